What follows belongs to an exercise in optimizing a design on an open flow for small area and a short achievable clock period; a production flow would make more cautious choices.
At most, simulation tests tie the RTL to the original design; equivalence was not proved.
Runs are listed by start time; runs that overlapped did not see each other's results, and the first one shown may already differ from the original design.
The series may have gaps, and a smaller design here may also do less where the tests do not look.
For runs 19, 21 to 23, 25, 29 and 33, only the layout was checked, not whether the RTL still works.

==> flow/run.sh <==
#!/bin/bash
# synth_recipe.tcl (not shown) runs the flow's synth.tcl, then flattens the netlist and writes it again
# the make line also repeats each setting of config.mk as NAME=value (left out here)
make -C /OpenROAD-flow-scripts/flow DESIGN_CONFIG=/design/flow/config.mk WORK_HOME=/design/flow/orfs CLKGATE_MAP_FILE= SYNTH_SCRIPT=/design/flow/synth_recipe.tcl finish
==> flow/config.mk <==
export PLATFORM = sky130hd
export DESIGN_NAME = iir_DF1_Biquad
export DESIGN_NICKNAME = iir_DF1_Biquad
export VERILOG_FILES = /design/flow/design.v
export SDC_FILE = /design/flow/constraint.sdc
export NUM_CORES = 4
export LEC_CHECK = 0
export CAP_MARGIN = 20
export CORE_MARGIN = 2
export CORE_UTILIZATION = 40
export SLEW_MARGIN = 20
==> flow/constraint.sdc <==
create_clock -name core_clock -period 11.0 [get_ports {clk}]
set_input_delay 2.2000 -clock core_clock [delete_from_list [all_inputs] [get_ports {clk}]]
set_output_delay 2.2000 -clock core_clock [all_outputs]
set_load 0.01 [all_outputs]
==> flow/design.v <==
`timescale 1ns / 1ps
module iir_DF1_Biquad (
  input clk,
  input rst,
  input signed [15:0] din,
  output signed [15:0] dout
);
  localparam signed [15:0] a1_fixed = -31881;
  localparam signed [15:0] a2_fixed = 15531;
  localparam signed [15:0] b0_fixed = 167;     
  localparam signed [15:0] b1_fixed = -302;    
  localparam signed [15:0] b2_fixed = 167;     
  reg signed [15:0] r_x;
  reg signed [15:0] r_x_z1;
  reg signed [15:0] r_x_z2;
  reg signed [15:0] r_y_z1;
  reg signed [15:0] r_y_z2;
  wire signed [31:0] w_product_a1;
  wire signed [31:0] w_product_a2;
  wire signed [31:0] w_product_b0;
  wire signed [31:0] w_product_b1;
  wire signed [31:0] w_product_b2;
  wire signed [31:0] w_sum;
  always @ (posedge clk)
    begin
      if (rst)
        begin
          r_x    <= 0;
          r_x_z1 <= 0;
          r_x_z2 <= 0;
          r_y_z1 <= 0;
          r_y_z2 <= 0;
        end
      else
        begin
          r_x <= din;
          r_x_z1 <= r_x;
          r_x_z2 <= r_x_z1;
          r_y_z1 <= w_sum >>> 14;   
          r_y_z2 <= r_y_z1;
        end
    end
  assign w_product_a1 = r_y_z1 * -a1_fixed;
  assign w_product_a2 = r_y_z2 * -a2_fixed;
  assign w_product_b0 = r_x * b0_fixed;
  assign w_product_b1 = r_x_z1 * b1_fixed;
  assign w_product_b2 = r_x_z2 * b2_fixed;
  assign w_sum = w_product_b0 + w_product_b1 + w_product_b2 + w_product_a1 + w_product_a2;
  assign dout = r_y_z1;
endmodule
==> metrics.yaml, run 1 <==
insertion_delay_ns: 0.40
max_slew_margin: 0.336
start_util: 0.403
worst_pin_slew_ns: 0.996
row_count: 86
grt_pass1_vias: 15300
fp.dieH_microns: 239
clock_sinks: 80
async_flop_share: 0
syn_avg_cell_area_sq_um: 10.5
ys.flop_type: "dfxtp_1"
ys_seq_elements: 80
clkSlewWorstSetupHoldPaths_ns: 0.07
vias: 13200
max_cap_viol_count: 0
start_kind: "flip-flop"
skew_ns: 0.0188
critical_path_buf_inv_count: 9
grt.total_usage: 0.189
firstDrtPassIters: 6
min_path_type: "flip-flop to flip-flop"
final_common_cell: "inv_1"
drt_iter0_drc: 495
yosys_warnings: 1
fin_crit_sh: 0.967
crit_family: "adder cells"
setup_viol: 0
port_buffers: 33
cts_tree: "done"
fmax_mhz: 94.0
syn_to_final_growth_pct: 7.86
grt_max_degree: 82
clockRootBuffer: "clkbuf_16"
drive_gt1_frac: 0.0344
max_stage_delay_ns: 0.54
overflow: 0
antenna_cells: 0
nNetsFinal: 3112
totalWireLength_microns: 48700
syn_nets: 3074
max-clock-path-buffers: 2
vias_per_cell: 4.64
ys_seq_area_frac: 0.0726
arrival_ns: 10.90
gp_congestion: 0.886
ys_types: 58
status: "complete, no violations"
synth_edf_count: 0
final_max_slew_viol_count: 0
critPathMaxFanout: 5
pin_count: 34
criticalPathCategory: "flip-flop to flip-flop"
die_width_microns: 239
synthCells: 2108
hold_viol: 0
cp_slowest_cell: "fa_1"
cp_common_cell: "fa_1"
dp_hpwl_microns: 43200
fin_tns_setup_ns: 0
ant_nets: 0
post-route-min-period_ns: 10.64
syn_area_sq_um: 22100
cts_made_buffers: 9
hold_buffers: 0
die-area_sq_um: 57000
critical_path_required_ns: 11.27
layout_common_cells: "inv_1, fa_1, ha_1"
htree_num_levels: 3
grt_pass1_wl_microns: 81100
wl_per_cell_microns: 17.1
core-area_sq_um: 54800
antenna_found_initial: 0
drcViolationCount: 0
cp-end-kind: "flip-flop"
nFillCells: 5186
routing by layer:
metal | global-route usage | share of wire | vias up
met5 | 0 | 0 | -
met3 | 0.0239 | 0.025 | 50
met1 | 0.233 | 0.41 | 6788
met2 | 0.344 | 0.53 | 127
met4 | 0.0532 | 0.027 | 0
li1 | - | - | 6271
Yosys cell counts, drive strengths merged (4+ instances only):
cell / n / area share
inv: 744 / 0.13
fa: 479 / 0.43
ha: 469 / 0.27
dfxtp: 80 / 0.073
xnor2: 67 / 0.027
nor2: 61 / 0.010
nor2b: 35 / 0.0099
a21oi: 19 / 0.0043
xor2: 17 / 0.0067
nand2: 16 / 0.0027
clkbuf: 11 / 0.0019
o21ai: 11 / 0.0027
nand3: 10 / 0.0023
nor3: 9 / 0.0020
o21a: 9 / 0.0031
mux2i: 7 / 0.0032
a21o: 6 / 0.0020
a211oi: 5 / 0.0017
and2: 4 / 0.0011
o21bai: 4 / 0.0014
or2: 4 / 0.0011
state kept, by name, indices dropped and copies added, names as in the netlist:
| name | count |
|---|---|
| r_x_z1 | 16 |
| r_y_z1 | 16 |
| r_x | 16 |
| r_x_z2 | 16 |
| r_y_z2 | 16 |
per-stage QoR:
step | setup WS (ns) | cell area (sq um) | hold slack, ns | std cells | utilization
floorplan | 0.746 | 22100 | 0.488 | 2108 | -
global placement | 0.190 | 23300 | 0.521 | 2837 | 0.425
detailed placement | -0.0316 | 23300 | 0.544 | 2837 | 0.425
CTS | 0.00347 | 23500 | 0.555 | 2853 | 0.430
global route | -0.0248 | 23800 | 0.540 | 2855 | 0.434
finish | 0.363 | 23800 | 0.528 | 2855 | 0.434
cells by family after synthesis:
group | after synthesis | share of synthesized area
simple gates | 150 | 0.0329
fa+ha+maj | 948 | 0.701
compound gates | 81 | 0.0280
flops | 80 | 0.0726
xor+xnor | 84 | 0.0333
buf+inv | 758 | 0.129
mux | 7 | 0.00318
worst paths after layout:
path | from | end | slack, ns | cells after the start
max | r_x_z1[2]$_SDFF_PP0_ | r_y_z1[15]$_SDFF_PP0_ | 0.36 | 39
min | r_x_z1[1]$_SDFF_PP0_ | r_x_z2[1]$_SDFF_PP0_ | 0.53 | 2
max reg2reg | r_x_z1[2]$_SDFF_PP0_ | r_y_z1[15]$_SDFF_PP0_ | 0.36 | 39
min reg2reg | r_x_z1[1]$_SDFF_PP0_ | r_x_z2[1]$_SDFF_PP0_ | 0.53 | 2
tightest hold or removal path, delay by kind of cell, from the launching register on:
family	cells	cell delay, ns
buf+inv	1	0.08
simple gates	1	0.06
flops	1	0.34
area by class of cell:
cell class / count / area (sq um) / share of cell area
Clock buffer: 9 / 225 / 0.00946
Clock inverter: 7 / 61.3 / 0.00258
Inverter: 744 / 2790 / 0.117
Multi-Input combinational cell: 1270 / 17800 / 0.749
Sequential cell: 80 / 1620 / 0.0680
Tap cell: 704 / 881 / 0.0370
Timing Repair Buffer: 41 / 388 / 0.0163
timing repair:
action,CTS,global route
setup endpoints to repair,1,9
resized for setup,1,50
buffers inserted,0,2
endpoints found under the hold margin,0,0
pin swaps,0,18
Power of run 1 is not shown: default switching activity piles up to over one toggle a cycle in this logic, so the estimate is an artifact.
==> inputs of run 2 (changes only) <==
==> flow/design.v (replaced) <==
module iir_DF1_Biquad (
  input clk,
  input rst,
  input signed [15:0] din,
  output signed [15:0] dout
);
  reg [15:0] y, xa, xb;
  reg c0_0;
  reg c0_1;
  reg c0_2;
  reg c0_3;
  reg c0_4;
  reg c0_5;
  reg c0_6;
  reg c0_7;
  reg c0_8;
  reg c0_9;
  reg c0_10;
  reg c0_11;
  reg c0_12;
  reg c0_13;
  reg c0_14;
  reg c0_15;
  reg c0_16;
  reg c0_17;
  reg c0_18;
  reg c0_19;
  reg c0_20;
  reg c0_21;
  reg c0_22;
  reg c0_23;
  reg c0_24;
  reg c0_25;
  reg c0_26;
  reg c0_27;
  reg c0_28;
  reg c0_29;
  reg c1_0;
  reg c1_1;
  reg c1_2;
  reg c1_3;
  reg c1_4;
  reg c1_5;
  reg c1_6;
  reg c1_7;
  reg c1_8;
  reg c1_9;
  reg c1_10;
  reg c1_11;
  reg c1_12;
  reg c1_13;
  reg c1_14;
  reg c1_15;
  reg c1_16;
  reg c1_17;
  reg c1_18;
  reg c1_19;
  reg c1_20;
  reg c1_21;
  reg c1_22;
  reg c1_23;
  reg c1_24;
  reg c1_25;
  reg c1_26;
  reg c1_29;
  wire s1;
  wire c2;
  wire s3;
  wire c4;
  wire s5;
  wire c6;
  wire s7;
  wire c8;
  wire s9;
  wire c10;
  wire s11;
  wire c12;
  wire s13;
  wire c14;
  wire s15;
  wire c16;
  wire s17;
  wire c18;
  wire s19;
  wire c20;
  wire s21;
  wire c22;
  wire s23;
  wire c24;
  wire s25;
  wire c26;
  wire s27;
  wire c28;
  wire s29;
  wire c30;
  wire s31;
  wire c32;
  wire s33;
  wire c34;
  wire s35;
  wire c36;
  wire s37;
  wire c38;
  wire s39;
  wire c40;
  wire s41;
  wire c42;
  wire s43;
  wire c44;
  wire s45;
  wire c46;
  wire s47;
  wire c48;
  wire s49;
  wire c50;
  wire s51;
  wire c52;
  wire s53;
  wire c54;
  wire s55;
  wire c56;
  wire s57;
  wire c58;
  wire s59;
  wire c60;
  wire s61;
  wire c62;
  wire s63;
  wire c64;
  wire s65;
  wire c66;
  wire s67;
  wire c68;
  wire s69;
  wire c70;
  wire s71;
  wire c72;
  wire s73;
  wire c74;
  wire s75;
  wire c76;
  wire s77;
  wire c78;
  wire s79;
  wire c80;
  wire s81;
  wire c82;
  wire s83;
  wire c84;
  wire s85;
  wire c86;
  wire s87;
  wire c88;
  wire s89;
  wire c90;
  wire s91;
  wire c92;
  wire s93;
  wire c94;
  wire s95;
  wire c96;
  wire s97;
  wire c98;
  wire s99;
  wire c100;
  wire s101;
  wire c102;
  wire s103;
  wire c104;
  wire s105;
  wire c106;
  wire s107;
  wire c108;
  wire s109;
  wire c110;
  wire s111;
  wire c112;
  wire s113;
  wire c114;
  wire s115;
  wire c116;
  wire s117;
  wire c118;
  wire s119;
  wire c120;
  wire s121;
  wire c122;
  wire s123;
  wire c124;
  wire s125;
  wire c126;
  wire s127;
  wire c128;
  wire s129;
  wire c130;
  wire s131;
  wire c132;
  wire s133;
  wire c134;
  wire s135;
  wire c136;
  wire s137;
  wire c138;
  wire s139;
  wire c140;
  wire s141;
  wire c142;
  wire s143;
  wire c144;
  wire s145;
  wire c146;
  wire s147;
  wire c148;
  wire s149;
  wire c150;
  wire s151;
  wire c152;
  wire s153;
  wire c154;
  wire s155;
  wire c156;
  wire s157;
  wire c158;
  wire s159;
  wire c160;
  wire s161;
  wire c162;
  wire s163;
  wire c164;
  wire s165;
  wire c166;
  wire s167;
  wire c168;
  wire s169;
  wire c170;
  wire s171;
  wire c172;
  wire s173;
  wire c174;
  wire s175;
  wire c176;
  wire s177;
  wire c178;
  wire s179;
  wire c180;
  wire s181;
  wire c182;
  wire s183;
  wire c184;
  wire s185;
  wire c186;
  wire s187;
  wire c188;
  wire s189;
  wire c190;
  wire s191;
  wire c192;
  wire s193;
  wire c194;
  wire s195;
  wire c196;
  wire s197;
  wire c198;
  wire s199;
  wire c200;
  wire s201;
  wire c202;
  wire s203;
  wire c204;
  wire s205;
  wire c206;
  wire s207;
  wire c208;
  wire s209;
  wire c210;
  wire s211;
  wire c212;
  wire s213;
  wire c214;
  wire s215;
  wire c216;
  wire s217;
  wire c218;
  wire s219;
  wire c220;
  wire s221;
  wire c222;
  wire s223;
  wire c224;
  wire s225;
  wire c226;
  wire s227;
  wire c228;
  wire s229;
  wire c230;
  wire s231;
  wire c232;
  wire s233;
  wire c234;
  wire s235;
  wire c236;
  wire s237;
  wire c238;
  wire s239;
  wire c240;
  wire s241;
  wire c242;
  wire s243;
  wire c244;
  wire s245;
  wire c246;
  wire s247;
  wire c248;
  wire s249;
  wire c250;
  wire s251;
  wire c252;
  wire s253;
  wire c254;
  wire s255;
  wire c256;
  wire s257;
  wire c258;
  wire s259;
  wire c260;
  wire s261;
  wire c262;
  wire s263;
  wire c264;
  wire s265;
  wire c266;
  wire s267;
  wire c268;
  wire s269;
  wire c270;
  wire s271;
  wire c272;
  wire s273;
  wire c274;
  wire s275;
  wire c276;
  wire s277;
  wire c278;
  wire s279;
  wire c280;
  wire s281;
  wire c282;
  wire s283;
  wire c284;
  wire s285;
  wire c286;
  wire s287;
  wire c288;
  wire s289;
  wire c290;
  wire s291;
  wire c292;
  wire s293;
  wire c294;
  wire s295;
  wire c296;
  wire s297;
  wire c298;
  wire s299;
  wire c300;
  wire s301;
  wire c302;
  wire s303;
  wire c304;
  wire s305;
  wire c306;
  wire s307;
  wire c308;
  wire s309;
  wire c310;
  wire s311;
  wire c312;
  wire s313;
  wire c314;
  wire s315;
  wire c316;
  wire s317;
  wire c318;
  wire s319;
  wire c320;
  wire s321;
  wire c322;
  wire s323;
  wire c324;
  wire s325;
  wire c326;
  wire s327;
  wire c328;
  wire s329;
  wire c330;
  wire s331;
  wire c332;
  wire s333;
  wire c334;
  wire s335;
  wire c336;
  wire s337;
  wire c338;
  wire s339;
  wire c340;
  wire s341;
  wire c342;
  wire s343;
  wire c344;
  wire s345;
  wire c346;
  wire s347;
  wire c348;
  wire s349;
  wire c350;
  wire s351;
  wire c352;
  wire s353;
  wire c354;
  wire s355;
  wire c356;
  wire s357;
  wire c358;
  wire s359;
  wire c360;
  wire s361;
  wire c362;
  wire s363;
  wire c364;
  wire s365;
  wire c366;
  wire s367;
  wire c368;
  wire s369;
  wire c370;
  wire s371;
  wire c372;
  wire s373;
  wire c374;
  wire s375;
  wire c376;
  wire s377;
  wire c378;
  wire s379;
  wire c380;
  wire s381;
  wire c382;
  wire s383;
  wire c384;
  wire s385;
  wire c386;
  wire s387;
  wire c388;
  wire s389;
  wire c390;
  wire s391;
  wire c392;
  wire s393;
  wire c394;
  wire s395;
  wire c396;
  wire s397;
  wire c398;
  wire s399;
  wire c400;
  wire s401;
  wire c402;
  wire s403;
  wire c404;
  wire s405;
  wire c406;
  wire s407;
  wire c408;
  wire s409;
  wire c410;
  wire s411;
  wire c412;
  wire s413;
  wire c414;
  wire s415;
  wire c416;
  wire s417;
  wire c418;
  wire s419;
  wire c420;
  wire s421;
  wire c422;
  wire s423;
  wire c424;
  wire s425;
  wire c426;
  wire s427;
  wire c428;
  wire s429;
  wire c430;
  wire s431;
  wire c432;
  wire s433;
  wire c434;
  wire s435;
  wire c436;
  wire s437;
  wire c438;
  wire s439;
  wire c440;
  wire s441;
  wire c442;
  wire s443;
  wire c444;
  wire s445;
  wire c446;
  wire s447;
  wire c448;
  wire s449;
  wire c450;
  wire s451;
  wire c452;
  wire s453;
  wire c454;
  wire s455;
  wire c456;
  wire s457;
  wire c458;
  wire s459;
  wire c460;
  wire s461;
  wire c462;
  wire s463;
  wire c464;
  wire s465;
  wire c466;
  wire s467;
  wire c468;
  wire s469;
  wire c470;
  wire s471;
  wire c472;
  wire s473;
  wire c474;
  wire s475;
  wire c476;
  wire s477;
  wire c478;
  wire s479;
  wire c480;
  wire s481;
  wire c482;
  wire s483;
  wire c484;
  wire s485;
  wire c486;
  wire s487;
  wire c488;
  wire s489;
  wire c490;
  wire s491;
  wire c492;
  wire s493;
  wire c494;
  wire s495;
  wire c496;
  wire s497;
  wire c498;
  wire s499;
  wire c500;
  wire s501;
  wire c502;
  wire s503;
  wire c504;
  wire s505;
  wire c506;
  wire s507;
  wire c508;
  wire s509;
  wire c510;
  wire s511;
  wire c512;
  wire s513;
  wire c514;
  wire s515;
  wire c516;
  wire s517;
  wire c518;
  wire s519;
  wire c520;
  wire s521;
  wire c522;
  wire s523;
  wire c524;
  wire s525;
  wire c526;
  wire s527;
  wire c528;
  wire s529;
  wire c530;
  wire s531;
  wire c532;
  wire s533;
  wire c534;
  wire s535;
  wire c536;
  wire s537;
  wire c538;
  wire s539;
  wire c540;
  wire s541;
  wire c542;
  wire s543;
  wire c544;
  wire s545;
  wire c546;
  wire s547;
  wire c548;
  wire s549;
  wire c550;
  wire s551;
  wire c552;
  wire s553;
  wire c554;
  wire s555;
  wire c556;
  wire s557;
  wire c558;
  wire s559;
  wire c560;
  wire s561;
  wire c562;
  wire s563;
  wire c564;
  wire s565;
  wire c566;
  wire s567;
  wire c568;
  wire s569;
  wire c570;
  wire s571;
  wire c572;
  wire s573;
  wire c574;
  wire s575;
  wire c576;
  wire s577;
  wire c578;
  wire s579;
  wire c580;
  wire s581;
  wire c582;
  wire s583;
  wire c584;
  wire s585;
  wire c586;
  wire s587;
  wire c588;
  wire s589;
  wire c590;
  wire s591;
  wire c592;
  wire s593;
  wire c594;
  wire s595;
  wire c596;
  wire s597;
  wire c598;
  wire s599;
  wire c600;
  wire s601;
  wire c602;
  wire s603;
  wire c604;
  wire s605;
  wire c606;
  wire s607;
  wire c608;
  wire s609;
  wire c610;
  wire s611;
  wire c612;
  wire s613;
  wire c614;
  wire s615;
  wire c616;
  wire s617;
  wire c618;
  wire s619;
  wire c620;
  wire s621;
  wire c622;
  wire s623;
  wire c624;
  wire s625;
  wire c626;
  wire s627;
  wire c628;
  wire s629;
  wire c630;
  wire s631;
  wire c632;
  wire s633;
  wire c634;
  wire s635;
  wire c636;
  wire s637;
  wire c638;
  wire s639;
  wire c640;
  wire s641;
  wire c642;
  wire s643;
  wire c644;
  wire s645;
  wire c646;
  wire s647;
  wire c648;
  wire s649;
  wire c650;
  wire s651;
  wire c652;
  wire s653;
  wire c654;
  wire s655;
  wire c656;
  wire s657;
  wire c658;
  wire s659;
  wire c660;
  wire s661;
  wire c662;
  wire s663;
  wire c664;
  wire s665;
  wire c666;
  wire s667;
  wire c668;
  wire s669;
  wire c670;
  wire s671;
  wire c672;
  wire s673;
  wire c674;
  wire s675;
  wire c676;
  wire s677;
  wire c678;
  wire s679;
  wire c680;
  wire s681;
  wire c682;
  wire s683;
  wire c684;
  wire s685;
  wire c686;
  wire s687;
  wire c688;
  wire s689;
  wire c690;
  wire s691;
  wire c692;
  wire s693;
  wire c694;
  wire s695;
  wire c696;
  wire s697;
  wire c698;
  wire s699;
  wire c700;
  wire s701;
  wire c702;
  wire s703;
  wire c704;
  wire s705;
  wire c706;
  wire s707;
  wire c708;
  wire s709;
  wire c710;
  wire s711;
  wire c712;
  wire s713;
  wire c714;
  wire s715;
  wire c716;
  wire s717;
  wire c718;
  wire s719;
  wire c720;
  wire s721;
  wire c722;
  wire [29:0] s_sum = {c720, s719, s717, c712, c706, s705, c694, c686, c678, s677, c662, c652, c642, c632, s629, c614, c606, c598, c590, s589, c576, c570, s567, c560, c556, c552, s549, c546, c544, c1_0} + {s721, c718, c716, s715, s711, c700, s699, s693, s685, c670, s669, s661, s651, s641, s631, s621, s613, s605, s597, c582, s581, s575, s569, s563, s559, s555, s551, s547, s545, s543};
  assign s1 = ~xb[0] ^ y[0];
  assign c2 = ~xb[0] & y[0];
  assign s3 = ~(~xb[1] ^ xa[0]);
  assign c4 = ~xb[1] | xa[0];
  assign s5 = y[1] ^ c2 ^ s3;
  assign c6 = (y[1] & c2) | (s3 & (y[1] ^ c2));
  assign s7 = ~xb[2] ^ xa[1] ^ y[2];
  assign c8 = (~xb[2] & xa[1]) | (y[2] & (~xb[2] ^ xa[1]));
  assign s9 = y[0] ^ c4 ^ s7;
  assign c10 = (y[0] & c4) | (s7 & (y[0] ^ c4));
  assign s11 = c6 ^ s9;
  assign c12 = c6 & s9;
  assign s13 = ~xb[3] ^ xb[0] ^ xa[2];
  assign c14 = (~xb[3] & xb[0]) | (xa[2] & (~xb[3] ^ xb[0]));
  assign s15 = y[3] ^ y[1] ^ c8;
  assign c16 = (y[3] & y[1]) | (c8 & (y[3] ^ y[1]));
  assign s17 = s13 ^ c10 ^ s15;
  assign c18 = (s13 & c10) | (s15 & (s13 ^ c10));
  assign s19 = c12 ^ s17 ^ ~din[3];
  assign c20 = (c12 & s17) | (~din[3] & (c12 ^ s17));
  assign s21 = ~xb[4] ^ xb[1] ^ xa[3];
  assign c22 = (~xb[4] & xb[1]) | (xa[3] & (~xb[4] ^ xb[1]));
  assign s23 = xa[0] ^ y[4] ^ y[2];
  assign c24 = (xa[0] & y[4]) | (y[2] & (xa[0] ^ y[4]));
  assign s25 = y[0] ^ c14 ^ s21;
  assign c26 = (y[0] & c14) | (s21 & (y[0] ^ c14));
  assign s27 = s23 ^ c16 ^ s25;
  assign c28 = (s23 & c16) | (s25 & (s23 ^ c16));
  assign s29 = c18 ^ s27 ^ ~din[4];
  assign c30 = (c18 & s27) | (~din[4] & (c18 ^ s27));
  assign s31 = din[1] ^ c20;
  assign c32 = din[1] & c20;
  assign s33 = ~xb[5] ^ xb[2] ^ xb[0];
  assign c34 = (~xb[5] & xb[2]) | (xb[0] & (~xb[5] ^ xb[2]));
  assign s35 = xa[4] ^ xa[1] ^ y[5];
  assign c36 = (xa[4] & xa[1]) | (y[5] & (xa[4] ^ xa[1]));
  assign s37 = y[3] ^ y[1] ^ c22;
  assign c38 = (y[3] & y[1]) | (c22 & (y[3] ^ y[1]));
  assign s39 = c24 ^ s33 ^ s35;
  assign c40 = (c24 & s33) | (s35 & (c24 ^ s33));
  assign s41 = c26 ^ s37 ^ s39;
  assign c42 = (c26 & s37) | (s39 & (c26 ^ s37));
  assign s43 = c28 ^ s41 ^ ~din[5];
  assign c44 = (c28 & s41) | (~din[5] & (c28 ^ s41));
  assign s45 = din[2] ^ din[0] ^ c30;
  assign c46 = (din[2] & din[0]) | (c30 & (din[2] ^ din[0]));
  assign s47 = s43 ^ c32;
  assign c48 = s43 & c32;
  assign s49 = ~(~xb[6] ^ xb[3]);
  assign c50 = ~xb[6] | xb[3];
  assign s51 = xb[1] ^ xa[5] ^ xa[2];
  assign c52 = (xb[1] & xa[5]) | (xa[2] & (xb[1] ^ xa[5]));
  assign s53 = ~xa[0] ^ y[6] ^ y[4];
  assign c54 = (~xa[0] & y[6]) | (y[4] & (~xa[0] ^ y[6]));
  assign s55 = y[2] ^ y[0] ^ s49;
  assign c56 = (y[2] & y[0]) | (s49 & (y[2] ^ y[0]));
  assign s57 = c34 ^ c36 ^ s51;
  assign c58 = (c34 & c36) | (s51 & (c34 ^ c36));
  assign s59 = s53 ^ s55 ^ c38;
  assign c60 = (s53 & s55) | (c38 & (s53 ^ s55));
  assign s61 = c40 ^ s57 ^ s59;
  assign c62 = (c40 & s57) | (s59 & (c40 ^ s57));
  assign s63 = c42 ^ s61 ^ ~din[6];
  assign c64 = (c42 & s61) | (~din[6] & (c42 ^ s61));
  assign s65 = din[3] ^ din[1] ^ c44;
  assign c66 = (din[3] & din[1]) | (c44 & (din[3] ^ din[1]));
  assign s67 = s63 ^ c46 ^ s65;
  assign c68 = (s63 & c46) | (s65 & (s63 ^ c46));
  assign s69 = ~xb[7] ^ xb[4] ^ xb[2];
  assign c70 = (~xb[7] & xb[4]) | (xb[2] & (~xb[7] ^ xb[4]));
  assign s71 = xb[0] ^ xa[6] ^ xa[3];
  assign c72 = (xb[0] & xa[6]) | (xa[3] & (xb[0] ^ xa[6]));
  assign s73 = ~xa[1] ^ y[7] ^ y[5];
  assign c74 = (~xa[1] & y[7]) | (y[5] & (~xa[1] ^ y[7]));
  assign s75 = y[3] ^ y[1] ^ c50;
  assign c76 = (y[3] & y[1]) | (c50 & (y[3] ^ y[1]));
  assign s77 = c52 ^ c54 ^ s69;
  assign c78 = (c52 & c54) | (s69 & (c52 ^ c54));
  assign s79 = s71 ^ s73 ^ c56;
  assign c80 = (s71 & s73) | (c56 & (s71 ^ s73));
  assign s81 = s75 ^ c58 ^ s77;
  assign c82 = (s75 & c58) | (s77 & (s75 ^ c58));
  assign s83 = s79 ^ c60 ^ s81;
  assign c84 = (s79 & c60) | (s81 & (s79 ^ c60));
  assign s85 = c62 ^ s83 ^ ~din[7];
  assign c86 = (c62 & s83) | (~din[7] & (c62 ^ s83));
  assign s87 = din[4] ^ din[2] ^ din[0];
  assign c88 = (din[4] & din[2]) | (din[0] & (din[4] ^ din[2]));
  assign s89 = c64 ^ s85 ^ s87;
  assign c90 = (c64 & s85) | (s87 & (c64 ^ s85));
  assign s91 = c66 ^ s89;
  assign c92 = c66 & s89;
  assign s93 = ~xb[8] ^ xb[5] ^ xb[3];
  assign c94 = (~xb[8] & xb[5]) | (xb[3] & (~xb[8] ^ xb[5]));
  assign s95 = xb[1] ^ xa[7] ^ xa[4];
  assign c96 = (xb[1] & xa[7]) | (xa[4] & (xb[1] ^ xa[7]));
  assign s97 = ~xa[2] ^ ~xa[0] ^ y[8];
  assign c98 = (~xa[2] & ~xa[0]) | (y[8] & (~xa[2] ^ ~xa[0]));
  assign s99 = y[6] ^ y[4] ^ y[2];
  assign c100 = (y[6] & y[4]) | (y[2] & (y[6] ^ y[4]));
  assign s101 = ~y[0] ^ c70 ^ c72;
  assign c102 = (~y[0] & c70) | (c72 & (~y[0] ^ c70));
  assign s103 = c74 ^ s93 ^ s95;
  assign c104 = (c74 & s93) | (s95 & (c74 ^ s93));
  assign s105 = s97 ^ s99 ^ c76;
  assign c106 = (s97 & s99) | (c76 & (s97 ^ s99));
  assign s107 = c78 ^ s101 ^ s103;
  assign c108 = (c78 & s101) | (s103 & (c78 ^ s101));
  assign s109 = c80 ^ s105 ^ c82;
  assign c110 = (c80 & s105) | (c82 & (c80 ^ s105));
  assign s111 = s107 ^ c84 ^ s109;
  assign c112 = (s107 & c84) | (s109 & (s107 ^ c84));
  assign s113 = ~din[8] ^ din[5] ^ din[3];
  assign c114 = (~din[8] & din[5]) | (din[3] & (~din[8] ^ din[5]));
  assign s115 = din[1] ^ s111 ^ c86;
  assign c116 = (din[1] & s111) | (c86 & (din[1] ^ s111));
  assign s117 = c88 ^ s113 ^ c90;
  assign c118 = (c88 & s113) | (c90 & (c88 ^ s113));
  assign s119 = s115 ^ c92;
  assign c120 = s115 & c92;
  assign s121 = ~(~xb[9] ^ xb[6]);
  assign c122 = ~xb[9] | xb[6];
  assign s123 = xb[4] ^ xb[2] ^ xa[8];
  assign c124 = (xb[4] & xb[2]) | (xa[8] & (xb[4] ^ xb[2]));
  assign s125 = xa[5] ^ ~xa[3] ^ ~xa[1];
  assign c126 = (xa[5] & ~xa[3]) | (~xa[1] & (xa[5] ^ ~xa[3]));
  assign s127 = y[9] ^ y[7] ^ y[5];
  assign c128 = (y[9] & y[7]) | (y[5] & (y[9] ^ y[7]));
  assign s129 = y[3] ^ ~y[1] ^ s121;
  assign c130 = (y[3] & ~y[1]) | (s121 & (y[3] ^ ~y[1]));
  assign s131 = c94 ^ c96 ^ c98;
  assign c132 = (c94 & c96) | (c98 & (c94 ^ c96));
  assign s133 = c100 ^ s123 ^ s125;
  assign c134 = (c100 & s123) | (s125 & (c100 ^ s123));
  assign s135 = s127 ^ s129 ^ c102;
  assign c136 = (s127 & s129) | (c102 & (s127 ^ s129));
  assign s137 = c104 ^ s131 ^ s133;
  assign c138 = (c104 & s131) | (s133 & (c104 ^ s131));
  assign s139 = c106 ^ s135 ^ c108;
  assign c140 = (c106 & s135) | (c108 & (c106 ^ s135));
  assign s141 = s137 ^ c110 ^ s139;
  assign c142 = (s137 & c110) | (s139 & (s137 ^ c110));
  assign s143 = ~din[9] ^ din[6] ^ din[4];
  assign c144 = (~din[9] & din[6]) | (din[4] & (~din[9] ^ din[6]));
  assign s145 = din[2] ^ c112 ^ s141;
  assign c146 = (din[2] & c112) | (s141 & (din[2] ^ c112));
  assign s147 = c114 ^ s143 ^ s145;
  assign c148 = (c114 & s143) | (s145 & (c114 ^ s143));
  assign s149 = c116 ^ s147 ^ c118;
  assign c150 = (c116 & s147) | (c118 & (c116 ^ s147));
  assign s151 = ~(~xb[10] ^ xb[7]);
  assign c152 = ~xb[10] | xb[7];
  assign s153 = xb[5] ^ xb[3] ^ xa[9];
  assign c154 = (xb[5] & xb[3]) | (xa[9] & (xb[5] ^ xb[3]));
  assign s155 = xa[6] ^ ~xa[4] ^ ~xa[2];
  assign c156 = (xa[6] & ~xa[4]) | (~xa[2] & (xa[6] ^ ~xa[4]));
  assign s157 = y[10] ^ y[8] ^ y[6];
  assign c158 = (y[10] & y[8]) | (y[6] & (y[10] ^ y[8]));
  assign s159 = y[4] ^ ~y[2] ^ y[0];
  assign c160 = (y[4] & ~y[2]) | (y[0] & (y[4] ^ ~y[2]));
  assign s161 = c122 ^ s151 ^ c124;
  assign c162 = (c122 & s151) | (c124 & (c122 ^ s151));
  assign s163 = c126 ^ c128 ^ s153;
  assign c164 = (c126 & c128) | (s153 & (c126 ^ c128));
  assign s165 = s155 ^ s157 ^ s159;
  assign c166 = (s155 & s157) | (s159 & (s155 ^ s157));
  assign s167 = c130 ^ c132 ^ c134;
  assign c168 = (c130 & c132) | (c134 & (c130 ^ c132));
  assign s169 = s161 ^ s163 ^ s165;
  assign c170 = (s161 & s163) | (s165 & (s161 ^ s163));
  assign s171 = c136 ^ c138 ^ s167;
  assign c172 = (c136 & c138) | (s167 & (c136 ^ c138));
  assign s173 = s169 ^ c140 ^ s171;
  assign c174 = (s169 & c140) | (s171 & (s169 ^ c140));
  assign s175 = ~din[10] ^ din[7] ^ din[5];
  assign c176 = (~din[10] & din[7]) | (din[5] & (~din[10] ^ din[7]));
  assign s177 = din[3] ^ c142 ^ s173;
  assign c178 = (din[3] & c142) | (s173 & (din[3] ^ c142));
  assign s179 = c144 ^ s175 ^ c146;
  assign c180 = (c144 & s175) | (c146 & (c144 ^ s175));
  assign s181 = s177 ^ c148 ^ s179;
  assign c182 = (s177 & c148) | (s179 & (s177 ^ c148));
  assign s183 = ~xb[11] ^ xb[8] ^ xb[6];
  assign c184 = (~xb[11] & xb[8]) | (xb[6] & (~xb[11] ^ xb[8]));
  assign s185 = xb[4] ^ xa[10] ^ xa[7];
  assign c186 = (xb[4] & xa[10]) | (xa[7] & (xb[4] ^ xa[10]));
  assign s187 = ~xa[5] ^ ~xa[3] ^ y[11];
  assign c188 = (~xa[5] & ~xa[3]) | (y[11] & (~xa[5] ^ ~xa[3]));
  assign s189 = y[9] ^ y[7] ^ y[5];
  assign c190 = (y[9] & y[7]) | (y[5] & (y[9] ^ y[7]));
  assign s191 = ~y[3] ^ y[1] ^ c152;
  assign c192 = (~y[3] & y[1]) | (c152 & (~y[3] ^ y[1]));
  assign s193 = c154 ^ c156 ^ c158;
  assign c194 = (c154 & c156) | (c158 & (c154 ^ c156));
  assign s195 = c160 ^ s183 ^ s185;
  assign c196 = (c160 & s183) | (s185 & (c160 ^ s183));
  assign s197 = s187 ^ s189 ^ s191;
  assign c198 = (s187 & s189) | (s191 & (s187 ^ s189));
  assign s199 = c162 ^ c164 ^ c166;
  assign c200 = (c162 & c164) | (c166 & (c162 ^ c164));
  assign s201 = s193 ^ s195 ^ s197;
  assign c202 = (s193 & s195) | (s197 & (s193 ^ s195));
  assign s203 = c168 ^ c170 ^ s199;
  assign c204 = (c168 & c170) | (s199 & (c168 ^ c170));
  assign s205 = s201 ^ c172 ^ s203;
  assign c206 = (s201 & c172) | (s203 & (s201 ^ c172));
  assign s207 = ~din[11] ^ din[8] ^ din[6];
  assign c208 = (~din[11] & din[8]) | (din[6] & (~din[11] ^ din[8]));
  assign s209 = din[4] ^ c174 ^ s205;
  assign c210 = (din[4] & c174) | (s205 & (din[4] ^ c174));
  assign s211 = c176 ^ s207 ^ c178;
  assign c212 = (c176 & s207) | (c178 & (c176 ^ s207));
  assign s213 = s209 ^ c180 ^ s211;
  assign c214 = (s209 & c180) | (s211 & (s209 ^ c180));
  assign s215 = ~xb[12] ^ xb[9] ^ xb[7];
  assign c216 = (~xb[12] & xb[9]) | (xb[7] & (~xb[12] ^ xb[9]));
  assign s217 = xb[5] ^ xa[11] ^ xa[8];
  assign c218 = (xb[5] & xa[11]) | (xa[8] & (xb[5] ^ xa[11]));
  assign s219 = ~xa[6] ^ ~xa[4] ^ y[12];
  assign c220 = (~xa[6] & ~xa[4]) | (y[12] & (~xa[6] ^ ~xa[4]));
  assign s221 = y[10] ^ y[8] ^ y[6];
  assign c222 = (y[10] & y[8]) | (y[6] & (y[10] ^ y[8]));
  assign s223 = ~y[4] ^ y[2] ^ c184;
  assign c224 = (~y[4] & y[2]) | (c184 & (~y[4] ^ y[2]));
  assign s225 = c186 ^ c188 ^ c190;
  assign c226 = (c186 & c188) | (c190 & (c186 ^ c188));
  assign s227 = s215 ^ s217 ^ s219;
  assign c228 = (s215 & s217) | (s219 & (s215 ^ s217));
  assign s229 = s221 ^ c192 ^ c194;
  assign c230 = (s221 & c192) | (c194 & (s221 ^ c192));
  assign s231 = c196 ^ s223 ^ s225;
  assign c232 = (c196 & s223) | (s225 & (c196 ^ s223));
  assign s233 = s227 ^ c198 ^ c200;
  assign c234 = (s227 & c198) | (c200 & (s227 ^ c198));
  assign s235 = s229 ^ s231 ^ c202;
  assign c236 = (s229 & s231) | (c202 & (s229 ^ s231));
  assign s237 = c204 ^ s233 ^ s235;
  assign c238 = (c204 & s233) | (s235 & (c204 ^ s233));
  assign s239 = ~din[12] ^ din[9] ^ din[7];
  assign c240 = (~din[12] & din[9]) | (din[7] & (~din[12] ^ din[9]));
  assign s241 = din[5] ^ c206 ^ c208;
  assign c242 = (din[5] & c206) | (c208 & (din[5] ^ c206));
  assign s243 = s237 ^ s239 ^ c210;
  assign c244 = (s237 & s239) | (c210 & (s237 ^ s239));
  assign s245 = s241 ^ c212 ^ s243;
  assign c246 = (s241 & c212) | (s243 & (s241 ^ c212));
  assign s247 = ~xb[13] ^ xb[10] ^ xb[8];
  assign c248 = (~xb[13] & xb[10]) | (xb[8] & (~xb[13] ^ xb[10]));
  assign s249 = xb[6] ^ xa[12] ^ xa[9];
  assign c250 = (xb[6] & xa[12]) | (xa[9] & (xb[6] ^ xa[12]));
  assign s251 = ~xa[7] ^ ~xa[5] ^ y[13];
  assign c252 = (~xa[7] & ~xa[5]) | (y[13] & (~xa[7] ^ ~xa[5]));
  assign s253 = y[11] ^ y[9] ^ y[7];
  assign c254 = (y[11] & y[9]) | (y[7] & (y[11] ^ y[9]));
  assign s255 = ~y[5] ^ y[3] ^ c216;
  assign c256 = (~y[5] & y[3]) | (c216 & (~y[5] ^ y[3]));
  assign s257 = c218 ^ c220 ^ c222;
  assign c258 = (c218 & c220) | (c222 & (c218 ^ c220));
  assign s259 = s247 ^ s249 ^ s251;
  assign c260 = (s247 & s249) | (s251 & (s247 ^ s249));
  assign s261 = s253 ^ c224 ^ c226;
  assign c262 = (s253 & c224) | (c226 & (s253 ^ c224));
  assign s263 = c228 ^ s255 ^ s257;
  assign c264 = (c228 & s255) | (s257 & (c228 ^ s255));
  assign s265 = s259 ^ c230 ^ c232;
  assign c266 = (s259 & c230) | (c232 & (s259 ^ c230));
  assign s267 = s261 ^ s263 ^ c234;
  assign c268 = (s261 & s263) | (c234 & (s261 ^ s263));
  assign s269 = s265 ^ c236 ^ ~din[13];
  assign c270 = (s265 & c236) | (~din[13] & (s265 ^ c236));
  assign s271 = din[10] ^ din[8] ^ din[6];
  assign c272 = (din[10] & din[8]) | (din[6] & (din[10] ^ din[8]));
  assign s273 = s267 ^ c238 ^ c240;
  assign c274 = (s267 & c238) | (c240 & (s267 ^ c238));
  assign s275 = s269 ^ s271 ^ c242;
  assign c276 = (s269 & s271) | (c242 & (s269 ^ s271));
  assign s277 = s273 ^ c244 ^ s275;
  assign c278 = (s273 & c244) | (s275 & (s273 ^ c244));
  assign s279 = ~(~xb[14] ^ xb[11]);
  assign c280 = ~xb[14] | xb[11];
  assign s281 = xb[9] ^ xb[7] ^ xa[13];
  assign c282 = (xb[9] & xb[7]) | (xa[13] & (xb[9] ^ xb[7]));
  assign s283 = xa[10] ^ ~xa[8] ^ ~xa[6];
  assign c284 = (xa[10] & ~xa[8]) | (~xa[6] & (xa[10] ^ ~xa[8]));
  assign s285 = y[14] ^ y[12] ^ y[10];
  assign c286 = (y[14] & y[12]) | (y[10] & (y[14] ^ y[12]));
  assign s287 = y[8] ^ ~y[6] ^ y[4];
  assign c288 = (y[8] & ~y[6]) | (y[4] & (y[8] ^ ~y[6]));
  assign s289 = ~y[0] ^ s279 ^ c248;
  assign c290 = (~y[0] & s279) | (c248 & (~y[0] ^ s279));
  assign s291 = c250 ^ c252 ^ c254;
  assign c292 = (c250 & c252) | (c254 & (c250 ^ c252));
  assign s293 = s281 ^ s283 ^ s285;
  assign c294 = (s281 & s283) | (s285 & (s281 ^ s283));
  assign s295 = s287 ^ c256 ^ c258;
  assign c296 = (s287 & c256) | (c258 & (s287 ^ c256));
  assign s297 = c260 ^ s289 ^ s291;
  assign c298 = (c260 & s289) | (s291 & (c260 ^ s289));
  assign s299 = s293 ^ c262 ^ c264;
  assign c300 = (s293 & c262) | (c264 & (s293 ^ c262));
  assign s301 = s295 ^ s297 ^ c266;
  assign c302 = (s295 & s297) | (c266 & (s295 ^ s297));
  assign s303 = s299 ^ c268 ^ ~din[14];
  assign c304 = (s299 & c268) | (~din[14] & (s299 ^ c268));
  assign s305 = din[11] ^ din[9] ^ din[7];
  assign c306 = (din[11] & din[9]) | (din[7] & (din[11] ^ din[9]));
  assign s307 = s301 ^ c270 ^ c272;
  assign c308 = (s301 & c270) | (c272 & (s301 ^ c270));
  assign s309 = s303 ^ s305 ^ c274;
  assign c310 = (s303 & s305) | (c274 & (s303 ^ s305));
  assign s311 = s307 ^ c276 ^ s309;
  assign c312 = (s307 & c276) | (s309 & (s307 ^ c276));
  assign s313 = xb[15] ^ xb[12] ^ xb[10];
  assign c314 = (xb[15] & xb[12]) | (xb[10] & (xb[15] ^ xb[12]));
  assign s315 = xb[8] ^ xa[14] ^ xa[11];
  assign c316 = (xb[8] & xa[14]) | (xa[11] & (xb[8] ^ xa[14]));
  assign s317 = ~xa[9] ^ ~xa[7] ^ ~y[15];
  assign c318 = (~xa[9] & ~xa[7]) | (~y[15] & (~xa[9] ^ ~xa[7]));
  assign s319 = y[13] ^ y[11] ^ y[9];
  assign c320 = (y[13] & y[11]) | (y[9] & (y[13] ^ y[11]));
  assign s321 = ~y[7] ^ y[5] ^ ~y[1];
  assign c322 = (~y[7] & y[5]) | (~y[1] & (~y[7] ^ y[5]));
  assign s323 = c280 ^ c282 ^ c284;
  assign c324 = (c280 & c282) | (c284 & (c280 ^ c282));
  assign s325 = c286 ^ c288 ^ s313;
  assign c326 = (c286 & c288) | (s313 & (c286 ^ c288));
  assign s327 = s315 ^ s317 ^ s319;
  assign c328 = (s315 & s317) | (s319 & (s315 ^ s317));
  assign s329 = s321 ^ c290 ^ c292;
  assign c330 = (s321 & c290) | (c292 & (s321 ^ c290));
  assign s331 = c294 ^ s323 ^ s325;
  assign c332 = (c294 & s323) | (s325 & (c294 ^ s323));
  assign s333 = s327 ^ c296 ^ c298;
  assign c334 = (s327 & c296) | (c298 & (s327 ^ c296));
  assign s335 = s329 ^ s331 ^ c300;
  assign c336 = (s329 & s331) | (c300 & (s329 ^ s331));
  assign s337 = s333 ^ c302 ^ din[15];
  assign c338 = (s333 & c302) | (din[15] & (s333 ^ c302));
  assign s339 = din[12] ^ din[10] ^ din[8];
  assign c340 = (din[12] & din[10]) | (din[8] & (din[12] ^ din[10]));
  assign s341 = s335 ^ c304 ^ c306;
  assign c342 = (s335 & c304) | (c306 & (s335 ^ c304));
  assign s343 = s337 ^ s339 ^ c308;
  assign c344 = (s337 & s339) | (c308 & (s337 ^ s339));
  assign s345 = s341 ^ c310 ^ s343;
  assign c346 = (s341 & c310) | (s343 & (s341 ^ c310));
  assign s347 = ~(xb[13] ^ xb[11]);
  assign c348 = xb[13] | xb[11];
  assign s349 = xb[9] ^ ~xa[15] ^ xa[12];
  assign c350 = (xb[9] & ~xa[15]) | (xa[12] & (xb[9] ^ ~xa[15]));
  assign s351 = ~xa[10] ^ ~xa[8] ^ y[14];
  assign c352 = (~xa[10] & ~xa[8]) | (y[14] & (~xa[10] ^ ~xa[8]));
  assign s353 = y[12] ^ y[10] ^ ~y[8];
  assign c354 = (y[12] & y[10]) | (~y[8] & (y[12] ^ y[10]));
  assign s355 = y[6] ^ ~y[2] ^ s347;
  assign c356 = (y[6] & ~y[2]) | (s347 & (y[6] ^ ~y[2]));
  assign s357 = c314 ^ c316 ^ c318;
  assign c358 = (c314 & c316) | (c318 & (c314 ^ c316));
  assign s359 = c320 ^ c322 ^ s349;
  assign c360 = (c320 & c322) | (s349 & (c320 ^ c322));
  assign s361 = s351 ^ s353 ^ s355;
  assign c362 = (s351 & s353) | (s355 & (s351 ^ s353));
  assign s363 = c324 ^ c326 ^ c328;
  assign c364 = (c324 & c326) | (c328 & (c324 ^ c326));
  assign s365 = s357 ^ s359 ^ c330;
  assign c366 = (s357 & s359) | (c330 & (s357 ^ s359));
  assign s367 = s361 ^ c332 ^ s363;
  assign c368 = (s361 & c332) | (s363 & (s361 ^ c332));
  assign s369 = c334 ^ s365 ^ s367;
  assign c370 = (c334 & s365) | (s367 & (c334 ^ s365));
  assign s371 = c336 ^ din[13] ^ din[11];
  assign c372 = (c336 & din[13]) | (din[11] & (c336 ^ din[13]));
  assign s373 = din[9] ^ s369 ^ c338;
  assign c374 = (din[9] & s369) | (c338 & (din[9] ^ s369));
  assign s375 = c340 ^ s371 ^ c342;
  assign c376 = (c340 & s371) | (c342 & (c340 ^ s371));
  assign s377 = s373 ^ c344 ^ s375;
  assign c378 = (s373 & c344) | (s375 & (s373 ^ c344));
  assign s379 = ~(xb[14] ^ xb[12]);
  assign c380 = xb[14] | xb[12];
  assign s381 = xb[10] ^ xa[13] ^ ~xa[11];
  assign c382 = (xb[10] & xa[13]) | (~xa[11] & (xb[10] ^ xa[13]));
  assign s383 = ~xa[9] ^ ~y[15] ^ y[13];
  assign c384 = (~xa[9] & ~y[15]) | (y[13] & (~xa[9] ^ ~y[15]));
  assign s385 = y[11] ^ ~y[9] ^ y[7];
  assign c386 = (y[11] & ~y[9]) | (y[7] & (y[11] ^ ~y[9]));
  assign s387 = ~y[3] ^ c348 ^ s379;
  assign c388 = (~y[3] & c348) | (s379 & (~y[3] ^ c348));
  assign s389 = c350 ^ c352 ^ c354;
  assign c390 = (c350 & c352) | (c354 & (c350 ^ c352));
  assign s391 = s381 ^ s383 ^ s385;
  assign c392 = (s381 & s383) | (s385 & (s381 ^ s383));
  assign s393 = c356 ^ s387 ^ c358;
  assign c394 = (c356 & s387) | (c358 & (c356 ^ s387));
  assign s395 = c360 ^ s389 ^ s391;
  assign c396 = (c360 & s389) | (s391 & (c360 ^ s389));
  assign s397 = c362 ^ c364 ^ s393;
  assign c398 = (c362 & c364) | (s393 & (c362 ^ c364));
  assign s399 = s395 ^ c366 ^ c368;
  assign c400 = (s395 & c366) | (c368 & (s395 ^ c366));
  assign s401 = s397 ^ din[14] ^ din[12];
  assign c402 = (s397 & din[14]) | (din[12] & (s397 ^ din[14]));
  assign s403 = din[10] ^ c370 ^ s399;
  assign c404 = (din[10] & c370) | (s399 & (din[10] ^ c370));
  assign s405 = c372 ^ s401 ^ s403;
  assign c406 = (c372 & s401) | (s403 & (c372 ^ s401));
  assign s407 = c374 ^ s405 ^ c376;
  assign c408 = (c374 & s405) | (c376 & (c374 ^ s405));
  assign s409 = ~(~xb[15] ^ xb[13]);
  assign c410 = ~xb[15] | xb[13];
  assign s411 = xb[11] ^ xa[14] ^ ~xa[12];
  assign c412 = (xb[11] & xa[14]) | (~xa[12] & (xb[11] ^ xa[14]));
  assign s413 = ~xa[10] ^ y[14] ^ y[12];
  assign c414 = (~xa[10] & y[14]) | (y[12] & (~xa[10] ^ y[14]));
  assign s415 = ~y[10] ^ y[8] ^ ~y[4];
  assign c416 = (~y[10] & y[8]) | (~y[4] & (~y[10] ^ y[8]));
  assign s417 = c380 ^ s409 ^ c382;
  assign c418 = (c380 & s409) | (c382 & (c380 ^ s409));
  assign s419 = c384 ^ c386 ^ s411;
  assign c420 = (c384 & c386) | (s411 & (c384 ^ c386));
  assign s421 = s413 ^ s415 ^ c388;
  assign c422 = (s413 & s415) | (c388 & (s413 ^ s415));
  assign s423 = c390 ^ c392 ^ s417;
  assign c424 = (c390 & c392) | (s417 & (c390 ^ c392));
  assign s425 = s419 ^ s421 ^ c394;
  assign c426 = (s419 & s421) | (c394 & (s419 ^ s421));
  assign s427 = c396 ^ s423 ^ c398;
  assign c428 = (c396 & s423) | (c398 & (c396 ^ s423));
  assign s429 = s425 ^ ~din[15] ^ din[13];
  assign c430 = (s425 & ~din[15]) | (din[13] & (s425 ^ ~din[15]));
  assign s431 = din[11] ^ c400 ^ s427;
  assign c432 = (din[11] & c400) | (s427 & (din[11] ^ c400));
  assign s433 = c402 ^ s429 ^ c404;
  assign c434 = (c402 & s429) | (c404 & (c402 ^ s429));
  assign s435 = s431 ^ c406 ^ s433;
  assign c436 = (s431 & c406) | (s433 & (s431 ^ c406));
  assign s437 = ~(xb[14] ^ xb[12]);
  assign c438 = xb[14] | xb[12];
  assign s439 = ~xa[15] ^ ~xa[13] ^ ~xa[11];
  assign c440 = (~xa[15] & ~xa[13]) | (~xa[11] & (~xa[15] ^ ~xa[13]));
  assign s441 = ~y[15] ^ y[13] ^ ~y[11];
  assign c442 = (~y[15] & y[13]) | (~y[11] & (~y[15] ^ y[13]));
  assign s443 = y[9] ^ ~y[5] ^ c410;
  assign c444 = (y[9] & ~y[5]) | (c410 & (y[9] ^ ~y[5]));
  assign s445 = s437 ^ c412 ^ c414;
  assign c446 = (s437 & c412) | (c414 & (s437 ^ c412));
  assign s447 = c416 ^ s439 ^ s441;
  assign c448 = (c416 & s439) | (s441 & (c416 ^ s439));
  assign s449 = s443 ^ c418 ^ c420;
  assign c450 = (s443 & c418) | (c420 & (s443 ^ c418));
  assign s451 = s445 ^ s447 ^ c422;
  assign c452 = (s445 & s447) | (c422 & (s445 ^ s447));
  assign s453 = c424 ^ s449 ^ s451;
  assign c454 = (c424 & s449) | (s451 & (c424 ^ s449));
  assign s455 = c426 ^ s453 ^ c428;
  assign c456 = (c426 & s453) | (c428 & (c426 ^ s453));
  assign s457 = din[14] ^ din[12] ^ c430;
  assign c458 = (din[14] & din[12]) | (c430 & (din[14] ^ din[12]));
  assign s459 = c432 ^ s455 ^ s457;
  assign c460 = (c432 & s455) | (s457 & (c432 ^ s455));
  assign s461 = c434 ^ s459;
  assign c462 = c434 & s459;
  assign s463 = ~(~xb[15] ^ xb[13]);
  assign c464 = ~xb[15] | xb[13];
  assign s465 = ~xa[14] ^ ~xa[12] ^ y[14];
  assign c466 = (~xa[14] & ~xa[12]) | (y[14] & (~xa[14] ^ ~xa[12]));
  assign s467 = ~y[12] ^ y[10] ^ ~y[6];
  assign c468 = (~y[12] & y[10]) | (~y[6] & (~y[12] ^ y[10]));
  assign s469 = c438 ^ s463 ^ c440;
  assign c470 = (c438 & s463) | (c440 & (c438 ^ s463));
  assign s471 = c442 ^ s465 ^ s467;
  assign c472 = (c442 & s465) | (s467 & (c442 ^ s465));
  assign s473 = c444 ^ c446 ^ c448;
  assign c474 = (c444 & c446) | (c448 & (c444 ^ c446));
  assign s475 = s469 ^ s471 ^ c450;
  assign c476 = (s469 & s471) | (c450 & (s469 ^ s471));
  assign s477 = s473 ^ c452 ^ s475;
  assign c478 = (s473 & c452) | (s475 & (s473 ^ c452));
  assign s479 = c454 ^ ~din[15] ^ din[13];
  assign c480 = (c454 & ~din[15]) | (din[13] & (c454 ^ ~din[15]));
  assign s481 = s477 ^ c456 ^ s479;
  assign c482 = (s477 & c456) | (s479 & (s477 ^ c456));
  assign s483 = c458 ^ s481 ^ c460;
  assign c484 = (c458 & s481) | (c460 & (c458 ^ s481));
  assign s485 = ~(xb[14] ^ xa[15]);
  assign c486 = xb[14] | xa[15];
  assign s487 = ~xa[13] ^ ~y[15] ^ ~y[13];
  assign c488 = (~xa[13] & ~y[15]) | (~y[13] & (~xa[13] ^ ~y[15]));
  assign s489 = y[11] ^ ~y[7] ^ c464;
  assign c490 = (y[11] & ~y[7]) | (c464 & (y[11] ^ ~y[7]));
  assign s491 = s485 ^ c466 ^ c468;
  assign c492 = (s485 & c466) | (c468 & (s485 ^ c466));
  assign s493 = s487 ^ s489 ^ c470;
  assign c494 = (s487 & s489) | (c470 & (s487 ^ s489));
  assign s495 = c472 ^ s491 ^ c474;
  assign c496 = (c472 & s491) | (c474 & (c472 ^ s491));
  assign s497 = s493 ^ c476 ^ s495;
  assign c498 = (s493 & c476) | (s495 & (s493 ^ c476));
  assign s499 = din[14] ^ c478 ^ s497;
  assign c500 = (din[14] & c478) | (s497 & (din[14] ^ c478));
  assign s501 = c480 ^ s499 ^ c482;
  assign c502 = (c480 & s499) | (c482 & (c480 ^ s499));
  assign s503 = ~xb[15] ^ ~xa[14] ^ ~y[14];
  assign c504 = (~xb[15] & ~xa[14]) | (~y[14] & (~xb[15] ^ ~xa[14]));
  assign s505 = y[12] ^ ~y[8] ^ c486;
  assign c506 = (y[12] & ~y[8]) | (c486 & (y[12] ^ ~y[8]));
  assign s507 = c488 ^ s503 ^ c490;
  assign c508 = (c488 & s503) | (c490 & (c488 ^ s503));
  assign s509 = s505 ^ c492 ^ s507;
  assign c510 = (s505 & c492) | (s507 & (s505 ^ c492));
  assign s511 = c494 ^ s509 ^ c496;
  assign c512 = (c494 & s509) | (c496 & (c494 ^ s509));
  assign s513 = ~din[15] ^ c498 ^ s511;
  assign c514 = (~din[15] & c498) | (s511 & (~din[15] ^ c498));
  assign s515 = c500 ^ s513;
  assign c516 = c500 & s513;
  assign s517 = ~(xa[15] ^ y[15]);
  assign c518 = xa[15] | y[15];
  assign s519 = y[13] ^ ~y[9] ^ s517;
  assign c520 = (y[13] & ~y[9]) | (s517 & (y[13] ^ ~y[9]));
  assign s521 = c504 ^ c506 ^ s519;
  assign c522 = (c504 & c506) | (s519 & (c504 ^ c506));
  assign s523 = c508 ^ s521 ^ c510;
  assign c524 = (c508 & s521) | (c510 & (c508 ^ s521));
  assign s525 = s523 ^ c512 ^ c514;
  assign c526 = (s523 & c512) | (c514 & (s523 ^ c512));
  assign s527 = ~(y[14] ^ ~y[10]);
  assign c528 = y[14] | ~y[10];
  assign s529 = c518 ^ s527 ^ c520;
  assign c530 = (c518 & s527) | (c520 & (c518 ^ s527));
  assign s531 = c522 ^ s529 ^ c524;
  assign c532 = (c522 & s529) | (c524 & (c522 ^ s529));
  assign s533 = ~y[15] ^ ~y[11] ^ c528;
  assign c534 = (~y[15] & ~y[11]) | (c528 & (~y[15] ^ ~y[11]));
  assign s535 = s533 ^ c530;
  assign c536 = s533 & c530;
  assign s537 = ~y[12] ^ c534;
  assign c538 = ~y[12] & c534;
  assign s539 = ~(~y[13] ^ c538);
  assign c540 = ~y[13] | c538;
  assign s541 = ~(~y[14] ^ c540);
  assign c542 = ~y[14] | c540;
  assign s543 = y[0] ^ c0_0;
  assign c544 = y[0] & c0_0;
  assign s545 = y[1] ^ c0_1 ^ c1_1;
  assign c546 = (y[1] & c0_1) | (c1_1 & (y[1] ^ c0_1));
  assign s547 = y[2] ^ c0_2 ^ c1_2;
  assign c548 = (y[2] & c0_2) | (c1_2 & (y[2] ^ c0_2));
  assign s549 = y[3] ^ y[0] ^ c0_3;
  assign c550 = (y[3] & y[0]) | (c0_3 & (y[3] ^ y[0]));
  assign s551 = c1_3 ^ c548;
  assign c552 = c1_3 & c548;
  assign s553 = y[4] ^ y[1] ^ c0_4;
  assign c554 = (y[4] & y[1]) | (c0_4 & (y[4] ^ y[1]));
  assign s555 = c1_4 ^ c550 ^ s553;
  assign c556 = (c1_4 & c550) | (s553 & (c1_4 ^ c550));
  assign s557 = y[5] ^ y[2] ^ c0_5;
  assign c558 = (y[5] & y[2]) | (c0_5 & (y[5] ^ y[2]));
  assign s559 = c1_5 ^ c554 ^ s557;
  assign c560 = (c1_5 & c554) | (s557 & (c1_5 ^ c554));
  assign s561 = y[6] ^ y[3] ^ c0_6;
  assign c562 = (y[6] & y[3]) | (c0_6 & (y[6] ^ y[3]));
  assign s563 = c1_6 ^ c558 ^ s561;
  assign c564 = (c1_6 & c558) | (s561 & (c1_6 ^ c558));
  assign s565 = y[7] ^ y[4] ^ y[0];
  assign c566 = (y[7] & y[4]) | (y[0] & (y[7] ^ y[4]));
  assign s567 = c0_7 ^ c1_7 ^ c562;
  assign c568 = (c0_7 & c1_7) | (c562 & (c0_7 ^ c1_7));
  assign s569 = s565 ^ c564;
  assign c570 = s565 & c564;
  assign s571 = y[8] ^ y[5] ^ y[1];
  assign c572 = (y[8] & y[5]) | (y[1] & (y[8] ^ y[5]));
  assign s573 = c0_8 ^ c1_8 ^ c566;
  assign c574 = (c0_8 & c1_8) | (c566 & (c0_8 ^ c1_8));
  assign s575 = s571 ^ c568 ^ s573;
  assign c576 = (s571 & c568) | (s573 & (s571 ^ c568));
  assign s577 = y[9] ^ y[6] ^ y[2];
  assign c578 = (y[9] & y[6]) | (y[2] & (y[9] ^ y[6]));
  assign s579 = c0_9 ^ c1_9 ^ c572;
  assign c580 = (c0_9 & c1_9) | (c572 & (c0_9 ^ c1_9));
  assign s581 = s577 ^ c574 ^ s579;
  assign c582 = (s577 & c574) | (s579 & (s577 ^ c574));
  assign s583 = y[10] ^ y[7] ^ y[3];
  assign c584 = (y[10] & y[7]) | (y[3] & (y[10] ^ y[7]));
  assign s585 = ~y[0] ^ c0_10 ^ c1_10;
  assign c586 = (~y[0] & c0_10) | (c1_10 & (~y[0] ^ c0_10));
  assign s587 = c578 ^ s583 ^ s585;
  assign c588 = (c578 & s583) | (s585 & (c578 ^ s583));
  assign s589 = c580 ^ s587;
  assign c590 = c580 & s587;
  assign s591 = y[11] ^ y[8] ^ y[4];
  assign c592 = (y[11] & y[8]) | (y[4] & (y[11] ^ y[8]));
  assign s593 = ~y[1] ^ c0_11 ^ c1_11;
  assign c594 = (~y[1] & c0_11) | (c1_11 & (~y[1] ^ c0_11));
  assign s595 = c584 ^ c586 ^ s591;
  assign c596 = (c584 & c586) | (s591 & (c584 ^ c586));
  assign s597 = s593 ^ c588 ^ s595;
  assign c598 = (s593 & c588) | (s595 & (s593 ^ c588));
  assign s599 = y[12] ^ y[9] ^ y[5];
  assign c600 = (y[12] & y[9]) | (y[5] & (y[12] ^ y[9]));
  assign s601 = ~y[2] ^ c0_12 ^ c1_12;
  assign c602 = (~y[2] & c0_12) | (c1_12 & (~y[2] ^ c0_12));
  assign s603 = c592 ^ c594 ^ s599;
  assign c604 = (c592 & c594) | (s599 & (c592 ^ c594));
  assign s605 = s601 ^ c596 ^ s603;
  assign c606 = (s601 & c596) | (s603 & (s601 ^ c596));
  assign s607 = y[13] ^ y[10] ^ y[6];
  assign c608 = (y[13] & y[10]) | (y[6] & (y[13] ^ y[10]));
  assign s609 = ~y[3] ^ c0_13 ^ c1_13;
  assign c610 = (~y[3] & c0_13) | (c1_13 & (~y[3] ^ c0_13));
  assign s611 = c600 ^ c602 ^ s607;
  assign c612 = (c600 & c602) | (s607 & (c600 ^ c602));
  assign s613 = s609 ^ c604 ^ s611;
  assign c614 = (s609 & c604) | (s611 & (s609 ^ c604));
  assign s615 = y[14] ^ y[11] ^ y[7];
  assign c616 = (y[14] & y[11]) | (y[7] & (y[14] ^ y[11]));
  assign s617 = ~y[4] ^ c0_14 ^ c1_14;
  assign c618 = (~y[4] & c0_14) | (c1_14 & (~y[4] ^ c0_14));
  assign s619 = c608 ^ c610 ^ s615;
  assign c620 = (c608 & c610) | (s615 & (c608 ^ c610));
  assign s621 = s617 ^ c612 ^ s619;
  assign c622 = (s617 & c612) | (s619 & (s617 ^ c612));
  assign s623 = ~y[15] ^ y[12] ^ y[8];
  assign c624 = (~y[15] & y[12]) | (y[8] & (~y[15] ^ y[12]));
  assign s625 = ~y[5] ^ y[0] ^ c0_15;
  assign c626 = (~y[5] & y[0]) | (c0_15 & (~y[5] ^ y[0]));
  assign s627 = c1_15 ^ c616 ^ c618;
  assign c628 = (c1_15 & c616) | (c618 & (c1_15 ^ c616));
  assign s629 = s623 ^ s625 ^ c620;
  assign c630 = (s623 & s625) | (c620 & (s623 ^ s625));
  assign s631 = s627 ^ c622;
  assign c632 = s627 & c622;
  assign s633 = y[13] ^ y[9] ^ ~y[6];
  assign c634 = (y[13] & y[9]) | (~y[6] & (y[13] ^ y[9]));
  assign s635 = y[1] ^ c0_16 ^ c1_16;
  assign c636 = (y[1] & c0_16) | (c1_16 & (y[1] ^ c0_16));
  assign s637 = c624 ^ c626 ^ s633;
  assign c638 = (c624 & c626) | (s633 & (c624 ^ c626));
  assign s639 = s635 ^ c628 ^ s637;
  assign c640 = (s635 & c628) | (s637 & (s635 ^ c628));
  assign s641 = c630 ^ s639;
  assign c642 = c630 & s639;
  assign s643 = y[14] ^ y[10] ^ ~y[7];
  assign c644 = (y[14] & y[10]) | (~y[7] & (y[14] ^ y[10]));
  assign s645 = y[2] ^ c0_17 ^ c1_17;
  assign c646 = (y[2] & c0_17) | (c1_17 & (y[2] ^ c0_17));
  assign s647 = c634 ^ c636 ^ s643;
  assign c648 = (c634 & c636) | (s643 & (c634 ^ c636));
  assign s649 = s645 ^ c638 ^ s647;
  assign c650 = (s645 & c638) | (s647 & (s645 ^ c638));
  assign s651 = c640 ^ s649;
  assign c652 = c640 & s649;
  assign s653 = ~y[15] ^ y[11] ^ ~y[8];
  assign c654 = (~y[15] & y[11]) | (~y[8] & (~y[15] ^ y[11]));
  assign s655 = y[3] ^ c0_18 ^ c1_18;
  assign c656 = (y[3] & c0_18) | (c1_18 & (y[3] ^ c0_18));
  assign s657 = c644 ^ c646 ^ s653;
  assign c658 = (c644 & c646) | (s653 & (c644 ^ c646));
  assign s659 = s655 ^ c648 ^ s657;
  assign c660 = (s655 & c648) | (s657 & (s655 ^ c648));
  assign s661 = c650 ^ s659;
  assign c662 = c650 & s659;
  assign s663 = y[12] ^ ~y[9] ^ y[4];
  assign c664 = (y[12] & ~y[9]) | (y[4] & (y[12] ^ ~y[9]));
  assign s665 = c0_19 ^ c1_19 ^ c654;
  assign c666 = (c0_19 & c1_19) | (c654 & (c0_19 ^ c1_19));
  assign s667 = c656 ^ s663 ^ c658;
  assign c668 = (c656 & s663) | (c658 & (c656 ^ s663));
  assign s669 = s665 ^ c660 ^ s667;
  assign c670 = (s665 & c660) | (s667 & (s665 ^ c660));
  assign s671 = y[13] ^ ~y[10] ^ y[5];
  assign c672 = (y[13] & ~y[10]) | (y[5] & (y[13] ^ ~y[10]));
  assign s673 = c0_20 ^ c1_20 ^ c664;
  assign c674 = (c0_20 & c1_20) | (c664 & (c0_20 ^ c1_20));
  assign s675 = s671 ^ c666 ^ s673;
  assign c676 = (s671 & c666) | (s673 & (s671 ^ c666));
  assign s677 = c668 ^ s675;
  assign c678 = c668 & s675;
  assign s679 = y[14] ^ ~y[11] ^ y[6];
  assign c680 = (y[14] & ~y[11]) | (y[6] & (y[14] ^ ~y[11]));
  assign s681 = c0_21 ^ c1_21 ^ c672;
  assign c682 = (c0_21 & c1_21) | (c672 & (c0_21 ^ c1_21));
  assign s683 = s679 ^ c674 ^ s681;
  assign c684 = (s679 & c674) | (s681 & (s679 ^ c674));
  assign s685 = c676 ^ s683;
  assign c686 = c676 & s683;
  assign s687 = ~y[15] ^ ~y[12] ^ y[7];
  assign c688 = (~y[15] & ~y[12]) | (y[7] & (~y[15] ^ ~y[12]));
  assign s689 = c0_22 ^ c1_22 ^ c680;
  assign c690 = (c0_22 & c1_22) | (c680 & (c0_22 ^ c1_22));
  assign s691 = s687 ^ c682 ^ s689;
  assign c692 = (s687 & c682) | (s689 & (s687 ^ c682));
  assign s693 = c684 ^ s691;
  assign c694 = c684 & s691;
  assign s695 = ~y[13] ^ y[8] ^ c0_23;
  assign c696 = (~y[13] & y[8]) | (c0_23 & (~y[13] ^ y[8]));
  assign s697 = c1_23 ^ c688 ^ s695;
  assign c698 = (c1_23 & c688) | (s695 & (c1_23 ^ c688));
  assign s699 = c690 ^ s697 ^ c692;
  assign c700 = (c690 & s697) | (c692 & (c690 ^ s697));
  assign s701 = ~y[14] ^ y[9] ^ c0_24;
  assign c702 = (~y[14] & y[9]) | (c0_24 & (~y[14] ^ y[9]));
  assign s703 = c1_24 ^ c696 ^ s701;
  assign c704 = (c1_24 & c696) | (s701 & (c1_24 ^ c696));
  assign s705 = c698 ^ s703;
  assign c706 = c698 & s703;
  assign s707 = y[15] ^ y[10] ^ c0_25;
  assign c708 = (y[15] & y[10]) | (c0_25 & (y[15] ^ y[10]));
  assign s709 = c1_25 ^ c702 ^ s707;
  assign c710 = (c1_25 & c702) | (s707 & (c1_25 ^ c702));
  assign s711 = c704 ^ s709;
  assign c712 = c704 & s709;
  assign s713 = y[11] ^ c0_26 ^ c1_26;
  assign c714 = (y[11] & c0_26) | (c1_26 & (y[11] ^ c0_26));
  assign s715 = c708 ^ s713 ^ c710;
  assign c716 = (c708 & s713) | (c710 & (c708 ^ s713));
  assign s717 = y[12] ^ c0_27 ^ c714;
  assign c718 = (y[12] & c0_27) | (c714 & (y[12] ^ c0_27));
  assign s719 = y[13] ^ c0_28;
  assign c720 = y[13] & c0_28;
  assign s721 = y[14] ^ c0_29 ^ c1_29;
  assign c722 = (y[14] & c0_29) | (c1_29 & (y[14] ^ c0_29));
  always @(posedge clk) begin
    if (rst) begin
      y <= 16'd0; xa <= 16'd0; xb <= 16'd0;
      c0_0 <= 1'b0;
      c0_1 <= 1'b0;
      c0_2 <= 1'b0;
      c0_3 <= 1'b0;
      c0_4 <= 1'b0;
      c0_5 <= 1'b0;
      c0_6 <= 1'b0;
      c0_7 <= 1'b0;
      c0_8 <= 1'b0;
      c0_9 <= 1'b0;
      c0_10 <= 1'b1;
      c0_11 <= 1'b0;
      c0_12 <= 1'b0;
      c0_13 <= 1'b0;
      c0_14 <= 1'b0;
      c0_15 <= 1'b1;
      c0_16 <= 1'b1;
      c0_17 <= 1'b1;
      c0_18 <= 1'b0;
      c0_19 <= 1'b1;
      c0_20 <= 1'b1;
      c0_21 <= 1'b1;
      c0_22 <= 1'b0;
      c0_23 <= 1'b1;
      c0_24 <= 1'b1;
      c0_25 <= 1'b0;
      c0_26 <= 1'b1;
      c0_27 <= 1'b1;
      c0_28 <= 1'b1;
      c0_29 <= 1'b1;
      c1_0 <= 1'b0;
      c1_1 <= 1'b0;
      c1_2 <= 1'b0;
      c1_3 <= 1'b0;
      c1_4 <= 1'b0;
      c1_5 <= 1'b0;
      c1_6 <= 1'b0;
      c1_7 <= 1'b0;
      c1_8 <= 1'b0;
      c1_9 <= 1'b0;
      c1_10 <= 1'b0;
      c1_11 <= 1'b0;
      c1_12 <= 1'b0;
      c1_13 <= 1'b0;
      c1_14 <= 1'b0;
      c1_15 <= 1'b0;
      c1_16 <= 1'b0;
      c1_17 <= 1'b0;
      c1_18 <= 1'b0;
      c1_19 <= 1'b0;
      c1_20 <= 1'b0;
      c1_21 <= 1'b0;
      c1_22 <= 1'b0;
      c1_23 <= 1'b0;
      c1_24 <= 1'b0;
      c1_25 <= 1'b0;
      c1_26 <= 1'b0;
      c1_29 <= 1'b0;
    end else begin
      y <= s_sum[29:14]; xa <= din; xb <= xa;
      c0_0 <= s1;
      c0_1 <= s5;
      c0_2 <= s11;
      c0_3 <= din[0];
      c0_4 <= s29;
      c0_5 <= s45;
      c0_6 <= c48;
      c0_7 <= s91;
      c0_8 <= s117;
      c0_9 <= c120;
      c0_10 <= s181;
      c0_11 <= c182;
      c0_12 <= c214;
      c0_13 <= c246;
      c0_14 <= c278;
      c0_15 <= c312;
      c0_16 <= c346;
      c0_17 <= c378;
      c0_18 <= s435;
      c0_19 <= c436;
      c0_20 <= c462;
      c0_21 <= s501;
      c0_22 <= s515;
      c0_23 <= c516;
      c0_24 <= s531;
      c0_25 <= s535;
      c0_26 <= s537;
      c0_27 <= s539;
      c0_28 <= s541;
      c0_29 <= y[15];
      c1_0 <= ~din[0];
      c1_1 <= ~din[1];
      c1_2 <= ~din[2];
      c1_3 <= s19;
      c1_4 <= s31;
      c1_5 <= s47;
      c1_6 <= s67;
      c1_7 <= c68;
      c1_8 <= s119;
      c1_9 <= s149;
      c1_10 <= c150;
      c1_11 <= s213;
      c1_12 <= s245;
      c1_13 <= s277;
      c1_14 <= s311;
      c1_15 <= s345;
      c1_16 <= s377;
      c1_17 <= s407;
      c1_18 <= c408;
      c1_19 <= s461;
      c1_20 <= s483;
      c1_21 <= c484;
      c1_22 <= c502;
      c1_23 <= s525;
      c1_24 <= c526;
      c1_25 <= c532;
      c1_26 <= c536;
      c1_29 <= c542;
    end
  end
  assign dout = y;
endmodule
==> run 2 against run 1 <==
Largest cell class unchanged. Still clean on timing, DRC and antenna. Count of clock-buffer cells in the layout grew 2. Critical path type unchanged. Sequential share of layout area is 8.7 points higher. Highest routed layer unchanged. Die area fell by 43%. Synthesized cell count is 45% lower. Flip-flop and latch count grew 25. Critical path depth is 28 lower. Worst setup slack improved by 5.3 ns. Non-clock buffer count shrank 2. Core utilization increased by 0.72 points.
==> metrics.yaml, run 2 <==
status: "complete, no violations"
ys_types: 50  # -14%
yosysMostFrequentCell: "inv_1"
arrival_ns: 5.61  # -5.29 ns
r2r_slack_ns: 5.62  # +5.26 ns
antenna_found_initial: 0  # unchanged
netlist.area_leader.share: 0.511  # +0.0766
wl_per_cell_microns: 18.5  # +8.3%
grt_pass1_wl_microns: 48300  # -40%
post-route-min-period_ns: 5.38  # -5.26 ns
critical_path_required_ns: 11.23  # -0.04 ns
clkSlewWorstSetupHoldPaths_ns: 0.07  # about the same
fmax_mhz: 186  # +98%
hold_buffers: 0  # unchanged
gp_congestion: 0.887  # +0.11%
start_util: 0.407  # +0.00447
htree_num_levels: 3  # unchanged
fp.dieH_microns: 181  # -24%
grt_pass1_vias: 8471  # -45%
final_common_cell: "inv_1"
max_slew_margin: 0.392  # +0.0555
synth_top_area_cell: "fa_1"
cp-end-kind: "flip-flop"
fin_tns_setup_ns: 0  # unchanged
reg_top3: "xa (16), xb (16), y (16)"
synth_edf_count: 0  # unchanged
async_flop_share: 0  # unchanged
vias_per_cell: 4.63  # about the same
overflow: 0  # unchanged
ant_nets: 0  # unchanged
final_max_slew_viol_count: 0  # unchanged
core-area_sq_um: 30700  # -44%
syn_area_sq_um: 12500  # -43%
drt_iter0_drc: 394  # -20%
synth.area.top_cells: "fa_1, dfxtp_1, inv_1, ha_1, nor2b_1"
cts_made_buffers: 9  # unchanged
pin_count: 34  # unchanged
cp_common_cell: "fa_1"
ys_seq_elements: 105  # +31%
firstDrtPassIters: 4  # -2
insertion_delay_ns: 0.38  # -0.02 ns
max_stage_delay_ns: 0.76  # +0.22 ns
syn_nets: 1571  # -49%
clockRootBuffer: "clkbuf_16"
antenna_cells: 0  # unchanged
criticalPathCategory: "flip-flop to flip-flop"
worst_pin_slew_ns: 0.911  # -0.0845 ns
path_cells: "inv_1 > fa_1 > fa_1 > fa_1 > fa_1 > fa_1 > fa_1 > fa_1 > inv_1 > fa_1 > nor2b_1"
row_count: 64  # -26%
die-area_sq_um: 32700  # -43%
drcViolationCount: 0  # unchanged
cp_slowest_cell: "dfxtp_1"
hold_viol: 0  # unchanged
max-clock-path-buffers: 2  # unchanged
critical_path_buf_inv_count: 2  # -7
cts_resized: 0  # -1
fin_crit_sh: 0.489  # -0.478
clock_sinks: 105  # +31%
grt_max_degree: 60  # -27%
ys.flop_type: "dfxtp_1"
port_buffers: 33  # unchanged
syn_to_final_growth_pct: 8.44
nNetsFinal: 1601  # -49%
synth_top_cells_by_count: "inv_1, fa_1, dfxtp_1"
syn_avg_cell_area_sq_um: 10.7  # +2.1%
critPathMaxFanout: 8  # +3
synthCells: 1169  # -45%
vias: 7412  # -44%
min_path_type: "flip-flop to flip-flop"
drive_gt1_frac: 0.0382  # +0.00380
nFillCells: 2911  # -44%
setup_viol: 0  # unchanged
start_kind: "flip-flop"
yosys_warnings: 1  # unchanged
totalWireLength_microns: 29600  # -39%
rsz0062_at_grt: "false"
crit_family: "adder cells"
max_cap_viol_count: 0  # unchanged
ys_seq_area_frac: 0.168  # +0.0957
layout_common_cells: "inv_1, fa_1, dfxtp_1"
die_width_microns: 181  # -24%
cts_setup_buffers: 0  # unchanged
grt.total_usage: 0.198  # +0.00942
cts_tree: "done"
skew_ns: 0.0107  # -0.00818 ns
dp_hpwl_microns: 25200  # -42%
## run 2: metal layers
layer,share of wire,wire (microns),global-route usage
met1,0.44,13000,0.271
met5,0,0,0
met3,0.043,1280,0.0347
met2,0.49,14500,0.328
met4,0.024,715,0.0526
## run 2: worst register-to-register path, delay by kind of cell (launching register included)
| family | cells | cell delay, ns |
|---|---|---|
| AND/OR/NAND/NOR | 1 | 0.14 |
| adder cells (fa/ha/maj) | 8 | 3.87 |
| buffers and inverters | 2 | 0.47 |
| flip-flops | 1 | 0.76 |
## run 2: layout make-up
cell class              instances  area, sq um  area share
multi-input cells             640         8790       0.649
flip-flops and latches        105         2100       0.155
inverters                     404         1520       0.112
well taps                     396          495      0.0366
repair buffers                 39          373      0.0275
clock buffers                  11          233      0.0172
clock inverters                 5         32.5     0.00240
## run 2: kinds of logic (layout without fill, tap and decap cells)
family	after synthesis	count (layout)	share of synthesized area
compound gates	89	89	0.0533
fa+ha+maj	384	384	0.576
simple gates	153	153	0.0627
flops	105	105	0.168
xor+xnor	8	8	0.00561
mux	6	6	0.00601
buf+inv	424	459	0.128
## run 2: stage by stage
stage | utilization | cells | hold WS, ns | worst slack [ns] | instance area [sq um]
2_1_floorplan | - | 1169 | 0.505 | 6.14 | 12500
3_3_place_gp | 0.433 | 1584 | 0.611 | 5.66 | 13300
3_5_place_dp | 0.433 | 1584 | 0.602 | 5.61 | 13300
4_1_cts | 0.442 | 1600 | 0.603 | 5.60 | 13500
5_1_grt | 0.442 | 1600 | 0.627 | 5.42 | 13500
6_report | 0.442 | 1600 | 0.609 | 5.62 | 13500
## run 2: final timing paths
kind,startpoint,to,depth (start not counted)
worst min-delay path,xa[15]$_SDFF_PP0_,xb[15]$_SDFF_PP0_,2
worst min register to register,xa[15]$_SDFF_PP0_,xb[15]$_SDFF_PP0_,2
worst max register to register,y[6]$_SDFF_PP0_,c1_12$_SDFF_PP0_,11
worst max-delay path,y[6]$_SDFF_PP0_,c1_12$_SDFF_PP0_,11
Power of run 2 is left out for the same reason.
==> run 3: too many edits to list; what changed since run 2 <==
flow/design.v: 1635 -> 2034 lines; modules unchanged: 0
  iir_DF1_Biquad: edited, 1635 -> 2030 lines, not shown
  iir_fa: new, 4 lines
==> module iir_fa as of run 3 <==
module iir_fa (input a, input b, input c, output s, output co);
  assign s = a ^ b ^ c;
  assign co = (a & b) | (c & (a ^ b));
endmodule
--- a/flow/config.mk
+++ b/flow/config.mk
@@ -9,3 +9,5 @@
 export CORE_MARGIN = 2
 export CORE_UTILIZATION = 40
 export SLEW_MARGIN = 20
+export SYNTH_HIERARCHICAL = 1
+export SYNTH_MINIMUM_KEEP_SIZE = 0
==> run 3 against run 2 <==
Still clean on timing, DRC and antenna. Synthesized cell count down 24%. Via count down 14%. Worst setup slack gained 0.28 ns. Synthesized area fell by 6.8%. Worst hold slack lost 0.092 ns. Critical path depth down 2. Register-to-register slack better by 0.32 ns.
==> metrics.yaml, run 3 <==
synth_edf_count: 0  # unchanged
nFillCells: 2660  # -8.6%
max_slew_margin: 0.272  # -0.120
critPathMaxFanout: 5  # -3
hold_viol: 0  # unchanged
syn_to_final_growth_pct: 9.86
dp_hpwl_microns: 20800  # -17%
clockRootBuffer: "clkbuf_16"
skew_ns: 0.0120  # +0.00131 ns
grt_pass1_vias: 7859  # -7.2%
cp-end-kind: "flip-flop"
die_width_microns: 175  # -3.4%
fin_tns_setup_ns: 0  # unchanged
drt_iter0_drc: 299  # -24%
ys_seq_elements: 106  # +0.95%
cts_resized: 0  # unchanged
min_from: "xa[15]$_SDFF_PP1_"
async_flop_share: 0  # unchanged
cts_made_buffers: 9  # unchanged
cp_slowest_cell: "clkdlybuf4s50_1"
htree_num_levels: 3  # unchanged
insertion_delay_ns: 0.37  # about the same
hold_buffers: 0  # unchanged
nNetsFinal: 1360  # -15%
die-area_sq_um: 30500  # -6.7%
syn_nets: 1315  # -16%
grt_pass1_wl_microns: 43200  # -11%
crit_start: "din[15]"
antenna_cells: 0  # unchanged
pin_count: 34  # unchanged
netlist.area_leader.share: 0.564  # +0.0529
grt.total_usage: 0.193  # -0.00494
cts_tree: "done"
max_cap_viol_count: 0  # unchanged
max_stage_delay_ns: 0.65  # -0.11 ns
yosysMostFrequentCell: "fa_1"
ys_types: 46  # -8.0%
gp_congestion: 0.827  # -6.8%
cts_setup_buffers: 0  # unchanged
syn_avg_cell_area_sq_um: 13.1  # +22%
synth.area.top_cells: "fa_1, dfxtp_1, ha_1, inv_1, nor2b_1"
synth_top_area_cell: "fa_1"
drcViolationCount: 0  # unchanged
clock_sinks: 106  # +0.95%
row_count: 62  # -3.1%
totalWireLength_microns: 25600  # -13%
clkSlewWorstSetupHoldPaths_ns: 0.09  # +0.02 ns
status: "complete, no violations"
firstDrtPassIters: 4  # unchanged
core-area_sq_um: 28700  # -6.4%
vias_per_cell: 4.81  # +3.8%
critical_path_required_ns: 11.25  # +0.02 ns
drive_gt1_frac: 0.0766  # +0.0384
path_cells: "clkdlybuf4s50_1 > fa_1 > fa_1 > inv_1 > fa_1 > inv_1 > fa_1 > fa_1 > or2_2"
syn_area_sq_um: 11600  # -6.8%
rsz0062_at_grt: "false"
start_kind: "input port"
fin_crit_sh: 0.464  # -0.0252
ys_seq_area_frac: 0.182  # +0.0140
vias: 6365  # -14%
cp_common_cell: "fa_1"
multi_input_comb_area_sq_um: 8860  # +0.71%
final_max_slew_viol_count: 0  # unchanged
ant_nets: 0  # unchanged
layout_common_cells: "fa_1, inv_1, dfxtp_1"
r2r_start: "y[7]$_SDFF_PP0_"
criticalPathCategory: "input port to flip-flop"
reg_top3: "xa (16), xb (16), y (16)"
fmax_mhz: 196  # +5.4%
setup_viol: 0  # unchanged
grt_max_degree: 107  # +78%
max-clock-path-buffers: 2  # unchanged
synth_top_cells_by_count: "fa_1, inv_1, dfxtp_1"
fp.dieH_microns: 175  # -3.4%
yosys_warnings: 7  # +6
wl_per_cell_microns: 19.4  # +4.7%
regArea_sq_um: 2120  # +0.95%
port_buffers: 33  # unchanged
arrival_ns: 5.36  # -0.25 ns
post-route-min-period_ns: 5.10  # -0.277 ns
worst_pin_slew_ns: 1.09  # +0.179 ns
antenna_found_initial: 0  # unchanged
min_path_type: "flip-flop to flip-flop"
ys.flop_type: "dfxtp_1"
overflow: 0  # unchanged
final_common_cell: "fa_1"
start_util: 0.405  # -0.00178
synthCells: 890  # -24%
[run 3: metrics by stage]
stage | instances | area [sq um] | hold slack (ns) | setup WS [ns] | util
3_3_place_gp | 1308 | 12500 | 0.504 | 5.54 | 0.435
5_1_grt | 1324 | 12800 | 0.542 | 5.75 | 0.445
3_5_place_dp | 1308 | 12500 | 0.504 | 5.52 | 0.435
6_report | 1324 | 12800 | 0.516 | 5.90 | 0.445
4_1_cts | 1324 | 12800 | 0.526 | 5.91 | 0.445
2_1_floorplan | 890 | 11600 | 0.478 | 6.27 | -
[run 3: cell type report]
class / instances / share of cell area
flip-flops and latches: 106 / 0.166
multi-input cells: 608 / 0.693
clock buffers: 10 / 0.0179
clock inverters: 6 / 0.00450
inverters: 164 / 0.0481
well taps: 384 / 0.0376
repair buffers: 46 / 0.0333
[run 3: final timing paths]
check                 endpoint  slack (ns)  cells after the start
max           c0_17$_SDFF_PP1_        5.90                      9
min          xb[15]$_SDFF_PP1_        0.52                      1
max reg2reg   c0_16$_SDFF_PP1_        5.94                      9
min reg2reg  xb[15]$_SDFF_PP1_        0.52                      1
[run 3: modules after synthesis (local to each module, per instance)]
module          cells  cell area, sq um  flops+latches
iir_fa              1              20.0              0
iir_DF1_Biquad    563              5090            106
[run 3: kinds of logic after synthesis]
family          after synthesis  synth area share
fa+ha+maj                   407             0.649
buf+inv                     176            0.0568
simple gates                140            0.0689
flops                       106             0.182
compound gates               48            0.0324
xor+xnor                     11           0.00828
mux                           2           0.00226
[run 3: critical path: cells and delay by family]
kind / cells / cell delay, ns
simple gates: 1 / 0.27
buf+inv: 3 / 0.77
fa+ha+maj: 5 / 2.12
[run 3: per-layer routing]
metal / share of wire / track usage / routed length, microns / up-vias
met3: 0.042 / 0.0311 / 1090 / 38
met2: 0.52 / 0.341 / 13300 / 128
met1: 0.41 / 0.247 / 10600 / 3429
met5: 0 / 0 / 0 / -
met4: 0.024 / 0.0549 / 625 / 0
li1: - / - / - / 2770
Power of run 3 is left out for the same reason.
## Run 4: large edit since run 3, in outline
flow/design.v: 2034 -> 2189 lines; modules unchanged: 1
  iir_DF1_Biquad: edited, 2030 -> 2185 lines, shown in part
==> module iir_DF1_Biquad, changes in run 4, first 132 of 3570 lines <==
@@ -5,6 +5,7 @@
   output signed [15:0] dout
 );
   reg [15:0] y, xa, xb;
+  reg [15:0] yc;   
   reg c0_0;
   reg c1_0;
   reg c0_1;
@@ -65,6 +66,48 @@
   reg c1_28;
   reg c0_29;
   reg c1_29;
+  reg p0_0;
+  reg p0_1;
+  reg p0_2;
+  reg p0_3;
+  reg p1_3;
+  reg p0_4;
+  reg p1_4;
+  reg p0_5;
+  reg p1_5;
+  reg p0_6;
+  reg p1_6;
+  reg p0_7;
+  reg p1_7;
+  reg p0_8;
+  reg p1_8;
+  reg p0_9;
+  reg p1_9;
+  reg p0_10;
+  reg p1_10;
+  reg p0_11;
+  reg p1_11;
+  reg p0_12;
+  reg p1_12;
+  reg p0_13;
+  reg p1_13;
+  reg p0_14;
+  reg p1_14;
+  reg p0_15;
+  reg p1_15;
+  reg p0_16;
+  reg p1_16;
+  reg p0_17;
+  reg p1_17;
+  reg p0_18;
+  reg p1_18;
+  reg p0_19;
+  reg p1_19;
+  reg p0_20;
+  reg p1_20;
+  reg p0_21;
+  reg p1_21;
+  reg p0_22;
   wire s1;
   wire c2;
   wire s3;
@@ -91,40 +134,40 @@
   wire c24;
   wire s25;
   wire c26;
-  wire s27;
-  wire c28;
-  wire s29;
-  wire c30;
+  wire n27;
+  wire s28;
+  wire c29;
+  wire n30;
   wire s31;
   wire c32;
-  wire s33;
-  wire c34;
-  wire s35;
-  wire c36;
+  wire n33;
+  wire s34;
+  wire c35;
+  wire n36;
   wire s37;
   wire c38;
-  wire s39;
-  wire c40;
-  wire s41;
-  wire c42;
+  wire n39;
+  wire s40;
+  wire c41;
+  wire n42;
   wire s43;
   wire c44;
-  wire s45;
-  wire c46;
-  wire s47;
-  wire c48;
+  wire n45;
+  wire s46;
+  wire c47;
+  wire n48;
   wire s49;
   wire c50;
-  wire s51;
-  wire c52;
-  wire s53;
-  wire c54;
-  wire s55;
-  wire c56;
-  wire s57;
-  wire c58;
-  wire s59;
-  wire c60;
+  wire n51;
+  wire s52;
+  wire c53;
+  wire s54;
+  wire c55;
+  wire s56;
+  wire c57;
+  wire s58;
+  wire c59;
+  wire n60;
   wire s61;
   wire c62;
   wire s63;
@@ -133,18 +176,18 @@
   wire c66;
   wire s67;
   wire c68;
-  wire n69;
-  wire s70;
-  wire c71;
-  wire s72;
==> run 4 against run 3 <==
Global-route usage is 0.50 points higher. Flip-flop and latch count grew 54. Die area rose by 11%. Cell count is 14% higher. Sequential share of layout area grew 5.7 points. Count of clock-buffer cells in the layout rose by 7. Critical path type is now flip-flop to flip-flop.
==> metrics.yaml, run 4 <==
grt_pass1_vias: 8586  # +9.3%
antenna_cells: 0  # unchanged
pin_count: 34  # unchanged
nNetsFinal: 1477  # +8.6%
port_buffers: 33  # unchanged
setup_ws_ns: 6.04  # +0.146 ns
die-area_sq_um: 33900  # +11%
clkSlewWorstSetupHoldPaths_ns: 0.07  # -0.02 ns
placed_area_sq_um: 13800  # +10%
final_common_cell: "fa_1"
rsz0062_at_grt: "false"
cts_resized: 0  # unchanged
synth_top_cells_by_count: "fa_1, inv_1, dfxtp_1"
ys.flop_type: "dfxtp_1"
post-route-min-period_ns: 4.96  # -0.146 ns
min_path_type: "flip-flop to flip-flop"
syn_area_sq_um: 13000  # +12%
gp_congestion: 0.862  # +4.2%
ys_seq_area_frac: 0.247  # +0.0643
die_width_microns: 184  # +5.5%
antenna_found_initial: 0  # unchanged
yosysMostFrequentCell: "fa_1"
cp-end-kind: "flip-flop"
vias: 7103  # +12%
start_util: 0.408  # +0.00293
drt_iter0_drc: 350  # +17%
criticalPathCategory: "flip-flop to flip-flop"
hold_buffers: 0  # unchanged
totalWireLength_microns: 29400  # +15%
layout_common_cells: "fa_1, inv_1, dfxtp_1"
setup_viol: 0  # unchanged
wl_per_cell_microns: 19.5  # +0.73%
final_max_slew_viol_count: 0  # unchanged
ys_types: 46  # unchanged
syn_nets: 1442  # +9.7%
hold_viol: 0  # unchanged
syn_avg_cell_area_sq_um: 12.7  # -3.0%
grt_pass1_wl_microns: 48100  # +12%
critPathMaxFanout: 6  # +1
cts_setup_buffers: 0  # unchanged
fp.dieH_microns: 184  # +5.5%
yosys_warnings: 7  # unchanged
critical_path_required_ns: 11.32  # +0.07 ns
fin_crit_sh: 0.451  # -0.0133
ant_nets: 0  # unchanged
arrival_ns: 5.28  # -0.08 ns
synthCells: 1024  # +15%
max_cap_viol_count: 0  # unchanged
synth.area.top_cells: "fa_1, dfxtp_1, ha_1, inv_1, nor2b_1"
core-area_sq_um: 31800  # +11%
dp_slack_ns: 6.06  # +0.540 ns
insertion_delay_ns: 0.43  # +0.06 ns
fmax_mhz: 202  # +2.9%
fin_tns_setup_ns: 0  # unchanged
netlist.area_leader.share: 0.506  # -0.0586
vias_per_cell: 4.71  # -2.0%
start_kind: "flip-flop"
status: "complete, no violations"
drcViolationCount: 0  # unchanged
synth_top_area_cell: "fa_1"
drive_gt1_frac: 0.0737  # -0.00290
grt.total_usage: 0.198  # +0.00498
row_count: 65  # +4.8%
nFillCells: 2942  # +11%
async_flop_share: 0  # unchanged
cts_made_buffers: 17  # +8
grt_max_degree: 103  # -3.7%
overflow: 0  # unchanged
worst_pin_slew_ns: 0.906  # -0.184 ns
max_slew_margin: 0.396  # +0.124
skew_ns: 0.0121  # +0.000141 ns
final_cell_area_sq_um: 14400  # +13%
cts_tree: "done"
firstDrtPassIters: 4  # unchanged
dp_hpwl_microns: 24700  # +19%
clock_sinks: 160  # +51%
synth_edf_count: 0  # unchanged
ys_seq_elements: 160  # +51%
syn_to_final_growth_pct: 10.8
hold_slack_ns: 0.637  # +0.120 ns
htree_num_levels: 4  # +1
max-clock-path-buffers: 2  # unchanged
clockRootBuffer: "clkbuf_16"
-- run 4: cell count changes in the layout (fill, tap and decap cells not counted), moves of 8 or more --
cell	delta
dfxtp_1	+54
inv_1	+35
nor2b_1	+24
nand2b_1	-20
buf_4	-12
or2_2	+12
and2_1	+9
clkbuf_16	+8
-- run 4: layout make-up --
class	instances	area [sq um]	share of cell area
Multi-Input combinational cell	647	8970	0.623
Sequential cell	160	3200	0.223
Inverter	199	747	0.0519
Tap cell	435	544	0.0378
Clock buffer	17	425	0.0296
Timing Repair Buffer	34	335	0.0233
Clock inverter	15	161	0.0112
-- run 4: kinds of logic after synthesis --
| logic type | Yosys count | share of synthesized area |
|---|---|---|
| compound gates | 48 | 0.0260 |
| xor+xnor | 10 | 0.00674 |
| fa+ha+maj | 400 | 0.575 |
| buf+inv | 217 | 0.0628 |
| flops | 160 | 0.247 |
| mux | 2 | 0.00164 |
| simple gates | 187 | 0.0812 |
-- run 4: per-layer routing --
layer / vias to the layer above / track usage / share of wire
li1: 3127 / - / -
met1: 3804 / 0.248 / 0.42
met2: 134 / 0.351 / 0.51
met3: 38 / 0.0385 / 0.042
met4: 0 / 0.0554 / 0.024
met5: - / 0 / 0
-- run 4: per-module statistics from Yosys (local to each module, per instance) --
| module | times used | flip-flops and latches |
|---|---|---|
| iir_DF1_Biquad | 1 | 160 |
| iir_fa | 327 | 0 |
-- run 4: stage by stage --
stage | util | std cells
6_report | 0.452 | 1507
5_1_grt | 0.452 | 1507
4_1_cts | 0.452 | 1507
3_5_place_dp | 0.434 | 1475
3_3_place_gp | 0.434 | 1475
2_1_floorplan | - | 1024
-- run 4: path summary, 6_finish.rpt --
check / slack [ns] / startpoint / endpoint / cells after the start
max: 6.04 / y[13]$_SDFF_PP0_ / y[12]$_SDFF_PP0_ / 13
min: 0.64 / xa[2]$_SDFF_PP0_ / xb[2]$_SDFF_PP0_ / 2
max reg2reg: 6.04 / y[13]$_SDFF_PP0_ / y[12]$_SDFF_PP0_ / 13
min reg2reg: 0.64 / xa[2]$_SDFF_PP0_ / xb[2]$_SDFF_PP0_ / 2
-- run 4: critical path, stage by stage, from the launching register on --
cell and delay, ns:
dfxtp_1 0.66, fa_1 0.52, fa_1 0.48, fa_1 0.51
fa_1 0.41, ha_1 0.33, a21o_1 0.19, a21o_1 0.18
a21oi_2 0.14, o22ai_1 0.14, o21a_1 0.25, or2_1 0.28
a311oi_2 0.37, mux2_1 0.36
Power of run 4 is left out for the same reason.
==> inputs of run 5 (changes only) <==
--- a/flow/design.v
+++ b/flow/design.v
@@ -1052,33 +1052,33 @@
   wire g942;
   wire p943;
   wire G944;
-  wire P945;
-  wire G946;
-  wire P947;
-  wire G948;
-  wire P949;
-  wire G950;
-  wire P951;
-  wire G952;
-  wire P953;
-  wire G954;
-  wire P955;
-  wire G956;
-  wire P957;
-  wire G958;
-  wire P959;
-  wire G960;
-  wire P961;
-  wire G962;
-  wire P963;
-  wire G964;
-  wire P965;
-  wire G966;
-  wire P967;
-  wire G968;
-  wire P969;
-  wire G970;
-  wire P971;
+  wire G945;
+  wire P946;
+  wire G947;
+  wire P948;
+  wire G949;
+  wire P950;
+  wire G951;
+  wire P952;
+  wire G953;
+  wire P954;
+  wire G955;
+  wire P956;
+  wire G957;
+  wire P958;
+  wire G959;
+  wire P960;
+  wire G961;
+  wire P962;
+  wire G963;
+  wire P964;
+  wire G965;
+  wire P966;
+  wire G967;
+  wire P968;
+  wire G969;
+  wire P970;
+  wire G971;
   wire G972;
   wire P973;
   wire G974;
@@ -1100,25 +1100,25 @@
   wire G990;
   wire P991;
   wire G992;
-  wire P993;
-  wire G994;
-  wire P995;
-  wire G996;
-  wire P997;
-  wire G998;
-  wire P999;
-  wire G1000;
-  wire P1001;
-  wire G1002;
-  wire P1003;
-  wire G1004;
-  wire P1005;
-  wire G1006;
-  wire P1007;
-  wire G1008;
-  wire P1009;
+  wire G993;
+  wire P994;
+  wire G995;
+  wire P996;
+  wire G997;
+  wire P998;
+  wire G999;
+  wire P1000;
+  wire G1001;
+  wire P1002;
+  wire G1003;
+  wire P1004;
+  wire G1005;
+  wire P1006;
+  wire G1007;
+  wire P1008;
+  wire G1009;
   wire G1010;
-  wire P1011;
+  wire G1011;
   wire G1012;
   wire P1013;
   wire G1014;
@@ -1130,69 +1130,18 @@
   wire G1020;
   wire P1021;
   wire G1022;
-  wire P1023;
+  wire G1023;
   wire G1024;
-  wire P1025;
+  wire G1025;
   wire G1026;
-  wire P1027;
+  wire G1027;
   wire G1028;
-  wire P1029;
+  wire G1029;
   wire G1030;
-  wire P1031;
+  wire G1031;
   wire G1032;
-  wire P1033;
+  wire G1033;
   wire G1034;
-  wire P1035;
-  wire G1036;
-  wire P1037;
-  wire G1038;
-  wire P1039;
-  wire G1040;
-  wire P1041;
-  wire G1042;
-  wire P1043;
-  wire G1044;
-  wire P1045;
-  wire G1046;
-  wire P1047;
-  wire G1048;
-  wire P1049;
-  wire G1050;
-  wire P1051;
-  wire G1052;
-  wire P1053;
-  wire G1054;
-  wire P1055;
-  wire G1056;
-  wire P1057;
-  wire G1058;
-  wire P1059;
-  wire G1060;
-  wire P1061;
-  wire G1062;
-  wire P1063;
-  wire G1064;
-  wire P1065;
-  wire G1066;
-  wire P1067;
-  wire G1068;
-  wire P1069;
-  wire G1070;
-  wire P1071;
-  wire G1072;
-  wire P1073;
-  wire G1074;
-  wire P1075;
-  wire G1076;
-  wire P1077;
-  wire G1078;
-  wire P1079;
-  wire G1080;
-  wire P1081;
-  wire G1082;
-  wire P1083;
-  wire G1084;
-  wire P1085;
   wire [29:14] s_sum;
   assign s1 = din[4] ^ din[7];
   assign c2 = din[4] & ~din[7];
@@ -1750,228 +1699,110 @@
   iir_fa us879 (.a(n878), .b(c794), .c(s795), .s(s879), .co(c880));
   assign n881 = ~c1_29;
   iir_fa us882 (.a(n881), .b(c796), .c(s797), .s(s882), .co(c883));
-  assign g884 = s799 & ~s725;
-  assign p885 = s799 ^ ~s725;
-  assign g886 = ~c800 & s802;
-  assign p887 = ~c800 ^ s802;
-  assign g888 = c803 & s805;
-  assign p889 = c803 ^ s805;
-  assign g890 = c806 & s808;
-  assign p891 = c806 ^ s808;
-  assign g892 = c809 & ~s811;
-  assign p893 = c809 ^ ~s811;
-  assign g894 = ~c812 & s814;
-  assign p895 = ~c812 ^ s814;
-  assign g896 = c815 & s817;
-  assign p897 = c815 ^ s817;
-  assign g898 = c818 & s819;
-  assign p899 = c818 ^ s819;
-  assign g900 = c820 & s821;
-  assign p901 = c820 ^ s821;
-  assign g902 = c822 & s824;
-  assign p903 = c822 ^ s824;
-  assign g904 = c825 & s827;
-  assign p905 = c825 ^ s827;
-  assign g906 = c828 & s830;
-  assign p907 = c828 ^ s830;
-  assign g908 = c831 & s833;
-  assign p909 = c831 ^ s833;
-  assign g910 = c834 & s836;
-  assign p911 = c834 ^ s836;
-  assign g912 = c837 & s839;
-  assign p913 = c837 ^ s839;
-  assign g914 = c840 & s842;
-  assign p915 = c840 ^ s842;
-  assign g916 = c843 & s845;
-  assign p917 = c843 ^ s845;
-  assign g918 = c846 & s848;
-  assign p919 = c846 ^ s848;
-  assign g920 = c849 & s851;
-  assign p921 = c849 ^ s851;
-  assign g922 = c852 & s854;
-  assign p923 = c852 ^ s854;
-  assign g924 = c855 & s857;
-  assign p925 = c855 ^ s857;
-  assign g926 = c858 & ~s860;
-  assign p927 = c858 ^ ~s860;
-  assign g928 = ~c861 & s863;
-  assign p929 = ~c861 ^ s863;
-  assign g930 = c864 & ~s866;
-  assign p931 = c864 ^ ~s866;
-  assign g932 = ~c867 & ~s869;
-  assign p933 = ~c867 ^ ~s869;
-  assign g934 = ~c870 & s871;
-  assign p935 = ~c870 ^ s871;
-  assign g936 = c872 & s873;
-  assign p937 = c872 ^ s873;
-  assign g938 = c874 & s876;
-  assign p939 = c874 ^ s876;
-  assign g940 = c877 & s879;
-  assign p941 = c877 ^ s879;
-  assign g942 = c880 & s882;
-  assign p943 = c880 ^ s882;
-  assign G944 = g886 | (p887 & g884);
-  assign P945 = p887 & p885;
-  assign G946 = g890 | (p891 & g888);
-  assign P947 = p891 & p889;
-  assign G948 = g894 | (p895 & g892);
-  assign P949 = p895 & p893;
-  assign G950 = g898 | (p899 & g896);
-  assign P951 = p899 & p897;
-  assign G952 = g902 | (p903 & g900);
-  assign P953 = p903 & p901;
-  assign G954 = g906 | (p907 & g904);
-  assign P955 = p907 & p905;
-  assign G956 = g910 | (p911 & g908);
-  assign P957 = p911 & p909;
-  assign G958 = g914 | (p915 & g912);
-  assign P959 = p915 & p913;
-  assign G960 = g918 | (p919 & g916);
-  assign P961 = p919 & p917;
-  assign G962 = g922 | (p923 & g920);
-  assign P963 = p923 & p921;
-  assign G964 = g926 | (p927 & g924);
-  assign P965 = p927 & p925;
-  assign G966 = g930 | (p931 & g928);
-  assign P967 = p931 & p929;
-  assign G968 = g934 | (p935 & g932);
-  assign P969 = p935 & p933;
-  assign G970 = g938 | (p939 & g936);
-  assign P971 = p939 & p937;
-  assign G972 = g942 | (p943 & g940);
-  assign P973 = p943 & p941;
-  assign G974 = g888 | (p889 & G944);
-  assign P975 = p889 & P945;
-  assign G976 = G946 | (P947 & G944);
-  assign P977 = P947 & P945;
-  assign G978 = g896 | (p897 & G948);
-  assign P979 = p897 & P949;
-  assign G980 = G950 | (P951 & G948);
-  assign P981 = P951 & P949;
-  assign G982 = g904 | (p905 & G952);
-  assign P983 = p905 & P953;
-  assign G984 = G954 | (P955 & G952);
-  assign P985 = P955 & P953;
-  assign G986 = g912 | (p913 & G956);
-  assign P987 = p913 & P957;
-  assign G988 = G958 | (P959 & G956);
-  assign P989 = P959 & P957;
-  assign G990 = g920 | (p921 & G960);
-  assign P991 = p921 & P961;
-  assign G992 = G962 | (P963 & G960);
-  assign P993 = P963 & P961;
-  assign G994 = g928 | (p929 & G964);
-  assign P995 = p929 & P965;
-  assign G996 = G966 | (P967 & G964);
-  assign P997 = P967 & P965;
-  assign G998 = g936 | (p937 & G968);
-  assign P999 = p937 & P969;
-  assign G1000 = G970 | (P971 & G968);
-  assign P1001 = P971 & P969;
-  assign G1002 = g892 | (p893 & G976);
-  assign P1003 = p893 & P977;
-  assign G1004 = G948 | (P949 & G976);
-  assign P1005 = P949 & P977;
-  assign G1006 = G978 | (P979 & G976);
-  assign P1007 = P979 & P977;
-  assign G1008 = G980 | (P981 & G976);
-  assign P1009 = P981 & P977;
-  assign G1010 = g908 | (p909 & G984);
-  assign P1011 = p909 & P985;
-  assign G1012 = G956 | (P957 & G984);
-  assign P1013 = P957 & P985;
-  assign G1014 = G986 | (P987 & G984);
-  assign P1015 = P987 & P985;
-  assign G1016 = G988 | (P989 & G984);
-  assign P1017 = P989 & P985;
-  assign G1018 = g924 | (p925 & G992);
-  assign P1019 = p925 & P993;
-  assign G1020 = G964 | (P965 & G992);
-  assign P1021 = P965 & P993;
-  assign G1022 = G994 | (P995 & G992);
-  assign P1023 = P995 & P993;
-  assign G1024 = G996 | (P997 & G992);
-  assign P1025 = P997 & P993;
-  assign G1026 = g940 | (p941 & G1000);
-  assign P1027 = p941 & P1001;
-  assign G1028 = G972 | (P973 & G1000);
-  assign P1029 = P973 & P1001;
-  assign G1030 = g900 | (p901 & G1008);
-  assign P1031 = p901 & P1009;
-  assign G1032 = G952 | (P953 & G1008);
-  assign P1033 = P953 & P1009;
-  assign G1034 = G982 | (P983 & G1008);
-  assign P1035 = P983 & P1009;
-  assign G1036 = G984 | (P985 & G1008);
-  assign P1037 = P985 & P1009;
-  assign G1038 = G1010 | (P1011 & G1008);
-  assign P1039 = P1011 & P1009;
-  assign G1040 = G1012 | (P1013 & G1008);
-  assign P1041 = P1013 & P1009;
-  assign G1042 = G1014 | (P1015 & G1008);
-  assign P1043 = P1015 & P1009;
-  assign G1044 = G1016 | (P1017 & G1008);
-  assign P1045 = P1017 & P1009;
-  assign G1046 = g932 | (p933 & G1024);
-  assign P1047 = p933 & P1025;
-  assign G1048 = G968 | (P969 & G1024);
-  assign P1049 = P969 & P1025;
-  assign G1050 = G998 | (P999 & G1024);
-  assign P1051 = P999 & P1025;
-  assign G1052 = G1000 | (P1001 & G1024);
-  assign P1053 = P1001 & P1025;
-  assign G1054 = G1026 | (P1027 & G1024);
-  assign P1055 = P1027 & P1025;
-  assign G1056 = G1028 | (P1029 & G1024);
-  assign P1057 = P1029 & P1025;
-  assign G1058 = g916 | (p917 & G1044);
-  assign P1059 = p917 & P1045;
-  assign G1060 = G960 | (P961 & G1044);
-  assign P1061 = P961 & P1045;
-  assign G1062 = G990 | (P991 & G1044);
-  assign P1063 = P991 & P1045;
-  assign G1064 = G992 | (P993 & G1044);
-  assign P1065 = P993 & P1045;
-  assign G1066 = G1018 | (P1019 & G1044);
-  assign P1067 = P1019 & P1045;
-  assign G1068 = G1020 | (P1021 & G1044);
-  assign P1069 = P1021 & P1045;
-  assign G1070 = G1022 | (P1023 & G1044);
-  assign P1071 = P1023 & P1045;
-  assign G1072 = G1024 | (P1025 & G1044);
-  assign P1073 = P1025 & P1045;
-  assign G1074 = G1046 | (P1047 & G1044);
-  assign P1075 = P1047 & P1045;
-  assign G1076 = G1048 | (P1049 & G1044);
-  assign P1077 = P1049 & P1045;
-  assign G1078 = G1050 | (P1051 & G1044);
-  assign P1079 = P1051 & P1045;
-  assign G1080 = G1052 | (P1053 & G1044);
-  assign P1081 = P1053 & P1045;
-  assign G1082 = G1054 | (P1055 & G1044);
-  assign P1083 = P1055 & P1045;
-  assign G1084 = G1056 | (P1057 & G1044);
-  assign P1085 = P1057 & P1045;
-  assign s_sum[14] = p913 ^ G1040;
-  assign s_sum[15] = p915 ^ G1042;
-  assign s_sum[16] = p917 ^ G1044;
-  assign s_sum[17] = p919 ^ G1058;
-  assign s_sum[18] = p921 ^ G1060;
-  assign s_sum[19] = p923 ^ G1062;
-  assign s_sum[20] = p925 ^ G1064;
-  assign s_sum[21] = p927 ^ G1066;
-  assign s_sum[22] = p929 ^ G1068;
-  assign s_sum[23] = p931 ^ G1070;
-  assign s_sum[24] = p933 ^ G1072;
-  assign s_sum[25] = p935 ^ G1074;
-  assign s_sum[26] = p937 ^ G1076;
-  assign s_sum[27] = p939 ^ G1078;
-  assign s_sum[28] = p941 ^ G1080;
-  assign s_sum[29] = p943 ^ G1082;
+  iir_pg ug884 (.a(s799), .b(~s725), .g(g884), .p(p885));
+  iir_pg ug886 (.a(~c800), .b(s802), .g(g886), .p(p887));
+  iir_pg ug888 (.a(c803), .b(s805), .g(g888), .p(p889));
+  iir_pg ug890 (.a(c806), .b(s808), .g(g890), .p(p891));
+  iir_pg ug892 (.a(c809), .b(~s811), .g(g892), .p(p893));
+  iir_pg ug894 (.a(~c812), .b(s814), .g(g894), .p(p895));
+  iir_pg ug896 (.a(c815), .b(s817), .g(g896), .p(p897));
+  iir_pg ug898 (.a(c818), .b(s819), .g(g898), .p(p899));
+  iir_pg ug900 (.a(c820), .b(s821), .g(g900), .p(p901));
+  iir_pg ug902 (.a(c822), .b(s824), .g(g902), .p(p903));
+  iir_pg ug904 (.a(c825), .b(s827), .g(g904), .p(p905));
+  iir_pg ug906 (.a(c828), .b(s830), .g(g906), .p(p907));
+  iir_pg ug908 (.a(c831), .b(s833), .g(g908), .p(p909));
+  iir_pg ug910 (.a(c834), .b(s836), .g(g910), .p(p911));
+  iir_pg ug912 (.a(c837), .b(s839), .g(g912), .p(p913));
+  iir_pg ug914 (.a(c840), .b(s842), .g(g914), .p(p915));
+  iir_pg ug916 (.a(c843), .b(s845), .g(g916), .p(p917));
+  iir_pg ug918 (.a(c846), .b(s848), .g(g918), .p(p919));
+  iir_pg ug920 (.a(c849), .b(s851), .g(g920), .p(p921));
+  iir_pg ug922 (.a(c852), .b(s854), .g(g922), .p(p923));
+  iir_pg ug924 (.a(c855), .b(s857), .g(g924), .p(p925));
+  iir_pg ug926 (.a(c858), .b(~s860), .g(g926), .p(p927));
+  iir_pg ug928 (.a(~c861), .b(s863), .g(g928), .p(p929));
+  iir_pg ug930 (.a(c864), .b(~s866), .g(g930), .p(p931));
+  iir_pg ug932 (.a(~c867), .b(~s869), .g(g932), .p(p933));
+  iir_pg ug934 (.a(~c870), .b(s871), .g(g934), .p(p935));
+  iir_pg ug936 (.a(c872), .b(s873), .g(g936), .p(p937));
+  iir_pg ug938 (.a(c874), .b(s876), .g(g938), .p(p939));
+  iir_pg ug940 (.a(c877), .b(s879), .g(g940), .p(p941));
+  iir_pg ug942 (.a(c880), .b(s882), .g(g942), .p(p943));
+  iir_gg uG944 (.gh(g886), .ph(p887), .gl(g884), .g(G944));
+  iir_gp uG945 (.gh(g890), .ph(p891), .gl(g888), .pl(p889), .g(G945), .p(P946));
+  iir_gp uG947 (.gh(g894), .ph(p895), .gl(g892), .pl(p893), .g(G947), .p(P948));
+  iir_gp uG949 (.gh(g898), .ph(p899), .gl(g896), .pl(p897), .g(G949), .p(P950));
+  iir_gp uG951 (.gh(g902), .ph(p903), .gl(g900), .pl(p901), .g(G951), .p(P952));
+  iir_gp uG953 (.gh(g906), .ph(p907), .gl(g904), .pl(p905), .g(G953), .p(P954));
+  iir_gp uG955 (.gh(g910), .ph(p911), .gl(g908), .pl(p909), .g(G955), .p(P956));
+  iir_gp uG957 (.gh(g914), .ph(p915), .gl(g912), .pl(p913), .g(G957), .p(P958));
+  iir_gp uG959 (.gh(g918), .ph(p919), .gl(g916), .pl(p917), .g(G959), .p(P960));
+  iir_gp uG961 (.gh(g922), .ph(p923), .gl(g920), .pl(p921), .g(G961), .p(P962));
+  iir_gp uG963 (.gh(g926), .ph(p927), .gl(g924), .pl(p925), .g(G963), .p(P964));
+  iir_gp uG965 (.gh(g930), .ph(p931), .gl(g928), .pl(p929), .g(G965), .p(P966));
+  iir_gp uG967 (.gh(g934), .ph(p935), .gl(g932), .pl(p933), .g(G967), .p(P968));
+  iir_gp uG969 (.gh(g938), .ph(p939), .gl(g936), .pl(p937), .g(G969), .p(P970));
+  iir_gg uG971 (.gh(G945), .ph(P946), .gl(G944), .g(G971));
+  iir_gp uG972 (.gh(G949), .ph(P950), .gl(G947), .pl(P948), .g(G972), .p(P973));
+  iir_gp uG974 (.gh(G953), .ph(P954), .gl(G951), .pl(P952), .g(G974), .p(P975));
+  iir_gp uG976 (.gh(g912), .ph(p913), .gl(G955), .pl(P956), .g(G976), .p(P977));
+  iir_gp uG978 (.gh(G957), .ph(P958), .gl(G955), .pl(P956), .g(G978), .p(P979));
+  iir_gp uG980 (.gh(g920), .ph(p921), .gl(G959), .pl(P960), .g(G980), .p(P981));
+  iir_gp uG982 (.gh(G961), .ph(P962), .gl(G959), .pl(P960), .g(G982), .p(P983));
+  iir_gp uG984 (.gh(g928), .ph(p929), .gl(G963), .pl(P964), .g(G984), .p(P985));
+  iir_gp uG986 (.gh(G965), .ph(P966), .gl(G963), .pl(P964), .g(G986), .p(P987));
+  iir_gp uG988 (.gh(g936), .ph(p937), .gl(G967), .pl(P968), .g(G988), .p(P989));
+  iir_gp uG990 (.gh(G969), .ph(P970), .gl(G967), .pl(P968), .g(G990), .p(P991));
+  iir_gg uG992 (.gh(G972), .ph(P973), .gl(G971), .g(G992));
+  iir_gp uG993 (.gh(G955), .ph(P956), .gl(G974), .pl(P975), .g(G993), .p(P994));
+  iir_gp uG995 (.gh(G976), .ph(P977), .gl(G974), .pl(P975), .g(G995), .p(P996));
+  iir_gp uG997 (.gh(G978), .ph(P979), .gl(G974), .pl(P975), .g(G997), .p(P998));
+  iir_gp uG999 (.gh(g924), .ph(p925), .gl(G982), .pl(P983), .g(G999), .p(P1000));
+  iir_gp uG1001 (.gh(G963), .ph(P964), .gl(G982), .pl(P983), .g(G1001), .p(P1002));
+  iir_gp uG1003 (.gh(G984), .ph(P985), .gl(G982), .pl(P983), .g(G1003), .p(P1004));
+  iir_gp uG1005 (.gh(G986), .ph(P987), .gl(G982), .pl(P983), .g(G1005), .p(P1006));
+  iir_gp uG1007 (.gh(g940), .ph(p941), .gl(G990), .pl(P991), .g(G1007), .p(P1008));
+  iir_gg uG1009 (.gh(G993), .ph(P994), .gl(G992), .g(G1009));
+  iir_gg uG1010 (.gh(G995), .ph(P996), .gl(G992), .g(G1010));
+  iir_gg uG1011 (.gh(G997), .ph(P998), .gl(G992), .g(G1011));
+  iir_gp uG1012 (.gh(g932), .ph(p933), .gl(G1005), .pl(P1006), .g(G1012), .p(P1013));
+  iir_gp uG1014 (.gh(G967), .ph(P968), .gl(G1005), .pl(P1006), .g(G1014), .p(P1015));
+  iir_gp uG1016 (.gh(G988), .ph(P989), .gl(G1005), .pl(P1006), .g(G1016), .p(P1017));
+  iir_gp uG1018 (.gh(G990), .ph(P991), .gl(G1005), .pl(P1006), .g(G1018), .p(P1019));
+  iir_gp uG1020 (.gh(G1007), .ph(P1008), .gl(G1005), .pl(P1006), .g(G1020), .p(P1021));
+  iir_gg uG1022 (.gh(g916), .ph(p917), .gl(G1011), .g(G1022));
+  iir_gg uG1023 (.gh(G959), .ph(P960), .gl(G1011), .g(G1023));
+  iir_gg uG1024 (.gh(G980), .ph(P981), .gl(G1011), .g(G1024));
+  iir_gg uG1025 (.gh(G982), .ph(P983), .gl(G1011), .g(G1025));
+  iir_gg uG1026 (.gh(G999), .ph(P1000), .gl(G1011), .g(G1026));
+  iir_gg uG1027 (.gh(G1001), .ph(P1002), .gl(G1011), .g(G1027));
+  iir_gg uG1028 (.gh(G1003), .ph(P1004), .gl(G1011), .g(G1028));
+  iir_gg uG1029 (.gh(G1005), .ph(P1006), .gl(G1011), .g(G1029));
+  iir_gg uG1030 (.gh(G1012), .ph(P1013), .gl(G1011), .g(G1030));
+  iir_gg uG1031 (.gh(G1014), .ph(P1015), .gl(G1011), .g(G1031));
+  iir_gg uG1032 (.gh(G1016), .ph(P1017), .gl(G1011), .g(G1032));
+  iir_gg uG1033 (.gh(G1018), .ph(P1019), .gl(G1011), .g(G1033));
+  iir_gg uG1034 (.gh(G1020), .ph(P1021), .gl(G1011), .g(G1034));
+  iir_sr us_sum_14 (.p(p913), .c(G1009), .rst(rst), .s(s_sum[14]));
+  iir_sr us_sum_15 (.p(p915), .c(G1010), .rst(rst), .s(s_sum[15]));
+  iir_sr us_sum_16 (.p(p917), .c(G1011), .rst(rst), .s(s_sum[16]));
+  iir_sr us_sum_17 (.p(p919), .c(G1022), .rst(rst), .s(s_sum[17]));
+  iir_sr us_sum_18 (.p(p921), .c(G1023), .rst(rst), .s(s_sum[18]));
+  iir_sr us_sum_19 (.p(p923), .c(G1024), .rst(rst), .s(s_sum[19]));
+  iir_sr us_sum_20 (.p(p925), .c(G1025), .rst(rst), .s(s_sum[20]));
+  iir_sr us_sum_21 (.p(p927), .c(G1026), .rst(rst), .s(s_sum[21]));
+  iir_sr us_sum_22 (.p(p929), .c(G1027), .rst(rst), .s(s_sum[22]));
+  iir_sr us_sum_23 (.p(p931), .c(G1028), .rst(rst), .s(s_sum[23]));
+  iir_sr us_sum_24 (.p(p933), .c(G1029), .rst(rst), .s(s_sum[24]));
+  iir_sr us_sum_25 (.p(p935), .c(G1030), .rst(rst), .s(s_sum[25]));
+  iir_sr us_sum_26 (.p(p937), .c(G1031), .rst(rst), .s(s_sum[26]));
+  iir_sr us_sum_27 (.p(p939), .c(G1032), .rst(rst), .s(s_sum[27]));
+  iir_sr us_sum_28 (.p(p941), .c(G1033), .rst(rst), .s(s_sum[28]));
+  iir_sr us_sum_29 (.p(p943), .c(G1034), .rst(rst), .s(s_sum[29]));
   always @(posedge clk) begin
     if (rst) begin
-      y <= 16'd0; xa <= 16'd0; xb <= 16'd0;
-      yc <= 16'hffff;
+      xa <= 16'd0; xb <= 16'd0;
       c0_0 <= 1'b1;
       c1_0 <= 1'b1;
       c0_1 <= 1'b0;
@@ -2075,8 +1906,7 @@
       p1_21 <= 1'b0;
       p0_22 <= 1'b1;
     end else begin
-      y <= s_sum[29:14]; xa <= din; xb <= xa;
-      yc <= ~s_sum[29:14];
+      xa <= din; xb <= xa;
       c0_0 <= xb[0];
       c1_0 <= yc[0];
       c0_1 <= s485;
@@ -2181,9 +2011,27 @@
       p0_22 <= din[15];
     end
   end
+  always @(posedge clk) begin
+    y <= s_sum[29:14];
+    yc <= ~s_sum[29:14];
+  end
   assign dout = y;
 endmodule
 module iir_fa (input a, input b, input c, output s, output co);
   assign s = a ^ b ^ c;
   assign co = (a & b) | (c & (a ^ b));
 endmodule
+module iir_pg (input a, input b, output g, output p);
+  assign g = a & b;
+  assign p = a ^ b;
+endmodule
+module iir_gp (input gh, input ph, input gl, input pl, output g, output p);
+  assign g = gh | (ph & gl);
+  assign p = ph & pl;
+endmodule
+module iir_gg (input gh, input ph, input gl, output g);
+  assign g = gh | (ph & gl);
+endmodule
+module iir_sr (input p, input c, input rst, output s);
+  assign s = ~rst & (p ^ c);
+endmodule
==> run 5 against run 4 <==
Routed wire length shrank 1.5%. Worst hold slack lost 0.042 ns. Critical path type unchanged. Flip-flop and latch count is the same. Still clean. First-iteration DRC count shrank 6.9%. Worst setup slack gained 0.45 ns.
==> metrics.yaml, run 5 <==
row_count: 66  # +1.5%
post-route-min-period_ns: 4.51  # -0.447 ns
ys.flop_type: "dfxtp_1"
synthAdderAreaFrac: 0.567  # -0.00797
nFillCells: 2965  # +0.78%
antenna_cells: 0  # unchanged
htree_num_levels: 4  # unchanged
totalWireLength_microns: 29000  # -1.5%
ys_types: 16  # -65%
dp_hpwl_microns: 23600  # -4.4%
synth_simple_gate_area_share: 0.0824  # +0.00119
placed_area_sq_um: 14000  # +1.4%
hold_viol: 0  # unchanged
synth_top_cells_by_count: "fa_1, inv_1, dfxtp_1"
vias_per_cell: 4.58  # -2.8%
port_buffers: 33  # unchanged
grt_pass1_wl_microns: 47700  # -0.92%
max_stage_delay_ns: 0.71  # +0.05 ns
final_common_cell: "fa_1"
min_path_type: "flip-flop to flip-flop"
cts_resized: 0  # unchanged
syn_avg_cell_area_sq_um: 12.8  # +0.59%
fin_crit_sh: 0.410  # -0.0406
nNetsFinal: 1491  # +0.95%
muxShareOfSynthArea: 0  # -0.00164
crit_family: "adder cells"
clock_sinks: 160  # unchanged
rsz0062_at_grt: "false"
async_flop_share: 0  # unchanged
wl_per_cell_microns: 19.0  # -2.7%
yosysMostFrequentCell: "fa_1"
die-area_sq_um: 34400  # +1.4%
pin_count: 34  # unchanged
cts_tree: "done"
syn_nets: 1452  # +0.69%
critical_path_buf_inv_count: 1  # +1
yosys_warnings: 7  # unchanged
max_cap_viol_count: 0  # unchanged
grt.total_usage: 0.192  # -0.00643
synth.area.top_cells: "fa_1, dfxtp_1, ha_1, inv_1, nor2b_1"
fin_tns_setup_ns: 0  # unchanged
start_kind: "flip-flop"
firstDrtPassIters: 6  # +2
status: "complete, no violations"
die_width_microns: 186  # +0.72%
vias: 6999  # -1.5%
cp_slowest_cell: "dfxtp_1"
path_cells: "fa_1 > fa_1 > fa_1 > fa_1 > ha_1 > a21o_1 > a21o_1 > a21o_1 > a21o_1 > a21o_1 > xnor2_1 > nor2_1 > inv_1"
cts_setup_buffers: 0  # unchanged
grt_pass1_vias: 8448  # -1.6%
fmax_mhz: 222  # +9.9%
criticalPathCategory: "flip-flop to flip-flop"
core-area_sq_um: 32500  # +2.1%
synth_edf_count: 0  # unchanged
layout_common_cells: "fa_1, inv_1, dfxtp_1"
max-clock-path-buffers: 2  # unchanged
max_slew_margin: 0.342  # -0.0547
clkSlewWorstSetupHoldPaths_ns: 0.07  # about the same
gp_congestion: 0.843  # -2.2%
ys_seq_area_frac: 0.243  # -0.00358
skew_ns: 0.0136  # +0.00151 ns
drt_iter0_drc: 326  # -6.9%
critPathMaxFanout: 14  # +8
drcViolationCount: 0  # unchanged
synth_xor_area_frac: 0.0113  # +0.00455
synth_top_family_by_area: "adder cells"
netlist.area_leader.share: 0.497  # -0.00886
ant_nets: 0  # unchanged
ys_seq_elements: 160  # unchanged
clockRootBuffer: "clkbuf_16"
setup_viol: 0  # unchanged
start_util: 0.406  # -0.00234
final_cell_area_sq_um: 14600  # +1.2%
critical_path_required_ns: 11.32  # about the same
synthCells: 1033  # +0.88%
insertion_delay_ns: 0.43  # about the same
syn_to_final_growth_pct: 10.4
synth_compound_area_frac: 0.0313  # +0.00532
antenna_found_initial: 0  # unchanged
arrival_ns: 4.83  # -0.45 ns
drive_gt1_frac: 0.0654  # -0.00826
hold_buffers: 0  # unchanged
overflow: 0  # unchanged
grt_max_degree: 109  # +5.8%
syn_area_sq_um: 13200  # +1.5%
cp_common_cell: "a21o_1"
synth_top_area_cell: "fa_1"
fp.dieH_microns: 186  # +0.72%
cts_made_buffers: 17  # unchanged
worst_pin_slew_ns: 0.988  # +0.0820 ns
final_max_slew_viol_count: 0  # unchanged
cp-end-kind: "flip-flop"
[run 5: cell count changes in the layout (fill, tap and decap cells not counted), moves of 6 or more]
cell and change:
inv_8 -6, a21o_1 +47, inv_1 +7, nor2_1 -11, nor3_1 -6, xnor2_1 +13
a21oi_1 -8, nor2b_1 +15, xor2_1 -6, nand2_1 -15, and2_1 +27
[run 5: Yosys stat by module, one instance, submodules excluded]
module / times used / area [sq um]
iir_pg: 30 / 12.5
iir_DF1_Biquad: 1 / 5420
iir_sr: 16 / 12.5
iir_gg: 19 / 7.51
iir_gp: 36 / 13.8
iir_fa: 327 / 20.0
[run 5: cell type report]
| cell class | instances | area, sq um | share of cell area |
|---|---|---|---|
| flip-flops and latches | 160 | 3200 | 0.220 |
| repair buffers | 34 | 335 | 0.0230 |
| clock buffers | 21 | 460 | 0.0316 |
| well taps | 442 | 553 | 0.0380 |
| multi-input cells | 653 | 9120 | 0.627 |
| inverters | 206 | 773 | 0.0531 |
| clock inverters | 11 | 106 | 0.00731 |
[run 5: through the flow]
stage	hold WS (ns)	setup WS (ns)	std cells	util
final	0.595	6.49	1527	0.448
after global routing	0.616	6.27	1527	0.448
after CTS	0.610	6.46	1527	0.448
after detailed placement	0.591	6.47	1495	0.431
after global placement	0.583	6.58	1495	0.431
after floorplan	0.520	6.99	1033	-
[run 5: final timing paths]
check        slack (ns)              end        startpoint  cells past startpoint
max                6.49   yc[13]$_DFF_P_      y[9]$_DFF_P_                     13
min                0.59  c0_0$_SDFF_PP1_  xb[0]$_SDFF_PP0_                      1
min reg2reg        0.59  c0_0$_SDFF_PP1_  xb[0]$_SDFF_PP0_                      1
max reg2reg        6.49   yc[13]$_DFF_P_      y[9]$_DFF_P_                     13
[run 5: logic make-up (layout without fill, tap and decap cells)]
| group | count (synthesis) | after routing |
|---|---|---|
| AO/OA/AOI/OAI | 55 | 55 |
| XOR/XNOR | 17 | 17 |
| adder cells (fa/ha/maj) | 401 | 401 |
| buffers and inverters | 220 | 272 |
| flip-flops | 160 | 160 |
| AND/OR/NAND/NOR | 180 | 180 |
[run 5: metal layers]
layer / GRT usage / up-vias / part of all wire
met5: 0 / - / 0
met4: 0.0460 / 0 / 0.017
met3: 0.0301 / 23 / 0.035
met2: 0.345 / 117 / 0.52
met1: 0.243 / 3751 / 0.42
li1: - / 3108 / -
Power of run 5 is left out for the same reason.
==> run 6: too many edits to list; what changed since run 5 <==
flow/design.v: 2037 -> 2080 lines; modules unchanged: 5
  iir_DF1_Biquad: edited, 2019 -> 2062 lines, shown in part
==> module iir_DF1_Biquad, changes in run 6, first 129 of 3301 lines <==
@@ -5,109 +5,89 @@
   output signed [15:0] dout
 );
   reg [15:0] y, xa, xb;
-  reg [15:0] yc;   
   reg c0_0;
   reg c1_0;
+  reg c2_0;
   reg c0_1;
   reg c1_1;
+  reg c2_1;
   reg c0_2;
   reg c1_2;
+  reg c2_2;
   reg c0_3;
   reg c1_3;
+  reg c2_3;
   reg c0_4;
   reg c1_4;
+  reg c2_4;
   reg c0_5;
   reg c1_5;
+  reg c2_5;
   reg c0_6;
   reg c1_6;
+  reg c2_6;
   reg c0_7;
   reg c1_7;
+  reg c2_7;
   reg c0_8;
   reg c1_8;
+  reg c2_8;
   reg c0_9;
   reg c1_9;
+  reg c2_9;
   reg c0_10;
   reg c1_10;
+  reg c2_10;
   reg c0_11;
   reg c1_11;
+  reg c2_11;
   reg c0_12;
   reg c1_12;
+  reg c2_12;
   reg c0_13;
   reg c1_13;
+  reg c2_13;
   reg c0_14;
   reg c1_14;
+  reg c2_14;
   reg c0_15;
   reg c1_15;
+  reg c2_15;
   reg c0_16;
   reg c1_16;
+  reg c2_16;
   reg c0_17;
   reg c1_17;
+  reg c2_17;
   reg c0_18;
   reg c1_18;
+  reg c2_18;
   reg c0_19;
   reg c1_19;
+  reg c2_19;
   reg c0_20;
   reg c1_20;
+  reg c2_20;
   reg c0_21;
   reg c1_21;
+  reg c2_21;
   reg c0_22;
   reg c1_22;
+  reg c2_22;
   reg c0_23;
   reg c1_23;
+  reg c2_23;
   reg c0_24;
   reg c1_24;
+  reg c2_24;
   reg c0_25;
   reg c1_25;
+  reg c2_25;
   reg c0_26;
   reg c1_26;
-  reg c0_27;
   reg c1_27;
-  reg c0_28;
   reg c1_28;
   reg c0_29;
-  reg c1_29;
-  reg p0_0;
-  reg p0_1;
-  reg p0_2;
-  reg p0_3;
-  reg p1_3;
-  reg p0_4;
-  reg p1_4;
-  reg p0_5;
-  reg p1_5;
-  reg p0_6;
-  reg p1_6;
-  reg p0_7;
-  reg p1_7;
-  reg p0_8;
-  reg p1_8;
-  reg p0_9;
-  reg p1_9;
-  reg p0_10;
-  reg p1_10;
-  reg p0_11;
-  reg p1_11;
-  reg p0_12;
-  reg p1_12;
-  reg p0_13;
-  reg p1_13;
-  reg p0_14;
-  reg p1_14;
-  reg p0_15;
-  reg p1_15;
-  reg p0_16;
-  reg p1_16;
-  reg p0_17;
-  reg p1_17;
-  reg p0_18;
-  reg p1_18;
-  reg p0_19;
-  reg p1_19;
-  reg p0_20;
==> run 6 against run 5 <==
Sequential share of layout area is 4.1 points lower. Worst setup slack worse by 0.067 ns. Global-route usage is 1.1 points higher. Cell count is 2.9% higher. Routed wire length is 6.6% higher. Synthesized cell count is 2.6% higher. Clock skew is 0.00094 ns lower. Register-to-register slack worse by 0.07 ns. Flip-flop and latch count is 29 lower. Synthesized area is 0.12% lower. Non-clock buffer count is 15 higher. Via count is 7.3% higher.
==> metrics.yaml, run 6 <==
syn_to_final_growth_pct: 11.1
async_flop_share: 0  # unchanged
clockRootBuffer: "clkbuf_16"
htree_num_levels: 4  # unchanged
port_buffers: 33  # unchanged
path_cells: "buf_4 > fa_1 > fa_1 > fa_1 > fa_1 > ha_1 > and2_1 > a21o_1 > a21o_1 > a21o_1 > a21o_1 > xnor2_1 > nor2_1"
syn_area_sq_um: 13200  # -0.12%
cp-end-kind: "flip-flop"
cts_tree: "done"
synth_top_cells_by_count: "fa_1, inv_1, dfxtp_1"
grt_max_degree: 96  # -12%
fin_crit_sh: 0.416  # +0.00608
antenna_cells: 0  # unchanged
fin_tns_setup_ns: 0  # unchanged
row_count: 66  # unchanged
clock_sinks: 131  # -18%
reg_top3: "xa (16), xb (16), y (16)"
status: "complete, no violations"
ys_types: 13  # -3
totalWireLength_microns: 30900  # +6.6%
grt_pass1_vias: 8985  # +6.4%
criticalPathCategory: "flip-flop to flip-flop"
start_util: 0.406  # -0.000501
cts_setup_buffers: 0  # unchanged
hold_buffers: 0  # unchanged
max-clock-path-buffers: 2  # unchanged
critPathMaxFanout: 7  # -7
crit_family: "adder cells"
netlist.area_leader.share: 0.497  # +0.000614
yosys_warnings: 7  # unchanged
syn_nets: 1483  # +2.1%
gp_congestion: 0.878  # +4.2%
clkSlewWorstSetupHoldPaths_ns: 0.07  # about the same
final_max_slew_viol_count: 0  # unchanged
dp_hpwl_microns: 25100  # +6.3%
fmax_mhz: 219  # -1.5%
setup_viol: 0  # unchanged
synth_top_area_cell: "fa_1"
placed_area_sq_um: 14100  # +0.67%
final_common_cell: "fa_1"
arrival_ns: 4.88  # +0.05 ns
max_cap_viol_count: 0  # unchanged
final_cell_area_sq_um: 14600  # +0.46%
setup_ws_ns: 6.42  # -0.0669 ns
ant_nets: 0  # unchanged
grt_pass1_wl_microns: 50700  # +6.4%
synth_edf_count: 0  # unchanged
yosysMostFrequentCell: "fa_1"
drive_gt1_frac: 0.0425  # -0.0229
die_width_microns: 185  # about the same
ys_seq_elements: 131  # -18%
hold_slack_ns: 0.517  # -0.0781 ns
drcViolationCount: 0  # unchanged
regArea_sq_um: 2620  # -18%
ys.flop_type: "dfxtp_1"
wl_per_cell_microns: 19.6  # +3.6%
fp.dieH_microns: 185  # about the same
overflow: 0  # unchanged
critical_path_buf_inv_count: 1  # unchanged
nNetsFinal: 1539  # +3.2%
vias_per_cell: 4.78  # +4.3%
insertion_delay_ns: 0.43  # about the same
max_slew_margin: 0.361  # +0.0193
die-area_sq_um: 34400  # -0.12%
start_kind: "flip-flop"
skew_ns: 0.0127  # -0.000943 ns
layout_common_cells: "fa_1, inv_1, dfxtp_1"
post-route-min-period_ns: 4.58  # +0.0669 ns
critical_path_required_ns: 11.31  # about the same
cts_resized: 0  # unchanged
multi_input_comb_area_sq_um: 9840  # +7.8%
vias: 7511  # +7.3%
hold_viol: 0  # unchanged
drt_iter0_drc: 373  # +14%
pin_count: 34  # unchanged
antenna_found_initial: 0  # unchanged
grt.total_usage: 0.203  # +0.0114
rsz0062_at_grt: "false"
worst_pin_slew_ns: 0.959  # -0.0289 ns
syn_avg_cell_area_sq_um: 12.4  # -2.7%
nFillCells: 2998  # +1.1%
synth.area.top_cells: "fa_1, dfxtp_1, ha_1, a21o_1, inv_1"
cts_made_buffers: 17  # unchanged
cp_slowest_cell: "dfxtp_1"
min_path_type: "flip-flop to flip-flop"
firstDrtPassIters: 4  # -2
max_stage_delay_ns: 0.73  # +0.02 ns
ys_seq_area_frac: 0.199  # -0.0438
synthCells: 1060  # +2.6%
core-area_sq_um: 32500  # unchanged
dp_slack_ns: 6.26  # -0.217 ns
-- run 6: cell count changes after synthesis, moves of 9 or more --
cell	delta
inv_1	-41
and2_1	+50
a21o_1	+59
dfxtp_1	-29
nor2b_1	-9
or2_1	+37
or2_2	-39
-- run 6: worst paths after layout --
check,from,to,slack (ns),cells after the start
worst max-delay path,y[8]$_DFF_P_,y[15]$_DFF_P_,6.42,13
worst min-delay path,xa[15]$_SDFF_PP0_,xb[15]$_SDFF_PP0_,0.52,1
worst max register to register,y[8]$_DFF_P_,y[15]$_DFF_P_,6.42,13
worst min register to register,xa[15]$_SDFF_PP0_,xb[15]$_SDFF_PP0_,0.52,1
-- run 6: cells by family (layout without fill, tap and decap cells) --
| family | Yosys count | in the layout | share of synthesized area |
|---|---|---|---|
| compound gates | 114 | 114 | 0.0650 |
| xor+xnor | 16 | 16 | 0.0106 |
| fa+ha+maj | 405 | 405 | 0.571 |
| buf+inv | 177 | 246 | 0.0535 |
| flops | 131 | 131 | 0.199 |
| simple gates | 217 | 217 | 0.100 |
-- run 6: modules after synthesis, one instance, submodules excluded --
| module | cell area, sq um | copies in the design | cells |
|---|---|---|---|
| iir_sr | 12.5 | 16 | 2 |
| iir_gg | 7.51 | 28 | 1 |
| iir_gp | 13.8 | 86 | 2 |
| iir_DF1_Biquad | 4650 | 1 | 471 |
| iir_fa | 20.0 | 327 | 1 |
| iir_pg | 12.5 | 30 | 1 |
-- run 6: metrics by stage --
stage | std cells | util
4_1_cts | 1571 | 0.450
2_1_floorplan | 1060 | -
3_5_place_dp | 1539 | 0.434
5_1_grt | 1571 | 0.450
3_3_place_gp | 1539 | 0.434
6_report | 1571 | 0.450
-- run 6: final cells by class --
type | instances | share of cell area
Inverter | 165 | 0.0424
Clock buffer | 20 | 0.0312
Timing Repair Buffer | 49 | 0.0306
Sequential cell | 131 | 0.179
Clock inverter | 12 | 0.00573
Tap cell | 442 | 0.0378
Multi-Input combinational cell | 752 | 0.673
-- run 6: metal layers --
metal  vias to the layer above  track usage  wire [microns]
li1                       3340            -               -
met2                       126        0.344           15100
met4                         0       0.0587             674
met1                      4003        0.270           14100
met3                        42       0.0342             969
met5                         -            0               0
Power of run 6 is left out for the same reason.
==> inputs of run 7 (changes only) <==
==> flow/design.v: back to that of run 5 <==
--- a/flow/config.mk
+++ b/flow/config.mk
@@ -8,6 +8,7 @@
 export CAP_MARGIN = 20
 export CORE_MARGIN = 2
 export CORE_UTILIZATION = 40
+export CTS_BUF_LIST = sky130_fd_sc_hd__clkbuf_8
 export SLEW_MARGIN = 20
 export SYNTH_HIERARCHICAL = 1
 export SYNTH_MINIMUM_KEEP_SIZE = 0
==> run 7 against run 6 <==
Worst hold slack better by 0.083 ns. Clock skew rose by 0.0011 ns. Die area rose by 0.12%. Fmax grew 1.5%. Highest routed layer unchanged.
==> metrics.yaml, run 7 <==
max-clock-path-buffers: 2  # unchanged
wirelength_met1_microns: 12300  # -13%
clockRootBuffer: "clkbuf_8"
die_width_microns: 186  # about the same
arrival_ns: 4.87  # about the same
path_cells: "fa_1 > fa_1 > fa_1 > fa_1 > ha_1 > a21o_1 > a21o_1 > a21o_1 > a21o_1 > a21o_1 > xnor2_1 > nor2_1 > inv_1"
core-area_sq_um: 32500  # unchanged
start_util: 0.406  # +0.000501
grt.total_usage: 0.191  # -0.0125
grt_max_degree: 109  # +14%
synthAdderAreaFrac: 0.567  # -0.00450
gp_congestion: 0.843  # -4.0%
antenna_found_initial: 0  # unchanged
worst_pin_slew_ns: 1.01  # +0.0484 ns
clkSlewWorstSetupHoldPaths_ns: 0.10  # +0.03 ns
max_slew_margin: 0.329  # -0.0322
dr_wl_met3_microns: 1060  # +9.0%
wl_met2_microns: 15000  # -0.38%
clock_sinks: 160  # +22%
grt_pass1_vias: 8428  # -6.2%
rsz0062_at_grt: "false"
ys.flop_type: "dfxtp_1"
fmax_mhz: 222  # +1.5%
fin_crit_sh: 0.410  # -0.00625
netlist.area_leader.share: 0.497  # -0.000614
drcViolationCount: 0  # unchanged
synth_compound_area_frac: 0.0313  # -0.0337
max_stage_delay_ns: 0.72  # about the same
layout_common_cells: "fa_1, inv_1, dfxtp_1"
syn_nets: 1452  # -2.1%
criticalPathCategory: "flip-flop to flip-flop"
ys_seq_elements: 160  # +22%
yosysMostFrequentCell: "fa_1"
synth_top_cells_by_count: "fa_1, inv_1, dfxtp_1"
yosys_warnings: 7  # unchanged
cp_common_cell: "a21o_1"
synth_simple_gate_area_share: 0.0824  # -0.0177
vias_per_cell: 4.57  # -4.4%
cp_slowest_cell: "dfxtp_1"
fp.dieH_microns: 186  # about the same
ys_seq_area_frac: 0.243  # +0.0438
row_count: 66  # unchanged
critical_path_required_ns: 11.36  # +0.05 ns
final_common_cell: "fa_1"
status: "complete, no violations"
nNetsFinal: 1491  # -3.1%
vias: 6981  # -7.1%
max_cap_viol_count: 0  # unchanged
pin_count: 34  # unchanged
cts_setup_buffers: 0  # unchanged
dp_hpwl_microns: 23600  # -5.9%
cp-end-kind: "flip-flop"
drive_gt1_frac: 0.0654  # +0.0229
cts_resized: 0  # unchanged
fin_util: 0.442  # -0.00798
hold_viol: 0  # unchanged
synth_xor_area_frac: 0.0113  # +0.000651
antenna_cells: 0  # unchanged
firstDrtPassIters: 6  # +2
synthCells: 1033  # -2.5%
die-area_sq_um: 34400  # +0.12%
syn_to_final_growth_pct: 8.96
fin_tns_setup_ns: 0  # unchanged
port_buffers: 33  # unchanged
crit_family: "adder cells"
synth_edf_count: 0  # unchanged
grt_pass1_wl_microns: 47400  # -6.5%
htree_num_levels: 4  # unchanged
start_kind: "flip-flop"
totalWireLength_microns: 28800  # -6.6%
insertion_delay_ns: 0.46  # +0.03 ns
overflow: 0  # unchanged
async_flop_share: 0  # unchanged
synth_top_family_by_area: "adder cells"
muxShareOfSynthArea: 0  # unchanged
cts_tree: "done"
drt_iter0_drc: 290  # -22%
post-route-min-period_ns: 4.51  # -0.0687 ns
nFillCells: 2984  # -0.47%
wl_per_cell_microns: 18.9  # -3.9%
ant_nets: 0  # unchanged
synth_top_area_cell: "fa_1"
syn_area_sq_um: 13200  # +0.12%
cts_made_buffers: 17  # unchanged
skew_ns: 0.0138  # +0.00114 ns
critical_path_buf_inv_count: 1  # unchanged
ys_types: 16  # +3
synth.area.top_cells: "fa_1, dfxtp_1, ha_1, inv_1, nor2b_1"
syn_avg_cell_area_sq_um: 12.8  # +2.7%
critPathMaxFanout: 14  # +7
setup_viol: 0  # unchanged
final_max_slew_viol_count: 0  # unchanged
hold_buffers: 0  # unchanged
dr.max_layer_used: "met4"
min_path_type: "flip-flop to flip-flop"
## run 7: logic make-up after synthesis
family          Yosys count
fa+ha+maj               401
buf+inv                 220
simple gates            180
flops                   160
compound gates           55
xor+xnor                 17
## run 7: final cells by class
class	instances	area [sq um]	area share
well taps	442	553	0.0385
flip-flops and latches	160	3200	0.223
inverters	206	773	0.0538
clock buffers	19	262	0.0182
clock inverters	13	114	0.00793
repair buffers	34	335	0.0234
multi-input cells	653	9120	0.635
## run 7: path summary, 6_finish.rpt
check / from / end / slack (ns) / depth (start not counted)
max: y[9]$_DFF_P_ / yc[9]$_DFF_P_ / 6.49 / 13
min: xb[0]$_SDFF_PP0_ / c0_0$_SDFF_PP1_ / 0.60 / 1
max reg2reg: y[9]$_DFF_P_ / yc[9]$_DFF_P_ / 6.49 / 13
min reg2reg: xb[0]$_SDFF_PP0_ / c0_0$_SDFF_PP1_ / 0.60 / 1
## run 7: routing by layer
layer / vias to the layer above / GRT usage
li1: 3111 / -
met2: 113 / 0.341
met5: - / 0
met4: 0 / 0.0460
met1: 3735 / 0.241
met3: 22 / 0.0311
## run 7: per-module statistics from Yosys (local to each module, per instance)
module | cell area (sq um) | cells inside | copies in the design | flops+latches
iir_gp | 13.8 | 2 | 36 | 0
iir_fa | 20.0 | 1 | 327 | 0
iir_sr | 12.5 | 2 | 16 | 0
iir_pg | 12.5 | 1 | 30 | 0
iir_gg | 7.51 | 1 | 19 | 0
iir_DF1_Biquad | 5420 | 553 | 1 | 160
## run 7: metrics by stage
step	setup slack [ns]	area (sq um)	hold slack, ns	cells
floorplan	6.99	13200	0.520	1033
global placement	6.58	14000	0.583	1495
detailed placement	6.47	14000	0.591	1495
CTS	6.45	14400	0.618	1527
global route	6.27	14400	0.622	1527
finish	6.49	14400	0.599	1527
Power of run 7 is left out for the same reason.
## Run 8: large edit since run 7, in outline
flow/design.v: 2037 -> 1835 lines; modules unchanged: 5
  iir_DF1_Biquad: edited, 2019 -> 1817 lines, shown in part
==> module iir_DF1_Biquad, changes in run 8, first 129 of 3088 lines <==
@@ -5,109 +5,91 @@
   output signed [15:0] dout
 );
   reg [15:0] y, xa, xb;
-  reg [15:0] yc;   
+  reg rst_d;
+  wire rst_y;
   reg c0_0;
   reg c1_0;
+  reg c2_0;
   reg c0_1;
   reg c1_1;
+  reg c2_1;
   reg c0_2;
   reg c1_2;
+  reg c2_2;
   reg c0_3;
   reg c1_3;
+  reg c2_3;
   reg c0_4;
   reg c1_4;
+  reg c2_4;
   reg c0_5;
   reg c1_5;
+  reg c2_5;
   reg c0_6;
   reg c1_6;
+  reg c2_6;
   reg c0_7;
   reg c1_7;
+  reg c2_7;
   reg c0_8;
   reg c1_8;
+  reg c2_8;
   reg c0_9;
   reg c1_9;
+  reg c2_9;
   reg c0_10;
   reg c1_10;
+  reg c2_10;
   reg c0_11;
   reg c1_11;
+  reg c2_11;
   reg c0_12;
   reg c1_12;
+  reg c2_12;
   reg c0_13;
   reg c1_13;
+  reg c2_13;
   reg c0_14;
   reg c1_14;
+  reg c2_14;
   reg c0_15;
   reg c1_15;
+  reg c2_15;
   reg c0_16;
   reg c1_16;
+  reg c2_16;
   reg c0_17;
   reg c1_17;
+  reg c2_17;
   reg c0_18;
   reg c1_18;
+  reg c2_18;
   reg c0_19;
   reg c1_19;
+  reg c2_19;
   reg c0_20;
   reg c1_20;
+  reg c2_20;
   reg c0_21;
   reg c1_21;
+  reg c2_21;
   reg c0_22;
   reg c1_22;
+  reg c2_22;
   reg c0_23;
   reg c1_23;
+  reg c2_23;
   reg c0_24;
   reg c1_24;
+  reg c2_24;
   reg c0_25;
   reg c1_25;
+  reg c2_25;
   reg c0_26;
   reg c1_26;
-  reg c0_27;
   reg c1_27;
-  reg c0_28;
   reg c1_28;
   reg c0_29;
-  reg c1_29;
-  reg p0_0;
-  reg p0_1;
-  reg p0_2;
-  reg p0_3;
-  reg p1_3;
-  reg p0_4;
-  reg p1_4;
-  reg p0_5;
-  reg p1_5;
-  reg p0_6;
-  reg p1_6;
-  reg p0_7;
-  reg p1_7;
-  reg p0_8;
-  reg p1_8;
-  reg p0_9;
-  reg p1_9;
-  reg p0_10;
-  reg p1_10;
-  reg p0_11;
-  reg p1_11;
-  reg p0_12;
-  reg p1_12;
-  reg p0_13;
-  reg p1_13;
-  reg p0_14;
-  reg p1_14;
-  reg p0_15;
-  reg p1_15;
-  reg p0_16;
-  reg p1_16;
-  reg p0_17;
-  reg p1_17;
-  reg p0_18;
-  reg p1_18;
-  reg p0_19;
==> run 8 against run 7 <==
Worst setup slack worse by 0.35 ns. Die area is 9.9% lower. Non-clock buffer count is 13 higher. Critical path type unchanged. Cell count is 13% lower. Still clean on timing, DRC and antenna. Count of clock-buffer cells in the layout is 1 lower.
==> metrics.yaml, run 8 <==
muxShareOfSynthArea: 0  # unchanged
status: "complete, no violations"
netlist.area_leader.share: 0.552  # +0.0557
synth_xor_area_frac: 0.0118  # +0.000528
htree_num_levels: 4  # unchanged
wirelength_met1_microns: 10400  # -15%
synth.area.top_cells: "fa_1, dfxtp_1, ha_1, inv_1, a21o_1"
max-clock-path-buffers: 2  # unchanged
hold_viol: 0  # unchanged
setup_viol: 0  # unchanged
syn_to_final_growth_pct: 11.2
die_width_microns: 176  # -5.1%
firstDrtPassIters: 5  # -1
overflow: 0  # unchanged
syn_avg_cell_area_sq_um: 13.8  # +7.9%
clkSlewWorstSetupHoldPaths_ns: 0.09  # about the same
cts_resized: 0  # unchanged
cts_made_buffers: 17  # unchanged
port_buffers: 33  # unchanged
reg_top3: "xa (16), xb (16), y (16)"
clockRootBuffer: "clkbuf_8"
final_common_cell: "fa_1"
grt.total_usage: 0.182  # -0.00847
drcViolationCount: 0  # unchanged
max_cap_viol_count: 0  # unchanged
ys.flop_type: "dfxtp_1"
die-area_sq_um: 31000  # -9.9%
antenna_found_initial: 0  # unchanged
synth_compound_area_frac: 0.0348  # +0.00351
synth_simple_gate_area_share: 0.0415  # -0.0409
start_util: 0.403  # -0.00305
insertion_delay_ns: 0.45  # about the same
synth_edf_count: 0  # unchanged
dp_hpwl_microns: 20600  # -13%
yosys_warnings: 7  # unchanged
post-route-min-period_ns: 4.86  # +0.348 ns
antenna_cells: 0  # unchanged
synthCells: 861  # -17%
ant_nets: 0  # unchanged
cp-end-kind: "flip-flop"
ys_seq_elements: 132  # -18%
totalWireLength_microns: 25700  # -11%
ys_types: 12  # -4
nNetsFinal: 1347  # -9.7%
dr.max_layer_used: "met4"
pin_count: 34  # unchanged
max_slew_margin: 0.275  # -0.0541
drive_gt1_frac: 0.0491  # -0.0163
grt_max_degree: 35  # -68%
criticalPathCategory: "flip-flop to flip-flop"
core-area_sq_um: 29400  # -9.4%
fin_crit_sh: 0.441  # +0.0317
cts_setup_buffers: 0  # unchanged
worst_pin_slew_ns: 1.09  # +0.0796 ns
grt_pass1_vias: 7270  # -14%
syn_area_sq_um: 11900  # -10%
synth_top_cells_by_count: "fa_1, inv_1, dfxtp_1"
async_flop_share: 0  # unchanged
wl_per_cell_microns: 19.4  # +2.8%
rsz0062_at_grt: "false"
clock_sinks: 132  # -18%
hold_buffers: 0  # unchanged
start_kind: "flip-flop"
skew_ns: 0.0107  # -0.00313 ns
grt_pass1_wl_microns: 40800  # -14%
synth_top_area_cell: "fa_1"
final_max_slew_viol_count: 0  # unchanged
critical_path_required_ns: 11.32  # -0.04 ns
critPathMaxFanout: 14  # unchanged
row_count: 63  # -4.5%
fin_tns_setup_ns: 0  # unchanged
vias_per_cell: 4.67  # +2.2%
fp.dieH_microns: 176  # -5.1%
fmax_mhz: 206  # -7.2%
cts_tree: "done"
gp_congestion: 0.819  # -2.9%
syn_nets: 1284  # -12%
vias: 6195  # -11%
synth_top_family_by_area: "adder cells"
ys_seq_area_frac: 0.223  # -0.0200
yosysMostFrequentCell: "fa_1"
drt_iter0_drc: 269  # -7.2%
wl_met2_microns: 14000  # -6.6%
min_path_type: "flip-flop to flip-flop"
arrival_ns: 5.18  # +0.31 ns
dr_wl_met3_microns: 1030  # -2.3%
synthAdderAreaFrac: 0.635  # +0.0678
layout_common_cells: "fa_1, inv_1, dfxtp_1"
## run 8: Yosys stat by module (local to each module, per instance)
module / cell area (sq um) / flip-flops and latches
iir_DF1_Biquad: 4090 / 132
iir_fa: 20.0 / 0
iir_gp: 13.8 / 0
iir_pg: 12.5 / 0
iir_sr: 12.5 / 0
iir_gg: 7.51 / 0
## run 8: worst paths after layout
kind                                  startpoint             to  slack (ns)  cells after the start
worst max register to register      y[5]$_DFF_P_  y[14]$_DFF_P_        6.14                     13
worst min register to register  xb[0]$_SDFF_PP0_   c0_0$_DFF_P_        0.47                      0
worst min-delay path            xb[0]$_SDFF_PP0_   c0_0$_DFF_P_        0.47                      0
worst max-delay path                y[5]$_DFF_P_  y[14]$_DFF_P_        6.14                     13
## run 8: critical path: stages, from the launching register on
cell and delay, ns:
dfxtp_1 1.05, inv_1 0.17, ha_1 0.38, fa_1 0.48, fa_1 0.58, fa_1 0.41, ha_1 0.32, and2_1 0.18
and2_1 0.17, and2_1 0.15, a21o_1 0.37, a21o_1 0.25, xnor2_1 0.15, nor2_1 0.06
## run 8: kinds of logic (layout without fill, tap and decap cells)
| logic type | count (synthesis) | count (layout) |
|---|---|---|
| buffers and inverters | 168 | 243 |
| flip-flops | 132 | 132 |
| AND/OR/NAND/NOR | 85 | 85 |
| XOR/XNOR | 16 | 16 |
| AO/OA/AOI/OAI | 55 | 55 |
| adder cells (fa/ha/maj) | 405 | 405 |
## run 8: layout make-up
type                            count  area, sq um
Timing Repair Buffer               47          435
Multi-Input combinational cell    561         8570
Fill cell                        2700        16200
Tap cell                          390          488
Clock inverter                     13          174
Sequential cell                   132         2640
Inverter                          165          619
Clock buffer                       18          248
## run 8: through the flow
stage	area, sq um	cells	utilization	hold WS, ns	setup WS, ns
final	13200	1326	0.448	0.465	6.14
after global routing	13200	1326	0.448	0.486	5.88
after CTS	13200	1326	0.448	0.479	6.14
after detailed placement	12800	1295	0.434	0.464	6.14
after global placement	12800	1295	0.434	0.464	6.25
after floorplan	11900	861	-	0.399	6.74
## run 8: routing by layer
metal | vias to the layer above | GRT usage
met5 | - | 0
met4 | 0 | 0.0355
met3 | 22 | 0.0342
met2 | 132 | 0.331
met1 | 3346 | 0.228
li1 | 2695 | -
Power of run 8 is left out for the same reason.
==> run 9: too many edits to list; what changed since run 8 <==
flow/design.v: 1835 -> 1941 lines; modules unchanged: 5
  iir_DF1_Biquad: edited, 1817 -> 1923 lines, shown in part
==> module iir_DF1_Biquad, changes in run 9, first 130 of 2980 lines <==
@@ -7,89 +7,109 @@
   reg [15:0] y, xa, xb;
   reg rst_d;
   wire rst_y;
+  reg [15:0] yc;   
   reg c0_0;
   reg c1_0;
-  reg c2_0;
   reg c0_1;
   reg c1_1;
-  reg c2_1;
   reg c0_2;
   reg c1_2;
-  reg c2_2;
   reg c0_3;
   reg c1_3;
-  reg c2_3;
   reg c0_4;
   reg c1_4;
-  reg c2_4;
   reg c0_5;
   reg c1_5;
-  reg c2_5;
   reg c0_6;
   reg c1_6;
-  reg c2_6;
   reg c0_7;
   reg c1_7;
-  reg c2_7;
   reg c0_8;
   reg c1_8;
-  reg c2_8;
   reg c0_9;
   reg c1_9;
-  reg c2_9;
   reg c0_10;
   reg c1_10;
-  reg c2_10;
   reg c0_11;
   reg c1_11;
-  reg c2_11;
   reg c0_12;
   reg c1_12;
-  reg c2_12;
   reg c0_13;
   reg c1_13;
-  reg c2_13;
   reg c0_14;
   reg c1_14;
-  reg c2_14;
   reg c0_15;
   reg c1_15;
-  reg c2_15;
   reg c0_16;
   reg c1_16;
-  reg c2_16;
   reg c0_17;
   reg c1_17;
-  reg c2_17;
   reg c0_18;
   reg c1_18;
-  reg c2_18;
   reg c0_19;
   reg c1_19;
-  reg c2_19;
   reg c0_20;
   reg c1_20;
-  reg c2_20;
   reg c0_21;
   reg c1_21;
-  reg c2_21;
   reg c0_22;
   reg c1_22;
-  reg c2_22;
   reg c0_23;
   reg c1_23;
-  reg c2_23;
   reg c0_24;
   reg c1_24;
-  reg c2_24;
   reg c0_25;
   reg c1_25;
-  reg c2_25;
   reg c0_26;
   reg c1_26;
+  reg c0_27;
   reg c1_27;
+  reg c0_28;
   reg c1_28;
   reg c0_29;
+  reg c1_29;
+  reg p0_0;
+  reg p0_1;
+  reg p0_2;
+  reg p0_3;
+  reg p1_3;
+  reg p0_4;
+  reg p1_4;
+  reg p0_5;
+  reg p1_5;
+  reg p0_6;
+  reg p1_6;
+  reg p0_7;
+  reg p1_7;
+  reg p0_8;
+  reg p1_8;
+  reg p0_9;
+  reg p1_9;
+  reg p0_10;
+  reg p1_10;
+  reg p0_11;
+  reg p1_11;
+  reg p0_12;
+  reg p1_12;
+  reg p0_13;
+  reg p1_13;
+  reg p0_14;
+  reg p1_14;
+  reg p0_15;
+  reg p1_15;
+  reg p0_16;
+  reg p1_16;
+  reg p0_17;
+  reg p1_17;
+  reg p0_18;
+  reg p1_18;
+  reg p0_19;
+  reg p1_19;
+  reg p0_20;
+  reg p1_20;
==> run 9 against run 8 <==
Highest routed layer unchanged. Die area rose by 5.9%. Clock skew rose by 0.0040 ns. Global-route usage fell by 0.38 points. Worst hold slack got worse by 0.015 ns. First-iteration DRC count fell by 4.8%. Critical endpoint is now yc[5]$_DFF_P_. Count of clock-buffer cells in the layout fell by 1. Critical path depth did not move. Worst setup slack improved by 0.34 ns. Synthesized cell count rose by 8.0%. Flip-flop and latch count rose by 30. Via count rose by 4.3%. Routed wire length rose by 2.4%.
==> metrics.yaml, run 9 <==
synthCells: 930  # +8.0%
clockRootBuffer: "clkbuf_8"
max_cap_viol_count: 0  # unchanged
grt.total_usage: 0.179  # -0.00380
ant_nets: 0  # unchanged
syn_area_sq_um: 12600  # +6.1%
antenna_found_initial: 0  # unchanged
cts_resized: 0  # unchanged
final_common_cell: "fa_1"
totalWireLength_microns: 26400  # +2.4%
start_util: 0.409  # +0.00565
synth_edf_count: 0  # unchanged
regArea_sq_um: 3240  # +23%
wl_per_cell_microns: 19.0  # -2.2%
nFillCells: 2860  # +5.9%
rsz0062_at_grt: "false"
post-route-min-period_ns: 4.52  # -0.336 ns
firstDrtPassIters: 4  # -1
arrival_ns: 4.89  # -0.29 ns
dp_hpwl_microns: 22600  # +9.9%
multi_input_comb_area_sq_um: 8530  # -0.48%
cts_tree: "done"
yosys_warnings: 7  # unchanged
ys.flop_type: "dfxtp_1"
ys_seq_area_frac: 0.258  # +0.0351
fin_tns_setup_ns: 0  # unchanged
skew_ns: 0.0147  # +0.00403 ns
cp_slowest_cell: "dfxtp_1"
clkSlewWorstSetupHoldPaths_ns: 0.10  # about the same
cts_made_buffers: 17  # unchanged
async_flop_share: 0  # unchanged
max_stage_delay_ns: 0.71  # -0.34 ns
fmax_mhz: 221  # +7.4%
hold_buffers: 0  # unchanged
grt_max_degree: 35  # unchanged
status: "complete, no violations"
nNetsFinal: 1399  # +3.9%
worst_pin_slew_ns: 0.838  # -0.249 ns
overflow: 0  # unchanged
port_buffers: 33  # unchanged
critPathMaxFanout: 14  # unchanged
grt_pass1_vias: 7716  # +6.1%
ys_seq_elements: 162  # +23%
critical_path_required_ns: 11.37  # +0.05 ns
row_count: 64  # +1.6%
syn_to_final_growth_pct: 9.60
crit_family: "adder cells"
antenna_cells: 0  # unchanged
hold_viol: 0  # unchanged
start_kind: "flip-flop"
ys_types: 13  # +1
netlist.area_leader.share: 0.521  # -0.0315
synth_top_cells_by_count: "fa_1, inv_1, dfxtp_1"
max_slew_margin: 0.441  # +0.166
cts_setup_buffers: 0  # unchanged
vias: 6459  # +4.3%
fin_crit_sh: 0.411  # -0.0305
path_cells: "fa_1 > fa_1 > fa_1 > fa_1 > ha_1 > and2_1 > a21o_1 > a21o_1 > a21o_1 > a21o_1 > xnor2_1 > nor2_1 > inv_1"
insertion_delay_ns: 0.48  # +0.03 ns
synth_top_area_cell: "fa_1"
gp_congestion: 0.824  # +0.61%
die_width_microns: 181  # +2.9%
clock_sinks: 162  # +23%
core-area_sq_um: 30700  # +4.6%
cp-end-kind: "flip-flop"
fp.dieH_microns: 181  # +2.9%
syn_avg_cell_area_sq_um: 13.5  # -1.8%
drcViolationCount: 0  # unchanged
vias_per_cell: 4.65  # -0.47%
layout_common_cells: "fa_1, inv_1, dfxtp_1"
min_path_type: "flip-flop to flip-flop"
criticalPathCategory: "flip-flop to flip-flop"
pin_count: 34  # unchanged
critical_path_buf_inv_count: 1  # unchanged
final_max_slew_viol_count: 0  # unchanged
drive_gt1_frac: 0.0322  # -0.0169
grt_pass1_wl_microns: 42500  # +4.1%
syn_nets: 1349  # +5.1%
synth.area.top_cells: "fa_1, dfxtp_1, ha_1, inv_1, a21o_1"
max-clock-path-buffers: 2  # unchanged
die-area_sq_um: 32900  # +5.9%
yosysMostFrequentCell: "fa_1"
setup_viol: 0  # unchanged
drt_iter0_drc: 256  # -4.8%
htree_num_levels: 4  # unchanged
## run 9: cell type report
class,instances,area share
flip-flops and latches,162,0.235
inverters,207,0.0564
well taps,396,0.0360
repair buffers,34,0.0245
clock buffers,17,0.0170
clock inverters,15,0.0116
multi-input cells,558,0.619
## run 9: cell families (layout without fill, tap and decap cells)
family                     Yosys count  after routing  synth area share
adders and majority gates          401            401             0.595
buffers and inverters              210            273            0.0635
DFF                                162            162             0.258
and+or+nand+nor                     85             85            0.0391
AOI/OAI and AO/OA                   55             55            0.0329
xor gates and xnor gates            17             17            0.0118
## run 9: path summary, 6_finish.rpt
check,start,end,slack (ns),cells after the start
setup reg to reg,y[8]$_DFF_P_,yc[5]$_DFF_P_,6.48,13
setup / recovery,y[8]$_DFF_P_,yc[5]$_DFF_P_,6.48,13
hold reg to reg,xb[0]$_SDFF_PP0_,c0_0$_DFF_P_,0.45,0
hold / removal,xb[0]$_SDFF_PP0_,c0_0$_DFF_P_,0.45,0
## run 9: modules after synthesis, one instance, submodules excluded
module,copies in the design,area [sq um],flops+latches,cells inside
iir_sr,16,12.5,0,2
iir_gg,19,7.51,0,1
iir_gp,36,13.8,0,2
iir_DF1_Biquad,1,4810,162,450
iir_fa,327,20.0,0,1
iir_pg,30,12.5,0,1
## run 9: stage by stage
step / hold slack [ns] / area [sq um] / std cells / setup WS [ns] / util
after detailed placement: 0.440 / 13400 / 1357 / 6.46 / 0.435
after global placement: 0.440 / 13400 / 1357 / 6.50 / 0.435
after CTS: 0.456 / 13800 / 1389 / 6.45 / 0.448
after global routing: 0.457 / 13800 / 1389 / 6.23 / 0.448
final: 0.450 / 13800 / 1389 / 6.48 / 0.448
after floorplan: 0.399 / 12600 / 930 / 6.99 / -
## run 9: per-layer routing
metal,wire length (microns),global-route usage,part of all wire,up-vias
met5,0,0,0,-
met4,437,0.0543,0.017,0
met3,847,0.0298,0.032,25
met2,14400,0.321,0.54,91
met1,10700,0.220,0.41,3514
li1,-,-,-,2829
Power of run 9 is left out for the same reason.
## Run 10: large edit since run 9, in outline
flow/design.v: 1941 -> 1947 lines; modules unchanged: 5
  iir_DF1_Biquad: edited, 1923 -> 1921 lines, shown in part
  iir_pgn: new, 4 lines
  iir_pgm: new, 4 lines
==> module iir_DF1_Biquad, changes in run 10, first 126 of 2741 lines <==
@@ -244,16 +244,16 @@
   wire c132;
   wire s133;
   wire c134;
-  wire n135;
-  wire s136;
-  wire c137;
-  wire s138;
-  wire c139;
-  wire s140;
-  wire c141;
-  wire s142;
-  wire c143;
-  wire n144;
+  wire s135;
+  wire c136;
+  wire s137;
+  wire c138;
+  wire s139;
+  wire c140;
+  wire s141;
+  wire c142;
+  wire s143;
+  wire c144;
   wire s145;
   wire c146;
   wire s147;
@@ -262,24 +262,24 @@
   wire c150;
   wire s151;
   wire c152;
-  wire n153;
-  wire s154;
-  wire c155;
-  wire s156;
-  wire c157;
-  wire s158;
-  wire c159;
-  wire s160;
-  wire c161;
-  wire s162;
-  wire c163;
-  wire s164;
-  wire c165;
-  wire s166;
-  wire c167;
-  wire s168;
-  wire c169;
-  wire n170;
+  wire s153;
+  wire c154;
+  wire s155;
+  wire c156;
+  wire s157;
+  wire c158;
+  wire s159;
+  wire c160;
+  wire s161;
+  wire c162;
+  wire s163;
+  wire c164;
+  wire s165;
+  wire c166;
+  wire s167;
+  wire c168;
+  wire s169;
+  wire c170;
   wire s171;
   wire c172;
   wire s173;
@@ -300,63 +300,63 @@
   wire c188;
   wire s189;
   wire c190;
-  wire s191;
-  wire c192;
-  wire s193;
-  wire c194;
-  wire s195;
-  wire c196;
-  wire s197;
-  wire c198;
-  wire s199;
-  wire c200;
-  wire s201;
-  wire c202;
-  wire s203;
-  wire c204;
-  wire s205;
-  wire c206;
-  wire s207;
-  wire c208;
-  wire s209;
-  wire c210;
-  wire s211;
-  wire c212;
-  wire s213;
-  wire c214;
-  wire s215;
-  wire c216;
-  wire s217;
-  wire c218;
-  wire s219;
-  wire c220;
+  wire n191;
+  wire s192;
+  wire c193;
+  wire s194;
+  wire c195;
+  wire s196;
+  wire c197;
+  wire s198;
+  wire c199;
+  wire s200;
+  wire c201;
+  wire s202;
+  wire c203;
+  wire s204;
+  wire c205;
+  wire s206;
+  wire c207;
+  wire s208;
+  wire c209;
+  wire s210;
+  wire c211;
+  wire s212;
==> module iir_pgn as of run 10 <==
module iir_pgn (input a, input b, output g, output p);
  assign g = ~(a | b);
  assign p = a ^ b;
endmodule
==> module iir_pgm as of run 10 <==
module iir_pgm (input a, input b, output g, output p);
  assign g = a & ~b;
  assign p = ~(a ^ b);
endmodule
==> run 10 against run 9 <==
Still clean. Clock skew up 0.0048 ns. Worst hold slack improved by 0.0023 ns. Sequential share of layout area is 0.22 points lower. Die area up 0.45%. Critical endpoint is now yc[4]$_DFF_P_.
==> metrics.yaml, run 10 <==
rr_endpoint: "yc[4]$_DFF_P_"
clock_sinks: 162  # unchanged
fmax_mhz: 226  # +2.1%
insertion_delay_ns: 0.45  # -0.03 ns
clockRootBuffer: "clkbuf_8"
grt_pass1_wl_microns: 42600  # +0.26%
firstDrtPassIters: 4  # unchanged
pin_count: 34  # unchanged
final_common_cell: "fa_1"
totalWireLength_microns: 26800  # +1.7%
drcViolationCount: 0  # unchanged
syn_avg_cell_area_sq_um: 13.4  # -0.93%
min_path_type: "flip-flop to flip-flop"
drive_gt1_frac: 0.0337  # +0.00150
htree_num_levels: 4  # unchanged
post-route-min-period_ns: 4.43  # -0.0912 ns
yosys_warnings: 7  # unchanged
syn_nets: 1363  # +1.0%
setup_viol: 0  # unchanged
cp-end-kind: "flip-flop"
max_cap_viol_count: 0  # unchanged
hold_slack_ns: 0.452  # +0.00233 ns
overflow: 0  # unchanged
synth_edf_count: 0  # unchanged
min_from: "xb[0]$_SDFF_PP0_"
die-area_sq_um: 33000  # +0.45%
fin_crit_sh: 0.403  # -0.00829
criticalPathCategory: "flip-flop to flip-flop"
antenna_cells: 0  # unchanged
rsz0062_at_grt: "false"
fin_tns_setup_ns: 0  # unchanged
max-clock-path-buffers: 2  # unchanged
hold_depth: 0  # unchanged
grt.total_usage: 0.177  # -0.00133
max_slew_margin: 0.431  # -0.00938
synth.area.top_cells: "fa_1, dfxtp_1, ha_1, inv_1, a21o_1"
critPathMaxFanout: 14  # unchanged
synth_top_area_cell: "fa_1"
yosysMostFrequentCell: "fa_1"
hold_buffers: 0  # unchanged
hold_viol: 0  # unchanged
synth_top_cells_by_count: "fa_1, inv_1, dfxtp_1"
start_util: 0.403  # -0.00549
vias_per_cell: 4.65  # about the same
skew_ns: 0.0195  # +0.00476 ns
critical_path_required_ns: 11.34  # -0.03 ns
whs_endpoint: "c0_0$_DFF_P_"
cts_tree: "done"
netlist.area_leader.share: 0.519  # -0.00237
nNetsFinal: 1415  # +1.1%
cts_setup_buffers: 0  # unchanged
wl_per_cell_microns: 19.0  # +0.18%
ys_seq_area_frac: 0.257  # -0.00118
arrival_ns: 4.77  # -0.12 ns
gp_congestion: 0.847  # +2.8%
grt_pass1_vias: 7715  # -0.013%
ff2ff_path_depth: 16  # +3
antenna_found_initial: 0  # unchanged
nFillCells: 2869  # +0.31%
synthCells: 943  # +1.4%
ys_types: 13  # unchanged
dp_hpwl_microns: 22900  # +1.2%
r2r_start: "yc[7]$_DFF_P_"
layout_common_cells: "fa_1, inv_1, dfxtp_1"
syn_area_sq_um: 12600  # +0.46%
r2r_slack_ns: 6.57  # +0.09 ns
die_width_microns: 182  # +0.22%
final_max_slew_viol_count: 0  # unchanged
cts_resized: 0  # unchanged
status: "complete, no violations"
core-area_sq_um: 31300  # +1.8%
drt_iter0_drc: 276  # +7.8%
fp.dieH_microns: 182  # +0.22%
ys.flop_type: "dfxtp_1"
clkSlewWorstSetupHoldPaths_ns: 0.10  # about the same
async_flop_share: 0  # unchanged
ant_nets: 0  # unchanged
start_kind: "flip-flop"
worst_pin_slew_ns: 0.852  # +0.0141 ns
port_buffers: 33  # unchanged
cts_made_buffers: 17  # unchanged
syn_to_final_growth_pct: 10.1
row_count: 65  # +1.6%
vias: 6557  # +1.5%
grt_max_degree: 35  # unchanged
ys_seq_elements: 162  # unchanged
==> run 10: layer usage <==
metal,GRT usage,up-vias,wire length (microns)
met4,0.0315,0,335
met3,0.0357,21,971
met1,0.223,3559,11200
met2,0.320,114,14300
li1,-,2863,-
met5,0,-,0
==> run 10: area by class of cell <==
| cell class | instances | area (sq um) | share of cell area |
|---|---|---|---|
| Sequential cell | 162 | 3240 | 0.233 |
| Clock inverter | 15 | 208 | 0.0149 |
| Inverter | 219 | 822 | 0.0591 |
| Tap cell | 402 | 503 | 0.0362 |
| Timing Repair Buffer | 36 | 353 | 0.0254 |
| Clock buffer | 17 | 234 | 0.0168 |
| Multi-Input combinational cell | 559 | 8540 | 0.614 |
==> run 10: modules after synthesis (local to each module, per instance) <==
module / copies in the design / cells / flip-flops and latches
iir_DF1_Biquad: 1 / 463 / 162
iir_gp: 36 / 2 / 0
iir_gg: 19 / 1 / 0
iir_sr: 16 / 2 / 0
iir_fa: 327 / 1 / 0
iir_pg: 30 / 1 / 0
==> run 10: per-stage QoR <==
step / utilization / std cells / setup slack, ns / cell area, sq um
2_1_floorplan: - / 943 / 7.10 / 12600
3_3_place_gp: 0.430 / 1378 / 6.60 / 13500
3_5_place_dp: 0.430 / 1378 / 6.56 / 13500
4_1_cts: 0.444 / 1410 / 6.54 / 13900
5_1_grt: 0.444 / 1410 / 6.34 / 13900
6_report: 0.444 / 1410 / 6.57 / 13900
==> run 10: logic make-up after synthesis <==
logic type	Yosys count	share of synthesized area
AOI/OAI and AO/OA	55	0.0327
xor gates and xnor gates	17	0.0118
adders and majority gates	402	0.593
buffers and inverters	222	0.0668
DFF	162	0.257
and+or+nand+nor	85	0.0390
==> run 10: how the worst max path moves through the flow <==
stage | depth (start not counted) | to | from
after floorplan | 15 | yc[12]$_DFF_P_ | yc[0]$_DFF_P_
after global placement | 16 | yc[4]$_DFF_P_ | yc[7]$_DFF_P_
after detailed placement | 16 | yc[4]$_DFF_P_ | yc[7]$_DFF_P_
after CTS | 16 | yc[4]$_DFF_P_ | yc[7]$_DFF_P_
after global routing | 16 | yc[10]$_DFF_P_ | yc[7]$_DFF_P_
final | 16 | yc[4]$_DFF_P_ | yc[7]$_DFF_P_
==> run 10: worst max-delay path, stage by stage (launching register included) <==
cell     delay [ns]
dfxtp_1        0.61
inv_1          0.13
ha_1           0.34
fa_1           0.47
fa_1           0.55
inv_1          0.05
fa_1           0.47
inv_1          0.04
ha_1           0.25
and2_1         0.15
a21o_1         0.18
a21o_1         0.18
a21o_1         0.34
a21o_1         0.25
xnor2_1        0.12
nor2_1         0.11
inv_1          0.07
Power of run 10 is left out for the same reason.
==> inputs of run 11 (changes only) <==
--- a/flow/config.mk
+++ b/flow/config.mk
@@ -8,7 +8,7 @@
 export CAP_MARGIN = 20
 export CORE_MARGIN = 2
 export CORE_UTILIZATION = 40
-export CTS_BUF_LIST = sky130_fd_sc_hd__clkbuf_8
+export CTS_BUF_LIST = sky130_fd_sc_hd__clkbuf_4 sky130_fd_sc_hd__clkbuf_8
 export SLEW_MARGIN = 20
 export SYNTH_HIERARCHICAL = 1
 export SYNTH_MINIMUM_KEEP_SIZE = 0
==> run 11 against run 10 <==
Die area unchanged. Critical path type unchanged. Flip-flop and latch count unchanged. Via count down 0.11%. Core utilization about the same. Highest routed layer unchanged. Global-route usage unchanged. Non-clock buffer count unchanged. Largest cell class unchanged.
==> metrics.yaml, run 11 <==
max_slew_margin: 0.431  # -0.000524
post-route-min-period_ns: 4.43  # +0.00372 ns
ys.flop_type: "dfxtp_1"
nNetsFinal: 1415  # unchanged
criticalPathCategory: "flip-flop to flip-flop"
vias_per_cell: 4.65  # -0.11%
min_from: "xb[0]$_SDFF_PP0_"
nFillCells: 2867  # -0.070%
clock_sinks: 162  # unchanged
row_count: 65  # unchanged
crit_start: "yc[7]$_DFF_P_"
vias: 6550  # -0.11%
yosys_warnings: 7  # unchanged
clkSlewWorstSetupHoldPaths_ns: 0.10  # about the same
hold_buffers: 0  # unchanged
max_cap_viol_count: 0  # unchanged
r2r_start: "yc[7]$_DFF_P_"
skew_ns: 0.0202  # +0.000742 ns
core-area_sq_um: 31300  # unchanged
drt_iter0_drc: 276  # unchanged
final_cells: 1410  # unchanged
fin_crit_sh: 0.403  # about the same
dp.cells: 1378  # unchanged
syn_nets: 1363  # unchanged
hold_slack_ns: 0.452  # +0.00000300 ns
synth_top_cells_by_count: "fa_1, inv_1, dfxtp_1"
clockRootBuffer: "clkbuf_8"
rsz0062_at_grt: "false"
gp_congestion: 0.847  # unchanged
start_kind: "flip-flop"
die-area_sq_um: 33000  # unchanged
final_max_slew_viol_count: 0  # unchanged
grt.total_usage: 0.177  # unchanged
htree_num_levels: 4  # unchanged
ant_nets: 0  # unchanged
status: "complete, no violations"
pin_count: 34  # unchanged
cts_tree: "done"
ys_types: 13  # unchanged
arrival_ns: 4.77  # about the same
port_buffers: 33  # unchanged
cp-end-kind: "flip-flop"
grt_pass1_vias: 7715  # unchanged
wl_per_cell_microns: 19.0  # about the same
async_flop_share: 0  # unchanged
setup_viol: 0  # unchanged
hold_viol: 0  # unchanged
r2r_slack_ns: 6.57  # about the same
syn_area_sq_um: 12600  # unchanged
synthCells: 943  # unchanged
dp_hpwl_microns: 22900  # unchanged
max-clock-path-buffers: 2  # unchanged
critical_path_required_ns: 11.34  # about the same
ys_seq_elements: 162  # unchanged
start_util: 0.403  # unchanged
antenna_cells: 0  # unchanged
grt_pass1_wl_microns: 42600  # unchanged
antenna_found_initial: 0  # unchanged
cts_made_buffers: 17  # unchanged
final_common_cell: "fa_1"
crit_end: "yc[4]$_DFF_P_"
overflow: 0  # unchanged
yosysMostFrequentCell: "fa_1"
cts_resized: 0  # unchanged
cts_setup_buffers: 0  # unchanged
grt_max_degree: 35  # unchanged
ff2ff_path_depth: 16  # unchanged
netlist.area_leader.share: 0.519  # unchanged
syn_avg_cell_area_sq_um: 13.4  # unchanged
insertion_delay_ns: 0.46  # about the same
layout_common_cells: "fa_1, inv_1, dfxtp_1"
ys_seq_area_frac: 0.257  # unchanged
synth.area.top_cells: "fa_1, dfxtp_1, ha_1, inv_1, a21o_1"
rr_endpoint: "yc[4]$_DFF_P_"
firstDrtPassIters: 4  # unchanged
fin_tns_setup_ns: 0  # unchanged
die_width_microns: 182  # unchanged
fmax_mhz: 226  # about the same
drcViolationCount: 0  # unchanged
syn_to_final_growth_pct: 10.1  # about the same
synth_edf_count: 0  # unchanged
worst_pin_slew_ns: 0.852  # +0.000785 ns
min_path_type: "flip-flop to flip-flop"
fp.dieH_microns: 182  # unchanged
fin_util: 0.444  # about the same
totalWireLength_microns: 26800  # about the same
drive_gt1_frac: 0.0347  # +0.000992
critPathMaxFanout: 14  # unchanged
synth_top_area_cell: "fa_1"
-- run 11: metrics by stage --
step | area [sq um] | setup slack (ns)
after global placement | 13500 | 6.60
after global routing | 13900 | 6.34
after floorplan | 12600 | 7.10
final | 13900 | 6.57
after CTS | 13900 | 6.54
after detailed placement | 13500 | 6.56
-- run 11: area by class of cell --
cell class / instances / area [sq um] / area share
clock inverter: 14 / 204 / 0.0147
tap: 402 / 503 / 0.0362
multi-input combinational: 559 / 8540 / 0.614
sequential: 162 / 3240 / 0.233
inverter: 219 / 822 / 0.0591
timing repair buffer: 36 / 353 / 0.0254
clock buffer: 18 / 241 / 0.0174
-- run 11: worst min path at each step --
stage                              end  slack [ns]  cells after the start
final                     c0_0$_DFF_P_        0.45                      0
after global routing      c0_0$_DFF_P_        0.47                      0
after CTS                 c0_0$_DFF_P_        0.45                      0
after detailed placement  c0_0$_DFF_P_        0.44                      0
after global placement    c0_0$_DFF_P_        0.44                      0
after floorplan           c0_0$_DFF_P_        0.40                      0
-- run 11: metal layers --
layer / vias to the layer above / wire length [microns] / GRT usage
met5: - / 0 / 0
met4: 0 / 321 / 0.0315
met3: 19 / 1040 / 0.0357
met2: 118 / 14300 / 0.320
met1: 3550 / 11100 / 0.223
li1: 2863 / - / -
-- run 11: cells by family (layout without fill, tap and decap cells) --
group / count (synthesis) / in the layout / share of synthesized area
adders and majority gates: 402 / 402 / 0.593
buffers and inverters: 222 / 287 / 0.0668
DFF: 162 / 162 / 0.257
and+or+nand+nor: 85 / 85 / 0.0390
xor gates and xnor gates: 17 / 17 / 0.0118
AOI/OAI and AO/OA: 55 / 55 / 0.0327
-- run 11: worst max-delay path, stage by stage, from the launching register on --
cell and delay, ns:
dfxtp_1 0.62, inv_1 0.13, ha_1 0.34, fa_1 0.47
fa_1 0.55, inv_1 0.05, fa_1 0.47, inv_1 0.04
ha_1 0.25, and2_1 0.15, a21o_1 0.18, a21o_1 0.18
a21o_1 0.34, a21o_1 0.25, xnor2_1 0.12, nor2_1 0.11
inv_1 0.07
-- run 11: Yosys stat by module, one instance, submodules excluded --
| module | copies in the design | cells inside | area [sq um] | flip-flops and latches |
|---|---|---|---|---|
| iir_sr | 16 | 2 | 12.5 | 0 |
| iir_fa | 327 | 1 | 20.0 | 0 |
| iir_gg | 19 | 1 | 7.51 | 0 |
| iir_DF1_Biquad | 1 | 463 | 4860 | 162 |
| iir_pg | 30 | 1 | 12.5 | 0 |
| iir_gp | 36 | 2 | 13.8 | 0 |
Power of run 11 is left out for the same reason.
==> inputs of run 12 (changes only) <==
--- a/flow/config.mk
+++ b/flow/config.mk
@@ -8,7 +8,9 @@
 export CAP_MARGIN = 20
 export CORE_MARGIN = 2
 export CORE_UTILIZATION = 40
-export CTS_BUF_LIST = sky130_fd_sc_hd__clkbuf_4 sky130_fd_sc_hd__clkbuf_8
+export CTS_BUF_LIST = sky130_fd_sc_hd__clkbuf_8
+export CTS_CLUSTER_DIAMETER = 200
+export CTS_CLUSTER_SIZE = 40
 export SLEW_MARGIN = 20
 export SYNTH_HIERARCHICAL = 1
 export SYNTH_MINIMUM_KEEP_SIZE = 0
==> run 12 against run 11 <==
Critical path depth is the same. Non-clock buffer count is the same. Via count grew 0.11%. First-iteration DRC count is the same.
==> metrics.yaml, run 12 <==
status: "complete, no violations"
final_cells: 1410  # unchanged
post-route-min-period_ns: 4.43  # -0.00372 ns
totalWireLength_microns: 26800  # about the same
cts_setup_buffers: 0  # unchanged
clkSlewWorstSetupHoldPaths_ns: 0.10  # about the same
drcViolationCount: 0  # unchanged
max_cap_viol_count: 0  # unchanged
syn_area_sq_um: 12600  # unchanged
syn_to_final_growth_pct: 10.1  # about the same
synth_top_cells_by_count: "fa_1, inv_1, dfxtp_1"
fmax_mhz: 226  # about the same
critical_path_required_ns: 11.34  # about the same
syn_avg_cell_area_sq_um: 13.4  # unchanged
final_max_slew_viol_count: 0  # unchanged
cts_tree: "done"
synthCells: 943  # unchanged
worst_pin_slew_ns: 0.852  # -0.000785 ns
pin_count: 34  # unchanged
crit_family: "adder cells"
critical_path_buf_inv_count: 4  # unchanged
wl_per_cell_microns: 19.0  # about the same
row_count: 65  # unchanged
antenna_found_initial: 0  # unchanged
drive_gt1_frac: 0.0337  # -0.000992
grt_pass1_vias: 7715  # unchanged
max-clock-path-buffers: 2  # unchanged
min_path_type: "flip-flop to flip-flop"
fin_tns_setup_ns: 0  # unchanged
dp_hpwl_microns: 22900  # unchanged
hold_slack_ns: 0.452  # -0.00000300 ns
crit_end: "yc[4]$_DFF_P_"
placed_area_sq_um: 13500  # unchanged
die-area_sq_um: 33000  # unchanged
dp.cells: 1378  # unchanged
synth_edf_count: 0  # unchanged
ys_types: 13  # unchanged
yosysMostFrequentCell: "fa_1"
ff2ff_path_depth: 16  # unchanged
synth.area.top_cells: "fa_1, dfxtp_1, ha_1, inv_1, a21o_1"
nFillCells: 2869  # +0.070%
die_width_microns: 182  # unchanged
nNetsFinal: 1415  # unchanged
start_util: 0.403  # unchanged
ant_nets: 0  # unchanged
rr_endpoint: "yc[4]$_DFF_P_"
yosys_warnings: 7  # unchanged
grt_pass1_wl_microns: 42600  # unchanged
clock_sinks: 162  # unchanged
hold_buffers: 0  # unchanged
final_cell_area_sq_um: 13900  # about the same
critical_path_depth: 16  # unchanged
firstDrtPassIters: 4  # unchanged
hold_viol: 0  # unchanged
max_stage_delay_ns: 0.61  # about the same
final_common_cell: "fa_1"
skew_ns: 0.0195  # -0.000742 ns
ys_seq_elements: 162  # unchanged
start_kind: "flip-flop"
cp_slowest_cell: "dfxtp_1"
synth_top_area_cell: "fa_1"
antenna_cells: 0  # unchanged
vias_per_cell: 4.65  # +0.11%
syn_nets: 1363  # unchanged
r2r_slack_ns: 6.57  # about the same
grt_max_degree: 35  # unchanged
fp.dieH_microns: 182  # unchanged
htree_num_levels: 4  # unchanged
cp-end-kind: "flip-flop"
clockRootBuffer: "clkbuf_8"
crit_start: "yc[7]$_DFF_P_"
core-area_sq_um: 31300  # unchanged
grt.total_usage: 0.177  # unchanged
overflow: 0  # unchanged
insertion_delay_ns: 0.45  # about the same
netlist.area_leader.share: 0.519  # unchanged
vias: 6557  # +0.11%
cts_made_buffers: 17  # unchanged
async_flop_share: 0  # unchanged
gp_congestion: 0.847  # unchanged
setup_viol: 0  # unchanged
path_cells: "inv_1 > ha_1 > fa_1 > fa_1 > inv_1 > fa_1 > inv_1 > ha_1 > and2_1 > a21o_1 > a21o_1 > a21o_1 > a21o_1 > xnor2_1 > nor2_1 > inv_1"
fin_crit_sh: 0.403  # about the same
rsz0062_at_grt: "false"
drt_iter0_drc: 276  # unchanged
arrival_ns: 4.77  # about the same
ys.flop_type: "dfxtp_1"
max_slew_margin: 0.431  # +0.000524
layout_common_cells: "fa_1, inv_1, dfxtp_1"
port_buffers: 33  # unchanged
cts_resized: 0  # unchanged
r2r_start: "yc[7]$_DFF_P_"
critPathMaxFanout: 14  # unchanged
criticalPathCategory: "flip-flop to flip-flop"
ys_seq_area_frac: 0.257  # unchanged
==> run 12: cell counts after synthesis <==
Identical to the previous run, type by type.
==> run 12: area by class of cell <==
type                    count  area (sq um)  area share
multi-input cells         559          8540       0.614
flip-flops and latches    162          3240       0.233
clock inverters            15           208      0.0149
repair buffers             36           353      0.0254
clock buffers              17           234      0.0168
inverters                 219           822      0.0591
well taps                 402           503      0.0362
==> run 12: modules after synthesis, one instance, submodules excluded <==
| module | cells inside | cell area, sq um | copies in the design | flops+latches |
|---|---|---|---|---|
| iir_DF1_Biquad | 463 | 4860 | 1 | 162 |
| iir_fa | 1 | 20.0 | 327 | 0 |
| iir_gp | 2 | 13.8 | 36 | 0 |
| iir_pg | 1 | 12.5 | 30 | 0 |
| iir_sr | 2 | 12.5 | 16 | 0 |
| iir_gg | 1 | 7.51 | 19 | 0 |
==> run 12: kinds of logic after synthesis <==
family / Yosys count / share of synthesized area
buffers and inverters: 222 / 0.0668
flip-flops: 162 / 0.257
AO/OA/AOI/OAI: 55 / 0.0327
AND/OR/NAND/NOR: 85 / 0.0390
adder cells (fa/ha/maj): 402 / 0.593
XOR/XNOR: 17 / 0.0118
==> run 12: worst min path at each step <==
stage	startpoint	endpoint	cells past startpoint
finish	xb[0]$_SDFF_PP0_	c0_0$_DFF_P_	0
global route	xb[0]$_SDFF_PP0_	c0_0$_DFF_P_	0
CTS	xb[0]$_SDFF_PP0_	c0_0$_DFF_P_	0
detailed placement	xb[0]$_SDFF_PP0_	c0_0$_DFF_P_	0
global placement	xb[0]$_SDFF_PP0_	c0_0$_DFF_P_	0
floorplan	xb[0]$_SDFF_PP0_	c0_0$_DFF_P_	0
==> run 12: per-layer routing <==
metal  wire length, microns  global-route usage  part of all wire  up-vias
li1                       -                   -                 -     2863
met1                  11200               0.223              0.42     3559
met2                  14300               0.320              0.53      114
met3                    971              0.0357             0.036       21
met4                    335              0.0315             0.012        0
met5                      0                   0                 0        -
==> run 12: metrics by stage <==
stage	setup WS, ns	util
floorplan	7.10	-
global placement	6.60	0.430
detailed placement	6.56	0.430
CTS	6.54	0.444
global route	6.34	0.444
finish	6.57	0.444
Power of run 12 is left out for the same reason.
==> inputs of run 13 (changes only) <==
--- a/flow/config.mk
+++ b/flow/config.mk
@@ -7,10 +7,9 @@
 export LEC_CHECK = 0
 export CAP_MARGIN = 20
 export CORE_MARGIN = 2
-export CORE_UTILIZATION = 40
+export CORE_UTILIZATION = 60
 export CTS_BUF_LIST = sky130_fd_sc_hd__clkbuf_8
-export CTS_CLUSTER_DIAMETER = 200
-export CTS_CLUSTER_SIZE = 40
+export PLACE_DENSITY = 0.8
 export SLEW_MARGIN = 20
 export SYNTH_HIERARCHICAL = 1
 export SYNTH_MINIMUM_KEEP_SIZE = 0
==> run 13 against run 12 <==
Non-clock buffer count is the same. Worst setup slack lost 0.024 ns. First-iteration DRC count grew 4.0%. Sequential share of layout area grew 0.41 points. Flip-flop and latch count is the same. Die area shrank 33%. Register-to-register slack lost 0.02 ns. Global-route usage grew 8.8 points. Synthesized area is the same. Synthesized cell count is the same. Critical endpoint is now y[6]$_DFF_P_. Largest cell class unchanged.
==> metrics.yaml, run 13 <==
cts_made_buffers: 17  # unchanged
max-clock-path-buffers: 2  # unchanged
syn_nets: 1363  # unchanged
cts_setup_buffers: 0  # unchanged
ys.flop_type: "dfxtp_1"
synth_edf_count: 0  # unchanged
grt_max_degree: 35  # unchanged
synth_top_cells_by_count: "fa_1, inv_1, dfxtp_1"
syn_avg_cell_area_sq_um: 13.4  # unchanged
max_cap_viol_count: 0  # unchanged
crit_family: "adder cells"
min_path_type: "flip-flop to flip-flop"
hold_viol: 0  # unchanged
async_flop_share: 0  # unchanged
clkSlewWorstSetupHoldPaths_ns: 0.10  # about the same
nNetsFinal: 1415  # unchanged
hold_buffers: 0  # unchanged
cts_resized: 0  # unchanged
yosys_warnings: 7  # unchanged
cp_common_cell: "fa_1"
fin_crit_sh: 0.405  # +0.00214
critPathMaxFanout: 14  # unchanged
clock_sinks: 162  # unchanged
syn_area_sq_um: 12600  # unchanged
dp_hpwl_microns: 22300  # -2.7%
critical_path_buf_inv_count: 0  # -4
fin_tns_setup_ns: 0  # unchanged
pin_count: 34  # unchanged
drcViolationCount: 0  # unchanged
synthCells: 943  # unchanged
nFillCells: 1526  # -47%
gp_congestion: 0.898  # +6.0%
rsz0062_at_grt: "false"
die-area_sq_um: 22200  # -33%
overflow: 0  # unchanged
path_cells: "fa_1 > fa_1 > fa_1 > fa_1 > ha_1 > and2_1 > and2_1 > and2_1 > a21o_1 > a21o_1 > xnor2_1 > nor2_1"
drive_gt1_frac: 0.0347  # +0.000992
htree_num_levels: 4  # unchanged
drt_iter0_drc: 287  # +4.0%
vias: 6762  # +3.1%
final_max_slew_viol_count: 0  # unchanged
start_util: 0.606  # +0.203
insertion_delay_ns: 0.46  # about the same
critical_path_required_ns: 11.30  # -0.04 ns
max_stage_delay_ns: 0.68  # +0.07 ns
start_kind: "flip-flop"
firstDrtPassIters: 4  # unchanged
ys_seq_elements: 162  # unchanged
cp-end-kind: "flip-flop"
port_buffers: 33  # unchanged
fmax_mhz: 225  # -0.53%
cts_tree: "done"
grt_pass1_vias: 8006  # +3.8%
skew_ns: 0.0179  # -0.00158 ns
antenna_cells: 0  # unchanged
max_slew_margin: 0.426  # -0.00524
worst_pin_slew_ns: 0.859  # +0.00785 ns
ant_nets: 0  # unchanged
criticalPathCategory: "flip-flop to flip-flop"
grt.total_usage: 0.265  # +0.0875
wl_per_cell_microns: 20.8  # +9.2%
status: "complete, no violations"
core-area_sq_um: 20800  # -33%
clockRootBuffer: "clkbuf_8"
syn_to_final_growth_pct: 8.23
cp_slowest_cell: "dfxtp_1"
antenna_found_initial: 0  # unchanged
die_width_microns: 149  # -18%
fp.dieH_microns: 149  # -18%
post-route-min-period_ns: 4.45  # +0.0235 ns
row_count: 53  # -18%
grt_pass1_wl_microns: 42100  # -1.0%
ys_types: 13  # unchanged
ys_seq_area_frac: 0.257  # unchanged
setup_viol: 0  # unchanged
netlist.area_leader.share: 0.519  # unchanged
layout_common_cells: "fa_1, inv_1, dfxtp_1"
synth_top_area_cell: "fa_1"
yosysMostFrequentCell: "fa_1"
totalWireLength_microns: 26700  # -0.62%
arrival_ns: 4.75  # -0.02 ns
vias_per_cell: 5.27  # +13%
final_common_cell: "fa_1"
synth.area.top_cells: "fa_1, dfxtp_1, ha_1, inv_1, a21o_1"
-- run 13: cell counts after synthesis --
No cell type changed its count.
-- run 13: cells by family (layout without fill, tap and decap cells) --
group	count (synthesis)	after routing	synth area share
AO/OA/AOI/OAI	55	55	0.0327
XOR/XNOR	17	17	0.0118
adder cells (fa/ha/maj)	402	402	0.593
AND/OR/NAND/NOR	85	85	0.0390
flip-flops	162	162	0.257
buffers and inverters	222	287	0.0668
-- run 13: stage by stage --
step / hold WS (ns) / cell area, sq um / utilization / worst slack [ns] / cells
2_1_floorplan: 0.399 / 12600 / - / 7.10 / 943
3_3_place_gp: 0.434 / 13300 / 0.639 / 6.68 / 1251
3_5_place_dp: 0.452 / 13300 / 0.639 / 6.59 / 1251
4_1_cts: 0.467 / 13700 / 0.656 / 6.57 / 1283
5_1_grt: 0.486 / 13700 / 0.656 / 6.37 / 1283
6_report: 0.454 / 13700 / 0.656 / 6.55 / 1283
-- run 13: area by class of cell --
type	instances	area [sq um]	share of cell area
multi-input combinational	559	8540	0.625
sequential	162	3240	0.237
clock buffer	18	248	0.0181
tap	275	344	0.0252
clock inverter	14	115	0.00842
timing repair buffer	36	353	0.0258
inverter	219	822	0.0602
-- run 13: path summary, 6_finish.rpt --
check,startpoint,to,slack (ns),cells after the start
worst min-delay path,xb[0]$_SDFF_PP0_,c0_0$_DFF_P_,0.45,0
worst max register to register,yc[5]$_DFF_P_,y[6]$_DFF_P_,6.55,12
worst max-delay path,yc[5]$_DFF_P_,y[6]$_DFF_P_,6.55,12
worst min register to register,xb[0]$_SDFF_PP0_,c0_0$_DFF_P_,0.45,0
-- run 13: per-module statistics from Yosys (local to each module, per instance) --
module          cell area (sq um)  flops+latches  copies in the design
iir_sr                       12.5              0                    16
iir_gp                       13.8              0                    36
iir_gg                       7.51              0                    19
iir_DF1_Biquad               4860            162                     1
iir_fa                       20.0              0                   327
iir_pg                       12.5              0                    30
-- run 13: metal layers --
layer	track usage	vias up	part of all wire
met4	0.117	0	0.041
met2	0.466	204	0.53
met5	0	-	0
li1	-	2867	-
met1	0.314	3624	0.37
met3	0.0575	67	0.053
Power of run 13 is left out for the same reason.
==> inputs of run 14 (changes only) <==
--- a/flow/config.mk
+++ b/flow/config.mk
@@ -7,9 +7,9 @@
 export LEC_CHECK = 0
 export CAP_MARGIN = 20
 export CORE_MARGIN = 2
-export CORE_UTILIZATION = 60
+export CORE_UTILIZATION = 70
 export CTS_BUF_LIST = sky130_fd_sc_hd__clkbuf_8
-export PLACE_DENSITY = 0.8
+export PLACE_DENSITY = 0.9
 export SLEW_MARGIN = 20
 export SYNTH_HIERARCHICAL = 1
 export SYNTH_MINIMUM_KEEP_SIZE = 0
==> run 14 against run 13 <==
Still clean on timing, DRC and antenna. Global-route usage rose by 8.4 points. Design area rose by 0.13%. Sequential share of layout area barely moved. Fmax fell by 3.5%. Critical path type unchanged.
==> metrics.yaml, run 14 <==
status: "complete, no violations"
max_slew_margin: 0.405  # -0.0211
final_common_cell: "fa_1"
hold_buffers: 0  # unchanged
ys_seq_area_frac: 0.257  # unchanged
criticalPathCategory: "flip-flop to flip-flop"
grt_max_degree: 35  # unchanged
skew_ns: 0.0187  # +0.000772 ns
synth_top_area_cell: "fa_1"
netlist.area_leader.share: 0.519  # unchanged
die_width_microns: 138  # -7.2%
max-clock-path-buffers: 2  # unchanged
cts_tree: "done"
clockRootBuffer: "clkbuf_8"
cts_setup_buffers: 0  # unchanged
regArea_sq_um: 3240  # unchanged
cts_made_buffers: 17  # unchanged
syn_nets: 1363  # unchanged
antenna_found_initial: 0  # unchanged
dr.max_layer_used: "met4"
fin_util: 0.767  # +0.111
yosysMostFrequentCell: "fa_1"
antenna_cells: 0  # unchanged
drt_iter0_drc: 413  # +44%
setup_viol: 0  # unchanged
dp_hpwl_microns: 24100  # +7.9%
grt_pass1_vias: 8895  # +11%
yosys_warnings: 7  # unchanged
fin_crit_sh: 0.419  # +0.0145
firstDrtPassIters: 5  # +1
layout_common_cells: "fa_1, inv_1, dfxtp_1"
row_count: 49  # -7.5%
arrival_ns: 4.92  # +0.17 ns
nFillCells: 979  # -36%
gp_congestion: 0.945  # +5.2%
vias: 7192  # +6.4%
grt.total_usage: 0.349  # +0.0840
ys.flop_type: "dfxtp_1"
fp.dieH_microns: 138  # -7.2%
fmax_mhz: 217  # -3.5%
post-route-min-period_ns: 4.61  # +0.160 ns
drcViolationCount: 0  # unchanged
pin_count: 34  # unchanged
ant_nets: 0  # unchanged
critical_path_required_ns: 11.30  # about the same
wl_per_cell_microns: 24.6  # +18%
port_buffers: 33  # unchanged
min_path_type: "flip-flop to flip-flop"
die-area_sq_um: 19100  # -14%
syn_area_sq_um: 12600  # unchanged
max_cap_viol_count: 0  # unchanged
synthCells: 943  # unchanged
insertion_delay_ns: 0.47  # about the same
rsz0062_at_grt: "false"
synth_edf_count: 0  # unchanged
synth.area.top_cells: "fa_1, dfxtp_1, ha_1, inv_1, a21o_1"
synth_top_cells_by_count: "fa_1, inv_1, dfxtp_1"
cp-end-kind: "flip-flop"
wl_met2_microns: 15900  # +12%
vias_per_cell: 5.82  # +10%
multi_input_comb_area_sq_um: 8540  # unchanged
start_kind: "flip-flop"
cts_resized: 0  # unchanged
overflow: 0  # unchanged
clock_sinks: 162  # unchanged
syn_avg_cell_area_sq_um: 13.4  # unchanged
wirelength_met1_microns: 9970  # +0.96%
final_max_slew_viol_count: 0  # unchanged
hold_viol: 0  # unchanged
syn_to_final_growth_pct: 8.36
start_util: 0.708  # +0.101
critPathMaxFanout: 14  # unchanged
totalWireLength_microns: 30400  # +14%
core-area_sq_um: 17800  # -14%
htree_num_levels: 4  # unchanged
ys_types: 13  # unchanged
fin_tns_setup_ns: 0  # unchanged
ys_seq_elements: 162  # unchanged
nNetsFinal: 1414  # -0.071%
clkSlewWorstSetupHoldPaths_ns: 0.09  # about the same
dr_wl_met3_microns: 1790  # +26%
grt_pass1_wl_microns: 47900  # +14%
async_flop_share: 0  # unchanged
worst_pin_slew_ns: 0.891  # +0.0315 ns
drive_gt1_frac: 0.0308  # -0.00391
[run 14: cell counts after synthesis]
No cell type changed its count.
[run 14: final timing paths]
check / from / to / slack, ns / cells past startpoint
setup / recovery: yc[7]$_DFF_P_ / y[6]$_DFF_P_ / 6.39 / 15
hold / removal: xb[0]$_SDFF_PP0_ / c0_0$_DFF_P_ / 0.45 / 0
setup reg to reg: yc[7]$_DFF_P_ / y[6]$_DFF_P_ / 6.39 / 15
hold reg to reg: xb[0]$_SDFF_PP0_ / c0_0$_DFF_P_ / 0.45 / 0
[run 14: layer usage]
layer  track usage  up-vias
li1              -     2859
met1         0.374     3796
met2         0.605      364
met3        0.0762      173
met4         0.263        0
met5             0        -
[run 14: per-module statistics from Yosys, one instance, submodules excluded]
| module | flip-flops and latches | cell area (sq um) | cells inside | copies in the design |
|---|---|---|---|---|
| iir_DF1_Biquad | 162 | 4860 | 463 | 1 |
| iir_gp | 0 | 13.8 | 2 | 36 |
| iir_fa | 0 | 20.0 | 1 | 327 |
| iir_sr | 0 | 12.5 | 2 | 16 |
| iir_pg | 0 | 12.5 | 1 | 30 |
| iir_gg | 0 | 7.51 | 1 | 19 |
[run 14: cell type report]
type | count | share of cell area
Inverter | 219 | 0.0601
Clock inverter | 14 | 0.0155
Clock buffer | 17 | 0.0171
Multi-Input combinational cell | 559 | 0.624
Tap cell | 229 | 0.0209
Timing Repair Buffer | 35 | 0.0252
Sequential cell | 162 | 0.237
[run 14: critical path: stages, from the launching register on]
cell and delay, ns:
dfxtp_1 0.59, inv_1 0.18, ha_1 0.36, fa_1 0.47, fa_1 0.55, inv_1 0.05, fa_1 0.47, inv_1 0.05
ha_1 0.27, and2_1 0.15, a21o_1 0.18, a21o_1 0.19, a21o_1 0.34, a21o_1 0.25, xnor2_1 0.24, nor2_1 0.10
[run 14: through the flow]
step                cells  hold WS, ns  setup WS (ns)  instance area (sq um)
floorplan             943        0.399           7.10                  12600
global placement     1204        0.436           6.73                  13200
detailed placement   1204        0.436           6.57                  13200
CTS                  1235        0.448           6.48                  13700
global route         1235        0.467           6.25                  13700
finish               1235        0.449           6.39                  13700
[run 14: kinds of logic (layout without fill, tap and decap cells)]
group / Yosys count / in the layout / share of synthesized area
buf+inv: 222 / 285 / 0.0668
fa+ha+maj: 402 / 402 / 0.593
xor+xnor: 17 / 17 / 0.0118
simple gates: 85 / 85 / 0.0390
flops: 162 / 162 / 0.257
compound gates: 55 / 55 / 0.0327
Power of run 14 is left out for the same reason.
## Run 15: large edit since run 14, in outline
flow/design.v: 1947 -> 1877 lines; modules unchanged: 7
  iir_DF1_Biquad: edited, 1921 -> 1851 lines, not shown
--- a/flow/config.mk
+++ b/flow/config.mk
@@ -7,9 +7,9 @@
 export LEC_CHECK = 0
 export CAP_MARGIN = 20
 export CORE_MARGIN = 2
-export CORE_UTILIZATION = 70
+export CORE_UTILIZATION = 60
 export CTS_BUF_LIST = sky130_fd_sc_hd__clkbuf_8
-export PLACE_DENSITY = 0.9
+export PLACE_DENSITY = 0.8
 export SLEW_MARGIN = 20
 export SYNTH_HIERARCHICAL = 1
 export SYNTH_MINIMUM_KEEP_SIZE = 0
==> run 15 against run 14 <==
Still clean on timing, DRC and antenna. Cell count is 3.3% higher. Register-to-register slack improved by 0.16 ns. Design area shrank 1.4%. Worst setup slack better by 0.16 ns. Global-route usage fell by 7.5 points. Core utilization is 10 points lower. First-iteration DRC count is 25% lower. Via count decreased by 6.1%. Critical path depth unchanged. Critical endpoint is now yc[11]$_DFF_P_.
==> metrics.yaml, run 15 <==
status: "complete, no violations"
wl_per_cell_microns: 21.3  # -13%
start_util: 0.612  # -0.0961
ys.flop_type: "dfxtp_1"
final_common_cell: "fa_1"
drive_gt1_frac: 0.0338  # +0.00298
layout_common_cells: "fa_1, inv_1, dfxtp_1"
min_path_type: "flip-flop to flip-flop"
crit_start: "yc[1]$_DFF_P_"
arrival_ns: 4.81  # -0.11 ns
grt.total_usage: 0.274  # -0.0748
max-clock-path-buffers: 2  # unchanged
fp.dieH_microns: 148  # +6.9%
ant_nets: 0  # unchanged
grt_pass1_wl_microns: 42600  # -11%
insertion_delay_ns: 0.46  # about the same
cts_resized: 0  # unchanged
htree_num_levels: 4  # unchanged
skew_ns: 0.0241  # +0.00542 ns
firstDrtPassIters: 4  # -1
synth_top_area_cell: "fa_1"
max_cap_viol_count: 0  # unchanged
syn_to_final_growth_pct: 8.62
die-area_sq_um: 21900  # +14%
antenna_cells: 0  # unchanged
critical_path_required_ns: 11.36  # +0.06 ns
ys_types: 12  # -1
fin_crit_sh: 0.405  # -0.0147
rr_endpoint: "yc[11]$_DFF_P_"
criticalPathCategory: "flip-flop to flip-flop"
syn_area_sq_um: 12400  # -1.7%
rsz0062_at_grt: "false"
cp-end-kind: "flip-flop"
row_count: 52  # +6.1%
crit_end: "yc[11]$_DFF_P_"
fmax_mhz: 225  # +3.6%
ys_seq_area_frac: 0.239  # -0.0182
hold_slack_ns: 0.479  # +0.0302 ns
vias: 6751  # -6.1%
r2r_slack_ns: 6.55  # +0.16 ns
critPathMaxFanout: 14  # unchanged
pin_count: 34  # unchanged
start_kind: "flip-flop"
drt_iter0_drc: 309  # -25%
synth_top_cells_by_count: "fa_1, inv_1, dfxtp_1"
synthCells: 942  # -0.11%
core-area_sq_um: 20300  # +14%
clkSlewWorstSetupHoldPaths_ns: 0.10  # about the same
drcViolationCount: 0  # unchanged
ys_seq_elements: 148  # -8.6%
clockRootBuffer: "clkbuf_8"
syn_avg_cell_area_sq_um: 13.2  # -1.6%
r2r_start: "yc[1]$_DFF_P_"
overflow: 0  # unchanged
yosys_warnings: 7  # unchanged
gp_congestion: 0.872  # -7.6%
dp_hpwl_microns: 22400  # -6.9%
cts_made_buffers: 17  # unchanged
totalWireLength_microns: 27200  # -11%
cts_tree: "done"
vias_per_cell: 5.29  # -9.1%
nNetsFinal: 1416  # +0.14%
antenna_found_initial: 0  # unchanged
fin_tns_setup_ns: 0  # unchanged
hold_buffers: 0  # unchanged
synth_edf_count: 0  # unchanged
hold_viol: 0  # unchanged
setup_viol: 0  # unchanged
port_buffers: 33  # unchanged
synth.area.top_cells: "fa_1, dfxtp_1, ha_1, inv_1, a21o_1"
grt_pass1_vias: 8057  # -9.4%
clock_sinks: 148  # -8.6%
worst_pin_slew_ns: 0.851  # -0.0395 ns
netlist.area_leader.share: 0.527  # +0.00878
final_max_slew_viol_count: 0  # unchanged
cts_setup_buffers: 0  # unchanged
syn_nets: 1365  # +0.15%
yosysMostFrequentCell: "fa_1"
die_width_microns: 148  # +6.9%
post-route-min-period_ns: 4.45  # -0.162 ns
ff2ff_path_depth: 15  # unchanged
max_slew_margin: 0.432  # +0.0264
async_flop_share: 0  # unchanged
grt_max_degree: 35  # unchanged
## run 15: cell families (layout without fill, tap and decap cells)
kind of cell,after synthesis,in the layout,share of synthesized area
flip-flops,148,148,0.239
buffers and inverters,233,297,0.0713
XOR/XNOR,16,16,0.0113
adder cells (fa/ha/maj),405,405,0.606
AO/OA/AOI/OAI,55,55,0.0333
AND/OR/NAND/NOR,85,85,0.0396
## run 15: metrics by stage
step / instances / instance area [sq um] / util / setup WS, ns
floorplan: 942 / 12400 / - / 7.02
global placement: 1244 / 13100 / 0.644 / 6.52
detailed placement: 1244 / 13100 / 0.644 / 6.47
CTS: 1276 / 13500 / 0.664 / 6.54
global route: 1276 / 13500 / 0.664 / 6.31
finish: 1276 / 13500 / 0.664 / 6.55
## run 15: Yosys stat by module (local to each module, per instance)
module	flops+latches	copies in the design	area [sq um]
iir_DF1_Biquad	148	1	4650
iir_gp	0	36	13.8
iir_gg	0	19	7.51
iir_fa	0	327	20.0
iir_pg	0	30	12.5
iir_sr	0	16	12.5
## run 15: worst max-delay path: stages (launching register included)
cell     delay [ns]
dfxtp_1        0.62
fa_1           0.47
inv_1          0.07
fa_1           0.42
fa_1           0.49
inv_1          0.05
fa_1           0.44
ha_1           0.30
and2_1         0.17
a21o_1         0.19
a21o_1         0.19
a21o_1         0.33
a21o_1         0.25
xnor2_1        0.14
nor2_1         0.15
inv_1          0.08
## run 15: area by class of cell
class                   count  area (sq um)
clock inverters            14           160
repair buffers             35           345
fillers                  1431          6820
multi-input cells         561          8570
flip-flops and latches    148          2960
inverters                 230           863
clock buffers              18           248
well taps                 270           338
## run 15: worst min path at each step
stage | from | end | slack (ns) | cells after the start
global route | xb[0]$_SDFF_PP0_ | c0_0$_DFF_P_ | 0.50 | 0
finish | xb[0]$_SDFF_PP0_ | c0_0$_DFF_P_ | 0.48 | 0
global placement | xb[0]$_SDFF_PP0_ | c0_0$_DFF_P_ | 0.45 | 0
floorplan | xb[0]$_SDFF_PP0_ | c0_0$_DFF_P_ | 0.40 | 0
detailed placement | xb[0]$_SDFF_PP0_ | c0_0$_DFF_P_ | 0.46 | 0
CTS | xb[0]$_SDFF_PP0_ | c0_0$_DFF_P_ | 0.49 | 0
## run 15: layer usage
| layer | vias up | share of wire | wire length (microns) | GRT usage |
|---|---|---|---|---|
| met5 | - | 0 | 0 | 0 |
| met3 | 74 | 0.066 | 1790 | 0.0636 |
| met1 | 3566 | 0.35 | 9530 | 0.316 |
| met4 | 0 | 0.042 | 1140 | 0.118 |
| li1 | 2848 | - | - | - |
| met2 | 263 | 0.54 | 14700 | 0.491 |
Power of run 15 is left out for the same reason.
==> inputs of run 16 (changes only) <==
==> flow/flow/run.sh (new file) <==
#!/bin/bash
# The standard layout (standard.sh, standard synthesis unchanged) with two
# settings changed: clock tree synthesis inserts no dummy loads, and the port
# buffers are buf_2 cells instead of the default delay buffers.
set -euo pipefail
export CTS_ARGS="-sink_clustering_enable -repair_clock_nets -buf_list sky130_fd_sc_hd__clkbuf_8 -dont_use_dummy_load"
export BUFFER_PORTS_ARGS="-buffer_cell sky130_fd_sc_hd__buf_2"
bash standard.sh > standard.log 2>&1
==> flow/standard.sh (new file) <==
#!/bin/bash
# synth_recipe.tcl (not shown) runs the flow's synth.tcl, then flattens the netlist and writes it again
# the make line also repeats each setting of config.mk as NAME=value (left out here)
make -C /OpenROAD-flow-scripts/flow DESIGN_CONFIG=/design/flow/config.mk WORK_HOME=/design/flow/orfs CLKGATE_MAP_FILE= SYNTH_SCRIPT=/design/flow/synth_recipe.tcl "${@:-finish}"
removed: flow/run.sh
==> run 16 against run 15 <==
Still clean on timing, DRC and antenna. Routed wire length grew 0.25%. Sequential share of layout area up 0.58 points. Clock skew is 0.0061 ns higher. Global-route usage up 0.11 points.
==> metrics.yaml, run 16 <==
setup_viol: 0  # unchanged
met2_usage: 0.477  # -0.0137
min_from: "xb[0]$_SDFF_PP0_"
r2r_slack_ns: 6.56  # about the same
arrival_ns: 4.76  # -0.05 ns
critical_path_depth: 15  # unchanged
grt_pass1_vias: 8119  # +0.77%
syn_nets: 1365  # unchanged
ant_nets: 0  # unchanged
antenna_cells: 0  # unchanged
synth_top_cells_by_count: "fa_1, inv_1, dfxtp_1"
crit_family: "adder cells"
synth.area.top_cells: "fa_1, dfxtp_1, ha_1, inv_1, a21o_1"
fmax_mhz: 225  # +0.29%
die-area_sq_um: 21900  # unchanged
cp_common_cell: "fa_1"
ys_types: 12  # unchanged
clockRootBuffer: "clkbuf_8"
worst_pin_slew_ns: 0.863  # +0.0114 ns
port_buffers: 33  # unchanged
drt_iter0_drc: 397  # +28%
critical_path_buf_inv_count: 3  # unchanged
max_stage_delay_ns: 0.59  # -0.03 ns
max-clock-path-buffers: 2  # unchanged
min_path_type: "flip-flop to flip-flop"
hold_depth: 0  # unchanged
syn_area_sq_um: 12400  # unchanged
dp_hpwl_microns: 22800  # +2.0%
vias_per_cell: 5.38  # +1.7%
start_util: 0.612  # unchanged
critPathMaxFanout: 14  # unchanged
netlist.area_leader.share: 0.527  # unchanged
fp.dieH_microns: 148  # unchanged
clock_sinks: 148  # unchanged
busiest_layer: "met2"
nNetsFinal: 1415  # -0.071%
vias: 6780  # +0.43%
synth_edf_count: 0  # unchanged
firstDrtPassIters: 8  # +4
totalWireLength_microns: 27300  # +0.25%
cts_made_buffers: 17  # unchanged
final_common_cell: "fa_1"
row_count: 52  # unchanged
grt_pass1_wl_microns: 43100  # +1.2%
use_met3: 0.0654  # +0.00185
gp_congestion: 0.931  # +6.7%
pin_count: 34  # unchanged
syn_avg_cell_area_sq_um: 13.2  # unchanged
grt.total_usage: 0.275  # +0.00113
syn_to_final_growth_pct: 5.83
skew_ns: 0.0302  # +0.00614 ns
hold_viol: 0  # unchanged
synth_top_area_cell: "fa_1"
critical_path_required_ns: 11.32  # -0.04 ns
antenna_found_initial: 0  # unchanged
drcViolationCount: 0  # unchanged
ys.flop_type: "dfxtp_1"
clkSlewWorstSetupHoldPaths_ns: 0.09  # about the same
r2r_start: "yc[4]$_DFF_P_"
rsz0062_at_grt: "false"
max_cap_viol_count: 0  # unchanged
rr_endpoint: "yc[3]$_DFF_P_"
fin_tns_setup_ns: 0  # unchanged
max_slew_margin: 0.424  # -0.00759
start_kind: "flip-flop"
cts_resized: 0  # unchanged
core-area_sq_um: 20300  # unchanged
synthCells: 942  # unchanged
ys_seq_area_frac: 0.239  # unchanged
fin_crit_sh: 0.403  # -0.00116
criticalPathCategory: "flip-flop to flip-flop"
path_cells: "fa_1 > fa_1 > fa_1 > inv_1 > fa_1 > inv_1 > ha_1 > and2_1 > and2_1 > and2_1 > a21o_1 > a21o_1 > xnor2_1 > nor2_1 > inv_1"
cp_slowest_cell: "dfxtp_1"
insertion_delay_ns: 0.46  # about the same
grt_use_met1: 0.329  # +0.0129
overflow: 0  # unchanged
cp-end-kind: "flip-flop"
grt_max_degree: 35  # unchanged
yosysMostFrequentCell: "fa_1"
htree_num_levels: 4  # unchanged
wl_per_cell_microns: 21.6  # +1.5%
cts_tree: "done"
hold_buffers: 0  # unchanged
drive_gt1_frac: 0.0515  # +0.0177
cts_setup_buffers: 0  # unchanged
ff2ff_path_depth: 15  # unchanged
async_flop_share: 0  # unchanged
whs_endpoint: "c0_0$_DFF_P_"
die_width_microns: 148  # unchanged
layout_common_cells: "fa_1, inv_1, dfxtp_1"
final_max_slew_viol_count: 0  # unchanged
ys_seq_elements: 148  # unchanged
status: "complete, no violations"
post-route-min-period_ns: 4.44  # -0.0128 ns
yosys_warnings: 7  # unchanged
[run 16: cell types whose count changed in the layout (fill, tap and decap cells not counted), sizes merged]
cell	delta
clkbuf	-1
inv	-8
clkinv	-4
clkdlybuf4s50	-33
bufinv	-2
buf	+32
[run 16: worst max path at each step]
| stage | to | slack (ns) | start |
|---|---|---|---|
| after detailed placement | yc[3]$_DFF_P_ | 6.55 | yc[2]$_DFF_P_ |
| after floorplan | yc[12]$_DFF_P_ | 7.02 | yc[4]$_DFF_P_ |
| after CTS | yc[3]$_DFF_P_ | 6.55 | yc[2]$_DFF_P_ |
| after global placement | yc[3]$_DFF_P_ | 6.68 | yc[4]$_DFF_P_ |
| final | yc[3]$_DFF_P_ | 6.56 | yc[4]$_DFF_P_ |
| after global routing | yc[8]$_DFF_P_ | 6.39 | yc[2]$_DFF_P_ |
[run 16: metrics by stage]
stage                     cell area [sq um]   util  setup WS, ns  hold WS [ns]  cells
after floorplan                       12400      -          7.02         0.399    942
after global placement                12900  0.636          6.68         0.452   1243
after detailed placement              12900  0.636          6.55         0.455   1243
after CTS                             13100  0.647          6.55         0.467   1260
after global routing                  13100  0.647          6.39         0.475   1260
final                                 13100  0.647          6.56         0.462   1260
[run 16: Yosys stat by module (local to each module, per instance)]
module / area (sq um) / flip-flops and latches / times used
iir_fa: 20.0 / 0 / 327
iir_DF1_Biquad: 4650 / 148 / 1
iir_pg: 12.5 / 0 / 30
iir_gg: 7.51 / 0 / 19
iir_sr: 12.5 / 0 / 16
iir_gp: 13.8 / 0 / 36
[run 16: kinds of logic (layout without fill, tap and decap cells)]
family	count (synthesis)	after routing	share of synthesized area
adders and majority gates	405	405	0.606
buffers and inverters	233	281	0.0713
DFF	148	148	0.239
and+or+nand+nor	85	85	0.0396
AOI/OAI and AO/OA	55	55	0.0333
xor gates and xnor gates	16	16	0.0113
[run 16: final cells by class]
type	instances	area, sq um
Tap cell	270	338
Inverter	230	863
Multi-Input combinational cell	561	8570
Sequential cell	148	2960
Timing Repair Buffer	34	173
Fill cell	1468	7160
Clock buffer	17	234
[run 16: routing by layer]
metal	up-vias	wire, microns
met2	269	14300
met3	95	2050
li1	2832	-
met5	-	0
met4	0	1310
met1	3584	9630
Power of run 16 is left out for the same reason.
==> inputs of run 17 (changes only) <==
==> flow/flow/run.sh (replaced) <==
#!/bin/bash
# The standard layout (standard.sh, standard synthesis unchanged) with a few
# settings changed: clock tree synthesis inserts no dummy loads, the port buffers are
# buf_2 cells instead of the default delay buffers, and timing repair aims for a
# setup slack of 6.7 ns rather than 0.
set -euo pipefail
export CTS_ARGS="-sink_clustering_enable -repair_clock_nets -buf_list sky130_fd_sc_hd__clkbuf_8 -dont_use_dummy_load"
export BUFFER_PORTS_ARGS="-buffer_cell sky130_fd_sc_hd__buf_2"
export SETUP_SLACK_MARGIN=6.7
bash standard.sh > standard.log 2>&1
==> run 17 against run 16 <==
Die area stayed put. Cell count unchanged. Design area grew 0.32%. Non-clock buffer count did not move. Highest routed layer unchanged.
==> metrics.yaml, run 17 <==
syn_avg_cell_area_sq_um: 13.2  # unchanged
fin_crit_sh: 0.379  # -0.0241
ys_types: 12  # unchanged
cp_slowest_cell: "dfxtp_1"
dp.cells: 1243  # unchanged
grt_pass1_vias: 8118  # -0.012%
synth_edf_count: 0  # unchanged
final_cell_area_sq_um: 13200  # +0.32%
dp_hpwl_microns: 22800  # unchanged
ys_seq_elements: 148  # unchanged
insertion_delay_ns: 0.45  # about the same
grt_max_degree: 35  # unchanged
vias_per_cell: 5.38  # about the same
placed_area_sq_um: 12900  # unchanged
port_buffers: 33  # unchanged
core-area_sq_um: 20300  # unchanged
vias: 6778  # -0.029%
wl_per_cell_microns: 21.6  # -0.36%
firstDrtPassIters: 7  # -1
setup_viol: 0  # unchanged
clockRootBuffer: "clkbuf_8"
synthCells: 942  # unchanged
grt_pass1_wl_microns: 43100  # about the same
layout_common_cells: "fa_1, inv_1, dfxtp_1"
die-area_sq_um: 21900  # unchanged
ant_nets: 0  # unchanged
cts_made_buffers: 17  # unchanged
ys_seq_area_frac: 0.239  # unchanged
syn_to_final_growth_pct: 6.17
syn_area_sq_um: 12400  # unchanged
drcViolationCount: 0  # unchanged
row_count: 52  # unchanged
post-route-min-period_ns: 4.17  # -0.265 ns
fp.dieH_microns: 148  # unchanged
skew_ns: 0.0293  # -0.000937 ns
max-clock-path-buffers: 2  # unchanged
final_max_slew_viol_count: 0  # unchanged
critPathMaxFanout: 8  # -6
max_cap_viol_count: 0  # unchanged
min_path_type: "flip-flop to flip-flop"
hold_viol: 0  # unchanged
grt.total_usage: 0.275  # about the same
fmax_mhz: 240  # +6.3%
worst_pin_slew_ns: 0.830  # -0.0332 ns
netlist.area_leader.share: 0.527  # unchanged
max_slew_margin: 0.446  # +0.0221
path_cells: "inv_1 > ha_1 > fa_1 > fa_1 > fa_1 > fa_1 > fa_1 > fa_1"
synth.area.top_cells: "fa_1, dfxtp_1, ha_1, inv_1, a21o_1"
arrival_ns: 4.47  # -0.29 ns
gp_congestion: 0.931  # unchanged
status: "complete, no violations"
ys.flop_type: "dfxtp_1"
clock_sinks: 148  # unchanged
nNetsFinal: 1415  # unchanged
synth_top_cells_by_count: "fa_1, inv_1, dfxtp_1"
antenna_cells: 0  # unchanged
pin_count: 34  # unchanged
yosysMostFrequentCell: "fa_1"
die_width_microns: 148  # unchanged
syn_nets: 1365  # unchanged
criticalPathCategory: "flip-flop to flip-flop"
overflow: 0  # unchanged
rsz0062_at_grt: "true"
totalWireLength_microns: 27200  # -0.36%
synth_top_area_cell: "fa_1"
final_common_cell: "fa_1"
drt_iter0_drc: 406  # +2.3%
yosys_warnings: 7  # unchanged
fin_tns_setup_ns: 0  # unchanged
antenna_found_initial: 0  # unchanged
cp_common_cell: "fa_1"
start_kind: "flip-flop"
async_flop_share: 0  # unchanged
cts_tree: "done"
cp-end-kind: "flip-flop"
max_stage_delay_ns: 0.86  # +0.27 ns
start_util: 0.612  # unchanged
final_cells: 1260  # unchanged
critical_path_required_ns: 11.30  # -0.02 ns
drive_gt1_frac: 0.0697  # +0.0182
clkSlewWorstSetupHoldPaths_ns: 0.09  # about the same
htree_num_levels: 4  # unchanged
## run 17: cell counts after synthesis
Identical to the previous run, type by type.
## run 17: layer usage
metal,wire length (microns),vias to the layer above,global-route usage,part of all wire
li1,-,2831,-,-
met1,9690,3573,0.329,0.36
met2,14200,280,0.477,0.52
met3,1940,94,0.0654,0.071
met4,1300,0,0.123,0.048
met5,0,-,0,0
## run 17: modules after synthesis (local to each module, per instance)
module / flops+latches / cells inside
iir_gp: 0 / 2
iir_pg: 0 / 1
iir_gg: 0 / 1
iir_DF1_Biquad: 148 / 462
iir_sr: 0 / 2
iir_fa: 0 / 1
## run 17: metrics by stage
step                utilization  hold WS [ns]  setup slack [ns]
CTS                       0.648         0.467              6.70
floorplan                     -         0.399              7.02
detailed placement        0.636         0.455              6.55
global route              0.649         0.475              6.67
finish                    0.649         0.462              6.83
global placement          0.636         0.452              6.68
## run 17: cell type report
type,count,area [sq um]
clock buffer,17,234
fill,1457,7120
inverter,230,863
multi-input combinational,561,8580
sequential,148,2990
tap,270,338
timing repair buffer,34,173
## run 17: logic make-up (layout without fill, tap and decap cells)
family,count (synthesis),count (layout),synth area share
fa+ha+maj,405,405,0.606
simple gates,85,85,0.0396
compound gates,55,55,0.0333
buf+inv,233,281,0.0713
flops,148,148,0.239
xor+xnor,16,16,0.0113
## run 17: worst paths after layout
path / start / to / slack [ns] / cells after the start
max reg2reg: y[4]$_DFF_P_ / c1_14$_DFF_P_ / 6.83 / 8
min: xb[0]$_SDFF_PP0_ / c0_0$_DFF_P_ / 0.46 / 0
min reg2reg: xb[0]$_SDFF_PP0_ / c0_0$_DFF_P_ / 0.46 / 0
max: y[4]$_DFF_P_ / c1_14$_DFF_P_ / 6.83 / 8
## run 17: timing repair
item                                   4_1_cts  5_1_grt
setup buffers                                0        0
endpoints found under the hold margin        0        0
setup endpoints to repair                   26       31
hold buffers                                 0        0
pin swaps                                    0        1
gates resized for setup                      9       13
## run 17: worst max-delay path: cells and delay by family, from the launching register on
kind                       cells  cell delay [ns]
adders and majority gates      7             3.08
buffers and inverters          1             0.10
DFF                            1             0.86
Power of run 17 is left out for the same reason.
==> inputs of run 18 (changes only) <==
==> flow/flow/run.sh (replaced) <==
#!/bin/bash
# The standard layout (standard.sh, standard synthesis unchanged) with a few
# settings changed: clock tree synthesis inserts no dummy loads, the port buffers are
# buf_2 cells instead of the default delay buffers, and timing repair aims for a
# setup slack of 7.2 ns rather than 0.
set -euo pipefail
export CTS_ARGS="-sink_clustering_enable -repair_clock_nets -buf_list sky130_fd_sc_hd__clkbuf_8 -dont_use_dummy_load"
export BUFFER_PORTS_ARGS="-buffer_cell sky130_fd_sc_hd__buf_2"
export SETUP_SLACK_MARGIN=7.2
bash standard.sh > standard.log 2>&1
==> run 18 against run 17 <==
Count of clock-buffer cells in the layout unchanged. Critical path depth rose by 7. Via count up 2.1%. Sequential share of layout area down 0.15 points. Fmax about the same. Register-to-register slack is essentially flat. Synthesized area is the same. Critical path type unchanged. Critical endpoint is now y[3]$_DFF_P_. Highest routed layer unchanged.
==> metrics.yaml, run 18 <==
critical_path_buf_inv_count: 3  # +2
min_path_type: "flip-flop to flip-flop"
antenna_found_initial: 1  # +1
gp_congestion: 0.904  # -2.9%
max_slew_margin: 0.488  # +0.0423
cts_made_buffers: 17  # unchanged
fin_crit_sh: 0.379  # about the same
netlist.area_leader.share: 0.527  # unchanged
cts_tree: "done"
die_width_microns: 148  # unchanged
die-area_sq_um: 21900  # unchanged
skew_ns: 0.0378  # +0.00848 ns
setup_ws_ns: 6.83  # -0.000330 ns
final_common_cell: "fa_1"
grt.total_usage: 0.276  # +0.000633
post-route-min-period_ns: 4.17  # +0.000330 ns
totalWireLength_microns: 28000  # +3.1%
clkSlewWorstSetupHoldPaths_ns: 0.09  # about the same
rsz0062_at_grt: "true"
max_stage_delay_ns: 0.53  # -0.33 ns
setup_viol: 0  # unchanged
synth_edf_count: 0  # unchanged
start_util: 0.612  # unchanged
arrival_ns: 4.56  # +0.09 ns
cp_common_cell: "fa_1"
fin_tns_setup_ns: 0  # unchanged
cp_slowest_cell: "fa_1"
vias_per_cell: 5.41  # +0.49%
pin_count: 34  # unchanged
drcViolationCount: 0  # unchanged
hold_viol: 0  # unchanged
firstDrtPassIters: 4  # -3
r2r_slack_ns: 6.83  # about the same
grt_pass1_vias: 8014  # -1.3%
start_kind: "flip-flop"
synthCells: 942  # unchanged
nFillCells: 1402  # -3.8%
overflow: 0  # unchanged
fmax_mhz: 240  # about the same
synth.area.top_cells: "fa_1, dfxtp_1, ha_1, inv_1, a21o_1"
wl_per_cell_microns: 21.9  # +1.5%
insertion_delay_ns: 0.47  # +0.02 ns
max_cap_viol_count: 0  # unchanged
nNetsFinal: 1435  # +1.4%
clockRootBuffer: "clkbuf_8"
hold_buffers: 0  # unchanged
layout_common_cells: "fa_1, inv_1, dfxtp_1"
row_count: 52  # unchanged
dp_hpwl_microns: 22100  # -3.1%
final_max_slew_viol_count: 0  # unchanged
yosys_warnings: 7  # unchanged
drt_iter0_drc: 388  # -4.4%
critPathMaxFanout: 6  # -2
status: "complete, no violations"
dp_slack_ns: 6.60  # +0.0474 ns
grt_pass1_wl_microns: 42700  # -0.98%
syn_to_final_growth_pct: 9.70
core-area_sq_um: 20300  # unchanged
syn_area_sq_um: 12400  # unchanged
grt_max_degree: 35  # unchanged
vias: 6919  # +2.1%
max-clock-path-buffers: 2  # unchanged
ys.flop_type: "dfxtp_1"
clock_sinks: 148  # unchanged
syn_nets: 1365  # unchanged
cp-end-kind: "flip-flop"
synth_top_area_cell: "fa_1"
path_cells: "fa_1 > inv_1 > fa_1 > fa_1 > inv_1 > fa_1 > ha_4 > and2_4 > a21o_1 > a21o_1 > a21o_4 > a21o_1 > xnor2_2 > nor2_2 > buf_4"
yosysMostFrequentCell: "fa_1"
worst_pin_slew_ns: 0.767  # -0.0623 ns
syn_avg_cell_area_sq_um: 13.2  # unchanged
port_buffers: 33  # unchanged
htree_num_levels: 4  # unchanged
synth_top_cells_by_count: "fa_1, inv_1, dfxtp_1"
async_flop_share: 0  # unchanged
ys_seq_elements: 148  # unchanged
ys_types: 12  # unchanged
critical_path_required_ns: 11.39  # +0.09 ns
fp.dieH_microns: 148  # unchanged
ant_nets: 0  # unchanged
crit_family: "adder cells"
antenna_cells: 0  # unchanged
drive_gt1_frac: 0.143  # +0.0729
criticalPathCategory: "flip-flop to flip-flop"
ys_seq_area_frac: 0.239  # unchanged
## run 18: cell counts after synthesis
No cell type changed its count.
## run 18: cell type report
type | count | area, sq um | share of cell area
multi-input combinational | 562 | 8770 | 0.644
sequential | 148 | 3070 | 0.225
tap | 270 | 338 | 0.0248
clock buffer | 17 | 234 | 0.0172
inverter | 230 | 863 | 0.0634
timing repair buffer | 53 | 339 | 0.0249
## run 18: worst paths after layout
path / from / endpoint / depth (start not counted)
setup / recovery: yc[1]$_DFF_P_ / y[3]$_DFF_P_ / 15
hold / removal: xb[0]$_SDFF_PP0_ / c0_0$_DFF_P_ / 0
setup reg to reg: yc[1]$_DFF_P_ / y[3]$_DFF_P_ / 15
hold reg to reg: xb[0]$_SDFF_PP0_ / c0_0$_DFF_P_ / 0
## run 18: per-module statistics from Yosys (local to each module, per instance)
module / flops+latches / cells
iir_sr: 0 / 2
iir_gg: 0 / 1
iir_gp: 0 / 2
iir_pg: 0 / 1
iir_DF1_Biquad: 148 / 462
iir_fa: 0 / 1
## run 18: cells by family after synthesis
logic type      Yosys count  synth area share
flops                   148             0.239
fa+ha+maj               405             0.606
compound gates           55            0.0333
xor+xnor                 16            0.0113
buf+inv                 233            0.0713
simple gates             85            0.0396
## run 18: what timing repair did
action / 4_1_cts / 5_1_grt
gates resized for setup: 55 / 35
pin swaps: 9 / 12
buffers inserted: 16 / 3
setup endpoints to repair: 51 / 51
cloned: 1 / 0
## run 18: layer usage
layer | part of all wire | global-route usage | wire length (microns)
met4 | 0.046 | 0.117 | 1280
met3 | 0.056 | 0.0716 | 1560
met1 | 0.36 | 0.324 | 10200
met2 | 0.53 | 0.483 | 15000
met5 | 0 | 0 | 0
## run 18: through the flow
step / std cells / hold WS [ns] / cell area (sq um) / util
floorplan: 942 / 0.399 / 12400 / -
global placement: 1243 / 0.452 / 12900 / 0.637
detailed placement: 1243 / 0.440 / 12900 / 0.637
CTS: 1277 / 0.459 / 13400 / 0.662
global route: 1280 / 0.467 / 13600 / 0.671
finish: 1280 / 0.453 / 13600 / 0.671
Power of run 18 is left out for the same reason.
==> run 19: too many edits to list; what changed since run 18 <==
flow/design.v: 1877 -> 1929 lines; modules unchanged: 7
  iir_DF1_Biquad: edited, 1851 -> 1899 lines, shown in part
  iir_ha: new, 4 lines
==> module iir_DF1_Biquad, changes in run 19, first 116 of 3011 lines <==
@@ -91,49 +91,49 @@
   reg c1_27;
   reg c1_28;
   reg c0_29;
-  wire s1;
-  wire c2;
+  wire hs1;
+  wire hc2;
   wire s3;
   wire c4;
-  wire s5;
-  wire c6;
-  wire s7;
-  wire c8;
-  wire s9;
-  wire c10;
-  wire s11;
-  wire c12;
-  wire s13;
-  wire c14;
-  wire s15;
-  wire c16;
-  wire s17;
-  wire c18;
-  wire s19;
-  wire c20;
-  wire s21;
-  wire c22;
-  wire s23;
-  wire c24;
-  wire s25;
-  wire c26;
-  wire s27;
-  wire c28;
-  wire n29;
-  wire s30;
-  wire c31;
-  wire s32;
-  wire c33;
-  wire s34;
-  wire c35;
-  wire s36;
-  wire c37;
-  wire s38;
-  wire c39;
-  wire s40;
-  wire c41;
-  wire s42;
-  wire c43;
+  wire hs5;
+  wire hc6;
+  wire k7;
+  wire s8;
+  wire c9;
+  wire s10;
+  wire c11;
+  wire s12;
+  wire c13;
+  wire s14;
+  wire c15;
+  wire s16;
+  wire c17;
+  wire s18;
+  wire c19;
+  wire s20;
+  wire c21;
+  wire s22;
+  wire c23;
+  wire s24;
+  wire c25;
+  wire s26;
+  wire c27;
+  wire s28;
+  wire c29;
+  wire n30;
+  wire s31;
+  wire c32;
+  wire s33;
+  wire c34;
+  wire s35;
+  wire c36;
+  wire s37;
+  wire c38;
+  wire s39;
+  wire c40;
+  wire hs41;
+  wire hc42;
+  wire k43;
   wire s44;
   wire c45;
   wire s46;
@@ -142,29 +142,29 @@
   wire c49;
   wire s50;
   wire c51;
-  wire s52;
-  wire c53;
-  wire s54;
-  wire c55;
-  wire s56;
-  wire c57;
-  wire s58;
-  wire c59;
-  wire s60;
-  wire c61;
-  wire s62;
-  wire c63;
-  wire s64;
-  wire c65;
+  wire hs52;
+  wire hc53;
+  wire k54;
+  wire s55;
+  wire c56;
+  wire s57;
+  wire c58;
==> module iir_ha as of run 19 <==
module iir_ha (input a, input b, output s, output c);
  assign s = a ^ b;
  assign c = a & b;
endmodule
==> flow/flow/run.sh (replaced) <==
#!/bin/bash
# The standard layout (standard.sh, standard synthesis unchanged) with a few
# settings changed: clock tree synthesis inserts no dummy loads, the port buffers are
# buf_2 cells instead of the default delay buffers, and timing repair aims for a
# setup slack of 7.0 ns rather than 0.
set -euo pipefail
export CTS_ARGS="-sink_clustering_enable -repair_clock_nets -buf_list sky130_fd_sc_hd__clkbuf_8 -dont_use_dummy_load"
export BUFFER_PORTS_ARGS="-buffer_cell sky130_fd_sc_hd__buf_2"
export SETUP_SLACK_MARGIN=7.0
bash standard.sh > standard.log 2>&1
==> run 19 against run 18 <==
Core utilization increased by 0.53 points. Routed wire length is 4.8% higher. Fmax is 2.1% higher. Cell count fell by 2.1%. Sequential share of layout area shrank 0.29 points. Via count increased by 1.6%. Synthesized area decreased by 0.81%. Worst hold slack better by 0.0085 ns.
==> metrics.yaml, run 19 <==
vias: 7032  # +1.6%
hold_buffers: 0  # unchanged
yosys_warnings: 7  # unchanged
wl_per_cell_microns: 23.4  # +7.1%
final_max_slew_viol_count: 0  # unchanged
firstDrtPassIters: 4  # unchanged
htree_num_levels: 4  # unchanged
nFillCells: 1371  # -2.2%
status: "complete, no violations"
min_path_type: "flip-flop to flip-flop"
antenna_cells: 0  # unchanged
async_flop_share: 0  # unchanged
start_util: 0.611  # -0.00102
synth_top_area_cell: "fa_1"
grt_pass1_vias: 8108  # +1.2%
final_common_cell: "fa_1"
setup_viol: 0  # unchanged
syn_area_sq_um: 12300  # -0.81%
layout_common_cells: "fa_1, inv_1, dfxtp_1"
max-clock-path-buffers: 2  # unchanged
vias_per_cell: 5.61  # +3.8%
row_count: 52  # unchanged
grt_pass1_wl_microns: 44100  # +3.4%
totalWireLength_microns: 29300  # +4.8%
post-route-min-period_ns: 4.09  # -0.0868 ns
arrival_ns: 4.41  # -0.15 ns
fin_tns_setup_ns: 0  # unchanged
nNetsFinal: 1408  # -1.9%
ant_nets: 0  # unchanged
critical_path_required_ns: 11.32  # -0.07 ns
skew_ns: 0.0254  # -0.0123 ns
syn_to_final_growth_pct: 10.8
ys.flop_type: "dfxtp_1"
max_slew_margin: 0.466  # -0.0220
fmax_mhz: 245  # +2.1%
synthCells: 903  # -4.1%
synth.area.top_cells: "fa_1, dfxtp_1, ha_1, inv_1, a21o_1"
clock_sinks: 148  # unchanged
rsz0062_at_grt: "true"
syn_avg_cell_area_sq_um: 13.6  # +3.5%
fp.dieH_microns: 147  # -0.39%
criticalPathCategory: "flip-flop to flip-flop"
drcViolationCount: 0  # unchanged
ys_seq_elements: 148  # unchanged
ys_types: 15  # +3
overflow: 0  # unchanged
die_width_microns: 147  # -0.39%
syn_nets: 1326  # -2.9%
cp-end-kind: "flip-flop"
drt_iter0_drc: 469  # +21%
regArea_sq_um: 3030  # -1.1%
insertion_delay_ns: 0.45  # -0.02 ns
core-area_sq_um: 20200  # -0.64%
critPathMaxFanout: 7  # +1
die-area_sq_um: 21700  # -0.78%
cts_made_buffers: 17  # unchanged
clkSlewWorstSetupHoldPaths_ns: 0.09  # about the same
port_buffers: 33  # unchanged
synth_top_cells_by_count: "fa_1, inv_1, dfxtp_1"
synth_edf_count: 0  # unchanged
grt.total_usage: 0.284  # +0.00869
multi_input_comb_area_sq_um: 9040  # +3.0%
dp_hpwl_microns: 22500  # +1.7%
clockRootBuffer: "clkbuf_8"
yosysMostFrequentCell: "fa_1"
hold_viol: 0  # unchanged
drive_gt1_frac: 0.149  # +0.00595
pin_count: 34  # unchanged
gp_congestion: 0.901  # -0.42%
cts_tree: "done"
fin_crit_sh: 0.371  # -0.00789
max_cap_viol_count: 0  # unchanged
r2r_slack_ns: 6.91  # +0.09 ns
worst_pin_slew_ns: 0.799  # +0.0319 ns
grt_max_degree: 35  # unchanged
netlist.area_leader.share: 0.532  # +0.00429
ys_seq_area_frac: 0.241  # +0.00194
start_kind: "flip-flop"
antenna_found_initial: 0  # -1
run 19: final timing paths:
kind	from	to	cells past startpoint
hold reg to reg	xb[0]$_SDFF_PP0_	c0_0$_DFF_P_	0
setup / recovery	yc[2]$_DFF_P_	yc[5]$_DFF_P_	15
setup reg to reg	yc[2]$_DFF_P_	yc[5]$_DFF_P_	15
hold / removal	xb[0]$_SDFF_PP0_	c0_0$_DFF_P_	0
run 19: cells by family after synthesis:
kind of cell	count (synthesis)	share of synthesized area
DFF	148	0.241
AOI/OAI and AO/OA	55	0.0335
adders and majority gates	405	0.611
xor gates and xnor gates	16	0.0114
buffers and inverters	154	0.0478
and+or+nand+nor	125	0.0559
run 19: per-layer routing:
metal	share of wire	routed length [microns]	up-vias	track usage
li1	-	-	2854	-
met1	0.35	10400	3741	0.342
met2	0.52	15300	321	0.472
met3	0.065	1900	116	0.0680
met4	0.059	1730	0	0.167
met5	0	0	-	0
run 19: layout make-up:
cell class	count	area share
clock buffers	17	0.0172
inverters	151	0.0416
multi-input cells	602	0.663
flip-flops and latches	148	0.222
well taps	270	0.0248
repair buffers	65	0.0315
run 19: stage by stage:
step	hold WS, ns	utilization	instances	instance area (sq um)	worst slack, ns
after floorplan	0.406	-	903	12300	7.03
after global placement	0.456	0.636	1208	12800	6.56
after detailed placement	0.451	0.636	1208	12800	6.48
after CTS	0.462	0.662	1238	13400	6.97
after global routing	0.472	0.676	1253	13600	6.83
final	0.461	0.676	1253	13600	6.91
run 19: per-module statistics from Yosys, one instance, submodules excluded:
module | cells | cell area [sq um] | flops+latches | times used
iir_DF1_Biquad | 383 | 4050 | 148 | 1
iir_fa | 1 | 20.0 | 0 | 327
iir_gp | 2 | 13.8 | 0 | 36
iir_ha | 1 | 12.5 | 0 | 45
iir_pg | 1 | 12.5 | 0 | 25
iir_sr | 2 | 12.5 | 0 | 16
iir_gg | 1 | 7.51 | 0 | 19
run 19: worst max-delay path, stage by stage, from the launching register on:
cell and delay, ns:
dfxtp_4 0.36, fa_1 0.52, fa_2 0.39, inv_2 0.08
fa_1 0.43, fa_1 0.51, ha_4 0.32, nor2_2 0.04
a21o_1 0.16, a21o_1 0.15, a21o_1 0.20, a21o_4 0.24
a21o_1 0.21, xnor2_2 0.14, nor2_1 0.15, inv_1 0.07
run 19: repair_timing:
action / in CTS / in global routing
buffers inserted: 12 / 15
setup endpoints to repair: 42 / 39
pin swaps: 10 / 21
gates cloned: 1 / 0
resized for setup: 56 / 32
Power of run 19 is left out for the same reason.
==> inputs of run 20 (changes only) <==
==> flow/design.v: back to that of run 15 <==
==> flow/flow/run.sh (replaced) <==
#!/bin/bash
# The standard layout (standard.sh, standard synthesis unchanged) with a few
# settings changed: clock tree synthesis inserts no dummy loads, the port buffers are
# buf_2 cells instead of the default delay buffers, and timing repair aims for a
# setup slack of 6.85 ns rather than 0.
set -euo pipefail
export CTS_ARGS="-sink_clustering_enable -repair_clock_nets -buf_list sky130_fd_sc_hd__clkbuf_8 -dont_use_dummy_load"
export BUFFER_PORTS_ARGS="-buffer_cell sky130_fd_sc_hd__buf_2"
export SETUP_SLACK_MARGIN=6.85
bash standard.sh > standard.log 2>&1
==> run 20 against run 19 <==
Sequential share of layout area rose by 0.30 points. First-iteration DRC count fell by 2.6%. Routed wire length is 2.7% lower. Worst hold slack lost 0.00088 ns. Flip-flop and latch count unchanged. Synthesized area up 0.81%. Via count shrank 1.3%. Largest cell class unchanged.
==> metrics.yaml, run 20 <==
status: "complete, no violations"
cp-end-kind: "flip-flop"
synth_top_family_by_area: "adder cells"
ys_seq_area_frac: 0.239  # -0.00194
drive_gt1_frac: 0.0994  # -0.0491
start_util: 0.612  # +0.00102
fin_tns_setup_ns: 0  # unchanged
synth_top_area_cell: "fa_1"
cts_tree: "done"
pin_count: 34  # unchanged
ys.flop_type: "dfxtp_1"
grt_pass1_wl_microns: 43100  # -2.3%
die_width_microns: 148  # +0.39%
nNetsFinal: 1431  # +1.6%
netlist.area_leader.share: 0.527  # -0.00429
skew_ns: 0.0282  # +0.00277 ns
clkSlewWorstSetupHoldPaths_ns: 0.09  # about the same
grt_pass1_vias: 8122  # +0.17%
synth_compound_area_frac: 0.0333  # -0.000270
min_path_type: "flip-flop to flip-flop"
clockRootBuffer: "clkbuf_8"
syn_avg_cell_area_sq_um: 13.2  # -3.4%
syn_area_sq_um: 12400  # +0.81%
port_buffers: 33  # unchanged
drcViolationCount: 0  # unchanged
totalWireLength_microns: 28600  # -2.7%
worst_pin_slew_ns: 0.864  # +0.0645 ns
hold_viol: 0  # unchanged
vias_per_cell: 5.44  # -3.0%
die-area_sq_um: 21900  # +0.79%
dp_hpwl_microns: 22800  # +1.6%
max_slew_margin: 0.423  # -0.0430
fin_crit_sh: 0.373  # +0.00180
yosysMostFrequentCell: "fa_1"
final_common_cell: "fa_1"
arrival_ns: 4.41  # about the same
synth_edf_count: 0  # unchanged
synth.area.top_cells: "fa_1, dfxtp_1, ha_1, inv_1, a21o_1"
setup_viol: 0  # unchanged
critical_path_required_ns: 11.31  # about the same
antenna_found_initial: 0  # unchanged
max-clock-path-buffers: 2  # unchanged
layout_common_cells: "fa_1, inv_1, dfxtp_1"
max_cap_viol_count: 0  # unchanged
dp.cells: 1243  # +2.9%
htree_num_levels: 4  # unchanged
post-route-min-period_ns: 4.11  # +0.0198 ns
synth_top_cells_by_count: "fa_1, inv_1, dfxtp_1"
ys_types: 12  # -3
grt.total_usage: 0.275  # -0.00912
synthCells: 942  # +4.3%
syn_nets: 1365  # +2.9%
core-area_sq_um: 20300  # +0.65%
ant_nets: 0  # unchanged
rsz0062_at_grt: "true"
gp_congestion: 0.931  # +3.4%
start_kind: "flip-flop"
synth_simple_gate_area_share: 0.0396  # -0.0163
wl_per_cell_microns: 22.4  # -4.4%
syn_to_final_growth_pct: 7.81
critPathMaxFanout: 8  # +1
ys_seq_elements: 148  # unchanged
async_flop_share: 0  # unchanged
muxShareOfSynthArea: 0  # unchanged
row_count: 52  # unchanged
overflow: 0  # unchanged
fp.dieH_microns: 148  # +0.39%
yosys_warnings: 7  # unchanged
cts_made_buffers: 17  # unchanged
grt_max_degree: 35  # unchanged
final_max_slew_viol_count: 0  # unchanged
final_cells: 1276  # +1.8%
insertion_delay_ns: 0.46  # about the same
drt_iter0_drc: 457  # -2.6%
synthAdderAreaFrac: 0.606  # -0.00493
criticalPathCategory: "flip-flop to flip-flop"
antenna_cells: 0  # unchanged
vias: 6943  # -1.3%
clock_sinks: 148  # unchanged
synth_xor_area_frac: 0.0113  # -0.0000918
fmax_mhz: 244  # -0.48%
firstDrtPassIters: 4  # unchanged
==> run 20: changes by cell type in the layout (fill, tap and decap cells not counted), sizes merged <==
cell and change:
buf -16, nand2 -1, nor2b -2, and2 -14
and3 -1, nor2 -21, nor3b -1, inv +79
==> run 20: layout make-up <==
type                    count  area (sq um)
clock buffers              17           234
fillers                  1426          6920
inverters                 230           863
multi-input cells         562          8650
flip-flops and latches    148          3020
well taps                 270           338
repair buffers             49           285
==> run 20: critical path, cell delays in order (launching register included) <==
cell and delay [ns]:
dfxtp_1 0.83, inv_1 0.16, fa_1 0.47, fa_1 0.57, fa_1 0.47, fa_1 0.49
fa_1 0.56, fa_1 0.42
==> run 20: repair_timing <==
action | 4_1_cts | 5_1_grt
gates resized for setup | 23 | 24
pin swaps | 1 | 6
setup endpoints to repair | 34 | 34
gates cloned | 0 | 1
buffers inserted | 0 | 15
hold buffers | 0 | 0
==> run 20: Yosys stat by module (local to each module, per instance) <==
module / copies in the design / flip-flops and latches
iir_DF1_Biquad: 1 / 148
iir_fa: 327 / 0
iir_gp: 36 / 0
iir_pg: 30 / 0
iir_sr: 16 / 0
iir_gg: 19 / 0
==> run 20: worst paths after layout <==
kind,from,end,slack (ns),cells past startpoint
max,y[2]$_DFF_P_,c1_11$_DFF_P_,6.89,7
min,xb[0]$_SDFF_PP0_,c0_0$_DFF_P_,0.46,0
max reg2reg,y[2]$_DFF_P_,c1_11$_DFF_P_,6.89,7
min reg2reg,xb[0]$_SDFF_PP0_,c0_0$_DFF_P_,0.46,0
==> run 20: per-layer routing <==
metal	track usage	wire length (microns)	share of wire	vias to the layer above
met5	0	0	0	-
met4	0.123	1320	0.046	0
met3	0.0654	2120	0.074	97
met2	0.478	15100	0.53	311
met1	0.329	10000	0.35	3668
li1	-	-	-	2867
==> run 20: cell families after synthesis <==
logic type / Yosys count
AOI/OAI and AO/OA: 55
xor gates and xnor gates: 16
adders and majority gates: 405
buffers and inverters: 233
DFF: 148
and+or+nand+nor: 85
==> run 20: per-stage QoR <==
step           hold slack, ns   util  instance area [sq um]  worst slack, ns
2_1_floorplan           0.399      -                  12400             7.02
3_3_place_gp            0.452  0.636                  12900             6.68
3_5_place_dp            0.455  0.636                  12900             6.55
4_1_cts                 0.467  0.649                  13200             6.83
5_1_grt                 0.475  0.659                  13400             6.80
6_report                0.460  0.659                  13400             6.89
Power of run 20 is left out for the same reason.
==> inputs of run 21 (changes only) <==
==> flow/design.v: back to that of run 19 <==
==> flow/flow/run.sh (replaced) <==
#!/bin/bash
# The standard layout (standard.sh, standard synthesis unchanged) with a few
# settings changed: clock tree synthesis inserts no dummy loads, the port buffers are
# buf_2 cells instead of the default delay buffers, and timing repair aims for a
# setup slack of 6.7 ns rather than 0.
set -euo pipefail
export CTS_ARGS="-sink_clustering_enable -repair_clock_nets -buf_list sky130_fd_sc_hd__clkbuf_8 -dont_use_dummy_load"
export BUFFER_PORTS_ARGS="-buffer_cell sky130_fd_sc_hd__buf_2"
export SETUP_SLACK_MARGIN=6.7
bash standard.sh > standard.log 2>&1
==> run 21 against run 20 <==
Register-to-register slack got worse by 0.03 ns. Count of clock-buffer cells in the layout is the same. Worst setup slack worse by 0.030 ns. Fmax down 0.71%. Critical path type unchanged. Highest routed layer unchanged.
==> metrics.yaml, run 21 <==
status: "complete, no violations"
final_common_cell: "fa_1"
multi_input_comb_area_sq_um: 8770  # +1.5%
critical_path_buf_inv_count: 2  # +1
setup_viol: 0  # unchanged
syn_nets: 1326  # -2.9%
rsz0062_at_grt: "true"
grt.total_usage: 0.276  # +0.000279
criticalPathCategory: "flip-flop to flip-flop"
drt_iter0_drc: 396  # -13%
yosys_warnings: 7  # unchanged
drive_gt1_frac: 0.0775  # -0.0219
pin_count: 34  # unchanged
max_cap_viol_count: 0  # unchanged
syn_area_sq_um: 12300  # -0.81%
synth_xor_area_frac: 0.0114  # +0.0000918
syn_avg_cell_area_sq_um: 13.6  # +3.5%
critPathMaxFanout: 14  # +6
vias_per_cell: 5.38  # -1.1%
synth_edf_count: 0  # unchanged
cp-end-kind: "flip-flop"
ys_seq_elements: 148  # unchanged
path_cells: "fa_1 > fa_1 > fa_1 > inv_1 > fa_1 > ha_1 > and2_1 > and2_1 > and2_1 > a21o_2 > a21o_1 > xnor2_1 > nor2_2 > inv_1"
grt_pass1_vias: 7907  # -2.6%
skew_ns: 0.0335  # +0.00536 ns
start_util: 0.611  # -0.00102
synth_top_family_by_area: "adder cells"
synth_top_cells_by_count: "fa_1, inv_1, dfxtp_1"
port_buffers: 33  # unchanged
ys.flop_type: "dfxtp_1"
critical_path_required_ns: 11.33  # +0.02 ns
gp_congestion: 0.901  # -3.3%
worst_pin_slew_ns: 0.836  # -0.0271 ns
synth_simple_gate_area_share: 0.0559  # +0.0163
fp.dieH_microns: 147  # -0.39%
insertion_delay_ns: 0.45  # about the same
netlist.area_leader.share: 0.532  # +0.00429
antenna_cells: 0  # unchanged
grt_pass1_wl_microns: 42800  # -0.86%
ys_seq_area_frac: 0.241  # +0.00194
fin_util: 0.650  # -0.00921
final_max_slew_viol_count: 0  # unchanged
core-area_sq_um: 20200  # -0.64%
layout_common_cells: "fa_1, inv_1, dfxtp_1"
clockRootBuffer: "clkbuf_8"
synth_top_area_cell: "fa_1"
ant_nets: 0  # unchanged
syn_to_final_growth_pct: 6.48
cts_tree: "done"
row_count: 52  # unchanged
overflow: 0  # unchanged
synth_compound_area_frac: 0.0335  # +0.000270
r2r_slack_ns: 6.86  # -0.03 ns
antenna_found_initial: 0  # unchanged
synthAdderAreaFrac: 0.611  # +0.00493
clkSlewWorstSetupHoldPaths_ns: 0.08  # about the same
arrival_ns: 4.46  # +0.05 ns
max-clock-path-buffers: 2  # unchanged
vias: 6589  # -5.1%
fin_tns_setup_ns: 0  # unchanged
muxShareOfSynthArea: 0  # unchanged
die_width_microns: 147  # -0.39%
max_stage_delay_ns: 0.52  # -0.31 ns
nNetsFinal: 1380  # -3.6%
drcViolationCount: 0  # unchanged
hold_viol: 0  # unchanged
dp_hpwl_microns: 22500  # -1.5%
start_kind: "flip-flop"
max_slew_margin: 0.442  # +0.0181
crit_family: "adder cells"
yosysMostFrequentCell: "fa_1"
htree_num_levels: 4  # unchanged
grt_max_degree: 35  # unchanged
async_flop_share: 0  # unchanged
fin_crit_sh: 0.376  # +0.00268
nFillCells: 1473  # +3.3%
post-route-min-period_ns: 4.14  # +0.0295 ns
fmax_mhz: 242  # -0.71%
die-area_sq_um: 21700  # -0.78%
cp_common_cell: "fa_1"
totalWireLength_microns: 26800  # -6.2%
synthCells: 903  # -4.1%
clock_sinks: 148  # unchanged
synth.area.top_cells: "fa_1, dfxtp_1, ha_1, inv_1, a21o_1"
wl_per_cell_microns: 21.9  # -2.3%
min_path_type: "flip-flop to flip-flop"
ys_types: 15  # +3
regArea_sq_um: 3000  # -0.62%
firstDrtPassIters: 4  # unchanged
cp_slowest_cell: "fa_1"
cts_made_buffers: 17  # unchanged
hold_buffers: 0  # unchanged
-- run 21: cell count changes after synthesis --
cell | before | now
inv_1 | 230 | 151
nor2_1 | 16 | 37
and2_1 | 36 | 50
nor2b_1 | 32 | 34
and3_1 | 0 | 1
nand2_1 | 0 | 1
nor3b_1 | 0 | 1
-- run 21: stage by stage --
step | cell area (sq um) | worst slack, ns | instances | hold slack [ns]
2_1_floorplan | 12300 | 7.03 | 903 | 0.406
3_3_place_gp | 12800 | 6.56 | 1208 | 0.456
3_5_place_dp | 12800 | 6.48 | 1208 | 0.451
4_1_cts | 13100 | 6.73 | 1225 | 0.462
5_1_grt | 13100 | 6.68 | 1225 | 0.500
6_report | 13100 | 6.86 | 1225 | 0.465
-- run 21: final cells by class --
class | instances | share of cell area
Timing Repair Buffer | 38 | 0.0155
Sequential cell | 148 | 0.229
Multi-Input combinational cell | 601 | 0.669
Inverter | 151 | 0.0432
Tap cell | 270 | 0.0258
Clock buffer | 17 | 0.0178
-- run 21: cell families (layout without fill, tap and decap cells) --
group,count (synthesis),in the layout
xor+xnor,16,16
compound gates,55,55
fa+ha+maj,405,405
buf+inv,154,206
simple gates,125,125
flops,148,148
-- run 21: routing by layer --
layer  up-vias  global-route usage  wire, microns  share of wire
met5         -                   0              0              0
met4         0               0.137           1360          0.051
met2       240               0.471          14100           0.52
met3        91              0.0674           1660          0.062
li1       2781                   -              -              -
met1      3477               0.329           9710           0.36
-- run 21: path summary, 6_finish.rpt --
kind                    start            end  depth (start not counted)
min reg2reg  xb[0]$_SDFF_PP0_   c0_0$_DFF_P_                          0
max             yc[4]$_DFF_P_  yc[4]$_DFF_P_                         14
max reg2reg     yc[4]$_DFF_P_  yc[4]$_DFF_P_                         14
min          xb[0]$_SDFF_PP0_   c0_0$_DFF_P_                          0
-- run 21: timing repair --
| item | 4_1_cts | 5_1_grt |
|---|---|---|
| resized for setup | 12 | 14 |
| pin swaps | 0 | 1 |
| endpoints found under the setup margin | 26 | 24 |
| setup buffers | 0 | 0 |
-- run 21: worst register-to-register path: stages, from the launching register on --
cell	delay, ns
dfxtp_4	0.40
fa_1	0.50
fa_1	0.42
fa_1	0.52
inv_1	0.06
fa_1	0.44
ha_1	0.34
and2_1	0.18
and2_1	0.16
and2_1	0.15
a21o_2	0.32
a21o_1	0.20
xnor2_1	0.14
nor2_2	0.16
inv_1	0.05
-- run 21: Yosys stat by module, one instance, submodules excluded --
module | cells inside | flip-flops and latches | area (sq um) | times used
iir_ha | 1 | 0 | 12.5 | 45
iir_gp | 2 | 0 | 13.8 | 36
iir_gg | 1 | 0 | 7.51 | 19
iir_pg | 1 | 0 | 12.5 | 25
iir_sr | 2 | 0 | 12.5 | 16
iir_fa | 1 | 0 | 20.0 | 327
iir_DF1_Biquad | 383 | 148 | 4050 | 1
Power of run 21 is left out for the same reason.
## Run 22: large edit since run 21, in outline
flow/design.v: 1929 -> 1883 lines; modules unchanged: 8
  iir_DF1_Biquad: edited, 1899 -> 1853 lines, shown in part
==> module iir_DF1_Biquad, changes in run 22, first 114 of 1426 lines <==
@@ -7,7 +7,6 @@
   reg [15:0] y, xa, xb;
   reg rst_d;
   wire rst_y;
-  reg [15:0] yc;   
   reg c0_0;
   reg c1_0;
   reg c2_0;
@@ -682,315 +681,315 @@
   wire c589;
   wire hs590;
   wire hc591;
-  wire k592;
-  wire s593;
-  wire c594;
-  wire s595;
-  wire c596;
-  wire s597;
-  wire c598;
-  wire s599;
-  wire c600;
-  wire s601;
-  wire c602;
-  wire hs603;
-  wire hc604;
-  wire k605;
-  wire s606;
-  wire c607;
-  wire hs608;
-  wire hc609;
-  wire k610;
-  wire s611;
-  wire c612;
-  wire hs613;
-  wire hc614;
-  wire k615;
-  wire s616;
-  wire c617;
-  wire hs618;
-  wire hc619;
-  wire k620;
-  wire s621;
-  wire c622;
-  wire hs623;
-  wire hc624;
-  wire k625;
-  wire hs626;
-  wire hc627;
-  wire k628;
-  wire hs629;
-  wire hc630;
+  wire s592;
+  wire c593;
+  wire s594;
+  wire c595;
+  wire s596;
+  wire c597;
+  wire s598;
+  wire c599;
+  wire s600;
+  wire c601;
+  wire hs602;
+  wire hc603;
+  wire k604;
+  wire s605;
+  wire c606;
+  wire hs607;
+  wire hc608;
+  wire k609;
+  wire s610;
+  wire c611;
+  wire hs612;
+  wire hc613;
+  wire k614;
+  wire s615;
+  wire c616;
+  wire hs617;
+  wire hc618;
+  wire k619;
+  wire s620;
+  wire c621;
+  wire hs622;
+  wire hc623;
+  wire k624;
+  wire hs625;
+  wire hc626;
+  wire k627;
+  wire hs628;
+  wire hc629;
+  wire k630;
   wire hs631;
   wire hc632;
-  wire k633;
-  wire s634;
-  wire c635;
-  wire s636;
-  wire c637;
-  wire s638;
-  wire c639;
-  wire s640;
-  wire c641;
-  wire hs642;
-  wire hc643;
-  wire s644;
-  wire c645;
-  wire n646;
-  wire s647;
-  wire c648;
-  wire s649;
-  wire c650;
-  wire n651;
-  wire s652;
-  wire c653;
-  wire s654;
==> flow/flow/run.sh (replaced) <==
#!/bin/bash
# The standard layout (standard.sh, standard synthesis unchanged) with a few
# settings changed: clock tree synthesis inserts no dummy loads, the port buffers are
# buf_2 cells instead of the default delay buffers, and timing repair aims for a
# setup slack of 6.6 ns rather than 0.
set -euo pipefail
export CTS_ARGS="-sink_clustering_enable -repair_clock_nets -buf_list sky130_fd_sc_hd__clkbuf_8 -dont_use_dummy_load"
export BUFFER_PORTS_ARGS="-buffer_cell sky130_fd_sc_hd__buf_2"
export SETUP_SLACK_MARGIN=6.6
bash standard.sh > standard.log 2>&1
==> run 22 against run 21 <==
Still clean. Die area down 3.9%. Routed wire length decreased by 7.5%. Sequential share of layout area down 1.9 points. Synthesized area decreased by 4.0%. Worst setup slack got worse by 0.13 ns. Core utilization is 0.40 points higher. Clock skew rose by 0.0020 ns. Synthesized cell count shrank 7.1%. Flip-flop and latch count shrank 16. Non-clock buffer count is 9 higher. Design area down 3.2%. First-iteration DRC count increased by 10%.
==> metrics.yaml, run 22 <==
min_from: "y[12]$_DFF_P_"
pin_count: 34  # unchanged
start_util: 0.610  # -0.00103
final_common_cell: "fa_1"
firstDrtPassIters: 6  # +2
ys_seq_elements: 132  # -11%
syn_nets: 1262  # -4.8%
nNetsFinal: 1325  # -4.0%
insertion_delay_ns: 0.46  # about the same
reg_top3: "xa (16), xb (16), y (16)"
ant_nets: 0  # unchanged
cp-end-kind: "flip-flop"
antenna_cells: 0  # unchanged
clock_sinks: 132  # -11%
port_buffers: 33  # unchanged
max-clock-path-buffers: 2  # unchanged
clkSlewWorstSetupHoldPaths_ns: 0.09  # about the same
skew_ns: 0.0356  # +0.00202 ns
gp_congestion: 0.871  # -3.3%
synth_edf_count: 0  # unchanged
hold_viol: 0  # unchanged
grt_max_degree: 35  # unchanged
arrival_ns: 4.57  # +0.11 ns
async_flop_share: 0  # unchanged
drive_gt1_frac: 0.0844  # +0.00696
htree_num_levels: 4  # unchanged
synthCells: 839  # -7.1%
start_kind: "flip-flop"
yosysMostFrequentCell: "fa_1"
rsz0062_at_grt: "false"
fp.dieH_microns: 144  # -2.0%
ys.flop_type: "dfxtp_1"
fin_util: 0.654  # +0.00396
layout_common_cells: "fa_1, dfxtp_1, inv_1"
final_max_slew_viol_count: 0  # unchanged
core-area_sq_um: 19400  # -3.8%
drcViolationCount: 0  # unchanged
placed_area_sq_um: 12400  # -3.5%
overflow: 0  # unchanged
clockRootBuffer: "clkbuf_8"
criticalPathCategory: "flip-flop to flip-flop"
max_cap_viol_count: 0  # unchanged
synth.area.top_cells: "fa_1, dfxtp_1, ha_1, a21o_1, inv_1"
synth_top_cells_by_count: "fa_1, dfxtp_1, inv_1"
nFillCells: 1428  # -3.1%
syn_to_final_growth_pct: 7.31
totalWireLength_microns: 24800  # -7.5%
grt_pass1_wl_microns: 39200  # -8.3%
fin_crit_sh: 0.388  # +0.0120
die_width_microns: 144  # -2.0%
netlist.area_leader.share: 0.554  # +0.0221
fmax_mhz: 234  # -3.1%
setup_viol: 0  # unchanged
cts_tree: "done"
syn_avg_cell_area_sq_um: 14.1  # +3.3%
die-area_sq_um: 20800  # -3.9%
antenna_found_initial: 0  # unchanged
ys_seq_area_frac: 0.223  # -0.0171
dp_hpwl_microns: 19900  # -11%
yosys_warnings: 7  # unchanged
cts_made_buffers: 17  # unchanged
critical_path_required_ns: 11.30  # -0.03 ns
syn_area_sq_um: 11800  # -4.0%
status: "complete, no violations"
critPathMaxFanout: 13  # -1
post-route-min-period_ns: 4.27  # +0.132 ns
drt_iter0_drc: 436  # +10%
min_path_type: "flip-flop to flip-flop"
synth_top_area_cell: "fa_1"
row_count: 51  # -1.9%
wl_per_cell_microns: 21.3  # -2.7%
grt.total_usage: 0.265  # -0.0105
worst_pin_slew_ns: 0.660  # -0.176 ns
ys_types: 16  # +1
crit_start: "y[6]$_DFF_P_"
r2r_start: "y[6]$_DFF_P_"
vias: 6347  # -3.7%
final_cell_area_sq_um: 12700  # -3.2%
max_slew_margin: 0.560  # +0.118
fin_tns_setup_ns: 0  # unchanged
vias_per_cell: 5.45  # +1.3%
grt_pass1_vias: 7515  # -5.0%
==> run 22: changes by cell type in the layout (fill, tap and decap cells not counted), sizes merged <==
cell,before,now
dfxtp,148,132
nand2,1,2
buf,38,47
nor2,37,28
and2,50,52
or2,1,3
inv,151,107
==> run 22: stage by stage <==
step	hold slack, ns	instances	setup slack (ns)
floorplan	0.406	839	6.73
global placement	0.445	1145	6.31
detailed placement	0.459	1145	6.20
CTS	0.468	1162	6.61
global route	0.467	1165	6.60
finish	0.456	1165	6.73
==> run 22: routing by layer <==
| metal | part of all wire | vias to the layer above | routed length (microns) | track usage |
|---|---|---|---|---|
| met2 | 0.53 | 172 | 13200 | 0.463 |
| met1 | 0.39 | 3474 | 9740 | 0.338 |
| met4 | 0.027 | 0 | 662 | 0.0925 |
| met3 | 0.046 | 51 | 1150 | 0.0447 |
| met5 | 0 | - | 0 | 0 |
| li1 | - | 2650 | - | - |
==> run 22: layout make-up <==
type                    count  area [sq um]  share of cell area
multi-input cells         597          8770               0.691
inverters                 107           402              0.0317
repair buffers             47           289              0.0228
well taps                 265           332              0.0261
flip-flops and latches    132          2670               0.210
clock buffers              17           234              0.0184
==> run 22: path summary, 6_finish.rpt <==
kind | endpoint | slack [ns] | cells after the start
max reg2reg | y[11]$_DFF_P_ | 6.73 | 13
min reg2reg | c1_26$_DFF_P_ | 0.46 | 0
min | c1_26$_DFF_P_ | 0.46 | 0
max | y[11]$_DFF_P_ | 6.73 | 13
==> run 22: timing repair <==
item | CTS | global route
pin swaps | 0 | 0
hold buffers | 0 | 0
setup buffers | 0 | 3
resized for setup | 10 | 11
endpoints found under the setup margin | 16 | 14
==> run 22: cells by family (layout without fill, tap and decap cells) <==
kind of cell             count (synthesis)  in the layout  share of synthesized area
adder cells (fa/ha/maj)                405            405                      0.636
flip-flops                             132            132                      0.223
buffers and inverters                  110            171                     0.0358
AO/OA/AOI/OAI                           55             55                     0.0349
AND/OR/NAND/NOR                        121            121                     0.0578
XOR/XNOR                                16             16                     0.0119
==> run 22: Yosys stat by module, one instance, submodules excluded <==
| module | area (sq um) | copies in the design | cells inside | flops+latches |
|---|---|---|---|---|
| iir_ha | 12.5 | 42 | 1 | 0 |
| iir_sr | 12.5 | 16 | 2 | 0 |
| iir_DF1_Biquad | 3560 | 1 | 319 | 132 |
| iir_gg | 7.51 | 19 | 1 | 0 |
| iir_gp | 13.8 | 36 | 2 | 0 |
| iir_pg | 12.5 | 28 | 1 | 0 |
| iir_fa | 20.0 | 327 | 1 | 0 |
==> run 22: critical path, stage by stage (launching register included) <==
cell     delay [ns]
dfxtp_4        0.56
ha_1           0.33
and2_1         0.17
fa_1           0.48
fa_1           0.55
fa_1           0.43
ha_1           0.33
a21o_1         0.20
a21o_1         0.24
a21o_1         0.26
a21o_1         0.19
a21o_1         0.15
xnor2_1        0.16
nor2_1         0.07
Power of run 22 is left out for the same reason.
==> inputs of run 23 (changes only) <==
==> flow/design.v: back to that of run 19 <==
==> run 23 against run 22 <==
Still clean. Die area increased by 4.0%. Global-route usage increased by 1.1 points. Core utilization decreased by 0.51 points. Cell count increased by 5.2%. Critical path type unchanged.
==> metrics.yaml, run 23 <==
drt_iter0_drc: 395  # -9.4%
skew_ns: 0.0323  # -0.00323 ns
cts_setup_buffers: 0  # unchanged
ant_nets: 0  # unchanged
critical_path_required_ns: 11.32  # +0.02 ns
syn_to_final_growth_pct: 6.29
arrival_ns: 4.57  # about the same
synth_top_cells_by_count: "fa_1, inv_1, dfxtp_1"
totalWireLength_microns: 26800  # +8.3%
row_count: 52  # +2.0%
fp.dieH_microns: 147  # +2.0%
wl_per_cell_microns: 21.9  # +3.0%
yosysMostFrequentCell: "fa_1"
synth_edf_count: 0  # unchanged
criticalPathCategory: "flip-flop to flip-flop"
firstDrtPassIters: 5  # -1
hold_slack_ns: 0.467  # +0.0109 ns
grt_pass1_vias: 7910  # +5.3%
antenna_cells: 0  # unchanged
clkSlewWorstSetupHoldPaths_ns: 0.08  # about the same
port_buffers: 33  # unchanged
vias_per_cell: 5.41  # -0.66%
fin_crit_sh: 0.386  # -0.00142
overflow: 0  # unchanged
ys_seq_elements: 148  # +12%
antenna_found_initial: 0  # unchanged
max-clock-path-buffers: 2  # unchanged
netlist.area_leader.share: 0.532  # -0.0221
syn_nets: 1326  # +5.1%
min_path_type: "flip-flop to flip-flop"
drive_gt1_frac: 0.0712  # -0.0132
async_flop_share: 0  # unchanged
grt_pass1_wl_microns: 42800  # +9.0%
ys.flop_type: "dfxtp_1"
yosys_warnings: 7  # unchanged
htree_num_levels: 4  # unchanged
gp_congestion: 0.901  # +3.4%
pin_count: 34  # unchanged
final_common_cell: "fa_1"
cts_made_buffers: 17  # unchanged
worst_pin_slew_ns: 0.846  # +0.186 ns
vias: 6630  # +4.5%
ys_types: 15  # -1
die_width_microns: 147  # +2.0%
hold_viol: 0  # unchanged
rsz0062_at_grt: "true"
start_kind: "flip-flop"
max_cap_viol_count: 0  # unchanged
core-area_sq_um: 20200  # +4.0%
setup_viol: 0  # unchanged
insertion_delay_ns: 0.45  # about the same
max_slew_margin: 0.435  # -0.125
syn_area_sq_um: 12300  # +4.1%
die-area_sq_um: 21700  # +4.0%
critPathMaxFanout: 14  # +1
ys_seq_area_frac: 0.241  # +0.0171
fin_tns_setup_ns: 0  # unchanged
status: "complete, no violations"
start_util: 0.611  # +0.00103
dp_hpwl_microns: 22500  # +13%
synthCells: 903  # +7.6%
cts_tree: "done"
cp-end-kind: "flip-flop"
nFillCells: 1481  # +3.7%
synth_top_area_cell: "fa_1"
post-route-min-period_ns: 4.25  # -0.0156 ns
nNetsFinal: 1380  # +4.2%
hold_buffers: 0  # unchanged
clock_sinks: 148  # +12%
drcViolationCount: 0  # unchanged
fmax_mhz: 235  # +0.37%
syn_avg_cell_area_sq_um: 13.6  # -3.2%
grt.total_usage: 0.276  # +0.0106
grt_max_degree: 35  # unchanged
clockRootBuffer: "clkbuf_8"
layout_common_cells: "fa_1, inv_1, dfxtp_1"
final_max_slew_viol_count: 0  # unchanged
synth.area.top_cells: "fa_1, dfxtp_1, ha_1, inv_1, a21o_1"
run 23: cell types whose count changed after synthesis, sizes merged:
| cell | previous run | this run |
|---|---|---|
| or2 | 3 | 1 |
| inv | 107 | 151 |
| and2 | 52 | 50 |
| dfxtp | 132 | 148 |
| nand2 | 2 | 1 |
| nor2 | 28 | 37 |
run 23: modules after synthesis (local to each module, per instance):
module,flops+latches,area [sq um]
iir_DF1_Biquad,148,4050
iir_fa,0,20.0
iir_gg,0,7.51
iir_gp,0,13.8
iir_ha,0,12.5
iir_pg,0,12.5
iir_sr,0,12.5
run 23: cell type report:
cell class              count  area [sq um]  share of cell area
repair buffers             38           203              0.0155
clock buffers              17           234              0.0179
multi-input cells         601          8760               0.670
inverters                 151           567              0.0433
flip-flops and latches    148          2980               0.228
well taps                 270           338              0.0258
run 23: routing by layer:
| layer | wire length (microns) | vias to the layer above | track usage |
|---|---|---|---|
| met3 | 1590 | 90 | 0.0674 |
| li1 | - | 2781 | - |
| met5 | 0 | - | 0 |
| met2 | 14100 | 234 | 0.471 |
| met4 | 1400 | 0 | 0.137 |
| met1 | 9800 | 3525 | 0.329 |
run 23: timing repair:
action	in CTS	in global routing
pin swaps	0	0
gates resized for setup	4	11
endpoints found under the setup margin	20	26
run 23: cells by family after synthesis:
logic type	Yosys count	share of synthesized area
AOI/OAI and AO/OA	55	0.0335
xor gates and xnor gates	16	0.0114
adders and majority gates	405	0.611
buffers and inverters	154	0.0478
DFF	148	0.241
and+or+nand+nor	125	0.0559
run 23: worst paths after layout:
kind	slack [ns]	to	startpoint	cells after the start
hold reg to reg	0.47	c0_0$_DFF_P_	xb[0]$_SDFF_PP0_	0
setup / recovery	6.75	yc[4]$_DFF_P_	yc[3]$_DFF_P_	15
hold / removal	0.47	c0_0$_DFF_P_	xb[0]$_SDFF_PP0_	0
setup reg to reg	6.75	yc[4]$_DFF_P_	yc[3]$_DFF_P_	15
run 23: per-stage QoR:
step                       util  instance area, sq um  setup WS (ns)  instances
after floorplan               -                 12300           7.03        903
after detailed placement  0.636                 12800           6.48       1208
after global routing      0.649                 13100           6.58       1225
final                     0.649                 13100           6.75       1225
after global placement    0.636                 12800           6.56       1208
after CTS                 0.648                 13100           6.60       1225
run 23: worst max-delay path: stages, from the launching register on:
cell and delay [ns]:
dfxtp_2 0.48, fa_1 0.45, fa_1 0.37, inv_1 0.09, fa_1 0.43, fa_1 0.46
ha_1 0.40, nor2_1 0.09, a21o_1 0.18, a21o_1 0.14, a21o_1 0.14, a21o_2 0.30
a21o_1 0.20, xnor2_1 0.12, nor2_1 0.22, inv_1 0.06
Power of run 23 is left out for the same reason.
## Run 24: large edit since run 23, in outline
flow/design.v: 1929 -> 1836 lines; modules unchanged: 8
  iir_DF1_Biquad: edited, 1899 -> 1806 lines, shown in part
==> module iir_DF1_Biquad, changes in run 24, first 128 of 1573 lines <==
@@ -7,90 +7,66 @@
   reg [15:0] y, xa, xb;
   reg rst_d;
   wire rst_y;
-  reg [15:0] yc;   
   reg c0_0;
   reg c1_0;
-  reg c2_0;
   reg c0_1;
   reg c1_1;
-  reg c2_1;
   reg c0_2;
   reg c1_2;
-  reg c2_2;
   reg c0_3;
   reg c1_3;
-  reg c2_3;
   reg c0_4;
   reg c1_4;
-  reg c2_4;
   reg c0_5;
   reg c1_5;
-  reg c2_5;
   reg c0_6;
   reg c1_6;
-  reg c2_6;
   reg c0_7;
   reg c1_7;
-  reg c2_7;
   reg c0_8;
   reg c1_8;
-  reg c2_8;
   reg c0_9;
   reg c1_9;
-  reg c2_9;
   reg c0_10;
   reg c1_10;
-  reg c2_10;
   reg c0_11;
   reg c1_11;
-  reg c2_11;
   reg c0_12;
   reg c1_12;
-  reg c2_12;
   reg c0_13;
   reg c1_13;
-  reg c2_13;
   reg c0_14;
   reg c1_14;
-  reg c2_14;
   reg c0_15;
   reg c1_15;
-  reg c2_15;
   reg c0_16;
   reg c1_16;
-  reg c2_16;
   reg c0_17;
   reg c1_17;
-  reg c2_17;
   reg c0_18;
   reg c1_18;
-  reg c2_18;
   reg c0_19;
   reg c1_19;
-  reg c2_19;
   reg c0_20;
   reg c1_20;
-  reg c2_20;
   reg c0_21;
   reg c1_21;
-  reg c2_21;
   reg c0_22;
   reg c1_22;
-  reg c2_22;
   reg c0_23;
   reg c1_23;
-  reg c2_23;
   reg c0_24;
   reg c1_24;
-  reg c2_24;
   reg c0_25;
   reg c1_25;
-  reg c2_25;
   reg c0_26;
   reg c1_26;
+  reg c0_27;
   reg c1_27;
+  reg c0_28;
   reg c1_28;
   reg c0_29;
+  reg c1_29;
   wire hs1;
   wire hc2;
   wire s3;
@@ -683,122 +659,122 @@
   wire hs590;
   wire hc591;
   wire k592;
-  wire s593;
-  wire c594;
-  wire s595;
-  wire c596;
+  wire n593;
+  wire s594;
+  wire c595;
+  wire n596;
   wire s597;
   wire c598;
-  wire s599;
-  wire c600;
-  wire s601;
-  wire c602;
-  wire hs603;
-  wire hc604;
-  wire k605;
+  wire n599;
+  wire s600;
+  wire c601;
+  wire n602;
+  wire s603;
+  wire c604;
+  wire n605;
   wire s606;
   wire c607;
-  wire hs608;
-  wire hc609;
-  wire k610;
+  wire s608;
==> run 24 against run 23 <==
Synthesized cell count is 10% lower. Fmax is 1.6% lower. Routed wire length is 7.6% lower. Cell count is 10% lower. Sequential share of layout area is 4.8 points lower. Worst setup slack worse by 0.069 ns. Critical path type unchanged. First-iteration DRC count is 41% lower. Flip-flop and latch count is 41 lower. Clock skew is 0.00085 ns higher. Design area is 7.7% lower. Via count is 7.1% lower.
==> metrics.yaml, run 24 <==
port_buffers: 33  # unchanged
syn_nets: 1235  # -6.9%
r2r_slack_ns: 6.68  # -0.07 ns
min_path_type: "flip-flop to flip-flop"
clock_sinks: 107  # -28%
grt_pass1_wl_microns: 40600  # -5.0%
fp.dieH_microns: 141  # -4.0%
fin_crit_sh: 0.393  # +0.00623
criticalPathCategory: "flip-flop to flip-flop"
vias_per_cell: 5.60  # +3.5%
overflow: 0  # unchanged
syn_avg_cell_area_sq_um: 14.0  # +2.6%
yosys_warnings: 7  # unchanged
skew_ns: 0.0332  # +0.000852 ns
hold_slack_ns: 0.524  # +0.0563 ns
insertion_delay_ns: 0.40  # -0.05 ns
fin_tns_setup_ns: 0  # unchanged
ys.flop_type: "dfxtp_1"
layout_common_cells: "fa_1, inv_1, dfxtp_1"
cts_made_buffers: 9  # -8
syn_area_sq_um: 11300  # -8.0%
synth_top_cells_by_count: "fa_1, dfxtp_1, inv_1"
vias: 6161  # -7.1%
firstDrtPassIters: 4  # -1
clockRootBuffer: "clkbuf_8"
drcViolationCount: 0  # unchanged
synth_top_area_cell: "fa_1"
start_kind: "flip-flop"
post-route-min-period_ns: 4.32  # +0.0686 ns
cp-end-kind: "flip-flop"
grt.total_usage: 0.281  # +0.00492
pin_count: 34  # unchanged
antenna_cells: 0  # unchanged
critPathMaxFanout: 13  # -1
fin_util: 0.648  # -0.00103
gp_congestion: 0.896  # -0.52%
synth.area.top_cells: "fa_1, dfxtp_1, ha_1, a21o_1, inv_1"
htree_num_levels: 3  # -1
synth_edf_count: 0  # unchanged
reg_top3: "xa (16), xb (16), y (16)"
core-area_sq_um: 18600  # -7.6%
wl_per_cell_microns: 22.6  # +2.9%
nNetsFinal: 1293  # -6.3%
max_slew_margin: 0.563  # +0.128
async_flop_share: 0  # unchanged
cts_tree: "done"
drt_iter0_drc: 234  # -41%
ys_seq_elements: 107  # -28%
status: "complete, no violations"
final_max_slew_viol_count: 0  # unchanged
max_cap_viol_count: 0  # unchanged
synthCells: 810  # -10%
yosysMostFrequentCell: "fa_1"
max-clock-path-buffers: 2  # unchanged
final_common_cell: "fa_1"
worst_pin_slew_ns: 0.656  # -0.190 ns
die-area_sq_um: 20000  # -7.8%
die_width_microns: 141  # -4.0%
clkSlewWorstSetupHoldPaths_ns: 0.11  # +0.03 ns
dp_hpwl_microns: 20000  # -11%
arrival_ns: 4.60  # +0.03 ns
setup_viol: 0  # unchanged
netlist.area_leader.share: 0.578  # +0.0462
grt_max_degree: 35  # unchanged
fmax_mhz: 231  # -1.6%
totalWireLength_microns: 24800  # -7.6%
start_util: 0.608  # -0.00283
hold_viol: 0  # unchanged
critical_path_required_ns: 11.28  # -0.04 ns
ant_nets: 0  # unchanged
hold_buffers: 0  # unchanged
syn_to_final_growth_pct: 6.62
ys_seq_area_frac: 0.189  # -0.0515
antenna_found_initial: 0  # unchanged
row_count: 50  # -3.8%
rsz0062_at_grt: "false"
drive_gt1_frac: 0.0878  # +0.0166
ys_types: 14  # -1
grt_pass1_vias: 7565  # -4.4%
-- run 24: cell count changes in the layout (fill, tap and decap cells not counted), moves of 4 or more --
cell	before	now
and2_1	50	56
buf_4	5	14
dfxtp_1	136	94
fa_2	0	4
dfxtp_2	10	5
fa_1	327	323
inv_1	151	103
clkbuf_8	17	9
nor2_1	37	26
dfxtp_4	2	8
-- run 24: metal layers --
metal  up-vias  track usage  wire length (microns)
met4         0        0.136                   1370
li1       2556            -                      -
met2       214        0.497                  13300
met1      3303        0.336                   8900
met5         -            0                      0
met3        88       0.0466                   1230
-- run 24: layout make-up --
cell class / count / area [sq um]
multi-input combinational: 597 / 8790
fill: 1326 / 6560
sequential: 107 / 2180
inverter: 103 / 387
timing repair buffer: 50 / 308
tap: 234 / 293
clock buffer: 9 / 124
-- run 24: cells by family after synthesis --
| kind of cell | share of synthesized area |
|---|---|
| AOI/OAI and AO/OA | 0.0364 |
| xor gates and xnor gates | 0.0124 |
| adders and majority gates | 0.666 |
| buffers and inverters | 0.0360 |
| DFF | 0.189 |
| and+or+nand+nor | 0.0600 |
-- run 24: modules after synthesis, one instance, submodules excluded --
module,cells inside,cell area (sq um),times used
iir_pg,1,12.5,29
iir_ha,1,12.5,44
iir_DF1_Biquad,287,3030,1
iir_sr,2,12.5,16
iir_fa,1,20.0,327
iir_gg,1,7.51,19
iir_gp,2,13.8,36
-- run 24: worst paths after layout --
path | startpoint | depth (start not counted) | end
max | y[11]$_DFF_P_ | 9 | c1_13$_DFF_P_
min | y[15]$_DFF_P_ | 0 | c1_29$_DFF_P_
max reg2reg | y[11]$_DFF_P_ | 9 | c1_13$_DFF_P_
min reg2reg | y[15]$_DFF_P_ | 0 | c1_29$_DFF_P_
-- run 24: critical path, cell delays in order (launching register included) --
cell     delay [ns]
dfxtp_2        0.37
buf_6          0.18
fa_2           0.37
fa_1           0.49
fa_2           0.38
fa_1           0.48
fa_1           0.54
fa_2           0.46
fa_1           0.53
fa_1           0.40
-- run 24: stage by stage --
step                      cell area (sq um)  cells  worst slack, ns
after floorplan                       11300    810             6.64
after global placement                11800   1082             6.41
after detailed placement              11800   1082             6.27
after CTS                             12100   1100             6.62
after global routing                  12100   1100             6.60
final                                 12100   1100             6.68
-- run 24: what timing repair did --
action,CTS,global route
pin swaps,0,1
resized for setup,13,11
setup buffers,9,0
endpoints found under the setup margin,30,9
Power of run 24 is left out for the same reason.
==> inputs of run 25 (changes only) <==
==> flow/design.v: back to that of run 22 <==
==> flow/flow/run.sh (replaced) <==
#!/bin/bash
# The standard layout (standard.sh, standard synthesis unchanged) with a few
# settings changed: clock tree synthesis inserts no dummy loads, the port buffers are
# buf_2 cells instead of the default delay buffers, and timing repair aims for a
# setup slack of 6.8 ns rather than 0.
set -euo pipefail
export CTS_ARGS="-sink_clustering_enable -repair_clock_nets -buf_list sky130_fd_sc_hd__clkbuf_8 -dont_use_dummy_load"
export BUFFER_PORTS_ARGS="-buffer_cell sky130_fd_sc_hd__buf_2"
export SETUP_SLACK_MARGIN=6.8
bash standard.sh > standard.log 2>&1
==> run 25 against run 24 <==
Count of clock-buffer cells in the layout rose by 8. Fmax rose by 5.6%. Largest cell class unchanged. Still clean on timing, DRC and antenna. Worst setup slack improved by 0.23 ns. Flip-flop and latch count rose by 25.
==> metrics.yaml, run 25 <==
syn_nets: 1262  # +2.2%
insertion_delay_ns: 0.45  # +0.05 ns
regArea_sq_um: 2670  # +23%
antenna_found_initial: 0  # unchanged
max_cap_viol_count: 0  # unchanged
pin_count: 34  # unchanged
fin_crit_sh: 0.372  # -0.0210
post-route-min-period_ns: 4.09  # -0.231 ns
drt_iter0_drc: 386  # +65%
dr_wl_met3_microns: 1190  # -3.6%
fmax_mhz: 245  # +5.6%
arrival_ns: 4.40  # -0.20 ns
drive_gt1_frac: 0.107  # +0.0192
criticalPathCategory: "flip-flop to flip-flop"
setup_viol: 0  # unchanged
dr.max_layer_used: "met4"
critPathMaxFanout: 9  # -4
r2r_slack_ns: 6.91  # +0.23 ns
vias_per_cell: 5.46  # -2.6%
ys.flop_type: "dfxtp_1"
port_buffers: 33  # unchanged
fp.dieH_microns: 144  # +2.1%
drcViolationCount: 0  # unchanged
netlist.area_leader.share: 0.554  # -0.0242
dp_hpwl_microns: 19800  # -1.3%
ys_seq_area_frac: 0.223  # +0.0344
final_cell_area_sq_um: 12900  # +6.8%
synth_top_area_cell: "fa_1"
start_kind: "flip-flop"
clockRootBuffer: "clkbuf_8"
nFillCells: 1368  # +3.2%
grt_pass1_vias: 7539  # -0.34%
core-area_sq_um: 19400  # +4.1%
firstDrtPassIters: 7  # +3
layout_common_cells: "fa_1, dfxtp_1, inv_1"
ys_types: 16  # +2
syn_avg_cell_area_sq_um: 14.1  # +0.75%
vias: 6443  # +4.6%
multi_input_comb_area_sq_um: 8820  # +0.34%
min_path_type: "flip-flop to flip-flop"
grt_pass1_wl_microns: 39700  # -2.2%
async_flop_share: 0  # unchanged
clock_sinks: 132  # +23%
grt_max_degree: 35  # unchanged
clkSlewWorstSetupHoldPaths_ns: 0.07  # -0.04 ns
synth_edf_count: 0  # unchanged
syn_to_final_growth_pct: 9.13
final_max_slew_viol_count: 0  # unchanged
cp-end-kind: "flip-flop"
synthCells: 839  # +3.6%
die-area_sq_um: 20800  # +4.2%
wl_per_cell_microns: 21.2  # -6.2%
gp_congestion: 0.902  # +0.69%
die_width_microns: 144  # +2.1%
htree_num_levels: 4  # +1
grt.total_usage: 0.267  # -0.0139
fin_tns_setup_ns: 0  # unchanged
skew_ns: 0.0274  # -0.00580 ns
totalWireLength_microns: 25000  # +0.72%
synth_top_cells_by_count: "fa_1, dfxtp_1, inv_1"
syn_area_sq_um: 11800  # +4.4%
status: "complete, no violations"
start_util: 0.610  # +0.00180
critical_path_required_ns: 11.31  # +0.03 ns
max-clock-path-buffers: 2  # unchanged
row_count: 51  # +2.0%
wl_met2_microns: 13500  # +1.2%
reg_top3: "xa (16), xb (16), y (16)"
hold_viol: 0  # unchanged
final_common_cell: "fa_1"
overflow: 0  # unchanged
rsz0062_at_grt: "true"
antenna_cells: 0  # unchanged
ant_nets: 0  # unchanged
max_slew_margin: 0.557  # -0.00618
wirelength_met1_microns: 9490  # +6.7%
synth.area.top_cells: "fa_1, dfxtp_1, ha_1, a21o_1, inv_1"
ys_seq_elements: 132  # +23%
yosys_warnings: 7  # unchanged
cts_made_buffers: 17  # +8
hold_buffers: 0  # unchanged
cts_tree: "done"
nNetsFinal: 1341  # +3.7%
worst_pin_slew_ns: 0.665  # +0.00927 ns
yosysMostFrequentCell: "fa_1"
placed_area_sq_um: 12400  # +4.5%
run 25: cell types whose count changed after synthesis, moves of 2 or more:
cell and change:
dfxtp_1 +25, and2_1 -4, inv_1 +4, ha_1 -2, nand2_1 +2, nor2_1 +2
or2_2 +2
run 25: stage by stage:
step	util	cells	hold slack, ns	worst slack (ns)
2_1_floorplan	-	839	0.406	6.81
3_3_place_gp	0.638	1143	0.456	6.46
3_5_place_dp	0.638	1143	0.462	6.36
4_1_cts	0.654	1165	0.470	6.80
5_1_grt	0.665	1181	0.491	6.75
6_report	0.665	1181	0.468	6.91
run 25: worst max-delay path, stage by stage, from the launching register on:
cell and delay, ns:
dfxtp_4 0.38, buf_12 0.16, fa_1 0.53, inv_1 0.05
fa_2 0.33, inv_2 0.06, fa_1 0.43, fa_1 0.60
ha_4 0.22, a21o_1 0.20, a21o_1 0.21, a21o_1 0.23
a21o_1 0.19, a21o_1 0.15, xnor2_1 0.15, nor2_1 0.05
run 25: area by class of cell:
| type | instances | share of cell area |
|---|---|---|
| Inverter | 107 | 0.0311 |
| Multi-Input combinational cell | 597 | 0.684 |
| Tap cell | 265 | 0.0257 |
| Clock buffer | 17 | 0.0181 |
| Timing Repair Buffer | 63 | 0.0344 |
| Sequential cell | 132 | 0.207 |
run 25: worst paths after layout:
kind,to,cells past startpoint,startpoint
min reg2reg,c0_0$_DFF_P_,0,xb[0]$_SDFF_PP0_
max reg2reg,y[11]$_DFF_P_,15,y[13]$_DFF_P_
max,y[11]$_DFF_P_,15,y[13]$_DFF_P_
min,c0_0$_DFF_P_,0,xb[0]$_SDFF_PP0_
run 25: cell families after synthesis:
family                     Yosys count  share of synthesized area
AOI/OAI and AO/OA                   55                     0.0349
and+or+nand+nor                    121                     0.0578
xor gates and xnor gates            16                     0.0119
DFF                                132                      0.223
buffers and inverters              110                     0.0358
adders and majority gates          405                      0.636
run 25: routing by layer:
metal,GRT usage,vias to the layer above
li1,-,2688
met1,0.335,3513
met2,0.468,177
met3,0.0437,65
met4,0.101,0
met5,0,-
run 25: repair_timing:
action / in CTS / in global routing
setup buffers: 5 / 16
resized for setup: 15 / 21
pin swaps: 0 / 10
setup endpoints to repair: 30 / 15
run 25: per-module statistics from Yosys (local to each module, per instance):
| module | flops+latches | area [sq um] | cells |
|---|---|---|---|
| iir_gg | 0 | 7.51 | 1 |
| iir_DF1_Biquad | 132 | 3560 | 319 |
| iir_ha | 0 | 12.5 | 1 |
| iir_sr | 0 | 12.5 | 2 |
| iir_gp | 0 | 13.8 | 2 |
| iir_pg | 0 | 12.5 | 1 |
| iir_fa | 0 | 20.0 | 1 |
Power of run 25 is left out for the same reason.
==> inputs of run 26 (changes only) <==
==> flow/design.v: back to that of run 24 <==
==> flow/flow/run.sh (replaced) <==
#!/bin/bash
# The standard layout (standard.sh, standard synthesis unchanged) with a few
# settings changed: clock tree synthesis inserts no dummy loads, the port buffers are
# buf_2 cells instead of the default delay buffers, and timing repair aims for a
# setup slack of 7.0 ns rather than 0.
set -euo pipefail
export CTS_ARGS="-sink_clustering_enable -repair_clock_nets -buf_list sky130_fd_sc_hd__clkbuf_8 -dont_use_dummy_load"
export BUFFER_PORTS_ARGS="-buffer_cell sky130_fd_sc_hd__buf_2"
export SETUP_SLACK_MARGIN=7.0
bash standard.sh > standard.log 2>&1
==> run 26 against run 25 <==
Critical path depth shrank 7. Sequential share of layout area shrank 3.5 points. Clock skew grew 0.011 ns.
==> metrics.yaml, run 26 <==
netlist.area_leader.share: 0.578  # +0.0242
synth_top_cells_by_count: "fa_1, dfxtp_1, inv_1"
critical_path_required_ns: 11.24  # -0.07 ns
syn_nets: 1235  # -2.1%
firstDrtPassIters: 6  # -1
skew_ns: 0.0380  # +0.0106 ns
ant_nets: 0  # unchanged
drive_gt1_frac: 0.306  # +0.199
die_width_microns: 141  # -2.1%
insertion_delay_ns: 0.39  # -0.06 ns
final_common_cell: "fa_1"
hold_slack_ns: 0.532  # +0.0638 ns
start_kind: "flip-flop"
grt_pass1_wl_microns: 43000  # +8.2%
ff2ff_path_depth: 8  # -7
hold_buffers: 0  # unchanged
ys_seq_elements: 107  # -19%
dp_hpwl_microns: 19600  # -1.1%
syn_to_final_growth_pct: 15.9
setup_viol: 0  # unchanged
syn_area_sq_um: 11300  # -4.2%
yosysMostFrequentCell: "fa_1"
hold_viol: 0  # unchanged
grt.total_usage: 0.304  # +0.0378
pin_count: 34  # unchanged
grt_pass1_vias: 7734  # +2.6%
hold_depth: 1  # +1
layout_common_cells: "fa_1, fa_2, inv_1"
row_count: 50  # -2.0%
crit_start: "y[14]$_DFF_P_"
start_util: 0.608  # -0.00180
vias_per_cell: 5.77  # +5.8%
core-area_sq_um: 18600  # -3.9%
overflow: 0  # unchanged
min_path_type: "flip-flop to flip-flop"
antenna_cells: 0  # unchanged
gp_congestion: 0.886  # -1.8%
die-area_sq_um: 20000  # -4.1%
grt_max_degree: 35  # unchanged
max_slew_margin: 0.603  # +0.0458
post-route-min-period_ns: 4.28  # +0.190 ns
drcViolationCount: 0  # unchanged
use_met3: 0.0510  # +0.00725
arrival_ns: 4.52  # +0.12 ns
cp-end-kind: "flip-flop"
async_flop_share: 0  # unchanged
fmax_mhz: 234  # -4.4%
clockRootBuffer: "clkbuf_8"
busiest_layer: "met2"
rsz0062_at_grt: "true"
final_cell_area_sq_um: 13100  # +1.7%
max-clock-path-buffers: 2  # unchanged
synth_top_area_cell: "fa_1"
met2_usage: 0.546  # +0.0778
max_cap_viol_count: 0  # unchanged
final_max_slew_viol_count: 0  # unchanged
synthCells: 810  # -3.5%
cts_made_buffers: 9  # -8
totalWireLength_microns: 28600  # +14%
r2r_slack_ns: 6.72  # -0.19 ns
vias: 6624  # +2.8%
syn_avg_cell_area_sq_um: 14.0  # -0.75%
fin_crit_sh: 0.389  # +0.0172
worst_pin_slew_ns: 0.596  # -0.0687 ns
critPathMaxFanout: 2  # -7
status: "complete, no violations"
r2r_start: "y[14]$_DFF_P_"
grt_use_met1: 0.333  # -0.00177
port_buffers: 33  # unchanged
wl_per_cell_microns: 24.9  # +18%
antenna_found_initial: 0  # unchanged
criticalPathCategory: "flip-flop to flip-flop"
fp.dieH_microns: 141  # -2.1%
htree_num_levels: 3  # -1
nNetsFinal: 1341  # unchanged
cts_tree: "done"
clkSlewWorstSetupHoldPaths_ns: 0.11  # +0.04 ns
ys_seq_area_frac: 0.189  # -0.0344
drt_iter0_drc: 413  # +7.0%
fin_tns_setup_ns: 0  # unchanged
synth_edf_count: 0  # unchanged
clock_sinks: 107  # -19%
ys.flop_type: "dfxtp_1"
synth.area.top_cells: "fa_1, dfxtp_1, ha_1, a21o_1, inv_1"
placed_area_sq_um: 11900  # -3.4%
yosys_warnings: 7  # unchanged
ys_types: 14  # -2
min_from: "xa[6]$_SDFF_PP0_"
reg_top3: "xa (16), xb (16), y (16)"
-- run 26: final timing paths --
| check | endpoint |
|---|---|
| setup / recovery | c1_16$_DFF_P_ |
| hold / removal | xb[6]$_SDFF_PP0_ |
| setup reg to reg | c1_16$_DFF_P_ |
| hold reg to reg | xb[6]$_SDFF_PP0_ |
-- run 26: final cells by class --
cell class,count,area [sq um]
clock buffer,9,124
fill,1205,5520
sequential,107,2260
inverter,103,405
tap,234,293
timing repair buffer,97,787
multi-input combinational,598,9260
-- run 26: repair_timing --
action / 4_1_cts / 5_1_grt
pin swaps: 42 / 72
endpoints found under the hold margin: 0 / 0
setup buffers: 60 / 3
gates resized for setup: 109 / 54
cloned: 0 / 1
setup endpoints to repair: 47 / 41
-- run 26: metrics by stage --
step / util / worst slack, ns / std cells
floorplan: - / 6.85 / 810
global placement: 0.641 / 6.58 / 1075
detailed placement: 0.641 / 6.49 / 1075
CTS: 0.691 / 6.78 / 1144
global route: 0.704 / 6.64 / 1148
finish: 0.704 / 6.72 / 1148
-- run 26: per-layer routing --
layer | vias to the layer above | part of all wire
li1 | 2674 | -
met1 | 3560 | 0.33
met2 | 278 | 0.54
met3 | 112 | 0.055
met4 | 0 | 0.078
met5 | - | 0
-- run 26: logic make-up (layout without fill, tap and decap cells) --
group	Yosys count	in the layout	synth area share
AO/OA/AOI/OAI	55	56	0.0364
buffers and inverters	106	209	0.0360
adder cells (fa/ha/maj)	407	407	0.666
XOR/XNOR	16	16	0.0124
flip-flops	107	107	0.189
AND/OR/NAND/NOR	119	119	0.0600
-- run 26: critical path: stages, from the launching register on --
cell,delay (ns)
dfxtp_4,0.40
fa_2,0.40
fa_1,0.50
fa_2,0.37
fa_2,0.55
fa_2,0.48
fa_2,0.56
fa_1,0.42
fa_1,0.44
-- run 26: Yosys stat by module, one instance, submodules excluded --
module	flip-flops and latches	cells	times used
iir_gg	0	1	19
iir_DF1_Biquad	107	287	1
iir_ha	0	1	44
iir_fa	0	1	327
iir_sr	0	2	16
iir_pg	0	1	29
iir_gp	0	2	36
Power of run 26 is left out for the same reason.
==> inputs of run 27 (changes only) <==
==> flow/flow/run.sh (replaced) <==
#!/bin/bash
# The standard layout (standard.sh, standard synthesis unchanged) with a few
# settings changed: clock tree synthesis inserts no dummy loads, the port buffers are
# buf_2 cells instead of the default delay buffers, and timing repair aims for a
# setup slack of 6.7 ns rather than 0.
set -euo pipefail
export CTS_ARGS="-sink_clustering_enable -repair_clock_nets -buf_list sky130_fd_sc_hd__clkbuf_8 -sink_clustering_size 12 -dont_use_dummy_load"
export BUFFER_PORTS_ARGS="-buffer_cell sky130_fd_sc_hd__buf_2"
export SETUP_SLACK_MARGIN=6.7
bash standard.sh > standard.log 2>&1
==> run 27 against run 26 <==
Cell count down 2.8%. Critical path depth grew 1. First-iteration DRC count shrank 17%. Routed wire length fell by 10%. Fmax grew 1.2%. Die area unchanged. Synthesized area unchanged. Register-to-register slack better by 0.05 ns. Still clean. Highest routed layer unchanged. Via count shrank 4.7%. Count of clock-buffer cells in the layout did not move. Non-clock buffer count is 31 lower. Critical path type unchanged. Flip-flop and latch count unchanged.
==> metrics.yaml, run 27 <==
wl_per_cell_microns: 22.9  # -7.9%
worst_pin_slew_ns: 0.663  # +0.0672 ns
wl_met2_microns: 13800  # -10%
reg_top3: "xa (16), xb (16), y (16)"
hold_buffers: 0  # unchanged
grt_max_degree: 35  # unchanged
clockRootBuffer: "clkbuf_8"
synth_top_area_cell: "fa_1"
totalWireLength_microns: 25600  # -10%
vias_per_cell: 5.66  # -2.0%
max_cap_viol_count: 0  # unchanged
syn_nets: 1235  # unchanged
fin_tns_setup_ns: 0  # unchanged
synth_top_cells_by_count: "fa_1, dfxtp_1, inv_1"
clkSlewWorstSetupHoldPaths_ns: 0.11  # about the same
critical_path_required_ns: 11.26  # +0.02 ns
row_count: 50  # unchanged
die-area_sq_um: 20000  # unchanged
max_slew_margin: 0.558  # -0.0448
hold_viol: 0  # unchanged
ant_nets: 0  # unchanged
fmax_mhz: 237  # +1.2%
synth.area.top_cells: "fa_1, dfxtp_1, ha_1, a21o_1, inv_1"
critPathMaxFanout: 13  # +11
layout_common_cells: "fa_1, inv_1, dfxtp_1"
synthCells: 810  # unchanged
firstDrtPassIters: 4  # -2
ys_seq_elements: 107  # unchanged
final_common_cell: "fa_1"
netlist.area_leader.share: 0.578  # unchanged
overflow: 0  # unchanged
gp_congestion: 0.897  # +1.3%
htree_num_levels: 3  # unchanged
drcViolationCount: 0  # unchanged
path_cells: "buf_12 > fa_2 > fa_1 > fa_2 > fa_1 > fa_1 > fa_2 > fa_1 > fa_1"
dr.max_layer_used: "met4"
start_kind: "flip-flop"
syn_avg_cell_area_sq_um: 14.0  # unchanged
synth_edf_count: 0  # unchanged
criticalPathCategory: "flip-flop to flip-flop"
pin_count: 34  # unchanged
max-clock-path-buffers: 2  # unchanged
cp_common_cell: "fa_1"
ys_seq_area_frac: 0.189  # unchanged
antenna_cells: 0  # unchanged
ys_types: 14  # unchanged
final_max_slew_viol_count: 0  # unchanged
fin_crit_sh: 0.384  # -0.00476
ys.flop_type: "dfxtp_1"
dp_hpwl_microns: 20200  # +3.5%
vias: 6312  # -4.7%
wirelength_met1_microns: 8430  # -10%
antenna_found_initial: 0  # unchanged
rsz0062_at_grt: "false"
fp.dieH_microns: 141  # unchanged
syn_area_sq_um: 11300  # unchanged
async_flop_share: 0  # unchanged
dr_wl_met3_microns: 1650  # +4.0%
insertion_delay_ns: 0.40  # about the same
cts_made_buffers: 9  # unchanged
arrival_ns: 4.48  # -0.04 ns
grt_pass1_vias: 7493  # -3.1%
clock_sinks: 107  # unchanged
die_width_microns: 141  # unchanged
core-area_sq_um: 18600  # unchanged
cts_tree: "done"
port_buffers: 33  # unchanged
nFillCells: 1296  # +7.6%
setup_viol: 0  # unchanged
nNetsFinal: 1309  # -2.4%
yosysMostFrequentCell: "fa_1"
skew_ns: 0.0286  # -0.00935 ns
drt_iter0_drc: 341  # -17%
drive_gt1_frac: 0.128  # -0.178
cp-end-kind: "flip-flop"
min_path_type: "flip-flop to flip-flop"
start_util: 0.608  # unchanged
post-route-min-period_ns: 4.23  # -0.0524 ns
max_stage_delay_ns: 0.56  # about the same
yosys_warnings: 7  # unchanged
grt.total_usage: 0.284  # -0.0206
status: "complete, no violations"
syn_to_final_growth_pct: 8.53
cp_slowest_cell: "fa_2"
grt_pass1_wl_microns: 40700  # -5.2%
## run 27: cell counts after synthesis
No cell type changed its count.
## run 27: Yosys stat by module (local to each module, per instance)
module,times used,cells inside,flip-flops and latches,area [sq um]
iir_gp,36,2,0,13.8
iir_sr,16,2,0,12.5
iir_pg,29,1,0,12.5
iir_fa,327,1,0,20.0
iir_DF1_Biquad,1,287,107,3030
iir_gg,19,1,0,7.51
iir_ha,44,1,0,12.5
## run 27: timing repair
action,4_1_cts,5_1_grt
endpoints found under the setup margin,36,24
gates resized for setup,24,21
setup buffers,16,12
pin swaps,3,9
## run 27: cell type report
cell class	count	area, sq um	share of cell area
Clock buffer	9	124	0.0101
Sequential cell	107	2200	0.179
Tap cell	234	293	0.0238
Timing Repair Buffer	66	437	0.0355
Multi-Input combinational cell	597	8850	0.720
Inverter	103	387	0.0314
## run 27: kinds of logic after synthesis
logic type,share of synthesized area
compound gates,0.0364
xor+xnor,0.0124
fa+ha+maj,0.666
buf+inv,0.0360
flops,0.189
simple gates,0.0600
## run 27: routing by layer
layer  global-route usage  up-vias
met4                0.161        0
met5                    0        -
met2                0.502      265
li1                     -     2597
met3               0.0530      100
met1                0.326     3350
## run 27: metrics by stage
step	utilization	hold slack, ns	instances	instance area (sq um)	worst slack (ns)
final	0.660	0.546	1116	12300	6.77
after global routing	0.660	0.562	1116	12300	6.68
after CTS	0.651	0.558	1104	12100	6.70
after detailed placement	0.634	0.571	1079	11800	6.31
after global placement	0.634	0.562	1079	11800	6.39
after floorplan	-	0.501	810	11300	6.70
## run 27: final timing paths
check	from	endpoint	slack, ns	depth (start not counted)
setup / recovery	y[14]$_DFF_P_	c1_16$_DFF_P_	6.77	9
hold reg to reg	y[14]$_DFF_P_	c0_29$_DFF_P_	0.55	1
setup reg to reg	y[14]$_DFF_P_	c1_16$_DFF_P_	6.77	9
hold / removal	y[14]$_DFF_P_	c0_29$_DFF_P_	0.55	1
## run 27: worst max-delay path, delay by kind of cell (launching register included)
family                   cells  cell delay, ns
flip-flops                   1            0.34
buffers and inverters        1            0.16
adder cells (fa/ha/maj)      8            3.58
Power of run 27 is left out for the same reason.
==> inputs of run 28 (changes only) <==
==> flow/flow/run.sh (replaced) <==
#!/bin/bash
# The standard layout (standard.sh, standard synthesis unchanged) with a few
# settings changed: clock tree synthesis inserts no dummy loads, the port buffers are
# buf_2 cells instead of the default delay buffers, and timing repair aims for a
# setup slack of 6.7 ns rather than 0.
set -euo pipefail
export CTS_ARGS="-sink_clustering_enable -repair_clock_nets -buf_list {sky130_fd_sc_hd__clkbuf_8 sky130_fd_sc_hd__clkbuf_16} -dont_use_dummy_load"
export BUFFER_PORTS_ARGS="-buffer_cell sky130_fd_sc_hd__buf_2"
export SETUP_SLACK_MARGIN=6.7
bash standard.sh > standard.log 2>&1
==> run 28 against run 27 <==
Design area rose by 0.31%. Core utilization rose by 0.20 points. Critical path depth did not move. Register-to-register slack barely moved. Global-route usage rose by 0.11 points. Sequential share of layout area fell by 0.055 points. Synthesized cell count did not move. Non-clock buffer count fell by 5. Clock skew fell by 0.0084 ns. Flip-flop and latch count did not move. First-iteration DRC count rose by 8.2%. Critical endpoint unchanged.
==> metrics.yaml, run 28 <==
cp-end-kind: "flip-flop"
die-area_sq_um: 20000  # unchanged
fmax_mhz: 237  # about the same
firstDrtPassIters: 4  # unchanged
antenna_found_initial: 0  # unchanged
syn_area_sq_um: 11300  # unchanged
min_from: "y[15]$_DFF_P_"
totalWireLength_microns: 25900  # +1.0%
grt_pass1_vias: 7643  # +2.0%
rr_endpoint: "c1_16$_DFF_P_"
arrival_ns: 4.45  # -0.03 ns
drcViolationCount: 0  # unchanged
port_buffers: 33  # unchanged
dp.cells: 1079  # unchanged
overflow: 0  # unchanged
post-route-min-period_ns: 4.23  # -0.00146 ns
synth_edf_count: 0  # unchanged
row_count: 50  # unchanged
pin_count: 34  # unchanged
cts_tree: "done"
grt_max_degree: 35  # unchanged
wl_per_cell_microns: 23.3  # +1.5%
fin_crit_sh: 0.384  # about the same
whs_endpoint: "c1_29$_DFF_P_"
grt_pass1_wl_microns: 40800  # +0.27%
gp_congestion: 0.897  # unchanged
ys.flop_type: "dfxtp_1"
final_cells: 1111  # -0.45%
netlist.area_leader.share: 0.578  # unchanged
synthCells: 810  # unchanged
start_util: 0.608  # unchanged
path_cells: "buf_8 > fa_2 > fa_1 > fa_2 > fa_1 > fa_1 > fa_1 > fa_1 > fa_1"
yosys_warnings: 7  # unchanged
ys_seq_elements: 107  # unchanged
r2r_start: "y[14]$_DFF_P_"
final_common_cell: "fa_1"
worst_pin_slew_ns: 0.683  # +0.0192 ns
hold_viol: 0  # unchanged
reg_top3: "xa (16), xb (16), y (16)"
hold_buffers: 0  # unchanged
ys_seq_area_frac: 0.189  # unchanged
syn_avg_cell_area_sq_um: 14.0  # unchanged
start_kind: "flip-flop"
dp_hpwl_microns: 20200  # unchanged
skew_ns: 0.0202  # -0.00843 ns
async_flop_share: 0  # unchanged
status: "complete, no violations"
max_stage_delay_ns: 0.53  # -0.03 ns
rsz0062_at_grt: "true"
crit_family: "adder cells"
fin_tns_setup_ns: 0  # unchanged
layout_common_cells: "fa_1, inv_1, dfxtp_1"
drive_gt1_frac: 0.120  # -0.00839
critical_path_buf_inv_count: 1  # unchanged
synth_top_cells_by_count: "fa_1, dfxtp_1, inv_1"
grt.total_usage: 0.285  # +0.00114
max-clock-path-buffers: 2  # unchanged
die_width_microns: 141  # unchanged
critPathMaxFanout: 13  # unchanged
drt_iter0_drc: 369  # +8.2%
ant_nets: 0  # unchanged
ys_types: 14  # unchanged
max_slew_margin: 0.545  # -0.0128
ff2ff_path_depth: 9  # unchanged
syn_to_final_growth_pct: 8.86
insertion_delay_ns: 0.36  # -0.04 ns
synth_top_area_cell: "fa_1"
cp_common_cell: "fa_1"
hold_depth: 1  # unchanged
clock_sinks: 107  # unchanged
r2r_slack_ns: 6.77  # about the same
criticalPathCategory: "flip-flop to flip-flop"
yosysMostFrequentCell: "fa_1"
vias: 6356  # +0.70%
clockRootBuffer: "clkbuf_16"
nNetsFinal: 1304  # -0.38%
max_cap_viol_count: 0  # unchanged
cp_slowest_cell: "fa_1"
core-area_sq_um: 18600  # unchanged
synth.area.top_cells: "fa_1, dfxtp_1, ha_1, a21o_1, inv_1"
clkSlewWorstSetupHoldPaths_ns: 0.08  # -0.03 ns
cts_made_buffers: 9  # unchanged
fp.dieH_microns: 141  # unchanged
antenna_cells: 0  # unchanged
htree_num_levels: 3  # unchanged
final_cell_area_sq_um: 12300  # +0.31%
min_path_type: "flip-flop to flip-flop"
placed_area_sq_um: 11800  # unchanged
syn_nets: 1235  # unchanged
critical_path_required_ns: 11.22  # -0.04 ns
setup_viol: 0  # unchanged
final_max_slew_viol_count: 0  # unchanged
vias_per_cell: 5.72  # +1.2%
[run 28: cell counts after synthesis]
Identical to the previous run, type by type.
[run 28: metal layers]
metal	wire length, microns	GRT usage	vias to the layer above
li1	-	-	2583
met1	8550	0.319	3423
met2	14000	0.505	240
met3	1520	0.0543	110
met4	1800	0.175	0
met5	0	0	-
[run 28: metrics by stage]
| stage | hold slack [ns] | worst slack (ns) | util |
|---|---|---|---|
| 3_3_place_gp | 0.562 | 6.39 | 0.634 |
| 4_1_cts | 0.552 | 6.70 | 0.655 |
| 5_1_grt | 0.556 | 6.68 | 0.662 |
| 6_report | 0.537 | 6.77 | 0.662 |
| 3_5_place_dp | 0.571 | 6.31 | 0.634 |
| 2_1_floorplan | 0.501 | 6.70 | - |
[run 28: layout make-up]
| type | count | area [sq um] |
|---|---|---|
| multi-input combinational | 597 | 8840 |
| fill | 1286 | 6310 |
| sequential | 107 | 2200 |
| timing repair buffer | 61 | 390 |
| inverter | 103 | 387 |
| tap | 234 | 293 |
| clock buffer | 9 | 225 |
[run 28: per-module statistics from Yosys (local to each module, per instance)]
module | times used | cell area, sq um | cells inside | flops+latches
iir_sr | 16 | 12.5 | 2 | 0
iir_gg | 19 | 7.51 | 1 | 0
iir_DF1_Biquad | 1 | 3030 | 287 | 107
iir_fa | 327 | 20.0 | 1 | 0
iir_ha | 44 | 12.5 | 1 | 0
iir_pg | 29 | 12.5 | 1 | 0
iir_gp | 36 | 13.8 | 2 | 0
[run 28: worst max-delay path by stage]
| stage | startpoint | end | cells past startpoint | slack [ns] |
|---|---|---|---|---|
| finish | y[14]$_DFF_P_ | c1_16$_DFF_P_ | 9 | 6.77 |
| global route | y[3]$_DFF_P_ | c1_13$_DFF_P_ | 9 | 6.68 |
| CTS | y[11]$_DFF_P_ | c1_13$_DFF_P_ | 8 | 6.70 |
| floorplan | y[12]$_DFF_P_ | c1_14$_DFF_P_ | 8 | 6.70 |
| detailed placement | y[9]$_DFF_P_ | c1_18$_DFF_P_ | 8 | 6.31 |
| global placement | y[9]$_DFF_P_ | c1_18$_DFF_P_ | 8 | 6.39 |
[run 28: repair_timing]
action                     in CTS  in global routing
resized for setup              25                 15
setup endpoints to repair      34                 28
pin swaps                       3                  4
setup buffers                  12                 11
[run 28: cells by family after synthesis]
logic type / synth area share
AO/OA/AOI/OAI: 0.0364
XOR/XNOR: 0.0124
adder cells (fa/ha/maj): 0.666
buffers and inverters: 0.0360
flip-flops: 0.189
AND/OR/NAND/NOR: 0.0600
[run 28: worst register-to-register path, delay by kind of cell, from the launching register on]
| kind | cells | cell delay, ns |
|---|---|---|
| fa+ha+maj | 8 | 3.60 |
| buf+inv | 1 | 0.17 |
| flops | 1 | 0.32 |
Power of run 28 is left out for the same reason.
==> inputs of run 29 (changes only) <==
--- a/flow/design.v
+++ b/flow/design.v
@@ -7,6 +7,7 @@
   reg [15:0] y, xa, xb;
   reg rst_d;
   wire rst_y;
+  reg [15:0] yc;   
   reg c0_0;
   reg c1_0;
   reg c0_1;
@@ -741,175 +742,175 @@
   wire k672;
   wire hs673;
   wire hc674;
-  wire hs675;
-  wire hc676;
-  wire hs677;
-  wire hc678;
-  wire k679;
-  wire hs680;
-  wire hc681;
-  wire s682;
-  wire c683;
-  wire s684;
-  wire c685;
-  wire s686;
-  wire c687;
-  wire hs688;
-  wire hc689;
-  wire k690;
-  wire s691;
-  wire c692;
-  wire n693;
+  wire k675;
+  wire hs676;
+  wire hc677;
+  wire k678;
+  wire hs679;
+  wire hc680;
+  wire k681;
+  wire hs682;
+  wire hc683;
+  wire k684;
+  wire s685;
+  wire c686;
+  wire s687;
+  wire c688;
+  wire s689;
+  wire c690;
+  wire hs691;
+  wire hc692;
+  wire k693;
   wire s694;
   wire c695;
   wire s696;
   wire c697;
-  wire n698;
-  wire s699;
-  wire c700;
-  wire s701;
-  wire c702;
-  wire n703;
+  wire s698;
+  wire c699;
+  wire s700;
+  wire c701;
+  wire s702;
+  wire c703;
   wire s704;
   wire c705;
   wire s706;
   wire c707;
-  wire n708;
-  wire s709;
-  wire c710;
-  wire s711;
-  wire c712;
-  wire n713;
+  wire s708;
+  wire c709;
+  wire s710;
+  wire c711;
+  wire s712;
+  wire c713;
   wire s714;
   wire c715;
-  wire s716;
-  wire c717;
-  wire n718;
+  wire n716;
+  wire s717;
+  wire c718;
   wire s719;
   wire c720;
-  wire s721;
-  wire c722;
-  wire n723;
+  wire n721;
+  wire s722;
+  wire c723;
   wire s724;
   wire c725;
-  wire s726;
-  wire c727;
-  wire n728;
+  wire n726;
+  wire s727;
+  wire c728;
   wire s729;
   wire c730;
-  wire s731;
-  wire c732;
-  wire n733;
+  wire n731;
+  wire s732;
+  wire c733;
   wire s734;
   wire c735;
-  wire s736;
-  wire c737;
-  wire hs738;
-  wire hc739;
-  wire k740;
-  wire s741;
-  wire c742;
-  wire hs743;
-  wire hc744;
-  wire k745;
-  wire s746;
-  wire c747;
-  wire hs748;
-  wire hc749;
-  wire k750;
-  wire s751;
-  wire c752;
-  wire hs753;
-  wire hc754;
-  wire k755;
-  wire hs756;
-  wire hc757;
-  wire hs758;
-  wire hc759;
-  wire s760;
-  wire c761;
-  wire s762;
-  wire c763;
+  wire hs736;
+  wire hc737;
+  wire k738;
+  wire s739;
+  wire c740;
+  wire hs741;
+  wire hc742;
+  wire k743;
+  wire s744;
+  wire c745;
+  wire hs746;
+  wire hc747;
+  wire k748;
+  wire s749;
+  wire c750;
+  wire hs751;
+  wire hc752;
+  wire k753;
+  wire hs754;
+  wire hc755;
+  wire k756;
+  wire hs757;
+  wire hc758;
+  wire k759;
+  wire n760;
+  wire s761;
+  wire c762;
+  wire n763;
   wire s764;
   wire c765;
-  wire s766;
-  wire c767;
-  wire s768;
-  wire c769;
-  wire s770;
-  wire c771;
-  wire s772;
-  wire c773;
+  wire n766;
+  wire s767;
+  wire c768;
+  wire s769;
+  wire c770;
+  wire s771;
+  wire c772;
+  wire n773;
   wire s774;
   wire c775;
-  wire s776;
-  wire c777;
-  wire s778;
-  wire c779;
-  wire s780;
-  wire c781;
+  wire n776;
+  wire s777;
+  wire c778;
+  wire s779;
+  wire c780;
+  wire n781;
   wire s782;
   wire c783;
-  wire s784;
-  wire c785;
-  wire s786;
-  wire c787;
+  wire n784;
+  wire s785;
+  wire c786;
+  wire n787;
   wire s788;
   wire c789;
-  wire s790;
-  wire c791;
-  wire s792;
-  wire c793;
-  wire s794;
-  wire c795;
-  wire s796;
-  wire c797;
-  wire s798;
-  wire c799;
+  wire n790;
+  wire s791;
+  wire c792;
+  wire s793;
+  wire c794;
+  wire s795;
+  wire c796;
+  wire s797;
+  wire c798;
+  wire n799;
   wire s800;
   wire c801;
   wire s802;
   wire c803;
   wire s804;
   wire c805;
-  wire hs806;
-  wire hc807;
-  wire hs808;
-  wire hc809;
-  wire k810;
-  wire hs811;
-  wire hc812;
-  wire k813;
-  wire hs814;
-  wire hc815;
-  wire k816;
-  wire s817;
-  wire c818;
-  wire s819;
-  wire c820;
-  wire s821;
-  wire c822;
-  wire s823;
-  wire c824;
-  wire s825;
-  wire c826;
-  wire s827;
-  wire c828;
-  wire s829;
-  wire c830;
-  wire s831;
-  wire c832;
+  wire s806;
+  wire c807;
+  wire s808;
+  wire c809;
+  wire s810;
+  wire c811;
+  wire s812;
+  wire c813;
+  wire n814;
+  wire s815;
+  wire c816;
+  wire hs817;
+  wire hc818;
+  wire k819;
+  wire hs820;
+  wire hc821;
+  wire k822;
+  wire hs823;
+  wire hc824;
+  wire k825;
+  wire hs826;
+  wire hc827;
+  wire k828;
+  wire n829;
+  wire s830;
+  wire c831;
+  wire n832;
   wire s833;
   wire c834;
-  wire n835;
-  wire s836;
-  wire c837;
+  wire s835;
+  wire c836;
+  wire n837;
   wire s838;
   wire c839;
-  wire s840;
-  wire c841;
-  wire s842;
-  wire c843;
+  wire n840;
+  wire s841;
+  wire c842;
+  wire n843;
   wire s844;
   wire c845;
   wire n846;
@@ -918,132 +919,132 @@
   wire n849;
   wire s850;
   wire c851;
-  wire s852;
-  wire c853;
-  wire n854;
-  wire s855;
-  wire c856;
-  wire n857;
-  wire s858;
-  wire c859;
-  wire n860;
-  wire s861;
-  wire c862;
-  wire n863;
-  wire s864;
-  wire c865;
-  wire s866;
-  wire c867;
-  wire n868;
-  wire s869;
-  wire c870;
-  wire n871;
-  wire s872;
-  wire c873;
-  wire n874;
-  wire s875;
-  wire c876;
-  wire n877;
-  wire s878;
-  wire c879;
-  wire s880;
-  wire c881;
-  wire n882;
-  wire s883;
-  wire c884;
-  wire n885;
-  wire s886;
-  wire c887;
-  wire g888;
-  wire p889;
-  wire hs890;
-  wire hc891;
-  wire g892;
-  wire p893;
-  wire g894;
-  wire p895;
-  wire g896;
-  wire p897;
-  wire g898;
-  wire p899;
-  wire g900;
-  wire p901;
-  wire g902;
-  wire p903;
-  wire g904;
-  wire p905;
-  wire g906;
-  wire p907;
-  wire g908;
-  wire p909;
-  wire g910;
-  wire p911;
-  wire g912;
-  wire p913;
-  wire g914;
-  wire p915;
-  wire g916;
-  wire p917;
-  wire g918;
-  wire p919;
-  wire g920;
-  wire p921;
-  wire g922;
-  wire p923;
-  wire g924;
-  wire p925;
-  wire g926;
-  wire p927;
-  wire g928;
-  wire p929;
-  wire g930;
-  wire p931;
-  wire g932;
-  wire p933;
-  wire g934;
-  wire p935;
-  wire g936;
-  wire p937;
-  wire g938;
-  wire p939;
-  wire g940;
-  wire p941;
-  wire g942;
-  wire p943;
-  wire g944;
-  wire p945;
-  wire g946;
-  wire p947;
-  wire g948;
-  wire p949;
-  wire G950;
-  wire G951;
-  wire P952;
-  wire G953;
-  wire P954;
-  wire G955;
-  wire P956;
-  wire G957;
-  wire P958;
-  wire G959;
-  wire P960;
-  wire G961;
-  wire P962;
-  wire G963;
-  wire P964;
-  wire G965;
-  wire P966;
-  wire G967;
-  wire P968;
-  wire G969;
-  wire P970;
-  wire G971;
-  wire P972;
-  wire G973;
-  wire P974;
+  wire n852;
+  wire s853;
+  wire c854;
+  wire n855;
+  wire s856;
+  wire c857;
+  wire n858;
+  wire s859;
+  wire c860;
+  wire n861;
+  wire s862;
+  wire c863;
+  wire n864;
+  wire s865;
+  wire c866;
+  wire n867;
+  wire s868;
+  wire c869;
+  wire n870;
+  wire s871;
+  wire c872;
+  wire n873;
+  wire s874;
+  wire c875;
+  wire s876;
+  wire c877;
+  wire n878;
+  wire s879;
+  wire c880;
+  wire n881;
+  wire s882;
+  wire c883;
+  wire n884;
+  wire s885;
+  wire c886;
+  wire s887;
+  wire c888;
+  wire n889;
+  wire s890;
+  wire c891;
+  wire n892;
+  wire s893;
+  wire c894;
+  wire n895;
+  wire s896;
+  wire c897;
+  wire n898;
+  wire s899;
+  wire c900;
+  wire n901;
+  wire s902;
+  wire c903;
+  wire n904;
+  wire s905;
+  wire c906;
+  wire s907;
+  wire c908;
+  wire s909;
+  wire c910;
+  wire g911;
+  wire p912;
+  wire g913;
+  wire p914;
+  wire g915;
+  wire p916;
+  wire g917;
+  wire p918;
+  wire g919;
+  wire p920;
+  wire g921;
+  wire p922;
+  wire g923;
+  wire p924;
+  wire hs925;
+  wire hc926;
+  wire g927;
+  wire p928;
+  wire hs929;
+  wire hc930;
+  wire g931;
+  wire p932;
+  wire g933;
+  wire p934;
+  wire g935;
+  wire p936;
+  wire g937;
+  wire p938;
+  wire g939;
+  wire p940;
+  wire g941;
+  wire p942;
+  wire g943;
+  wire p944;
+  wire g945;
+  wire p946;
+  wire g947;
+  wire p948;
+  wire g949;
+  wire p950;
+  wire g951;
+  wire p952;
+  wire g953;
+  wire p954;
+  wire g955;
+  wire p956;
+  wire g957;
+  wire p958;
+  wire g959;
+  wire p960;
+  wire g961;
+  wire p962;
+  wire g963;
+  wire p964;
+  wire g965;
+  wire p966;
+  wire g967;
+  wire p968;
+  wire g969;
+  wire p970;
+  wire g971;
+  wire p972;
+  wire g973;
+  wire p974;
   wire G975;
-  wire P976;
-  wire G977;
+  wire G976;
+  wire P977;
   wire G978;
   wire P979;
   wire G980;
@@ -1065,10 +1066,10 @@
   wire G996;
   wire P997;
   wire G998;
-  wire G999;
-  wire P1000;
-  wire G1001;
-  wire P1002;
+  wire P999;
+  wire G1000;
+  wire P1001;
+  wire G1002;
   wire G1003;
   wire P1004;
   wire G1005;
@@ -1082,31 +1083,56 @@
   wire G1013;
   wire P1014;
   wire G1015;
-  wire G1016;
+  wire P1016;
   wire G1017;
-  wire G1018;
-  wire P1019;
-  wire G1020;
-  wire P1021;
-  wire G1022;
-  wire P1023;
+  wire P1018;
+  wire G1019;
+  wire P1020;
+  wire G1021;
+  wire P1022;
+  wire G1023;
   wire G1024;
   wire P1025;
   wire G1026;
   wire P1027;
   wire G1028;
-  wire G1029;
+  wire P1029;
   wire G1030;
-  wire G1031;
+  wire P1031;
   wire G1032;
-  wire G1033;
+  wire P1033;
   wire G1034;
-  wire G1035;
+  wire P1035;
   wire G1036;
-  wire G1037;
+  wire P1037;
   wire G1038;
-  wire G1039;
+  wire P1039;
   wire G1040;
+  wire G1041;
+  wire G1042;
+  wire G1043;
+  wire P1044;
+  wire G1045;
+  wire P1046;
+  wire G1047;
+  wire P1048;
+  wire G1049;
+  wire P1050;
+  wire G1051;
+  wire P1052;
+  wire G1053;
+  wire G1054;
+  wire G1055;
+  wire G1056;
+  wire G1057;
+  wire G1058;
+  wire G1059;
+  wire G1060;
+  wire G1061;
+  wire G1062;
+  wire G1063;
+  wire G1064;
+  wire G1065;
   wire [29:14] s_sum;
   iir_ha uhs1 (.a(xb[15]), .b(xb[12]), .s(hs1), .c(hc2));
   iir_fa us3 (.a(xb[4]), .b(xb[2]), .c(xb[0]), .s(s3), .co(c4));
@@ -1500,234 +1526,259 @@
   iir_fa us665 (.a(n664), .b(s588), .c(c586), .s(s665), .co(c666));
   iir_ha uhs667 (.a(y[12]), .b(c589), .s(hs667), .c(hc668));
   assign k669 = ~(hs667 | hc668);
-  iir_ha uhs670 (.a(y[12]), .b(y[15]), .s(hs670), .c(hc671));
-  assign k672 = y[12] & hs670;
-  iir_ha uhs673 (.a(y[13]), .b(y[9]), .s(hs673), .c(hc674));
-  iir_ha uhs675 (.a(y[14]), .b(y[10]), .s(hs675), .c(hc676));
-  iir_ha uhs677 (.a(y[11]), .b(y[15]), .s(hs677), .c(hc678));
-  assign k679 = y[11] & hs677;
-  iir_ha uhs680 (.a(y[7]), .b(y[4]), .s(hs680), .c(hc681));
-  iir_fa us682 (.a(y[8]), .b(y[5]), .c(y[1]), .s(s682), .co(c683));
-  iir_fa us684 (.a(y[9]), .b(y[6]), .c(y[2]), .s(s684), .co(c685));
-  iir_fa us686 (.a(y[10]), .b(y[7]), .c(y[3]), .s(s686), .co(c687));
-  iir_ha uhs688 (.a(c0_10), .b(y[0]), .s(hs688), .c(hc689));
-  assign k690 = c0_10 & hs688;
-  iir_fa us691 (.a(y[11]), .b(y[8]), .c(y[4]), .s(s691), .co(c692));
-  assign n693 = ~y[1];
-  iir_fa us694 (.a(n693), .b(c0_11), .c(c1_11), .s(s694), .co(c695));
-  iir_fa us696 (.a(y[12]), .b(y[9]), .c(y[5]), .s(s696), .co(c697));
-  assign n698 = ~y[2];
-  iir_fa us699 (.a(n698), .b(c0_12), .c(c1_12), .s(s699), .co(c700));
-  iir_fa us701 (.a(y[13]), .b(y[10]), .c(y[6]), .s(s701), .co(c702));
-  assign n703 = ~y[3];
-  iir_fa us704 (.a(n703), .b(c0_13), .c(c1_13), .s(s704), .co(c705));
-  iir_fa us706 (.a(y[14]), .b(y[11]), .c(y[7]), .s(s706), .co(c707));
-  assign n708 = ~y[4];
-  iir_fa us709 (.a(n708), .b(c0_14), .c(c1_14), .s(s709), .co(c710));
-  iir_fa us711 (.a(y[8]), .b(y[0]), .c(c0_15), .s(s711), .co(c712));
-  assign n713 = ~c1_15;
-  iir_fa us714 (.a(y[5]), .b(n713), .c(hs670), .s(s714), .co(c715));
-  iir_fa us716 (.a(y[1]), .b(c0_16), .c(c1_16), .s(s716), .co(c717));
-  assign n718 = ~y[6];
-  iir_fa us719 (.a(n718), .b(hs673), .c(k672), .s(s719), .co(c720));
-  iir_fa us721 (.a(y[2]), .b(c0_17), .c(c1_17), .s(s721), .co(c722));
-  assign n723 = ~y[7];
-  iir_fa us724 (.a(n723), .b(hc674), .c(hs675), .s(s724), .co(c725));
-  iir_fa us726 (.a(y[3]), .b(c0_18), .c(c1_18), .s(s726), .co(c727));
-  assign n728 = ~hc676;
-  iir_fa us729 (.a(y[8]), .b(n728), .c(hs677), .s(s729), .co(c730));
-  iir_fa us731 (.a(y[12]), .b(y[4]), .c(c0_19), .s(s731), .co(c732));
-  assign n733 = ~y[9];
-  iir_fa us734 (.a(n733), .b(c1_19), .c(k679), .s(s734), .co(c735));
-  iir_fa us736 (.a(y[13]), .b(y[5]), .c(c0_20), .s(s736), .co(c737));
-  iir_ha uhs738 (.a(c1_20), .b(y[10]), .s(hs738), .c(hc739));
-  assign k740 = c1_20 & hs738;
-  iir_fa us741 (.a(y[14]), .b(y[6]), .c(c0_21), .s(s741), .co(c742));
-  iir_ha uhs743 (.a(c1_21), .b(y[11]), .s(hs743), .c(hc744));
-  assign k745 = c1_21 & hs743;
-  iir_fa us746 (.a(y[7]), .b(c0_22), .c(c1_22), .s(s746), .co(c747));
-  iir_ha uhs748 (.a(y[15]), .b(y[12]), .s(hs748), .c(hc749));
-  assign k750 = ~(hs748 | hc749);
-  iir_fa us751 (.a(y[8]), .b(c0_23), .c(c1_23), .s(s751), .co(c752));
-  iir_ha uhs753 (.a(y[9]), .b(y[14]), .s(hs753), .c(hc754));
-  assign k755 = y[9] & hs753;
-  iir_ha uhs756 (.a(y[15]), .b(y[10]), .s(hs756), .c(hc757));
-  iir_ha uhs758 (.a(y[3]), .b(y[0]), .s(hs758), .c(hc759));
-  iir_fa us760 (.a(y[4]), .b(y[1]), .c(c0_4), .s(s760), .co(c761));
-  iir_fa us762 (.a(y[5]), .b(y[2]), .c(c0_5), .s(s762), .co(c763));
-  iir_fa us764 (.a(y[6]), .b(y[3]), .c(c0_6), .s(s764), .co(c765));
-  iir_fa us766 (.a(y[0]), .b(c0_7), .c(c1_7), .s(s766), .co(c767));
-  iir_fa us768 (.a(c0_8), .b(c1_8), .c(hc681), .s(s768), .co(c769));
-  iir_fa us770 (.a(c0_9), .b(c1_9), .c(c683), .s(s770), .co(c771));
-  iir_fa us772 (.a(c1_10), .b(c685), .c(s686), .s(s772), .co(c773));
-  iir_fa us774 (.a(k690), .b(c687), .c(s691), .s(s774), .co(c775));
-  iir_fa us776 (.a(c692), .b(c695), .c(s696), .s(s776), .co(c777));
-  iir_fa us778 (.a(c697), .b(c700), .c(s701), .s(s778), .co(c779));
-  iir_fa us780 (.a(c702), .b(c705), .c(s706), .s(s780), .co(c781));
-  iir_fa us782 (.a(c707), .b(c710), .c(s711), .s(s782), .co(c783));
-  iir_fa us784 (.a(c712), .b(s716), .c(s719), .s(s784), .co(c785));
-  iir_fa us786 (.a(c717), .b(s721), .c(s724), .s(s786), .co(c787));
-  iir_fa us788 (.a(c722), .b(s726), .c(c725), .s(s788), .co(c789));
-  iir_fa us790 (.a(c727), .b(s731), .c(s734), .s(s790), .co(c791));
-  iir_fa us792 (.a(c732), .b(s736), .c(c735), .s(s792), .co(c793));
-  iir_fa us794 (.a(k740), .b(c737), .c(s741), .s(s794), .co(c795));
-  iir_fa us796 (.a(hs748), .b(k745), .c(c742), .s(s796), .co(c797));
-  iir_fa us798 (.a(k750), .b(c747), .c(s751), .s(s798), .co(c799));
-  iir_fa us800 (.a(c0_24), .b(c1_24), .c(c752), .s(s800), .co(c801));
-  iir_fa us802 (.a(c0_25), .b(hs756), .c(k755), .s(s802), .co(c803));
-  iir_fa us804 (.a(y[11]), .b(c1_26), .c(hc757), .s(s804), .co(c805));
-  iir_ha uhs806 (.a(y[12]), .b(c0_27), .s(hs806), .c(hc807));
-  iir_ha uhs808 (.a(y[13]), .b(c0_28), .s(hs808), .c(hc809));
-  assign k810 = y[13] & hs808;
-  iir_ha uhs811 (.a(y[14]), .b(c0_29), .s(hs811), .c(hc812));
-  assign k813 = y[14] & hs811;
-  iir_ha uhs814 (.a(y[0]), .b(c0_0), .s(hs814), .c(hc815));
-  assign k816 = y[0] & hs814;
-  iir_fa us817 (.a(y[1]), .b(c0_1), .c(c1_1), .s(s817), .co(c818));
-  iir_fa us819 (.a(y[2]), .b(c0_2), .c(c1_2), .s(s819), .co(c820));
-  iir_fa us821 (.a(c0_3), .b(c1_3), .c(hs758), .s(s821), .co(c822));
-  iir_fa us823 (.a(c1_4), .b(hc759), .c(s760), .s(s823), .co(c824));
-  iir_fa us825 (.a(c1_5), .b(c761), .c(s762), .s(s825), .co(c826));
-  iir_fa us827 (.a(c1_6), .b(c763), .c(s764), .s(s827), .co(c828));
-  iir_fa us829 (.a(hs680), .b(c765), .c(s766), .s(s829), .co(c830));
-  iir_fa us831 (.a(c767), .b(s682), .c(s768), .s(s831), .co(c832));
-  iir_fa us833 (.a(s684), .b(c769), .c(s770), .s(s833), .co(c834));
-  assign n835 = ~hs688;
-  iir_fa us836 (.a(n835), .b(c771), .c(s772), .s(s836), .co(c837));
-  iir_fa us838 (.a(s694), .b(c773), .c(s774), .s(s838), .co(c839));
-  iir_fa us840 (.a(s699), .b(c775), .c(s776), .s(s840), .co(c841));
-  iir_fa us842 (.a(s704), .b(c777), .c(s778), .s(s842), .co(c843));
-  iir_fa us844 (.a(s709), .b(c779), .c(s780), .s(s844), .co(c845));
-  assign n846 = ~s714;
-  iir_fa us847 (.a(n846), .b(c781), .c(s782), .s(s847), .co(c848));
-  assign n849 = ~c715;
-  iir_fa us850 (.a(n849), .b(c783), .c(s784), .s(s850), .co(c851));
-  iir_fa us852 (.a(c720), .b(s786), .c(c785), .s(s852), .co(c853));
-  assign n854 = ~s729;
-  iir_fa us855 (.a(n854), .b(c787), .c(s788), .s(s855), .co(c856));
-  assign n857 = ~c730;
-  iir_fa us858 (.a(n857), .b(c789), .c(s790), .s(s858), .co(c859));
-  assign n860 = ~hs738;
-  iir_fa us861 (.a(n860), .b(c791), .c(s792), .s(s861), .co(c862));
-  assign n863 = ~hs743;
-  iir_fa us864 (.a(n863), .b(s794), .c(c793), .s(s864), .co(c865));
-  iir_fa us866 (.a(s746), .b(c795), .c(s796), .s(s866), .co(c867));
-  assign n868 = ~y[13];
-  iir_fa us869 (.a(n868), .b(c797), .c(s798), .s(s869), .co(c870));
-  assign n871 = ~hs753;
-  iir_fa us872 (.a(n871), .b(c799), .c(s800), .s(s872), .co(c873));
-  assign n874 = ~c1_25;
-  iir_fa us875 (.a(n874), .b(c801), .c(s802), .s(s875), .co(c876));
-  assign n877 = ~c0_26;
-  iir_fa us878 (.a(n877), .b(s804), .c(c803), .s(s878), .co(c879));
-  iir_fa us880 (.a(c1_27), .b(hs806), .c(c805), .s(s880), .co(c881));
-  assign n882 = ~hs808;
-  iir_fa us883 (.a(c1_28), .b(hc807), .c(n882), .s(s883), .co(c884));
-  assign n885 = ~hs811;
-  iir_fa us886 (.a(c1_29), .b(n885), .c(k810), .s(s886), .co(c887));
-  iir_ha uhs890 (.a(hs814), .b(c1_0), .s(hs890), .c(hc891));
-  assign g888 = ~(hs890 | hc891);
-  assign p889 = hs890;
-  iir_pg ug892 (.a(k816), .b(s817), .g(g892), .p(p893));
-  iir_pg ug894 (.a(c818), .b(s819), .g(g894), .p(p895));
-  iir_pg ug896 (.a(c820), .b(s821), .g(g896), .p(p897));
-  iir_pg ug898 (.a(c822), .b(s823), .g(g898), .p(p899));
-  iir_pg ug900 (.a(c824), .b(s825), .g(g900), .p(p901));
-  iir_pg ug902 (.a(c826), .b(s827), .g(g902), .p(p903));
-  iir_pg ug904 (.a(c828), .b(s829), .g(g904), .p(p905));
-  iir_pg ug906 (.a(c830), .b(s831), .g(g906), .p(p907));
-  iir_pg ug908 (.a(c832), .b(s833), .g(g908), .p(p909));
-  iir_pg ug910 (.a(c834), .b(s836), .g(g910), .p(p911));
-  iir_pg ug912 (.a(c837), .b(s838), .g(g912), .p(p913));
-  iir_pg ug914 (.a(c839), .b(s840), .g(g914), .p(p915));
-  iir_pg ug916 (.a(c841), .b(s842), .g(g916), .p(p917));
-  iir_pg ug918 (.a(c843), .b(s844), .g(g918), .p(p919));
-  iir_pg ug920 (.a(c845), .b(s847), .g(g920), .p(p921));
-  iir_pg ug922 (.a(c848), .b(s850), .g(g922), .p(p923));
-  iir_pg ug924 (.a(c851), .b(s852), .g(g924), .p(p925));
-  iir_pg ug926 (.a(c853), .b(s855), .g(g926), .p(p927));
-  iir_pg ug928 (.a(c856), .b(s858), .g(g928), .p(p929));
-  iir_pg ug930 (.a(c859), .b(s861), .g(g930), .p(p931));
-  iir_pg ug932 (.a(c862), .b(s864), .g(g932), .p(p933));
-  iir_pg ug934 (.a(c865), .b(s866), .g(g934), .p(p935));
-  iir_pg ug936 (.a(c867), .b(s869), .g(g936), .p(p937));
-  iir_pg ug938 (.a(c870), .b(s872), .g(g938), .p(p939));
-  iir_pg ug940 (.a(c873), .b(s875), .g(g940), .p(p941));
-  iir_pg ug942 (.a(c876), .b(s878), .g(g942), .p(p943));
-  iir_pg ug944 (.a(c879), .b(s880), .g(g944), .p(p945));
-  iir_pg ug946 (.a(c881), .b(s883), .g(g946), .p(p947));
-  iir_pg ug948 (.a(c884), .b(s886), .g(g948), .p(p949));
-  iir_gg uG950 (.gh(g892), .ph(p893), .gl(g888), .g(G950));
-  iir_gp uG951 (.gh(g896), .ph(p897), .gl(g894), .pl(p895), .g(G951), .p(P952));
-  iir_gp uG953 (.gh(g900), .ph(p901), .gl(g898), .pl(p899), .g(G953), .p(P954));
-  iir_gp uG955 (.gh(g904), .ph(p905), .gl(g902), .pl(p903), .g(G955), .p(P956));
-  iir_gp uG957 (.gh(g908), .ph(p909), .gl(g906), .pl(p907), .g(G957), .p(P958));
-  iir_gp uG959 (.gh(g912), .ph(p913), .gl(g910), .pl(p911), .g(G959), .p(P960));
-  iir_gp uG961 (.gh(g916), .ph(p917), .gl(g914), .pl(p915), .g(G961), .p(P962));
-  iir_gp uG963 (.gh(g920), .ph(p921), .gl(g918), .pl(p919), .g(G963), .p(P964));
-  iir_gp uG965 (.gh(g924), .ph(p925), .gl(g922), .pl(p923), .g(G965), .p(P966));
-  iir_gp uG967 (.gh(g928), .ph(p929), .gl(g926), .pl(p927), .g(G967), .p(P968));
-  iir_gp uG969 (.gh(g932), .ph(p933), .gl(g930), .pl(p931), .g(G969), .p(P970));
-  iir_gp uG971 (.gh(g936), .ph(p937), .gl(g934), .pl(p935), .g(G971), .p(P972));
-  iir_gp uG973 (.gh(g940), .ph(p941), .gl(g938), .pl(p939), .g(G973), .p(P974));
-  iir_gp uG975 (.gh(g944), .ph(p945), .gl(g942), .pl(p943), .g(G975), .p(P976));
-  iir_gg uG977 (.gh(G951), .ph(P952), .gl(G950), .g(G977));
-  iir_gp uG978 (.gh(G955), .ph(P956), .gl(G953), .pl(P954), .g(G978), .p(P979));
-  iir_gp uG980 (.gh(G959), .ph(P960), .gl(G957), .pl(P958), .g(G980), .p(P981));
-  iir_gp uG982 (.gh(g918), .ph(p919), .gl(G961), .pl(P962), .g(G982), .p(P983));
-  iir_gp uG984 (.gh(G963), .ph(P964), .gl(G961), .pl(P962), .g(G984), .p(P985));
-  iir_gp uG986 (.gh(g926), .ph(p927), .gl(G965), .pl(P966), .g(G986), .p(P987));
-  iir_gp uG988 (.gh(G967), .ph(P968), .gl(G965), .pl(P966), .g(G988), .p(P989));
-  iir_gp uG990 (.gh(g934), .ph(p935), .gl(G969), .pl(P970), .g(G990), .p(P991));
-  iir_gp uG992 (.gh(G971), .ph(P972), .gl(G969), .pl(P970), .g(G992), .p(P993));
-  iir_gp uG994 (.gh(g942), .ph(p943), .gl(G973), .pl(P974), .g(G994), .p(P995));
-  iir_gp uG996 (.gh(G975), .ph(P976), .gl(G973), .pl(P974), .g(G996), .p(P997));
-  iir_gg uG998 (.gh(G978), .ph(P979), .gl(G977), .g(G998));
-  iir_gp uG999 (.gh(G961), .ph(P962), .gl(G980), .pl(P981), .g(G999), .p(P1000));
-  iir_gp uG1001 (.gh(G982), .ph(P983), .gl(G980), .pl(P981), .g(G1001), .p(P1002));
-  iir_gp uG1003 (.gh(G984), .ph(P985), .gl(G980), .pl(P981), .g(G1003), .p(P1004));
-  iir_gp uG1005 (.gh(g930), .ph(p931), .gl(G988), .pl(P989), .g(G1005), .p(P1006));
-  iir_gp uG1007 (.gh(G969), .ph(P970), .gl(G988), .pl(P989), .g(G1007), .p(P1008));
-  iir_gp uG1009 (.gh(G990), .ph(P991), .gl(G988), .pl(P989), .g(G1009), .p(P1010));
-  iir_gp uG1011 (.gh(G992), .ph(P993), .gl(G988), .pl(P989), .g(G1011), .p(P1012));
-  iir_gp uG1013 (.gh(g946), .ph(p947), .gl(G996), .pl(P997), .g(G1013), .p(P1014));
-  iir_gg uG1015 (.gh(G999), .ph(P1000), .gl(G998), .g(G1015));
-  iir_gg uG1016 (.gh(G1001), .ph(P1002), .gl(G998), .g(G1016));
-  iir_gg uG1017 (.gh(G1003), .ph(P1004), .gl(G998), .g(G1017));
-  iir_gp uG1018 (.gh(g938), .ph(p939), .gl(G1011), .pl(P1012), .g(G1018), .p(P1019));
-  iir_gp uG1020 (.gh(G973), .ph(P974), .gl(G1011), .pl(P1012), .g(G1020), .p(P1021));
-  iir_gp uG1022 (.gh(G994), .ph(P995), .gl(G1011), .pl(P1012), .g(G1022), .p(P1023));
-  iir_gp uG1024 (.gh(G996), .ph(P997), .gl(G1011), .pl(P1012), .g(G1024), .p(P1025));
-  iir_gp uG1026 (.gh(G1013), .ph(P1014), .gl(G1011), .pl(P1012), .g(G1026), .p(P1027));
-  iir_gg uG1028 (.gh(g922), .ph(p923), .gl(G1017), .g(G1028));
-  iir_gg uG1029 (.gh(G965), .ph(P966), .gl(G1017), .g(G1029));
-  iir_gg uG1030 (.gh(G986), .ph(P987), .gl(G1017), .g(G1030));
-  iir_gg uG1031 (.gh(G988), .ph(P989), .gl(G1017), .g(G1031));
-  iir_gg uG1032 (.gh(G1005), .ph(P1006), .gl(G1017), .g(G1032));
-  iir_gg uG1033 (.gh(G1007), .ph(P1008), .gl(G1017), .g(G1033));
-  iir_gg uG1034 (.gh(G1009), .ph(P1010), .gl(G1017), .g(G1034));
-  iir_gg uG1035 (.gh(G1011), .ph(P1012), .gl(G1017), .g(G1035));
-  iir_gg uG1036 (.gh(G1018), .ph(P1019), .gl(G1017), .g(G1036));
-  iir_gg uG1037 (.gh(G1020), .ph(P1021), .gl(G1017), .g(G1037));
-  iir_gg uG1038 (.gh(G1022), .ph(P1023), .gl(G1017), .g(G1038));
-  iir_gg uG1039 (.gh(G1024), .ph(P1025), .gl(G1017), .g(G1039));
-  iir_gg uG1040 (.gh(G1026), .ph(P1027), .gl(G1017), .g(G1040));
-  iir_sr us_sum_14 (.p(p919), .c(G1015), .rst(rst_y), .s(s_sum[14]));
-  iir_sr us_sum_15 (.p(p921), .c(G1016), .rst(rst_y), .s(s_sum[15]));
-  iir_sr us_sum_16 (.p(p923), .c(G1017), .rst(rst_y), .s(s_sum[16]));
-  iir_sr us_sum_17 (.p(p925), .c(G1028), .rst(rst_y), .s(s_sum[17]));
-  iir_sr us_sum_18 (.p(p927), .c(G1029), .rst(rst_y), .s(s_sum[18]));
-  iir_sr us_sum_19 (.p(p929), .c(G1030), .rst(rst_y), .s(s_sum[19]));
-  iir_sr us_sum_20 (.p(p931), .c(G1031), .rst(rst_y), .s(s_sum[20]));
-  iir_sr us_sum_21 (.p(p933), .c(G1032), .rst(rst_y), .s(s_sum[21]));
-  iir_sr us_sum_22 (.p(p935), .c(G1033), .rst(rst_y), .s(s_sum[22]));
-  iir_sr us_sum_23 (.p(p937), .c(G1034), .rst(rst_y), .s(s_sum[23]));
-  iir_sr us_sum_24 (.p(p939), .c(G1035), .rst(rst_y), .s(s_sum[24]));
-  iir_sr us_sum_25 (.p(p941), .c(G1036), .rst(rst_y), .s(s_sum[25]));
-  iir_sr us_sum_26 (.p(p943), .c(G1037), .rst(rst_y), .s(s_sum[26]));
-  iir_sr us_sum_27 (.p(p945), .c(G1038), .rst(rst_y), .s(s_sum[27]));
-  iir_sr us_sum_28 (.p(p947), .c(G1039), .rst(rst_y), .s(s_sum[28]));
-  iir_sr us_sum_29 (.p(p949), .c(G1040), .rst(rst_y), .s(s_sum[29]));
+  iir_ha uhs670 (.a(yc[15]), .b(yc[12]), .s(hs670), .c(hc671));
+  assign k672 = yc[15] & hs670;
+  iir_ha uhs673 (.a(yc[13]), .b(yc[9]), .s(hs673), .c(hc674));
+  assign k675 = ~(hs673 | hc674);
+  iir_ha uhs676 (.a(yc[14]), .b(yc[10]), .s(hs676), .c(hc677));
+  assign k678 = ~(hs676 | hc677);
+  iir_ha uhs679 (.a(yc[15]), .b(yc[11]), .s(hs679), .c(hc680));
+  assign k681 = yc[15] & hs679;
+  iir_ha uhs682 (.a(yc[7]), .b(yc[4]), .s(hs682), .c(hc683));
+  assign k684 = ~(hs682 | hc683);
+  iir_fa us685 (.a(yc[8]), .b(yc[5]), .c(yc[1]), .s(s685), .co(c686));
+  iir_fa us687 (.a(yc[9]), .b(yc[6]), .c(yc[2]), .s(s687), .co(c688));
+  iir_fa us689 (.a(yc[0]), .b(c0_10), .c(c1_10), .s(s689), .co(c690));
+  iir_ha uhs691 (.a(yc[10]), .b(yc[7]), .s(hs691), .c(hc692));
+  assign k693 = ~(hs691 | hc692);
+  iir_fa us694 (.a(yc[1]), .b(c0_11), .c(c1_11), .s(s694), .co(c695));
+  iir_fa us696 (.a(yc[11]), .b(yc[8]), .c(yc[4]), .s(s696), .co(c697));
+  iir_fa us698 (.a(yc[2]), .b(c0_12), .c(c1_12), .s(s698), .co(c699));
+  iir_fa us700 (.a(yc[12]), .b(yc[9]), .c(yc[5]), .s(s700), .co(c701));
+  iir_fa us702 (.a(yc[3]), .b(c0_13), .c(c1_13), .s(s702), .co(c703));
+  iir_fa us704 (.a(yc[13]), .b(yc[10]), .c(yc[6]), .s(s704), .co(c705));
+  iir_fa us706 (.a(yc[4]), .b(c0_14), .c(c1_14), .s(s706), .co(c707));
+  iir_fa us708 (.a(yc[14]), .b(yc[11]), .c(yc[7]), .s(s708), .co(c709));
+  iir_fa us710 (.a(yc[5]), .b(c0_15), .c(c1_15), .s(s710), .co(c711));
+  iir_fa us712 (.a(yc[8]), .b(yc[0]), .c(hs670), .s(s712), .co(c713));
+  iir_fa us714 (.a(yc[6]), .b(c0_16), .c(c1_16), .s(s714), .co(c715));
+  assign n716 = ~yc[1];
+  iir_fa us717 (.a(n716), .b(hs673), .c(k672), .s(s717), .co(c718));
+  iir_fa us719 (.a(yc[7]), .b(c0_17), .c(c1_17), .s(s719), .co(c720));
+  assign n721 = ~yc[2];
+  iir_fa us722 (.a(n721), .b(hs676), .c(k675), .s(s722), .co(c723));
+  iir_fa us724 (.a(yc[8]), .b(c0_18), .c(c1_18), .s(s724), .co(c725));
+  assign n726 = ~k678;
+  iir_fa us727 (.a(yc[3]), .b(hs679), .c(n726), .s(s727), .co(c728));
+  iir_fa us729 (.a(yc[9]), .b(c0_19), .c(c1_19), .s(s729), .co(c730));
+  assign n731 = ~k681;
+  iir_fa us732 (.a(yc[12]), .b(yc[4]), .c(n731), .s(s732), .co(c733));
+  iir_fa us734 (.a(yc[10]), .b(c0_20), .c(c1_20), .s(s734), .co(c735));
+  iir_ha uhs736 (.a(yc[13]), .b(yc[5]), .s(hs736), .c(hc737));
+  assign k738 = ~(hs736 | hc737);
+  iir_fa us739 (.a(yc[11]), .b(c0_21), .c(c1_21), .s(s739), .co(c740));
+  iir_ha uhs741 (.a(yc[14]), .b(yc[6]), .s(hs741), .c(hc742));
+  assign k743 = ~(hs741 | hc742);
+  iir_fa us744 (.a(yc[15]), .b(yc[12]), .c(c0_22), .s(s744), .co(c745));
+  iir_ha uhs746 (.a(c1_22), .b(yc[7]), .s(hs746), .c(hc747));
+  assign k748 = c1_22 & hs746;
+  iir_fa us749 (.a(yc[13]), .b(c0_23), .c(c1_23), .s(s749), .co(c750));
+  iir_ha uhs751 (.a(yc[14]), .b(yc[9]), .s(hs751), .c(hc752));
+  assign k753 = yc[14] & hs751;
+  iir_ha uhs754 (.a(yc[15]), .b(yc[10]), .s(hs754), .c(hc755));
+  assign k756 = ~(hs754 | hc755);
+  iir_ha uhs757 (.a(yc[3]), .b(yc[0]), .s(hs757), .c(hc758));
+  assign k759 = ~(hs757 | hc758);
+  assign n760 = ~c0_4;
+  iir_fa us761 (.a(yc[4]), .b(yc[1]), .c(n760), .s(s761), .co(c762));
+  assign n763 = ~c0_5;
+  iir_fa us764 (.a(yc[5]), .b(yc[2]), .c(n763), .s(s764), .co(c765));
+  assign n766 = ~c0_6;
+  iir_fa us767 (.a(yc[6]), .b(yc[3]), .c(n766), .s(s767), .co(c768));
+  iir_fa us769 (.a(c0_7), .b(c1_7), .c(hs682), .s(s769), .co(c770));
+  iir_fa us771 (.a(c0_8), .b(c1_8), .c(k684), .s(s771), .co(c772));
+  assign n773 = ~c686;
+  iir_fa us774 (.a(c0_9), .b(c1_9), .c(n773), .s(s774), .co(c775));
+  assign n776 = ~hs691;
+  iir_fa us777 (.a(yc[3]), .b(n776), .c(c688), .s(s777), .co(c778));
+  iir_fa us779 (.a(k693), .b(c690), .c(s694), .s(s779), .co(c780));
+  assign n781 = ~c697;
+  iir_fa us782 (.a(c695), .b(n781), .c(s698), .s(s782), .co(c783));
+  assign n784 = ~c701;
+  iir_fa us785 (.a(c699), .b(n784), .c(s702), .s(s785), .co(c786));
+  assign n787 = ~c705;
+  iir_fa us788 (.a(c703), .b(n787), .c(s706), .s(s788), .co(c789));
+  assign n790 = ~c709;
+  iir_fa us791 (.a(c707), .b(n790), .c(s710), .s(s791), .co(c792));
+  iir_fa us793 (.a(c711), .b(s714), .c(s717), .s(s793), .co(c794));
+  iir_fa us795 (.a(c715), .b(s719), .c(c718), .s(s795), .co(c796));
+  iir_fa us797 (.a(c720), .b(s724), .c(c723), .s(s797), .co(c798));
+  assign n799 = ~c728;
+  iir_fa us800 (.a(c725), .b(s729), .c(n799), .s(s800), .co(c801));
+  iir_fa us802 (.a(hs736), .b(c730), .c(s734), .s(s802), .co(c803));
+  iir_fa us804 (.a(hs741), .b(k738), .c(c735), .s(s804), .co(c805));
+  iir_fa us806 (.a(k743), .b(c740), .c(s744), .s(s806), .co(c807));
+  iir_fa us808 (.a(k748), .b(c745), .c(s749), .s(s808), .co(c809));
+  iir_fa us810 (.a(c0_24), .b(c1_24), .c(c750), .s(s810), .co(c811));
+  iir_fa us812 (.a(c0_25), .b(hs754), .c(k753), .s(s812), .co(c813));
+  assign n814 = ~c1_26;
+  iir_fa us815 (.a(yc[11]), .b(c0_26), .c(n814), .s(s815), .co(c816));
+  iir_ha uhs817 (.a(c0_27), .b(yc[12]), .s(hs817), .c(hc818));
+  assign k819 = c0_27 & hs817;
+  iir_ha uhs820 (.a(yc[13]), .b(c0_28), .s(hs820), .c(hc821));
+  assign k822 = ~(hs820 | hc821);
+  iir_ha uhs823 (.a(yc[14]), .b(c0_29), .s(hs823), .c(hc824));
+  assign k825 = ~(hs823 | hc824);
+  iir_ha uhs826 (.a(yc[0]), .b(c0_0), .s(hs826), .c(hc827));
+  assign k828 = ~(hs826 | hc827);
+  assign n829 = ~yc[1];
+  iir_fa us830 (.a(n829), .b(c0_1), .c(c1_1), .s(s830), .co(c831));
+  assign n832 = ~yc[2];
+  iir_fa us833 (.a(n832), .b(c0_2), .c(c1_2), .s(s833), .co(c834));
+  iir_fa us835 (.a(c0_3), .b(c1_3), .c(hs757), .s(s835), .co(c836));
+  assign n837 = ~s761;
+  iir_fa us838 (.a(c1_4), .b(k759), .c(n837), .s(s838), .co(c839));
+  assign n840 = ~c1_5;
+  iir_fa us841 (.a(n840), .b(c762), .c(s764), .s(s841), .co(c842));
+  assign n843 = ~c1_6;
+  iir_fa us844 (.a(n843), .b(c765), .c(s767), .s(s844), .co(c845));
+  assign n846 = ~s769;
+  iir_fa us847 (.a(yc[0]), .b(c768), .c(n846), .s(s847), .co(c848));
+  assign n849 = ~s685;
+  iir_fa us850 (.a(n849), .b(c770), .c(s771), .s(s850), .co(c851));
+  assign n852 = ~s687;
+  iir_fa us853 (.a(n852), .b(c772), .c(s774), .s(s853), .co(c854));
+  assign n855 = ~s777;
+  iir_fa us856 (.a(s689), .b(c775), .c(n855), .s(s856), .co(c857));
+  assign n858 = ~s779;
+  iir_fa us859 (.a(s696), .b(c778), .c(n858), .s(s859), .co(c860));
+  assign n861 = ~s700;
+  iir_fa us862 (.a(n861), .b(c780), .c(s782), .s(s862), .co(c863));
+  assign n864 = ~s704;
+  iir_fa us865 (.a(n864), .b(c783), .c(s785), .s(s865), .co(c866));
+  assign n867 = ~s708;
+  iir_fa us868 (.a(n867), .b(c786), .c(s788), .s(s868), .co(c869));
+  assign n870 = ~s712;
+  iir_fa us871 (.a(n870), .b(c789), .c(s791), .s(s871), .co(c872));
+  assign n873 = ~c713;
+  iir_fa us874 (.a(n873), .b(c792), .c(s793), .s(s874), .co(c875));
+  iir_fa us876 (.a(s722), .b(c794), .c(s795), .s(s876), .co(c877));
+  assign n878 = ~s727;
+  iir_fa us879 (.a(n878), .b(c796), .c(s797), .s(s879), .co(c880));
+  assign n881 = ~s732;
+  iir_fa us882 (.a(n881), .b(c798), .c(s800), .s(s882), .co(c883));
+  assign n884 = ~c733;
+  iir_fa us885 (.a(n884), .b(s802), .c(c801), .s(s885), .co(c886));
+  iir_fa us887 (.a(s739), .b(c803), .c(s804), .s(s887), .co(c888));
+  assign n889 = ~hs746;
+  iir_fa us890 (.a(n889), .b(c805), .c(s806), .s(s890), .co(c891));
+  assign n892 = ~yc[8];
+  iir_fa us893 (.a(n892), .b(c807), .c(s808), .s(s893), .co(c894));
+  assign n895 = ~hs751;
+  iir_fa us896 (.a(n895), .b(c809), .c(s810), .s(s896), .co(c897));
+  assign n898 = ~c1_25;
+  iir_fa us899 (.a(n898), .b(c811), .c(s812), .s(s899), .co(c900));
+  assign n901 = ~s815;
+  iir_fa us902 (.a(k756), .b(n901), .c(c813), .s(s902), .co(c903));
+  assign n904 = ~c1_27;
+  iir_fa us905 (.a(n904), .b(hs817), .c(c816), .s(s905), .co(c906));
+  iir_fa us907 (.a(c1_28), .b(hs820), .c(k819), .s(s907), .co(c908));
+  iir_fa us909 (.a(c1_29), .b(hs823), .c(k822), .s(s909), .co(c910));
+  iir_pg ug911 (.a(hs826), .b(~c1_0), .g(g911), .p(p912));
+  iir_pg ug913 (.a(k828), .b(s830), .g(g913), .p(p914));
+  iir_pg ug915 (.a(c831), .b(s833), .g(g915), .p(p916));
+  iir_pg ug917 (.a(c834), .b(s835), .g(g917), .p(p918));
+  iir_pg ug919 (.a(c836), .b(s838), .g(g919), .p(p920));
+  iir_pg ug921 (.a(c839), .b(~s841), .g(g921), .p(p922));
+  iir_ha uhs925 (.a(c842), .b(s844), .s(hs925), .c(hc926));
+  assign g923 = ~(hs925 | hc926);
+  assign p924 = hs925;
+  iir_ha uhs929 (.a(c845), .b(s847), .s(hs929), .c(hc930));
+  assign g927 = ~(hs929 | hc930);
+  assign p928 = hs929;
+  iir_pg ug931 (.a(~c848), .b(s850), .g(g931), .p(p932));
+  iir_pg ug933 (.a(c851), .b(s853), .g(g933), .p(p934));
+  iir_pg ug935 (.a(c854), .b(s856), .g(g935), .p(p936));
+  iir_pg ug937 (.a(c857), .b(~s859), .g(g937), .p(p938));
+  iir_pg ug939 (.a(~c860), .b(s862), .g(g939), .p(p940));
+  iir_pg ug941 (.a(c863), .b(s865), .g(g941), .p(p942));
+  iir_pg ug943 (.a(c866), .b(s868), .g(g943), .p(p944));
+  iir_pg ug945 (.a(c869), .b(s871), .g(g945), .p(p946));
+  iir_pg ug947 (.a(c872), .b(s874), .g(g947), .p(p948));
+  iir_pg ug949 (.a(c875), .b(s876), .g(g949), .p(p950));
+  iir_pg ug951 (.a(c877), .b(s879), .g(g951), .p(p952));
+  iir_pg ug953 (.a(c880), .b(s882), .g(g953), .p(p954));
+  iir_pg ug955 (.a(c883), .b(s885), .g(g955), .p(p956));
+  iir_pg ug957 (.a(c886), .b(s887), .g(g957), .p(p958));
+  iir_pg ug959 (.a(c888), .b(s890), .g(g959), .p(p960));
+  iir_pg ug961 (.a(c891), .b(s893), .g(g961), .p(p962));
+  iir_pg ug963 (.a(c894), .b(s896), .g(g963), .p(p964));
+  iir_pg ug965 (.a(c897), .b(s899), .g(g965), .p(p966));
+  iir_pg ug967 (.a(c900), .b(s902), .g(g967), .p(p968));
+  iir_pg ug969 (.a(c903), .b(~s905), .g(g969), .p(p970));
+  iir_pg ug971 (.a(~c906), .b(s907), .g(g971), .p(p972));
+  iir_pg ug973 (.a(c908), .b(s909), .g(g973), .p(p974));
+  iir_gg uG975 (.gh(g913), .ph(p914), .gl(g911), .g(G975));
+  iir_gp uG976 (.gh(g917), .ph(p918), .gl(g915), .pl(p916), .g(G976), .p(P977));
+  iir_gp uG978 (.gh(g921), .ph(p922), .gl(g919), .pl(p920), .g(G978), .p(P979));
+  iir_gp uG980 (.gh(g927), .ph(p928), .gl(g923), .pl(p924), .g(G980), .p(P981));
+  iir_gp uG982 (.gh(g933), .ph(p934), .gl(g931), .pl(p932), .g(G982), .p(P983));
+  iir_gp uG984 (.gh(g937), .ph(p938), .gl(g935), .pl(p936), .g(G984), .p(P985));
+  iir_gp uG986 (.gh(g941), .ph(p942), .gl(g939), .pl(p940), .g(G986), .p(P987));
+  iir_gp uG988 (.gh(g945), .ph(p946), .gl(g943), .pl(p944), .g(G988), .p(P989));
+  iir_gp uG990 (.gh(g949), .ph(p950), .gl(g947), .pl(p948), .g(G990), .p(P991));
+  iir_gp uG992 (.gh(g953), .ph(p954), .gl(g951), .pl(p952), .g(G992), .p(P993));
+  iir_gp uG994 (.gh(g957), .ph(p958), .gl(g955), .pl(p956), .g(G994), .p(P995));
+  iir_gp uG996 (.gh(g961), .ph(p962), .gl(g959), .pl(p960), .g(G996), .p(P997));
+  iir_gp uG998 (.gh(g965), .ph(p966), .gl(g963), .pl(p964), .g(G998), .p(P999));
+  iir_gp uG1000 (.gh(g969), .ph(p970), .gl(g967), .pl(p968), .g(G1000), .p(P1001));
+  iir_gg uG1002 (.gh(G976), .ph(P977), .gl(G975), .g(G1002));
+  iir_gp uG1003 (.gh(G980), .ph(P981), .gl(G978), .pl(P979), .g(G1003), .p(P1004));
+  iir_gp uG1005 (.gh(G984), .ph(P985), .gl(G982), .pl(P983), .g(G1005), .p(P1006));
+  iir_gp uG1007 (.gh(g943), .ph(p944), .gl(G986), .pl(P987), .g(G1007), .p(P1008));
+  iir_gp uG1009 (.gh(G988), .ph(P989), .gl(G986), .pl(P987), .g(G1009), .p(P1010));
+  iir_gp uG1011 (.gh(g951), .ph(p952), .gl(G990), .pl(P991), .g(G1011), .p(P1012));
+  iir_gp uG1013 (.gh(G992), .ph(P993), .gl(G990), .pl(P991), .g(G1013), .p(P1014));
+  iir_gp uG1015 (.gh(g959), .ph(p960), .gl(G994), .pl(P995), .g(G1015), .p(P1016));
+  iir_gp uG1017 (.gh(G996), .ph(P997), .gl(G994), .pl(P995), .g(G1017), .p(P1018));
+  iir_gp uG1019 (.gh(g967), .ph(p968), .gl(G998), .pl(P999), .g(G1019), .p(P1020));
+  iir_gp uG1021 (.gh(G1000), .ph(P1001), .gl(G998), .pl(P999), .g(G1021), .p(P1022));
+  iir_gg uG1023 (.gh(G1003), .ph(P1004), .gl(G1002), .g(G1023));
+  iir_gp uG1024 (.gh(G986), .ph(P987), .gl(G1005), .pl(P1006), .g(G1024), .p(P1025));
+  iir_gp uG1026 (.gh(G1007), .ph(P1008), .gl(G1005), .pl(P1006), .g(G1026), .p(P1027));
+  iir_gp uG1028 (.gh(G1009), .ph(P1010), .gl(G1005), .pl(P1006), .g(G1028), .p(P1029));
+  iir_gp uG1030 (.gh(g955), .ph(p956), .gl(G1013), .pl(P1014), .g(G1030), .p(P1031));
+  iir_gp uG1032 (.gh(G994), .ph(P995), .gl(G1013), .pl(P1014), .g(G1032), .p(P1033));
+  iir_gp uG1034 (.gh(G1015), .ph(P1016), .gl(G1013), .pl(P1014), .g(G1034), .p(P1035));
+  iir_gp uG1036 (.gh(G1017), .ph(P1018), .gl(G1013), .pl(P1014), .g(G1036), .p(P1037));
+  iir_gp uG1038 (.gh(g971), .ph(p972), .gl(G1021), .pl(P1022), .g(G1038), .p(P1039));
+  iir_gg uG1040 (.gh(G1024), .ph(P1025), .gl(G1023), .g(G1040));
+  iir_gg uG1041 (.gh(G1026), .ph(P1027), .gl(G1023), .g(G1041));
+  iir_gg uG1042 (.gh(G1028), .ph(P1029), .gl(G1023), .g(G1042));
+  iir_gp uG1043 (.gh(g963), .ph(p964), .gl(G1036), .pl(P1037), .g(G1043), .p(P1044));
+  iir_gp uG1045 (.gh(G998), .ph(P999), .gl(G1036), .pl(P1037), .g(G1045), .p(P1046));
+  iir_gp uG1047 (.gh(G1019), .ph(P1020), .gl(G1036), .pl(P1037), .g(G1047), .p(P1048));
+  iir_gp uG1049 (.gh(G1021), .ph(P1022), .gl(G1036), .pl(P1037), .g(G1049), .p(P1050));
+  iir_gp uG1051 (.gh(G1038), .ph(P1039), .gl(G1036), .pl(P1037), .g(G1051), .p(P1052));
+  iir_gg uG1053 (.gh(g947), .ph(p948), .gl(G1042), .g(G1053));
+  iir_gg uG1054 (.gh(G990), .ph(P991), .gl(G1042), .g(G1054));
+  iir_gg uG1055 (.gh(G1011), .ph(P1012), .gl(G1042), .g(G1055));
+  iir_gg uG1056 (.gh(G1013), .ph(P1014), .gl(G1042), .g(G1056));
+  iir_gg uG1057 (.gh(G1030), .ph(P1031), .gl(G1042), .g(G1057));
+  iir_gg uG1058 (.gh(G1032), .ph(P1033), .gl(G1042), .g(G1058));
+  iir_gg uG1059 (.gh(G1034), .ph(P1035), .gl(G1042), .g(G1059));
+  iir_gg uG1060 (.gh(G1036), .ph(P1037), .gl(G1042), .g(G1060));
+  iir_gg uG1061 (.gh(G1043), .ph(P1044), .gl(G1042), .g(G1061));
+  iir_gg uG1062 (.gh(G1045), .ph(P1046), .gl(G1042), .g(G1062));
+  iir_gg uG1063 (.gh(G1047), .ph(P1048), .gl(G1042), .g(G1063));
+  iir_gg uG1064 (.gh(G1049), .ph(P1050), .gl(G1042), .g(G1064));
+  iir_gg uG1065 (.gh(G1051), .ph(P1052), .gl(G1042), .g(G1065));
+  iir_sr us_sum_14 (.p(p944), .c(G1040), .rst(rst_y), .s(s_sum[14]));
+  iir_sr us_sum_15 (.p(p946), .c(G1041), .rst(rst_y), .s(s_sum[15]));
+  iir_sr us_sum_16 (.p(p948), .c(G1042), .rst(rst_y), .s(s_sum[16]));
+  iir_sr us_sum_17 (.p(p950), .c(G1053), .rst(rst_y), .s(s_sum[17]));
+  iir_sr us_sum_18 (.p(p952), .c(G1054), .rst(rst_y), .s(s_sum[18]));
+  iir_sr us_sum_19 (.p(p954), .c(G1055), .rst(rst_y), .s(s_sum[19]));
+  iir_sr us_sum_20 (.p(p956), .c(G1056), .rst(rst_y), .s(s_sum[20]));
+  iir_sr us_sum_21 (.p(p958), .c(G1057), .rst(rst_y), .s(s_sum[21]));
+  iir_sr us_sum_22 (.p(p960), .c(G1058), .rst(rst_y), .s(s_sum[22]));
+  iir_sr us_sum_23 (.p(p962), .c(G1059), .rst(rst_y), .s(s_sum[23]));
+  iir_sr us_sum_24 (.p(p964), .c(G1060), .rst(rst_y), .s(s_sum[24]));
+  iir_sr us_sum_25 (.p(p966), .c(G1061), .rst(rst_y), .s(s_sum[25]));
+  iir_sr us_sum_26 (.p(p968), .c(G1062), .rst(rst_y), .s(s_sum[26]));
+  iir_sr us_sum_27 (.p(p970), .c(G1063), .rst(rst_y), .s(s_sum[27]));
+  iir_sr us_sum_28 (.p(p972), .c(G1064), .rst(rst_y), .s(s_sum[28]));
+  iir_sr us_sum_29 (.p(p974), .c(G1065), .rst(rst_y), .s(s_sum[29]));
   always @(posedge clk) begin
     if (rst) begin
       xa <= 16'd0; xb <= 16'd0;
@@ -1801,6 +1852,7 @@
   assign rst_y = rst | rst_d;
   always @(posedge clk) begin
     y <= s_sum[29:14];
+    yc <= ~s_sum[29:14];
   end
   assign dout = y;
 endmodule
==> flow/flow/run.sh (replaced) <==
#!/bin/bash
# The standard layout (standard.sh, standard synthesis unchanged) with a few
# settings changed: clock tree synthesis inserts no dummy loads, the port buffers are
# buf_2 cells instead of the default delay buffers, and timing repair aims for a
# setup slack of 6.75 ns rather than 0.
set -euo pipefail
export CTS_ARGS="-sink_clustering_enable -repair_clock_nets -buf_list {sky130_fd_sc_hd__clkbuf_8 sky130_fd_sc_hd__clkbuf_16} -dont_use_dummy_load"
export BUFFER_PORTS_ARGS="-buffer_cell sky130_fd_sc_hd__buf_2"
export SETUP_SLACK_MARGIN=6.75
bash standard.sh > standard.log 2>&1
==> run 29 against run 28 <==
Synthesized cell count increased by 7.5%. Die area increased by 4.1%. Core utilization increased by 1.1 points. Critical path type unchanged. Sequential share of layout area increased by 1.7 points. Synthesized area increased by 4.3%. Critical path depth decreased by 1. Non-clock buffer count decreased by 9. Clock skew increased by 0.0067 ns. Fmax decreased by 1.7%.
==> metrics.yaml, run 29 <==
synth_top_cells_by_count: "fa_1, inv_1, dfxtp_1"
wirelength_met1_microns: 9610  # +12%
final_common_cell: "fa_1"
vias: 6666  # +4.9%
synth.area.top_cells: "fa_1, dfxtp_1, ha_1, inv_1, a21o_1"
firstDrtPassIters: 5  # +1
totalWireLength_microns: 27900  # +7.8%
start_util: 0.609  # +0.00116
arrival_ns: 4.58  # +0.13 ns
synth_compound_area_frac: 0.0350  # -0.00149
muxShareOfSynthArea: 0  # unchanged
overflow: 0  # unchanged
die-area_sq_um: 20800  # +4.1%
yosysMostFrequentCell: "fa_1"
rsz0062_at_grt: "true"
syn_nets: 1296  # +4.9%
syn_avg_cell_area_sq_um: 13.6  # -3.0%
cts_made_buffers: 17  # +8
yosys_warnings: 7  # unchanged
regArea_sq_um: 2550  # +16%
post-route-min-period_ns: 4.30  # +0.0732 ns
grt_pass1_wl_microns: 43000  # +5.2%
htree_num_levels: 4  # +1
dr_wl_met3_microns: 1810  # +19%
criticalPathCategory: "flip-flop to flip-flop"
ys_seq_area_frac: 0.208  # +0.0194
nNetsFinal: 1364  # +4.6%
ys_types: 16  # +2
layout_common_cells: "fa_1, inv_1, dfxtp_1"
synth_xor_area_frac: 0.0119  # -0.000504
critical_path_required_ns: 11.28  # +0.06 ns
ys.flop_type: "dfxtp_1"
dr.max_layer_used: "met4"
gp_congestion: 0.935  # +4.3%
hold_buffers: 0  # unchanged
nFillCells: 1341  # +4.3%
synth_simple_gate_area_share: 0.0591  # -0.000857
cp-end-kind: "flip-flop"
clock_sinks: 123  # +15%
multi_input_comb_area_sq_um: 8900  # +0.76%
fp.dieH_microns: 144  # +2.0%
async_flop_share: 0  # unchanged
pin_count: 34  # unchanged
ant_nets: 0  # unchanged
die_width_microns: 144  # +2.0%
wl_per_cell_microns: 23.2  # -0.35%
port_buffers: 33  # unchanged
final_max_slew_viol_count: 0  # unchanged
synth_edf_count: 0  # unchanged
max_slew_margin: 0.498  # -0.0472
row_count: 51  # +2.0%
cts_tree: "done"
synth_top_area_cell: "fa_1"
dp_hpwl_microns: 20700  # +2.4%
drive_gt1_frac: 0.140  # +0.0201
hold_viol: 0  # unchanged
drt_iter0_drc: 378  # +2.4%
max_cap_viol_count: 0  # unchanged
fmax_mhz: 233  # -1.7%
max-clock-path-buffers: 2  # unchanged
synth_top_family_by_area: "adder cells"
netlist.area_leader.share: 0.554  # -0.0236
ys_seq_elements: 123  # +15%
antenna_cells: 0  # unchanged
status: "complete, no violations"
dp_slack_ns: 6.45  # +0.135 ns
grt_pass1_vias: 8031  # +5.1%
clkSlewWorstSetupHoldPaths_ns: 0.06  # -0.02 ns
worst_pin_slew_ns: 0.753  # +0.0708 ns
syn_to_final_growth_pct: 10.5
skew_ns: 0.0269  # +0.00671 ns
syn_area_sq_um: 11800  # +4.3%
core-area_sq_um: 19400  # +4.1%
critPathMaxFanout: 3  # -10
grt_max_degree: 35  # unchanged
setup_viol: 0  # unchanged
antenna_found_initial: 0  # unchanged
wl_met2_microns: 14900  # +6.6%
drcViolationCount: 0  # unchanged
start_kind: "flip-flop"
setup_ws_ns: 6.70  # -0.0732 ns
min_path_type: "flip-flop to flip-flop"
fin_crit_sh: 0.391  # +0.00666
insertion_delay_ns: 0.42  # +0.06 ns
clockRootBuffer: "clkbuf_16"
vias_per_cell: 5.55  # -3.1%
grt.total_usage: 0.293  # +0.00824
synthCells: 871  # +7.5%
fin_tns_setup_ns: 0  # unchanged
synthAdderAreaFrac: 0.639  # -0.0272
[run 29: changes by cell type in the layout (fill, tap and decap cells not counted), moves of 2 or more]
| cell | before | now |
|---|---|---|
| fa_1 | 320 | 310 |
| ha_1 | 77 | 75 |
| and2_1 | 56 | 51 |
| buf_4 | 25 | 18 |
| nor2_1 | 26 | 35 |
| dfxtp_1 | 83 | 86 |
| clkbuf_16 | 9 | 17 |
| inv_1 | 103 | 141 |
| dfxtp_4 | 12 | 18 |
| fa_2 | 7 | 17 |
| dfxtp_2 | 12 | 19 |
[run 29: per-module statistics from Yosys, one instance, submodules excluded]
module	times used	cell area (sq um)	flip-flops and latches
iir_sr	16	12.5	0
iir_gg	19	7.51	0
iir_pg	28	12.5	0
iir_ha	45	12.5	0
iir_gp	36	13.8	0
iir_fa	327	20.0	0
iir_DF1_Biquad	1	3510	123
[run 29: layout make-up]
| class | instances | area share |
|---|---|---|
| clock buffer | 17 | 0.0326 |
| inverter | 141 | 0.0405 |
| multi-input combinational | 604 | 0.682 |
| sequential | 123 | 0.196 |
| tap | 265 | 0.0254 |
| timing repair buffer | 52 | 0.0239 |
[run 29: worst max-delay path: stages, from the launching register on]
cell and delay (ns):
dfxtp_4 0.36, fa_2 0.41, fa_1 0.53, fa_2 0.36, fa_1 0.49, fa_1 0.62
fa_2 0.48, fa_1 0.53, fa_1 0.41
[run 29: worst paths after layout]
kind / cells past startpoint / startpoint / slack (ns) / end
max reg2reg: 8 / xb[7]$_SDFF_PP0_ / 6.70 / c1_16$_DFF_P_
min reg2reg: 0 / y[13]$_DFF_P_ / 0.49 / c0_28$_DFF_P_
max: 8 / xb[7]$_SDFF_PP0_ / 6.70 / c1_16$_DFF_P_
min: 0 / y[13]$_DFF_P_ / 0.49 / c0_28$_DFF_P_
[run 29: kinds of logic (layout without fill, tap and decap cells)]
family / after synthesis / in the layout
adder cells (fa/ha/maj): 407 / 407
buffers and inverters: 144 / 210
AND/OR/NAND/NOR: 126 / 126
flip-flops: 123 / 123
AO/OA/AOI/OAI: 55 / 55
XOR/XNOR: 16 / 16
[run 29: what timing repair did]
action                                 4_1_cts  5_1_grt
gates resized for setup                     46       29
endpoints found under the hold margin        0        0
setup buffers                               11        8
setup endpoints to repair                   29       24
pin swaps                                    8       11
[run 29: per-layer routing]
layer,up-vias,GRT usage
li1,2734,-
met1,3548,0.337
met2,287,0.511
met3,97,0.0692
met4,0,0.155
met5,-,0.0100
[run 29: per-stage QoR]
step | cells | hold WS [ns] | util | instance area (sq um)
floorplan | 871 | 0.500 | - | 11800
global placement | 1166 | 0.569 | 0.634 | 12300
detailed placement | 1166 | 0.568 | 0.634 | 12300
CTS | 1194 | 0.490 | 0.665 | 12900
global route | 1202 | 0.496 | 0.673 | 13100
finish | 1202 | 0.490 | 0.673 | 13100
Power of run 29 is left out for the same reason.
## Run 30: large edit since run 29, in outline
flow/design.v: 1888 -> 1813 lines; modules unchanged: 8
  iir_DF1_Biquad: edited, 1858 -> 1783 lines, shown in part
==> module iir_DF1_Biquad, changes in run 30, first 121 of 3100 lines <==
@@ -7,7 +7,6 @@
   reg [15:0] y, xa, xb;
   reg rst_d;
   wire rst_y;
-  reg [15:0] yc;   
   reg c0_0;
   reg c1_0;
   reg c0_1;
@@ -68,80 +67,80 @@
   reg c1_28;
   reg c0_29;
   reg c1_29;
-  wire hs1;
-  wire hc2;
-  wire s3;
-  wire c4;
-  wire hs5;
-  wire hc6;
-  wire k7;
-  wire s8;
-  wire c9;
-  wire s10;
-  wire c11;
-  wire s12;
-  wire c13;
-  wire s14;
-  wire c15;
+  wire s1;
+  wire c2;
+  wire hs3;
+  wire hc4;
+  wire k5;
+  wire s6;
+  wire c7;
+  wire hs8;
+  wire hc9;
+  wire k10;
+  wire s11;
+  wire c12;
+  wire hs13;
+  wire hc14;
+  wire k15;
   wire s16;
   wire c17;
-  wire s18;
-  wire c19;
-  wire s20;
-  wire c21;
-  wire s22;
-  wire c23;
-  wire s24;
-  wire c25;
-  wire s26;
-  wire c27;
+  wire hs18;
+  wire hc19;
+  wire k20;
+  wire s21;
+  wire c22;
+  wire s23;
+  wire c24;
+  wire hs25;
+  wire hc26;
+  wire k27;
   wire s28;
   wire c29;
-  wire n30;
-  wire s31;
-  wire c32;
-  wire s33;
-  wire c34;
+  wire s30;
+  wire c31;
+  wire hs32;
+  wire hc33;
+  wire k34;
   wire s35;
   wire c36;
   wire s37;
   wire c38;
   wire s39;
   wire c40;
-  wire hs41;
-  wire hc42;
-  wire k43;
-  wire s44;
-  wire c45;
-  wire s46;
-  wire c47;
+  wire s41;
+  wire c42;
+  wire s43;
+  wire c44;
+  wire hs45;
+  wire hc46;
+  wire k47;
   wire s48;
   wire c49;
   wire s50;
   wire c51;
-  wire hs52;
-  wire hc53;
-  wire k54;
-  wire s55;
-  wire c56;
-  wire s57;
-  wire c58;
-  wire s59;
-  wire c60;
-  wire s61;
-  wire c62;
-  wire hs63;
-  wire hc64;
-  wire k65;
-  wire s66;
-  wire c67;
-  wire s68;
-  wire c69;
-  wire s70;
-  wire c71;
-  wire s72;
==> flow/flow/run.sh (replaced) <==
#!/bin/bash
# The standard layout (standard.sh, standard synthesis unchanged) with a few
# settings changed: clock tree synthesis inserts no dummy loads, the port buffers are
# buf_2 cells instead of the default delay buffers, and timing repair aims for a
# setup slack of 6.7 ns rather than 0.
set -euo pipefail
export CTS_ARGS="-sink_clustering_enable -repair_clock_nets -buf_list {sky130_fd_sc_hd__clkbuf_8 sky130_fd_sc_hd__clkbuf_16} -dont_use_dummy_load"
export BUFFER_PORTS_ARGS="-buffer_cell sky130_fd_sc_hd__buf_2"
export SETUP_SLACK_MARGIN=6.7
bash standard.sh > standard.log 2>&1
==> run 30 against run 29 <==
Worst setup slack improved by 0.14 ns. Design area shrank 5.1%. Register-to-register slack better by 0.14 ns. Via count shrank 5.6%. Count of clock-buffer cells in the layout decreased by 8. Still clean. Critical endpoint is now c1_12$_DFF_P_. Clock skew fell by 0.010 ns.
==> metrics.yaml, run 30 <==
max_slew_margin: 0.483  # -0.0149
vias: 6296  # -5.6%
syn_nets: 1225  # -5.5%
criticalPathCategory: "flip-flop to flip-flop"
r2r_start: "xb[8]$_SDFF_PP0_"
antenna_cells: 0  # unchanged
hold_depth: 0  # unchanged
synth.area.top_cells: "fa_1, dfxtp_1, ha_1, a21o_1, inv_1"
dp_hpwl_microns: 20000  # -3.6%
wl_per_cell_microns: 23.2  # -0.18%
fmax_mhz: 241  # +3.5%
critical_path_required_ns: 11.23  # -0.05 ns
max_stage_delay_ns: 0.59  # -0.03 ns
pin_count: 34  # unchanged
min_path_type: "flip-flop to flip-flop"
yosys_warnings: 7  # unchanged
grt_pass1_vias: 7799  # -2.9%
ys_seq_elements: 107  # -13%
cts_made_buffers: 9  # -8
async_flop_share: 0  # unchanged
grt_pass1_wl_microns: 42000  # -2.1%
port_buffers: 33  # unchanged
grt.total_usage: 0.293  # about the same
netlist.area_leader.share: 0.580  # +0.0261
rr_endpoint: "c1_12$_DFF_P_"
final_max_slew_viol_count: 0  # unchanged
r2r_slack_ns: 6.85  # +0.14 ns
arrival_ns: 4.38  # -0.20 ns
min_from: "y[15]$_DFF_P_"
cts_tree: "done"
max_cap_viol_count: 0  # unchanged
cp_common_cell: "fa_1"
row_count: 50  # -2.0%
syn_area_sq_um: 11300  # -4.5%
ff2ff_path_depth: 9  # +1
post-route-min-period_ns: 4.15  # -0.145 ns
synth_top_cells_by_count: "fa_1, dfxtp_1, inv_1"
clockRootBuffer: "clkbuf_16"
clkSlewWorstSetupHoldPaths_ns: 0.08  # +0.02 ns
totalWireLength_microns: 25800  # -7.6%
drt_iter0_drc: 302  # -20%
yosysMostFrequentCell: "fa_1"
whs_endpoint: "c1_29$_DFF_P_"
htree_num_levels: 3  # -1
ys.flop_type: "dfxtp_1"
nNetsFinal: 1307  # -4.2%
synth_edf_count: 0  # unchanged
cp_slowest_cell: "dfxtp_1"
start_util: 0.607  # -0.00174
overflow: 0  # unchanged
fin_crit_sh: 0.378  # -0.0132
ys_seq_area_frac: 0.190  # -0.0186
vias_per_cell: 5.66  # +2.0%
drcViolationCount: 0  # unchanged
skew_ns: 0.0169  # -0.0100 ns
setup_viol: 0  # unchanged
ant_nets: 0  # unchanged
firstDrtPassIters: 4  # -1
fp.dieH_microns: 141  # -2.2%
final_common_cell: "fa_1"
drive_gt1_frac: 0.124  # -0.0158
hold_viol: 0  # unchanged
start_kind: "flip-flop"
antenna_found_initial: 1  # +1
fin_tns_setup_ns: 0  # unchanged
hold_buffers: 0  # unchanged
syn_avg_cell_area_sq_um: 14.1  # +4.1%
critPathMaxFanout: 4  # +1
reg_top3: "xa (16), xb (16), y (16)"
clock_sinks: 107  # -13%
ys_types: 14  # -2
synthCells: 799  # -8.3%
syn_to_final_growth_pct: 9.79
synth_top_area_cell: "fa_1"
gp_congestion: 0.892  # -4.7%
grt_max_degree: 35  # unchanged
layout_common_cells: "fa_1, inv_1, dfxtp_1"
rsz0062_at_grt: "false"
die_width_microns: 141  # -2.2%
worst_pin_slew_ns: 0.776  # +0.0223 ns
die-area_sq_um: 19900  # -4.4%
cp-end-kind: "flip-flop"
core-area_sq_um: 18600  # -4.2%
max-clock-path-buffers: 2  # unchanged
insertion_delay_ns: 0.36  # -0.06 ns
status: "complete, no violations"
path_cells: "fa_1 > fa_1 > fa_1 > inv_1 > fa_1 > fa_1 > inv_1 > fa_1 > fa_1"
run 30: cell types whose count changed after synthesis:
cell,before,now
ha_1,80,81
nand3_1,1,0
nor2_1,35,33
inv_1,141,91
dfxtp_1,123,107
nand2_1,1,0
nor2b_1,34,32
and2_1,52,51
run 30: metrics by stage:
step	worst slack, ns	hold slack, ns	util	cell area, sq um	std cells
after global placement	6.20	0.615	0.633	11800	1069
after floorplan	6.72	0.570	-	11300	799
after detailed placement	6.13	0.622	0.633	11800	1069
final	6.85	0.527	0.667	12400	1113
after global routing	6.67	0.540	0.667	12400	1113
after CTS	6.72	0.538	0.648	12000	1078
run 30: timing repair:
item / CTS / global route
setup endpoints to repair: 18 / 18
buffers inserted: 0 / 35
gates resized for setup: 27 / 24
run 30: cell type report:
cell class | instances | area [sq um]
clock buffer | 9 | 225
fill | 1287 | 6190
inverter | 91 | 342
multi-input combinational | 598 | 8780
sequential | 107 | 2200
tap | 234 | 293
timing repair buffer | 74 | 538
run 30: Yosys stat by module, one instance, submodules excluded:
| module | times used | cell area, sq um | flip-flops and latches |
|---|---|---|---|
| iir_fa | 327 | 20.0 | 0 |
| iir_sr | 16 | 12.5 | 0 |
| iir_ha | 45 | 12.5 | 0 |
| iir_DF1_Biquad | 1 | 2970 | 107 |
| iir_gg | 19 | 7.51 | 0 |
| iir_gp | 36 | 13.8 | 0 |
| iir_pg | 29 | 12.5 | 0 |
run 30: cells by family (layout without fill, tap and decap cells):
group                    Yosys count  count (layout)  share of synthesized area
XOR/XNOR                          16              16                     0.0124
adder cells (fa/ha/maj)          408             408                      0.670
buffers and inverters             94             174                     0.0322
AND/OR/NAND/NOR                  119             119                     0.0588
AO/OA/AOI/OAI                     55              55                     0.0366
flip-flops                       107             107                      0.190
run 30: worst max-delay path by stage:
stage,from,to,slack [ns],depth (start not counted)
after detailed placement,y[6]$_DFF_P_,y[8]$_DFF_P_,6.13,12
after CTS,xa[11]$_SDFF_PP0_,y[14]$_DFF_P_,6.72,12
after global routing,y[13]$_DFF_P_,y[12]$_DFF_P_,6.67,13
final,xb[8]$_SDFF_PP0_,c1_12$_DFF_P_,6.85,9
after global placement,y[7]$_DFF_P_,y[8]$_DFF_P_,6.20,12
after floorplan,y[11]$_DFF_P_,y[11]$_DFF_P_,6.72,12
run 30: critical path, delay by kind of cell, from the launching register on:
| kind | cells | cell delay [ns] |
|---|---|---|
| fa+ha+maj | 7 | 3.24 |
| buf+inv | 2 | 0.18 |
| flops | 1 | 0.59 |
run 30: per-layer routing:
layer  track usage  routed length, microns  up-vias
li1              -                       -     2598
met1         0.347                    9320     3432
met2         0.522                   14100      186
met3        0.0564                    1250       78
met4         0.131                    1080        2
met5             0                      13        -
Power of run 30 is left out for the same reason.
==> inputs of run 31 (changes only) <==
==> flow/flow/run.sh (replaced) <==
#!/bin/bash
# The standard layout (standard.sh, standard synthesis unchanged) with a few
# settings changed: clock tree synthesis inserts no dummy loads, the port buffers are
# buf_2 cells instead of the default delay buffers, and timing repair aims for a
# setup slack of 6.85 ns rather than 0.
set -euo pipefail
export CTS_ARGS="-sink_clustering_enable -repair_clock_nets -buf_list {sky130_fd_sc_hd__clkbuf_8 sky130_fd_sc_hd__clkbuf_16} -dont_use_dummy_load"
export BUFFER_PORTS_ARGS="-buffer_cell sky130_fd_sc_hd__buf_2"
export SETUP_SLACK_MARGIN=6.85
bash standard.sh > standard.log 2>&1
==> run 31 against run 30 <==
Routed wire length is essentially flat. Largest cell class unchanged. First-iteration DRC count grew 25%. Via count grew 0.84%. Worst setup slack gained 0.10 ns. Synthesized cell count is the same. Fmax grew 2.5%. Global-route usage shrank 0.37 points. Critical path depth grew 4.
==> metrics.yaml, run 31 <==
status: "complete, no violations"
start_util: 0.607  # unchanged
die-area_sq_um: 19900  # unchanged
clkSlewWorstSetupHoldPaths_ns: 0.06  # -0.02 ns
antenna_found_initial: 0  # -1
totalWireLength_microns: 25800  # about the same
start_kind: "flip-flop"
synth_top_area_cell: "fa_1"
insertion_delay_ns: 0.36  # about the same
fin_crit_sh: 0.368  # -0.00936
vias_per_cell: 5.68  # +0.48%
syn_to_final_growth_pct: 10.5
syn_avg_cell_area_sq_um: 14.1  # unchanged
row_count: 50  # unchanged
ys_types: 14  # unchanged
syn_area_sq_um: 11300  # unchanged
placed_area_sq_um: 11700  # -0.15%
fin_tns_setup_ns: 0  # unchanged
ys.flop_type: "dfxtp_1"
async_flop_share: 0  # unchanged
grt_pass1_vias: 7699  # -1.3%
cts_tree: "done"
min_path_type: "flip-flop to flip-flop"
ys_seq_area_frac: 0.190  # unchanged
grt_max_degree: 35  # unchanged
htree_num_levels: 3  # unchanged
port_buffers: 33  # unchanged
core-area_sq_um: 18600  # unchanged
synthCells: 799  # unchanged
firstDrtPassIters: 4  # unchanged
antenna_cells: 0  # unchanged
worst_pin_slew_ns: 0.809  # +0.0329 ns
rsz0062_at_grt: "true"
dp_hpwl_microns: 19400  # -3.1%
synth_top_cells_by_count: "fa_1, dfxtp_1, inv_1"
dp.cells: 1065  # -0.37%
nNetsFinal: 1311  # +0.31%
clock_sinks: 107  # unchanged
post-route-min-period_ns: 4.05  # -0.103 ns
skew_ns: 0.0161  # -0.000766 ns
netlist.area_leader.share: 0.580  # unchanged
ant_nets: 0  # unchanged
grt_pass1_wl_microns: 41400  # -1.5%
synth_edf_count: 0  # unchanged
cts_made_buffers: 9  # unchanged
criticalPathCategory: "flip-flop to flip-flop"
drive_gt1_frac: 0.146  # +0.0221
hold_slack_ns: 0.548  # +0.0211 ns
yosys_warnings: 7  # unchanged
die_width_microns: 141  # unchanged
wl_per_cell_microns: 23.1  # -0.43%
final_common_cell: "fa_1"
gp_congestion: 0.844  # -5.4%
vias: 6349  # +0.84%
overflow: 0  # unchanged
fp.dieH_microns: 141  # unchanged
drt_iter0_drc: 377  # +25%
synth.area.top_cells: "fa_1, dfxtp_1, ha_1, a21o_1, inv_1"
final_max_slew_viol_count: 0  # unchanged
reg_top3: "xa (16), xb (16), y (16)"
final_cells: 1117  # +0.36%
critPathMaxFanout: 6  # +2
max_cap_viol_count: 0  # unchanged
drcViolationCount: 0  # unchanged
yosysMostFrequentCell: "fa_1"
hold_viol: 0  # unchanged
clockRootBuffer: "clkbuf_16"
syn_nets: 1225  # unchanged
grt.total_usage: 0.289  # -0.00374
max_slew_margin: 0.461  # -0.0219
pin_count: 34  # unchanged
setup_viol: 0  # unchanged
arrival_ns: 4.26  # -0.12 ns
ys_seq_elements: 107  # unchanged
layout_common_cells: "fa_1, inv_1, ha_1"
critical_path_required_ns: 11.21  # -0.02 ns
cp-end-kind: "flip-flop"
max-clock-path-buffers: 2  # unchanged
final_cell_area_sq_um: 12500  # +0.66%
nFillCells: 1278  # -0.70%
fmax_mhz: 247  # +2.5%
## run 31: critical path, cell delays in order (launching register included)
cell     delay [ns]
dfxtp_4        0.37
buf_4          0.18
fa_1           0.50
fa_1           0.43
fa_1           0.51
fa_1           0.43
ha_1           0.35
and2_1         0.20
and2_1         0.17
a21o_4         0.23
a21o_1         0.18
a21o_1         0.15
xnor2_1        0.16
nor2_1         0.05
## run 31: worst paths after layout
check,cells past startpoint,end,from,slack [ns]
worst min-delay path,1,c1_29$_DFF_P_,y[15]$_DFF_P_,0.55
worst max register to register,13,y[12]$_DFF_P_,y[12]$_DFF_P_,6.95
worst max-delay path,13,y[12]$_DFF_P_,y[12]$_DFF_P_,6.95
worst min register to register,1,c1_29$_DFF_P_,y[15]$_DFF_P_,0.55
## run 31: per-stage QoR
step           worst slack [ns]   util
6_report                   6.95  0.671
5_1_grt                    6.81  0.671
4_1_cts                    6.85  0.658
3_5_place_dp               6.31  0.632
3_3_place_gp               6.45  0.632
2_1_floorplan              6.86      -
## run 31: area by class of cell
cell class,instances,area [sq um],area share
Multi-Input combinational cell,599,8840,0.709
Sequential cell,107,2240,0.180
Timing Repair Buffer,77,520,0.0418
Inverter,91,342,0.0274
Tap cell,234,293,0.0235
Clock buffer,9,225,0.0181
## run 31: logic make-up after synthesis
| logic type | Yosys count | share of synthesized area |
|---|---|---|
| DFF | 107 | 0.190 |
| AOI/OAI and AO/OA | 55 | 0.0366 |
| xor gates and xnor gates | 16 | 0.0124 |
| buffers and inverters | 94 | 0.0322 |
| and+or+nand+nor | 119 | 0.0588 |
| adders and majority gates | 408 | 0.670 |
## run 31: timing repair
action | CTS | global route
gates resized for setup | 35 | 27
cloned | 0 | 1
hold buffers | 0 | 0
buffers inserted | 24 | 18
endpoints found under the setup margin | 24 | 17
pin swaps | 0 | 4
## run 31: modules after synthesis, one instance, submodules excluded
module          cell area, sq um  flip-flops and latches  times used
iir_DF1_Biquad              2970                     107           1
iir_fa                      20.0                       0         327
iir_gp                      13.8                       0          36
iir_ha                      12.5                       0          45
iir_pg                      12.5                       0          29
iir_sr                      12.5                       0          16
iir_gg                      7.51                       0          19
## run 31: layer usage
layer | wire (microns) | share of wire | GRT usage | vias up
li1 | - | - | - | 2616
met1 | 9440 | 0.37 | 0.350 | 3424
met2 | 13700 | 0.53 | 0.504 | 222
met3 | 1410 | 0.055 | 0.0605 | 87
met4 | 1180 | 0.046 | 0.131 | 0
met5 | 0 | 0 | 0 | -
Power of run 31 is left out for the same reason.
==> inputs of run 32 (changes only) <==
==> flow/flow/run.sh (replaced) <==
#!/bin/bash
# The standard layout (standard.sh, standard synthesis unchanged) with a few
# settings changed: clock tree synthesis inserts no dummy loads, the port buffers are
# buf_2 cells instead of the default delay buffers, and timing repair aims for a
# setup slack of 7.0 ns rather than 0.
set -euo pipefail
export CTS_ARGS="-sink_clustering_enable -repair_clock_nets -buf_list {sky130_fd_sc_hd__clkbuf_8 sky130_fd_sc_hd__clkbuf_16} -dont_use_dummy_load"
export BUFFER_PORTS_ARGS="-buffer_cell sky130_fd_sc_hd__buf_2"
export SETUP_SLACK_MARGIN=7.0
bash standard.sh > standard.log 2>&1
==> run 32 against run 31 <==
Still clean. Synthesized cell count unchanged. Via count grew 3.2%. Non-clock buffer count rose by 22. Global-route usage decreased by 0.84 points. Routed wire length is 7.5% higher. Synthesized area stayed put. Critical endpoint is now y[8]$_DFF_P_.
==> metrics.yaml, run 32 <==
min_path_type: "flip-flop to flip-flop"
ys_seq_elements: 107  # unchanged
nNetsFinal: 1333  # +1.7%
synth_top_area_cell: "fa_1"
skew_ns: 0.0181  # +0.00199 ns
gp_congestion: 0.867  # +2.7%
placed_area_sq_um: 11700  # about the same
hold_viol: 0  # unchanged
final_cells: 1139  # +2.0%
setup_ws_ns: 6.97  # +0.0241 ns
fin_tns_setup_ns: 0  # unchanged
dp_slack_ns: 6.49  # +0.176 ns
port_buffers: 33  # unchanged
grt_pass1_wl_microns: 40600  # -1.9%
synth_top_cells_by_count: "fa_1, dfxtp_1, inv_1"
fmax_mhz: 248  # +0.60%
r2r_slack_ns: 6.97  # +0.02 ns
max_cap_viol_count: 0  # unchanged
pin_count: 34  # unchanged
fin_crit_sh: 0.366  # -0.00219
status: "complete, no violations"
ys.flop_type: "dfxtp_1"
r2r_start: "y[13]$_DFF_P_"
critPathMaxFanout: 4  # -2
totalWireLength_microns: 27700  # +7.5%
final_cell_area_sq_um: 13000  # +4.5%
syn_avg_cell_area_sq_um: 14.1  # unchanged
cp_slowest_cell: "fa_1"
cp-end-kind: "flip-flop"
ys_seq_area_frac: 0.190  # unchanged
clockRootBuffer: "clkbuf_16"
start_util: 0.607  # unchanged
critical_path_required_ns: 11.22  # about the same
cts_tree: "done"
max-clock-path-buffers: 2  # unchanged
syn_nets: 1225  # unchanged
synth.area.top_cells: "fa_1, dfxtp_1, ha_1, a21o_1, inv_1"
layout_common_cells: "fa_1, inv_1, dfxtp_1"
core-area_sq_um: 18600  # unchanged
ys_types: 14  # unchanged
ff2ff_path_depth: 13  # unchanged
wl_per_cell_microns: 24.3  # +5.4%
netlist.area_leader.share: 0.580  # unchanged
overflow: 0  # unchanged
critical_path_depth: 13  # unchanged
fp.dieH_microns: 141  # unchanged
cp_common_cell: "a21o_1"
row_count: 50  # unchanged
drive_gt1_frac: 0.234  # +0.0882
antenna_cells: 0  # unchanged
start_kind: "flip-flop"
post-route-min-period_ns: 4.03  # -0.0241 ns
firstDrtPassIters: 5  # +1
criticalPathCategory: "flip-flop to flip-flop"
rr_endpoint: "y[8]$_DFF_P_"
grt.total_usage: 0.281  # -0.00837
grt_max_degree: 35  # unchanged
hold_buffers: 0  # unchanged
clkSlewWorstSetupHoldPaths_ns: 0.08  # +0.02 ns
antenna_found_initial: 0  # unchanged
syn_to_final_growth_pct: 15.5
max_stage_delay_ns: 0.58  # +0.07 ns
die_width_microns: 141  # unchanged
htree_num_levels: 3  # unchanged
synth_edf_count: 0  # unchanged
cts_made_buffers: 9  # unchanged
crit_start: "y[13]$_DFF_P_"
die-area_sq_um: 19900  # unchanged
synthCells: 799  # unchanged
grt_pass1_vias: 7622  # -1.0%
reg_top3: "xa (16), xb (16), y (16)"
critical_path_buf_inv_count: 2  # +1
yosysMostFrequentCell: "fa_1"
yosys_warnings: 7  # unchanged
path_cells: "fa_2 > fa_1 > fa_1 > fa_1 > ha_4 > a21o_1 > a21o_1 > buf_4 > buf_6 > a21o_1 > a21o_1 > xnor2_1 > nor2_1"
clock_sinks: 107  # unchanged
vias_per_cell: 5.76  # +1.3%
insertion_delay_ns: 0.36  # about the same
arrival_ns: 4.25  # about the same
dp_hpwl_microns: 18700  # -3.4%
ant_nets: 0  # unchanged
vias: 6555  # +3.2%
dp.cells: 1064  # -0.094%
max_slew_margin: 0.564  # +0.103
final_common_cell: "fa_1"
async_flop_share: 0  # unchanged
drcViolationCount: 0  # unchanged
rsz0062_at_grt: "true"
drt_iter0_drc: 521  # +38%
crit_end: "y[8]$_DFF_P_"
crit_family: "adder cells"
syn_area_sq_um: 11300  # unchanged
final_max_slew_viol_count: 0  # unchanged
worst_pin_slew_ns: 0.654  # -0.155 ns
setup_viol: 0  # unchanged
run 32: cell count changes in the layout (fill, tap and decap cells not counted), sizes merged:
cell,delta
buf,+22
run 32: cells by family (layout without fill, tap and decap cells):
group | count (synthesis) | count (layout) | share of synthesized area
AND/OR/NAND/NOR | 119 | 119 | 0.0588
AO/OA/AOI/OAI | 55 | 56 | 0.0366
adder cells (fa/ha/maj) | 408 | 408 | 0.670
flip-flops | 107 | 107 | 0.190
XOR/XNOR | 16 | 16 | 0.0124
buffers and inverters | 94 | 199 | 0.0322
run 32: layout make-up:
class / count / area (sq um)
Sequential cell: 107 / 2270
Timing Repair Buffer: 99 / 747
Clock buffer: 9 / 225
Fill cell: 1147 / 5550
Multi-Input combinational cell: 599 / 9160
Tap cell: 234 / 293
Inverter: 91 / 342
run 32: how the worst min path moves through the flow:
| stage | start | to | slack [ns] | cells past startpoint |
|---|---|---|---|---|
| final | xa[8]$_SDFF_PP0_ | xb[8]$_SDFF_PP0_ | 0.58 | 1 |
| after global routing | xa[8]$_SDFF_PP0_ | xb[8]$_SDFF_PP0_ | 0.59 | 1 |
| after CTS | xa[8]$_SDFF_PP0_ | xb[8]$_SDFF_PP0_ | 0.58 | 1 |
| after detailed placement | y[15]$_DFF_P_ | c1_29$_DFF_P_ | 0.59 | 0 |
| after global placement | y[14]$_DFF_P_ | c0_29$_DFF_P_ | 0.59 | 0 |
| after floorplan | y[14]$_DFF_P_ | c0_29$_DFF_P_ | 0.49 | 0 |
run 32: per-module statistics from Yosys (local to each module, per instance), excerpt:
module          cells  copies in the design  flip-flops and latches  cell area, sq um
iir_DF1_Biquad    275                     1                     107              2970
iir_gp              2                    36                       0              13.8
iir_sr              2                    16                       0              12.5
iir_pg              1                    29                       0              12.5
iir_ha              1                    45                       0              12.5
iir_gg              1                    19                       0              7.51
run 32: repair_timing:
| action | CTS | global route |
|---|---|---|
| setup endpoints to repair | 28 | 26 |
| pin swaps | 6 | 47 |
| buffers inserted | 43 | 22 |
| gates resized for setup | 51 | 74 |
| cloned | 0 | 1 |
run 32: per-stage QoR:
stage               hold WS [ns]   util
floorplan                  0.495      -
global placement           0.593  0.632
detailed placement         0.591  0.632
CTS                        0.580  0.672
global route               0.593  0.701
finish                     0.581  0.701
run 32: routing by layer:
metal	vias up	global-route usage	wire (microns)	part of all wire
met3	70	0.0543	1510	0.055
met1	3575	0.353	10300	0.37
met4	0	0.106	985	0.036
met2	254	0.488	14900	0.54
met5	-	0	0	0
li1	2656	-	-	-
Power of run 32 is left out for the same reason.
## Run 33: large edit since run 32, in outline
flow/design.v: 1813 -> 1881 lines; modules unchanged: 8
  iir_DF1_Biquad: edited, 1783 -> 1851 lines, shown in part
==> module iir_DF1_Biquad, changes in run 33, first 112 of 1346 lines <==
@@ -7,6 +7,7 @@
   reg [15:0] y, xa, xb;
   reg rst_d;
   wire rst_y;
+  reg [15:0] yc;   
   reg c0_0;
   reg c1_0;
   reg c0_1;
@@ -666,61 +667,61 @@
   wire k597;
   wire hs598;
   wire hc599;
-  wire s600;
-  wire c601;
-  wire s602;
-  wire c603;
-  wire s604;
-  wire c605;
-  wire hs606;
-  wire hc607;
-  wire k608;
-  wire s609;
-  wire c610;
-  wire s611;
-  wire c612;
-  wire s613;
-  wire c614;
-  wire s615;
-  wire c616;
-  wire s617;
-  wire c618;
-  wire s619;
-  wire c620;
-  wire s621;
-  wire c622;
-  wire s623;
-  wire c624;
-  wire s625;
-  wire c626;
-  wire s627;
-  wire c628;
-  wire hs629;
-  wire hc630;
-  wire k631;
-  wire s632;
-  wire c633;
-  wire s634;
-  wire c635;
-  wire hs636;
-  wire hc637;
-  wire k638;
+  wire k600;
+  wire s601;
+  wire c602;
+  wire s603;
+  wire c604;
+  wire s605;
+  wire c606;
+  wire hs607;
+  wire hc608;
+  wire k609;
+  wire s610;
+  wire c611;
+  wire s612;
+  wire c613;
+  wire s614;
+  wire c615;
+  wire s616;
+  wire c617;
+  wire s618;
+  wire c619;
+  wire s620;
+  wire c621;
+  wire s622;
+  wire c623;
+  wire s624;
+  wire c625;
+  wire s626;
+  wire c627;
+  wire s628;
+  wire c629;
+  wire hs630;
+  wire hc631;
+  wire k632;
+  wire s633;
+  wire c634;
+  wire s635;
+  wire c636;
+  wire hs637;
+  wire hc638;
   wire s639;
   wire c640;
   wire s641;
   wire c642;
   wire hs643;
   wire hc644;
-  wire k645;
-  wire s646;
-  wire c647;
-  wire s648;
-  wire c649;
-  wire hs650;
-  wire hc651;
-  wire k652;
-  wire s653;
-  wire c654;
+  wire s645;
+  wire c646;
+  wire s647;
+  wire c648;
+  wire hs649;
+  wire hc650;
==> flow/flow/run.sh (replaced) <==
#!/bin/bash
# The standard layout (standard.sh, standard synthesis unchanged) with a few
# settings changed: clock tree synthesis inserts no dummy loads, the port buffers are
# buf_2 cells instead of the default delay buffers, and timing repair aims for a
# setup slack of 6.95 ns rather than 0.
set -euo pipefail
export CTS_ARGS="-sink_clustering_enable -repair_clock_nets -buf_list {sky130_fd_sc_hd__clkbuf_8 sky130_fd_sc_hd__clkbuf_16} -dont_use_dummy_load"
export BUFFER_PORTS_ARGS="-buffer_cell sky130_fd_sc_hd__buf_2"
export SETUP_SLACK_MARGIN=6.95
bash standard.sh > standard.log 2>&1
==> run 33 against run 32 <==
Sequential share of layout area is 2.1 points higher. Via count is 4.1% higher. Count of clock-buffer cells in the layout is 8 higher. Fmax is 4.2% lower. Critical path depth is 1 higher. Non-clock buffer count is 32 lower.
==> metrics.yaml, run 33 <==
fp.dieH_microns: 144  # +2.2%
drt_iter0_drc: 383  # -26%
ys_seq_area_frac: 0.209  # +0.0186
fmax_mhz: 238  # -4.2%
die-area_sq_um: 20800  # +4.5%
regArea_sq_um: 2590  # +14%
grt_pass1_wl_microns: 43300  # +6.5%
r2r_slack_ns: 6.80  # -0.18 ns
core-area_sq_um: 19400  # +4.4%
wl_per_cell_microns: 23.6  # -2.8%
synthCells: 872  # +9.1%
overflow: 0  # unchanged
port_buffers: 33  # unchanged
ys.flop_type: "dfxtp_1"
synth_top_area_cell: "fa_1"
max-clock-path-buffers: 2  # unchanged
nFillCells: 1256  # +9.5%
syn_avg_cell_area_sq_um: 13.5  # -4.1%
cts_tree: "done"
netlist.area_leader.share: 0.554  # -0.0259
hold_viol: 0  # unchanged
cts_made_buffers: 17  # +8
start_kind: "flip-flop"
max_cap_viol_count: 0  # unchanged
ant_nets: 0  # unchanged
placed_area_sq_um: 12300  # +4.7%
ys_seq_elements: 123  # +15%
final_max_slew_viol_count: 0  # unchanged
clkSlewWorstSetupHoldPaths_ns: 0.06  # -0.02 ns
setup_viol: 0  # unchanged
antenna_found_initial: 0  # unchanged
async_flop_share: 0  # unchanged
dp_hpwl_microns: 21000  # +12%
drive_gt1_frac: 0.170  # -0.0644
layout_common_cells: "fa_1, inv_1, dfxtp_1"
fin_tns_setup_ns: 0  # unchanged
vias: 6825  # +4.1%
fin_crit_sh: 0.382  # +0.0161
synth_top_cells_by_count: "fa_1, inv_1, dfxtp_1"
die_width_microns: 144  # +2.2%
status: "complete, no violations"
firstDrtPassIters: 4  # -1
clockRootBuffer: "clkbuf_16"
critical_path_required_ns: 11.28  # +0.06 ns
arrival_ns: 4.49  # +0.24 ns
row_count: 51  # +2.0%
htree_num_levels: 4  # +1
final_common_cell: "fa_1"
grt.total_usage: 0.296  # +0.0151
hold_buffers: 0  # unchanged
insertion_delay_ns: 0.42  # +0.06 ns
worst_pin_slew_ns: 0.757  # +0.104 ns
gp_congestion: 0.898  # +3.6%
crit_start: "yc[1]$_DFF_P_"
nNetsFinal: 1382  # +3.7%
yosys_warnings: 7  # unchanged
final_cell_area_sq_um: 13300  # +2.0%
r2r_start: "yc[1]$_DFF_P_"
syn_nets: 1298  # +6.0%
vias_per_cell: 5.60  # -2.7%
min_path_type: "flip-flop to flip-flop"
totalWireLength_microns: 28800  # +4.0%
min_from: "xa[10]$_SDFF_PP0_"
max_slew_margin: 0.494  # -0.0698
grt_max_degree: 35  # unchanged
multi_input_comb_area_sq_um: 8940  # -2.4%
ys_types: 13  # -1
pin_count: 34  # unchanged
skew_ns: 0.0236  # +0.00546 ns
grt_pass1_vias: 7972  # +4.6%
clock_sinks: 123  # +15%
criticalPathCategory: "flip-flop to flip-flop"
post-route-min-period_ns: 4.20  # +0.177 ns
antenna_cells: 0  # unchanged
cp-end-kind: "flip-flop"
critPathMaxFanout: 6  # +2
syn_area_sq_um: 11800  # +4.7%
syn_to_final_growth_pct: 12.6
yosysMostFrequentCell: "fa_1"
start_util: 0.609  # +0.00161
drcViolationCount: 0  # unchanged
synth.area.top_cells: "fa_1, dfxtp_1, ha_1, inv_1, a21o_1"
rsz0062_at_grt: "true"
synth_edf_count: 0  # unchanged
-- run 33: logic make-up after synthesis --
kind of cell | count (synthesis) | share of synthesized area
xor gates and xnor gates | 16 | 0.0119
buffers and inverters | 149 | 0.0482
AOI/OAI and AO/OA | 55 | 0.0350
and+or+nand+nor | 121 | 0.0563
adders and majority gates | 408 | 0.640
DFF | 123 | 0.209
-- run 33: path summary, 6_finish.rpt --
| path | cells past startpoint | to |
|---|---|---|
| worst max-delay path | 14 | yc[11]$_DFF_P_ |
| worst min-delay path | 1 | xb[10]$_SDFF_PP0_ |
| worst max register to register | 14 | yc[11]$_DFF_P_ |
| worst min register to register | 1 | xb[10]$_SDFF_PP0_ |
-- run 33: per-stage QoR --
step                       util  hold WS (ns)  cells  worst slack, ns
final                     0.685         0.532   1219             6.80
after global routing      0.685         0.542   1219             6.70
after CTS                 0.668         0.553   1195             6.92
after detailed placement  0.634         0.628   1169             6.50
after global placement    0.634         0.633   1169             6.59
after floorplan               -         0.504    872             6.98
-- run 33: layout make-up --
class	instances	share of cell area
Clock buffer	17	0.0320
Inverter	146	0.0412
Multi-Input combinational cell	601	0.672
Sequential cell	123	0.195
Tap cell	265	0.0249
Timing Repair Buffer	67	0.0345
-- run 33: per-layer routing --
layer / global-route usage / routed length (microns) / vias to the layer above
li1: - / - / 2780
met1: 0.364 / 10200 / 3622
met2: 0.498 / 14900 / 324
met3: 0.0719 / 2200 / 99
met4: 0.139 / 1530 / 0
met5: 0 / 0 / -
-- run 33: Yosys stat by module (local to each module, per instance) --
module / cell area (sq um) / times used / flops+latches
iir_sr: 12.5 / 16 / 0
iir_pg: 12.5 / 30 / 0
iir_ha: 12.5 / 44 / 0
iir_DF1_Biquad: 3500 / 1 / 123
iir_gp: 13.8 / 36 / 0
iir_fa: 20.0 / 327 / 0
iir_gg: 7.51 / 19 / 0
-- run 33: critical path, cell delays in order (launching register included) --
cell and delay [ns]:
dfxtp_4 0.36, fa_1 0.59, inv_1 0.08, fa_2 0.55, fa_2 0.46, fa_2 0.43, ha_4 0.24, a21o_1 0.21
a21o_1 0.23, a21o_1 0.26, a21o_1 0.17, a21o_1 0.16, xnor2_1 0.13, nor2_1 0.14, inv_1 0.06
-- run 33: what timing repair did --
item | CTS | global route
pin swaps | 10 | 35
gates resized for setup | 69 | 36
setup endpoints to repair | 46 | 41
setup buffers | 8 | 24
gates cloned | 1 | 0
Power of run 33 is left out for the same reason.
==> inputs of run 34 (changes only) <==
==> flow/design.v: back to that of run 30 <==
==> flow/flow/run.sh (replaced) <==
#!/bin/bash
# The standard layout (standard.sh, standard synthesis unchanged) with a few
# settings changed: clock tree synthesis inserts no dummy loads, the port buffers are
# buf_2 cells instead of the default delay buffers, and timing repair aims for a
# setup slack of 6.9 ns rather than 0.
set -euo pipefail
export CTS_ARGS="-sink_clustering_enable -repair_clock_nets -buf_list {sky130_fd_sc_hd__clkbuf_8 sky130_fd_sc_hd__clkbuf_16} -dont_use_dummy_load"
export BUFFER_PORTS_ARGS="-buffer_cell sky130_fd_sc_hd__buf_2"
export SETUP_SLACK_MARGIN=6.9
bash standard.sh > standard.log 2>&1
==> run 34 against run 33 <==
Via count decreased by 8.2%. Synthesized cell count decreased by 8.4%. Clock skew increased by 0.0054 ns. Flip-flop and latch count decreased by 16. Critical path depth decreased by 4. Worst setup slack improved by 0.16 ns. Cell count decreased by 8.4%. Routed wire length decreased by 12%. Global-route usage decreased by 2.3 points. Critical endpoint is now c1_15$_DFF_P_.
==> metrics.yaml, run 34 <==
status: "complete, no violations"
regArea_sq_um: 2250  # -13%
row_count: 50  # -2.0%
nFillCells: 1249  # -0.56%
setup_viol: 0  # unchanged
min_path_type: "flip-flop to flip-flop"
grt_max_degree: 35  # unchanged
min_from: "y[14]$_DFF_P_"
dp.cells: 1064  # -9.0%
max_cap_viol_count: 0  # unchanged
clockRootBuffer: "clkbuf_16"
cts_made_buffers: 9  # -8
critical_path_required_ns: 11.23  # -0.05 ns
final_max_slew_viol_count: 0  # unchanged
reg_top3: "xa (16), xb (16), y (16)"
post-route-min-period_ns: 4.04  # -0.161 ns
start_kind: "flip-flop"
dp_hpwl_microns: 18900  # -9.8%
clock_sinks: 107  # -13%
yosysMostFrequentCell: "fa_1"
ys_types: 14  # +1
rsz0062_at_grt: "true"
synth_edf_count: 0  # unchanged
cp_slowest_cell: "fa_1"
max_slew_margin: 0.516  # +0.0213
pin_count: 34  # unchanged
antenna_cells: 0  # unchanged
arrival_ns: 4.28  # -0.21 ns
criticalPathCategory: "flip-flop to flip-flop"
max_stage_delay_ns: 0.52  # -0.07 ns
syn_area_sq_um: 11300  # -4.5%
overflow: 0  # unchanged
netlist.area_leader.share: 0.580  # +0.0259
wl_per_cell_microns: 22.7  # -4.0%
fin_crit_sh: 0.368  # -0.0146
drcViolationCount: 0  # unchanged
multi_input_comb_area_sq_um: 8900  # -0.43%
gp_congestion: 0.827  # -8.0%
htree_num_levels: 3  # -1
synth_top_area_cell: "fa_1"
insertion_delay_ns: 0.37  # -0.05 ns
grt_pass1_vias: 7364  # -7.6%
syn_to_final_growth_pct: 11.1
vias: 6262  # -8.2%
fin_tns_setup_ns: 0  # unchanged
path_cells: "buf_4 > fa_1 > fa_1 > fa_1 > inv_1 > fa_1 > fa_1 > inv_1 > fa_1 > fa_1"
r2r_start: "xa[13]$_SDFF_PP0_"
cts_tree: "done"
syn_nets: 1225  # -5.6%
hold_buffers: 0  # unchanged
grt.total_usage: 0.272  # -0.0235
syn_avg_cell_area_sq_um: 14.1  # +4.3%
nNetsFinal: 1310  # -5.2%
hold_viol: 0  # unchanged
worst_pin_slew_ns: 0.726  # -0.0309 ns
skew_ns: 0.0290  # +0.00541 ns
die_width_microns: 141  # -2.2%
port_buffers: 33  # unchanged
drt_iter0_drc: 363  # -5.2%
async_flop_share: 0  # unchanged
critPathMaxFanout: 4  # -2
crit_start: "xa[13]$_SDFF_PP0_"
ys_seq_area_frac: 0.190  # -0.0186
grt_pass1_wl_microns: 39300  # -9.1%
ant_nets: 0  # unchanged
antenna_found_initial: 0  # unchanged
start_util: 0.607  # -0.00161
synth.area.top_cells: "fa_1, dfxtp_1, ha_1, a21o_1, inv_1"
fp.dieH_microns: 141  # -2.2%
yosys_warnings: 7  # unchanged
fmax_mhz: 247  # +4.0%
final_common_cell: "fa_1"
synthCells: 799  # -8.4%
hold_slack_ns: 0.578  # +0.0465 ns
cp_common_cell: "fa_1"
layout_common_cells: "fa_1, inv_1, dfxtp_1"
max-clock-path-buffers: 2  # unchanged
synth_top_cells_by_count: "fa_1, dfxtp_1, inv_1"
vias_per_cell: 5.61  # +0.22%
ys.flop_type: "dfxtp_1"
cp-end-kind: "flip-flop"
core-area_sq_um: 18600  # -4.2%
totalWireLength_microns: 25300  # -12%
clkSlewWorstSetupHoldPaths_ns: 0.08  # +0.02 ns
die-area_sq_um: 19900  # -4.3%
final_cells: 1116  # -8.4%
drive_gt1_frac: 0.154  # -0.0156
ys_seq_elements: 107  # -13%
firstDrtPassIters: 4  # unchanged
-- run 34: repair_timing --
action / 4_1_cts / 5_1_grt
endpoints found under the hold margin: 0 / 0
endpoints found under the setup margin: 27 / 18
setup buffers: 30 / 13
resized for setup: 34 / 29
pin swaps: 0 / 3
-- run 34: metal layers --
metal / wire length [microns] / GRT usage / up-vias
met5: 0 / 0 / -
met4: 885 / 0.112 / 0
met3: 1150 / 0.0445 / 54
met2: 13600 / 0.463 / 187
met1: 9750 / 0.354 / 3414
li1: - / - / 2607
-- run 34: path summary, 6_finish.rpt --
check                   to  cells past startpoint  slack, ns
max          c1_15$_DFF_P_                     10       6.96
min          c0_29$_DFF_P_                      1       0.58
max reg2reg  c1_15$_DFF_P_                     10       6.96
min reg2reg  c0_29$_DFF_P_                      1       0.58
-- run 34: cell families (layout without fill, tap and decap cells) --
group                    count (synthesis)  in the layout  synth area share
buffers and inverters                   94            177            0.0322
AO/OA/AOI/OAI                           55             55            0.0366
adder cells (fa/ha/maj)                408            408             0.670
XOR/XNOR                                16             16            0.0124
flip-flops                             107            107             0.190
AND/OR/NAND/NOR                        119            119            0.0588
-- run 34: worst max-delay path, delay by kind of cell, from the launching register on --
kind,cells,cell delay (ns)
adders and majority gates,7,3.21
buffers and inverters,3,0.33
DFF,1,0.37
-- run 34: per-module statistics from Yosys (local to each module, per instance) --
module | cell area, sq um | flops+latches | times used
iir_DF1_Biquad | 2970 | 107 | 1
iir_fa | 20.0 | 0 | 327
iir_gg | 7.51 | 0 | 19
iir_gp | 13.8 | 0 | 36
iir_ha | 12.5 | 0 | 45
iir_pg | 12.5 | 0 | 29
iir_sr | 12.5 | 0 | 16
-- run 34: layout make-up --
class | instances | share of cell area
clock buffers | 9 | 0.0180
well taps | 234 | 0.0234
repair buffers | 77 | 0.0418
multi-input cells | 598 | 0.710
inverters | 91 | 0.0273
flip-flops and latches | 107 | 0.179
-- run 34: through the flow --
stage,worst slack (ns),cell area (sq um),utilization
floorplan,6.91,11300,-
global placement,6.49,11700,0.632
detailed placement,6.37,11700,0.632
CTS,6.90,12300,0.661
global route,6.85,12500,0.674
finish,6.96,12500,0.674
Power of run 34 is left out for the same reason.
==> inputs of run 35 (changes only) <==
==> flow/flow/run.sh (replaced) <==
#!/bin/bash
# The standard layout (standard.sh, standard synthesis unchanged) with a few
# settings changed: clock tree synthesis inserts no dummy loads, the port buffers are
# buf_2 cells instead of the default delay buffers, and timing repair aims for a
# setup slack of 6.8 ns rather than 0.
set -euo pipefail
export CTS_ARGS="-sink_clustering_enable -repair_clock_nets -buf_list {sky130_fd_sc_hd__clkbuf_8 sky130_fd_sc_hd__clkbuf_16} -dont_use_dummy_load"
export BUFFER_PORTS_ARGS="-buffer_cell sky130_fd_sc_hd__buf_2"
export SETUP_SLACK_MARGIN=6.8
bash standard.sh > standard.log 2>&1
==> run 35 against run 34 <==
Still clean on timing, DRC and antenna. Routed wire length about the same. Fmax fell by 0.76%. Worst setup slack got worse by 0.031 ns. Core utilization decreased by 0.77 points. Count of clock-buffer cells in the layout is the same. Design area shrank 1.1%. Synthesized cell count unchanged. Global-route usage rose by 1.7 points. Sequential share of layout area about the same. Die area did not move. Highest routed layer unchanged.
==> metrics.yaml, run 35 <==
synthCells: 799  # unchanged
clockRootBuffer: "clkbuf_16"
overflow: 0  # unchanged
cts_tree: "done"
fp.dieH_microns: 141  # unchanged
syn_area_sq_um: 11300  # unchanged
max_cap_viol_count: 0  # unchanged
nNetsFinal: 1302  # -0.61%
drt_iter0_drc: 357  # -1.7%
setup_viol: 0  # unchanged
critical_path_required_ns: 11.22  # about the same
status: "complete, no violations"
vias: 6224  # -0.61%
wl_per_cell_microns: 22.9  # +0.67%
yosys_warnings: 7  # unchanged
die_width_microns: 141  # unchanged
fin_crit_sh: 0.370  # +0.00282
netlist.area_leader.share: 0.580  # unchanged
fmax_mhz: 245  # -0.76%
antenna_cells: 0  # unchanged
start_kind: "flip-flop"
gp_congestion: 0.841  # +1.8%
antenna_found_initial: 0  # unchanged
nFillCells: 1262  # +1.0%
hold_slack_ns: 0.524  # -0.0544 ns
ys_types: 14  # unchanged
cp_slowest_cell: "fa_1"
clock_sinks: 107  # unchanged
hold_viol: 0  # unchanged
synth_top_area_cell: "fa_1"
fin_tns_setup_ns: 0  # unchanged
cp-end-kind: "flip-flop"
firstDrtPassIters: 4  # unchanged
htree_num_levels: 3  # unchanged
cts_made_buffers: 9  # unchanged
grt_pass1_vias: 7727  # +4.9%
syn_avg_cell_area_sq_um: 14.1  # unchanged
final_common_cell: "fa_1"
ys_seq_area_frac: 0.190  # unchanged
criticalPathCategory: "flip-flop to flip-flop"
grt_pass1_wl_microns: 41700  # +5.9%
critPathMaxFanout: 15  # +11
ys_seq_elements: 107  # unchanged
synth_top_cells_by_count: "fa_1, dfxtp_1, inv_1"
start_util: 0.607  # unchanged
layout_common_cells: "fa_1, inv_1, dfxtp_1"
async_flop_share: 0  # unchanged
syn_to_final_growth_pct: 9.79
ys.flop_type: "dfxtp_1"
ant_nets: 0  # unchanged
insertion_delay_ns: 0.35  # -0.02 ns
hold_buffers: 0  # unchanged
path_cells: "buf_6 > fa_1 > fa_1 > fa_1 > fa_1 > ha_1 > a21o_1 > a21o_1 > a21o_4 > a21o_1 > a21o_1 > xnor2_1 > nor2_1"
clkSlewWorstSetupHoldPaths_ns: 0.07  # about the same
row_count: 50  # unchanged
arrival_ns: 4.29  # about the same
max_stage_delay_ns: 0.51  # about the same
die-area_sq_um: 19900  # unchanged
r2r_slack_ns: 6.93  # -0.03 ns
yosysMostFrequentCell: "fa_1"
vias_per_cell: 5.62  # +0.11%
drive_gt1_frac: 0.124  # -0.0306
pin_count: 34  # unchanged
final_max_slew_viol_count: 0  # unchanged
synth.area.top_cells: "fa_1, dfxtp_1, ha_1, a21o_1, inv_1"
syn_nets: 1225  # unchanged
max_slew_margin: 0.440  # -0.0754
skew_ns: 0.0138  # -0.0152 ns
port_buffers: 33  # unchanged
grt.total_usage: 0.290  # +0.0171
post-route-min-period_ns: 4.07  # +0.0310 ns
grt_max_degree: 35  # unchanged
max-clock-path-buffers: 2  # unchanged
synth_edf_count: 0  # unchanged
core-area_sq_um: 18600  # unchanged
dp_hpwl_microns: 19400  # +2.3%
min_path_type: "flip-flop to flip-flop"
drcViolationCount: 0  # unchanged
reg_top3: "xa (16), xb (16), y (16)"
rsz0062_at_grt: "false"
worst_pin_slew_ns: 0.839  # +0.113 ns
totalWireLength_microns: 25300  # about the same
## run 35: cell types whose count changed in the layout (fill, tap and decap cells not counted), sizes merged
| cell | delta |
|---|---|
| buf | -8 |
## run 35: kinds of logic after synthesis
family | Yosys count | share of synthesized area
and+or+nand+nor | 119 | 0.0588
xor gates and xnor gates | 16 | 0.0124
buffers and inverters | 94 | 0.0322
adders and majority gates | 408 | 0.670
AOI/OAI and AO/OA | 55 | 0.0366
DFF | 107 | 0.190
## run 35: worst paths after layout
path	startpoint	to	cells past startpoint
worst max-delay path	y[0]$_DFF_P_	y[11]$_DFF_P_	13
worst min register to register	y[14]$_DFF_P_	c0_29$_DFF_P_	0
worst max register to register	y[0]$_DFF_P_	y[11]$_DFF_P_	13
worst min-delay path	y[14]$_DFF_P_	c0_29$_DFF_P_	0
## run 35: worst max-delay path, delay by kind of cell (launching register included)
family	cells	cell delay (ns)
AO/OA/AOI/OAI	5	1.04
XOR/XNOR	1	0.14
adder cells (fa/ha/maj)	5	2.15
buffers and inverters	1	0.23
flip-flops	1	0.32
AND/OR/NAND/NOR	1	0.05
## run 35: layout make-up
class,instances,area (sq um),share of cell area
repair buffers,69,504,0.0407
inverters,91,342,0.0276
multi-input cells,598,8810,0.711
well taps,234,293,0.0236
flip-flops and latches,107,2220,0.179
clock buffers,9,225,0.0182
## run 35: metal layers
layer	wire (microns)	part of all wire	track usage
met1	9390	0.37	0.349
met2	13600	0.54	0.506
met3	1020	0.040	0.0503
met4	1260	0.050	0.144
met5	0	0	0
## run 35: per-stage QoR
step / setup WS, ns / cells / cell area (sq um) / util
after detailed placement: 6.23 / 1068 / 11800 / 0.633
after floorplan: 6.81 / 799 / 11300 / -
final: 6.93 / 1108 / 12400 / 0.667
after global routing: 6.78 / 1108 / 12400 / 0.667
after global placement: 6.35 / 1068 / 11800 / 0.633
after CTS: 6.79 / 1093 / 12200 / 0.656
## run 35: repair_timing
action / CTS / global route
pin swaps: 0 / 1
setup buffers: 16 / 15
gates resized for setup: 33 / 18
setup endpoints to repair: 24 / 14
## run 35: modules after synthesis, one instance, submodules excluded
module / flops+latches / copies in the design / cell area, sq um / cells inside
iir_pg: 0 / 29 / 12.5 / 1
iir_fa: 0 / 327 / 20.0 / 1
iir_ha: 0 / 45 / 12.5 / 1
iir_gp: 0 / 36 / 13.8 / 2
iir_gg: 0 / 19 / 7.51 / 1
iir_sr: 0 / 16 / 12.5 / 2
iir_DF1_Biquad: 107 / 1 / 2970 / 275
Power of run 35 is left out for the same reason.
==> inputs of run 36 (changes only) <==
--- a/flow/config.mk
+++ b/flow/config.mk
@@ -7,9 +7,9 @@
 export LEC_CHECK = 0
 export CAP_MARGIN = 20
 export CORE_MARGIN = 2
-export CORE_UTILIZATION = 60
+export CORE_UTILIZATION = 50
 export CTS_BUF_LIST = sky130_fd_sc_hd__clkbuf_8
-export PLACE_DENSITY = 0.8
+export PLACE_DENSITY = 0.7
 export SLEW_MARGIN = 20
 export SYNTH_HIERARCHICAL = 1
 export SYNTH_MINIMUM_KEEP_SIZE = 0
==> run 36 against run 35 <==
Synthesized cell count unchanged. Routed wire length down 6.4%. First-iteration DRC count down 25%. Critical path type unchanged. Largest cell class unchanged. Global-route usage down 6.1 points. Fmax up 0.20%. Clock skew up 0.011 ns. Design area up 0.11%. Count of clock-buffer cells in the layout unchanged.
==> metrics.yaml, run 36 <==
reg_top3: "xa (16), xb (16), y (16)"
skew_ns: 0.0249  # +0.0111 ns
syn_to_final_growth_pct: 9.92
cp-end-kind: "flip-flop"
grt.total_usage: 0.228  # -0.0613
yosysMostFrequentCell: "fa_1"
grt_pass1_vias: 7444  # -3.7%
arrival_ns: 4.28  # about the same
clkSlewWorstSetupHoldPaths_ns: 0.07  # about the same
final_common_cell: "fa_1"
fin_crit_sh: 0.370  # -0.000737
nNetsFinal: 1299  # -0.23%
row_count: 54  # +8.0%
layout_common_cells: "fa_1, inv_1, ha_1"
pin_count: 34  # unchanged
final_max_slew_viol_count: 0  # unchanged
rsz0062_at_grt: "true"
start_util: 0.514  # -0.0934
post-route-min-period_ns: 4.07  # -0.00811 ns
core-area_sq_um: 22000  # +18%
hold_viol: 0  # unchanged
htree_num_levels: 3  # unchanged
fin_tns_setup_ns: 0  # unchanged
firstDrtPassIters: 4  # unchanged
worst_pin_slew_ns: 0.792  # -0.0473 ns
cts_tree: "done"
fp.dieH_microns: 154  # +9.3%
drt_iter0_drc: 267  # -25%
overflow: 0  # unchanged
antenna_cells: 0  # unchanged
min_path_type: "flip-flop to flip-flop"
gp_congestion: 0.807  # -4.1%
ys_types: 14  # unchanged
drcViolationCount: 0  # unchanged
drive_gt1_frac: 0.122  # -0.00187
vias_per_cell: 5.20  # -7.4%
yosys_warnings: 7  # unchanged
ys_seq_elements: 107  # unchanged
totalWireLength_microns: 23700  # -6.4%
status: "complete, no violations"
grt_max_degree: 35  # unchanged
ys.flop_type: "dfxtp_1"
port_buffers: 33  # unchanged
grt_pass1_wl_microns: 39800  # -4.4%
start_kind: "flip-flop"
wl_per_cell_microns: 20.6  # -9.9%
clockRootBuffer: "clkbuf_16"
critical_path_required_ns: 11.22  # about the same
dp_hpwl_microns: 18900  # -2.7%
netlist.area_leader.share: 0.580  # unchanged
synth.area.top_cells: "fa_1, dfxtp_1, ha_1, a21o_1, inv_1"
syn_nets: 1225  # unchanged
antenna_found_initial: 0  # unchanged
clock_sinks: 107  # unchanged
async_flop_share: 0  # unchanged
synth_edf_count: 0  # unchanged
max_slew_margin: 0.472  # +0.0315
cts_made_buffers: 9  # unchanged
die-area_sq_um: 23800  # +19%
criticalPathCategory: "flip-flop to flip-flop"
ant_nets: 0  # unchanged
max_cap_viol_count: 0  # unchanged
synth_top_cells_by_count: "fa_1, dfxtp_1, inv_1"
synth_top_area_cell: "fa_1"
vias: 5986  # -3.8%
max-clock-path-buffers: 2  # unchanged
syn_avg_cell_area_sq_um: 14.1  # unchanged
insertion_delay_ns: 0.36  # about the same
synthCells: 799  # unchanged
die_width_microns: 154  # +9.3%
critPathMaxFanout: 4  # -11
fmax_mhz: 246  # +0.20%
syn_area_sq_um: 11300  # unchanged
setup_viol: 0  # unchanged
ys_seq_area_frac: 0.190  # unchanged
run 36: path summary, 6_finish.rpt:
kind	start	slack, ns	depth (start not counted)	endpoint
setup / recovery	xb[8]$_SDFF_PP0_	6.93	9	c1_14$_DFF_P_
hold / removal	y[14]$_DFF_P_	0.52	0	c0_29$_DFF_P_
setup reg to reg	xb[8]$_SDFF_PP0_	6.93	9	c1_14$_DFF_P_
hold reg to reg	y[14]$_DFF_P_	0.52	0	c0_29$_DFF_P_
run 36: final cells by class:
class / instances / area (sq um)
Fill cell: 1774 / 9560
Multi-Input combinational cell: 598 / 8790
Sequential cell: 107 / 2220
Timing Repair Buffer: 66 / 465
Tap cell: 280 / 350
Inverter: 91 / 342
Clock buffer: 9 / 225
run 36: through the flow:
stage	utilization	area (sq um)	instances	hold slack (ns)	setup slack, ns
after detailed placement	0.539	11800	1115	0.605	6.23
final	0.565	12400	1151	0.523	6.93
after floorplan	-	11300	799	0.537	6.81
after global routing	0.565	12400	1151	0.531	6.79
after CTS	0.553	12200	1129	0.524	6.81
after global placement	0.539	11800	1115	0.595	6.31
run 36: kinds of logic after synthesis:
| kind of cell | share of synthesized area |
|---|---|
| adder cells (fa/ha/maj) | 0.670 |
| AND/OR/NAND/NOR | 0.0588 |
| flip-flops | 0.190 |
| buffers and inverters | 0.0322 |
| AO/OA/AOI/OAI | 0.0366 |
| XOR/XNOR | 0.0124 |
run 36: critical path, cell delays in order, from the launching register on:
cell and delay (ns):
dfxtp_1 0.59, fa_1 0.51, fa_1 0.46, fa_1 0.49
inv_1 0.05, fa_1 0.48, fa_1 0.38, inv_1 0.09
fa_1 0.43, fa_1 0.45
run 36: modules after synthesis (local to each module, per instance):
module,flip-flops and latches,cell area [sq um]
iir_gg,0,7.51
iir_ha,0,12.5
iir_pg,0,12.5
iir_sr,0,12.5
iir_gp,0,13.8
iir_fa,0,20.0
iir_DF1_Biquad,107,2970
run 36: repair_timing:
| item | CTS | global route |
|---|---|---|
| pin swaps | 0 | 3 |
| hold buffers | 0 | 0 |
| setup buffers | 5 | 22 |
| gates resized for setup | 31 | 22 |
| endpoints found under the hold margin | 0 | 0 |
| setup endpoints to repair | 24 | 15 |
run 36: layer usage:
metal	global-route usage	share of wire	vias up
met5	0	0	-
met1	0.290	0.41	3240
met2	0.414	0.54	120
met3	0.0277	0.032	38
met4	0.0676	0.022	0
li1	-	-	2588
Power of run 36 is left out for the same reason.
==> inputs of run 37 (changes only) <==
==> flow/flow/run.sh (replaced) <==
#!/bin/bash
# The standard layout (standard.sh, standard synthesis unchanged) with a few
# settings changed: clock tree synthesis inserts no dummy loads, the port buffers are
# buf_2 cells instead of the default delay buffers, and timing repair aims for a
# setup slack of 6.9 ns rather than 0.
set -euo pipefail
export CTS_ARGS="-sink_clustering_enable -repair_clock_nets -buf_list {sky130_fd_sc_hd__clkbuf_8 sky130_fd_sc_hd__clkbuf_16} -dont_use_dummy_load"
export BUFFER_PORTS_ARGS="-buffer_cell sky130_fd_sc_hd__buf_2"
export SETUP_SLACK_MARGIN=6.9
bash standard.sh > standard.log 2>&1
==> run 37 against run 36 <==
Still clean on timing, DRC and antenna. Clock skew decreased by 0.0039 ns. Global-route usage increased by 0.72 points. Flip-flop and latch count unchanged. Worst hold slack improved by 0.021 ns. Register-to-register slack improved by 0.11 ns. Via count increased by 2.5%. Design area increased by 1.9%. Worst setup slack improved by 0.11 ns.
==> metrics.yaml, run 37 <==
die-area_sq_um: 23800  # unchanged
critical_path_buf_inv_count: 2  # unchanged
row_count: 54  # unchanged
post-route-min-period_ns: 3.96  # -0.106 ns
synth_edf_count: 0  # unchanged
ys_types: 14  # unchanged
drive_gt1_frac: 0.162  # +0.0399
hold_slack_ns: 0.544  # +0.0215 ns
nNetsFinal: 1319  # +1.5%
criticalPathCategory: "flip-flop to flip-flop"
ff2ff_path_depth: 9  # unchanged
placed_area_sq_um: 11800  # -0.18%
clock_sinks: 107  # unchanged
r2r_start: "xb[7]$_SDFF_PP0_"
critPathMaxFanout: 4  # unchanged
final_cell_area_sq_um: 12600  # +1.9%
vias: 6134  # +2.5%
path_cells: "inv_1 > ha_1 > fa_1 > fa_1 > inv_1 > fa_1 > fa_1 > fa_1 > fa_1"
die_width_microns: 154  # unchanged
firstDrtPassIters: 4  # unchanged
insertion_delay_ns: 0.36  # about the same
r2r_slack_ns: 7.04  # +0.11 ns
reg_top3: "xa (16), xb (16), y (16)"
fp.dieH_microns: 154  # unchanged
min_path_type: "flip-flop to flip-flop"
synthCells: 799  # unchanged
totalWireLength_microns: 24500  # +3.4%
critical_path_required_ns: 11.23  # about the same
hold_buffers: 0  # unchanged
ys_seq_elements: 107  # unchanged
crit_family: "adder cells"
whs_endpoint: "c1_29$_DFF_P_"
final_max_slew_viol_count: 0  # unchanged
wl_per_cell_microns: 20.9  # +1.6%
htree_num_levels: 3  # unchanged
async_flop_share: 0  # unchanged
yosysMostFrequentCell: "fa_1"
antenna_cells: 0  # unchanged
syn_area_sq_um: 11300  # unchanged
fin_util: 0.575  # +0.0107
status: "complete, no violations"
max_cap_viol_count: 0  # unchanged
pin_count: 34  # unchanged
synthAdderAreaFrac: 0.670  # unchanged
fin_crit_sh: 0.360  # -0.00962
cts_tree: "done"
rsz0062_at_grt: "false"
dp_hpwl_microns: 18700  # -0.65%
cp-end-kind: "flip-flop"
drcViolationCount: 0  # unchanged
max_slew_margin: 0.477  # +0.00476
hold_depth: 1  # +1
arrival_ns: 4.19  # -0.09 ns
antenna_found_initial: 1  # +1
max_stage_delay_ns: 0.57  # -0.02 ns
layout_common_cells: "fa_1, inv_1, ha_1"
synth_top_cells_by_count: "fa_1, dfxtp_1, inv_1"
fin_tns_setup_ns: 0  # unchanged
min_from: "y[15]$_DFF_P_"
start_util: 0.514  # unchanged
yosys_warnings: 7  # unchanged
hold_viol: 0  # unchanged
ys_seq_area_frac: 0.190  # unchanged
gp_congestion: 0.801  # -0.74%
syn_to_final_growth_pct: 12.0
muxShareOfSynthArea: 0  # unchanged
max-clock-path-buffers: 2  # unchanged
vias_per_cell: 5.24  # +0.72%
ys.flop_type: "dfxtp_1"
cp_slowest_cell: "fa_1"
netlist.area_leader.share: 0.580  # unchanged
cp_common_cell: "fa_1"
start_kind: "flip-flop"
overflow: 0  # unchanged
final_common_cell: "fa_1"
synth_simple_gate_area_share: 0.0588  # unchanged
skew_ns: 0.0210  # -0.00390 ns
clkSlewWorstSetupHoldPaths_ns: 0.07  # about the same
synth_top_family_by_area: "adder cells"
grt.total_usage: 0.236  # +0.00720
grt_max_degree: 35  # unchanged
rr_endpoint: "c1_10$_DFF_P_"
grt_pass1_vias: 7490  # +0.62%
syn_avg_cell_area_sq_um: 14.1  # unchanged
fmax_mhz: 253  # +2.7%
clockRootBuffer: "clkbuf_16"
synth.area.top_cells: "fa_1, dfxtp_1, ha_1, a21o_1, inv_1"
setup_viol: 0  # unchanged
drt_iter0_drc: 253  # -5.2%
core-area_sq_um: 22000  # unchanged
synth_top_area_cell: "fa_1"
worst_pin_slew_ns: 0.785  # -0.00714 ns
synth_compound_area_frac: 0.0366  # unchanged
synth_xor_area_frac: 0.0124  # unchanged
cts_made_buffers: 9  # unchanged
port_buffers: 33  # unchanged
ant_nets: 0  # unchanged
syn_nets: 1225  # unchanged
grt_pass1_wl_microns: 40800  # +2.5%
## run 37: cell types whose count changed in the layout (fill, tap and decap cells not counted), sizes merged
| cell | before | now |
|---|---|---|
| buf | 66 | 85 |
| a21o | 55 | 56 |
## run 37: what timing repair did
action / CTS / global route
setup buffers: 34 / 16
setup endpoints to repair: 26 / 21
cloned: 0 / 1
pin swaps: 0 / 11
resized for setup: 34 / 33
## run 37: Yosys stat by module (local to each module, per instance), excerpt
| module | flip-flops and latches | area, sq um | cells |
|---|---|---|---|
| iir_gp | 0 | 13.8 | 2 |
| iir_fa | 0 | 20.0 | 1 |
| iir_sr | 0 | 12.5 | 2 |
| iir_pg | 0 | 12.5 | 1 |
| iir_DF1_Biquad | 107 | 2970 | 275 |
| iir_gg | 0 | 7.51 | 1 |
## run 37: cell type report
| class | instances | area [sq um] |
|---|---|---|
| tap | 280 | 350 |
| timing repair buffer | 85 | 597 |
| sequential | 107 | 2250 |
| fill | 1731 | 9320 |
| clock buffer | 9 | 225 |
| multi-input combinational | 599 | 8870 |
| inverter | 91 | 342 |
## run 37: kinds of logic (layout without fill, tap and decap cells)
kind of cell,count (synthesis),in the layout
simple gates,119,119
xor+xnor,16,16
fa+ha+maj,408,408
buf+inv,94,185
compound gates,55,56
flops,107,107
## run 37: worst max path at each step
stage,to,start,cells after the start,slack [ns]
6_report,c1_10$_DFF_P_,xb[7]$_SDFF_PP0_,9,7.04
3_5_place_dp,y[8]$_DFF_P_,y[0]$_DFF_P_,14,6.48
3_3_place_gp,y[11]$_DFF_P_,y[0]$_DFF_P_,14,6.51
5_1_grt,y[4]$_DFF_P_,xa[8]$_SDFF_PP0_,12,6.90
4_1_cts,y[15]$_DFF_P_,y[12]$_DFF_P_,12,6.90
2_1_floorplan,y[11]$_DFF_P_,y[0]$_DFF_P_,13,6.91
## run 37: per-stage QoR
step	setup slack, ns	std cells
6_report	7.04	1171
5_1_grt	6.90	1171
4_1_cts	6.90	1154
3_5_place_dp	6.48	1111
3_3_place_gp	6.51	1111
2_1_floorplan	6.91	799
## run 37: metal layers
metal | GRT usage | share of wire | vias up
met5 | 0 | 0 | -
met4 | 0.0930 | 0.035 | 0
met3 | 0.0516 | 0.048 | 53
met2 | 0.407 | 0.52 | 140
met1 | 0.291 | 0.40 | 3316
li1 | - | - | 2625
Power of run 37 is left out for the same reason.

-- port drivers added, routing unchanged --
The results above use ideal ports. As a check the final layouts listed here were re-extracted and re-timed, cells and wires unchanged. Step 1 sets driving cells, clkbuf_16 on the clock port and buf_2 on the other inputs (assumed; they add their load-dependent delay and slew). Step 2 moves the port delays by t, midway between the first and last clock arrival at a register: inputs arrive t later, outputs are due t later. That takes back most of the time a late clock gives input paths. a / b / c = ideal ports / drivers / drivers and shift; a / b = the first two.
| run | t, ns | setup slack, ns | clock arrival spread, ns | slew at the worst register clock pin (ns) | worst data-port slew with drivers (ns) |
|---|---|---|---|---|---|
| run 1 | 0.446 | 0.363 / 0.363 / 0.363 | 0.019 / 0.019 | 0.08 / 0.08 | 0.04 |
| run 2 | 0.419 | 5.621 / 5.621 / 5.621 | 0.011 / 0.010 | 0.08 / 0.08 | 0.05 |
| run 3 | 0.409 | 5.898 / 5.914 / 5.505 | 0.012 / 0.012 | 0.09 / 0.09 | 0.03 |
| run 4 | 0.481 | 6.044 / 6.044 / 6.044 | 0.015 / 0.014 | 0.07 / 0.07 | 0.04 |
| run 5 | 0.475 | 6.490 / 6.490 / 6.490 | 0.013 / 0.013 | 0.07 / 0.07 | 0.03 |
| run 6 | 0.476 | 6.423 / 6.423 / 6.270 | 0.013 / 0.012 | 0.07 / 0.07 | 0.03 |
| run 7 | 0.496 | 6.492 / 6.492 / 6.492 | 0.015 / 0.015 | 0.10 / 0.10 | 0.03 |
| run 8 | 0.490 | 6.144 / 6.144 / 6.144 | 0.012 / 0.012 | 0.09 / 0.09 | 0.04 |
| run 9 | 0.515 | 6.480 / 6.480 / 6.480 | 0.016 / 0.016 | 0.10 / 0.10 | 0.04 |
| run 10 | 0.487 | 6.571 / 6.571 / 6.571 | 0.020 / 0.020 | 0.11 / 0.11 | 0.05 |
| run 11 | 0.488 | 6.567 / 6.567 / 6.567 | 0.020 / 0.020 | 0.11 / 0.11 | 0.05 |
| run 12 | 0.487 | 6.571 / 6.571 / 6.571 | 0.020 / 0.020 | 0.11 / 0.11 | 0.05 |
| run 13 | 0.495 | 6.548 / 6.548 / 6.548 | 0.018 / 0.018 | 0.10 / 0.10 | 0.04 |
| run 14 | 0.499 | 6.388 / 6.388 / 6.388 | 0.018 / 0.019 | 0.10 / 0.10 | 0.05 |
| run 15 | 0.491 | 6.550 / 6.550 / 6.453 | 0.024 / 0.024 | 0.10 / 0.10 | 0.03 |
| run 16 | 0.482 | 6.563 / 6.563 / 6.563 | 0.030 / 0.031 | 0.09 / 0.09 | 0.03 |
| run 17 | 0.476 | 6.827 / 6.827 / 6.827 | 0.029 / 0.029 | 0.09 / 0.09 | 0.03 |
| run 18 | 0.502 | 6.827 / 6.827 / 6.827 | 0.038 / 0.038 | 0.10 / 0.10 | 0.03 |
| run 19 | 0.484 | 6.914 / 6.914 / 6.855 | 0.026 / 0.025 | 0.09 / 0.09 | 0.03 |
| run 20 | 0.481 | 6.894 / 6.894 / 6.894 | 0.028 / 0.028 | 0.09 / 0.09 | 0.03 |
| run 21 | 0.480 | 6.865 / 6.865 / 6.865 | 0.034 / 0.034 | 0.09 / 0.09 | 0.03 |
| run 22 | 0.480 | 6.733 / 6.733 / 6.733 | 0.037 / 0.037 | 0.09 / 0.09 | 0.04 |
| run 23 | 0.480 | 6.749 / 6.749 / 6.749 | 0.033 / 0.034 | 0.09 / 0.09 | 0.03 |
| run 24 | 0.426 | 6.680 / 6.680 / 6.505 | 0.037 / 0.037 | 0.12 / 0.12 | 0.03 |
| run 25 | 0.475 | 6.911 / 6.911 / 6.911 | 0.028 / 0.027 | 0.08 / 0.08 | 0.04 |
| run 26 | 0.417 | 6.721 / 6.721 / 6.460 | 0.039 / 0.039 | 0.11 / 0.11 | 0.05 |
| run 27 | 0.426 | 6.774 / 6.774 / 6.429 | 0.030 / 0.030 | 0.11 / 0.11 | 0.06 |
| run 28 | 0.398 | 6.775 / 6.775 / 6.451 | 0.021 / 0.021 | 0.08 / 0.08 | 0.05 |
| run 29 | 0.454 | 6.702 / 6.702 / 6.475 | 0.027 / 0.027 | 0.07 / 0.07 | 0.06 |
| run 30 | 0.394 | 6.846 / 6.846 / 6.846 | 0.017 / 0.017 | 0.08 / 0.08 | 0.03 |
| run 31 | 0.395 | 6.949 / 6.949 / 6.949 | 0.016 / 0.016 | 0.08 / 0.08 | 0.03 |
| run 32 | 0.397 | 6.973 / 6.973 / 6.897 | 0.020 / 0.019 | 0.08 / 0.08 | 0.04 |
| run 33 | 0.451 | 6.796 / 6.796 / 6.796 | 0.024 / 0.023 | 0.06 / 0.06 | 0.04 |
| run 34 | 0.394 | 6.957 / 6.957 / 6.957 | 0.029 / 0.029 | 0.08 / 0.08 | 0.04 |
| run 35 | 0.388 | 6.926 / 6.926 / 6.926 | 0.014 / 0.014 | 0.07 / 0.07 | 0.03 |
| run 36 | 0.394 | 6.934 / 6.934 / 6.934 | 0.025 / 0.025 | 0.08 / 0.08 | 0.03 |
| run 37 | 0.399 | 7.040 / 7.040 / 6.995 | 0.023 / 0.022 | 0.08 / 0.08 | 0.03 |
After both steps setup and hold are still met in every run listed. For run 3, which loses most, drivers alone change the setup slack by +0.016 ns; drivers and shift together by -0.393 ns.
